What follows belongs to an exercise in optimizing a design on an open flow for small area, a short achievable clock period and few clock cycles; a production flow would make more cautious choices. In this exercise RTL edits were held to simulation tests only and were not proved equivalent to the original. The runs stand in the order in which they began. Some may have run side by side, so a run need not build on the results above it, and the first need not be the original design. Not every run is shown, and edits may drop behaviour that the tests do not exercise.

## design/flow/design.v

```verilog
`timescale 1ns/100ps
`default_nettype none
module Milestone_1 (
   input  logic            Clock_50,
   input  logic            Resetn, 
   input  logic            Initialize,
	input logic 	[15:0]   SRAM_read_data,
   output logic   [17:0]   SRAM_address,
   output logic   [15:0]   SRAM_write_data,
   output logic            SRAM_we_n,
	output logic 				sim_done
	);
typedef enum logic [6:0] {
	S_WAIT_FOR_PREVIOUS,
	S_LEAD_IN_START_1,
	S_2,
	S_3,
	S_4,
	S_5,
	S_6,
	S_7,
	S_8,
	S_9,
	S_10,
	S_11,
	S_12,
	S_13,
	S_14,
	S_15,
	S_16,
	S_17,
	S_18,
	S_LOOP_0,
	S_LOOP_1,
	S_LOOP_2,
	S_LOOP_3,
	S_LOOP_4,
	S_LOOP_5,
	S_LOOP_6,
	S_LOOP_7,
	S_LOOP_8,
	S_LOOP_9,
	S_LO_0,
	S_LO_1,
	S_LO_2,
	S_LO_3,
	S_LO_4,
	S_LO_5,
	S_LO_6,
	S_LO_7,
	S_LO_8,
	S_LO_9,
	S_LO_10,
	S_LO_11,
	S_LO_12,
	S_LO_13,
	S_LO_14,
	S_LO_15,
	S_LO_16,
	S_LO_17,
	S_LO_18,
	S_LO_19,
	S_LO_20,
	S_LO_21,
	S_LO_22,
	S_LO_23,
	S_LO_24,
	S_LO_25,
	S_LO_26,
	S_LO_27
} M1_state_type;
M1_state_type M1_state;
logic vga_enable;
logic [15:0] PIXEL_ROW_END;
logic [15:0] pixel_col_count;
logic data_req_flag;
logic UV_byte_flag;
logic [15:0] pixel_row_count;
logic [15:0] ee_high;
logic [15:0] ee_low;
logic [15:0] eo_high;
logic [15:0] eo_low;
logic [15:0] oo_high;
logic [15:0] oo_low;
logic [15:0] ee_buff;
logic [15:0] eo_buff;
logic [15:0] oo_buff;
logic [7:0] ee_high_writeout;
logic [7:0] oo_high_writeout;
logic [7:0] eo_high_writeout;
logic [7:0] ee_low_writeout;
logic [7:0] eo_low_writeout;
logic [7:0] oo_low_writeout;
logic [17:0] Y_sram_address;
logic [17:0] U_sram_address;
logic [17:0] V_sram_address;
logic [17:0] write_address;
logic [63:0] U_MAC;
logic [63:0] V_MAC;
logic [7:0] V_prime;
logic [7:0] U_prime;
logic [15:0] Y_data;
logic [15:0] U_data;
logic [15:0] V_data;
logic [15:0] V_data_buff;
logic [15:0] U_data_buff;
logic [7:0] UR[5:0]; 
logic [7:0] VR[5:0];
logic [31:0] a_result;
logic [31:0] b_result;
logic [31:0] c_result;
logic [31:0] a_IN1;
logic [31:0] a_IN2;
logic [31:0] b_IN1;
logic [31:0] b_IN2;
logic [31:0] c_IN1;
logic [31:0] c_IN2;
logic [31:0] a_result_buff;
logic [31:0] b_result_buff;
logic [31:0] c_result_buff;
assign a_result = a_IN1*a_IN2;
assign b_result = b_IN1*b_IN2;
assign c_result = c_IN1*c_IN2;
always @(posedge Clock_50 or negedge Resetn) begin
	if (~Resetn) begin
		pixel_row_count <= 0;
		pixel_col_count <= 0;
		PIXEL_ROW_END <= 320;
		M1_state <= S_WAIT_FOR_PREVIOUS;
		SRAM_address <= 0;
		SRAM_we_n <= 1;
		data_req_flag <= 0;
		UV_byte_flag <= 0;
		a_IN1 <= 0;
		a_IN2 <= 0;
		b_IN1 <= 0;
		b_IN2 <= 0;
		c_IN1 <= 0;
		c_IN2 <= 0;
		Y_sram_address <= 0;
		U_sram_address <= 38400;
		V_sram_address <= 57600;
		write_address <= 146944;
		Y_data <= 0;
		U_data <= 0;
		V_data <= 0;
		a_result_buff <= 0;
		b_result_buff <= 0;
		c_result_buff <= 0;
		VR[0]	<= 0;
		VR[1] <= 0;
		VR[2] <= 0;
		VR[3] <= 0;
		VR[4] <= 0;
		VR[5] <= 0;
		UR[0]	<= 0;
		UR[1] <= 0;
		UR[2] <= 0;
		UR[3] <= 0;
		UR[4] <= 0;
		UR[5] <= 0;
		ee_high <= 0;
		ee_low <= 0;
		eo_high <= 0;
		eo_low <= 0;
		oo_high <= 0;
		oo_low <= 0;
		ee_buff <= 0;
		eo_buff <= 0;
		oo_buff <= 0;
		sim_done <= 0;
		U_data_buff <= 0;
		V_data_buff <= 0;
		U_MAC <= 0;
		V_MAC <= 0;
		U_prime <= 0;
		V_prime <= 0;
		vga_enable <= 0;
	end else begin
		case(M1_state)
			S_WAIT_FOR_PREVIOUS: begin
				vga_enable <= 1;
				if(Initialize == 1) begin
					M1_state <= S_LEAD_IN_START_1;
					vga_enable <= 0;
				end
			end
			S_LEAD_IN_START_1: begin
				SRAM_address <= Y_sram_address;
				Y_sram_address <= Y_sram_address + 1'b1;
				SRAM_we_n <= 1'b1;
				M1_state <= S_2;
				pixel_row_count <= 0;
			end
			S_2: begin	 
				SRAM_address <= V_sram_address;
				V_sram_address <= V_sram_address + 1'b1;
				M1_state <= S_3;
			end
			S_3: begin   
				SRAM_address <= U_sram_address;
				U_sram_address <= U_sram_address + 1'b1;
				M1_state <= S_4;
			end
			S_4: begin  
				SRAM_address <= V_sram_address;
				V_sram_address <= V_sram_address + 1'b1;
				Y_data 		 <= SRAM_read_data;
				M1_state <= S_5;
			end
			S_5: begin  
				SRAM_address <= U_sram_address;
				U_sram_address <= U_sram_address + 1'b1;
				V_data 		 <= SRAM_read_data;
				VR[0]			 <= SRAM_read_data[15:8];
				M1_state <= S_6;
			end
			S_6: begin  
				U_data <= SRAM_read_data;
				UR[0]	 <= SRAM_read_data[15:8];
				VR[0]	<= V_data[15:8];
				VR[1] <= VR[0];
				a_IN1 <= 76284;
				a_IN2 <= Y_data[15:8] - 16;
				b_IN1 <= 104595;
				b_IN2 <= V_data[15:8] -128;
				c_IN1 <= 25624 ;
				c_IN2 <= SRAM_read_data[15:8] - 128;			
				M1_state <= S_7;
			end
			S_7: begin  
				UR[0]	<= U_data[15:8];
				UR[1] <= UR[0];
				VR[0]	<= V_data[15:8];
				VR[1] <= VR[0];
				VR[2] <= VR[1];
				V_data <= SRAM_read_data;
				V_data_buff <= V_data;
				ee_high <= ((a_result + b_result) >> 16);
				a_result_buff <= a_result;
				c_result_buff <= c_result;
				a_IN1 <= 53281;
				a_IN2 <= V_data[15:8] - 128;
				b_IN1 <= 132251;
				b_IN2 <= U_data[15:8] - 128;
				UV_byte_flag <= 1;
				M1_state <= S_8;
			end
			S_8: begin
				U_data <= SRAM_read_data;
				U_data_buff <= U_data;
				ee_low <= (a_result_buff - a_result - c_result_buff) >> 16;
				eo_high <= (a_result_buff + b_result) >> 16;
				b_result_buff <= b_result;
				UR[0]	<= U_data[15:8];
				UR[1] <= UR[0];
				UR[2] <= UR[1];
				VR[0]	<= V_data_buff[7:0];
				VR[1] <= VR[0];
				VR[2] <= VR[1];
				VR[3] <= VR[2];
				M1_state <= S_9;
			end
			S_9: begin
				UR[0]	<= U_data_buff[7:0];
				UR[1] <= UR[0];
				UR[2] <= UR[1];
				UR[3] <= UR[2];
				VR[0]	<= V_data[15:8];
				VR[1] <= VR[0];
				VR[2] <= VR[1];
				VR[3] <= VR[2];
				VR[4] <= VR[3];
				SRAM_we_n <= 1'b0;
				SRAM_address <= write_address;
				SRAM_write_data <= {ee_high_writeout, ee_low_writeout};
				write_address <= write_address + 18'b1;
				pixel_row_count <= pixel_row_count + 1;
				M1_state <= S_10;
			end
			S_10: begin
				SRAM_we_n <= 1'b1;
				UR[0]	<= U_data[15:8];
				UR[1] <= UR[0];
				UR[2] <= UR[1];
				UR[3] <= UR[2];
				UR[4] <= UR[3];
				VR[0]	<= V_data[7:0];
				VR[1] <= VR[0];
				VR[2] <= VR[1];
				VR[3] <= VR[2];
				VR[4] <= VR[3];
				VR[5] <= VR[4];
				M1_state <= S_11;
			end
			S_11: begin
				UR[0]	<= U_data[7:0];
				UR[1] <= UR[0];
				UR[2] <= UR[1];
				UR[3] <= UR[2];
				UR[4] <= UR[3];
				UR[5] <= UR[4];
				a_IN1 <= 21;
				a_IN2 <= VR[5];
				b_IN1 <= 52;
				b_IN2 <= VR[4];
				c_IN1 <= 159 ;
				c_IN2 <= VR[3];		
				M1_state <= S_12;
			end
			S_12: begin
				V_MAC <= a_result - b_result + c_result;
				a_IN1 <= 159;
				a_IN2 <= VR[2];
				b_IN1 <= 52;
				b_IN2 <= VR[1];
				c_IN1 <= 21;
				c_IN2 <= VR[0];
				M1_state <= S_13;
			end
			S_13: begin
				V_prime <= (V_MAC + a_result - b_result + c_result + 128) >> 8;
				a_IN1 <= 21;
				a_IN2 <= UR[5];
				b_IN1 <= 52;
				b_IN2 <= UR[4];
				c_IN1 <= 159 ;
				c_IN2 <= UR[3];		
				M1_state <= S_14;
			end
			S_14: begin
				U_MAC <= a_result - b_result + c_result;
				a_IN1 <= 159;
				a_IN2 <= UR[2];
				b_IN1 <= 52;
				b_IN2 <= UR[1];
				c_IN1 <= 21;
				c_IN2 <= UR[0];
				M1_state <= S_15;
			end
			S_15: begin
				SRAM_address <= Y_sram_address;
				Y_sram_address <= Y_sram_address + 1'b1;
				U_prime <= (U_MAC + a_result - b_result + c_result + 128) >> 8;
				a_IN1 <= 76284;
				a_IN2 <= Y_data[7:0] - 16;
				b_IN1 <= 104595;
				b_IN2 <= V_prime - 128;
				c_IN1 <= 25624 ;
				c_IN2 <= ((U_MAC + a_result - b_result + c_result + 128) >> 8) - 128;			
				M1_state <= S_16;
			end
			S_16: begin
				M1_state <= S_17;
			end
			S_17: begin
				a_IN1 <= 76284;
				a_IN2 <= Y_data[7:0] - 16;
				b_IN1 <= 104595;
				b_IN2 <= V_prime - 128;
				c_IN1 <= 25624 ;
				c_IN2 <= U_prime - 128;		
				SRAM_address <= V_sram_address;
				V_sram_address <= V_sram_address + 1'b1;
				M1_state <= S_18;
			end
			S_18: begin		
				data_req_flag <= 1;
				Y_data <= SRAM_read_data;		
				eo_low <= ((a_result + b_result) >> 16);
				a_result_buff <= a_result;
				c_result_buff <= c_result;
				a_IN1 <= 53281;
				a_IN2 <= V_prime - 128;
				b_IN1 <= 132251;
				b_IN2 <= U_prime - 128;
				M1_state <= S_LOOP_0;
			end
			S_LOOP_0: begin
				oo_high <= (a_result_buff - a_result - c_result_buff) >> 16;
				oo_low <= (a_result_buff + b_result) >> 16;
				if (data_req_flag == 1) begin
					SRAM_address <= U_sram_address;
					U_sram_address <= U_sram_address + 1;
				end
				if( UV_byte_flag == 0) begin
					b_IN2 <= V_data_buff[15:8] - 128;
					c_IN2 <= U_data_buff[15:8] - 128;	
				end else begin
					b_IN2 <= V_data_buff[7:0] - 128;
					c_IN2 <= U_data_buff[7:0] - 128;	
				end
				a_IN1 <= 76284;
				a_IN2 <= Y_data[15:8] - 16;
				b_IN1 <= 104595;
				c_IN1 <= 25624;
				M1_state <= S_LOOP_1;
			end
			S_LOOP_1: begin
				ee_high <= ((a_result + b_result) >> 16);
				SRAM_we_n <= 0;
				SRAM_address <= write_address;
				write_address <= write_address + 1;
				SRAM_write_data <= {eo_high_writeout, eo_low_writeout};
				pixel_row_count <= pixel_row_count + 1;
				if (data_req_flag == 1) begin
					V_data <= SRAM_read_data;
					V_data_buff <= V_data;
					VR[0]	<= SRAM_read_data[15:8];
					VR[1] <= VR[0];
					VR[2] <= VR[1];
					VR[3] <= VR[2];
					VR[4] <= VR[3];
					VR[5] <= VR[4];
				end
				a_result_buff <= a_result;
				c_result_buff <= c_result;
				if(UV_byte_flag == 0) begin
					a_IN2 <= V_data_buff[15:8] - 128;
					b_IN2 <= U_data_buff[15:8] - 128;
					UV_byte_flag <= 1;
				end else begin
					a_IN2 <= V_data_buff[7:0] - 128;
					b_IN2 <= U_data_buff[7:0] - 128;			
					UV_byte_flag <= 0;
				end
				a_IN1 <= 53281;
				b_IN1 <= 132251;
				M1_state <= S_LOOP_2;
			end
			S_LOOP_2: begin
				ee_low <= (a_result_buff - a_result - c_result_buff) >> 16;
				eo_high <= (a_result_buff + b_result) >> 16;
				SRAM_we_n <= 0;
				SRAM_address <= write_address;
				write_address <= write_address + 1;
				SRAM_write_data <= {oo_high_writeout, oo_low_writeout};
				pixel_row_count <= pixel_row_count + 1;
				a_IN1 <= 21;
				a_IN2 <= VR[5];
				b_IN1 <= 52;
				b_IN2 <= VR[4];
				c_IN1 <= 159 ;
				c_IN2 <= VR[3];		
				M1_state <= S_LOOP_3;
			end
			S_LOOP_3: begin
				V_MAC <= a_result - b_result + c_result;
				if (data_req_flag == 1) begin
					U_data_buff <= U_data;
					U_data <= SRAM_read_data;	
					UR[0]	<= SRAM_read_data[15:8];
					UR[1] <= UR[0];
					UR[2] <= UR[1];
					UR[3] <= UR[2];
					UR[4] <= UR[3];
					UR[5] <= UR[4];
				end
				a_IN1 <= 159;
				a_IN2 <= VR[2];
				b_IN1 <= 52;
				b_IN2 <= VR[1];
				c_IN1 <= 21;
				c_IN2 <= VR[0];
				SRAM_we_n <= 0;
				SRAM_address <= write_address;
				write_address <= write_address + 1;
				SRAM_write_data <= {ee_high_writeout, ee_low_writeout};
				pixel_row_count <= pixel_row_count + 1;
				M1_state <= S_LOOP_4;
			end
			S_LOOP_4: begin
				V_prime <= (V_MAC + a_result - b_result + c_result + 128) >> 8;				
				SRAM_we_n <= 1;
				SRAM_address <= Y_sram_address;
				Y_sram_address <= Y_sram_address + 1;
				if (data_req_flag == 1) begin
					VR[0]	<= V_data[7:0];
					VR[1] <= VR[0];
					VR[2] <= VR[1];
					VR[3] <= VR[2];
					VR[4] <= VR[3];
					VR[5] <= VR[4];
				end
				a_IN1 <= 21;
				a_IN2 <= UR[5];
				b_IN1 <= 52;
				b_IN2 <= UR[4];
				c_IN1 <= 159 ;
				c_IN2 <= UR[3];
				M1_state <= S_LOOP_5;
			end			
			S_LOOP_5: begin
				U_MAC <= a_result - b_result + c_result;
				a_IN1 <= 159;
				a_IN2 <= UR[2];
				b_IN1 <= 52;
				b_IN2 <= UR[1];
				c_IN1 <= 21;
				c_IN2 <= UR[0];
				M1_state <= S_LOOP_6;
			end	
			S_LOOP_6: begin
				if( data_req_flag == 0) begin
					SRAM_address <= V_sram_address;
					V_sram_address <= V_sram_address + 1;
				end
				U_prime <= (U_MAC + a_result - b_result + c_result + 128) >> 8;			
				if (data_req_flag == 1) begin
					UR[0]	<= U_data[7:0];
					UR[1] <= UR[0];
					UR[2] <= UR[1];
					UR[3] <= UR[2];
					UR[4] <= UR[3];
					UR[5] <= UR[4];				
				end
				a_IN1 <= 76284;
				a_IN2 <= Y_data[7:0] - 16;
				b_IN1 <= 104595;
				b_IN2 <= V_prime - 128;
				c_IN1 <= 25624 ;
				c_IN2 <= ((U_MAC + a_result - b_result + c_result + 128) >> 8) - 128;	
				M1_state <= S_LOOP_7;
			end	
			S_LOOP_7: begin
				Y_data <= SRAM_read_data;
				eo_low <= ((a_result + b_result) >> 16);
				a_result_buff <= a_result;
				c_result_buff <= c_result;
				a_IN1 <= 53281;
				a_IN2 <= V_prime - 128;
				b_IN1 <= 132251;
				b_IN2 <= U_prime - 128;
				data_req_flag <= ~data_req_flag;
				if(pixel_row_count < 468) begin
					M1_state <= S_LOOP_0;
				end else begin
					M1_state <= S_LO_0;
				end
			end		
			S_LO_0: begin
				oo_high <= (a_result_buff - a_result - c_result_buff) >> 16;
				oo_low <= (a_result_buff + b_result) >> 16;
				a_IN1 <= 76284;
				a_IN2 <= Y_data[15:8] - 16;
				b_IN1 <= 104595;
				b_IN2 <= V_data_buff[7:0] - 128;
				c_IN1 <= 25624;
				c_IN2 <= U_data_buff[7:0] - 128;	
				VR[0]	<= VR[0];
				VR[1] <= VR[0];
				VR[2] <= VR[1];
				VR[3] <= VR[2];
				VR[4] <= VR[3];
				VR[5] <= VR[4];
				M1_state <= S_LO_1;
			end
			S_LO_1: begin
				UR[0]	<= UR[0];
				UR[1] <= UR[0];
				UR[2] <= UR[1];
				UR[3] <= UR[2];
				UR[4] <= UR[3];
				UR[5] <= UR[4];
				ee_high <= ((a_result + b_result) >> 16);
				SRAM_we_n <= 0;
				SRAM_address <= write_address;
				write_address <= write_address + 1;
				SRAM_write_data <= {eo_high_writeout, eo_low_writeout};
				pixel_row_count <= pixel_row_count + 1;
				a_result_buff <= a_result;
				c_result_buff <= c_result;
				a_IN1 <= 53281;
				a_IN2 <= V_data_buff[7:0] - 128;
				b_IN1 <= 132251;
				b_IN2 <= U_data_buff[7:0] - 128;
				M1_state <= S_LO_2;
			end
			S_LO_2: begin
				ee_low <= (a_result_buff - a_result - c_result_buff) >> 16;
				eo_high <= (a_result_buff + b_result) >> 16;
				SRAM_we_n <= 0;
				SRAM_address <= write_address;
				write_address <= write_address + 1;
				SRAM_write_data <= {oo_high_writeout, oo_low_writeout};
				pixel_row_count <= pixel_row_count + 1;
				a_IN1 <= 21;
				a_IN2 <= VR[5];
				b_IN1 <= 52;
				b_IN2 <= VR[4];
				c_IN1 <= 159 ;
				c_IN2 <= VR[3];		
				M1_state <= S_LO_3;
			end
			S_LO_3: begin
				V_MAC <= a_result - b_result + c_result;
				a_IN1 <= 159;
				a_IN2 <= VR[2];
				b_IN1 <= 52;
				b_IN2 <= VR[1];
				c_IN1 <= 21;
				c_IN2 <= VR[0];
				SRAM_we_n <= 0;
				SRAM_address <= write_address;
				write_address <= write_address + 1;
				SRAM_write_data <= {ee_high_writeout, ee_low_writeout};
				pixel_row_count <= pixel_row_count + 1;
				M1_state <= S_LO_4;
			end
			S_LO_4: begin
				SRAM_we_n <= 1;
				V_prime <= (V_MAC + a_result - b_result + c_result + 128) >> 8;				
				a_IN1 <= 21;
				a_IN2 <= UR[5];
				b_IN1 <= 52;
				b_IN2 <= UR[4];
				c_IN1 <= 159 ;
				c_IN2 <= UR[3];
				SRAM_address <= Y_sram_address;
				Y_sram_address <= Y_sram_address + 1;
				M1_state <= S_LO_5;
			end
			S_LO_5: begin
				U_MAC <= a_result - b_result + c_result;
				a_IN1 <= 159;
				a_IN2 <= UR[2];
				b_IN1 <= 52;
				b_IN2 <= UR[1];
				c_IN1 <= 21;
				c_IN2 <= UR[0];
				M1_state <= S_LO_6;
			end
			S_LO_6: begin
				U_prime <= (U_MAC + a_result - b_result + c_result + 128) >> 8;			
				a_IN1 <= 76284;
				a_IN2 <= Y_data[7:0] - 16;
				b_IN1 <= 104595;
				b_IN2 <= V_prime - 128;
				c_IN1 <= 25624 ;
				c_IN2 <= ((U_MAC + a_result - b_result + c_result + 128) >> 8) - 128;	
				M1_state <= S_LO_7;
			end
			S_LO_7: begin
				Y_data <= SRAM_read_data;
				eo_low <= ((a_result + b_result) >> 16);
				a_result_buff <= a_result;
				c_result_buff <= c_result;
				a_IN1 <= 53281;
				a_IN2 <= V_prime - 128;
				b_IN1 <= 132251;
				b_IN2 <= U_prime - 128;
				M1_state <= S_LO_8;
			end
			S_LO_8: begin  
				oo_high <= (a_result_buff - a_result - c_result_buff) >> 16;
				oo_low <= (a_result_buff + b_result) >> 16;
				a_IN1 <= 76284;
				a_IN2 <= Y_data[15:8] - 16;
				b_IN1 <= 104595;
				b_IN2 <= V_data[15:8] - 128;
				c_IN1 <= 25624;
				c_IN2 <= U_data[15:8] - 128;	
				VR[0]	<= VR[0];
				VR[1] <= VR[0];
				VR[2] <= VR[0];
				VR[3] <= VR[2];
				VR[4] <= VR[3];
				VR[5] <= VR[4];
				M1_state <= S_LO_9;
			end
			S_LO_9: begin  
				ee_high <= ((a_result + b_result) >> 16);	
				SRAM_we_n <= 0;
				SRAM_address <= write_address;
				write_address <= write_address + 1;
				SRAM_write_data <= {eo_high_writeout, eo_low_writeout};
				pixel_row_count <= pixel_row_count + 1;
				a_result_buff <= a_result;
				c_result_buff <= c_result;
				a_IN1 <= 53281;
				a_IN2 <= V_data[15:8] - 128;
				b_IN1 <= 132251;
				b_IN2 <= U_data[15:8] - 128;
				UR[0]	<= UR[0];
				UR[1] <= UR[0];
				UR[2] <= UR[0];
				UR[3] <= UR[2];
				UR[4] <= UR[3];
				UR[5] <= UR[4];
				M1_state <= S_LO_10;
			end
			S_LO_10: begin  
				ee_low <= (a_result_buff - a_result - c_result_buff) >> 16;
				eo_high <= (a_result_buff + b_result) >> 16;
				SRAM_we_n <= 0;
				SRAM_address <= write_address;
				write_address <= write_address + 1;
				SRAM_write_data <= {oo_high_writeout, oo_low_writeout};
				pixel_row_count <= pixel_row_count + 1;
				a_IN1 <= 21;
				a_IN2 <= VR[5];
				b_IN1 <= 52;
				b_IN2 <= VR[4];
				c_IN1 <= 159 ;
				c_IN2 <= VR[3];	
				M1_state <= S_LO_11;
			end
			S_LO_11: begin  
				V_MAC <= a_result - b_result + c_result;
				a_IN1 <= 159;
				a_IN2 <= VR[2];
				b_IN1 <= 52;
				b_IN2 <= VR[1];
				c_IN1 <= 21;
				c_IN2 <= VR[0];
				SRAM_we_n <= 0;
				SRAM_address <= write_address;
				write_address <= write_address + 1;
				SRAM_write_data <= {ee_high_writeout, ee_low_writeout};
				pixel_row_count <= pixel_row_count + 1;
				M1_state <= S_LO_12;
			end
			S_LO_12: begin  
				SRAM_we_n <= 1;
				V_prime <= (V_MAC + a_result - b_result + c_result + 128) >> 8;				
				a_IN1 <= 21;
				a_IN2 <= UR[5];
				b_IN1 <= 52;
				b_IN2 <= UR[4];
				c_IN1 <= 159 ;
				c_IN2 <= UR[3];
				SRAM_address <= Y_sram_address;
				Y_sram_address <= Y_sram_address + 1;
				M1_state <= S_LO_13;
			end
			S_LO_13: begin  
				U_MAC <= a_result - b_result + c_result;
				a_IN1 <= 159;
				a_IN2 <= UR[2];
				b_IN1 <= 52;
				b_IN2 <= UR[1];
				c_IN1 <= 21;
				c_IN2 <= UR[0];
				M1_state <= S_LO_14;
			end
			S_LO_14: begin  
				U_prime <= (U_MAC + a_result - b_result + c_result + 128) >> 8;			
				a_IN1 <= 76284;
				a_IN2 <= Y_data[7:0] - 16;
				b_IN1 <= 104595;
				b_IN2 <= V_prime - 128;
				c_IN1 <= 25624 ;
				c_IN2 <= ((U_MAC + a_result - b_result + c_result + 128) >> 8) - 128;	
				M1_state <= S_LO_15;
			end
			S_LO_15: begin  
				Y_data <= SRAM_read_data;
				eo_low <= ((a_result + b_result) >> 16);
				a_result_buff <= a_result;
				c_result_buff <= c_result;
				a_IN1 <= 53281;
				a_IN2 <= V_prime - 128;
				b_IN1 <= 132251;
				b_IN2 <= U_prime - 128;
				M1_state <= S_LO_16;
			end
			S_LO_16: begin  
				oo_high <= (a_result_buff - a_result - c_result_buff) >> 16;
				oo_low <= (a_result_buff + b_result) >> 16;
				a_IN1 <= 76284;
				a_IN2 <= Y_data[15:8] - 16;
				b_IN1 <= 104595;
				b_IN2 <= V_data[7:0] - 128;
				c_IN1 <= 25624;
				c_IN2 <= U_data[7:0] - 128;	
				VR[0]	<= VR[0];
				VR[1] <= VR[0];
				VR[2] <= VR[0];
				VR[3] <= VR[0];
				VR[4] <= VR[3];
				VR[5] <= VR[4];
				M1_state <= S_LO_17;
			end
			S_LO_17: begin  
				ee_high <= ((a_result + b_result) >> 16);	
				SRAM_we_n <= 0;
				SRAM_address <= write_address;
				write_address <= write_address + 1;
				SRAM_write_data <= {eo_high_writeout, eo_low_writeout};
				pixel_row_count <= pixel_row_count + 1;
				a_result_buff <= a_result;
				c_result_buff <= c_result;
				a_IN1 <= 53281;
				a_IN2 <= V_data[7:0] - 128;
				b_IN1 <= 132251;
				b_IN2 <= U_data[7:0] - 128;
				UR[0]	<= UR[0];
				UR[1] <= UR[0];
				UR[2] <= UR[0];
				UR[3] <= UR[0];
				UR[4] <= UR[3];
				UR[5] <= UR[4];
				M1_state <= S_LO_18;
			end
			S_LO_18: begin  
				ee_low <= (a_result_buff - a_result - c_result_buff) >> 16;
				eo_high <= (a_result_buff + b_result) >> 16;
				SRAM_we_n <= 0;
				SRAM_address <= write_address;
				write_address <= write_address + 1;
				SRAM_write_data <= {oo_high_writeout, oo_low_writeout};
				pixel_row_count <= pixel_row_count + 1;
				a_IN1 <= 21;
				a_IN2 <= VR[5];
				b_IN1 <= 52;
				b_IN2 <= VR[4];
				c_IN1 <= 159 ;
				c_IN2 <= VR[3];		
				M1_state <= S_LO_19;
			end
			S_LO_19: begin  
				V_MAC <= a_result - b_result + c_result;
				a_IN1 <= 159;
				a_IN2 <= VR[2];
				b_IN1 <= 52;
				b_IN2 <= VR[1];
				c_IN1 <= 21;
				c_IN2 <= VR[0];
				SRAM_we_n <= 0;
				SRAM_address <= write_address;
				write_address <= write_address + 1;
				SRAM_write_data <= {ee_high_writeout, ee_low_writeout};
				pixel_row_count <= pixel_row_count + 1;
				M1_state <= S_LO_20;
			end
			S_LO_20: begin  
				SRAM_we_n <= 1;
				V_prime <= (V_MAC + a_result - b_result + c_result + 128) >> 8;				
				a_IN1 <= 21;
				a_IN2 <= UR[5];
				b_IN1 <= 52;
				b_IN2 <= UR[4];
				c_IN1 <= 159 ;
				c_IN2 <= UR[3];
				M1_state <= S_LO_21;
			end
			S_LO_21: begin  
				U_MAC <= a_result - b_result + c_result;
				a_IN1 <= 159;
				a_IN2 <= UR[2];
				b_IN1 <= 52;
				b_IN2 <= UR[1];
				c_IN1 <= 21;
				c_IN2 <= UR[0];
				M1_state <= S_LO_22;
			end
			S_LO_22: begin  
				U_prime <= (U_MAC + a_result - b_result + c_result + 128) >> 8;			
				a_IN1 <= 76284;
				a_IN2 <= Y_data[7:0] - 16;
				b_IN1 <= 104595;
				b_IN2 <= V_prime - 128;
				c_IN1 <= 25624 ;
				c_IN2 <= ((U_MAC + a_result - b_result + c_result + 128) >> 8) - 128;	
				M1_state <= S_LO_23;
			end
			S_LO_23: begin  
				eo_low <= ((a_result + b_result) >> 16);
				a_result_buff <= a_result;
				c_result_buff <= c_result;
				a_IN1 <= 53281;
				a_IN2 <= V_prime - 128;
				b_IN1 <= 132251;
				b_IN2 <= U_prime - 128;
				M1_state <= S_LO_24;
			end
			S_LO_24: begin  
				oo_high <= (a_result_buff - a_result - c_result_buff) >> 16;
				oo_low <= (a_result_buff + b_result) >> 16;
				M1_state <= S_LO_25;
			end
			S_LO_25: begin  
				ee_high <= ((a_result + b_result) >> 16);	
				SRAM_we_n <= 0;
				SRAM_address <= write_address;
				write_address <= write_address + 1;
				SRAM_write_data <= {eo_high_writeout, eo_low_writeout};
				pixel_row_count <= pixel_row_count + 1;
				M1_state <= S_LO_26;
			end
			S_LO_26: begin 
				ee_low <= (a_result_buff - a_result - c_result_buff) >> 16;
				eo_high <= (a_result_buff + b_result) >> 16;
				SRAM_we_n <= 0;
				SRAM_address <= write_address;
				write_address <= write_address + 1;
				SRAM_write_data <= {oo_high_writeout, oo_low_writeout};
				pixel_row_count <= pixel_row_count + 1;
				M1_state <= S_LO_27;
			end
			S_LO_27: begin 
				SRAM_we_n <= 1;
			V_sram_address <= V_sram_address - 1;
				if (pixel_col_count == 239) begin
					vga_enable <= 1;
					sim_done <= 1;
					M1_state <= S_WAIT_FOR_PREVIOUS;
				end else begin
					pixel_col_count <= pixel_col_count + 1;
					M1_state <= S_LEAD_IN_START_1;
				end
				VR[0]	<= 0;
				VR[1] <= 0;
				VR[2] <= 0;
				VR[3] <= 0;
				VR[4] <= 0;
				VR[5] <= 0;
				UR[0]	<= 0;
				UR[1] <= 0;
				UR[2] <= 0;
				UR[3] <= 0;
				UR[4] <= 0;
				UR[5] <= 0;
				Y_data <= 0;
				U_data <= 0;
				V_data <= 0;
				U_data_buff <= 0;
				V_data_buff <= 0;
			end
		endcase
	end
end
always_comb begin
	if (ee_high[15] == 1)		ee_high_writeout = 8'd0;
	else if (|ee_high[15:8])	ee_high_writeout = 8'hff;
	else								ee_high_writeout = ee_high[7:0];
	if (ee_low[15] == 1)			ee_low_writeout = 8'd0;
	else if (|ee_low[15:8])		ee_low_writeout = 8'hff;
	else								ee_low_writeout = ee_low[7:0];
	if (eo_high[15] == 1)		eo_high_writeout = 8'd0;
	else if (|eo_high[15:8])	eo_high_writeout = 8'hff;
	else								eo_high_writeout = eo_high[7:0];
	if (eo_low[15] == 1)			eo_low_writeout = 8'd0;
	else if (|eo_low[15:8])		eo_low_writeout = 8'hff;
	else								eo_low_writeout = eo_low[7:0];
	if (oo_high[15] == 1)		oo_high_writeout = 8'd0;
	else if (|oo_high[15:8])	oo_high_writeout = 8'hff;
	else								oo_high_writeout = oo_high[7:0];
	if (oo_low[15] == 1)			oo_low_writeout = 8'd0;
	else if (|oo_low[15:8])		oo_low_writeout = 8'hff;
	else								oo_low_writeout = oo_low[7:0];
end
endmodule
```

## design/flow/run.sh

```bash
#!/bin/bash
# synth_recipe.tcl (not shown) runs the flow's synth.tcl, then flattens the netlist and writes it again
# the make line also repeats each setting of config.mk as NAME=value (left out here)
make -C /OpenROAD-flow-scripts/flow DESIGN_CONFIG=/design/flow/config.mk WORK_HOME=/design/flow/orfs CLKGATE_MAP_FILE= SYNTH_SCRIPT=/design/flow/synth_recipe.tcl finish
```

## design/flow/config.mk

```make
export PLATFORM = sky130hd
export DESIGN_NAME = Milestone_1
export DESIGN_NICKNAME = Milestone_1
export VERILOG_FILES = /design/flow/design.v
export SDC_FILE = /design/flow/constraint.sdc
export NUM_CORES = 4
export LEC_CHECK = 0
export CAP_MARGIN = 20
export CORE_MARGIN = 2
export CORE_UTILIZATION = 40
export SLEW_MARGIN = 20
```

## design/flow/constraint.sdc

```tcl
create_clock -name core_clock -period 14.0 [get_ports {Clock_50}]
set_input_delay 2.8000 -clock core_clock [delete_from_list [all_inputs] [get_ports {Clock_50}]]
set_output_delay 2.8000 -clock core_clock [all_outputs]
set_load 0.01 [all_outputs]
```

==> results of run 1 <==
cell type report:
type,instances,share of cell area
multi-input cells,5315,0.629
flip-flops and latches,623,0.217
inverters,1201,0.0622
well taps,2189,0.0378
clock buffers,105,0.0301
repair buffers,139,0.0165
clock inverters,35,0.00787
diodes,2,0.0000691
routing by layer:
metal	vias to the layer above	share of wire
met5	-	0.000067
met2	1365	0.46
met1	25427	0.45
met4	2	0.036
li1	24464	-
met3	325	0.053
cell families after synthesis:
logic type	Yosys count	synth area share
AOI/OAI and AO/OA	1402	0.135
xor gates and xnor gates	388	0.0518
adders and majority gates	1475	0.347
buffers and inverters	1427	0.0806
DFF	623	0.236
muxes	91	0.0146
other	2	0.000113
and+or+nand+nor	1957	0.135
cell usage in the layout, fill, tap and decap left out, types with 108 or more instances in the layout:
master   Yosys  layout
o21ai_0    469     469
nand2_1    892     892
a21oi_1    301     297
ha_1       853     853
a21o_1     108     108
xor2_1     120     120
and2_1     178     178
dfrtp_1    592     591
inv_1     1200    1199
nand3_1    168     167
xnor2_1    265     265
nor2_1     346     342
fa_1       618     618
through the flow:
stage | area (sq um) | hold WS [ns] | instances | util | setup slack [ns]
after detailed placement | 69700 | 0.447 | 9467 | 0.423 | 1.45
after global placement | 69700 | 0.449 | 9467 | 0.423 | 1.55
final | 72500 | 0.461 | 9609 | 0.439 | 1.27
after global routing | 72500 | 0.497 | 9607 | 0.439 | 0.431
after CTS | 72500 | 0.468 | 9607 | 0.439 | 1.35
after floorplan | 66500 | 0.433 | 7365 | - | 2.85
sequential cells by signal, summed over array words and instances (netlist names), 18 cells and up:
| signal | count |
|---|---|
| V_sram_address | 18 |
| VR | 48 |
| U_MAC | 40 |
| Y_sram_address | 18 |
| U_sram_address | 18 |
| UR | 48 |
| SRAM_address | 18 |
| a_result_buff | 32 |
| c_IN2 | 32 |
| c_result_buff | 32 |
| write_address | 18 |
worst min path at each step:
| stage | slack [ns] | to | from |
|---|---|---|---|
| finish | 0.46 | sim_done | sim_done |
| floorplan | 0.43 | eo_high[5] | eo_high[5] |
| detailed placement | 0.45 | sim_done | sim_done |
| global route | 0.50 | sim_done | sim_done |
| CTS | 0.47 | sim_done | sim_done |
| global placement | 0.45 | sim_done | sim_done |
critical path, delay by kind of cell (launching register included):
family	cells	cell delay, ns
AO/OA/AOI/OAI	15	3.17
XOR/XNOR	3	1.31
adder cells (fa/ha/maj)	12	5.25
buffers and inverters	6	0.70
flip-flops	1	0.66
AND/OR/NAND/NOR	6	1.44
==> run notes, run 1 <==
status timing/DRC/antenna clean; flop-to-flop setup slack 1.27 ns; Max Freq 0.0786 GHz; Post-CTS Setup Inserts 0; Yosys warnings 3; met2 global-route usage 0.368; Reg area 15700 sq um; area grow syn2layout 9.01%; CP Capture Point c_IN2[31]; vias in the first global route 52248; final setup vio count 0; per-cell routed wire length 20.1 microns; GRT busiest layer met2; HPWL Detailed 157000 microns; Period Utilization, post-route 0.909; initial antenna violation count 5; 1st-pass router iterations 11; Worst-Skew Late Latency 0.74 ns; relative slew slack 0.189; Post-CTS Hold Fix Bufs 0; Max clock buf depth 3; largest net degree at the start of global routing 143; clk_skew 0.0891 ns; Fin. Hold Viols 0; met3 Use GR 0.0321; Unique masters post-synth 101; TritonCTS clock tree built; WL final 193000 microns; cell count after synthesis 7365; RSZ-0062 raised after global routing false; # IOs 55; gr ovfl total 0; Worst Setup End Kind flip-flop; met1 GRT Util 0.317; Num CTS Buffers 76; Die ar. 169000 sq um; minimum clock period 12.73 ns; GRT Overall Usage 0.229; TNS Setup 0 ns; htree depth 3; critical path peak fanout 14; Synth area leaders dfrtp_1 22%, fa_1 19%, ha_1 16%; CP peak stage delay 0.66 ns; site row count 149; most frequent cells after synthesis 1200 x inv_1, 892 x nand2_1, 853 x ha_1; Post-synth EDFFs 16; Initial Util 0.403; hold path depth 1; ANT nets after route 0; Port Buffers 54; Chip Height 412 microns; final slew viol count 0; CP max-delay cell dfrtp_1; Die Wd 412 microns; most frequent CP cell fa_1; RR Startpoint b_IN1[7]; Yosys reg bits 623; Syn Area/Cell 9.03 sq um; cts repair resizes 0; worst-margin pin slew 1.21 ns; multi-input combinational cell area 45600 sq um; crit path kind flip-flop to flip-flop; CTS clk-pin slew, worst paths 0.06 ns; leading area contributor after synthesis dfrtp_1; Detailed Route Iter0 Violations 4473; # fillers 16115; ys flop type dfrtp_1; reg2reg end c_IN2[31]; worst min path class flip-flop to flip-flop; synthesized cell area 66500 sq um; first-pass GRT wire length 304000 microns; Nets 8846; core area 165000 sq um; top cell type's share of synthesized area 0.223; Worst Path Required 14.56 ns; CP arrival 13.29 ns; Max-cap violations 0; most frequent cell after synthesis inv_1; FF-to-FF path depth 42; Critical Path Start b_IN1[7]; total number of vias 51583; sequential share of the synthesized area 0.236; # clock sinks 623; Post-route DRC 0; vias per inst 5.37; RePlAce Congestion 0.940; CTS Root Cell clkbuf_16; asr flop ratio synth 0.974; startpoint types flip-flop; layout cells sized above 1 0.0473
Testbench counts, summed over its fixed seeds: cycles 1,242,248.
Power of run 1 is not shown: default switching activity piles up to over one toggle a cycle in this logic, so the estimate is an artifact.
==> run 2: changes to the inputs <==
==> design/flow/design.v (replaced) <==
`timescale 1ns/100ps
`default_nettype none
module Milestone_1 (
   input  logic            Clock_50,
   input  logic            Resetn,
   input  logic            Initialize,
   input  logic   [15:0]   SRAM_read_data,
   output logic   [17:0]   SRAM_address,
   output logic   [15:0]   SRAM_write_data,
   output logic            SRAM_we_n,
   output logic            sim_done
);
localparam [1:0] M_IDLE = 2'd0, M_PRO = 2'd1, M_RUN = 2'd2, M_DONE = 2'd3;
logic [1:0]  mode;
logic [3:0]  cnt;           
logic [7:0]  pcol;          
logic [15:0] y_addr;
logic [15:0] u_addr;
logic [17:0] w_addr;
logic [15:0] yreg;
logic [7:0]  uw [0:5];
logic [7:0]  vw [0:5];
logic [15:0] upend;
logic [7:0]  vhold;
logic [7:0]  vf, ubf;
logic [9:0]  ugf;
wire run = (mode == M_RUN);
wire pro = (mode == M_PRO);
wire b0 = run & (cnt == 4'd0);
wire b1 = run & (cnt == 4'd1);
wire b2 = run & (cnt == 4'd2);
wire b3 = run & (cnt == 4'd3);
wire b4 = run & (cnt == 4'd4);
wire podd = pcol[0];
wire tail = (pcol >= 8'd156);       
wire last_col = (pcol == 8'd159);
wire uv_read = (pcol <= 8'd153);
wire [10:0] xo, go;
wire [9:0]  fo;
wire xs = (cnt == 4'd2);
wire [7:0] xy = (cnt == 4'd0) ? yreg[15:8] : yreg[7:0];
wire [7:0] xx = (cnt == 4'd0) ? vw[2] : (cnt == 4'd1) ? vf : ubf;
m1_unit_rb ux (.s(xs), .y(xy), .x(xx), .o(xo));
wire gs = (cnt == 4'd1);
wire [7:0] gy = (cnt == 4'd2) ? yreg[7:0] : yreg[15:8];
wire [9:0] gu = (cnt == 4'd2) ? ugf : {2'b00, uw[2]};
wire [7:0] gv = (cnt == 4'd2) ? vf : vw[2];
m1_unit_gb ug (.s(gs), .y(gy), .u(gu), .v(gv), .o(go));
wire fsel = (cnt == 4'd0);    
m1_filter uf (.a(fsel ? vw[0] : uw[0]), .b(fsel ? vw[1] : uw[1]),
              .c(fsel ? vw[2] : uw[2]), .d(fsel ? vw[3] : uw[3]),
              .e(fsel ? vw[4] : uw[4]), .f(fsel ? vw[5] : uw[5]), .o(fo));
function automatic [7:0] sat(input [10:0] o);
   sat = ~o[10] ? 8'd0 : (|o[9:8]) ? 8'hff : o[7:0];
endfunction
wire [7:0] xsat = sat(xo);
wire [7:0] gsat = sat(go);
wire shift = b1 | (pro & (cnt >= 4'd3));
logic [1:0] src;
always_comb begin
   if (pro) begin
      case (cnt)
         4'd3, 4'd7: src = 2'd0;
         4'd6, 4'd8: src = 2'd1;
         default:    src = 2'd2;
      endcase
   end else begin
      src = tail ? 2'd2 : podd ? 2'd1 : 2'd0;
   end
end
wire [7:0] unew = (src == 2'd0) ? upend[15:8] : (src == 2'd1) ? upend[7:0] : uw[5];
wire [7:0] vnew = (src == 2'd0) ? SRAM_read_data[15:8] : (src == 2'd1) ? vhold : vw[5];
wire upend_ld = (b1 & podd) | (pro & (cnt == 4'd2 || cnt == 4'd6 || cnt == 4'd8));
wire vhold_ld = shift & (src == 2'd0);
always_ff @(posedge Clock_50) begin
   if (shift) begin
      uw[0] <= uw[1]; uw[1] <= uw[2]; uw[2] <= uw[3]; uw[3] <= uw[4]; uw[4] <= uw[5]; uw[5] <= unew;
      vw[0] <= vw[1]; vw[1] <= vw[2]; vw[2] <= vw[3]; vw[3] <= vw[4]; vw[4] <= vw[5]; vw[5] <= vnew;
   end
   if (upend_ld) upend <= SRAM_read_data;
   if (vhold_ld) vhold <= SRAM_read_data[7:0];
   if (b2 | (pro & (cnt == 4'd4))) yreg <= SRAM_read_data;
   if (b0) vf <= fo[7:0];
   if (b1) begin
      ubf <= fo[7:0];
      ugf <= (pcol == 8'd0) ? {2'b00, fo[7:0]} : fo;
   end
   if (b0) SRAM_write_data <= {xsat, gsat};
   else if (b1 | b2) SRAM_write_data <= {gsat, xsat};
end
wire [16:0] v_addr = {1'b0, u_addr} + 17'd19200;
always_ff @(posedge Clock_50 or negedge Resetn) begin
   if (~Resetn) begin
      mode <= M_IDLE;
      cnt <= 4'd0;
      pcol <= 8'd0;
      y_addr <= 16'd0;
      u_addr <= 16'd38400;
      w_addr <= 18'd146944;
      SRAM_address <= 18'd0;
      SRAM_we_n <= 1'b1;
      sim_done <= 1'b0;
   end else begin
      SRAM_we_n <= 1'b1;
      case (mode)
         M_IDLE: if (Initialize) begin
            mode <= M_PRO;
            cnt <= 4'd0;
            SRAM_address <= {2'b00, u_addr};
         end
         M_PRO: begin
            cnt <= cnt + 4'd1;
            case (cnt)
               4'd0, 4'd4, 4'd7: begin
                  SRAM_address <= {1'b0, v_addr};
                  u_addr <= u_addr + 16'd1;
               end
               4'd1: begin
                  SRAM_address <= {2'b00, y_addr};
                  y_addr <= y_addr + 16'd1;
               end
               4'd3, 4'd5: SRAM_address <= {2'b00, u_addr};
               4'd8: begin
                  SRAM_address <= {2'b00, y_addr};
                  y_addr <= y_addr + 16'd1;
                  mode <= M_RUN;
                  cnt <= 4'd0;
                  pcol <= 8'd0;
               end
               default: ;
            endcase
         end
         M_RUN: begin
            cnt <= (cnt == 4'd4) ? 4'd0 : cnt + 4'd1;
            case (cnt)
               4'd0, 4'd1, 4'd2: begin
                  SRAM_address <= w_addr;
                  SRAM_we_n <= 1'b0;
                  w_addr <= w_addr + 18'd1;
               end
               4'd3: begin
                  if (w_addr == 18'd0) begin
                     mode <= M_DONE;
                     sim_done <= 1'b1;
                  end
                  if (podd) begin
                     SRAM_address <= {1'b0, v_addr};
                     if (uv_read) u_addr <= u_addr + 16'd1;
                  end else begin
                     SRAM_address <= {2'b00, u_addr};
                  end
               end
               default: begin  
                  pcol <= pcol + 8'd1;
                  if (last_col) begin
                     mode <= M_PRO;
                     cnt <= 4'd0;
                     SRAM_address <= {2'b00, u_addr};
                  end else begin
                     SRAM_address <= {2'b00, y_addr};
                     if (pcol != 8'd158) y_addr <= y_addr + 16'd1;
                  end
               end
            endcase
         end
         default: ;
      endcase
   end
end
endmodule
module m1_unit_rb(input s, input [7:0] y, input [7:0] x, output [10:0] o);
  wire t0 = ~y[4] ^ ~x[6];
  wire t1 = ~y[4] & ~x[6];
  wire t2 = ~y[5] ^ ~x[7] ^ (s) & ~x[5];
  wire t3 = (~y[5] & ~x[7]) | (~y[5] & (s) & ~x[5]) | (~x[7] & (s) & ~x[5]);
  wire t4 = (~s) & x[5] ^ (~s) & x[3];
  wire t5 = (~s) & x[5] & (~s) & x[3];
  wire t6 = ~y[6] ^ (s) & ~x[6] ^ (~s) & x[6];
  wire t7 = (~y[6] & (s) & ~x[6]) | (~y[6] & (~s) & x[6]) | ((s) & ~x[6] & (~s) & x[6]);
  wire t8 = (~s) & x[4] ^ (s) & x[3];
  wire t9 = (~s) & x[4] & (s) & x[3];
  wire t10 = ~y[7] ^ y[0] ^ (s) & ~x[7];
  wire t11 = (~y[7] & y[0]) | (~y[7] & (s) & ~x[7]) | (y[0] & (s) & ~x[7]);
  wire t12 = (~s) & x[7] ^ (~s) & x[5];
  wire t13 = (~s) & x[7] & (~s) & x[5];
  wire t14 = y[1] ^ (~s) & x[6];
  wire t15 = y[1] & (~s) & x[6];
  wire t16 = y[2] ^ y[0] ^ (~s) & x[7];
  wire t17 = (y[2] & y[0]) | (y[2] & (~s) & x[7]) | (y[0] & (~s) & x[7]);
  wire t18 = (s) & x[6] ^ x[4];
  wire t19 = (s) & x[6] & x[4];
  wire t20 = y[3] ^ y[1] ^ (s) & x[7];
  wire t21 = (y[3] & y[1]) | (y[3] & (s) & x[7]) | (y[1] & (s) & x[7]);
  wire t22 = x[5] ^ (s) & x[2];
  wire t23 = x[5] & (s) & x[2];
  wire t24 = y[4] ^ y[2] ^ y[0];
  wire t25 = (y[4] & y[2]) | (y[4] & y[0]) | (y[2] & y[0]);
  wire t26 = x[6] ^ (s) & x[3];
  wire t27 = x[6] & (s) & x[3];
  wire t28 = y[5] ^ y[3] ^ y[1];
  wire t29 = (y[5] & y[3]) | (y[5] & y[1]) | (y[3] & y[1]);
  wire t30 = x[7] ^ (s) & x[4];
  wire t31 = x[7] & (s) & x[4];
  wire t32 = y[6] ^ y[4] ^ y[2];
  wire t33 = (y[6] & y[4]) | (y[6] & y[2]) | (y[4] & y[2]);
  wire t34 = (s) & x[5] ^ (~s) & ~x[4] ^ (~s) & x[2];
  wire t35 = ((s) & x[5] & (~s) & ~x[4]) | ((s) & x[5] & (~s) & x[2]) | ((~s) & ~x[4] & (~s) & x[2]);
  wire t36 = y[7] ^ y[5] ^ y[3];
  wire t37 = (y[7] & y[5]) | (y[7] & y[3]) | (y[5] & y[3]);
  wire t38 = y[0] ^ (s) & x[6] ^ (~s) & ~x[5];
  wire t39 = (y[0] & (s) & x[6]) | (y[0] & (~s) & ~x[5]) | ((s) & x[6] & (~s) & ~x[5]);
  wire t40 = (~s) & x[3] ^ (~s) & ~x[1];
  wire t41 = (~s) & x[3] & (~s) & ~x[1];
  wire t42 = y[6] ^ y[4] ^ y[1];
  wire t43 = (y[6] & y[4]) | (y[6] & y[1]) | (y[4] & y[1]);
  wire t44 = (s) & x[7] ^ (~s) & ~x[6] ^ (~s) & x[4];
  wire t45 = ((s) & x[7] & (~s) & ~x[6]) | ((s) & x[7] & (~s) & x[4]) | ((~s) & ~x[6] & (~s) & x[4]);
  wire t46 = (~s) & ~x[2] ^ x[0] ^ (s);
  wire t47 = ((~s) & ~x[2] & x[0]) | ((~s) & ~x[2] & (s)) | (x[0] & (s));
  wire t48 = y[7] ^ y[5] ^ y[2];
  wire t49 = (y[7] & y[5]) | (y[7] & y[2]) | (y[5] & y[2]);
  wire t50 = (~s) & ~x[7] ^ (~s) & x[5] ^ (~s) & ~x[3];
  wire t51 = ((~s) & ~x[7] & (~s) & x[5]) | ((~s) & ~x[7] & (~s) & ~x[3]) | ((~s) & x[5] & (~s) & ~x[3]);
  wire t52 = y[6] ^ y[3] ^ (~s) & x[6];
  wire t53 = (y[6] & y[3]) | (y[6] & (~s) & x[6]) | (y[3] & (~s) & x[6]);
  wire t54 = y[7] ^ y[4];
  wire t55 = y[7] & y[4];
  wire t56 = ~y[0] ^ ~x[2];
  wire t57 = ~y[0] & ~x[2];
  wire t58 = ~y[1] ^ ~x[3] ^ (s) & ~x[1];
  wire t59 = (~y[1] & ~x[3]) | (~y[1] & (s) & ~x[1]) | (~x[3] & (s) & ~x[1]);
  wire t60 = ~y[2] ^ ~x[4] ^ (s) & ~x[2];
  wire t61 = (~y[2] & ~x[4]) | (~y[2] & (s) & ~x[2]) | (~x[4] & (s) & ~x[2]);
  wire t62 = ~y[3] ^ ~x[5] ^ (s) & ~x[3];
  wire t63 = (~y[3] & ~x[5]) | (~y[3] & (s) & ~x[3]) | (~x[5] & (s) & ~x[3]);
  wire t64 = (~s) & x[3] ^ (~s) & x[1];
  wire t65 = (~s) & x[3] & (~s) & x[1];
  wire t66 = t0 ^ (s) & ~x[4] ^ (~s) & x[4];
  wire t67 = (t0 & (s) & ~x[4]) | (t0 & (~s) & x[4]) | ((s) & ~x[4] & (~s) & x[4]);
  wire t68 = (~s) & x[2] ^ (s) & x[1] ^ 1'b1;
  wire t69 = ((~s) & x[2] & (s) & x[1]) | ((~s) & x[2] & 1'b1) | ((s) & x[1] & 1'b1);
  wire t70 = t1 ^ t2 ^ t4;
  wire t71 = (t1 & t2) | (t1 & t4) | (t2 & t4);
  wire t72 = (s) & x[2] ^ x[0] ^ 1'b1;
  wire t73 = ((s) & x[2] & x[0]) | ((s) & x[2] & 1'b1) | (x[0] & 1'b1);
  wire t74 = t3 ^ t5 ^ t6;
  wire t75 = (t3 & t5) | (t3 & t6) | (t5 & t6);
  wire t76 = t8 ^ x[1] ^ 1'b1;
  wire t77 = (t8 & x[1]) | (t8 & 1'b1) | (x[1] & 1'b1);
  wire t78 = t7 ^ t9 ^ t10;
  wire t79 = (t7 & t9) | (t7 & t10) | (t9 & t10);
  wire t80 = t12 ^ (s) & x[4] ^ x[2];
  wire t81 = (t12 & (s) & x[4]) | (t12 & x[2]) | ((s) & x[4] & x[2]);
  wire t82 = t11 ^ t13 ^ t14;
  wire t83 = (t11 & t13) | (t11 & t14) | (t13 & t14);
  wire t84 = (s) & x[5] ^ x[3] ^ (s) & x[0];
  wire t85 = ((s) & x[5] & x[3]) | ((s) & x[5] & (s) & x[0]) | (x[3] & (s) & x[0]);
  wire t86 = t15 ^ t16 ^ t18;
  wire t87 = (t15 & t16) | (t15 & t18) | (t16 & t18);
  wire t88 = (s) & x[1] ^ (~s) & ~x[0] ^ 1'b1;
  wire t89 = ((s) & x[1] & (~s) & ~x[0]) | ((s) & x[1] & 1'b1) | ((~s) & ~x[0] & 1'b1);
  wire t90 = t17 ^ t19 ^ t20;
  wire t91 = (t17 & t19) | (t17 & t20) | (t19 & t20);
  wire t92 = t22 ^ (~s) & ~x[1] ^ (~s);
  wire t93 = (t22 & (~s) & ~x[1]) | (t22 & (~s)) | ((~s) & ~x[1] & (~s));
  wire t94 = t21 ^ t23 ^ t24;
  wire t95 = (t21 & t23) | (t21 & t24) | (t23 & t24);
  wire t96 = t26 ^ (~s) & ~x[2] ^ (~s) & x[0];
  wire t97 = (t26 & (~s) & ~x[2]) | (t26 & (~s) & x[0]) | ((~s) & ~x[2] & (~s) & x[0]);
  wire t98 = t25 ^ t27 ^ t28;
  wire t99 = (t25 & t27) | (t25 & t28) | (t27 & t28);
  wire t100 = t30 ^ (~s) & ~x[3] ^ (~s) & x[1];
  wire t101 = (t30 & (~s) & ~x[3]) | (t30 & (~s) & x[1]) | ((~s) & ~x[3] & (~s) & x[1]);
  wire t102 = t29 ^ t31 ^ t32;
  wire t103 = (t29 & t31) | (t29 & t32) | (t31 & t32);
  wire t104 = t34 ^ (~s) & ~x[0] ^ (~s);
  wire t105 = (t34 & (~s) & ~x[0]) | (t34 & (~s)) | ((~s) & ~x[0] & (~s));
  wire t106 = t33 ^ t35 ^ t36;
  wire t107 = (t33 & t35) | (t33 & t36) | (t35 & t36);
  wire t108 = t38 ^ t40 ^ 1'b1;
  wire t109 = (t38 & t40) | (t38 & 1'b1) | (t40 & 1'b1);
  wire t110 = t37 ^ t39 ^ t41;
  wire t111 = (t37 & t39) | (t37 & t41) | (t39 & t41);
  wire t112 = t42 ^ t44 ^ t46;
  wire t113 = (t42 & t44) | (t42 & t46) | (t44 & t46);
  wire t114 = t43 ^ t45 ^ t47;
  wire t115 = (t43 & t45) | (t43 & t47) | (t45 & t47);
  wire t116 = t48 ^ t50 ^ x[1];
  wire t117 = (t48 & t50) | (t48 & x[1]) | (t50 & x[1]);
  wire t118 = t49 ^ t51 ^ t52;
  wire t119 = (t49 & t51) | (t49 & t52) | (t51 & t52);
  wire t120 = (~s) & ~x[4] ^ x[2] ^ 1'b1;
  wire t121 = ((~s) & ~x[4] & x[2]) | ((~s) & ~x[4] & 1'b1) | (x[2] & 1'b1);
  wire t122 = t53 ^ t54 ^ (~s) & x[7];
  wire t123 = (t53 & t54) | (t53 & (~s) & x[7]) | (t54 & (~s) & x[7]);
  wire t124 = (~s) & ~x[5] ^ x[3] ^ (~s);
  wire t125 = ((~s) & ~x[5] & x[3]) | ((~s) & ~x[5] & (~s)) | (x[3] & (~s));
  wire t126 = t55 ^ y[5] ^ (~s) & ~x[6];
  wire t127 = (t55 & y[5]) | (t55 & (~s) & ~x[6]) | (y[5] & (~s) & ~x[6]);
  wire t128 = x[4] ^ (s);
  wire t129 = x[4] & (s);
  wire t130 = y[6] ^ (~s) & ~x[7] ^ x[5];
  wire t131 = (y[6] & (~s) & ~x[7]) | (y[6] & x[5]) | ((~s) & ~x[7] & x[5]);
  wire t132 = t56 ^ (s) & ~x[0];
  wire t133 = t56 & (s) & ~x[0];
  wire t134 = t57 ^ t58 ^ (~s) & x[1];
  wire t135 = (t57 & t58) | (t57 & (~s) & x[1]) | (t58 & (~s) & x[1]);
  wire t136 = t59 ^ t60 ^ (~s) & x[2];
  wire t137 = (t59 & t60) | (t59 & (~s) & x[2]) | (t60 & (~s) & x[2]);
  wire t138 = t61 ^ t62 ^ t64;
  wire t139 = (t61 & t62) | (t61 & t64) | (t62 & t64);
  wire t140 = t63 ^ t65 ^ t66;
  wire t141 = (t63 & t65) | (t63 & t66) | (t65 & t66);
  wire t142 = t67 ^ t69 ^ t70;
  wire t143 = (t67 & t69) | (t67 & t70) | (t69 & t70);
  wire t144 = t71 ^ t73 ^ t74;
  wire t145 = (t71 & t73) | (t71 & t74) | (t73 & t74);
  wire t146 = t75 ^ t77 ^ t78;
  wire t147 = (t75 & t77) | (t75 & t78) | (t77 & t78);
  wire t148 = t79 ^ t81 ^ t82;
  wire t149 = (t79 & t81) | (t79 & t82) | (t81 & t82);
  wire t150 = t83 ^ t85 ^ t86;
  wire t151 = (t83 & t85) | (t83 & t86) | (t85 & t86);
  wire t152 = t87 ^ t89 ^ t90;
  wire t153 = (t87 & t89) | (t87 & t90) | (t89 & t90);
  wire t154 = t91 ^ t93 ^ t94;
  wire t155 = (t91 & t93) | (t91 & t94) | (t93 & t94);
  wire t156 = t95 ^ t97 ^ t98;
  wire t157 = (t95 & t97) | (t95 & t98) | (t97 & t98);
  wire t158 = t99 ^ t101 ^ t102;
  wire t159 = (t99 & t101) | (t99 & t102) | (t101 & t102);
  wire t160 = t103 ^ t105 ^ t106;
  wire t161 = (t103 & t105) | (t103 & t106) | (t105 & t106);
  wire t162 = t107 ^ t109 ^ t110;
  wire t163 = (t107 & t109) | (t107 & t110) | (t109 & t110);
  wire t164 = t111 ^ t113 ^ t114;
  wire t165 = (t111 & t113) | (t111 & t114) | (t113 & t114);
  wire t166 = t115 ^ t117 ^ t118;
  wire t167 = (t115 & t117) | (t115 & t118) | (t117 & t118);
  wire t168 = t119 ^ t121 ^ t122;
  wire t169 = (t119 & t121) | (t119 & t122) | (t121 & t122);
  wire t170 = t123 ^ t125 ^ t126;
  wire t171 = (t123 & t125) | (t123 & t126) | (t125 & t126);
  wire t172 = t127 ^ t129 ^ t130;
  wire t173 = (t127 & t129) | (t127 & t130) | (t129 & t130);
  wire t174 = t131 ^ y[7] ^ x[6];
  wire t175 = (t131 & y[7]) | (t131 & x[6]) | (y[7] & x[6]);
  wire t176 = t132 ^ (~s) & x[0];
  wire t177 = t132 & (~s) & x[0];
  wire t178 = t133 ^ t134 ^ (s);
  wire t179 = (t133 & t134) | (t133 & (s)) | (t134 & (s));
  wire t180 = t135 ^ t136 ^ (~s) & x[0];
  wire t181 = (t135 & t136) | (t135 & (~s) & x[0]) | (t136 & (~s) & x[0]);
  wire t182 = t137 ^ t138 ^ (s) & x[0];
  wire t183 = (t137 & t138) | (t137 & (s) & x[0]) | (t138 & (s) & x[0]);
  wire t184 = t139 ^ t140 ^ t68;
  wire t185 = (t139 & t140) | (t139 & t68) | (t140 & t68);
  wire t186 = t141 ^ t142 ^ t72;
  wire t187 = (t141 & t142) | (t141 & t72) | (t142 & t72);
  wire t188 = t143 ^ t144 ^ t76;
  wire t189 = (t143 & t144) | (t143 & t76) | (t144 & t76);
  wire t190 = t145 ^ t146 ^ t80;
  wire t191 = (t145 & t146) | (t145 & t80) | (t146 & t80);
  wire t192 = t147 ^ t148 ^ t84;
  wire t193 = (t147 & t148) | (t147 & t84) | (t148 & t84);
  wire t194 = t149 ^ t150 ^ t88;
  wire t195 = (t149 & t150) | (t149 & t88) | (t150 & t88);
  wire t196 = t151 ^ t152 ^ t92;
  wire t197 = (t151 & t152) | (t151 & t92) | (t152 & t92);
  wire t198 = t153 ^ t154 ^ t96;
  wire t199 = (t153 & t154) | (t153 & t96) | (t154 & t96);
  wire t200 = t155 ^ t156 ^ t100;
  wire t201 = (t155 & t156) | (t155 & t100) | (t156 & t100);
  wire t202 = t157 ^ t158 ^ t104;
  wire t203 = (t157 & t158) | (t157 & t104) | (t158 & t104);
  wire t204 = t159 ^ t160 ^ t108;
  wire t205 = (t159 & t160) | (t159 & t108) | (t160 & t108);
  wire t206 = t161 ^ t162 ^ t112;
  wire t207 = (t161 & t162) | (t161 & t112) | (t162 & t112);
  wire t208 = t163 ^ t164 ^ t116;
  wire t209 = (t163 & t164) | (t163 & t116) | (t164 & t116);
  wire t210 = t165 ^ t166 ^ t120;
  wire t211 = (t165 & t166) | (t165 & t120) | (t166 & t120);
  wire t212 = t167 ^ t168 ^ t124;
  wire t213 = (t167 & t168) | (t167 & t124) | (t168 & t124);
  wire t214 = t169 ^ t170 ^ t128;
  wire t215 = (t169 & t170) | (t169 & t128) | (t170 & t128);
  wire t216 = t171 ^ t172 ^ (s);
  wire t217 = (t171 & t172) | (t171 & (s)) | (t172 & (s));
  wire t218 = t173 ^ t174 ^ 1'b1;
  wire t219 = (t173 & t174) | (t173 & 1'b1) | (t174 & 1'b1);
  wire t220 = t175 ^ x[7];
  wire t221 = t175 & x[7];
  wire [26:0] r0 = {1'b0, t221, t219, t217, t215, t213, t211, t209, t207, t205, t203, t201, t199, t197, t195, t193, t191, t189, t187, t185, t183, t181, t179, t177, t176, ~x[1], ~x[0]};
  wire [26:0] r1 = {1'b0, 1'b1, t220, t218, t216, t214, t212, t210, t208, t206, t204, t202, t200, t198, t196, t194, t192, t190, t188, t186, t184, t182, t180, t178, (~s), 1'b0, 1'b1};
  wire [26:0] sm = r0 + r1;
  assign o = sm[26:16];
endmodule
module m1_unit_gb(input s, input [7:0] y, input [9:0] u, input [7:0] v, output [10:0] o);
  wire t0 = ~y[5] ^ (~s) & u[4];
  wire t1 = ~y[5] & (~s) & u[4];
  wire t2 = y[2] ^ y[0];
  wire t3 = y[2] & y[0];
  wire t4 = y[3] ^ y[1] ^ (~s) & ~u[9];
  wire t5 = (y[3] & y[1]) | (y[3] & (~s) & ~u[9]) | (y[1] & (~s) & ~u[9]);
  wire t6 = (~s) & ~u[7] ^ (~s) & ~u[2];
  wire t7 = (~s) & ~u[7] & (~s) & ~u[2];
  wire t8 = y[4] ^ y[2] ^ y[0];
  wire t9 = (y[4] & y[2]) | (y[4] & y[0]) | (y[2] & y[0]);
  wire t10 = y[5] ^ y[3] ^ y[1];
  wire t11 = (y[5] & y[3]) | (y[5] & y[1]) | (y[3] & y[1]);
  wire t12 = y[6] ^ y[4] ^ y[2];
  wire t13 = (y[6] & y[4]) | (y[6] & y[2]) | (y[4] & y[2]);
  wire t14 = y[7] ^ y[5] ^ y[3];
  wire t15 = (y[7] & y[5]) | (y[7] & y[3]) | (y[5] & y[3]);
  wire t16 = y[0] ^ (~s) & ~u[6] ^ (~s) & u[3];
  wire t17 = (y[0] & (~s) & ~u[6]) | (y[0] & (~s) & u[3]) | ((~s) & ~u[6] & (~s) & u[3]);
  wire t18 = y[6] ^ y[4] ^ y[1];
  wire t19 = (y[6] & y[4]) | (y[6] & y[1]) | (y[4] & y[1]);
  wire t20 = (~s) & ~u[7] ^ (~s) & u[4] ^ (~s) & ~u[2];
  wire t21 = ((~s) & ~u[7] & (~s) & u[4]) | ((~s) & ~u[7] & (~s) & ~u[2]) | ((~s) & u[4] & (~s) & ~u[2]);
  wire t22 = (s) & u[7] ^ (s) & u[0];
  wire t23 = (s) & u[7] & (s) & u[0];
  wire t24 = y[7] ^ y[5] ^ y[2];
  wire t25 = (y[7] & y[5]) | (y[7] & y[2]) | (y[5] & y[2]);
  wire t26 = (~s) & ~u[8] ^ (~s) & u[5] ^ (~s) & ~u[3];
  wire t27 = ((~s) & ~u[8] & (~s) & u[5]) | ((~s) & ~u[8] & (~s) & ~u[3]) | ((~s) & u[5] & (~s) & ~u[3]);
  wire t28 = y[6] ^ y[3] ^ (~s) & u[9];
  wire t29 = (y[6] & y[3]) | (y[6] & (~s) & u[9]) | (y[3] & (~s) & u[9]);
  wire t30 = (~s) & u[6] ^ (~s) & ~u[4];
  wire t31 = (~s) & u[6] & (~s) & ~u[4];
  wire t32 = y[7] ^ y[4];
  wire t33 = y[7] & y[4];
  wire t34 = ~y[3] ^ (~s) & u[2] ^ (~s) & ~u[0];
  wire t35 = (~y[3] & (~s) & u[2]) | (~y[3] & (~s) & ~u[0]) | ((~s) & u[2] & (~s) & ~u[0]);
  wire t36 = ~y[4] ^ (~s) & u[3] ^ (~s) & ~u[1];
  wire t37 = (~y[4] & (~s) & u[3]) | (~y[4] & (~s) & ~u[1]) | ((~s) & u[3] & (~s) & ~u[1]);
  wire t38 = (s) & ~u[6] ^ (s) & ~u[4] ^ (s) & u[1];
  wire t39 = ((s) & ~u[6] & (s) & ~u[4]) | ((s) & ~u[6] & (s) & u[1]) | ((s) & ~u[4] & (s) & u[1]);
  wire t40 = t0 ^ (~s) & ~u[2] ^ (s) & ~u[7];
  wire t41 = (t0 & (~s) & ~u[2]) | (t0 & (s) & ~u[7]) | ((~s) & ~u[2] & (s) & ~u[7]);
  wire t42 = (s) & ~u[5] ^ (s) & u[2] ^ (s) & u[0];
  wire t43 = ((s) & ~u[5] & (s) & u[2]) | ((s) & ~u[5] & (s) & u[0]) | ((s) & u[2] & (s) & u[0]);
  wire t44 = (~s) & ~v[7] ^ (~s) & ~v[2];
  wire t45 = (~s) & ~v[7] & (~s) & ~v[2];
  wire t46 = t1 ^ ~y[6] ^ (~s) & u[5];
  wire t47 = (t1 & ~y[6]) | (t1 & (~s) & u[5]) | (~y[6] & (~s) & u[5]);
  wire t48 = (~s) & ~u[3] ^ (s) & ~u[6] ^ (s) & u[3];
  wire t49 = ((~s) & ~u[3] & (s) & ~u[6]) | ((~s) & ~u[3] & (s) & u[3]) | ((s) & ~u[6] & (s) & u[3]);
  wire t50 = (s) & u[1] ^ (~s) & ~v[3] ^ (s);
  wire t51 = ((s) & u[1] & (~s) & ~v[3]) | ((s) & u[1] & (s)) | ((~s) & ~v[3] & (s));
  wire t52 = ~y[7] ^ y[0] ^ (~s) & u[6];
  wire t53 = (~y[7] & y[0]) | (~y[7] & (~s) & u[6]) | (y[0] & (~s) & u[6]);
  wire t54 = (~s) & ~u[4] ^ (s) & ~u[7] ^ (s) & u[4];
  wire t55 = ((~s) & ~u[4] & (s) & ~u[7]) | ((~s) & ~u[4] & (s) & u[4]) | ((s) & ~u[7] & (s) & u[4]);
  wire t56 = (s) & u[2] ^ (~s) & ~v[4];
  wire t57 = (s) & u[2] & (~s) & ~v[4];
  wire t58 = y[1] ^ (~s) & u[7] ^ (~s) & ~u[5];
  wire t59 = (y[1] & (~s) & u[7]) | (y[1] & (~s) & ~u[5]) | ((~s) & u[7] & (~s) & ~u[5]);
  wire t60 = (~s) & ~u[0] ^ (s) & u[5] ^ (s) & u[3];
  wire t61 = ((~s) & ~u[0] & (s) & u[5]) | ((~s) & ~u[0] & (s) & u[3]) | ((s) & u[5] & (s) & u[3]);
  wire t62 = (s) & u[0] ^ (~s) & ~v[5] ^ (~s);
  wire t63 = ((s) & u[0] & (~s) & ~v[5]) | ((s) & u[0] & (~s)) | ((~s) & ~v[5] & (~s));
  wire t64 = t2 ^ (~s) & u[8] ^ (~s) & ~u[6];
  wire t65 = (t2 & (~s) & u[8]) | (t2 & (~s) & ~u[6]) | ((~s) & u[8] & (~s) & ~u[6]);
  wire t66 = (~s) & ~u[1] ^ (s) & u[6] ^ (s) & u[4];
  wire t67 = ((~s) & ~u[1] & (s) & u[6]) | ((~s) & ~u[1] & (s) & u[4]) | ((s) & u[6] & (s) & u[4]);
  wire t68 = (s) & u[1] ^ (~s) & ~v[6] ^ 1'b1;
  wire t69 = ((s) & u[1] & (~s) & ~v[6]) | ((s) & u[1] & 1'b1) | ((~s) & ~v[6] & 1'b1);
  wire t70 = t3 ^ t4 ^ t6;
  wire t71 = (t3 & t4) | (t3 & t6) | (t4 & t6);
  wire t72 = (s) & u[7] ^ (s) & u[5] ^ (s) & u[2];
  wire t73 = ((s) & u[7] & (s) & u[5]) | ((s) & u[7] & (s) & u[2]) | ((s) & u[5] & (s) & u[2]);
  wire t74 = (~s) & ~v[7] ^ (~s) & ~v[0] ^ (~s);
  wire t75 = ((~s) & ~v[7] & (~s) & ~v[0]) | ((~s) & ~v[7] & (~s)) | ((~s) & ~v[0] & (~s));
  wire t76 = t5 ^ t7 ^ t8;
  wire t77 = (t5 & t7) | (t5 & t8) | (t7 & t8);
  wire t78 = (~s) & ~u[8] ^ (~s) & ~u[3] ^ (~s) & u[0];
  wire t79 = ((~s) & ~u[8] & (~s) & ~u[3]) | ((~s) & ~u[8] & (~s) & u[0]) | ((~s) & ~u[3] & (~s) & u[0]);
  wire t80 = (s) & u[6] ^ (s) & u[3] ^ (~s) & ~v[1];
  wire t81 = ((s) & u[6] & (s) & u[3]) | ((s) & u[6] & (~s) & ~v[1]) | ((s) & u[3] & (~s) & ~v[1]);
  wire t82 = t9 ^ t10 ^ (~s) & u[9];
  wire t83 = (t9 & t10) | (t9 & (~s) & u[9]) | (t10 & (~s) & u[9]);
  wire t84 = (~s) & ~u[4] ^ (~s) & u[1] ^ (s) & u[7];
  wire t85 = ((~s) & ~u[4] & (~s) & u[1]) | ((~s) & ~u[4] & (s) & u[7]) | ((~s) & u[1] & (s) & u[7]);
  wire t86 = (s) & u[4] ^ (~s) & ~v[2] ^ (~s) & v[0];
  wire t87 = ((s) & u[4] & (~s) & ~v[2]) | ((s) & u[4] & (~s) & v[0]) | ((~s) & ~v[2] & (~s) & v[0]);
  wire t88 = t11 ^ t12 ^ (~s) & ~u[5];
  wire t89 = (t11 & t12) | (t11 & (~s) & ~u[5]) | (t12 & (~s) & ~u[5]);
  wire t90 = (~s) & u[2] ^ (~s) & ~u[0] ^ (s) & u[5];
  wire t91 = ((~s) & u[2] & (~s) & ~u[0]) | ((~s) & u[2] & (s) & u[5]) | ((~s) & ~u[0] & (s) & u[5]);
  wire t92 = (~s) & ~v[3] ^ (~s) & v[1] ^ (~s);
  wire t93 = ((~s) & ~v[3] & (~s) & v[1]) | ((~s) & ~v[3] & (~s)) | ((~s) & v[1] & (~s));
  wire t94 = t13 ^ t14 ^ t16;
  wire t95 = (t13 & t14) | (t13 & t16) | (t14 & t16);
  wire t96 = (~s) & ~u[1] ^ (s) & u[6] ^ (~s) & ~v[4];
  wire t97 = ((~s) & ~u[1] & (s) & u[6]) | ((~s) & ~u[1] & (~s) & ~v[4]) | ((s) & u[6] & (~s) & ~v[4]);
  wire t98 = (~s) & v[2] ^ (~s) & ~v[0] ^ (s);
  wire t99 = ((~s) & v[2] & (~s) & ~v[0]) | ((~s) & v[2] & (s)) | ((~s) & ~v[0] & (s));
  wire t100 = t15 ^ t17 ^ t18;
  wire t101 = (t15 & t17) | (t15 & t18) | (t17 & t18);
  wire t102 = t20 ^ t22 ^ (~s) & ~v[5];
  wire t103 = (t20 & t22) | (t20 & (~s) & ~v[5]) | (t22 & (~s) & ~v[5]);
  wire t104 = (~s) & v[3] ^ (~s) & ~v[1] ^ (s);
  wire t105 = ((~s) & v[3] & (~s) & ~v[1]) | ((~s) & v[3] & (s)) | ((~s) & ~v[1] & (s));
  wire t106 = t19 ^ t21 ^ t23;
  wire t107 = (t19 & t21) | (t19 & t23) | (t21 & t23);
  wire t108 = t24 ^ t26 ^ (s) & u[1];
  wire t109 = (t24 & t26) | (t24 & (s) & u[1]) | (t26 & (s) & u[1]);
  wire t110 = (~s) & ~v[6] ^ (~s) & v[4] ^ (~s) & ~v[2];
  wire t111 = ((~s) & ~v[6] & (~s) & v[4]) | ((~s) & ~v[6] & (~s) & ~v[2]) | ((~s) & v[4] & (~s) & ~v[2]);
  wire t112 = t25 ^ t27 ^ t28;
  wire t113 = (t25 & t27) | (t25 & t28) | (t27 & t28);
  wire t114 = t30 ^ (s) & u[2] ^ (~s) & ~v[7];
  wire t115 = (t30 & (s) & u[2]) | (t30 & (~s) & ~v[7]) | ((s) & u[2] & (~s) & ~v[7]);
  wire t116 = (~s) & v[5] ^ (~s) & ~v[3] ^ (s);
  wire t117 = ((~s) & v[5] & (~s) & ~v[3]) | ((~s) & v[5] & (s)) | ((~s) & ~v[3] & (s));
  wire t118 = t29 ^ t31 ^ t32;
  wire t119 = (t29 & t31) | (t29 & t32) | (t31 & t32);
  wire t120 = (~s) & u[7] ^ (~s) & ~u[5] ^ (s) & u[3];
  wire t121 = ((~s) & u[7] & (~s) & ~u[5]) | ((~s) & u[7] & (s) & u[3]) | ((~s) & ~u[5] & (s) & u[3]);
  wire t122 = (~s) & v[6] ^ (~s) & ~v[4] ^ (~s);
  wire t123 = ((~s) & v[6] & (~s) & ~v[4]) | ((~s) & v[6] & (~s)) | ((~s) & ~v[4] & (~s));
  wire t124 = t33 ^ y[5] ^ (~s) & u[8];
  wire t125 = (t33 & y[5]) | (t33 & (~s) & u[8]) | (y[5] & (~s) & u[8]);
  wire t126 = (~s) & ~u[6] ^ (s) & u[4] ^ (~s) & v[7];
  wire t127 = ((~s) & ~u[6] & (s) & u[4]) | ((~s) & ~u[6] & (~s) & v[7]) | ((s) & u[4] & (~s) & v[7]);
  wire t128 = (~s) & ~v[5] ^ 1'b1;
  wire t129 = (~s) & ~v[5] & 1'b1;
  wire t130 = y[6] ^ (~s) & ~u[9] ^ (~s) & ~u[7];
  wire t131 = (y[6] & (~s) & ~u[9]) | (y[6] & (~s) & ~u[7]) | ((~s) & ~u[9] & (~s) & ~u[7]);
  wire t132 = (s) & u[5] ^ (~s) & ~v[6];
  wire t133 = (s) & u[5] & (~s) & ~v[6];
  wire t134 = y[7] ^ (~s) & ~u[8];
  wire t135 = y[7] & (~s) & ~u[8];
  wire t136 = ~y[0] ^ (s) & ~u[2];
  wire t137 = ~y[0] & (s) & ~u[2];
  wire t138 = ~y[1] ^ (~s) & u[0] ^ (s) & ~u[3];
  wire t139 = (~y[1] & (~s) & u[0]) | (~y[1] & (s) & ~u[3]) | ((~s) & u[0] & (s) & ~u[3]);
  wire t140 = (s) & ~u[1] ^ (~s) & ~v[3];
  wire t141 = (s) & ~u[1] & (~s) & ~v[3];
  wire t142 = ~y[2] ^ (~s) & u[1] ^ (s) & ~u[4];
  wire t143 = (~y[2] & (~s) & u[1]) | (~y[2] & (s) & ~u[4]) | ((~s) & u[1] & (s) & ~u[4]);
  wire t144 = (s) & ~u[2] ^ (~s) & ~v[4];
  wire t145 = (s) & ~u[2] & (~s) & ~v[4];
  wire t146 = t34 ^ (s) & ~u[5] ^ (s) & ~u[3];
  wire t147 = (t34 & (s) & ~u[5]) | (t34 & (s) & ~u[3]) | ((s) & ~u[5] & (s) & ~u[3]);
  wire t148 = (s) & u[0] ^ (~s) & ~v[5] ^ (~s) & ~v[0];
  wire t149 = ((s) & u[0] & (~s) & ~v[5]) | ((s) & u[0] & (~s) & ~v[0]) | ((~s) & ~v[5] & (~s) & ~v[0]);
  wire t150 = t35 ^ t36 ^ t38;
  wire t151 = (t35 & t36) | (t35 & t38) | (t36 & t38);
  wire t152 = (~s) & ~v[6] ^ (~s) & ~v[1] ^ (s);
  wire t153 = ((~s) & ~v[6] & (~s) & ~v[1]) | ((~s) & ~v[6] & (s)) | ((~s) & ~v[1] & (s));
  wire t154 = t37 ^ t39 ^ t40;
  wire t155 = (t37 & t39) | (t37 & t40) | (t39 & t40);
  wire t156 = t42 ^ t44 ^ (s);
  wire t157 = (t42 & t44) | (t42 & (s)) | (t44 & (s));
  wire t158 = t41 ^ t43 ^ t45;
  wire t159 = (t41 & t43) | (t41 & t45) | (t43 & t45);
  wire t160 = t46 ^ t48 ^ t50;
  wire t161 = (t46 & t48) | (t46 & t50) | (t48 & t50);
  wire t162 = t47 ^ t49 ^ t51;
  wire t163 = (t47 & t49) | (t47 & t51) | (t49 & t51);
  wire t164 = t52 ^ t54 ^ t56;
  wire t165 = (t52 & t54) | (t52 & t56) | (t54 & t56);
  wire t166 = t53 ^ t55 ^ t57;
  wire t167 = (t53 & t55) | (t53 & t57) | (t55 & t57);
  wire t168 = t58 ^ t60 ^ t62;
  wire t169 = (t58 & t60) | (t58 & t62) | (t60 & t62);
  wire t170 = t59 ^ t61 ^ t63;
  wire t171 = (t59 & t61) | (t59 & t63) | (t61 & t63);
  wire t172 = t64 ^ t66 ^ t68;
  wire t173 = (t64 & t66) | (t64 & t68) | (t66 & t68);
  wire t174 = t65 ^ t67 ^ t69;
  wire t175 = (t65 & t67) | (t65 & t69) | (t67 & t69);
  wire t176 = t70 ^ t72 ^ t74;
  wire t177 = (t70 & t72) | (t70 & t74) | (t72 & t74);
  wire t178 = t71 ^ t73 ^ t75;
  wire t179 = (t71 & t73) | (t71 & t75) | (t73 & t75);
  wire t180 = t76 ^ t78 ^ t80;
  wire t181 = (t76 & t78) | (t76 & t80) | (t78 & t80);
  wire t182 = t77 ^ t79 ^ t81;
  wire t183 = (t77 & t79) | (t77 & t81) | (t79 & t81);
  wire t184 = t82 ^ t84 ^ t86;
  wire t185 = (t82 & t84) | (t82 & t86) | (t84 & t86);
  wire t186 = t83 ^ t85 ^ t87;
  wire t187 = (t83 & t85) | (t83 & t87) | (t85 & t87);
  wire t188 = t88 ^ t90 ^ t92;
  wire t189 = (t88 & t90) | (t88 & t92) | (t90 & t92);
  wire t190 = t89 ^ t91 ^ t93;
  wire t191 = (t89 & t91) | (t89 & t93) | (t91 & t93);
  wire t192 = t94 ^ t96 ^ t98;
  wire t193 = (t94 & t96) | (t94 & t98) | (t96 & t98);
  wire t194 = t95 ^ t97 ^ t99;
  wire t195 = (t95 & t97) | (t95 & t99) | (t97 & t99);
  wire t196 = t100 ^ t102 ^ t104;
  wire t197 = (t100 & t102) | (t100 & t104) | (t102 & t104);
  wire t198 = t101 ^ t103 ^ t105;
  wire t199 = (t101 & t103) | (t101 & t105) | (t103 & t105);
  wire t200 = t106 ^ t108 ^ t110;
  wire t201 = (t106 & t108) | (t106 & t110) | (t108 & t110);
  wire t202 = t107 ^ t109 ^ t111;
  wire t203 = (t107 & t109) | (t107 & t111) | (t109 & t111);
  wire t204 = t112 ^ t114 ^ t116;
  wire t205 = (t112 & t114) | (t112 & t116) | (t114 & t116);
  wire t206 = t113 ^ t115 ^ t117;
  wire t207 = (t113 & t115) | (t113 & t117) | (t115 & t117);
  wire t208 = t118 ^ t120 ^ t122;
  wire t209 = (t118 & t120) | (t118 & t122) | (t120 & t122);
  wire t210 = t119 ^ t121 ^ t123;
  wire t211 = (t119 & t121) | (t119 & t123) | (t121 & t123);
  wire t212 = t124 ^ t126 ^ t128;
  wire t213 = (t124 & t126) | (t124 & t128) | (t126 & t128);
  wire t214 = t125 ^ t127 ^ t129;
  wire t215 = (t125 & t127) | (t125 & t129) | (t127 & t129);
  wire t216 = t130 ^ t132 ^ (s);
  wire t217 = (t130 & t132) | (t130 & (s)) | (t132 & (s));
  wire t218 = t131 ^ t133 ^ t134;
  wire t219 = (t131 & t133) | (t131 & t134) | (t133 & t134);
  wire t220 = (s) & u[6] ^ (~s) & ~v[7] ^ (s);
  wire t221 = ((s) & u[6] & (~s) & ~v[7]) | ((s) & u[6] & (s)) | ((~s) & ~v[7] & (s));
  wire t222 = t135 ^ (~s) & u[9];
  wire t223 = t135 & (~s) & u[9];
  wire t224 = t136 ^ (s) & ~u[0];
  wire t225 = t136 & (s) & ~u[0];
  wire t226 = t137 ^ t138 ^ t140;
  wire t227 = (t137 & t138) | (t137 & t140) | (t138 & t140);
  wire t228 = t139 ^ t141 ^ t142;
  wire t229 = (t139 & t141) | (t139 & t142) | (t141 & t142);
  wire t230 = t143 ^ t145 ^ t146;
  wire t231 = (t143 & t145) | (t143 & t146) | (t145 & t146);
  wire t232 = t147 ^ t149 ^ t150;
  wire t233 = (t147 & t149) | (t147 & t150) | (t149 & t150);
  wire t234 = t151 ^ t153 ^ t154;
  wire t235 = (t151 & t153) | (t151 & t154) | (t153 & t154);
  wire t236 = t155 ^ t157 ^ t158;
  wire t237 = (t155 & t157) | (t155 & t158) | (t157 & t158);
  wire t238 = t159 ^ t161 ^ t162;
  wire t239 = (t159 & t161) | (t159 & t162) | (t161 & t162);
  wire t240 = t163 ^ t165 ^ t166;
  wire t241 = (t163 & t165) | (t163 & t166) | (t165 & t166);
  wire t242 = t167 ^ t169 ^ t170;
  wire t243 = (t167 & t169) | (t167 & t170) | (t169 & t170);
  wire t244 = t171 ^ t173 ^ t174;
  wire t245 = (t171 & t173) | (t171 & t174) | (t173 & t174);
  wire t246 = t175 ^ t177 ^ t178;
  wire t247 = (t175 & t177) | (t175 & t178) | (t177 & t178);
  wire t248 = t179 ^ t181 ^ t182;
  wire t249 = (t179 & t181) | (t179 & t182) | (t181 & t182);
  wire t250 = t183 ^ t185 ^ t186;
  wire t251 = (t183 & t185) | (t183 & t186) | (t185 & t186);
  wire t252 = t187 ^ t189 ^ t190;
  wire t253 = (t187 & t189) | (t187 & t190) | (t189 & t190);
  wire t254 = t191 ^ t193 ^ t194;
  wire t255 = (t191 & t193) | (t191 & t194) | (t193 & t194);
  wire t256 = t195 ^ t197 ^ t198;
  wire t257 = (t195 & t197) | (t195 & t198) | (t197 & t198);
  wire t258 = t199 ^ t201 ^ t202;
  wire t259 = (t199 & t201) | (t199 & t202) | (t201 & t202);
  wire t260 = t203 ^ t205 ^ t206;
  wire t261 = (t203 & t205) | (t203 & t206) | (t205 & t206);
  wire t262 = t207 ^ t209 ^ t210;
  wire t263 = (t207 & t209) | (t207 & t210) | (t209 & t210);
  wire t264 = t211 ^ t213 ^ t214;
  wire t265 = (t211 & t213) | (t211 & t214) | (t213 & t214);
  wire t266 = t215 ^ t217 ^ t218;
  wire t267 = (t215 & t217) | (t215 & t218) | (t217 & t218);
  wire t268 = t219 ^ t221 ^ t222;
  wire t269 = (t219 & t221) | (t219 & t222) | (t221 & t222);
  wire t270 = (s) & ~u[0] ^ (~s) & ~v[0];
  wire t271 = (s) & ~u[0] & (~s) & ~v[0];
  wire t272 = (s) & ~u[1] ^ (~s) & ~v[1];
  wire t273 = (s) & ~u[1] & (~s) & ~v[1];
  wire t274 = t224 ^ (~s) & ~v[2] ^ (~s);
  wire t275 = (t224 & (~s) & ~v[2]) | (t224 & (~s)) | ((~s) & ~v[2] & (~s));
  wire t276 = t225 ^ t226 ^ (s);
  wire t277 = (t225 & t226) | (t225 & (s)) | (t226 & (s));
  wire t278 = t227 ^ t228 ^ t144;
  wire t279 = (t227 & t228) | (t227 & t144) | (t228 & t144);
  wire t280 = t229 ^ t230 ^ t148;
  wire t281 = (t229 & t230) | (t229 & t148) | (t230 & t148);
  wire t282 = t231 ^ t232 ^ t152;
  wire t283 = (t231 & t232) | (t231 & t152) | (t232 & t152);
  wire t284 = t233 ^ t234 ^ t156;
  wire t285 = (t233 & t234) | (t233 & t156) | (t234 & t156);
  wire t286 = t235 ^ t236 ^ t160;
  wire t287 = (t235 & t236) | (t235 & t160) | (t236 & t160);
  wire t288 = t237 ^ t238 ^ t164;
  wire t289 = (t237 & t238) | (t237 & t164) | (t238 & t164);
  wire t290 = t239 ^ t240 ^ t168;
  wire t291 = (t239 & t240) | (t239 & t168) | (t240 & t168);
  wire t292 = t241 ^ t242 ^ t172;
  wire t293 = (t241 & t242) | (t241 & t172) | (t242 & t172);
  wire t294 = t243 ^ t244 ^ t176;
  wire t295 = (t243 & t244) | (t243 & t176) | (t244 & t176);
  wire t296 = t245 ^ t246 ^ t180;
  wire t297 = (t245 & t246) | (t245 & t180) | (t246 & t180);
  wire t298 = t247 ^ t248 ^ t184;
  wire t299 = (t247 & t248) | (t247 & t184) | (t248 & t184);
  wire t300 = t249 ^ t250 ^ t188;
  wire t301 = (t249 & t250) | (t249 & t188) | (t250 & t188);
  wire t302 = t251 ^ t252 ^ t192;
  wire t303 = (t251 & t252) | (t251 & t192) | (t252 & t192);
  wire t304 = t253 ^ t254 ^ t196;
  wire t305 = (t253 & t254) | (t253 & t196) | (t254 & t196);
  wire t306 = t255 ^ t256 ^ t200;
  wire t307 = (t255 & t256) | (t255 & t200) | (t256 & t200);
  wire t308 = t257 ^ t258 ^ t204;
  wire t309 = (t257 & t258) | (t257 & t204) | (t258 & t204);
  wire t310 = t259 ^ t260 ^ t208;
  wire t311 = (t259 & t260) | (t259 & t208) | (t260 & t208);
  wire t312 = t261 ^ t262 ^ t212;
  wire t313 = (t261 & t262) | (t261 & t212) | (t262 & t212);
  wire t314 = t263 ^ t264 ^ t216;
  wire t315 = (t263 & t264) | (t263 & t216) | (t264 & t216);
  wire t316 = t265 ^ t266 ^ t220;
  wire t317 = (t265 & t266) | (t265 & t220) | (t266 & t220);
  wire t318 = t267 ^ t268 ^ (s) & u[7];
  wire t319 = (t267 & t268) | (t267 & (s) & u[7]) | (t268 & (s) & u[7]);
  wire t320 = t269 ^ t223 ^ 1'b1;
  wire t321 = (t269 & t223) | (t269 & 1'b1) | (t223 & 1'b1);
  wire [26:0] r0 = {t321, t319, t317, t315, t313, t311, t309, t307, t305, t303, t301, t299, t297, t295, t293, t291, t289, t287, t285, t283, t281, t279, t277, t275, t273, t271, t270};
  wire [26:0] r1 = {1'b0, t320, t318, t316, t314, t312, t310, t308, t306, t304, t302, t300, t298, t296, t294, t292, t290, t288, t286, t284, t282, t280, t278, t276, t274, t272, 1'b1};
  wire [26:0] sm = r0 + r1;
  assign o = sm[26:16];
endmodule
module m1_filter(input [7:0] a, b, c, d, e, f, output [9:0] o);
  wire t0 = a[5] ^ a[3];
  wire t1 = a[5] & a[3];
  wire t2 = a[6] ^ a[4] ^ a[2];
  wire t3 = (a[6] & a[4]) | (a[6] & a[2]) | (a[4] & a[2]);
  wire t4 = ~b[4] ^ b[2] ^ ~b[0];
  wire t5 = (~b[4] & b[2]) | (~b[4] & ~b[0]) | (b[2] & ~b[0]);
  wire t6 = a[7] ^ a[5] ^ a[3];
  wire t7 = (a[7] & a[5]) | (a[7] & a[3]) | (a[5] & a[3]);
  wire t8 = ~b[5] ^ b[3] ^ ~b[1];
  wire t9 = (~b[5] & b[3]) | (~b[5] & ~b[1]) | (b[3] & ~b[1]);
  wire t10 = ~c[7] ^ c[2] ^ c[0];
  wire t11 = (~c[7] & c[2]) | (~c[7] & c[0]) | (c[2] & c[0]);
  wire t12 = ~d[7] ^ d[2];
  wire t13 = ~d[7] & d[2];
  wire t14 = a[6] ^ a[4] ^ ~b[6];
  wire t15 = (a[6] & a[4]) | (a[6] & ~b[6]) | (a[4] & ~b[6]);
  wire t16 = b[4] ^ ~b[2] ^ c[3];
  wire t17 = (b[4] & ~b[2]) | (b[4] & c[3]) | (~b[2] & c[3]);
  wire t18 = c[1] ^ d[3] ^ d[1];
  wire t19 = (c[1] & d[3]) | (c[1] & d[1]) | (d[3] & d[1]);
  wire t20 = a[7] ^ a[5] ^ ~b[7];
  wire t21 = (a[7] & a[5]) | (a[7] & ~b[7]) | (a[5] & ~b[7]);
  wire t22 = b[5] ^ ~b[3] ^ c[4];
  wire t23 = (b[5] & ~b[3]) | (b[5] & c[4]) | (~b[3] & c[4]);
  wire t24 = c[2] ^ d[4];
  wire t25 = c[2] & d[4];
  wire t26 = a[6] ^ b[6];
  wire t27 = a[6] & b[6];
  wire t28 = a[4] ^ a[2] ^ a[0];
  wire t29 = (a[4] & a[2]) | (a[4] & a[0]) | (a[2] & a[0]);
  wire t30 = ~b[2] ^ b[0];
  wire t31 = ~b[2] & b[0];
  wire t32 = t0 ^ a[1] ^ ~b[3];
  wire t33 = (t0 & a[1]) | (t0 & ~b[3]) | (a[1] & ~b[3]);
  wire t34 = b[1] ^ ~c[5] ^ c[0];
  wire t35 = (b[1] & ~c[5]) | (b[1] & c[0]) | (~c[5] & c[0]);
  wire t36 = ~d[5] ^ d[0] ^ ~e[3];
  wire t37 = (~d[5] & d[0]) | (~d[5] & ~e[3]) | (d[0] & ~e[3]);
  wire t38 = t1 ^ t2 ^ t4;
  wire t39 = (t1 & t2) | (t1 & t4) | (t2 & t4);
  wire t40 = ~c[6] ^ c[1] ^ ~d[6];
  wire t41 = (~c[6] & c[1]) | (~c[6] & ~d[6]) | (c[1] & ~d[6]);
  wire t42 = d[1] ^ ~e[4] ^ e[2];
  wire t43 = (d[1] & ~e[4]) | (d[1] & e[2]) | (~e[4] & e[2]);
  wire t44 = ~e[0] ^ f[6];
  wire t45 = ~e[0] & f[6];
  wire t46 = t3 ^ t5 ^ t6;
  wire t47 = (t3 & t5) | (t3 & t6) | (t5 & t6);
  wire t48 = t8 ^ t10 ^ t12;
  wire t49 = (t8 & t10) | (t8 & t12) | (t10 & t12);
  wire t50 = d[0] ^ ~e[5] ^ e[3];
  wire t51 = (d[0] & ~e[5]) | (d[0] & e[3]) | (~e[5] & e[3]);
  wire t52 = ~e[1] ^ f[7] ^ f[5];
  wire t53 = (~e[1] & f[7]) | (~e[1] & f[5]) | (f[7] & f[5]);
  wire t54 = t7 ^ t9 ^ t11;
  wire t55 = (t7 & t9) | (t7 & t11) | (t9 & t11);
  wire t56 = t13 ^ t14 ^ t16;
  wire t57 = (t13 & t14) | (t13 & t16) | (t14 & t16);
  wire t58 = t18 ^ ~e[6] ^ e[4];
  wire t59 = (t18 & ~e[6]) | (t18 & e[4]) | (~e[6] & e[4]);
  wire t60 = ~e[2] ^ f[6] ^ f[4];
  wire t61 = (~e[2] & f[6]) | (~e[2] & f[4]) | (f[6] & f[4]);
  wire t62 = t15 ^ t17 ^ t19;
  wire t63 = (t15 & t17) | (t15 & t19) | (t17 & t19);
  wire t64 = t20 ^ t22 ^ t24;
  wire t65 = (t20 & t22) | (t20 & t24) | (t22 & t24);
  wire t66 = d[2] ^ ~e[7] ^ e[5];
  wire t67 = (d[2] & ~e[7]) | (d[2] & e[5]) | (~e[7] & e[5]);
  wire t68 = ~e[3] ^ f[7] ^ f[5];
  wire t69 = (~e[3] & f[7]) | (~e[3] & f[5]) | (f[7] & f[5]);
  wire t70 = t21 ^ t23 ^ t25;
  wire t71 = (t21 & t23) | (t21 & t25) | (t23 & t25);
  wire t72 = t26 ^ ~b[4] ^ c[5];
  wire t73 = (t26 & ~b[4]) | (t26 & c[5]) | (~b[4] & c[5]);
  wire t74 = c[3] ^ d[5] ^ d[3];
  wire t75 = (c[3] & d[5]) | (c[3] & d[3]) | (d[5] & d[3]);
  wire t76 = e[6] ^ ~e[4] ^ f[6];
  wire t77 = (e[6] & ~e[4]) | (e[6] & f[6]) | (~e[4] & f[6]);
  wire t78 = t27 ^ a[7] ^ b[7];
  wire t79 = (t27 & a[7]) | (t27 & b[7]) | (a[7] & b[7]);
  wire t80 = ~b[5] ^ c[6] ^ c[4];
  wire t81 = (~b[5] & c[6]) | (~b[5] & c[4]) | (c[6] & c[4]);
  wire t82 = d[6] ^ d[4] ^ e[7];
  wire t83 = (d[6] & d[4]) | (d[6] & e[7]) | (d[4] & e[7]);
  wire t84 = ~b[6] ^ c[7];
  wire t85 = ~b[6] & c[7];
  wire t86 = a[2] ^ a[0] ^ ~b[0];
  wire t87 = (a[2] & a[0]) | (a[2] & ~b[0]) | (a[0] & ~b[0]);
  wire t88 = a[3] ^ a[1] ^ ~b[1];
  wire t89 = (a[3] & a[1]) | (a[3] & ~b[1]) | (a[1] & ~b[1]);
  wire t90 = ~c[3] ^ ~d[3] ^ ~e[1];
  wire t91 = (~c[3] & ~d[3]) | (~c[3] & ~e[1]) | (~d[3] & ~e[1]);
  wire t92 = t28 ^ t30 ^ ~c[4];
  wire t93 = (t28 & t30) | (t28 & ~c[4]) | (t30 & ~c[4]);
  wire t94 = ~d[4] ^ ~e[2] ^ e[0];
  wire t95 = (~d[4] & ~e[2]) | (~d[4] & e[0]) | (~e[2] & e[0]);
  wire t96 = f[4] ^ f[2];
  wire t97 = f[4] & f[2];
  wire t98 = t29 ^ t31 ^ t32;
  wire t99 = (t29 & t31) | (t29 & t32) | (t31 & t32);
  wire t100 = t34 ^ t36 ^ e[1];
  wire t101 = (t34 & t36) | (t34 & e[1]) | (t36 & e[1]);
  wire t102 = f[5] ^ f[3] ^ f[1];
  wire t103 = (f[5] & f[3]) | (f[5] & f[1]) | (f[3] & f[1]);
  wire t104 = t33 ^ t35 ^ t37;
  wire t105 = (t33 & t35) | (t33 & t37) | (t35 & t37);
  wire t106 = t38 ^ t40 ^ t42;
  wire t107 = (t38 & t40) | (t38 & t42) | (t40 & t42);
  wire t108 = t44 ^ f[4] ^ f[2];
  wire t109 = (t44 & f[4]) | (t44 & f[2]) | (f[4] & f[2]);
  wire t110 = t39 ^ t41 ^ t43;
  wire t111 = (t39 & t41) | (t39 & t43) | (t41 & t43);
  wire t112 = t45 ^ t46 ^ t48;
  wire t113 = (t45 & t46) | (t45 & t48) | (t46 & t48);
  wire t114 = t50 ^ t52 ^ f[3];
  wire t115 = (t50 & t52) | (t50 & f[3]) | (t52 & f[3]);
  wire t116 = t47 ^ t49 ^ t51;
  wire t117 = (t47 & t49) | (t47 & t51) | (t49 & t51);
  wire t118 = t53 ^ t54 ^ t56;
  wire t119 = (t53 & t54) | (t53 & t56) | (t54 & t56);
  wire t120 = t58 ^ t60 ^ 1'b1;
  wire t121 = (t58 & t60) | (t58 & 1'b1) | (t60 & 1'b1);
  wire t122 = t55 ^ t57 ^ t59;
  wire t123 = (t55 & t57) | (t55 & t59) | (t57 & t59);
  wire t124 = t61 ^ t62 ^ t64;
  wire t125 = (t61 & t62) | (t61 & t64) | (t62 & t64);
  wire t126 = t66 ^ t68 ^ 1'b1;
  wire t127 = (t66 & t68) | (t66 & 1'b1) | (t68 & 1'b1);
  wire t128 = t63 ^ t65 ^ t67;
  wire t129 = (t63 & t65) | (t63 & t67) | (t65 & t67);
  wire t130 = t69 ^ t70 ^ t72;
  wire t131 = (t69 & t70) | (t69 & t72) | (t70 & t72);
  wire t132 = t74 ^ t76 ^ 1'b1;
  wire t133 = (t74 & t76) | (t74 & 1'b1) | (t76 & 1'b1);
  wire t134 = t71 ^ t73 ^ t75;
  wire t135 = (t71 & t73) | (t71 & t75) | (t73 & t75);
  wire t136 = t77 ^ t78 ^ t80;
  wire t137 = (t77 & t78) | (t77 & t80) | (t78 & t80);
  wire t138 = t82 ^ ~e[5] ^ f[7];
  wire t139 = (t82 & ~e[5]) | (t82 & f[7]) | (~e[5] & f[7]);
  wire t140 = t79 ^ t81 ^ t83;
  wire t141 = (t79 & t81) | (t79 & t83) | (t81 & t83);
  wire t142 = t84 ^ c[5] ^ d[7];
  wire t143 = (t84 & c[5]) | (t84 & d[7]) | (c[5] & d[7]);
  wire t144 = d[5] ^ ~e[6] ^ 1'b1;
  wire t145 = (d[5] & ~e[6]) | (d[5] & 1'b1) | (~e[6] & 1'b1);
  wire t146 = t85 ^ ~b[7] ^ c[6];
  wire t147 = (t85 & ~b[7]) | (t85 & c[6]) | (~b[7] & c[6]);
  wire t148 = d[6] ^ ~e[7];
  wire t149 = d[6] & ~e[7];
  wire t150 = a[1] ^ ~c[1];
  wire t151 = a[1] & ~c[1];
  wire t152 = t86 ^ ~c[2] ^ ~d[2];
  wire t153 = (t86 & ~c[2]) | (t86 & ~d[2]) | (~c[2] & ~d[2]);
  wire t154 = ~e[0] ^ f[2];
  wire t155 = ~e[0] & f[2];
  wire t156 = t87 ^ t88 ^ t90;
  wire t157 = (t87 & t88) | (t87 & t90) | (t88 & t90);
  wire t158 = f[3] ^ f[1] ^ 1'b1;
  wire t159 = (f[3] & f[1]) | (f[3] & 1'b1) | (f[1] & 1'b1);
  wire t160 = t89 ^ t91 ^ t92;
  wire t161 = (t89 & t91) | (t89 & t92) | (t91 & t92);
  wire t162 = t94 ^ t96 ^ f[0];
  wire t163 = (t94 & t96) | (t94 & f[0]) | (t96 & f[0]);
  wire t164 = t93 ^ t95 ^ t97;
  wire t165 = (t93 & t95) | (t93 & t97) | (t95 & t97);
  wire t166 = t98 ^ t100 ^ t102;
  wire t167 = (t98 & t100) | (t98 & t102) | (t100 & t102);
  wire t168 = t99 ^ t101 ^ t103;
  wire t169 = (t99 & t101) | (t99 & t103) | (t101 & t103);
  wire t170 = t104 ^ t106 ^ t108;
  wire t171 = (t104 & t106) | (t104 & t108) | (t106 & t108);
  wire t172 = t105 ^ t107 ^ t109;
  wire t173 = (t105 & t107) | (t105 & t109) | (t107 & t109);
  wire t174 = t110 ^ t112 ^ t114;
  wire t175 = (t110 & t112) | (t110 & t114) | (t112 & t114);
  wire t176 = t111 ^ t113 ^ t115;
  wire t177 = (t111 & t113) | (t111 & t115) | (t113 & t115);
  wire t178 = t116 ^ t118 ^ t120;
  wire t179 = (t116 & t118) | (t116 & t120) | (t118 & t120);
  wire t180 = t117 ^ t119 ^ t121;
  wire t181 = (t117 & t119) | (t117 & t121) | (t119 & t121);
  wire t182 = t122 ^ t124 ^ t126;
  wire t183 = (t122 & t124) | (t122 & t126) | (t124 & t126);
  wire t184 = t123 ^ t125 ^ t127;
  wire t185 = (t123 & t125) | (t123 & t127) | (t125 & t127);
  wire t186 = t128 ^ t130 ^ t132;
  wire t187 = (t128 & t130) | (t128 & t132) | (t130 & t132);
  wire t188 = t129 ^ t131 ^ t133;
  wire t189 = (t129 & t131) | (t129 & t133) | (t131 & t133);
  wire t190 = t134 ^ t136 ^ t138;
  wire t191 = (t134 & t136) | (t134 & t138) | (t136 & t138);
  wire t192 = t135 ^ t137 ^ t139;
  wire t193 = (t135 & t137) | (t135 & t139) | (t137 & t139);
  wire t194 = t140 ^ t142 ^ t144;
  wire t195 = (t140 & t142) | (t140 & t144) | (t142 & t144);
  wire t196 = t141 ^ t143 ^ t145;
  wire t197 = (t141 & t143) | (t141 & t145) | (t143 & t145);
  wire t198 = t146 ^ t148 ^ 1'b1;
  wire t199 = (t146 & t148) | (t146 & 1'b1) | (t148 & 1'b1);
  wire t200 = t147 ^ t149 ^ c[7];
  wire t201 = (t147 & t149) | (t147 & c[7]) | (t149 & c[7]);
  wire t202 = d[7] ^ 1'b1;
  wire t203 = d[7] & 1'b1;
  wire t204 = a[0] ^ ~c[0];
  wire t205 = a[0] & ~c[0];
  wire t206 = t150 ^ ~d[1] ^ f[1];
  wire t207 = (t150 & ~d[1]) | (t150 & f[1]) | (~d[1] & f[1]);
  wire t208 = t151 ^ t152 ^ t154;
  wire t209 = (t151 & t152) | (t151 & t154) | (t152 & t154);
  wire t210 = t153 ^ t155 ^ t156;
  wire t211 = (t153 & t155) | (t153 & t156) | (t155 & t156);
  wire t212 = t157 ^ t159 ^ t160;
  wire t213 = (t157 & t159) | (t157 & t160) | (t159 & t160);
  wire t214 = t161 ^ t163 ^ t164;
  wire t215 = (t161 & t163) | (t161 & t164) | (t163 & t164);
  wire t216 = t165 ^ t167 ^ t168;
  wire t217 = (t165 & t167) | (t165 & t168) | (t167 & t168);
  wire t218 = t169 ^ t171 ^ t172;
  wire t219 = (t169 & t171) | (t169 & t172) | (t171 & t172);
  wire t220 = t173 ^ t175 ^ t176;
  wire t221 = (t173 & t175) | (t173 & t176) | (t175 & t176);
  wire t222 = t177 ^ t179 ^ t180;
  wire t223 = (t177 & t179) | (t177 & t180) | (t179 & t180);
  wire t224 = t181 ^ t183 ^ t184;
  wire t225 = (t181 & t183) | (t181 & t184) | (t183 & t184);
  wire t226 = t185 ^ t187 ^ t188;
  wire t227 = (t185 & t187) | (t185 & t188) | (t187 & t188);
  wire t228 = t189 ^ t191 ^ t192;
  wire t229 = (t189 & t191) | (t189 & t192) | (t191 & t192);
  wire t230 = t193 ^ t195 ^ t196;
  wire t231 = (t193 & t195) | (t193 & t196) | (t195 & t196);
  wire t232 = t197 ^ t199 ^ t200;
  wire t233 = (t197 & t199) | (t197 & t200) | (t199 & t200);
  wire t234 = t204 ^ ~d[0];
  wire t235 = t204 & ~d[0];
  wire t236 = t205 ^ t206 ^ 1'b1;
  wire t237 = (t205 & t206) | (t205 & 1'b1) | (t206 & 1'b1);
  wire t238 = t207 ^ t208 ^ f[0];
  wire t239 = (t207 & t208) | (t207 & f[0]) | (t208 & f[0]);
  wire t240 = t209 ^ t210 ^ t158;
  wire t241 = (t209 & t210) | (t209 & t158) | (t210 & t158);
  wire t242 = t211 ^ t212 ^ t162;
  wire t243 = (t211 & t212) | (t211 & t162) | (t212 & t162);
  wire t244 = t213 ^ t214 ^ t166;
  wire t245 = (t213 & t214) | (t213 & t166) | (t214 & t166);
  wire t246 = t215 ^ t216 ^ t170;
  wire t247 = (t215 & t216) | (t215 & t170) | (t216 & t170);
  wire t248 = t217 ^ t218 ^ t174;
  wire t249 = (t217 & t218) | (t217 & t174) | (t218 & t174);
  wire t250 = t219 ^ t220 ^ t178;
  wire t251 = (t219 & t220) | (t219 & t178) | (t220 & t178);
  wire t252 = t221 ^ t222 ^ t182;
  wire t253 = (t221 & t222) | (t221 & t182) | (t222 & t182);
  wire t254 = t223 ^ t224 ^ t186;
  wire t255 = (t223 & t224) | (t223 & t186) | (t224 & t186);
  wire t256 = t225 ^ t226 ^ t190;
  wire t257 = (t225 & t226) | (t225 & t190) | (t226 & t190);
  wire t258 = t227 ^ t228 ^ t194;
  wire t259 = (t227 & t228) | (t227 & t194) | (t228 & t194);
  wire t260 = t229 ^ t230 ^ t198;
  wire t261 = (t229 & t230) | (t229 & t198) | (t230 & t198);
  wire t262 = t231 ^ t232 ^ t202;
  wire t263 = (t231 & t232) | (t231 & t202) | (t232 & t202);
  wire t264 = t233 ^ t201 ^ t203;
  wire t265 = (t233 & t201) | (t233 & t203) | (t201 & t203);
  wire [17:0] r0 = {1'b1, t265, t263, t261, t259, t257, t255, t253, t251, t249, t247, t245, t243, t241, t239, t237, t235, t234};
  wire [17:0] r1 = {1'b0, 1'b1, t264, t262, t260, t258, t256, t254, t252, t250, t248, t246, t244, t242, t240, t238, t236, f[0]};
  wire [17:0] sm = r0 + r1;
  assign o = sm[17:8];
endmodule
==> run notes, run 2 <==
status timing/DRC/antenna clean; synthesized cell area 24000 sq um (-64%); Yosys warnings 3 (unchanged); most frequent cells in the layout 382 x inv_1, 256 x nand2_1, 254 x fa_1, 170 x edfxtp_1, 154 x nor2_1; top cell type's share of synthesized area 0.213 (-0.00988); Period Utilization, post-route 0.612 (-0.297); worst-margin pin slew 1.07 ns (-0.141 ns); most frequent cell after synthesis inv_1; min setup slack post-route 5.43 ns (+4.16 ns); Unique masters post-synth 91 (-9.9%); total number of vias 17599 (-66%); Worst Setup End Kind flip-flop; critical path peak fanout 61 (+47); cell area after layout 26400 sq um (-64%); TritonCTS clock tree built; htree depth 1 (-2); pre-CTS setup slack 5.37 ns (+3.92 ns); minimum clock period 8.57 ns (-4.16 ns); worst min path class flip-flop to flip-flop; site row count 89 (-40%); Die ar. 61900 sq um (-63%); # IOs 55 (unchanged); RR Startpoint cnt[2]; RePlAce Congestion 0.987 (+5.1%); # fillers 5575 (-65%); Initial Util 0.405 (+0.00247); Die Wd 249 microns (-40%); CTS clk-pin slew, worst paths 0.06 ns (about the same); ys flop type edfxtp_1; HPWL Detailed 52900 microns (-66%); vias per inst 5.40 (+0.66%); Post-CTS Hold Fix Bufs 0 (unchanged); Post-synth EDFFs 170 (+154); Syn Area/Cell 9.87 sq um (+9.3%); Post-route DRC 0 (unchanged); Synth area leaders edfxtp_1 21%, fa_1 21%, ha_1 8.0%; most frequent cells after synthesis 382 x inv_1, 258 x nand2_1, 254 x fa_1; Placed Area 25400 sq um (-64%); Antenna diodes 0 (-2); final slew viol count 0 (unchanged); Nets 2890 (-67%); Worst-Skew Late Latency 0.58 ns (-0.16 ns); CP arrival 8.89 ns (-4.40 ns); sequential share of the synthesized area 0.301 (+0.0652); CTS Root Cell clkbuf_16; first-pass GRT wire length 105000 microns (-65%); Final Non-Filler Cells 3257 (-66%); Chip Height 249 microns (-40%); layout cells sized above 1 0.0608 (+0.0135); reg2reg end SRAM_write_data[0]; cell count after synthesis 2429 (-67%); RSZ-0062 raised after global routing false; Critical Path Start cnt[2]; Yosys reg bits 254 (-59%); top flop regs uw: 48 flops, vw: 48 flops; TNS Setup 0 ns (unchanged); cts repair resizes 0 (unchanged); WL final 66300 microns (-66%); Worst Path Required 14.32 ns (-0.24 ns); commonest non-fill, non-tap cell in the layout inv_1; Fin. Hold Viols 0 (unchanged); final setup vio count 0 (unchanged); vias in the first global route 18426 (-65%); Port Buffers 54 (unchanged); gr ovfl total 0 (unchanged); area grow syn2layout 10.0%; startpoint types flip-flop; FF-to-FF path depth 23 (-45%); # clock sinks 254 (-59%); leading area contributor after synthesis edfxtp_1; Detailed Route Iter0 Violations 1310 (-71%); clk_skew 0.0198 ns (-0.0693 ns); per-cell routed wire length 20.3 microns (+1.3%); placed cells 3208 (-66%); Post-CTS Setup Inserts 0 (unchanged); asr flop ratio synth 0.331 (-0.644); flop-to-flop setup slack 5.43 ns (+4.16 ns); core area 59100 sq um (-64%); Max-cap violations 0 (unchanged); Num CTS Buffers 27 (-64%); largest net degree at the start of global routing 85 (-41%); CP Capture Point SRAM_write_data[0]; relative slew slack 0.285 (+0.0965); GRT Overall Usage 0.216 (-0.0136); Max Freq 0.117 GHz (+49%); initial antenna violation count 1 (-4); crit path kind flip-flop to flip-flop; ANT nets after route 0 (unchanged); 1st-pass router iterations 8 (-3); Max clock buf depth 3 (unchanged)
==> run 2: changes by cell type after synthesis, sizes merged, moves of 213 or more <==
cell,previous run,this run
ha,853,153
dfrtp,592,73
nand2,892,258
a21oi,302,89
o21ai,482,136
fa,618,254
inv,1201,384
==> run 2: worst min-delay path by stage <==
stage              from        to  slack, ns  cells after the start
2_1_floorplan  vw[5][0]  vw[4][0]       0.42                      0
3_3_place_gp   vw[1][1]  vw[0][1]       0.43                      0
3_5_place_dp   uw[1][1]  uw[0][1]       0.43                      0
4_1_cts        uw[1][1]  uw[0][1]       0.45                      0
5_1_grt        uw[5][1]  uw[4][1]       0.45                      0
6_report       uw[1][1]  uw[0][1]       0.45                      0
==> run 2: worst max-delay path, cell delays in order (launching register included) <==
cell and delay, ns:
dfrtp_1 0.75, nor2_1 0.24, nand2_2 0.11, buf_4 0.54, inv_2 0.24, mux2i_1 0.17, o21ai_1 0.63, inv_1 0.51
xnor2_1 0.40, nand2_1 0.15, fa_1 0.46, fa_1 0.47, fa_1 0.55, inv_1 0.04, ha_1 0.30, a21oi_1 0.22
nor3_1 0.07, a211oi_1 0.58, o21ai_0 0.33, a22oi_2 0.44, o41a_1 0.18, nand4_1 0.32, a31oi_1 0.44, o22ai_1 0.14
==> run 2: cells by family after synthesis <==
| logic type | synth area share |
|---|---|
| AO/OA/AOI/OAI | 0.115 |
| XOR/XNOR | 0.0639 |
| adder cells (fa/ha/maj) | 0.294 |
| buffers and inverters | 0.0754 |
| flip-flops | 0.301 |
| multiplexers | 0.0354 |
| other | 0.000313 |
| AND/OR/NAND/NOR | 0.114 |
==> run 2: layout make-up <==
type                            instances  area (sq um)  share of cell area
Multi-Input combinational cell       1705         15000               0.568
Sequential cell                       254          7220               0.274
Inverter                              391          1470              0.0558
Tap cell                              773           967              0.0367
Timing Repair Buffer                   85           774              0.0294
Clock buffer                           34           732              0.0278
Clock inverter                         15           231             0.00878
==> run 2: through the flow <==
step                utilization  hold WS, ns
floorplan                     -        0.420
global placement          0.430        0.429
detailed placement        0.430        0.432
CTS                       0.446        0.447
global route              0.446        0.454
finish                    0.446        0.446
==> run 2: metal layers <==
| layer | global-route usage | wire (microns) | vias to the layer above |
|---|---|---|---|
| met3 | 0.0247 | 3510 | 108 |
| li1 | - | - | 8127 |
| met5 | 0 | 13 | - |
| met4 | 0.0592 | 1940 | 2 |
| met2 | 0.373 | 32400 | 543 |
| met1 | 0.286 | 28300 | 8819 |
Testbench counts for the RTL of run 2, summed over its fixed seeds: cycles 776,644.
Power of run 2 is not shown: the default activity estimate is doubtful for this run.
==> run 3: changes to the inputs <==
--- a/design/flow/design.v
+++ b/design/flow/design.v
@@ -15,2 +15,3 @@
 logic [3:0]  cnt;           
+logic [4:0]  ph;            
 logic [7:0]  pcol;          
@@ -24,11 +25,11 @@
 logic [7:0]  vhold;
-logic [7:0]  vf, ubf;
-logic [9:0]  ugf;
+logic [9:0]  f1;           
+logic [7:0]  f2;           
 wire run = (mode == M_RUN);
 wire pro = (mode == M_PRO);
-wire b0 = run & (cnt == 4'd0);
-wire b1 = run & (cnt == 4'd1);
-wire b2 = run & (cnt == 4'd2);
-wire b3 = run & (cnt == 4'd3);
-wire b4 = run & (cnt == 4'd4);
+wire b0 = ph[0];
+wire b1 = ph[1];
+wire b2 = ph[2];
+wire b3 = ph[3];
+wire b4 = ph[4];
 wire podd = pcol[0];
@@ -39,12 +40,12 @@
 wire [9:0]  fo;
-wire xs = (cnt == 4'd2);
-wire [7:0] xy = (cnt == 4'd0) ? yreg[15:8] : yreg[7:0];
-wire [7:0] xx = (cnt == 4'd0) ? vw[2] : (cnt == 4'd1) ? vf : ubf;
+wire xs = b2;
+wire [7:0] xy = b0 ? yreg[15:8] : yreg[7:0];
+wire [7:0] xx = b0 ? vw[2] : f1[7:0];    
 m1_unit_rb ux (.s(xs), .y(xy), .x(xx), .o(xo));
-wire gs = (cnt == 4'd1);
-wire [7:0] gy = (cnt == 4'd2) ? yreg[7:0] : yreg[15:8];
-wire [9:0] gu = (cnt == 4'd2) ? ugf : {2'b00, uw[2]};
-wire [7:0] gv = (cnt == 4'd2) ? vf : vw[2];
+wire gs = b1;
+wire [7:0] gy = b2 ? yreg[7:0] : yreg[15:8];
+wire [9:0] gu = b2 ? {f1[9:8] & {2{pcol != 8'd0}}, f1[7:0]} : {2'b00, uw[2]};
+wire [7:0] gv = b2 ? f2 : vw[2];
 m1_unit_gb ug (.s(gs), .y(gy), .u(gu), .v(gv), .o(go));
-wire fsel = (cnt == 4'd0);    
+wire fsel = b0;    
 m1_filter uf (.a(fsel ? vw[0] : uw[0]), .b(fsel ? vw[1] : uw[1]),
@@ -82,9 +83,5 @@
    if (b2 | (pro & (cnt == 4'd4))) yreg <= SRAM_read_data;
-   if (b0) vf <= fo[7:0];
-   if (b1) begin
-      ubf <= fo[7:0];
-      ugf <= (pcol == 8'd0) ? {2'b00, fo[7:0]} : fo;
-   end
-   if (b0) SRAM_write_data <= {xsat, gsat};
-   else if (b1 | b2) SRAM_write_data <= {gsat, xsat};
+   f1 <= fo;
+   f2 <= f1[7:0];
+   SRAM_write_data <= b0 ? {xsat, gsat} : {gsat, xsat};
 end
@@ -95,2 +92,3 @@
       cnt <= 4'd0;
+      ph <= 5'd0;
       pcol <= 8'd0;
@@ -126,3 +124,3 @@
                   mode <= M_RUN;
-                  cnt <= 4'd0;
+                  ph <= 5'd1;
                   pcol <= 8'd0;
@@ -133,5 +131,5 @@
          M_RUN: begin
-            cnt <= (cnt == 4'd4) ? 4'd0 : cnt + 4'd1;
-            case (cnt)
-               4'd0, 4'd1, 4'd2: begin
+            ph <= {ph[3:0], ph[4]};
+            case (1'b1)
+               b0, b1, b2: begin
                   SRAM_address <= w_addr;
@@ -140,5 +138,6 @@
                end
-               4'd3: begin
+               b3: begin
                   if (w_addr == 18'd0) begin
                      mode <= M_DONE;
+                     ph <= 5'd0;
                      sim_done <= 1'b1;
@@ -156,2 +155,3 @@
                      mode <= M_PRO;
+                     ph <= 5'd0;
                      cnt <= 4'd0;
@@ -171,16 +171,16 @@
 module m1_unit_rb(input s, input [7:0] y, input [7:0] x, output [10:0] o);
-  wire t0 = ~y[4] ^ ~x[6];
-  wire t1 = ~y[4] & ~x[6];
-  wire t2 = ~y[5] ^ ~x[7] ^ (s) & ~x[5];
-  wire t3 = (~y[5] & ~x[7]) | (~y[5] & (s) & ~x[5]) | (~x[7] & (s) & ~x[5]);
-  wire t4 = (~s) & x[5] ^ (~s) & x[3];
-  wire t5 = (~s) & x[5] & (~s) & x[3];
-  wire t6 = ~y[6] ^ (s) & ~x[6] ^ (~s) & x[6];
-  wire t7 = (~y[6] & (s) & ~x[6]) | (~y[6] & (~s) & x[6]) | ((s) & ~x[6] & (~s) & x[6]);
-  wire t8 = (~s) & x[4] ^ (s) & x[3];
-  wire t9 = (~s) & x[4] & (s) & x[3];
-  wire t10 = ~y[7] ^ y[0] ^ (s) & ~x[7];
-  wire t11 = (~y[7] & y[0]) | (~y[7] & (s) & ~x[7]) | (y[0] & (s) & ~x[7]);
-  wire t12 = (~s) & x[7] ^ (~s) & x[5];
-  wire t13 = (~s) & x[7] & (~s) & x[5];
+  wire t0 = y[4] ^ x[6];
+  wire t1 = y[4] | x[6];
+  wire t2 = (s) & ~x[5] ^ (~s) & x[5] ^ (~s) & x[3];
+  wire t3 = ((s) & ~x[5] & (~s) & x[5]) | ((s) & ~x[5] & (~s) & x[3]) | ((~s) & x[5] & (~s) & x[3]);
+  wire t4 = y[5] ^ x[7];
+  wire t5 = y[5] | x[7];
+  wire t6 = (s) & ~x[6] ^ (~s) & x[6] ^ (~s) & x[4];
+  wire t7 = ((s) & ~x[6] & (~s) & x[6]) | ((s) & ~x[6] & (~s) & x[4]) | ((~s) & x[6] & (~s) & x[4]);
+  wire t8 = (s) & x[3] ^ x[1];
+  wire t9 = (s) & x[3] & x[1];
+  wire t10 = y[0] ^ (s) & ~x[7] ^ (~s) & x[7];
+  wire t11 = (y[0] & (s) & ~x[7]) | (y[0] & (~s) & x[7]) | ((s) & ~x[7] & (~s) & x[7]);
+  wire t12 = (~s) & x[5] ^ (s) & x[4];
+  wire t13 = (~s) & x[5] & (s) & x[4];
   wire t14 = y[1] ^ (~s) & x[6];
@@ -227,12 +227,12 @@
   wire t55 = y[7] & y[4];
-  wire t56 = ~y[0] ^ ~x[2];
-  wire t57 = ~y[0] & ~x[2];
-  wire t58 = ~y[1] ^ ~x[3] ^ (s) & ~x[1];
-  wire t59 = (~y[1] & ~x[3]) | (~y[1] & (s) & ~x[1]) | (~x[3] & (s) & ~x[1]);
-  wire t60 = ~y[2] ^ ~x[4] ^ (s) & ~x[2];
-  wire t61 = (~y[2] & ~x[4]) | (~y[2] & (s) & ~x[2]) | (~x[4] & (s) & ~x[2]);
-  wire t62 = ~y[3] ^ ~x[5] ^ (s) & ~x[3];
-  wire t63 = (~y[3] & ~x[5]) | (~y[3] & (s) & ~x[3]) | (~x[5] & (s) & ~x[3]);
-  wire t64 = (~s) & x[3] ^ (~s) & x[1];
-  wire t65 = (~s) & x[3] & (~s) & x[1];
+  wire t56 = y[0] ^ x[2];
+  wire t57 = y[0] | x[2];
+  wire t58 = (s) & ~x[1] ^ (~s) & x[1] ^ (s);
+  wire t59 = ((s) & ~x[1] & (~s) & x[1]) | ((s) & ~x[1] & (s)) | ((~s) & x[1] & (s));
+  wire t60 = (s) & ~x[2] ^ (~s) & x[2] ^ (~s) & x[0];
+  wire t61 = ((s) & ~x[2] & (~s) & x[2]) | ((s) & ~x[2] & (~s) & x[0]) | ((~s) & x[2] & (~s) & x[0]);
+  wire t62 = (s) & ~x[3] ^ (~s) & x[3] ^ (~s) & x[1];
+  wire t63 = ((s) & ~x[3] & (~s) & x[3]) | ((s) & ~x[3] & (~s) & x[1]) | ((~s) & x[3] & (~s) & x[1]);
+  wire t64 = y[3] ^ x[5];
+  wire t65 = y[3] | x[5];
   wire t66 = t0 ^ (s) & ~x[4] ^ (~s) & x[4];
@@ -241,14 +241,14 @@
   wire t69 = ((~s) & x[2] & (s) & x[1]) | ((~s) & x[2] & 1'b1) | ((s) & x[1] & 1'b1);
-  wire t70 = t1 ^ t2 ^ t4;
-  wire t71 = (t1 & t2) | (t1 & t4) | (t2 & t4);
-  wire t72 = (s) & x[2] ^ x[0] ^ 1'b1;
-  wire t73 = ((s) & x[2] & x[0]) | ((s) & x[2] & 1'b1) | (x[0] & 1'b1);
-  wire t74 = t3 ^ t5 ^ t6;
-  wire t75 = (t3 & t5) | (t3 & t6) | (t5 & t6);
-  wire t76 = t8 ^ x[1] ^ 1'b1;
-  wire t77 = (t8 & x[1]) | (t8 & 1'b1) | (x[1] & 1'b1);
+  wire t70 = t2 ^ t4 ^ (s) & x[2];
+  wire t71 = (t2 & t4) | (t2 & (s) & x[2]) | (t4 & (s) & x[2]);
+  wire t72 = ~t1 ^ x[0] ^ 1'b1;
+  wire t73 = (~t1 & x[0]) | (~t1 & 1'b1) | (x[0] & 1'b1);
+  wire t74 = t3 ^ t6 ^ t8;
+  wire t75 = (t3 & t6) | (t3 & t8) | (t6 & t8);
+  wire t76 = t5 ^ y[6] ^ ~1'b1;
+  wire t77 = (t5 & y[6]) | (t5 & ~1'b1) | (y[6] & ~1'b1);
   wire t78 = t7 ^ t9 ^ t10;
   wire t79 = (t7 & t9) | (t7 & t10) | (t9 & t10);
-  wire t80 = t12 ^ (s) & x[4] ^ x[2];
-  wire t81 = (t12 & (s) & x[4]) | (t12 & x[2]) | ((s) & x[4] & x[2]);
+  wire t80 = ~y[7] ^ t12 ^ x[2];
+  wire t81 = (~y[7] & t12) | (~y[7] & x[2]) | (t12 & x[2]);
   wire t82 = t11 ^ t13 ^ t14;
@@ -305,10 +305,10 @@
   wire t133 = t56 & (s) & ~x[0];
-  wire t134 = t57 ^ t58 ^ (~s) & x[1];
-  wire t135 = (t57 & t58) | (t57 & (~s) & x[1]) | (t58 & (~s) & x[1]);
-  wire t136 = t59 ^ t60 ^ (~s) & x[2];
-  wire t137 = (t59 & t60) | (t59 & (~s) & x[2]) | (t60 & (~s) & x[2]);
+  wire t134 = t57 ^ y[1] ^ x[3];
+  wire t135 = (t57 & y[1]) | (t57 & x[3]) | (y[1] & x[3]);
+  wire t136 = y[2] ^ x[4] ^ ~t59;
+  wire t137 = (y[2] & x[4]) | (y[2] & ~t59) | (x[4] & ~t59);
   wire t138 = t61 ^ t62 ^ t64;
   wire t139 = (t61 & t62) | (t61 & t64) | (t62 & t64);
-  wire t140 = t63 ^ t65 ^ t66;
-  wire t141 = (t63 & t65) | (t63 & t66) | (t65 & t66);
+  wire t140 = t63 ^ t66 ^ t68;
+  wire t141 = (t63 & t66) | (t63 & t68) | (t66 & t68);
   wire t142 = t67 ^ t69 ^ t70;
@@ -317,4 +317,4 @@
   wire t145 = (t71 & t73) | (t71 & t74) | (t73 & t74);
-  wire t146 = t75 ^ t77 ^ t78;
-  wire t147 = (t75 & t77) | (t75 & t78) | (t77 & t78);
+  wire t146 = t75 ^ t78 ^ t80;
+  wire t147 = (t75 & t78) | (t75 & t80) | (t78 & t80);
   wire t148 = t79 ^ t81 ^ t82;
@@ -349,16 +349,16 @@
   wire t177 = t132 & (~s) & x[0];
-  wire t178 = t133 ^ t134 ^ (s);
-  wire t179 = (t133 & t134) | (t133 & (s)) | (t134 & (s));
-  wire t180 = t135 ^ t136 ^ (~s) & x[0];
-  wire t181 = (t135 & t136) | (t135 & (~s) & x[0]) | (t136 & (~s) & x[0]);
-  wire t182 = t137 ^ t138 ^ (s) & x[0];
-  wire t183 = (t137 & t138) | (t137 & (s) & x[0]) | (t138 & (s) & x[0]);
-  wire t184 = t139 ^ t140 ^ t68;
-  wire t185 = (t139 & t140) | (t139 & t68) | (t140 & t68);
+  wire t178 = ~t134 ^ t133 ^ t58;
+  wire t179 = (~t134 & t133) | (~t134 & t58) | (t133 & t58);
+  wire t180 = t135 ^ t136 ^ ~t60;
+  wire t181 = (t135 & t136) | (t135 & ~t60) | (t136 & ~t60);
+  wire t182 = ~t137 ^ t138 ^ (s) & x[0];
+  wire t183 = (~t137 & t138) | (~t137 & (s) & x[0]) | (t138 & (s) & x[0]);
+  wire t184 = ~t65 ^ t139 ^ t140;
+  wire t185 = (~t65 & t139) | (~t65 & t140) | (t139 & t140);
   wire t186 = t141 ^ t142 ^ t72;
   wire t187 = (t141 & t142) | (t141 & t72) | (t142 & t72);
-  wire t188 = t143 ^ t144 ^ t76;
-  wire t189 = (t143 & t144) | (t143 & t76) | (t144 & t76);
-  wire t190 = t145 ^ t146 ^ t80;
-  wire t191 = (t145 & t146) | (t145 & t80) | (t146 & t80);
+  wire t188 = ~t76 ^ t143 ^ t144;
+  wire t189 = (~t76 & t143) | (~t76 & t144) | (t143 & t144);
+  wire t190 = ~t77 ^ t145 ^ t146;
+  wire t191 = (~t77 & t145) | (~t77 & t146) | (t145 & t146);
   wire t192 = t147 ^ t148 ^ t84;
@@ -393,4 +393,4 @@
   wire t221 = t175 & x[7];
-  wire [26:0] r0 = {1'b0, t221, t219, t217, t215, t213, t211, t209, t207, t205, t203, t201, t199, t197, t195, t193, t191, t189, t187, t185, t183, t181, t179, t177, t176, ~x[1], ~x[0]};
-  wire [26:0] r1 = {1'b0, 1'b1, t220, t218, t216, t214, t212, t210, t208, t206, t204, t202, t200, t198, t196, t194, t192, t190, t188, t186, t184, t182, t180, t178, (~s), 1'b0, 1'b1};
+  wire [26:0] r0 = {1'b0, t221, t219, t217, t215, t213, t211, t209, t207, t205, t203, t201, t199, t197, t195, t193, t191, t189, t187, t185, t183, ~t181, t179, t177, t176, ~x[1], 1'b1};
+  wire [26:0] r1 = {1'b0, 1'b1, t220, t218, t216, t214, t212, t210, t208, t206, t204, t202, t200, t198, t196, t194, t192, t190, t188, t186, t184, t182, ~t180, t178, (~s), 1'b0, ~x[0]};
   wire [26:0] sm = r0 + r1;
@@ -399,4 +399,4 @@
 module m1_unit_gb(input s, input [7:0] y, input [9:0] u, input [7:0] v, output [10:0] o);
-  wire t0 = ~y[5] ^ (~s) & u[4];
-  wire t1 = ~y[5] & (~s) & u[4];
+  wire t0 = (~s) & u[4] ^ (~s) & ~u[2];
+  wire t1 = (~s) & u[4] & (~s) & ~u[2];
   wire t2 = y[2] ^ y[0];
@@ -433,26 +433,26 @@
   wire t33 = y[7] & y[4];
-  wire t34 = ~y[3] ^ (~s) & u[2] ^ (~s) & ~u[0];
-  wire t35 = (~y[3] & (~s) & u[2]) | (~y[3] & (~s) & ~u[0]) | ((~s) & u[2] & (~s) & ~u[0]);
-  wire t36 = ~y[4] ^ (~s) & u[3] ^ (~s) & ~u[1];
-  wire t37 = (~y[4] & (~s) & u[3]) | (~y[4] & (~s) & ~u[1]) | ((~s) & u[3] & (~s) & ~u[1]);
-  wire t38 = (s) & ~u[6] ^ (s) & ~u[4] ^ (s) & u[1];
-  wire t39 = ((s) & ~u[6] & (s) & ~u[4]) | ((s) & ~u[6] & (s) & u[1]) | ((s) & ~u[4] & (s) & u[1]);
-  wire t40 = t0 ^ (~s) & ~u[2] ^ (s) & ~u[7];
-  wire t41 = (t0 & (~s) & ~u[2]) | (t0 & (s) & ~u[7]) | ((~s) & ~u[2] & (s) & ~u[7]);
-  wire t42 = (s) & ~u[5] ^ (s) & u[2] ^ (s) & u[0];
-  wire t43 = ((s) & ~u[5] & (s) & u[2]) | ((s) & ~u[5] & (s) & u[0]) | ((s) & u[2] & (s) & u[0]);
-  wire t44 = (~s) & ~v[7] ^ (~s) & ~v[2];
-  wire t45 = (~s) & ~v[7] & (~s) & ~v[2];
-  wire t46 = t1 ^ ~y[6] ^ (~s) & u[5];
-  wire t47 = (t1 & ~y[6]) | (t1 & (~s) & u[5]) | (~y[6] & (~s) & u[5]);
-  wire t48 = (~s) & ~u[3] ^ (s) & ~u[6] ^ (s) & u[3];
-  wire t49 = ((~s) & ~u[3] & (s) & ~u[6]) | ((~s) & ~u[3] & (s) & u[3]) | ((s) & ~u[6] & (s) & u[3]);
-  wire t50 = (s) & u[1] ^ (~s) & ~v[3] ^ (s);
-  wire t51 = ((s) & u[1] & (~s) & ~v[3]) | ((s) & u[1] & (s)) | ((~s) & ~v[3] & (s));
-  wire t52 = ~y[7] ^ y[0] ^ (~s) & u[6];
-  wire t53 = (~y[7] & y[0]) | (~y[7] & (~s) & u[6]) | (y[0] & (~s) & u[6]);
-  wire t54 = (~s) & ~u[4] ^ (s) & ~u[7] ^ (s) & u[4];
-  wire t55 = ((~s) & ~u[4] & (s) & ~u[7]) | ((~s) & ~u[4] & (s) & u[4]) | ((s) & ~u[7] & (s) & u[4]);
-  wire t56 = (s) & u[2] ^ (~s) & ~v[4];
-  wire t57 = (s) & u[2] & (~s) & ~v[4];
+  wire t34 = (~s) & u[2] ^ (~s) & ~u[0] ^ (s) & ~u[5];
+  wire t35 = ((~s) & u[2] & (~s) & ~u[0]) | ((~s) & u[2] & (s) & ~u[5]) | ((~s) & ~u[0] & (s) & ~u[5]);
+  wire t36 = (~s) & u[3] ^ (~s) & ~u[1] ^ (s) & ~u[6];
+  wire t37 = ((~s) & u[3] & (~s) & ~u[1]) | ((~s) & u[3] & (s) & ~u[6]) | ((~s) & ~u[1] & (s) & ~u[6]);
+  wire t38 = (s) & ~u[4] ^ (s) & u[1] ^ (~s) & ~v[6];
+  wire t39 = ((s) & ~u[4] & (s) & u[1]) | ((s) & ~u[4] & (~s) & ~v[6]) | ((s) & u[1] & (~s) & ~v[6]);
+  wire t40 = t0 ^ (s) & ~u[7] ^ (s) & ~u[5];
+  wire t41 = (t0 & (s) & ~u[7]) | (t0 & (s) & ~u[5]) | ((s) & ~u[7] & (s) & ~u[5]);
+  wire t42 = (s) & u[2] ^ (s) & u[0] ^ (~s) & ~v[7];
+  wire t43 = ((s) & u[2] & (s) & u[0]) | ((s) & u[2] & (~s) & ~v[7]) | ((s) & u[0] & (~s) & ~v[7]);
+  wire t44 = (~s) & ~v[2] ^ (s);
+  wire t45 = (~s) & ~v[2] & (s);
+  wire t46 = t1 ^ (~s) & u[5] ^ (~s) & ~u[3];
+  wire t47 = (t1 & (~s) & u[5]) | (t1 & (~s) & ~u[3]) | ((~s) & u[5] & (~s) & ~u[3]);
+  wire t48 = (s) & ~u[6] ^ (s) & u[3] ^ (s) & u[1];
+  wire t49 = ((s) & ~u[6] & (s) & u[3]) | ((s) & ~u[6] & (s) & u[1]) | ((s) & u[3] & (s) & u[1]);
+  wire t50 = ~y[6] ^ (~s) & ~v[3] ^ (s);
+  wire t51 = (~y[6] & (~s) & ~v[3]) | (~y[6] & (s)) | ((~s) & ~v[3] & (s));
+  wire t52 = y[0] ^ (~s) & u[6] ^ (~s) & ~u[4];
+  wire t53 = (y[0] & (~s) & u[6]) | (y[0] & (~s) & ~u[4]) | ((~s) & u[6] & (~s) & ~u[4]);
+  wire t54 = (s) & ~u[7] ^ (s) & u[4] ^ (s) & u[2];
+  wire t55 = ((s) & ~u[7] & (s) & u[4]) | ((s) & ~u[7] & (s) & u[2]) | ((s) & u[4] & (s) & u[2]);
+  wire t56 = ~y[7] ^ (~s) & ~v[4];
+  wire t57 = ~y[7] & (~s) & ~v[4];
   wire t58 = y[1] ^ (~s) & u[7] ^ (~s) & ~u[5];
@@ -535,24 +535,24 @@
   wire t135 = y[7] & (~s) & ~u[8];
-  wire t136 = ~y[0] ^ (s) & ~u[2];
-  wire t137 = ~y[0] & (s) & ~u[2];
-  wire t138 = ~y[1] ^ (~s) & u[0] ^ (s) & ~u[3];
-  wire t139 = (~y[1] & (~s) & u[0]) | (~y[1] & (s) & ~u[3]) | ((~s) & u[0] & (s) & ~u[3]);
-  wire t140 = (s) & ~u[1] ^ (~s) & ~v[3];
-  wire t141 = (s) & ~u[1] & (~s) & ~v[3];
-  wire t142 = ~y[2] ^ (~s) & u[1] ^ (s) & ~u[4];
-  wire t143 = (~y[2] & (~s) & u[1]) | (~y[2] & (s) & ~u[4]) | ((~s) & u[1] & (s) & ~u[4]);
-  wire t144 = (s) & ~u[2] ^ (~s) & ~v[4];
-  wire t145 = (s) & ~u[2] & (~s) & ~v[4];
-  wire t146 = t34 ^ (s) & ~u[5] ^ (s) & ~u[3];
-  wire t147 = (t34 & (s) & ~u[5]) | (t34 & (s) & ~u[3]) | ((s) & ~u[5] & (s) & ~u[3]);
-  wire t148 = (s) & u[0] ^ (~s) & ~v[5] ^ (~s) & ~v[0];
-  wire t149 = ((s) & u[0] & (~s) & ~v[5]) | ((s) & u[0] & (~s) & ~v[0]) | ((~s) & ~v[5] & (~s) & ~v[0]);
+  wire t136 = (s) & ~u[2] ^ (s) & ~u[0];
+  wire t137 = (s) & ~u[2] & (s) & ~u[0];
+  wire t138 = (~s) & u[0] ^ (s) & ~u[3] ^ (s) & ~u[1];
+  wire t139 = ((~s) & u[0] & (s) & ~u[3]) | ((~s) & u[0] & (s) & ~u[1]) | ((s) & ~u[3] & (s) & ~u[1]);
+  wire t140 = (~s) & ~v[3] ^ (s);
+  wire t141 = (~s) & ~v[3] & (s);
+  wire t142 = (~s) & u[1] ^ (s) & ~u[4] ^ (s) & ~u[2];
+  wire t143 = ((~s) & u[1] & (s) & ~u[4]) | ((~s) & u[1] & (s) & ~u[2]) | ((s) & ~u[4] & (s) & ~u[2]);
+  wire t144 = ~y[2] ^ (~s) & ~v[4];
+  wire t145 = ~y[2] & (~s) & ~v[4];
+  wire t146 = t34 ^ (s) & ~u[3] ^ (s) & u[0];
+  wire t147 = (t34 & (s) & ~u[3]) | (t34 & (s) & u[0]) | ((s) & ~u[3] & (s) & u[0]);
+  wire t148 = ~y[3] ^ (~s) & ~v[5] ^ (~s) & ~v[0];
+  wire t149 = (~y[3] & (~s) & ~v[5]) | (~y[3] & (~s) & ~v[0]) | ((~s) & ~v[5] & (~s) & ~v[0]);
   wire t150 = t35 ^ t36 ^ t38;
   wire t151 = (t35 & t36) | (t35 & t38) | (t36 & t38);
-  wire t152 = (~s) & ~v[6] ^ (~s) & ~v[1] ^ (s);
-  wire t153 = ((~s) & ~v[6] & (~s) & ~v[1]) | ((~s) & ~v[6] & (s)) | ((~s) & ~v[1] & (s));
+  wire t152 = ~y[4] ^ (~s) & ~v[1] ^ (s);
+  wire t153 = (~y[4] & (~s) & ~v[1]) | (~y[4] & (s)) | ((~s) & ~v[1] & (s));
   wire t154 = t37 ^ t39 ^ t40;
   wire t155 = (t37 & t39) | (t37 & t40) | (t39 & t40);
-  wire t156 = t42 ^ t44 ^ (s);
-  wire t157 = (t42 & t44) | (t42 & (s)) | (t44 & (s));
+  wire t156 = ~y[5] ^ t42 ^ t44;
+  wire t157 = (~y[5] & t42) | (~y[5] & t44) | (t42 & t44);
   wire t158 = t41 ^ t43 ^ t45;
@@ -623,4 +623,4 @@
   wire t223 = t135 & (~s) & u[9];
-  wire t224 = t136 ^ (s) & ~u[0];
-  wire t225 = t136 & (s) & ~u[0];
+  wire t224 = t136 ^ (~s) & ~v[2];
+  wire t225 = t136 & (~s) & ~v[2];
   wire t226 = t137 ^ t138 ^ t140;
@@ -673,6 +673,6 @@
   wire t273 = (s) & ~u[1] & (~s) & ~v[1];
-  wire t274 = t224 ^ (~s) & ~v[2] ^ (~s);
-  wire t275 = (t224 & (~s) & ~v[2]) | (t224 & (~s)) | ((~s) & ~v[2] & (~s));
-  wire t276 = t225 ^ t226 ^ (s);
-  wire t277 = (t225 & t226) | (t225 & (s)) | (t226 & (s));
+  wire t274 = ~y[0] ^ t224 ^ (~s);
+  wire t275 = (~y[0] & t224) | (~y[0] & (~s)) | (t224 & (~s));
+  wire t276 = ~y[1] ^ t225 ^ t226;
+  wire t277 = (~y[1] & t225) | (~y[1] & t226) | (t225 & t226);
   wire t278 = t227 ^ t228 ^ t144;
@@ -727,194 +727,194 @@
 module m1_filter(input [7:0] a, b, c, d, e, f, output [9:0] o);
-  wire t0 = a[5] ^ a[3];
-  wire t1 = a[5] & a[3];
-  wire t2 = a[6] ^ a[4] ^ a[2];
-  wire t3 = (a[6] & a[4]) | (a[6] & a[2]) | (a[4] & a[2]);
-  wire t4 = ~b[4] ^ b[2] ^ ~b[0];
-  wire t5 = (~b[4] & b[2]) | (~b[4] & ~b[0]) | (b[2] & ~b[0]);
-  wire t6 = a[7] ^ a[5] ^ a[3];
-  wire t7 = (a[7] & a[5]) | (a[7] & a[3]) | (a[5] & a[3]);
-  wire t8 = ~b[5] ^ b[3] ^ ~b[1];
-  wire t9 = (~b[5] & b[3]) | (~b[5] & ~b[1]) | (b[3] & ~b[1]);
-  wire t10 = ~c[7] ^ c[2] ^ c[0];
-  wire t11 = (~c[7] & c[2]) | (~c[7] & c[0]) | (c[2] & c[0]);
-  wire t12 = ~d[7] ^ d[2];
-  wire t13 = ~d[7] & d[2];
-  wire t14 = a[6] ^ a[4] ^ ~b[6];
-  wire t15 = (a[6] & a[4]) | (a[6] & ~b[6]) | (a[4] & ~b[6]);
-  wire t16 = b[4] ^ ~b[2] ^ c[3];
-  wire t17 = (b[4] & ~b[2]) | (b[4] & c[3]) | (~b[2] & c[3]);
-  wire t18 = c[1] ^ d[3] ^ d[1];
-  wire t19 = (c[1] & d[3]) | (c[1] & d[1]) | (d[3] & d[1]);
-  wire t20 = a[7] ^ a[5] ^ ~b[7];
-  wire t21 = (a[7] & a[5]) | (a[7] & ~b[7]) | (a[5] & ~b[7]);
-  wire t22 = b[5] ^ ~b[3] ^ c[4];
-  wire t23 = (b[5] & ~b[3]) | (b[5] & c[4]) | (~b[3] & c[4]);
-  wire t24 = c[2] ^ d[4];
-  wire t25 = c[2] & d[4];
-  wire t26 = a[6] ^ b[6];
-  wire t27 = a[6] & b[6];
-  wire t28 = a[4] ^ a[2] ^ a[0];
-  wire t29 = (a[4] & a[2]) | (a[4] & a[0]) | (a[2] & a[0]);
-  wire t30 = ~b[2] ^ b[0];
-  wire t31 = ~b[2] & b[0];
-  wire t32 = t0 ^ a[1] ^ ~b[3];
-  wire t33 = (t0 & a[1]) | (t0 & ~b[3]) | (a[1] & ~b[3]);
-  wire t34 = b[1] ^ ~c[5] ^ c[0];
-  wire t35 = (b[1] & ~c[5]) | (b[1] & c[0]) | (~c[5] & c[0]);
-  wire t36 = ~d[5] ^ d[0] ^ ~e[3];
-  wire t37 = (~d[5] & d[0]) | (~d[5] & ~e[3]) | (d[0] & ~e[3]);
+  wire t0 = b[3] ^ c[5];
+  wire t1 = b[3] | c[5];
+  wire t2 = b[4] ^ b[0] ^ c[6];
+  wire t3 = (b[4] & b[0]) | (b[4] & c[6]) | (b[0] & c[6]);
+  wire t4 = d[6] ^ e[4] ^ e[0];
+  wire t5 = (d[6] & e[4]) | (d[6] & e[0]) | (e[4] & e[0]);
+  wire t6 = b[5] ^ b[1] ^ c[7];
+  wire t7 = (b[5] & b[1]) | (b[5] & c[7]) | (b[1] & c[7]);
+  wire t8 = d[7] ^ e[5] ^ e[1];
+  wire t9 = (d[7] & e[5]) | (d[7] & e[1]) | (e[5] & e[1]);
+  wire t10 = a[7] ^ a[5] ^ a[3];
+  wire t11 = (a[7] & a[5]) | (a[7] & a[3]) | (a[5] & a[3]);
+  wire t12 = b[3] ^ c[2];
+  wire t13 = b[3] & c[2];
+  wire t14 = b[6] ^ b[2] ^ e[6];
+  wire t15 = (b[6] & b[2]) | (b[6] & e[6]) | (b[2] & e[6]);
+  wire t16 = a[6] ^ a[4] ^ b[4];
+  wire t17 = (a[6] & a[4]) | (a[6] & b[4]) | (a[4] & b[4]);
+  wire t18 = c[3] ^ c[1] ^ d[3];
+  wire t19 = (c[3] & c[1]) | (c[3] & d[3]) | (c[1] & d[3]);
+  wire t20 = b[7] ^ b[3] ^ e[7];
+  wire t21 = (b[7] & b[3]) | (b[7] & e[7]) | (b[3] & e[7]);
+  wire t22 = a[7] ^ a[5] ^ b[5];
+  wire t23 = (a[7] & a[5]) | (a[7] & b[5]) | (a[5] & b[5]);
+  wire t24 = c[4] ^ c[2];
+  wire t25 = c[4] & c[2];
+  wire t26 = b[4] ^ e[4];
+  wire t27 = b[4] | e[4];
+  wire t28 = b[2] ^ c[4] ^ d[4];
+  wire t29 = (b[2] & c[4]) | (b[2] & d[4]) | (c[4] & d[4]);
+  wire t30 = a[4] ^ a[2];
+  wire t31 = a[4] & a[2];
+  wire t32 = t0 ^ a[5] ^ a[3];
+  wire t33 = (t0 & a[5]) | (t0 & a[3]) | (a[5] & a[3]);
+  wire t34 = a[1] ^ b[1] ^ c[0];
+  wire t35 = (a[1] & b[1]) | (a[1] & c[0]) | (b[1] & c[0]);
+  wire t36 = d[0] ^ e[1] ^ f[5];
+  wire t37 = (d[0] & e[1]) | (d[0] & f[5]) | (e[1] & f[5]);
   wire t38 = t1 ^ t2 ^ t4;
   wire t39 = (t1 & t2) | (t1 & t4) | (t2 & t4);
-  wire t40 = ~c[6] ^ c[1] ^ ~d[6];
-  wire t41 = (~c[6] & c[1]) | (~c[6] & ~d[6]) | (c[1] & ~d[6]);
-  wire t42 = d[1] ^ ~e[4] ^ e[2];
-  wire t43 = (d[1] & ~e[4]) | (d[1] & e[2]) | (~e[4] & e[2]);
-  wire t44 = ~e[0] ^ f[6];
-  wire t45 = ~e[0] & f[6];
+  wire t40 = a[6] ^ a[4] ^ a[2];
+  wire t41 = (a[6] & a[4]) | (a[6] & a[2]) | (a[4] & a[2]);
+  wire t42 = b[2] ^ c[1] ^ d[1];
+  wire t43 = (b[2] & c[1]) | (b[2] & d[1]) | (c[1] & d[1]);
+  wire t44 = e[2] ^ f[6];
+  wire t45 = e[2] & f[6];
   wire t46 = t3 ^ t5 ^ t6;
   wire t47 = (t3 & t5) | (t3 & t6) | (t5 & t6);
-  wire t48 = t8 ^ t10 ^ t12;
-  wire t49 = (t8 & t10) | (t8 & t12) | (t10 & t12);
-  wire t50 = d[0] ^ ~e[5] ^ e[3];
-  wire t51 = (d[0] & ~e[5]) | (d[0] & e[3]) | (~e[5] & e[3]);
-  wire t52 = ~e[1] ^ f[7] ^ f[5];
-  wire t53 = (~e[1] & f[7]) | (~e[1] & f[5]) | (f[7] & f[5]);
-  wire t54 = t7 ^ t9 ^ t11;
-  wire t55 = (t7 & t9) | (t7 & t11) | (t9 & t11);
-  wire t56 = t13 ^ t14 ^ t16;
-  wire t57 = (t13 & t14) | (t13 & t16) | (t14 & t16);
-  wire t58 = t18 ^ ~e[6] ^ e[4];
-  wire t59 = (t18 & ~e[6]) | (t18 & e[4]) | (~e[6] & e[4]);
-  wire t60 = ~e[2] ^ f[6] ^ f[4];
-  wire t61 = (~e[2] & f[6]) | (~e[2] & f[4]) | (f[6] & f[4]);
-  wire t62 = t15 ^ t17 ^ t19;
-  wire t63 = (t15 & t17) | (t15 & t19) | (t17 & t19);
-  wire t64 = t20 ^ t22 ^ t24;
-  wire t65 = (t20 & t22) | (t20 & t24) | (t22 & t24);
-  wire t66 = d[2] ^ ~e[7] ^ e[5];
-  wire t67 = (d[2] & ~e[7]) | (d[2] & e[5]) | (~e[7] & e[5]);
-  wire t68 = ~e[3] ^ f[7] ^ f[5];
-  wire t69 = (~e[3] & f[7]) | (~e[3] & f[5]) | (f[7] & f[5]);
-  wire t70 = t21 ^ t23 ^ t25;
-  wire t71 = (t21 & t23) | (t21 & t25) | (t23 & t25);
-  wire t72 = t26 ^ ~b[4] ^ c[5];
-  wire t73 = (t26 & ~b[4]) | (t26 & c[5]) | (~b[4] & c[5]);
+  wire t48 = t10 ^ t12 ^ c[0];
+  wire t49 = (t10 & t12) | (t10 & c[0]) | (t12 & c[0]);
+  wire t50 = d[2] ^ d[0] ^ e[3];
+  wire t51 = (d[2] & d[0]) | (d[2] & e[3]) | (d[0] & e[3]);
+  wire t52 = f[7] ^ f[5] ^ f[3];
+  wire t53 = (f[7] & f[5]) | (f[7] & f[3]) | (f[5] & f[3]);
+  wire t54 = t7 ^ t9 ^ t14;
+  wire t55 = (t7 & t9) | (t7 & t14) | (t9 & t14);
+  wire t56 = t11 ^ t13 ^ t16;
+  wire t57 = (t11 & t13) | (t11 & t16) | (t13 & t16);
+  wire t58 = t18 ^ d[1] ^ e[4];
+  wire t59 = (t18 & d[1]) | (t18 & e[4]) | (d[1] & e[4]);
+  wire t60 = f[6] ^ f[4] ^ 1'b1;
+  wire t61 = (f[6] & f[4]) | (f[6] & 1'b1) | (f[4] & 1'b1);
+  wire t62 = t15 ^ t20 ^ e[3];
+  wire t63 = (t15 & t20) | (t15 & e[3]) | (t20 & e[3]);
+  wire t64 = t17 ^ t19 ^ t22;
+  wire t65 = (t17 & t19) | (t17 & t22) | (t19 & t22);
+  wire t66 = t24 ^ d[4] ^ d[2];
+  wire t67 = (t24 & d[4]) | (t24 & d[2]) | (d[4] & d[2]);
+  wire t68 = e[5] ^ f[7] ^ f[5];
+  wire t69 = (e[5] & f[7]) | (e[5] & f[5]) | (f[7] & f[5]);
+  wire t70 = t23 ^ t25 ^ t26;
+  wire t71 = (t23 & t25) | (t23 & t26) | (t25 & t26);
+  wire t72 = a[6] ^ b[6] ^ c[5];
+  wire t73 = (a[6] & b[6]) | (a[6] & c[5]) | (b[6] & c[5]);
   wire t74 = c[3] ^ d[5] ^ d[3];
   wire t75 = (c[3] & d[5]) | (c[3] & d[3]) | (d[5] & d[3]);
-  wire t76 = e[6] ^ ~e[4] ^ f[6];
-  wire t77 = (e[6] & ~e[4]) | (e[6] & f[6]) | (~e[4] & f[6]);
-  wire t78 = t27 ^ a[7] ^ b[7];
-  wire t79 = (t27 & a[7]) | (t27 & b[7]) | (a[7] & b[7]);
-  wire t80 = ~b[5] ^ c[6] ^ c[4];
-  wire t81 = (~b[5] & c[6]) | (~b[5] & c[4]) | (c[6] & c[4]);
-  wire t82 = d[6] ^ d[4] ^ e[7];
-  wire t83 = (d[6] & d[4]) | (d[6] & e[7]) | (d[4] & e[7]);
-  wire t84 = ~b[6] ^ c[7];
-  wire t85 = ~b[6] & c[7];
-  wire t86 = a[2] ^ a[0] ^ ~b[0];
-  wire t87 = (a[2] & a[0]) | (a[2] & ~b[0]) | (a[0] & ~b[0]);
-  wire t88 = a[3] ^ a[1] ^ ~b[1];
-  wire t89 = (a[3] & a[1]) | (a[3] & ~b[1]) | (a[1] & ~b[1]);
-  wire t90 = ~c[3] ^ ~d[3] ^ ~e[1];
-  wire t91 = (~c[3] & ~d[3]) | (~c[3] & ~e[1]) | (~d[3] & ~e[1]);
-  wire t92 = t28 ^ t30 ^ ~c[4];
-  wire t93 = (t28 & t30) | (t28 & ~c[4]) | (t30 & ~c[4]);
-  wire t94 = ~d[4] ^ ~e[2] ^ e[0];
-  wire t95 = (~d[4] & ~e[2]) | (~d[4] & e[0]) | (~e[2] & e[0]);
-  wire t96 = f[4] ^ f[2];
-  wire t97 = f[4] & f[2];
-  wire t98 = t29 ^ t31 ^ t32;
-  wire t99 = (t29 & t31) | (t29 & t32) | (t31 & t32);
-  wire t100 = t34 ^ t36 ^ e[1];
-  wire t101 = (t34 & t36) | (t34 & e[1]) | (t36 & e[1]);
-  wire t102 = f[5] ^ f[3] ^ f[1];
-  wire t103 = (f[5] & f[3]) | (f[5] & f[1]) | (f[3] & f[1]);
+  wire t76 = e[6] ^ f[6] ^ 1'b1;
+  wire t77 = (e[6] & f[6]) | (e[6] & 1'b1) | (f[6] & 1'b1);
+  wire t78 = t27 ^ b[5] ^ e[5];
+  wire t79 = (t27 & b[5]) | (t27 & e[5]) | (b[5] & e[5]);
+  wire t80 = a[7] ^ b[7] ^ c[6];
+  wire t81 = (a[7] & b[7]) | (a[7] & c[6]) | (b[7] & c[6]);
+  wire t82 = c[4] ^ d[6] ^ d[4];
+  wire t83 = (c[4] & d[6]) | (c[4] & d[4]) | (d[6] & d[4]);
+  wire t84 = b[6] ^ e[6];
+  wire t85 = b[6] | e[6];
+  wire t86 = b[0] ^ c[2] ^ d[2];
+  wire t87 = (b[0] & c[2]) | (b[0] & d[2]) | (c[2] & d[2]);
+  wire t88 = b[1] ^ c[3] ^ d[3];
+  wire t89 = (b[1] & c[3]) | (b[1] & d[3]) | (c[3] & d[3]);
+  wire t90 = a[3] ^ a[1] ^ f[3];
+  wire t91 = (a[3] & a[1]) | (a[3] & f[3]) | (a[1] & f[3]);
+  wire t92 = t30 ^ a[0] ^ b[0];
+  wire t93 = (t30 & a[0]) | (t30 & b[0]) | (a[0] & b[0]);
+  wire t94 = e[0] ^ f[4] ^ f[2];
+  wire t95 = (e[0] & f[4]) | (e[0] & f[2]) | (f[4] & f[2]);
+  wire t96 = t28 ^ e[2];
+  wire t97 = t28 | e[2];
+  wire t98 = t29 ^ d[5] ^ e[3];
+  wire t99 = (t29 & d[5]) | (t29 & e[3]) | (d[5] & e[3]);
+  wire t100 = t31 ^ t32 ^ t34;
+  wire t101 = (t31 & t32) | (t31 & t34) | (t32 & t34);
+  wire t102 = t36 ^ f[3] ^ f[1];
+  wire t103 = (t36 & f[3]) | (t36 & f[1]) | (f[3] & f[1]);
   wire t104 = t33 ^ t35 ^ t37;
   wire t105 = (t33 & t35) | (t33 & t37) | (t35 & t37);
-  wire t106 = t38 ^ t40 ^ t42;
-  wire t107 = (t38 & t40) | (t38 & t42) | (t40 & t42);
-  wire t108 = t44 ^ f[4] ^ f[2];
-  wire t109 = (t44 & f[4]) | (t44 & f[2]) | (f[4] & f[2]);
-  wire t110 = t39 ^ t41 ^ t43;
-  wire t111 = (t39 & t41) | (t39 & t43) | (t41 & t43);
-  wire t112 = t45 ^ t46 ^ t48;
-  wire t113 = (t45 & t46) | (t45 & t48) | (t46 & t48);
-  wire t114 = t50 ^ t52 ^ f[3];
-  wire t115 = (t50 & t52) | (t50 & f[3]) | (t52 & f[3]);
-  wire t116 = t47 ^ t49 ^ t51;
-  wire t117 = (t47 & t49) | (t47 & t51) | (t49 & t51);
-  wire t118 = t53 ^ t54 ^ t56;
-  wire t119 = (t53 & t54) | (t53 & t56) | (t54 & t56);
-  wire t120 = t58 ^ t60 ^ 1'b1;
-  wire t121 = (t58 & t60) | (t58 & 1'b1) | (t60 & 1'b1);
-  wire t122 = t55 ^ t57 ^ t59;
-  wire t123 = (t55 & t57) | (t55 & t59) | (t57 & t59);
-  wire t124 = t61 ^ t62 ^ t64;
-  wire t125 = (t61 & t62) | (t61 & t64) | (t62 & t64);
-  wire t126 = t66 ^ t68 ^ 1'b1;
-  wire t127 = (t66 & t68) | (t66 & 1'b1) | (t68 & 1'b1);
-  wire t128 = t63 ^ t65 ^ t67;
-  wire t129 = (t63 & t65) | (t63 & t67) | (t65 & t67);
-  wire t130 = t69 ^ t70 ^ t72;
-  wire t131 = (t69 & t70) | (t69 & t72) | (t70 & t72);
-  wire t132 = t74 ^ t76 ^ 1'b1;
-  wire t133 = (t74 & t76) | (t74 & 1'b1) | (t76 & 1'b1);
+  wire t106 = t40 ^ t42 ^ t44;
+  wire t107 = (t40 & t42) | (t40 & t44) | (t42 & t44);
+  wire t108 = ~t38 ^ f[4] ^ f[2];
+  wire t109 = (~t38 & f[4]) | (~t38 & f[2]) | (f[4] & f[2]);
+  wire t110 = t39 ^ t46 ^ t8;
+  wire t111 = (t39 & t46) | (t39 & t8) | (t46 & t8);
+  wire t112 = t41 ^ t43 ^ t45;
+  wire t113 = (t41 & t43) | (t41 & t45) | (t43 & t45);
+  wire t114 = t48 ^ t50 ^ t52;
+  wire t115 = (t48 & t50) | (t48 & t52) | (t50 & t52);
+  wire t116 = t47 ^ t54 ^ e[2];
+  wire t117 = (t47 & t54) | (t47 & e[2]) | (t54 & e[2]);
+  wire t118 = t49 ^ t51 ^ t53;
+  wire t119 = (t49 & t51) | (t49 & t53) | (t51 & t53);
+  wire t120 = t56 ^ t58 ^ t60;
+  wire t121 = (t56 & t58) | (t56 & t60) | (t58 & t60);
+  wire t122 = t57 ^ t59 ^ t61;
+  wire t123 = (t57 & t59) | (t57 & t61) | (t59 & t61);
+  wire t124 = t64 ^ t66 ^ t68;
+  wire t125 = (t64 & t66) | (t64 & t68) | (t66 & t68);
+  wire t126 = t55 ^ t62 ^ ~1'b1;
+  wire t127 = (t55 & t62) | (t55 & ~1'b1) | (t62 & ~1'b1);
+  wire t128 = t65 ^ t67 ^ t69;
+  wire t129 = (t65 & t67) | (t65 & t69) | (t67 & t69);
+  wire t130 = t70 ^ t72 ^ t74;
+  wire t131 = (t70 & t72) | (t70 & t74) | (t72 & t74);
+  wire t132 = t63 ^ t21 ^ ~t76;
+  wire t133 = (t63 & t21) | (t63 & ~t76) | (t21 & ~t76);
   wire t134 = t71 ^ t73 ^ t75;
   wire t135 = (t71 & t73) | (t71 & t75) | (t73 & t75);
-  wire t136 = t77 ^ t78 ^ t80;
-  wire t137 = (t77 & t78) | (t77 & t80) | (t78 & t80);
-  wire t138 = t82 ^ ~e[5] ^ f[7];
-  wire t139 = (t82 & ~e[5]) | (t82 & f[7]) | (~e[5] & f[7]);
-  wire t140 = t79 ^ t81 ^ t83;
-  wire t141 = (t79 & t81) | (t79 & t83) | (t81 & t83);
-  wire t142 = t84 ^ c[5] ^ d[7];
-  wire t143 = (t84 & c[5]) | (t84 & d[7]) | (c[5] & d[7]);
-  wire t144 = d[5] ^ ~e[6] ^ 1'b1;
-  wire t145 = (d[5] & ~e[6]) | (d[5] & 1'b1) | (~e[6] & 1'b1);
-  wire t146 = t85 ^ ~b[7] ^ c[6];
-  wire t147 = (t85 & ~b[7]) | (t85 & c[6]) | (~b[7] & c[6]);
-  wire t148 = d[6] ^ ~e[7];
-  wire t149 = d[6] & ~e[7];
-  wire t150 = a[1] ^ ~c[1];
-  wire t151 = a[1] & ~c[1];
-  wire t152 = t86 ^ ~c[2] ^ ~d[2];
-  wire t153 = (t86 & ~c[2]) | (t86 & ~d[2]) | (~c[2] & ~d[2]);
-  wire t154 = ~e[0] ^ f[2];
-  wire t155 = ~e[0] & f[2];
-  wire t156 = t87 ^ t88 ^ t90;
-  wire t157 = (t87 & t88) | (t87 & t90) | (t88 & t90);
-  wire t158 = f[3] ^ f[1] ^ 1'b1;
-  wire t159 = (f[3] & f[1]) | (f[3] & 1'b1) | (f[1] & 1'b1);
-  wire t160 = t89 ^ t91 ^ t92;
-  wire t161 = (t89 & t91) | (t89 & t92) | (t91 & t92);
-  wire t162 = t94 ^ t96 ^ f[0];
-  wire t163 = (t94 & t96) | (t94 & f[0]) | (t96 & f[0]);
-  wire t164 = t93 ^ t95 ^ t97;
-  wire t165 = (t93 & t95) | (t93 & t97) | (t95 & t97);
-  wire t166 = t98 ^ t100 ^ t102;
-  wire t167 = (t98 & t100) | (t98 & t102) | (t100 & t102);
-  wire t168 = t99 ^ t101 ^ t103;
-  wire t169 = (t99 & t101) | (t99 & t103) | (t101 & t103);
-  wire t170 = t104 ^ t106 ^ t108;
-  wire t171 = (t104 & t106) | (t104 & t108) | (t106 & t108);
+  wire t136 = t77 ^ t80 ^ t82;
+  wire t137 = (t77 & t80) | (t77 & t82) | (t80 & t82);
+  wire t138 = ~t78 ^ e[7] ^ f[7];
+  wire t139 = (~t78 & e[7]) | (~t78 & f[7]) | (e[7] & f[7]);
+  wire t140 = t81 ^ t83 ^ t84;
+  wire t141 = (t81 & t83) | (t81 & t84) | (t83 & t84);
+  wire t142 = c[7] ^ c[5] ^ d[7];
+  wire t143 = (c[7] & c[5]) | (c[7] & d[7]) | (c[5] & d[7]);
+  wire t144 = ~t79 ^ d[5] ^ 1'b1;
+  wire t145 = (~t79 & d[5]) | (~t79 & 1'b1) | (d[5] & 1'b1);
+  wire t146 = t85 ^ b[7] ^ e[7];
+  wire t147 = (t85 & b[7]) | (t85 & e[7]) | (b[7] & e[7]);
+  wire t148 = c[6] ^ d[6];
+  wire t149 = c[6] & d[6];
+  wire t150 = c[1] ^ d[1];
+  wire t151 = c[1] | d[1];
+  wire t152 = a[2] ^ a[0] ^ f[2];
+  wire t153 = (a[2] & a[0]) | (a[2] & f[2]) | (a[0] & f[2]);
+  wire t154 = t86 ^ e[0];
+  wire t155 = t86 | e[0];
+  wire t156 = t87 ^ t88 ^ e[1];
+  wire t157 = (t87 & t88) | (t87 & e[1]) | (t88 & e[1]);
+  wire t158 = t90 ^ f[1] ^ 1'b1;
+  wire t159 = (t90 & f[1]) | (t90 & 1'b1) | (f[1] & 1'b1);
+  wire t160 = t91 ^ t92 ^ t94;
+  wire t161 = (t91 & t92) | (t91 & t94) | (t92 & t94);
+  wire t162 = ~t89 ^ t96 ^ f[0];
+  wire t163 = (~t89 & t96) | (~t89 & f[0]) | (t96 & f[0]);
+  wire t164 = t93 ^ t95 ^ t100;
+  wire t165 = (t93 & t95) | (t93 & t100) | (t95 & t100);
+  wire t166 = t97 ^ t98 ^ ~t102;
+  wire t167 = (t97 & t98) | (t97 & ~t102) | (t98 & ~t102);
+  wire t168 = t101 ^ t103 ^ t104;
+  wire t169 = (t101 & t103) | (t101 & t104) | (t103 & t104);
+  wire t170 = ~t99 ^ t106 ^ t108;
+  wire t171 = (~t99 & t106) | (~t99 & t108) | (t106 & t108);
   wire t172 = t105 ^ t107 ^ t109;
   wire t173 = (t105 & t107) | (t105 & t109) | (t107 & t109);
-  wire t174 = t110 ^ t112 ^ t114;
-  wire t175 = (t110 & t112) | (t110 & t114) | (t112 & t114);
-  wire t176 = t111 ^ t113 ^ t115;
-  wire t177 = (t111 & t113) | (t111 & t115) | (t113 & t115);
-  wire t178 = t116 ^ t118 ^ t120;
-  wire t179 = (t116 & t118) | (t116 & t120) | (t118 & t120);
-  wire t180 = t117 ^ t119 ^ t121;
-  wire t181 = (t117 & t119) | (t117 & t121) | (t119 & t121);
-  wire t182 = t122 ^ t124 ^ t126;
-  wire t183 = (t122 & t124) | (t122 & t126) | (t124 & t126);
-  wire t184 = t123 ^ t125 ^ t127;
-  wire t185 = (t123 & t125) | (t123 & t127) | (t125 & t127);
-  wire t186 = t128 ^ t130 ^ t132;
-  wire t187 = (t128 & t130) | (t128 & t132) | (t130 & t132);
-  wire t188 = t129 ^ t131 ^ t133;
-  wire t189 = (t129 & t131) | (t129 & t133) | (t131 & t133);
-  wire t190 = t134 ^ t136 ^ t138;
-  wire t191 = (t134 & t136) | (t134 & t138) | (t136 & t138);
+  wire t174 = ~t110 ^ t112 ^ t114;
+  wire t175 = (~t110 & t112) | (~t110 & t114) | (t112 & t114);
+  wire t176 = t113 ^ t115 ^ t118;
+  wire t177 = (t113 & t115) | (t113 & t118) | (t115 & t118);
+  wire t178 = t111 ^ t116 ^ ~t120;
+  wire t179 = (t111 & t116) | (t111 & ~t120) | (t116 & ~t120);
+  wire t180 = t119 ^ t121 ^ t122;
+  wire t181 = (t119 & t121) | (t119 & t122) | (t121 & t122);
+  wire t182 = t117 ^ t126 ^ ~t124;
+  wire t183 = (t117 & t126) | (t117 & ~t124) | (t126 & ~t124);
+  wire t184 = t123 ^ t125 ^ t128;
+  wire t185 = (t123 & t125) | (t123 & t128) | (t125 & t128);
+  wire t186 = t127 ^ t132 ^ ~t130;
+  wire t187 = (t127 & t132) | (t127 & ~t130) | (t132 & ~t130);
+  wire t188 = t129 ^ t131 ^ t134;
+  wire t189 = (t129 & t131) | (t129 & t134) | (t131 & t134);
+  wire t190 = ~t133 ^ t136 ^ t138;
+  wire t191 = (~t133 & t136) | (~t133 & t138) | (t136 & t138);
   wire t192 = t135 ^ t137 ^ t139;
@@ -925,22 +925,22 @@
   wire t197 = (t141 & t143) | (t141 & t145) | (t143 & t145);
-  wire t198 = t146 ^ t148 ^ 1'b1;
-  wire t199 = (t146 & t148) | (t146 & 1'b1) | (t148 & 1'b1);
-  wire t200 = t147 ^ t149 ^ c[7];
-  wire t201 = (t147 & t149) | (t147 & c[7]) | (t149 & c[7]);
-  wire t202 = d[7] ^ 1'b1;
-  wire t203 = d[7] & 1'b1;
-  wire t204 = a[0] ^ ~c[0];
-  wire t205 = a[0] & ~c[0];
-  wire t206 = t150 ^ ~d[1] ^ f[1];
-  wire t207 = (t150 & ~d[1]) | (t150 & f[1]) | (~d[1] & f[1]);
-  wire t208 = t151 ^ t152 ^ t154;
-  wire t209 = (t151 & t152) | (t151 & t154) | (t152 & t154);
-  wire t210 = t153 ^ t155 ^ t156;
-  wire t211 = (t153 & t155) | (t153 & t156) | (t155 & t156);
-  wire t212 = t157 ^ t159 ^ t160;
-  wire t213 = (t157 & t159) | (t157 & t160) | (t159 & t160);
+  wire t198 = ~t146 ^ t148 ^ 1'b1;
+  wire t199 = (~t146 & t148) | (~t146 & 1'b1) | (t148 & 1'b1);
+  wire t200 = t149 ^ c[7] ^ d[7];
+  wire t201 = (t149 & c[7]) | (t149 & d[7]) | (c[7] & d[7]);
+  wire t202 = ~t147 ^ 1'b1;
+  wire t203 = ~t147 & 1'b1;
+  wire t204 = c[0] ^ d[0];
+  wire t205 = c[0] | d[0];
+  wire t206 = t150 ^ a[1] ^ f[1];
+  wire t207 = (t150 & a[1]) | (t150 & f[1]) | (a[1] & f[1]);
+  wire t208 = t152 ^ t154 ^ f[0];
+  wire t209 = (t152 & t154) | (t152 & f[0]) | (t154 & f[0]);
+  wire t210 = t155 ^ t156 ^ ~t153;
+  wire t211 = (t155 & t156) | (t155 & ~t153) | (t156 & ~t153);
+  wire t212 = t159 ^ t160 ^ t162;
+  wire t213 = (t159 & t160) | (t159 & t162) | (t160 & t162);
   wire t214 = t161 ^ t163 ^ t164;
   wire t215 = (t161 & t163) | (t161 & t164) | (t163 & t164);
-  wire t216 = t165 ^ t167 ^ t168;
-  wire t217 = (t165 & t167) | (t165 & t168) | (t167 & t168);
+  wire t216 = t165 ^ t168 ^ t170;
+  wire t217 = (t165 & t168) | (t165 & t170) | (t168 & t170);
   wire t218 = t169 ^ t171 ^ t172;
@@ -949,8 +949,8 @@
   wire t221 = (t173 & t175) | (t173 & t176) | (t175 & t176);
-  wire t222 = t177 ^ t179 ^ t180;
-  wire t223 = (t177 & t179) | (t177 & t180) | (t179 & t180);
-  wire t224 = t181 ^ t183 ^ t184;
-  wire t225 = (t181 & t183) | (t181 & t184) | (t183 & t184);
-  wire t226 = t185 ^ t187 ^ t188;
-  wire t227 = (t185 & t187) | (t185 & t188) | (t187 & t188);
+  wire t222 = t179 ^ t182 ^ ~t177;
+  wire t223 = (t179 & t182) | (t179 & ~t177) | (t182 & ~t177);
+  wire t224 = t183 ^ t186 ^ ~t181;
+  wire t225 = (t183 & t186) | (t183 & ~t181) | (t186 & ~t181);
+  wire t226 = t185 ^ t188 ^ t190;
+  wire t227 = (t185 & t188) | (t185 & t190) | (t188 & t190);
   wire t228 = t189 ^ t191 ^ t192;
@@ -961,26 +961,26 @@
   wire t233 = (t197 & t199) | (t197 & t200) | (t199 & t200);
-  wire t234 = t204 ^ ~d[0];
-  wire t235 = t204 & ~d[0];
-  wire t236 = t205 ^ t206 ^ 1'b1;
-  wire t237 = (t205 & t206) | (t205 & 1'b1) | (t206 & 1'b1);
-  wire t238 = t207 ^ t208 ^ f[0];
-  wire t239 = (t207 & t208) | (t207 & f[0]) | (t208 & f[0]);
-  wire t240 = t209 ^ t210 ^ t158;
-  wire t241 = (t209 & t210) | (t209 & t158) | (t210 & t158);
-  wire t242 = t211 ^ t212 ^ t162;
-  wire t243 = (t211 & t212) | (t211 & t162) | (t212 & t162);
-  wire t244 = t213 ^ t214 ^ t166;
-  wire t245 = (t213 & t214) | (t213 & t166) | (t214 & t166);
-  wire t246 = t215 ^ t216 ^ t170;
-  wire t247 = (t215 & t216) | (t215 & t170) | (t216 & t170);
+  wire t234 = t204 ^ a[0];
+  wire t235 = t204 & a[0];
+  wire t236 = ~t205 ^ t206 ^ 1'b1;
+  wire t237 = (~t205 & t206) | (~t205 & 1'b1) | (t206 & 1'b1);
+  wire t238 = ~t151 ^ t207 ^ t208;
+  wire t239 = (~t151 & t207) | (~t151 & t208) | (t207 & t208);
+  wire t240 = ~t210 ^ t209 ^ t158;
+  wire t241 = (~t210 & t209) | (~t210 & t158) | (t209 & t158);
+  wire t242 = t211 ^ t157 ^ ~t212;
+  wire t243 = (t211 & t157) | (t211 & ~t212) | (t157 & ~t212);
+  wire t244 = ~t166 ^ t213 ^ t214;
+  wire t245 = (~t166 & t213) | (~t166 & t214) | (t213 & t214);
+  wire t246 = ~t167 ^ t215 ^ t216;
+  wire t247 = (~t167 & t215) | (~t167 & t216) | (t215 & t216);
   wire t248 = t217 ^ t218 ^ t174;
   wire t249 = (t217 & t218) | (t217 & t174) | (t218 & t174);
-  wire t250 = t219 ^ t220 ^ t178;
-  wire t251 = (t219 & t220) | (t219 & t178) | (t220 & t178);
-  wire t252 = t221 ^ t222 ^ t182;
-  wire t253 = (t221 & t222) | (t221 & t182) | (t222 & t182);
-  wire t254 = t223 ^ t224 ^ t186;
-  wire t255 = (t223 & t224) | (t223 & t186) | (t224 & t186);
-  wire t256 = t225 ^ t226 ^ t190;
-  wire t257 = (t225 & t226) | (t225 & t190) | (t226 & t190);
+  wire t250 = ~t178 ^ t219 ^ t220;
+  wire t251 = (~t178 & t219) | (~t178 & t220) | (t219 & t220);
+  wire t252 = ~t222 ^ t221 ^ t180;
+  wire t253 = (~t222 & t221) | (~t222 & t180) | (t221 & t180);
+  wire t254 = t223 ^ t224 ^ ~t184;
+  wire t255 = (t223 & t224) | (t223 & ~t184) | (t224 & ~t184);
+  wire t256 = t225 ^ t187 ^ ~t226;
+  wire t257 = (t225 & t187) | (t225 & ~t226) | (t187 & ~t226);
   wire t258 = t227 ^ t228 ^ t194;
@@ -993,4 +993,4 @@
   wire t265 = (t233 & t201) | (t233 & t203) | (t201 & t203);
-  wire [17:0] r0 = {1'b1, t265, t263, t261, t259, t257, t255, t253, t251, t249, t247, t245, t243, t241, t239, t237, t235, t234};
-  wire [17:0] r1 = {1'b0, 1'b1, t264, t262, t260, t258, t256, t254, t252, t250, t248, t246, t244, t242, t240, t238, t236, f[0]};
+  wire [17:0] r0 = {1'b1, t265, t263, t261, t259, ~t257, ~t255, t253, t251, t249, t247, t245, ~t243, t241, t239, t237, t235, t234};
+  wire [17:0] r1 = {1'b0, 1'b1, t264, t262, t260, t258, ~t256, ~t254, t252, t250, t248, t246, t244, ~t242, t240, t238, t236, f[0]};
   wire [17:0] sm = r0 + r1;
==> run notes, run 3 <==
Yosys warnings 3 (unchanged); FF-to-FF path depth 20 (-13%); Max-cap violations 0 (unchanged); relative slew slack 0.238 (-0.0469); Die Wd 245 microns (-1.6%); worst min path class flip-flop to flip-flop; CP peak stage delay 0.77 ns (+0.02 ns); Chip Height 245 microns (-1.6%); Detailed Route Iter0 Violations 1255 (-4.2%); clk_skew 0.0221 ns (+0.00231 ns); hold path depth 0 (unchanged); final slew viol count 0 (unchanged); htree depth 1 (unchanged); TritonCTS clock tree built; CP Capture Point f1[8]; Max Freq 0.136 GHz (+16%); total number of vias 16207 (-7.9%); initial antenna violation count 4 (+3); Num CTS Buffers 29 (+7.4%); largest net degree at the start of global routing 81 (-4.7%); CP top delay family adder cells; status timing/DRC/antenna clean; most frequent cell after synthesis inv_1; Worst Path Required 14.47 ns (+0.15 ns); Antenna diodes 0 (unchanged); TNS Setup 0 ns (unchanged); Reg area 7010 sq um (-2.9%); # fillers 5479 (-1.7%); RSZ-0062 raised after global routing false; Crit. path cell count 20 (-13%); most frequent cells after synthesis 369 x inv_1, 266 x fa_1, 185 x nand2_1; gr ovfl total 0 (unchanged); RePlAce Congestion 0.922 (-6.6%); Critical Path Start ph[0]; WL final 62500 microns (-5.7%); Initial Util 0.403 (-0.00227); flop-to-flop setup slack 6.63 ns (+1.19 ns); Unique masters post-synth 85 (-6.6%); first-pass GRT wire length 98100 microns (-6.8%); commonest non-fill, non-tap cell in the layout inv_1; area grow syn2layout 10.2%; Post-synth EDFFs 136 (-20%); CTS clk-pin slew, worst paths 0.06 ns (about the same); Fin. Hold Viols 0 (unchanged); CP arrival 7.84 ns (-1.05 ns); Worst Setup End Kind flip-flop; worst-margin pin slew 1.11 ns (+0.0386 ns); ANT nets after route 0 (unchanged); per-cell routed wire length 20.3 microns (-0.30%); minimum clock period 7.37 ns (-1.19 ns); crit path kind flip-flop to flip-flop; layout cells sized above 1 0.0665 (+0.00573); cell count after synthesis 2250 (-7.4%); final setup vio count 0 (unchanged); multi-input combinational cell area 14600 sq um (-2.6%); Yosys reg bits 259 (+2.0%); Max clock buf depth 3 (unchanged); Port Buffers 54 (unchanged); CP max-delay cell a2111oi_1; Post-route DRC 0 (unchanged); asr flop ratio synth 0.344 (+0.0129); critical path peak fanout 53 (-13%); startpoint types flip-flop; Worst-Skew Late Latency 0.59 ns (about the same); CP cell instances buf_4 -> mux2i_1 -> inv_1 -> fa_1 -> inv_1 -> fa_1 -> fa_1 -> fa_1 -> fa_1 -> fa_1 -> ha_1 -> a21o_1 -> a21oi_1 -> o21ai_1 -> a2111oi_1 -> o31ai_1 -> o21ai_1 -> nand2b_1 -> a21o_1 -> xnor2_1; HPWL Detailed 50000 microns (-5.5%); most frequent cells in the layout 369 x inv_1, 266 x fa_1, 184 x nand2_1, 168 x ha_1, 136 x edfxtp_1; synthesized cell area 23200 sq um (-3.2%); Nets 2745 (-5.0%); Post-CTS Setup Inserts 0 (unchanged); most frequent CP cell fa_1; Synth area leaders fa_1 23%, edfxtp_1 18%, ha_1 9.1%; vias per inst 5.26 (-2.6%); ys flop type edfxtp_1; RR Startpoint ph[0]; worst path bufs/invs 3 (-1); GRT Overall Usage 0.212 (-0.00327); # IOs 55 (unchanged); Period Utilization, post-route 0.527 (-0.0854); top cell type's share of synthesized area 0.229 (+0.0164); # clock sinks 259 (+2.0%); 1st-pass router iterations 5 (-3); sequential share of the synthesized area 0.302 (+0.000551); core area 57600 sq um (-2.6%); Post-CTS Hold Fix Bufs 0 (unchanged); vias in the first global route 16934 (-8.1%); reg2reg end f1[8]; cts repair resizes 0 (unchanged); CTS Root Cell clkbuf_16; Die ar. 60000 sq um (-3.1%); Syn Area/Cell 10.3 sq um (+4.5%); site row count 88 (-1.1%); top flop regs uw: 48 flops, vw: 48 flops; leading area contributor after synthesis fa_1
[run 3: changes by cell type in the layout (fill, tap and decap cells not counted), moves of 12 or more]
cell and delta:
edfxtp_1 -34, nor2_1 -29, mux2_2 +20, dfxtp_1 +34
xor2_1 +14, fa_1 +12, nand2_1 -72, xnor2_1 -15
inv_1 -13, o21ai_0 -39, ha_1 +15
[run 3: final cells by class]
cell class | count | area share
Sequential cell | 259 | 0.274
Tap cell | 765 | 0.0374
Timing Repair Buffer | 75 | 0.0272
Clock buffer | 35 | 0.0301
Clock inverter | 19 | 0.00704
Multi-Input combinational cell | 1555 | 0.570
Inverter | 372 | 0.0546
[run 3: logic make-up after synthesis]
kind of cell,share of synthesized area
compound gates,0.0999
xor+xnor,0.0656
fa+ha+maj,0.322
buf+inv,0.0715
flops,0.302
mux,0.0455
other cells,0.000323
simple gates,0.0933
[run 3: worst min-delay path by stage]
stage / start / endpoint / slack (ns)
4_1_cts: f1[3] / f2[3] / 0.36
6_report: f1[3] / f2[3] / 0.37
3_5_place_dp: f1[2] / f2[2] / 0.37
3_3_place_gp: f1[3] / f2[3] / 0.37
2_1_floorplan: f1[7] / f2[7] / 0.35
5_1_grt: f1[2] / f2[2] / 0.39
[run 3: metrics by stage]
step	hold slack (ns)	utilization	setup slack [ns]	cell area, sq um	cells
3_5_place_dp	0.367	0.428	6.65	24600	3026
5_1_grt	0.386	0.444	6.26	25600	3080
2_1_floorplan	0.351	-	7.00	23200	2254
3_3_place_gp	0.366	0.428	6.74	24600	3026
6_report	0.368	0.444	6.63	25600	3080
4_1_cts	0.360	0.444	6.61	25600	3080
[run 3: routing by layer]
metal  wire length (microns)  vias to the layer above  share of wire  track usage
met4                    2180                        6          0.035       0.0730
met3                    3310                      113          0.053       0.0262
met2                   30800                      444           0.49        0.368
met5                      32                        -        0.00051            0
met1                   26200                     8139           0.42        0.274
li1                        -                     7505              -            -
Testbench counts for the RTL of run 3, summed over its fixed seeds: cycles 776,644.
Power of run 3 is not shown: default switching activity piles up to over one toggle a cycle in this logic, so the estimate is an artifact.
==> run 4: changes to the inputs <==
--- a/design/flow/config.mk
+++ b/design/flow/config.mk
@@ -7,2 +7,3 @@
 export LEC_CHECK = 0
+export ABC_CLOCK_PERIOD_IN_PS = 4000
 export CAP_MARGIN = 20
@@ -10,2 +11,3 @@
 export CORE_UTILIZATION = 40
+export SETUP_SLACK_MARGIN = 5
 export SLEW_MARGIN = 20
==> run notes, run 4 <==
largest net degree at the start of global routing 81 (unchanged); initial antenna violation count 4 (unchanged); crit path kind flip-flop to flip-flop; Detailed Route Iter0 Violations 1255 (unchanged); Max Freq 0.136 GHz (unchanged); vias in the first global route 16934 (unchanged); TritonCTS clock tree built; Die ar. 60000 sq um (unchanged); most frequent cells in the layout 369 x inv_1, 266 x fa_1, 184 x nand2_1, 168 x ha_1, 136 x edfxtp_1; RR Startpoint ph[0]; Initial Util 0.403 (unchanged); top flop regs uw: 48 flops, vw: 48 flops; Period Utilization, post-route 0.527 (unchanged); most frequent cells after synthesis 369 x inv_1, 266 x fa_1, 185 x nand2_1; relative slew slack 0.238 (unchanged); area grow syn2layout 10.2% (unchanged); Die Wd 245 microns (unchanged); Num CTS Buffers 29 (unchanged); Max-cap violations 0 (unchanged); Post-route DRC 0 (unchanged); CP top delay family adder cells; most frequent CP cell fa_1; worst min path class flip-flop to flip-flop; WL final 62500 microns (unchanged); CP peak stage delay 0.77 ns (about the same); clk_skew 0.0221 ns (unchanged); Antenna diodes 0 (unchanged); cell count after synthesis 2250 (unchanged); Yosys warnings 3 (unchanged); Nets 2745 (unchanged); Post-synth EDFFs 136 (unchanged); final setup vio count 0 (unchanged); asr flop ratio synth 0.344 (unchanged); Chip Height 245 microns (unchanged); reg2reg end f1[8]; CP arrival 7.84 ns (about the same); HPWL Detailed 50000 microns (unchanged); Yosys reg bits 259 (unchanged); 1st-pass router iterations 5 (unchanged); Hold Crit Endpoint f2[3]; Port Buffers 54 (unchanged); # clock sinks 259 (unchanged); gr ovfl total 0 (unchanged); hold path depth 0 (unchanged); synthesized cell area 23200 sq um (unchanged); Post-CTS Hold Fix Bufs 0 (unchanged); worst path bufs/invs 3 (unchanged); Hold Crit Start f1[3]; flop-to-flop setup slack 6.63 ns (about the same); startpoint types flip-flop; CP cell instances buf_4 -> mux2i_1 -> inv_1 -> fa_1 -> inv_1 -> fa_1 -> fa_1 -> fa_1 -> fa_1 -> fa_1 -> ha_1 -> a21o_1 -> a21oi_1 -> o21ai_1 -> a2111oi_1 -> o31ai_1 -> o21ai_1 -> nand2b_1 -> a21o_1 -> xnor2_1; Max clock buf depth 3 (unchanged); commonest non-fill, non-tap cell in the layout inv_1; minimum clock period 7.37 ns (unchanged); # fillers 5479 (unchanged); total number of vias 16207 (unchanged); critical path peak fanout 53 (unchanged); site row count 88 (unchanged); RePlAce Congestion 0.922 (unchanged); first-pass GRT wire length 98100 microns (unchanged); worst-margin pin slew 1.11 ns (unchanged); CTS Root Cell clkbuf_16; TNS Setup 0 ns (unchanged); core area 57600 sq um (unchanged); Worst Path Required 14.47 ns (about the same); ys flop type edfxtp_1; RSZ-0062 raised after global routing false; htree depth 1 (unchanged); Unique masters post-synth 85 (unchanged); most frequent cell after synthesis inv_1; # IOs 55 (unchanged); Post-CTS Setup Inserts 0 (unchanged); Worst Setup End Kind flip-flop; layout cells sized above 1 0.0665 (unchanged); Fin. Hold Viols 0 (unchanged); cts repair resizes 0 (unchanged); status timing/DRC/antenna clean; Worst-Skew Late Latency 0.59 ns (about the same); top cell type's share of synthesized area 0.229 (unchanged); final slew viol count 0 (unchanged); CP max-delay cell a2111oi_1; CTS clk-pin slew, worst paths 0.06 ns (about the same); vias per inst 5.26 (unchanged); ANT nets after route 0 (unchanged); leading area contributor after synthesis fa_1; Synth area leaders fa_1 23%, edfxtp_1 18%, ha_1 9.1%; per-cell routed wire length 20.3 microns (unchanged); sequential share of the synthesized area 0.302 (unchanged); GRT Overall Usage 0.212 (unchanged); FF-to-FF path depth 20 (unchanged); Syn Area/Cell 10.3 sq um (unchanged)
run 4: cell counts after synthesis:
Identical to the previous run, type by type.
run 4: cell type report:
class	count	area, sq um	share of cell area
Timing Repair Buffer	75	696	0.0272
Tap cell	765	957	0.0374
Inverter	372	1400	0.0546
Multi-Input combinational cell	1555	14600	0.570
Clock buffer	35	769	0.0301
Clock inverter	19	180	0.00704
Sequential cell	259	7010	0.274
run 4: through the flow:
step / worst slack [ns] / cell area, sq um / cells / hold WS [ns] / util
after floorplan: 7.00 / 23200 / 2254 / 0.351 / -
after global placement: 6.74 / 24600 / 3026 / 0.366 / 0.428
after detailed placement: 6.65 / 24600 / 3026 / 0.367 / 0.428
after CTS: 6.61 / 25600 / 3080 / 0.360 / 0.444
after global routing: 6.26 / 25600 / 3080 / 0.386 / 0.444
final: 6.63 / 25600 / 3080 / 0.368 / 0.444
run 4: kinds of logic after synthesis:
family / synth area share
and+or+nand+nor: 0.0933
buffers and inverters: 0.0715
adders and majority gates: 0.322
AOI/OAI and AO/OA: 0.0999
DFF: 0.302
xor gates and xnor gates: 0.0656
muxes: 0.0455
other: 0.000323
run 4: layer usage:
metal | track usage | routed length, microns | vias up
met5 | 0 | 32 | -
met4 | 0.0730 | 2180 | 6
met3 | 0.0262 | 3310 | 113
met2 | 0.368 | 30800 | 444
met1 | 0.274 | 26200 | 8139
li1 | - | - | 7505
run 4: worst max-delay path by stage:
stage,from,end,slack (ns),cells after the start
4_1_cts,ph[0],f1[8],6.61,20
2_1_floorplan,ph[0],f1[8],7.00,23
5_1_grt,ph[0],f1[8],6.26,19
6_report,ph[0],f1[8],6.63,20
3_3_place_gp,ph[0],f1[8],6.74,19
3_5_place_dp,ph[0],f1[8],6.65,19
Power of run 4 is left out for the same reason.
==> run 5: changes to the inputs <==
==> design/flow/flow/run.sh (new file) <==
#!/bin/bash
# Standard ORFS layout (standard.sh, standard synthesis script) with a
# larger setup margin for OpenROAD's timing repair, so that repair works the
# design's own paths below the 14 ns constraint. The SDC is unchanged.
set -euo pipefail
MARGIN=$(cat flow/setup_margin.txt)
bash standard.sh SETUP_SLACK_MARGIN=$MARGIN finish > flow_make.log 2>&1
==> design/flow/flow/setup_margin.txt (new file) <==
7
==> design/flow/standard.sh (new file) <==
#!/bin/bash
# synth_recipe.tcl (not shown) runs the flow's synth.tcl, then flattens the netlist and writes it again
# the make line also repeats each setting of config.mk as NAME=value (left out here)
make -C /OpenROAD-flow-scripts/flow DESIGN_CONFIG=/design/flow/config.mk WORK_HOME=/design/flow/orfs CLKGATE_MAP_FILE= SYNTH_SCRIPT=/design/flow/synth_recipe.tcl "${@:-finish}"
--- a/design/flow/config.mk
+++ b/design/flow/config.mk
@@ -7,3 +7,2 @@
 export LEC_CHECK = 0
-export ABC_CLOCK_PERIOD_IN_PS = 4000
 export CAP_MARGIN = 20
@@ -11,3 +10,2 @@
 export CORE_UTILIZATION = 40
-export SETUP_SLACK_MARGIN = 5
 export SLEW_MARGIN = 20
removed: design/flow/run.sh
==> run notes, run 5 <==
synthesized cell area 23200 sq um (unchanged); Nets 2748 (+0.11%); cell count after synthesis 2250 (unchanged); Period Utilization, post-route 0.475 (-0.0512); critical path peak fanout 45 (-15%); Post-route DRC 0 (unchanged); ys flop type edfxtp_1; final setup vio count 0 (unchanged); commonest non-fill, non-tap cell in the layout inv_1; Critical Path Start ph[2]; Yosys reg bits 259 (unchanged); main combinational cell family by area after synthesis adder cells; leading area contributor after synthesis fa_1; vias per inst 5.27 (+0.17%); top cell type's share of synthesized area 0.229 (unchanged); minimum clock period 6.66 ns (-0.717 ns); GRT Overall Usage 0.213 (+0.000885); Max Freq 0.150 GHz (+11%); TNS Setup 0 ns (unchanged); Synth area leaders fa_1 23%, edfxtp_1 18%, ha_1 9.1%; FF-to-FF path depth 21 (+5.0%); initial antenna violation count 4 (unchanged); post-synthesis simple-gate area fraction 0.0933 (unchanged); Antenna diodes 0 (unchanged); Worst Path Required 14.50 ns (+0.03 ns); RSZ-0062 raised after global routing false; largest net degree at the start of global routing 81 (unchanged); most frequent cells in the layout 369 x inv_1, 266 x fa_1, 184 x nand2_1, 168 x ha_1, 136 x edfxtp_1; Fin. Hold Viols 0 (unchanged); top flop regs uw: 48 flops, vw: 48 flops; flop-to-flop setup slack 7.34 ns (+0.72 ns); pre-CTS setup slack 6.65 ns (unchanged); first-pass GRT wire length 98500 microns (+0.41%); CTS clk-pin slew, worst paths 0.06 ns (about the same); CP Capture Point SRAM_write_data[15]; total number of vias 16251 (+0.27%); relative slew slack 0.243 (+0.00414); RePlAce Congestion 0.922 (unchanged); final slew viol count 0 (unchanged); area grow syn2layout 10.7%; core area 57600 sq um (unchanged); layout cells sized above 1 0.0733 (+0.00682); reg2reg end SRAM_write_data[15]; Worst-Skew Late Latency 0.59 ns (about the same); # fillers 5468 (-0.20%); most frequent cell after synthesis inv_1; per-cell routed wire length 20.4 microns (+0.77%); gr ovfl total 0 (unchanged); post-synthesis xor/xnor area fraction 0.0656 (unchanged); Num CTS Buffers 29 (unchanged); post-synthesis mux area share 0.0455 (unchanged); clk_skew 0.0245 ns (+0.00236 ns); Port Buffers 54 (unchanged); worst-margin pin slew 1.10 ns (-0.00604 ns); min setup slack post-route 7.34 ns (+0.717 ns); # clock sinks 259 (unchanged); Chip Height 245 microns (unchanged); status timing/DRC/antenna clean; Detailed Route Iter0 Violations 1205 (-4.0%); compound-gate portion of the synthesized area 0.0999 (unchanged); site row count 88 (unchanged); Max clock buf depth 3 (unchanged); Yosys warnings 3 (unchanged); htree depth 1 (unchanged); RR Startpoint ph[2]; Post-synth EDFFs 136 (unchanged); vias in the first global route 16961 (+0.16%); HPWL Detailed 50000 microns (unchanged); worst min path class flip-flop to flip-flop; sequential share of the synthesized area 0.302 (unchanged); crit path kind flip-flop to flip-flop; CP arrival 7.16 ns (-0.68 ns); 1st-pass router iterations 5 (unchanged); Max-cap violations 0 (unchanged); CTS Root Cell clkbuf_16; Die Wd 245 microns (unchanged); Synth Area in Adders 0.322 (unchanged); Syn Area/Cell 10.3 sq um (unchanged); WL final 63000 microns (+0.87%); ANT nets after route 0 (unchanged); asr flop ratio synth 0.344 (unchanged); Initial Util 0.403 (unchanged); TritonCTS clock tree built; # IOs 55 (unchanged); Unique masters post-synth 85 (unchanged); Die ar. 60000 sq um (unchanged); startpoint types flip-flop; Worst Setup End Kind flip-flop; most frequent cells after synthesis 369 x inv_1, 266 x fa_1, 185 x nand2_1
==> run 5: cell count changes in the layout (fill, tap and decap cells not counted), sizes merged <==
cell / before / now
buf: 22 / 25
clkinv: 11 / 9
clkinvlp: 4 / 6
==> run 5: timing repair <==
action | in CTS | in global routing
gates resized for setup | 5 | 12
setup buffers | 1 | 2
hold buffers | 0 | 0
hold endpoints to repair | 0 | 0
endpoints found under the setup margin | 23 | 20
==> run 5: through the flow <==
step	hold WS (ns)	utilization	instances	cell area (sq um)
final	0.366	0.446	3083	25700
after global routing	0.386	0.446	3083	25700
after CTS	0.360	0.445	3081	25600
after detailed placement	0.367	0.428	3026	24600
after global placement	0.366	0.428	3026	24600
after floorplan	0.351	-	2254	23200
==> run 5: layer usage <==
layer | up-vias | GRT usage | wire [microns]
met4 | 6 | 0.0750 | 2310
met2 | 466 | 0.368 | 30900
met1 | 8128 | 0.275 | 26500
met3 | 123 | 0.0268 | 3290
li1 | 7528 | - | -
met5 | - | 0 | 32
==> run 5: worst max-delay path, stage by stage (launching register included) <==
cell      delay, ns
dfrtp_4        0.64
clkinv_1       0.11
buf_4          0.47
a21boi_0       0.24
buf_4          0.27
xnor2_1        0.30
nand2_1        0.12
xnor2_1        0.21
fa_1           0.47
fa_1           0.48
fa_1           0.52
inv_1          0.06
fa_1           0.55
ha_1           0.38
o21a_1         0.12
o22a_1         0.22
a211oi_4       0.35
o31ai_2        0.16
or4b_4         0.51
nand4_4        0.13
nor2_1         0.09
o22ai_1        0.15
==> run 5: worst min-delay path by stage <==
stage / startpoint / cells past startpoint / end
floorplan: f1[7] / 0 / f2[7]
global placement: f1[3] / 0 / f2[3]
detailed placement: f1[2] / 0 / f2[2]
CTS: f1[3] / 0 / f2[3]
global route: f1[2] / 0 / f2[2]
finish: f1[3] / 0 / f2[3]
==> run 5: area by class of cell <==
| class | count | area, sq um | area share |
|---|---|---|---|
| Inverter | 372 | 1400 | 0.0546 |
| Timing Repair Buffer | 78 | 763 | 0.0297 |
| Clock buffer | 35 | 769 | 0.0299 |
| Tap cell | 765 | 957 | 0.0372 |
| Multi-Input combinational cell | 1555 | 14600 | 0.569 |
| Clock inverter | 19 | 180 | 0.00701 |
| Sequential cell | 259 | 7020 | 0.273 |
==> run 5: kinds of logic after synthesis <==
logic type,after synthesis
buffers and inverters,440
DFF,259
AOI/OAI and AO/OA,366
muxes,99
and+or+nand+nor,471
xor gates and xnor gates,174
other,2
adders and majority gates,439
Power of run 5 is left out for the same reason.
==> run 6: changes to the inputs <==
==> design/flow/design.v (replaced) <==
`timescale 1ns/100ps
`default_nettype none
module Milestone_1 (
   input  logic            Clock_50,
   input  logic            Resetn,
   input  logic            Initialize,
   input  logic   [15:0]   SRAM_read_data,
   output logic   [17:0]   SRAM_address,
   output logic   [15:0]   SRAM_write_data,
   output logic            SRAM_we_n,
   output logic            sim_done
);
localparam [1:0] M_IDLE = 2'd0, M_PRO = 2'd1, M_RUN = 2'd2, M_DONE = 2'd3;
logic [1:0]  mode;
logic [3:0]  cnt;           
logic [4:0]  ph;            
logic [7:0]  pcol;          
logic [15:0] y_addr;
logic [15:0] u_addr;
logic [17:0] w_addr;
logic [15:0] yreg;          
logic [7:0]  uw [0:5];      
logic [7:0]  vw [0:5];      
logic [15:0] upend;         
logic [7:0]  vhold;         
logic [9:0]  f1;            
logic [7:0]  f2;            
wire pro = (mode == M_PRO);
wire b0 = ph[0];
wire b1 = ph[1];
wire b2 = ph[2];
wire b3 = ph[3];
wire b4 = ph[4];
wire podd = pcol[0];
wire tail = (pcol >= 8'd156);       
wire last_col = (pcol == 8'd159);
wire v_read = ~podd & (pcol <= 8'd154);
wire u_read = podd & (pcol <= 8'd153);
wire [7:0] xy = b0 ? yreg[15:8] : yreg[7:0];
wire [7:0] xx = b0 ? vw[2] : f1[7:0];
wire [10:0] xa0_d, xa1_d;
wire xac_d;
m1_unit_rb ux (.s(b2), .y(xy), .x(xx), .o0(xa0_d), .o1(xa1_d), .oc(xac_d));
wire [7:0] gy = b2 ? yreg[7:0] : yreg[15:8];
wire [9:0] gu = b2 ? {f1[9:8] & {2{pcol != 8'd0}}, f1[7:0]} : {2'b00, uw[2]};
wire [7:0] gv = b2 ? f2 : b1 ? 8'd128 : vw[2];
wire [10:0] ga0_d, ga1_d;
wire gac_d;
m1_unit_gb ug (.s(b1), .y(gy), .u(gu), .v(gv), .o0(ga0_d), .o1(ga1_d), .oc(gac_d));
wire fv = b4 | (pro & (cnt == 4'd8));
wire [9:0] fa0_d, fa1_d;
wire fac_d;
m1_filter uf (.a(fv ? vw[0] : uw[0]), .b(fv ? vw[1] : uw[1]),
              .c(fv ? vw[2] : uw[2]), .d(fv ? vw[3] : uw[3]),
              .e(fv ? vw[4] : uw[4]), .f(fv ? vw[5] : uw[5]),
              .o0(fa0_d), .o1(fa1_d), .oc(fac_d));
logic [10:0] xa0, xa1, ga0, ga1;
logic [9:0]  fa0, fa1;
logic        xac, gac, fac;
wire [10:0] xo = xa0 + xa1 + {10'd0, xac};
wire [10:0] go = ga0 + ga1 + {10'd0, gac};
wire [9:0]  fo = fa0 + fa1 + {9'd0, fac};
function automatic [7:0] sat(input [10:0] o);
   sat = ~o[10] ? 8'd0 : (|o[9:8]) ? 8'hff : o[7:0];
endfunction
wire [7:0] xsat = sat(xo);
wire [7:0] gsat = sat(go);
logic [1:0] usrc, vsrc;
logic ush, vsh;
always_comb begin
   if (pro) begin
      ush = (cnt >= 4'd3);
      vsh = (cnt >= 4'd2) & (cnt <= 4'd7);
      case (cnt)
         4'd3, 4'd7: usrc = 2'd0;
         4'd6, 4'd8: usrc = 2'd2;
         default:    usrc = 2'd3;
      endcase
      case (cnt)
         4'd2, 4'd6: vsrc = 2'd0;
         4'd5, 4'd7: vsrc = 2'd1;
         default:    vsrc = 2'd2;
      endcase
   end else begin
      ush = b3;
      vsh = b3;
      usrc = tail ? 2'd3 : podd ? 2'd2 : 2'd1;
      vsrc = tail ? 2'd2 : podd ? 2'd1 : 2'd0;
   end
end
wire [7:0] unew = (usrc == 2'd0) ? SRAM_read_data[15:8] : (usrc == 2'd1) ? upend[15:8] :
                  (usrc == 2'd2) ? upend[7:0] : uw[5];
wire [7:0] vnew = (vsrc == 2'd0) ? SRAM_read_data[15:8] : (vsrc == 2'd1) ? vhold : vw[5];
wire upend_ld = (b3 & podd) | (pro & (cnt == 4'd3 || cnt == 4'd7 || cnt == 4'd8));
wire vhold_ld = vsh & (vsrc == 2'd0);
always_ff @(posedge Clock_50) begin
   if (ush) begin
      uw[0] <= uw[1]; uw[1] <= uw[2]; uw[2] <= uw[3]; uw[3] <= uw[4]; uw[4] <= uw[5]; uw[5] <= unew;
   end
   if (vsh) begin
      vw[0] <= vw[1]; vw[1] <= vw[2]; vw[2] <= vw[3]; vw[3] <= vw[4]; vw[4] <= vw[5]; vw[5] <= vnew;
   end
   if (upend_ld) upend <= SRAM_read_data;
   if (vhold_ld) vhold <= SRAM_read_data[7:0];
   if (b2 | (pro & (cnt == 4'd4))) yreg <= SRAM_read_data;
   xa0 <= xa0_d; xa1 <= xa1_d; xac <= xac_d;
   ga0 <= ga0_d; ga1 <= ga1_d; gac <= gac_d;
   fa0 <= fa0_d; fa1 <= fa1_d; fac <= fac_d;
   f1 <= fo;
   f2 <= f1[7:0];
   SRAM_write_data <= b1 ? {xsat, gsat} : {gsat, xsat};
end
wire [16:0] v_addr = {1'b0, u_addr} + 17'd19200;
always_ff @(posedge Clock_50 or negedge Resetn) begin
   if (~Resetn) begin
      mode <= M_IDLE;
      cnt <= 4'd0;
      ph <= 5'd0;
      pcol <= 8'd0;
      y_addr <= 16'd0;
      u_addr <= 16'd38400;
      w_addr <= 18'd146944;
      SRAM_address <= 18'd0;
      SRAM_we_n <= 1'b1;
      sim_done <= 1'b0;
   end else begin
      SRAM_we_n <= 1'b1;
      case (mode)
         M_IDLE: if (Initialize) begin
            mode <= M_PRO;
            cnt <= 4'd0;
            SRAM_address <= {1'b0, v_addr};
         end
         M_PRO: begin
            cnt <= cnt + 4'd1;
            case (cnt)
               4'd0, 4'd4: begin
                  SRAM_address <= {2'b00, u_addr};
                  u_addr <= u_addr + 16'd1;
               end
               4'd1: begin
                  SRAM_address <= {2'b00, y_addr};
                  y_addr <= y_addr + 16'd1;
               end
               4'd3: SRAM_address <= {1'b0, v_addr};
               4'd5: SRAM_address <= {2'b00, u_addr};
               4'd8: begin
                  SRAM_address <= {2'b00, y_addr};
                  y_addr <= y_addr + 16'd1;
                  mode <= M_RUN;
                  ph <= 5'd1;
                  pcol <= 8'd0;
               end
               default: ;
            endcase
         end
         M_RUN: begin
            ph <= {ph[3:0], ph[4]};
            case (1'b1)
               b0: begin
                  if (podd) begin
                     SRAM_address <= {2'b00, u_addr};
                  end else begin
                     SRAM_address <= {1'b0, v_addr};
                     if (v_read) u_addr <= u_addr + 16'd1;
                  end
               end
               b1, b2, b3: begin
                  SRAM_address <= w_addr;
                  SRAM_we_n <= 1'b0;
                  w_addr <= w_addr + 18'd1;
               end
               default: begin  
                  pcol <= pcol + 8'd1;
                  if (w_addr == 18'd0) begin
                     mode <= M_DONE;
                     ph <= 5'd0;
                     sim_done <= 1'b1;
                  end else if (last_col) begin
                     mode <= M_PRO;
                     ph <= 5'd0;
                     cnt <= 4'd0;
                     SRAM_address <= {1'b0, v_addr};
                  end else begin
                     SRAM_address <= {2'b00, y_addr};
                     if (pcol != 8'd158) y_addr <= y_addr + 16'd1;
                  end
               end
            endcase
         end
         default: ;
      endcase
   end
end
endmodule
module m1_unit_rb(input s, input [7:0] y, input [7:0] x, output [10:0] o0, output [10:0] o1, output oc);
  wire t0 = y[4] ^ x[6];
  wire t1 = y[4] | x[6];
  wire t2 = ((s) & ~x[5]) ^ ((~s) & x[5]) ^ ((~s) & x[3]);
  wire t3 = (((s) & ~x[5]) & ((~s) & x[5])) | (((s) & ~x[5]) & ((~s) & x[3])) | (((~s) & x[5]) & ((~s) & x[3]));
  wire t4 = y[5] ^ x[7];
  wire t5 = y[5] | x[7];
  wire t6 = ((s) & ~x[6]) ^ ((~s) & x[6]) ^ ((~s) & x[4]);
  wire t7 = (((s) & ~x[6]) & ((~s) & x[6])) | (((s) & ~x[6]) & ((~s) & x[4])) | (((~s) & x[6]) & ((~s) & x[4]));
  wire t8 = ((s) & x[3]) ^ (x[1]);
  wire t9 = ((s) & x[3]) & (x[1]);
  wire t10 = (y[0]) ^ ((s) & ~x[7]) ^ ((~s) & x[7]);
  wire t11 = ((y[0]) & ((s) & ~x[7])) | ((y[0]) & ((~s) & x[7])) | (((s) & ~x[7]) & ((~s) & x[7]));
  wire t12 = ((~s) & x[5]) ^ ((s) & x[4]);
  wire t13 = ((~s) & x[5]) & ((s) & x[4]);
  wire t14 = (y[1]) ^ ((~s) & x[6]);
  wire t15 = (y[1]) & ((~s) & x[6]);
  wire t16 = (y[2]) ^ (y[0]) ^ ((~s) & x[7]);
  wire t17 = ((y[2]) & (y[0])) | ((y[2]) & ((~s) & x[7])) | ((y[0]) & ((~s) & x[7]));
  wire t18 = ((s) & x[6]) ^ (x[4]);
  wire t19 = ((s) & x[6]) & (x[4]);
  wire t20 = (y[3]) ^ (y[1]) ^ ((s) & x[7]);
  wire t21 = ((y[3]) & (y[1])) | ((y[3]) & ((s) & x[7])) | ((y[1]) & ((s) & x[7]));
  wire t22 = (x[5]) ^ ((s) & x[2]);
  wire t23 = (x[5]) & ((s) & x[2]);
  wire t24 = (y[4]) ^ (y[2]) ^ (y[0]);
  wire t25 = ((y[4]) & (y[2])) | ((y[4]) & (y[0])) | ((y[2]) & (y[0]));
  wire t26 = (x[6]) ^ ((s) & x[3]);
  wire t27 = (x[6]) & ((s) & x[3]);
  wire t28 = (y[5]) ^ (y[3]) ^ (y[1]);
  wire t29 = ((y[5]) & (y[3])) | ((y[5]) & (y[1])) | ((y[3]) & (y[1]));
  wire t30 = (x[7]) ^ ((s) & x[4]);
  wire t31 = (x[7]) & ((s) & x[4]);
  wire t32 = (y[6]) ^ (y[4]) ^ (y[2]);
  wire t33 = ((y[6]) & (y[4])) | ((y[6]) & (y[2])) | ((y[4]) & (y[2]));
  wire t34 = ((s) & x[5]) ^ ((~s) & ~x[4]) ^ ((~s) & x[2]);
  wire t35 = (((s) & x[5]) & ((~s) & ~x[4])) | (((s) & x[5]) & ((~s) & x[2])) | (((~s) & ~x[4]) & ((~s) & x[2]));
  wire t36 = (y[7]) ^ (y[5]) ^ (y[3]);
  wire t37 = ((y[7]) & (y[5])) | ((y[7]) & (y[3])) | ((y[5]) & (y[3]));
  wire t38 = (y[0]) ^ ((s) & x[6]) ^ ((~s) & ~x[5]);
  wire t39 = ((y[0]) & ((s) & x[6])) | ((y[0]) & ((~s) & ~x[5])) | (((s) & x[6]) & ((~s) & ~x[5]));
  wire t40 = ((~s) & x[3]) ^ ((~s) & ~x[1]);
  wire t41 = ((~s) & x[3]) & ((~s) & ~x[1]);
  wire t42 = (y[6]) ^ (y[4]) ^ (y[1]);
  wire t43 = ((y[6]) & (y[4])) | ((y[6]) & (y[1])) | ((y[4]) & (y[1]));
  wire t44 = ((s) & x[7]) ^ ((~s) & ~x[6]) ^ ((~s) & x[4]);
  wire t45 = (((s) & x[7]) & ((~s) & ~x[6])) | (((s) & x[7]) & ((~s) & x[4])) | (((~s) & ~x[6]) & ((~s) & x[4]));
  wire t46 = ((~s) & ~x[2]) ^ (x[0]) ^ ((s));
  wire t47 = (((~s) & ~x[2]) & (x[0])) | (((~s) & ~x[2]) & ((s))) | ((x[0]) & ((s)));
  wire t48 = (y[7]) ^ (y[5]) ^ (y[2]);
  wire t49 = ((y[7]) & (y[5])) | ((y[7]) & (y[2])) | ((y[5]) & (y[2]));
  wire t50 = ((~s) & ~x[7]) ^ ((~s) & x[5]) ^ ((~s) & ~x[3]);
  wire t51 = (((~s) & ~x[7]) & ((~s) & x[5])) | (((~s) & ~x[7]) & ((~s) & ~x[3])) | (((~s) & x[5]) & ((~s) & ~x[3]));
  wire t52 = (y[6]) ^ (y[3]) ^ ((~s) & x[6]);
  wire t53 = ((y[6]) & (y[3])) | ((y[6]) & ((~s) & x[6])) | ((y[3]) & ((~s) & x[6]));
  wire t54 = (y[7]) ^ (y[4]);
  wire t55 = (y[7]) & (y[4]);
  wire t56 = y[0] ^ x[2];
  wire t57 = y[0] | x[2];
  wire t58 = ((s) & ~x[1]) ^ ((~s) & x[1]) ^ ((s));
  wire t59 = (((s) & ~x[1]) & ((~s) & x[1])) | (((s) & ~x[1]) & ((s))) | (((~s) & x[1]) & ((s)));
  wire t60 = ((s) & ~x[2]) ^ ((~s) & x[2]) ^ ((~s) & x[0]);
  wire t61 = (((s) & ~x[2]) & ((~s) & x[2])) | (((s) & ~x[2]) & ((~s) & x[0])) | (((~s) & x[2]) & ((~s) & x[0]));
  wire t62 = ((s) & ~x[3]) ^ ((~s) & x[3]) ^ ((~s) & x[1]);
  wire t63 = (((s) & ~x[3]) & ((~s) & x[3])) | (((s) & ~x[3]) & ((~s) & x[1])) | (((~s) & x[3]) & ((~s) & x[1]));
  wire t64 = y[3] ^ x[5];
  wire t65 = y[3] | x[5];
  wire t66 = (t0) ^ ((s) & ~x[4]) ^ ((~s) & x[4]);
  wire t67 = ((t0) & ((s) & ~x[4])) | ((t0) & ((~s) & x[4])) | (((s) & ~x[4]) & ((~s) & x[4]));
  wire t68 = ((~s) & x[2]) ^ ((s) & x[1]) ^ (1'b1);
  wire t69 = (((~s) & x[2]) & ((s) & x[1])) | (((~s) & x[2]) & (1'b1)) | (((s) & x[1]) & (1'b1));
  wire t70 = (t2) ^ (t4) ^ ((s) & x[2]);
  wire t71 = ((t2) & (t4)) | ((t2) & ((s) & x[2])) | ((t4) & ((s) & x[2]));
  wire t72 = ~(t1) ^ (x[0]) ^ (1'b1);
  wire t73 = (~(t1) & (x[0])) | (~(t1) & (1'b1)) | ((x[0]) & (1'b1));
  wire t74 = (t3) ^ (t6) ^ (t8);
  wire t75 = ((t3) & (t6)) | ((t3) & (t8)) | ((t6) & (t8));
  wire t76 = (t5) ^ (y[6]) ^ ~(1'b1);
  wire t77 = ((t5) & (y[6])) | ((t5) & ~(1'b1)) | ((y[6]) & ~(1'b1));
  wire t78 = (t7) ^ (t9) ^ (t10);
  wire t79 = ((t7) & (t9)) | ((t7) & (t10)) | ((t9) & (t10));
  wire t80 = ~(y[7]) ^ (t12) ^ (x[2]);
  wire t81 = (~(y[7]) & (t12)) | (~(y[7]) & (x[2])) | ((t12) & (x[2]));
  wire t82 = (t11) ^ (t13) ^ (t14);
  wire t83 = ((t11) & (t13)) | ((t11) & (t14)) | ((t13) & (t14));
  wire t84 = ((s) & x[5]) ^ (x[3]) ^ ((s) & x[0]);
  wire t85 = (((s) & x[5]) & (x[3])) | (((s) & x[5]) & ((s) & x[0])) | ((x[3]) & ((s) & x[0]));
  wire t86 = (t15) ^ (t16) ^ (t18);
  wire t87 = ((t15) & (t16)) | ((t15) & (t18)) | ((t16) & (t18));
  wire t88 = ((s) & x[1]) ^ ((~s) & ~x[0]) ^ (1'b1);
  wire t89 = (((s) & x[1]) & ((~s) & ~x[0])) | (((s) & x[1]) & (1'b1)) | (((~s) & ~x[0]) & (1'b1));
  wire t90 = (t17) ^ (t19) ^ (t20);
  wire t91 = ((t17) & (t19)) | ((t17) & (t20)) | ((t19) & (t20));
  wire t92 = (t22) ^ ((~s) & ~x[1]) ^ ((~s));
  wire t93 = ((t22) & ((~s) & ~x[1])) | ((t22) & ((~s))) | (((~s) & ~x[1]) & ((~s)));
  wire t94 = (t21) ^ (t23) ^ (t24);
  wire t95 = ((t21) & (t23)) | ((t21) & (t24)) | ((t23) & (t24));
  wire t96 = (t26) ^ ((~s) & ~x[2]) ^ ((~s) & x[0]);
  wire t97 = ((t26) & ((~s) & ~x[2])) | ((t26) & ((~s) & x[0])) | (((~s) & ~x[2]) & ((~s) & x[0]));
  wire t98 = (t25) ^ (t27) ^ (t28);
  wire t99 = ((t25) & (t27)) | ((t25) & (t28)) | ((t27) & (t28));
  wire t100 = (t30) ^ ((~s) & ~x[3]) ^ ((~s) & x[1]);
  wire t101 = ((t30) & ((~s) & ~x[3])) | ((t30) & ((~s) & x[1])) | (((~s) & ~x[3]) & ((~s) & x[1]));
  wire t102 = (t29) ^ (t31) ^ (t32);
  wire t103 = ((t29) & (t31)) | ((t29) & (t32)) | ((t31) & (t32));
  wire t104 = (t34) ^ ((~s) & ~x[0]) ^ ((~s));
  wire t105 = ((t34) & ((~s) & ~x[0])) | ((t34) & ((~s))) | (((~s) & ~x[0]) & ((~s)));
  wire t106 = (t33) ^ (t35) ^ (t36);
  wire t107 = ((t33) & (t35)) | ((t33) & (t36)) | ((t35) & (t36));
  wire t108 = (t38) ^ (t40) ^ (1'b1);
  wire t109 = ((t38) & (t40)) | ((t38) & (1'b1)) | ((t40) & (1'b1));
  wire t110 = (t37) ^ (t39) ^ (t41);
  wire t111 = ((t37) & (t39)) | ((t37) & (t41)) | ((t39) & (t41));
  wire t112 = (t42) ^ (t44) ^ (t46);
  wire t113 = ((t42) & (t44)) | ((t42) & (t46)) | ((t44) & (t46));
  wire t114 = (t43) ^ (t45) ^ (t47);
  wire t115 = ((t43) & (t45)) | ((t43) & (t47)) | ((t45) & (t47));
  wire t116 = (t48) ^ (t50) ^ (x[1]);
  wire t117 = ((t48) & (t50)) | ((t48) & (x[1])) | ((t50) & (x[1]));
  wire t118 = (t49) ^ (t51) ^ (t52);
  wire t119 = ((t49) & (t51)) | ((t49) & (t52)) | ((t51) & (t52));
  wire t120 = ((~s) & ~x[4]) ^ (x[2]) ^ (1'b1);
  wire t121 = (((~s) & ~x[4]) & (x[2])) | (((~s) & ~x[4]) & (1'b1)) | ((x[2]) & (1'b1));
  wire t122 = (t53) ^ (t54) ^ ((~s) & x[7]);
  wire t123 = ((t53) & (t54)) | ((t53) & ((~s) & x[7])) | ((t54) & ((~s) & x[7]));
  wire t124 = ((~s) & ~x[5]) ^ (x[3]) ^ ((~s));
  wire t125 = (((~s) & ~x[5]) & (x[3])) | (((~s) & ~x[5]) & ((~s))) | ((x[3]) & ((~s)));
  wire t126 = (t55) ^ (y[5]) ^ ((~s) & ~x[6]);
  wire t127 = ((t55) & (y[5])) | ((t55) & ((~s) & ~x[6])) | ((y[5]) & ((~s) & ~x[6]));
  wire t128 = (x[4]) ^ ((s));
  wire t129 = (x[4]) & ((s));
  wire t130 = (y[6]) ^ ((~s) & ~x[7]) ^ (x[5]);
  wire t131 = ((y[6]) & ((~s) & ~x[7])) | ((y[6]) & (x[5])) | (((~s) & ~x[7]) & (x[5]));
  wire t132 = (t56) ^ ((s) & ~x[0]);
  wire t133 = (t56) & ((s) & ~x[0]);
  wire t134 = (t57) ^ (y[1]) ^ (x[3]);
  wire t135 = ((t57) & (y[1])) | ((t57) & (x[3])) | ((y[1]) & (x[3]));
  wire t136 = (y[2]) ^ (x[4]) ^ ~(t59);
  wire t137 = ((y[2]) & (x[4])) | ((y[2]) & ~(t59)) | ((x[4]) & ~(t59));
  wire t138 = (t61) ^ (t62) ^ (t64);
  wire t139 = ((t61) & (t62)) | ((t61) & (t64)) | ((t62) & (t64));
  wire t140 = (t63) ^ (t66) ^ (t68);
  wire t141 = ((t63) & (t66)) | ((t63) & (t68)) | ((t66) & (t68));
  wire t142 = (t67) ^ (t69) ^ (t70);
  wire t143 = ((t67) & (t69)) | ((t67) & (t70)) | ((t69) & (t70));
  wire t144 = (t71) ^ (t73) ^ (t74);
  wire t145 = ((t71) & (t73)) | ((t71) & (t74)) | ((t73) & (t74));
  wire t146 = (t75) ^ (t78) ^ (t80);
  wire t147 = ((t75) & (t78)) | ((t75) & (t80)) | ((t78) & (t80));
  wire t148 = (t79) ^ (t81) ^ (t82);
  wire t149 = ((t79) & (t81)) | ((t79) & (t82)) | ((t81) & (t82));
  wire t150 = (t83) ^ (t85) ^ (t86);
  wire t151 = ((t83) & (t85)) | ((t83) & (t86)) | ((t85) & (t86));
  wire t152 = (t87) ^ (t89) ^ (t90);
  wire t153 = ((t87) & (t89)) | ((t87) & (t90)) | ((t89) & (t90));
  wire t154 = (t91) ^ (t93) ^ (t94);
  wire t155 = ((t91) & (t93)) | ((t91) & (t94)) | ((t93) & (t94));
  wire t156 = (t95) ^ (t97) ^ (t98);
  wire t157 = ((t95) & (t97)) | ((t95) & (t98)) | ((t97) & (t98));
  wire t158 = (t99) ^ (t101) ^ (t102);
  wire t159 = ((t99) & (t101)) | ((t99) & (t102)) | ((t101) & (t102));
  wire t160 = (t103) ^ (t105) ^ (t106);
  wire t161 = ((t103) & (t105)) | ((t103) & (t106)) | ((t105) & (t106));
  wire t162 = (t107) ^ (t109) ^ (t110);
  wire t163 = ((t107) & (t109)) | ((t107) & (t110)) | ((t109) & (t110));
  wire t164 = (t111) ^ (t113) ^ (t114);
  wire t165 = ((t111) & (t113)) | ((t111) & (t114)) | ((t113) & (t114));
  wire t166 = (t115) ^ (t117) ^ (t118);
  wire t167 = ((t115) & (t117)) | ((t115) & (t118)) | ((t117) & (t118));
  wire t168 = (t119) ^ (t121) ^ (t122);
  wire t169 = ((t119) & (t121)) | ((t119) & (t122)) | ((t121) & (t122));
  wire t170 = (t123) ^ (t125) ^ (t126);
  wire t171 = ((t123) & (t125)) | ((t123) & (t126)) | ((t125) & (t126));
  wire t172 = (t127) ^ (t129) ^ (t130);
  wire t173 = ((t127) & (t129)) | ((t127) & (t130)) | ((t129) & (t130));
  wire t174 = (t131) ^ (y[7]) ^ (x[6]);
  wire t175 = ((t131) & (y[7])) | ((t131) & (x[6])) | ((y[7]) & (x[6]));
  wire t176 = (t132) ^ ((~s) & x[0]);
  wire t177 = (t132) & ((~s) & x[0]);
  wire t178 = ~(t134) ^ (t133) ^ (t58);
  wire t179 = (~(t134) & (t133)) | (~(t134) & (t58)) | ((t133) & (t58));
  wire t180 = (t135) ^ (t136) ^ ~(t60);
  wire t181 = ((t135) & (t136)) | ((t135) & ~(t60)) | ((t136) & ~(t60));
  wire t182 = ~(t137) ^ (t138) ^ ((s) & x[0]);
  wire t183 = (~(t137) & (t138)) | (~(t137) & ((s) & x[0])) | ((t138) & ((s) & x[0]));
  wire t184 = ~(t65) ^ (t139) ^ (t140);
  wire t185 = (~(t65) & (t139)) | (~(t65) & (t140)) | ((t139) & (t140));
  wire t186 = (t141) ^ (t142) ^ (t72);
  wire t187 = ((t141) & (t142)) | ((t141) & (t72)) | ((t142) & (t72));
  wire t188 = ~(t76) ^ (t143) ^ (t144);
  wire t189 = (~(t76) & (t143)) | (~(t76) & (t144)) | ((t143) & (t144));
  wire t190 = ~(t77) ^ (t145) ^ (t146);
  wire t191 = (~(t77) & (t145)) | (~(t77) & (t146)) | ((t145) & (t146));
  wire t192 = (t147) ^ (t148) ^ (t84);
  wire t193 = ((t147) & (t148)) | ((t147) & (t84)) | ((t148) & (t84));
  wire t194 = (t149) ^ (t150) ^ (t88);
  wire t195 = ((t149) & (t150)) | ((t149) & (t88)) | ((t150) & (t88));
  wire t196 = (t151) ^ (t152) ^ (t92);
  wire t197 = ((t151) & (t152)) | ((t151) & (t92)) | ((t152) & (t92));
  wire t198 = (t153) ^ (t154) ^ (t96);
  wire t199 = ((t153) & (t154)) | ((t153) & (t96)) | ((t154) & (t96));
  wire t200 = (t155) ^ (t156) ^ (t100);
  wire t201 = ((t155) & (t156)) | ((t155) & (t100)) | ((t156) & (t100));
  wire t202 = (t157) ^ (t158) ^ (t104);
  wire t203 = ((t157) & (t158)) | ((t157) & (t104)) | ((t158) & (t104));
  wire t204 = (t159) ^ (t160) ^ (t108);
  wire t205 = ((t159) & (t160)) | ((t159) & (t108)) | ((t160) & (t108));
  wire t206 = (t161) ^ (t162) ^ (t112);
  wire t207 = ((t161) & (t162)) | ((t161) & (t112)) | ((t162) & (t112));
  wire t208 = (t163) ^ (t164) ^ (t116);
  wire t209 = ((t163) & (t164)) | ((t163) & (t116)) | ((t164) & (t116));
  wire t210 = (t165) ^ (t166) ^ (t120);
  wire t211 = ((t165) & (t166)) | ((t165) & (t120)) | ((t166) & (t120));
  wire t212 = (t167) ^ (t168) ^ (t124);
  wire t213 = ((t167) & (t168)) | ((t167) & (t124)) | ((t168) & (t124));
  wire t214 = (t169) ^ (t170) ^ (t128);
  wire t215 = ((t169) & (t170)) | ((t169) & (t128)) | ((t170) & (t128));
  wire t216 = (t171) ^ (t172) ^ ((s));
  wire t217 = ((t171) & (t172)) | ((t171) & ((s))) | ((t172) & ((s)));
  wire t218 = (t173) ^ (t174) ^ (1'b1);
  wire t219 = ((t173) & (t174)) | ((t173) & (1'b1)) | ((t174) & (1'b1));
  wire t220 = (t175) ^ (x[7]);
  wire t221 = (t175) & (x[7]);
  wire [26:0] r0 = {1'b0, (t221), (t219), (t217), (t215), (t213), (t211), (t209), (t207), (t205), (t203), (t201), (t199), (t197), (t195), (t193), (t191), (t189), (t187), (t185), (t183), ~(t181), (t179), (t177), (t176), ~(x[1]), (1'b1)};
  wire [26:0] r1 = {1'b0, (1'b1), (t220), (t218), (t216), (t214), (t212), (t210), (t208), (t206), (t204), (t202), (t200), (t198), (t196), (t194), (t192), (t190), (t188), (t186), (t184), (t182), ~(t180), (t178), ((~s)), 1'b0, ~(x[0])};
  wire [16:0] lo = r0[15:0] + r1[15:0];
  assign o0 = r0[26:16];
  assign o1 = r1[26:16];
  assign oc = lo[16];
endmodule
module m1_unit_gb(input s, input [7:0] y, input [9:0] u, input [7:0] v, output [10:0] o0, output [10:0] o1, output oc);
  wire t0 = (y[2]) ^ (y[0]);
  wire t1 = (y[2]) & (y[0]);
  wire t2 = (y[3]) ^ (y[1]) ^ ((~s) & ~u[9]);
  wire t3 = ((y[3]) & (y[1])) | ((y[3]) & ((~s) & ~u[9])) | ((y[1]) & ((~s) & ~u[9]));
  wire t4 = v[7] ^ v[0];
  wire t5 = v[7] | v[0];
  wire t6 = (y[4]) ^ (y[2]) ^ (y[0]);
  wire t7 = ((y[4]) & (y[2])) | ((y[4]) & (y[0])) | ((y[2]) & (y[0]));
  wire t8 = (y[5]) ^ (y[3]) ^ (y[1]);
  wire t9 = ((y[5]) & (y[3])) | ((y[5]) & (y[1])) | ((y[3]) & (y[1]));
  wire t10 = (y[6]) ^ (y[4]) ^ (y[2]);
  wire t11 = ((y[6]) & (y[4])) | ((y[6]) & (y[2])) | ((y[4]) & (y[2]));
  wire t12 = (y[7]) ^ (y[5]) ^ (y[3]);
  wire t13 = ((y[7]) & (y[5])) | ((y[7]) & (y[3])) | ((y[5]) & (y[3]));
  wire t14 = v[4] ^ v[0];
  wire t15 = v[4] | v[0];
  wire t16 = (y[6]) ^ (y[4]) ^ (y[1]);
  wire t17 = ((y[6]) & (y[4])) | ((y[6]) & (y[1])) | ((y[4]) & (y[1]));
  wire t18 = ((~s) & ~u[7]) ^ ((~s) & u[4]) ^ ((~s) & ~u[2]);
  wire t19 = (((~s) & ~u[7]) & ((~s) & u[4])) | (((~s) & ~u[7]) & ((~s) & ~u[2])) | (((~s) & u[4]) & ((~s) & ~u[2]));
  wire t20 = (y[7]) ^ (y[5]) ^ (y[2]);
  wire t21 = ((y[7]) & (y[5])) | ((y[7]) & (y[2])) | ((y[5]) & (y[2]));
  wire t22 = ((~s) & ~u[8]) ^ ((~s) & u[5]) ^ ((~s) & ~u[3]);
  wire t23 = (((~s) & ~u[8]) & ((~s) & u[5])) | (((~s) & ~u[8]) & ((~s) & ~u[3])) | (((~s) & u[5]) & ((~s) & ~u[3]));
  wire t24 = (y[6]) ^ (y[3]) ^ ((~s) & u[9]);
  wire t25 = ((y[6]) & (y[3])) | ((y[6]) & ((~s) & u[9])) | ((y[3]) & ((~s) & u[9]));
  wire t26 = (y[3]) ^ (v[5]) ^ (v[0]);
  wire t27 = ((y[3]) & (v[5])) | ((y[3]) & (v[0])) | ((v[5]) & (v[0]));
  wire t28 = ((~s) & u[2]) ^ ((~s) & ~u[0]);
  wire t29 = ((~s) & u[2]) & ((~s) & ~u[0]);
  wire t30 = (y[4]) ^ (v[6]) ^ (v[1]);
  wire t31 = ((y[4]) & (v[6])) | ((y[4]) & (v[1])) | ((v[6]) & (v[1]));
  wire t32 = ((~s) & u[3]) ^ ((~s) & ~u[1]) ^ ((s) & ~u[6]);
  wire t33 = (((~s) & u[3]) & ((~s) & ~u[1])) | (((~s) & u[3]) & ((s) & ~u[6])) | (((~s) & ~u[1]) & ((s) & ~u[6]));
  wire t34 = ((s) & ~u[4]) ^ ((s) & u[1]);
  wire t35 = ((s) & ~u[4]) & ((s) & u[1]);
  wire t36 = (y[5]) ^ (v[7]) ^ (v[2]);
  wire t37 = ((y[5]) & (v[7])) | ((y[5]) & (v[2])) | ((v[7]) & (v[2]));
  wire t38 = ((~s) & u[4]) ^ ((~s) & ~u[2]) ^ ((s) & ~u[7]);
  wire t39 = (((~s) & u[4]) & ((~s) & ~u[2])) | (((~s) & u[4]) & ((s) & ~u[7])) | (((~s) & ~u[2]) & ((s) & ~u[7]));
  wire t40 = ((s) & ~u[5]) ^ ((s) & u[2]) ^ ((s) & u[0]);
  wire t41 = (((s) & ~u[5]) & ((s) & u[2])) | (((s) & ~u[5]) & ((s) & u[0])) | (((s) & u[2]) & ((s) & u[0]));
  wire t42 = ((~s) & u[5]) ^ ((~s) & ~u[3]) ^ ((s) & ~u[6]);
  wire t43 = (((~s) & u[5]) & ((~s) & ~u[3])) | (((~s) & u[5]) & ((s) & ~u[6])) | (((~s) & ~u[3]) & ((s) & ~u[6]));
  wire t44 = ((s) & u[3]) ^ ((s) & u[1]) ^ ((s));
  wire t45 = (((s) & u[3]) & ((s) & u[1])) | (((s) & u[3]) & ((s))) | (((s) & u[1]) & ((s)));
  wire t46 = y[6] ^ v[3];
  wire t47 = y[6] | v[3];
  wire t48 = (y[0]) ^ ((~s) & u[6]) ^ ((~s) & ~u[4]);
  wire t49 = ((y[0]) & ((~s) & u[6])) | ((y[0]) & ((~s) & ~u[4])) | (((~s) & u[6]) & ((~s) & ~u[4]));
  wire t50 = ((s) & ~u[7]) ^ ((s) & u[4]) ^ ((s) & u[2]);
  wire t51 = (((s) & ~u[7]) & ((s) & u[4])) | (((s) & ~u[7]) & ((s) & u[2])) | (((s) & u[4]) & ((s) & u[2]));
  wire t52 = y[7] ^ v[4];
  wire t53 = y[7] | v[4];
  wire t54 = (y[1]) ^ ((~s) & u[7]) ^ ((~s) & ~u[5]);
  wire t55 = ((y[1]) & ((~s) & u[7])) | ((y[1]) & ((~s) & ~u[5])) | (((~s) & u[7]) & ((~s) & ~u[5]));
  wire t56 = ((~s) & ~u[0]) ^ ((s) & u[5]) ^ ((s) & u[3]);
  wire t57 = (((~s) & ~u[0]) & ((s) & u[5])) | (((~s) & ~u[0]) & ((s) & u[3])) | (((s) & u[5]) & ((s) & u[3]));
  wire t58 = ~(v[5]) ^ ((s) & u[0]) ^ ((~s));
  wire t59 = (~(v[5]) & ((s) & u[0])) | (~(v[5]) & ((~s))) | (((s) & u[0]) & ((~s)));
  wire t60 = (t0) ^ ((~s) & u[8]) ^ ((~s) & ~u[6]);
  wire t61 = ((t0) & ((~s) & u[8])) | ((t0) & ((~s) & ~u[6])) | (((~s) & u[8]) & ((~s) & ~u[6]));
  wire t62 = ((~s) & ~u[1]) ^ ((s) & u[6]) ^ ((s) & u[4]);
  wire t63 = (((~s) & ~u[1]) & ((s) & u[6])) | (((~s) & ~u[1]) & ((s) & u[4])) | (((s) & u[6]) & ((s) & u[4]));
  wire t64 = ~(v[6]) ^ ((s) & u[1]) ^ (1'b1);
  wire t65 = (~(v[6]) & ((s) & u[1])) | (~(v[6]) & (1'b1)) | (((s) & u[1]) & (1'b1));
  wire t66 = (t1) ^ (t2) ^ (t4);
  wire t67 = ((t1) & (t2)) | ((t1) & (t4)) | ((t2) & (t4));
  wire t68 = ((~s) & ~u[7]) ^ ((~s) & ~u[2]) ^ ((s) & u[7]);
  wire t69 = (((~s) & ~u[7]) & ((~s) & ~u[2])) | (((~s) & ~u[7]) & ((s) & u[7])) | (((~s) & ~u[2]) & ((s) & u[7]));
  wire t70 = ((s) & u[5]) ^ ((s) & u[2]) ^ ((~s));
  wire t71 = (((s) & u[5]) & ((s) & u[2])) | (((s) & u[5]) & ((~s))) | (((s) & u[2]) & ((~s)));
  wire t72 = (t3) ^ (t6) ^ ((~s) & ~u[8]);
  wire t73 = ((t3) & (t6)) | ((t3) & ((~s) & ~u[8])) | ((t6) & ((~s) & ~u[8]));
  wire t74 = ((~s) & ~u[3]) ^ ((~s) & u[0]) ^ ((s) & u[6]);
  wire t75 = (((~s) & ~u[3]) & ((~s) & u[0])) | (((~s) & ~u[3]) & ((s) & u[6])) | (((~s) & u[0]) & ((s) & u[6]));
  wire t76 = (t5) ^ (v[1]) ^ ~((s) & u[3]);
  wire t77 = ((t5) & (v[1])) | ((t5) & ~((s) & u[3])) | ((v[1]) & ~((s) & u[3]));
  wire t78 = (t7) ^ (t8) ^ ((~s) & u[9]);
  wire t79 = ((t7) & (t8)) | ((t7) & ((~s) & u[9])) | ((t8) & ((~s) & u[9]));
  wire t80 = ((~s) & ~u[4]) ^ ((~s) & u[1]) ^ ((s) & u[7]);
  wire t81 = (((~s) & ~u[4]) & ((~s) & u[1])) | (((~s) & ~u[4]) & ((s) & u[7])) | (((~s) & u[1]) & ((s) & u[7]));
  wire t82 = ~(v[2]) ^ ((s) & u[4]) ^ (v[0]);
  wire t83 = (~(v[2]) & ((s) & u[4])) | (~(v[2]) & (v[0])) | (((s) & u[4]) & (v[0]));
  wire t84 = (t9) ^ (t10) ^ ((~s) & ~u[5]);
  wire t85 = ((t9) & (t10)) | ((t9) & ((~s) & ~u[5])) | ((t10) & ((~s) & ~u[5]));
  wire t86 = ((~s) & u[2]) ^ ((~s) & ~u[0]) ^ ((s) & u[5]);
  wire t87 = (((~s) & u[2]) & ((~s) & ~u[0])) | (((~s) & u[2]) & ((s) & u[5])) | (((~s) & ~u[0]) & ((s) & u[5]));
  wire t88 = ~(v[3]) ^ (v[1]) ^ ((~s));
  wire t89 = (~(v[3]) & (v[1])) | (~(v[3]) & ((~s))) | ((v[1]) & ((~s)));
  wire t90 = (t11) ^ (t12) ^ (t14);
  wire t91 = ((t11) & (t12)) | ((t11) & (t14)) | ((t12) & (t14));
  wire t92 = (y[0]) ^ ((~s) & ~u[6]) ^ ((~s) & u[3]);
  wire t93 = ((y[0]) & ((~s) & ~u[6])) | ((y[0]) & ((~s) & u[3])) | (((~s) & ~u[6]) & ((~s) & u[3]));
  wire t94 = ((~s) & ~u[1]) ^ ((s) & u[6]) ^ (v[2]);
  wire t95 = (((~s) & ~u[1]) & ((s) & u[6])) | (((~s) & ~u[1]) & (v[2])) | (((s) & u[6]) & (v[2]));
  wire t96 = (t15) ^ (v[5]) ^ (v[1]);
  wire t97 = ((t15) & (v[5])) | ((t15) & (v[1])) | ((v[5]) & (v[1]));
  wire t98 = (t13) ^ (t16) ^ (t18);
  wire t99 = ((t13) & (t16)) | ((t13) & (t18)) | ((t16) & (t18));
  wire t100 = ((s) & u[7]) ^ ((s) & u[0]) ^ (v[3]);
  wire t101 = (((s) & u[7]) & ((s) & u[0])) | (((s) & u[7]) & (v[3])) | (((s) & u[0]) & (v[3]));
  wire t102 = (t17) ^ (t19) ^ (t20);
  wire t103 = ((t17) & (t19)) | ((t17) & (t20)) | ((t19) & (t20));
  wire t104 = (t22) ^ ((s) & u[1]) ^ (v[4]);
  wire t105 = ((t22) & ((s) & u[1])) | ((t22) & (v[4])) | (((s) & u[1]) & (v[4]));
  wire t106 = (v[6]) ^ (v[2]) ^ ~((s));
  wire t107 = ((v[6]) & (v[2])) | ((v[6]) & ~((s))) | ((v[2]) & ~((s)));
  wire t108 = (t21) ^ (t23) ^ (t24);
  wire t109 = ((t21) & (t23)) | ((t21) & (t24)) | ((t23) & (t24));
  wire t110 = ((~s) & u[6]) ^ ((~s) & ~u[4]) ^ ((s) & u[2]);
  wire t111 = (((~s) & u[6]) & ((~s) & ~u[4])) | (((~s) & u[6]) & ((s) & u[2])) | (((~s) & ~u[4]) & ((s) & u[2]));
  wire t112 = (v[7]) ^ (v[3]) ^ ~(v[5]);
  wire t113 = ((v[7]) & (v[3])) | ((v[7]) & ~(v[5])) | ((v[3]) & ~(v[5]));
  wire t114 = (t25) ^ (y[7]) ^ (y[4]);
  wire t115 = ((t25) & (y[7])) | ((t25) & (y[4])) | ((y[7]) & (y[4]));
  wire t116 = ((~s) & u[7]) ^ ((~s) & ~u[5]) ^ ((s) & u[3]);
  wire t117 = (((~s) & u[7]) & ((~s) & ~u[5])) | (((~s) & u[7]) & ((s) & u[3])) | (((~s) & ~u[5]) & ((s) & u[3]));
  wire t118 = ~(v[4]) ^ (v[6]) ^ ((~s));
  wire t119 = (~(v[4]) & (v[6])) | (~(v[4]) & ((~s))) | ((v[6]) & ((~s)));
  wire t120 = (y[5]) ^ ((~s) & u[8]) ^ ((~s) & ~u[6]);
  wire t121 = ((y[5]) & ((~s) & u[8])) | ((y[5]) & ((~s) & ~u[6])) | (((~s) & u[8]) & ((~s) & ~u[6]));
  wire t122 = ((s) & u[4]) ^ (v[7]) ^ ((~s));
  wire t123 = (((s) & u[4]) & (v[7])) | (((s) & u[4]) & ((~s))) | ((v[7]) & ((~s)));
  wire t124 = (y[6]) ^ ((~s) & ~u[9]) ^ ((~s) & ~u[7]);
  wire t125 = ((y[6]) & ((~s) & ~u[9])) | ((y[6]) & ((~s) & ~u[7])) | (((~s) & ~u[9]) & ((~s) & ~u[7]));
  wire t126 = y[0] ^ v[2];
  wire t127 = y[0] | v[2];
  wire t128 = ((~s) & u[0]) ^ ((s) & ~u[3]) ^ ((s) & ~u[1]);
  wire t129 = (((~s) & u[0]) & ((s) & ~u[3])) | (((~s) & u[0]) & ((s) & ~u[1])) | (((s) & ~u[3]) & ((s) & ~u[1]));
  wire t130 = y[1] ^ v[3];
  wire t131 = y[1] | v[3];
  wire t132 = ((~s) & u[1]) ^ ((s) & ~u[4]) ^ ((s) & ~u[2]);
  wire t133 = (((~s) & u[1]) & ((s) & ~u[4])) | (((~s) & u[1]) & ((s) & ~u[2])) | (((s) & ~u[4]) & ((s) & ~u[2]));
  wire t134 = y[2] ^ v[4];
  wire t135 = y[2] | v[4];
  wire t136 = (t28) ^ ((s) & ~u[5]) ^ ((s) & ~u[3]);
  wire t137 = ((t28) & ((s) & ~u[5])) | ((t28) & ((s) & ~u[3])) | (((s) & ~u[5]) & ((s) & ~u[3]));
  wire t138 = ~(t26) ^ ((s) & u[0]) ^ ((s));
  wire t139 = (~(t26) & ((s) & u[0])) | (~(t26) & ((s))) | (((s) & u[0]) & ((s)));
  wire t140 = (t29) ^ (t32) ^ (t34);
  wire t141 = ((t29) & (t32)) | ((t29) & (t34)) | ((t32) & (t34));
  wire t142 = (t27) ^ (t30) ^ ~((s));
  wire t143 = ((t27) & (t30)) | ((t27) & ~((s))) | ((t30) & ~((s)));
  wire t144 = (t33) ^ (t35) ^ (t38);
  wire t145 = ((t33) & (t35)) | ((t33) & (t38)) | ((t35) & (t38));
  wire t146 = (t31) ^ (t36) ^ ~(t40);
  wire t147 = ((t31) & (t36)) | ((t31) & ~(t40)) | ((t36) & ~(t40));
  wire t148 = (t39) ^ (t41) ^ (t42);
  wire t149 = ((t39) & (t41)) | ((t39) & (t42)) | ((t41) & (t42));
  wire t150 = ~(t37) ^ (t44) ^ (t46);
  wire t151 = (~(t37) & (t44)) | (~(t37) & (t46)) | ((t44) & (t46));
  wire t152 = (t43) ^ (t45) ^ (t48);
  wire t153 = ((t43) & (t45)) | ((t43) & (t48)) | ((t45) & (t48));
  wire t154 = ~(t47) ^ (t50) ^ (t52);
  wire t155 = (~(t47) & (t50)) | (~(t47) & (t52)) | ((t50) & (t52));
  wire t156 = (t49) ^ (t51) ^ (t54);
  wire t157 = ((t49) & (t51)) | ((t49) & (t54)) | ((t51) & (t54));
  wire t158 = ~(t53) ^ (t56) ^ (t58);
  wire t159 = (~(t53) & (t56)) | (~(t53) & (t58)) | ((t56) & (t58));
  wire t160 = (t55) ^ (t57) ^ (t59);
  wire t161 = ((t55) & (t57)) | ((t55) & (t59)) | ((t57) & (t59));
  wire t162 = (t60) ^ (t62) ^ (t64);
  wire t163 = ((t60) & (t62)) | ((t60) & (t64)) | ((t62) & (t64));
  wire t164 = (t61) ^ (t63) ^ (t65);
  wire t165 = ((t61) & (t63)) | ((t61) & (t65)) | ((t63) & (t65));
  wire t166 = (t66) ^ (t68) ^ (t70);
  wire t167 = ((t66) & (t68)) | ((t66) & (t70)) | ((t68) & (t70));
  wire t168 = (t67) ^ (t69) ^ (t71);
  wire t169 = ((t67) & (t69)) | ((t67) & (t71)) | ((t69) & (t71));
  wire t170 = ~(t76) ^ (t72) ^ (t74);
  wire t171 = (~(t76) & (t72)) | (~(t76) & (t74)) | ((t72) & (t74));
  wire t172 = (t73) ^ (t75) ^ (t78);
  wire t173 = ((t73) & (t75)) | ((t73) & (t78)) | ((t75) & (t78));
  wire t174 = ~(t77) ^ (t80) ^ (t82);
  wire t175 = (~(t77) & (t80)) | (~(t77) & (t82)) | ((t80) & (t82));
  wire t176 = (t79) ^ (t81) ^ (t83);
  wire t177 = ((t79) & (t81)) | ((t79) & (t83)) | ((t81) & (t83));
  wire t178 = (t84) ^ (t86) ^ (t88);
  wire t179 = ((t84) & (t86)) | ((t84) & (t88)) | ((t86) & (t88));
  wire t180 = (t85) ^ (t87) ^ (t89);
  wire t181 = ((t85) & (t87)) | ((t85) & (t89)) | ((t87) & (t89));
  wire t182 = (t90) ^ (t92) ^ (t94);
  wire t183 = ((t90) & (t92)) | ((t90) & (t94)) | ((t92) & (t94));
  wire t184 = (t91) ^ (t93) ^ (t95);
  wire t185 = ((t91) & (t93)) | ((t91) & (t95)) | ((t93) & (t95));
  wire t186 = ~(t96) ^ (t98) ^ (t100);
  wire t187 = (~(t96) & (t98)) | (~(t96) & (t100)) | ((t98) & (t100));
  wire t188 = (t99) ^ (t101) ^ (t102);
  wire t189 = ((t99) & (t101)) | ((t99) & (t102)) | ((t101) & (t102));
  wire t190 = (t97) ^ (t106) ^ ~(t104);
  wire t191 = ((t97) & (t106)) | ((t97) & ~(t104)) | ((t106) & ~(t104));
  wire t192 = (t103) ^ (t105) ^ (t108);
  wire t193 = ((t103) & (t105)) | ((t103) & (t108)) | ((t105) & (t108));
  wire t194 = (t107) ^ (t112) ^ ~(t110);
  wire t195 = ((t107) & (t112)) | ((t107) & ~(t110)) | ((t112) & ~(t110));
  wire t196 = (t109) ^ (t111) ^ (t114);
  wire t197 = ((t109) & (t111)) | ((t109) & (t114)) | ((t111) & (t114));
  wire t198 = ~(t113) ^ (t116) ^ (t118);
  wire t199 = (~(t113) & (t116)) | (~(t113) & (t118)) | ((t116) & (t118));
  wire t200 = (t115) ^ (t117) ^ (t119);
  wire t201 = ((t115) & (t117)) | ((t115) & (t119)) | ((t117) & (t119));
  wire t202 = ~(v[5]) ^ (t120) ^ (t122);
  wire t203 = (~(v[5]) & (t120)) | (~(v[5]) & (t122)) | ((t120) & (t122));
  wire t204 = (t121) ^ (t123) ^ (t124);
  wire t205 = ((t121) & (t123)) | ((t121) & (t124)) | ((t123) & (t124));
  wire t206 = ~(v[6]) ^ ((s) & u[5]) ^ ((s));
  wire t207 = (~(v[6]) & ((s) & u[5])) | (~(v[6]) & ((s))) | (((s) & u[5]) & ((s)));
  wire t208 = (t125) ^ (y[7]) ^ ((~s) & ~u[8]);
  wire t209 = ((t125) & (y[7])) | ((t125) & ((~s) & ~u[8])) | ((y[7]) & ((~s) & ~u[8]));
  wire t210 = ~(v[7]) ^ ((s) & u[6]);
  wire t211 = ~(v[7]) & ((s) & u[6]);
  wire t212 = (t126) ^ ((s) & ~u[2]);
  wire t213 = (t126) & ((s) & ~u[2]);
  wire t214 = (t128) ^ (t130) ^ ((s));
  wire t215 = ((t128) & (t130)) | ((t128) & ((s))) | ((t130) & ((s)));
  wire t216 = (t129) ^ (t132) ^ (t134);
  wire t217 = ((t129) & (t132)) | ((t129) & (t134)) | ((t132) & (t134));
  wire t218 = (t133) ^ (t136) ^ (t138);
  wire t219 = ((t133) & (t136)) | ((t133) & (t138)) | ((t136) & (t138));
  wire t220 = (t137) ^ (t139) ^ (t140);
  wire t221 = ((t137) & (t139)) | ((t137) & (t140)) | ((t139) & (t140));
  wire t222 = (t143) ^ (t146) ^ ~(t141);
  wire t223 = ((t143) & (t146)) | ((t143) & ~(t141)) | ((t146) & ~(t141));
  wire t224 = (t145) ^ (t148) ^ (t150);
  wire t225 = ((t145) & (t148)) | ((t145) & (t150)) | ((t148) & (t150));
  wire t226 = (t149) ^ (t151) ^ (t152);
  wire t227 = ((t149) & (t151)) | ((t149) & (t152)) | ((t151) & (t152));
  wire t228 = (t153) ^ (t155) ^ (t156);
  wire t229 = ((t153) & (t155)) | ((t153) & (t156)) | ((t155) & (t156));
  wire t230 = (t157) ^ (t159) ^ (t160);
  wire t231 = ((t157) & (t159)) | ((t157) & (t160)) | ((t159) & (t160));
  wire t232 = (t161) ^ (t163) ^ (t164);
  wire t233 = ((t161) & (t163)) | ((t161) & (t164)) | ((t163) & (t164));
  wire t234 = (t165) ^ (t167) ^ (t168);
  wire t235 = ((t165) & (t167)) | ((t165) & (t168)) | ((t167) & (t168));
  wire t236 = (t169) ^ (t171) ^ (t172);
  wire t237 = ((t169) & (t171)) | ((t169) & (t172)) | ((t171) & (t172));
  wire t238 = (t173) ^ (t175) ^ (t176);
  wire t239 = ((t173) & (t175)) | ((t173) & (t176)) | ((t175) & (t176));
  wire t240 = (t177) ^ (t179) ^ (t180);
  wire t241 = ((t177) & (t179)) | ((t177) & (t180)) | ((t179) & (t180));
  wire t242 = (t181) ^ (t183) ^ (t184);
  wire t243 = ((t181) & (t183)) | ((t181) & (t184)) | ((t183) & (t184));
  wire t244 = (t185) ^ (t187) ^ (t188);
  wire t245 = ((t185) & (t187)) | ((t185) & (t188)) | ((t187) & (t188));
  wire t246 = (t191) ^ (t194) ^ ~(t189);
  wire t247 = ((t191) & (t194)) | ((t191) & ~(t189)) | ((t194) & ~(t189));
  wire t248 = (t193) ^ (t196) ^ (t198);
  wire t249 = ((t193) & (t196)) | ((t193) & (t198)) | ((t196) & (t198));
  wire t250 = (t197) ^ (t199) ^ (t200);
  wire t251 = ((t197) & (t199)) | ((t197) & (t200)) | ((t199) & (t200));
  wire t252 = (t201) ^ (t203) ^ (t204);
  wire t253 = ((t201) & (t203)) | ((t201) & (t204)) | ((t203) & (t204));
  wire t254 = (t205) ^ (t207) ^ (t208);
  wire t255 = ((t205) & (t207)) | ((t205) & (t208)) | ((t207) & (t208));
  wire t256 = (t209) ^ (t211) ^ ((~s) & u[9]);
  wire t257 = ((t209) & (t211)) | ((t209) & ((~s) & u[9])) | ((t211) & ((~s) & u[9]));
  wire t258 = ((s) & ~u[0]) ^ ((~s));
  wire t259 = ((s) & ~u[0]) & ((~s));
  wire t260 = ~(v[1]) ^ ((s) & ~u[1]) ^ ((s));
  wire t261 = (~(v[1]) & ((s) & ~u[1])) | (~(v[1]) & ((s))) | (((s) & ~u[1]) & ((s)));
  wire t262 = (t212) ^ ((s) & ~u[0]) ^ ((~s));
  wire t263 = ((t212) & ((s) & ~u[0])) | ((t212) & ((~s))) | (((s) & ~u[0]) & ((~s)));
  wire t264 = ~(t127) ^ (t213) ^ (t214);
  wire t265 = (~(t127) & (t213)) | (~(t127) & (t214)) | ((t213) & (t214));
  wire t266 = ~(t131) ^ (t215) ^ (t216);
  wire t267 = (~(t131) & (t215)) | (~(t131) & (t216)) | ((t215) & (t216));
  wire t268 = ~(t135) ^ (t217) ^ (t218);
  wire t269 = (~(t135) & (t217)) | (~(t135) & (t218)) | ((t217) & (t218));
  wire t270 = ~(t142) ^ (t219) ^ (t220);
  wire t271 = (~(t142) & (t219)) | (~(t142) & (t220)) | ((t219) & (t220));
  wire t272 = ~(t222) ^ (t221) ^ (t144);
  wire t273 = (~(t222) & (t221)) | (~(t222) & (t144)) | ((t221) & (t144));
  wire t274 = (t223) ^ (t147) ^ ~(t224);
  wire t275 = ((t223) & (t147)) | ((t223) & ~(t224)) | ((t147) & ~(t224));
  wire t276 = (t225) ^ (t226) ^ (t154);
  wire t277 = ((t225) & (t226)) | ((t225) & (t154)) | ((t226) & (t154));
  wire t278 = (t227) ^ (t228) ^ (t158);
  wire t279 = ((t227) & (t228)) | ((t227) & (t158)) | ((t228) & (t158));
  wire t280 = (t229) ^ (t230) ^ (t162);
  wire t281 = ((t229) & (t230)) | ((t229) & (t162)) | ((t230) & (t162));
  wire t282 = (t231) ^ (t232) ^ (t166);
  wire t283 = ((t231) & (t232)) | ((t231) & (t166)) | ((t232) & (t166));
  wire t284 = (t233) ^ (t234) ^ (t170);
  wire t285 = ((t233) & (t234)) | ((t233) & (t170)) | ((t234) & (t170));
  wire t286 = (t235) ^ (t236) ^ (t174);
  wire t287 = ((t235) & (t236)) | ((t235) & (t174)) | ((t236) & (t174));
  wire t288 = (t237) ^ (t238) ^ (t178);
  wire t289 = ((t237) & (t238)) | ((t237) & (t178)) | ((t238) & (t178));
  wire t290 = (t239) ^ (t240) ^ (t182);
  wire t291 = ((t239) & (t240)) | ((t239) & (t182)) | ((t240) & (t182));
  wire t292 = (t241) ^ (t242) ^ (t186);
  wire t293 = ((t241) & (t242)) | ((t241) & (t186)) | ((t242) & (t186));
  wire t294 = ~(t190) ^ (t243) ^ (t244);
  wire t295 = (~(t190) & (t243)) | (~(t190) & (t244)) | ((t243) & (t244));
  wire t296 = ~(t246) ^ (t245) ^ (t192);
  wire t297 = (~(t246) & (t245)) | (~(t246) & (t192)) | ((t245) & (t192));
  wire t298 = (t247) ^ (t195) ^ ~(t248);
  wire t299 = ((t247) & (t195)) | ((t247) & ~(t248)) | ((t195) & ~(t248));
  wire t300 = (t249) ^ (t250) ^ (t202);
  wire t301 = ((t249) & (t250)) | ((t249) & (t202)) | ((t250) & (t202));
  wire t302 = (t251) ^ (t252) ^ (t206);
  wire t303 = ((t251) & (t252)) | ((t251) & (t206)) | ((t252) & (t206));
  wire t304 = (t253) ^ (t254) ^ (t210);
  wire t305 = ((t253) & (t254)) | ((t253) & (t210)) | ((t254) & (t210));
  wire t306 = (t255) ^ (t256) ^ ((s) & u[7]);
  wire t307 = ((t255) & (t256)) | ((t255) & ((s) & u[7])) | ((t256) & ((s) & u[7]));
  wire t308 = (t257) ^ (1'b1);
  wire t309 = (t257) & (1'b1);
  wire [26:0] r0 = {(t309), (t307), (t305), (t303), (t301), ~(t299), (t297), (t295), (t293), (t291), (t289), (t287), (t285), (t283), (t281), (t279), (t277), ~(t275), (t273), (t271), (t269), (t267), (t265), (t263), (t261), (t259), (t258)};
  wire [26:0] r1 = {1'b0, (t308), (t306), (t304), (t302), (t300), ~(t298), (t296), (t294), (t292), (t290), (t288), (t286), (t284), (t282), (t280), (t278), (t276), ~(t274), (t272), (t270), (t268), (t266), (t264), (t262), (t260), ~(v[0])};
  wire [16:0] lo = r0[15:0] + r1[15:0];
  assign o0 = r0[26:16];
  assign o1 = r1[26:16];
  assign oc = lo[16];
endmodule
module m1_filter(input [7:0] a, b, c, d, e, f, output [9:0] o0, output [9:0] o1, output oc);
  wire t0 = b[3] ^ c[5];
  wire t1 = b[3] | c[5];
  wire t2 = (b[4]) ^ (b[0]) ^ (c[6]);
  wire t3 = ((b[4]) & (b[0])) | ((b[4]) & (c[6])) | ((b[0]) & (c[6]));
  wire t4 = (d[6]) ^ (e[4]) ^ (e[0]);
  wire t5 = ((d[6]) & (e[4])) | ((d[6]) & (e[0])) | ((e[4]) & (e[0]));
  wire t6 = (b[5]) ^ (b[1]) ^ (c[7]);
  wire t7 = ((b[5]) & (b[1])) | ((b[5]) & (c[7])) | ((b[1]) & (c[7]));
  wire t8 = (d[7]) ^ (e[5]) ^ (e[1]);
  wire t9 = ((d[7]) & (e[5])) | ((d[7]) & (e[1])) | ((e[5]) & (e[1]));
  wire t10 = (a[7]) ^ (a[5]) ^ (a[3]);
  wire t11 = ((a[7]) & (a[5])) | ((a[7]) & (a[3])) | ((a[5]) & (a[3]));
  wire t12 = (b[3]) ^ (c[2]);
  wire t13 = (b[3]) & (c[2]);
  wire t14 = (b[6]) ^ (b[2]) ^ (e[6]);
  wire t15 = ((b[6]) & (b[2])) | ((b[6]) & (e[6])) | ((b[2]) & (e[6]));
  wire t16 = (a[6]) ^ (a[4]) ^ (b[4]);
  wire t17 = ((a[6]) & (a[4])) | ((a[6]) & (b[4])) | ((a[4]) & (b[4]));
  wire t18 = (c[3]) ^ (c[1]) ^ (d[3]);
  wire t19 = ((c[3]) & (c[1])) | ((c[3]) & (d[3])) | ((c[1]) & (d[3]));
  wire t20 = (b[7]) ^ (b[3]) ^ (e[7]);
  wire t21 = ((b[7]) & (b[3])) | ((b[7]) & (e[7])) | ((b[3]) & (e[7]));
  wire t22 = (a[7]) ^ (a[5]) ^ (b[5]);
  wire t23 = ((a[7]) & (a[5])) | ((a[7]) & (b[5])) | ((a[5]) & (b[5]));
  wire t24 = (c[4]) ^ (c[2]);
  wire t25 = (c[4]) & (c[2]);
  wire t26 = b[4] ^ e[4];
  wire t27 = b[4] | e[4];
  wire t28 = (b[2]) ^ (c[4]) ^ (d[4]);
  wire t29 = ((b[2]) & (c[4])) | ((b[2]) & (d[4])) | ((c[4]) & (d[4]));
  wire t30 = (a[4]) ^ (a[2]);
  wire t31 = (a[4]) & (a[2]);
  wire t32 = (t0) ^ (a[5]) ^ (a[3]);
  wire t33 = ((t0) & (a[5])) | ((t0) & (a[3])) | ((a[5]) & (a[3]));
  wire t34 = (a[1]) ^ (b[1]) ^ (c[0]);
  wire t35 = ((a[1]) & (b[1])) | ((a[1]) & (c[0])) | ((b[1]) & (c[0]));
  wire t36 = (d[0]) ^ (e[1]) ^ (f[5]);
  wire t37 = ((d[0]) & (e[1])) | ((d[0]) & (f[5])) | ((e[1]) & (f[5]));
  wire t38 = (t1) ^ (t2) ^ (t4);
  wire t39 = ((t1) & (t2)) | ((t1) & (t4)) | ((t2) & (t4));
  wire t40 = (a[6]) ^ (a[4]) ^ (a[2]);
  wire t41 = ((a[6]) & (a[4])) | ((a[6]) & (a[2])) | ((a[4]) & (a[2]));
  wire t42 = (b[2]) ^ (c[1]) ^ (d[1]);
  wire t43 = ((b[2]) & (c[1])) | ((b[2]) & (d[1])) | ((c[1]) & (d[1]));
  wire t44 = (e[2]) ^ (f[6]);
  wire t45 = (e[2]) & (f[6]);
  wire t46 = (t3) ^ (t5) ^ (t6);
  wire t47 = ((t3) & (t5)) | ((t3) & (t6)) | ((t5) & (t6));
  wire t48 = (t10) ^ (t12) ^ (c[0]);
  wire t49 = ((t10) & (t12)) | ((t10) & (c[0])) | ((t12) & (c[0]));
  wire t50 = (d[2]) ^ (d[0]) ^ (e[3]);
  wire t51 = ((d[2]) & (d[0])) | ((d[2]) & (e[3])) | ((d[0]) & (e[3]));
  wire t52 = (f[7]) ^ (f[5]) ^ (f[3]);
  wire t53 = ((f[7]) & (f[5])) | ((f[7]) & (f[3])) | ((f[5]) & (f[3]));
  wire t54 = (t7) ^ (t9) ^ (t14);
  wire t55 = ((t7) & (t9)) | ((t7) & (t14)) | ((t9) & (t14));
  wire t56 = (t11) ^ (t13) ^ (t16);
  wire t57 = ((t11) & (t13)) | ((t11) & (t16)) | ((t13) & (t16));
  wire t58 = (t18) ^ (d[1]) ^ (e[4]);
  wire t59 = ((t18) & (d[1])) | ((t18) & (e[4])) | ((d[1]) & (e[4]));
  wire t60 = (f[6]) ^ (f[4]) ^ (1'b1);
  wire t61 = ((f[6]) & (f[4])) | ((f[6]) & (1'b1)) | ((f[4]) & (1'b1));
  wire t62 = (t15) ^ (t20) ^ (e[3]);
  wire t63 = ((t15) & (t20)) | ((t15) & (e[3])) | ((t20) & (e[3]));
  wire t64 = (t17) ^ (t19) ^ (t22);
  wire t65 = ((t17) & (t19)) | ((t17) & (t22)) | ((t19) & (t22));
  wire t66 = (t24) ^ (d[4]) ^ (d[2]);
  wire t67 = ((t24) & (d[4])) | ((t24) & (d[2])) | ((d[4]) & (d[2]));
  wire t68 = (e[5]) ^ (f[7]) ^ (f[5]);
  wire t69 = ((e[5]) & (f[7])) | ((e[5]) & (f[5])) | ((f[7]) & (f[5]));
  wire t70 = (t23) ^ (t25) ^ (t26);
  wire t71 = ((t23) & (t25)) | ((t23) & (t26)) | ((t25) & (t26));
  wire t72 = (a[6]) ^ (b[6]) ^ (c[5]);
  wire t73 = ((a[6]) & (b[6])) | ((a[6]) & (c[5])) | ((b[6]) & (c[5]));
  wire t74 = (c[3]) ^ (d[5]) ^ (d[3]);
  wire t75 = ((c[3]) & (d[5])) | ((c[3]) & (d[3])) | ((d[5]) & (d[3]));
  wire t76 = (e[6]) ^ (f[6]) ^ (1'b1);
  wire t77 = ((e[6]) & (f[6])) | ((e[6]) & (1'b1)) | ((f[6]) & (1'b1));
  wire t78 = (t27) ^ (b[5]) ^ (e[5]);
  wire t79 = ((t27) & (b[5])) | ((t27) & (e[5])) | ((b[5]) & (e[5]));
  wire t80 = (a[7]) ^ (b[7]) ^ (c[6]);
  wire t81 = ((a[7]) & (b[7])) | ((a[7]) & (c[6])) | ((b[7]) & (c[6]));
  wire t82 = (c[4]) ^ (d[6]) ^ (d[4]);
  wire t83 = ((c[4]) & (d[6])) | ((c[4]) & (d[4])) | ((d[6]) & (d[4]));
  wire t84 = b[6] ^ e[6];
  wire t85 = b[6] | e[6];
  wire t86 = (b[0]) ^ (c[2]) ^ (d[2]);
  wire t87 = ((b[0]) & (c[2])) | ((b[0]) & (d[2])) | ((c[2]) & (d[2]));
  wire t88 = (b[1]) ^ (c[3]) ^ (d[3]);
  wire t89 = ((b[1]) & (c[3])) | ((b[1]) & (d[3])) | ((c[3]) & (d[3]));
  wire t90 = (a[3]) ^ (a[1]) ^ (f[3]);
  wire t91 = ((a[3]) & (a[1])) | ((a[3]) & (f[3])) | ((a[1]) & (f[3]));
  wire t92 = (t30) ^ (a[0]) ^ (b[0]);
  wire t93 = ((t30) & (a[0])) | ((t30) & (b[0])) | ((a[0]) & (b[0]));
  wire t94 = (e[0]) ^ (f[4]) ^ (f[2]);
  wire t95 = ((e[0]) & (f[4])) | ((e[0]) & (f[2])) | ((f[4]) & (f[2]));
  wire t96 = t28 ^ e[2];
  wire t97 = t28 | e[2];
  wire t98 = (t29) ^ (d[5]) ^ (e[3]);
  wire t99 = ((t29) & (d[5])) | ((t29) & (e[3])) | ((d[5]) & (e[3]));
  wire t100 = (t31) ^ (t32) ^ (t34);
  wire t101 = ((t31) & (t32)) | ((t31) & (t34)) | ((t32) & (t34));
  wire t102 = (t36) ^ (f[3]) ^ (f[1]);
  wire t103 = ((t36) & (f[3])) | ((t36) & (f[1])) | ((f[3]) & (f[1]));
  wire t104 = (t33) ^ (t35) ^ (t37);
  wire t105 = ((t33) & (t35)) | ((t33) & (t37)) | ((t35) & (t37));
  wire t106 = (t40) ^ (t42) ^ (t44);
  wire t107 = ((t40) & (t42)) | ((t40) & (t44)) | ((t42) & (t44));
  wire t108 = ~(t38) ^ (f[4]) ^ (f[2]);
  wire t109 = (~(t38) & (f[4])) | (~(t38) & (f[2])) | ((f[4]) & (f[2]));
  wire t110 = (t39) ^ (t46) ^ (t8);
  wire t111 = ((t39) & (t46)) | ((t39) & (t8)) | ((t46) & (t8));
  wire t112 = (t41) ^ (t43) ^ (t45);
  wire t113 = ((t41) & (t43)) | ((t41) & (t45)) | ((t43) & (t45));
  wire t114 = (t48) ^ (t50) ^ (t52);
  wire t115 = ((t48) & (t50)) | ((t48) & (t52)) | ((t50) & (t52));
  wire t116 = (t47) ^ (t54) ^ (e[2]);
  wire t117 = ((t47) & (t54)) | ((t47) & (e[2])) | ((t54) & (e[2]));
  wire t118 = (t49) ^ (t51) ^ (t53);
  wire t119 = ((t49) & (t51)) | ((t49) & (t53)) | ((t51) & (t53));
  wire t120 = (t56) ^ (t58) ^ (t60);
  wire t121 = ((t56) & (t58)) | ((t56) & (t60)) | ((t58) & (t60));
  wire t122 = (t57) ^ (t59) ^ (t61);
  wire t123 = ((t57) & (t59)) | ((t57) & (t61)) | ((t59) & (t61));
  wire t124 = (t64) ^ (t66) ^ (t68);
  wire t125 = ((t64) & (t66)) | ((t64) & (t68)) | ((t66) & (t68));
  wire t126 = (t55) ^ (t62) ^ ~(1'b1);
  wire t127 = ((t55) & (t62)) | ((t55) & ~(1'b1)) | ((t62) & ~(1'b1));
  wire t128 = (t65) ^ (t67) ^ (t69);
  wire t129 = ((t65) & (t67)) | ((t65) & (t69)) | ((t67) & (t69));
  wire t130 = (t70) ^ (t72) ^ (t74);
  wire t131 = ((t70) & (t72)) | ((t70) & (t74)) | ((t72) & (t74));
  wire t132 = (t63) ^ (t21) ^ ~(t76);
  wire t133 = ((t63) & (t21)) | ((t63) & ~(t76)) | ((t21) & ~(t76));
  wire t134 = (t71) ^ (t73) ^ (t75);
  wire t135 = ((t71) & (t73)) | ((t71) & (t75)) | ((t73) & (t75));
  wire t136 = (t77) ^ (t80) ^ (t82);
  wire t137 = ((t77) & (t80)) | ((t77) & (t82)) | ((t80) & (t82));
  wire t138 = ~(t78) ^ (e[7]) ^ (f[7]);
  wire t139 = (~(t78) & (e[7])) | (~(t78) & (f[7])) | ((e[7]) & (f[7]));
  wire t140 = (t81) ^ (t83) ^ (t84);
  wire t141 = ((t81) & (t83)) | ((t81) & (t84)) | ((t83) & (t84));
  wire t142 = (c[7]) ^ (c[5]) ^ (d[7]);
  wire t143 = ((c[7]) & (c[5])) | ((c[7]) & (d[7])) | ((c[5]) & (d[7]));
  wire t144 = ~(t79) ^ (d[5]) ^ (1'b1);
  wire t145 = (~(t79) & (d[5])) | (~(t79) & (1'b1)) | ((d[5]) & (1'b1));
  wire t146 = (t85) ^ (b[7]) ^ (e[7]);
  wire t147 = ((t85) & (b[7])) | ((t85) & (e[7])) | ((b[7]) & (e[7]));
  wire t148 = (c[6]) ^ (d[6]);
  wire t149 = (c[6]) & (d[6]);
  wire t150 = c[1] ^ d[1];
  wire t151 = c[1] | d[1];
  wire t152 = (a[2]) ^ (a[0]) ^ (f[2]);
  wire t153 = ((a[2]) & (a[0])) | ((a[2]) & (f[2])) | ((a[0]) & (f[2]));
  wire t154 = t86 ^ e[0];
  wire t155 = t86 | e[0];
  wire t156 = (t87) ^ (t88) ^ (e[1]);
  wire t157 = ((t87) & (t88)) | ((t87) & (e[1])) | ((t88) & (e[1]));
  wire t158 = (t90) ^ (f[1]) ^ (1'b1);
  wire t159 = ((t90) & (f[1])) | ((t90) & (1'b1)) | ((f[1]) & (1'b1));
  wire t160 = (t91) ^ (t92) ^ (t94);
  wire t161 = ((t91) & (t92)) | ((t91) & (t94)) | ((t92) & (t94));
  wire t162 = ~(t89) ^ (t96) ^ (f[0]);
  wire t163 = (~(t89) & (t96)) | (~(t89) & (f[0])) | ((t96) & (f[0]));
  wire t164 = (t93) ^ (t95) ^ (t100);
  wire t165 = ((t93) & (t95)) | ((t93) & (t100)) | ((t95) & (t100));
  wire t166 = (t97) ^ (t98) ^ ~(t102);
  wire t167 = ((t97) & (t98)) | ((t97) & ~(t102)) | ((t98) & ~(t102));
  wire t168 = (t101) ^ (t103) ^ (t104);
  wire t169 = ((t101) & (t103)) | ((t101) & (t104)) | ((t103) & (t104));
  wire t170 = ~(t99) ^ (t106) ^ (t108);
  wire t171 = (~(t99) & (t106)) | (~(t99) & (t108)) | ((t106) & (t108));
  wire t172 = (t105) ^ (t107) ^ (t109);
  wire t173 = ((t105) & (t107)) | ((t105) & (t109)) | ((t107) & (t109));
  wire t174 = ~(t110) ^ (t112) ^ (t114);
  wire t175 = (~(t110) & (t112)) | (~(t110) & (t114)) | ((t112) & (t114));
  wire t176 = (t113) ^ (t115) ^ (t118);
  wire t177 = ((t113) & (t115)) | ((t113) & (t118)) | ((t115) & (t118));
  wire t178 = (t111) ^ (t116) ^ ~(t120);
  wire t179 = ((t111) & (t116)) | ((t111) & ~(t120)) | ((t116) & ~(t120));
  wire t180 = (t119) ^ (t121) ^ (t122);
  wire t181 = ((t119) & (t121)) | ((t119) & (t122)) | ((t121) & (t122));
  wire t182 = (t117) ^ (t126) ^ ~(t124);
  wire t183 = ((t117) & (t126)) | ((t117) & ~(t124)) | ((t126) & ~(t124));
  wire t184 = (t123) ^ (t125) ^ (t128);
  wire t185 = ((t123) & (t125)) | ((t123) & (t128)) | ((t125) & (t128));
  wire t186 = (t127) ^ (t132) ^ ~(t130);
  wire t187 = ((t127) & (t132)) | ((t127) & ~(t130)) | ((t132) & ~(t130));
  wire t188 = (t129) ^ (t131) ^ (t134);
  wire t189 = ((t129) & (t131)) | ((t129) & (t134)) | ((t131) & (t134));
  wire t190 = ~(t133) ^ (t136) ^ (t138);
  wire t191 = (~(t133) & (t136)) | (~(t133) & (t138)) | ((t136) & (t138));
  wire t192 = (t135) ^ (t137) ^ (t139);
  wire t193 = ((t135) & (t137)) | ((t135) & (t139)) | ((t137) & (t139));
  wire t194 = (t140) ^ (t142) ^ (t144);
  wire t195 = ((t140) & (t142)) | ((t140) & (t144)) | ((t142) & (t144));
  wire t196 = (t141) ^ (t143) ^ (t145);
  wire t197 = ((t141) & (t143)) | ((t141) & (t145)) | ((t143) & (t145));
  wire t198 = ~(t146) ^ (t148) ^ (1'b1);
  wire t199 = (~(t146) & (t148)) | (~(t146) & (1'b1)) | ((t148) & (1'b1));
  wire t200 = (t149) ^ (c[7]) ^ (d[7]);
  wire t201 = ((t149) & (c[7])) | ((t149) & (d[7])) | ((c[7]) & (d[7]));
  wire t202 = ~(t147) ^ (1'b1);
  wire t203 = ~(t147) & (1'b1);
  wire t204 = c[0] ^ d[0];
  wire t205 = c[0] | d[0];
  wire t206 = (t150) ^ (a[1]) ^ (f[1]);
  wire t207 = ((t150) & (a[1])) | ((t150) & (f[1])) | ((a[1]) & (f[1]));
  wire t208 = (t152) ^ (t154) ^ (f[0]);
  wire t209 = ((t152) & (t154)) | ((t152) & (f[0])) | ((t154) & (f[0]));
  wire t210 = (t155) ^ (t156) ^ ~(t153);
  wire t211 = ((t155) & (t156)) | ((t155) & ~(t153)) | ((t156) & ~(t153));
  wire t212 = (t159) ^ (t160) ^ (t162);
  wire t213 = ((t159) & (t160)) | ((t159) & (t162)) | ((t160) & (t162));
  wire t214 = (t161) ^ (t163) ^ (t164);
  wire t215 = ((t161) & (t163)) | ((t161) & (t164)) | ((t163) & (t164));
  wire t216 = (t165) ^ (t168) ^ (t170);
  wire t217 = ((t165) & (t168)) | ((t165) & (t170)) | ((t168) & (t170));
  wire t218 = (t169) ^ (t171) ^ (t172);
  wire t219 = ((t169) & (t171)) | ((t169) & (t172)) | ((t171) & (t172));
  wire t220 = (t173) ^ (t175) ^ (t176);
  wire t221 = ((t173) & (t175)) | ((t173) & (t176)) | ((t175) & (t176));
  wire t222 = (t179) ^ (t182) ^ ~(t177);
  wire t223 = ((t179) & (t182)) | ((t179) & ~(t177)) | ((t182) & ~(t177));
  wire t224 = (t183) ^ (t186) ^ ~(t181);
  wire t225 = ((t183) & (t186)) | ((t183) & ~(t181)) | ((t186) & ~(t181));
  wire t226 = (t185) ^ (t188) ^ (t190);
  wire t227 = ((t185) & (t188)) | ((t185) & (t190)) | ((t188) & (t190));
  wire t228 = (t189) ^ (t191) ^ (t192);
  wire t229 = ((t189) & (t191)) | ((t189) & (t192)) | ((t191) & (t192));
  wire t230 = (t193) ^ (t195) ^ (t196);
  wire t231 = ((t193) & (t195)) | ((t193) & (t196)) | ((t195) & (t196));
  wire t232 = (t197) ^ (t199) ^ (t200);
  wire t233 = ((t197) & (t199)) | ((t197) & (t200)) | ((t199) & (t200));
  wire t234 = (t204) ^ (a[0]);
  wire t235 = (t204) & (a[0]);
  wire t236 = ~(t205) ^ (t206) ^ (1'b1);
  wire t237 = (~(t205) & (t206)) | (~(t205) & (1'b1)) | ((t206) & (1'b1));
  wire t238 = ~(t151) ^ (t207) ^ (t208);
  wire t239 = (~(t151) & (t207)) | (~(t151) & (t208)) | ((t207) & (t208));
  wire t240 = ~(t210) ^ (t209) ^ (t158);
  wire t241 = (~(t210) & (t209)) | (~(t210) & (t158)) | ((t209) & (t158));
  wire t242 = (t211) ^ (t157) ^ ~(t212);
  wire t243 = ((t211) & (t157)) | ((t211) & ~(t212)) | ((t157) & ~(t212));
  wire t244 = ~(t166) ^ (t213) ^ (t214);
  wire t245 = (~(t166) & (t213)) | (~(t166) & (t214)) | ((t213) & (t214));
  wire t246 = ~(t167) ^ (t215) ^ (t216);
  wire t247 = (~(t167) & (t215)) | (~(t167) & (t216)) | ((t215) & (t216));
  wire t248 = (t217) ^ (t218) ^ (t174);
  wire t249 = ((t217) & (t218)) | ((t217) & (t174)) | ((t218) & (t174));
  wire t250 = ~(t178) ^ (t219) ^ (t220);
  wire t251 = (~(t178) & (t219)) | (~(t178) & (t220)) | ((t219) & (t220));
  wire t252 = ~(t222) ^ (t221) ^ (t180);
  wire t253 = (~(t222) & (t221)) | (~(t222) & (t180)) | ((t221) & (t180));
  wire t254 = (t223) ^ (t224) ^ ~(t184);
  wire t255 = ((t223) & (t224)) | ((t223) & ~(t184)) | ((t224) & ~(t184));
  wire t256 = (t225) ^ (t187) ^ ~(t226);
  wire t257 = ((t225) & (t187)) | ((t225) & ~(t226)) | ((t187) & ~(t226));
  wire t258 = (t227) ^ (t228) ^ (t194);
  wire t259 = ((t227) & (t228)) | ((t227) & (t194)) | ((t228) & (t194));
  wire t260 = (t229) ^ (t230) ^ (t198);
  wire t261 = ((t229) & (t230)) | ((t229) & (t198)) | ((t230) & (t198));
  wire t262 = (t231) ^ (t232) ^ (t202);
  wire t263 = ((t231) & (t232)) | ((t231) & (t202)) | ((t232) & (t202));
  wire t264 = (t233) ^ (t201) ^ (t203);
  wire t265 = ((t233) & (t201)) | ((t233) & (t203)) | ((t201) & (t203));
  wire [17:0] r0 = {(1'b1), (t265), (t263), (t261), (t259), ~(t257), ~(t255), (t253), (t251), (t249), (t247), (t245), ~(t243), (t241), (t239), (t237), (t235), (t234)};
  wire [17:0] r1 = {1'b0, (1'b1), (t264), (t262), (t260), (t258), ~(t256), ~(t254), (t252), (t250), (t248), (t246), (t244), ~(t242), (t240), (t238), (t236), (f[0])};
  wire [8:0] lo = r0[7:0] + r1[7:0];
  assign o0 = r0[17:8];
  assign o1 = r1[17:8];
  assign oc = lo[8];
endmodule
==> design/flow/run.sh (new file) <==
#!/bin/bash
# synth_recipe.tcl (not shown) runs the flow's synth.tcl, then flattens the netlist and writes it again
# the make line also repeats each setting of config.mk as NAME=value (left out here)
make -C /OpenROAD-flow-scripts/flow DESIGN_CONFIG=/design/flow/config.mk WORK_HOME=/design/flow/orfs CLKGATE_MAP_FILE= SYNTH_SCRIPT=/design/flow/synth_recipe.tcl finish
removed: design/flow/flow/run.sh
removed: design/flow/flow/setup_margin.txt
removed: design/flow/standard.sh
==> run notes, run 6 <==
status timing/DRC/antenna clean; final slew viol count 0 (unchanged); worst min path class flip-flop to flip-flop; 1st-pass router iterations 5 (unchanged); cell count after synthesis 2166 (-3.7%); most frequent cells in the layout 505 x inv_1, 329 x fa_1, 160 x ha_1, 136 x edfxtp_1, 100 x nand2_1; Worst-Skew Late Latency 0.58 ns (about the same); core area 60100 sq um (+4.4%); critical path peak fanout 48 (+6.7%); commonest non-fill, non-tap cell in the layout inv_1; gr ovfl total 0 (unchanged); vias in the first global route 16313 (-3.8%); Max clock buf depth 3 (unchanged); clk_skew 0.0279 ns (+0.00341 ns); initial antenna violation count 0 (-4); Hold Crit Start f1[6]; Num CTS Buffers 39 (+34%); synthesized cell area 24200 sq um (+4.4%); GRT Overall Usage 0.190 (-0.0228); RR Startpoint cnt[0]; Nets 2739 (-0.33%); top cell type's share of synthesized area 0.272 (+0.0424); total number of vias 15255 (-6.1%); area grow syn2layout 11.2%; htree depth 2 (+1); cts repair resizes 0 (-5); first-pass GRT wire length 92700 microns (-5.9%); Syn Area/Cell 11.2 sq um (+8.4%); relative slew slack 0.210 (-0.0320); Chip Height 250 microns (+2.1%); # IOs 55 (unchanged); Max-cap violations 0 (unchanged); CTS Root Cell clkbuf_16; # fillers 5665 (+3.6%); Final Non-Filler Cells 3038 (-1.5%); TritonCTS clock tree built; TNS Setup 0 ns (unchanged); # clock sinks 319 (+23%); placed cells 2971 (-1.8%); worst-margin pin slew 1.15 ns (+0.0467 ns); minimum clock period 6.34 ns (-0.313 ns); CP arrival 6.80 ns (-0.36 ns); HPWL Detailed 46700 microns (-6.7%); top flop regs uw: 48 flops, vw: 48 flops; asr flop ratio synth 0.279 (-0.0646); site row count 90 (+2.3%); Max Freq 0.158 GHz (+4.9%); Unique masters post-synth 77 (-9.4%); Synth area leaders fa_1 27%, edfxtp_1 17%, ha_1 8.3%; most frequent cell after synthesis inv_1; ANT nets after route 0 (unchanged); RePlAce Congestion 0.960 (+4.2%); CTS clk-pin slew, worst paths 0.07 ns (about the same); largest net degree at the start of global routing 63 (-22%); Worst Setup End Kind flip-flop; Period Utilization, post-route 0.453 (-0.0224); crit path kind flip-flop to flip-flop; RSZ-0062 raised after global routing false; Fin. Hold Viols 0 (unchanged); layout cells sized above 1 0.0665 (-0.00685); startpoint types flip-flop; Die Wd 250 microns (+2.1%); leading area contributor after synthesis fa_1; hold slack 0.398 ns (+0.0312 ns); final setup vio count 0 (unchanged); vias per inst 5.02 (-4.7%); Port Buffers 54 (unchanged); Worst Path Required 14.46 ns (-0.04 ns); ys flop type edfxtp_1; Post-route DRC 0 (unchanged); Post-synth EDFFs 136 (unchanged); Final Util 0.448 (+0.00190); Critical Path Start cnt[0]; Post-CTS Hold Fix Bufs 0 (unchanged); most frequent cells after synthesis 505 x inv_1, 329 x fa_1, 160 x ha_1; WL final 57800 microns (-8.3%); sequential share of the synthesized area 0.339 (+0.0369); Yosys warnings 3 (unchanged); per-cell routed wire length 19.0 microns (-6.9%); Yosys reg bits 319 (+23%); Antenna diodes 0 (unchanged); Initial Util 0.403 (about the same); Detailed Route Iter0 Violations 1002 (-17%); Die ar. 62600 sq um (+4.3%); Post-CTS Setup Inserts 0 (-1)
==> run 6: cell types whose count changed after synthesis, moves of 9 or more <==
cell and delta:
nand2_1 -85, xnor2_1 -65, o21ai_0 -41, inv_1 +136, nor2_1 -35, dfxtp_1 +60
nand3_1 -20, nand4_1 +10, fa_1 +63, clkbuf_1 -25, a21oi_1 -26, o21a_1 -9
xor2_1 -11
==> run 6: worst paths after layout <==
check                                  to  slack (ns)  cells after the start
max in group asynchronous       w_addr[2]       10.72                      2
worst max register to register        fac        7.66                     20
worst max-delay path                  fac        7.66                     20
worst min-delay path                f2[6]        0.40                      0
min in group asynchronous          cnt[2]        2.15                      1
worst min register to register      f2[6]        0.40                      0
==> run 6: metrics by stage <==
step / setup slack [ns] / instance area [sq um]
after detailed placement: 7.65 / 25700
final: 7.66 / 27000
after global routing: 7.28 / 27000
after global placement: 7.82 / 25700
after CTS: 7.65 / 26900
after floorplan: 8.15 / 24200
==> run 6: layout make-up <==
cell class	count	area, sq um	area share
Multi-Input combinational cell	1292	13900	0.517
Timing Repair Buffer	72	686	0.0254
Clock buffer	46	1010	0.0376
Sequential cell	319	8210	0.304
Tap cell	782	978	0.0363
Clock inverter	20	244	0.00905
Inverter	507	1900	0.0706
==> run 6: cell families after synthesis <==
logic type                 after synthesis  synth area share
buffers and inverters                  555            0.0881
adders and majority gates              494             0.356
and+or+nand+nor                        338            0.0687
DFF                                    319             0.339
AOI/OAI and AO/OA                      268            0.0721
xor gates and xnor gates                98            0.0354
muxes                                   93            0.0405
other                                    1          0.000155
==> run 6: critical path, stage by stage (launching register included) <==
cell     delay [ns]
dfrtp_1        0.39
inv_1          0.10
ha_1           0.31
and3b_1        0.33
a21oi_4        0.17
buf_4          0.64
mux2i_1        0.35
inv_1          0.15
fa_1           0.57
inv_1          0.06
fa_1           0.49
inv_1          0.06
fa_1           0.46
fa_1           0.49
inv_1          0.05
fa_1           0.49
fa_1           0.41
ha_1           0.30
a21o_1         0.16
a21oi_1        0.13
o21ai_1        0.07
==> run 6: metal layers <==
metal	wire, microns	vias up	global-route usage
li1	-	7062	-
met1	27500	7820	0.276
met2	27100	301	0.306
met3	2050	72	0.0213
met4	1130	0	0.0474
met5	0	-	0
Testbench counts for the RTL of run 6, summed over its fixed seeds: cycles 776,648.
Power of run 6 is left out for the same reason.
==> run 7: changes to the inputs <==
==> design/flow/flow/run.sh (new file) <==
#!/bin/bash
# Standard ORFS layout (standard.sh, standard synthesis script) with a
# larger setup margin for OpenROAD's timing repair, so that repair works the
# design's own paths below the 14 ns constraint. The SDC is unchanged.
set -euo pipefail
MARGIN=$(cat flow/setup_margin.txt)
bash standard.sh SETUP_SLACK_MARGIN=$MARGIN finish > flow_make.log 2>&1
==> design/flow/flow/setup_margin.txt (new file) <==
9
==> design/flow/standard.sh (new file) <==
#!/bin/bash
# synth_recipe.tcl (not shown) runs the flow's synth.tcl, then flattens the netlist and writes it again
# the make line also repeats each setting of config.mk as NAME=value (left out here)
make -C /OpenROAD-flow-scripts/flow DESIGN_CONFIG=/design/flow/config.mk WORK_HOME=/design/flow/orfs CLKGATE_MAP_FILE= SYNTH_SCRIPT=/design/flow/synth_recipe.tcl "${@:-finish}"
removed: design/flow/run.sh
==> run notes, run 7 <==
htree depth 2 (unchanged); Post-synth EDFFs 136 (unchanged); CP arrival 5.85 ns (-0.95 ns); Max clock buf depth 3 (unchanged); Syn Area/Cell 11.2 sq um (unchanged); most frequent cells in the layout 487 x inv_1, 308 x fa_1, 156 x ha_1, 136 x edfxtp_1, 100 x nand2_1; RR Startpoint cnt[0]; ANT nets after route 0 (unchanged); top cell type's share of synthesized area 0.272 (unchanged); Max Freq 0.185 GHz (+17%); Post-route DRC 0 (unchanged); sequential share of the synthesized area 0.339 (unchanged); # IOs 55 (unchanged); site row count 90 (unchanged); CTS clk-pin slew, worst paths 0.07 ns (about the same); RSZ-0062 raised after global routing true; Hold Crit Endpoint f2[6]; GRT Overall Usage 0.195 (+0.00490); top flop regs uw: 48 flops, vw: 48 flops; initial antenna violation count 1 (+1); Worst-Skew Late Latency 0.57 ns (about the same); relative slew slack 0.242 (+0.0316); reg2reg end fac; status timing/DRC/antenna clean; minimum clock period 5.42 ns (-0.926 ns); area grow syn2layout 16.9%; Hold Crit Start f1[6]; Period Utilization, post-route 0.387 (-0.0661); final slew viol count 0 (unchanged); worst-margin pin slew 1.11 ns (-0.0461 ns); Detailed Route Iter0 Violations 999 (-0.30%); core area 60100 sq um (unchanged); ys flop type edfxtp_1; FF-to-FF path depth 20 (unchanged); RePlAce Congestion 0.953 (-0.80%); Worst Path Required 14.44 ns (-0.02 ns); first-pass GRT wire length 94700 microns (+2.1%); crit path kind flip-flop to flip-flop; Unique masters post-synth 77 (unchanged); cell count after synthesis 2166 (unchanged); TritonCTS clock tree built; flop-to-flop setup slack 8.58 ns (+0.93 ns); synthesized cell area 24200 sq um (unchanged); layout cells sized above 1 0.136 (+0.0695); Fin. Hold Viols 0 (unchanged); cell area after layout 28300 sq um (+5.1%); asr flop ratio synth 0.279 (unchanged); Chip Height 250 microns (unchanged); per-cell routed wire length 19.2 microns (+1.2%); hold slack 0.381 ns (-0.0168 ns); TNS Setup 0 ns (unchanged); most frequent cells after synthesis 505 x inv_1, 329 x fa_1, 160 x ha_1; Port Buffers 54 (unchanged); # clock sinks 319 (unchanged); Max-cap violations 0 (unchanged); final setup vio count 0 (unchanged); critical path peak fanout 6 (-88%); Die ar. 62600 sq um (unchanged); # fillers 5490 (-3.1%); hold path depth 0 (unchanged); leading area contributor after synthesis fa_1; CTS Root Cell clkbuf_16; vias per inst 5.02 (about the same); Nets 2809 (+2.6%); clk_skew 0.0308 ns (+0.00293 ns); 1st-pass router iterations 5 (unchanged); vias in the first global route 16794 (+2.9%); startpoint types flip-flop; total number of vias 15618 (+2.4%); Die Wd 250 microns (unchanged); Post-CTS Hold Fix Bufs 0 (unchanged); worst min path class flip-flop to flip-flop; Num CTS Buffers 38 (-2.6%); Placed Area 25700 sq um (+0.33%); commonest non-fill, non-tap cell in the layout inv_1; gr ovfl total 0 (unchanged); Yosys reg bits 319 (unchanged); Worst Setup End Kind flip-flop; Initial Util 0.403 (unchanged); Synth area leaders fa_1 27%, edfxtp_1 17%, ha_1 8.3%; largest net degree at the start of global routing 61 (-3.2%); most frequent cell after synthesis inv_1; HPWL Detailed 46000 microns (-1.5%); WL final 59900 microns (+3.7%); Yosys warnings 3 (unchanged); Antenna diodes 0 (unchanged)
-- run 7: cell type report --
type                    instances  area [sq um]  share of cell area
flip-flops and latches        319          8220               0.290
multi-input cells            1292         14400               0.509
inverters                     507          1910              0.0673
repair inverters                1          5.00            0.000177
well taps                     782           978              0.0345
clock inverters                16           168             0.00592
repair buffers                142          1530              0.0542
clock buffers                  54          1090              0.0385
-- run 7: worst max path at each step --
stage / from / endpoint / slack (ns)
6_report: cnt[0] / fac / 8.58
3_5_place_dp: cnt[0] / fac / 7.80
5_1_grt: cnt[1] / fac / 8.42
3_3_place_gp: cnt[1] / fac / 7.97
4_1_cts: cnt[0] / fac / 8.55
2_1_floorplan: cnt[1] / fac / 8.46
-- run 7: what timing repair did --
action                                  CTS  global route
gates resized for setup                  74            58
pin swaps                                17            24
cloned                                    6             2
endpoints found under the setup margin   25            13
buffers inserted                         28            38
-- run 7: worst max-delay path, stage by stage (launching register included) --
cell and delay (ns):
dfrtp_1 0.38, inv_2 0.07, ha_4 0.15, and3b_2 0.23, a21oi_4 0.19, buf_12 0.18, mux2i_4 0.26, inv_2 0.07
fa_1 0.54, inv_1 0.05, fa_1 0.48, inv_1 0.05, fa_1 0.47, fa_1 0.52, inv_1 0.05, fa_1 0.49
fa_1 0.41, ha_1 0.30, a21o_1 0.19, a21oi_2 0.12, o21ai_1 0.06
-- run 7: stage by stage --
stage | worst slack (ns) | instances | utilization
after floorplan | 8.46 | 2166 | -
after global placement | 7.97 | 2969 | 0.428
after detailed placement | 7.80 | 2969 | 0.428
after CTS | 8.55 | 3073 | 0.460
after global routing | 8.42 | 3113 | 0.471
final | 8.58 | 3113 | 0.471
-- run 7: layer usage --
metal / vias to the layer above / routed length [microns] / global-route usage
li1: 7208 / - / -
met1: 7904 / 27000 / 0.270
met2: 413 / 28000 / 0.317
met3: 91 / 3280 / 0.0343
met4: 2 / 1600 / 0.0559
met5: - / 13 / 0
-- run 7: cell families (layout without fill, tap and decap cells) --
logic type,Yosys count,in the layout,synth area share
buf+inv,555,720,0.0881
flops,319,319,0.339
compound gates,268,268,0.0721
fa+ha+maj,494,494,0.356
simple gates,338,338,0.0687
mux,93,93,0.0405
xor+xnor,98,98,0.0354
other cells,1,1,0.000155
Power of run 7 is left out for the same reason.
--- run 8: outline of the changes from run 7 ---
design/flow/design.v: 1017 -> 752 lines; modules unchanged: 0
  Milestone_1: edited, 193 -> 188 lines
  m1_unit_x: new, 316 lines, shown in part
  m1_unit_gb: edited, 318 -> 246 lines
  removed: m1_unit_rb, m1_filter
==> module Milestone_1 as of run 8 <==
module Milestone_1 (
   input  logic            Clock_50,
   input  logic            Resetn,
   input  logic            Initialize,
   input  logic   [15:0]   SRAM_read_data,
   output logic   [17:0]   SRAM_address,
   output logic   [15:0]   SRAM_write_data,
   output logic            SRAM_we_n,
   output logic            sim_done
);
logic        busy;          
logic        pro;           
logic [3:0]  pcnt;          
logic [4:0]  ph;            
logic        wpend;         
logic [7:0]  pcol;          
logic [15:0] y_addr;
logic [15:0] u_addr;
logic [17:0] w_addr;
logic [15:0] yreg;          
logic [7:0]  uw [0:5];      
logic [7:0]  vw [0:5];      
logic [15:0] upend;         
logic [7:0]  vhold;         
logic [10:0] f1;            
logic [9:0]  f2;            
logic [7:0]  f3;
wire c0 = ph[0];
wire c1 = ph[1];
wire c2 = ph[2];
wire c3 = ph[3];
wire c4 = ph[4];
wire podd = pcol[0];
wire tail = (pcol >= 8'd156);       
wire last_col = (pcol == 8'd159);
wire v_read = ~podd & (pcol <= 8'd154);
wire [7:0] xy = c2 ? yreg[15:8] : yreg[7:0];
wire [7:0] xx = c2 ? vw[2] : f2[7:0];
wire [10:0] xa0_d, xa1_d;
wire xac_d;
m1_unit_x ux (.sr(c2 | c3), .sb(c4), .sfv(c0), .sfu(c1), .y(xy), .x(xx),
              .v0(vw[0]), .v1(vw[1]), .v2(vw[2]), .v3(vw[3]), .v4(vw[4]), .v5(vw[5]),
              .u0(uw[0]), .u1(uw[1]), .u2(uw[2]), .u3(uw[3]), .u4(uw[4]), .u5(uw[5]),
              .o0(xa0_d), .o1(xa1_d), .oc(xac_d));
wire [7:0] gy = c4 ? yreg[7:0] : yreg[15:8];
wire [9:0] gu = c4 ? {f2[9:8] & {2{pcol != 8'd0}}, f2[7:0]} : {2'b00, uw[2]};
wire [7:0] gv = c4 ? f3 : c3 ? 8'd128 : vw[2];
wire [10:0] ga0_d, ga1_d;
wire gac_d;
m1_unit_gb ug (.s(c3), .y(gy), .u(gu), .v(gv), .o0(ga0_d), .o1(ga1_d), .oc(gac_d));
logic [10:0] xa0, xa1, ga0, ga1;
logic        xac, gac;
wire [10:0] xo = xa0 + xa1 + {10'd0, xac};
wire [10:0] go = ga0 + ga1 + {10'd0, gac};
function automatic [7:0] sat(input [10:0] o);
   sat = ~o[10] ? 8'd0 : (|o[9:8]) ? 8'hff : o[7:0];
endfunction
wire [7:0] xsat = sat(xo);
wire [7:0] gsat = sat(go);
logic [1:0] usrc, vsrc;
logic ush, vsh, upend_ld;
always_comb begin
   if (pro) begin
      ush = 1'b0; vsh = 1'b0; upend_ld = 1'b0;
      usrc = 2'd3; vsrc = 2'd2;
      case (pcnt)
         4'd2: begin vsh = 1'b1; vsrc = 2'd0; end
         4'd3: begin vsh = 1'b1; ush = 1'b1; usrc = 2'd0; upend_ld = 1'b1; end
         4'd4: begin vsh = 1'b1; ush = 1'b1; end
         4'd5: begin vsh = 1'b1; vsrc = 2'd1; ush = 1'b1; end
         4'd6: begin ush = 1'b1; usrc = 2'd2; end
         4'd7: begin vsh = 1'b1; vsrc = 2'd0; end
         4'd8: begin vsh = 1'b1; vsrc = 2'd1; ush = 1'b1; usrc = 2'd0; upend_ld = 1'b1; end
         4'd9: begin ush = 1'b1; usrc = 2'd2; upend_ld = 1'b1; end
         default: ;
      endcase
   end else begin
      ush = c4;
      vsh = c4;
      upend_ld = c4 & podd;
      usrc = tail ? 2'd3 : podd ? 2'd2 : 2'd1;
      vsrc = tail ? 2'd2 : podd ? 2'd1 : 2'd0;
   end
end
wire [7:0] unew = (usrc == 2'd0) ? SRAM_read_data[15:8] : (usrc == 2'd1) ? upend[15:8] :
                  (usrc == 2'd2) ? upend[7:0] : uw[5];
wire [7:0] vnew = (vsrc == 2'd0) ? SRAM_read_data[15:8] : (vsrc == 2'd1) ? vhold : vw[5];
wire vhold_ld = vsh & (vsrc == 2'd0);
always_ff @(posedge Clock_50) begin
   if (ush) begin
      uw[0] <= uw[1]; uw[1] <= uw[2]; uw[2] <= uw[3]; uw[3] <= uw[4]; uw[4] <= uw[5]; uw[5] <= unew;
   end
   if (vsh) begin
      vw[0] <= vw[1]; vw[1] <= vw[2]; vw[2] <= vw[3]; vw[3] <= vw[4]; vw[4] <= vw[5]; vw[5] <= vnew;
   end
   if (upend_ld) upend <= SRAM_read_data;
   if (vhold_ld) vhold <= SRAM_read_data[7:0];
   if (c0) yreg <= SRAM_read_data;
   xa0 <= xa0_d; xa1 <= xa1_d; xac <= xac_d;
   ga0 <= ga0_d; ga1 <= ga1_d; gac <= gac_d;
   f1 <= xo;
   f2 <= f1[9:0];
   f3 <= f2[7:0];
   SRAM_write_data <= c3 ? {xsat, gsat} : {gsat, xsat};
end
wire [16:0] v_addr = {1'b0, u_addr} + 17'd19200;
always_ff @(posedge Clock_50 or negedge Resetn) begin
   if (~Resetn) begin
      busy <= 1'b0;
      pro <= 1'b0;
      pcnt <= 4'd0;
      ph <= 5'd0;
      wpend <= 1'b0;
      pcol <= 8'd0;
      y_addr <= 16'd0;
      u_addr <= 16'd38400;
      w_addr <= 18'd146944;
      SRAM_address <= 18'd0;
      SRAM_we_n <= 1'b1;
      sim_done <= 1'b0;
   end else begin
      SRAM_we_n <= 1'b1;
      if (~busy) begin
         if (Initialize & ~sim_done) begin
            busy <= 1'b1;
            pro <= 1'b1;
            pcnt <= 4'd0;
            SRAM_address <= {1'b0, v_addr};
         end
      end else begin
         if (ph != 5'd0) ph <= {ph[3:0], ph[4]};
         if (c4) wpend <= 1'b1;
         if (c0) wpend <= 1'b0;
         if (c3 | c4 | (c0 & wpend)) begin
            SRAM_address <= w_addr;
            SRAM_we_n <= 1'b0;
            w_addr <= w_addr + 18'd1;
         end
         if (c1 & ~pro) begin
            if (last_col) begin
               pro <= 1'b1;
               pcnt <= 4'd0;
               SRAM_address <= {1'b0, v_addr};
            end else if (podd) begin
               SRAM_address <= {2'b00, u_addr};
            end else begin
               SRAM_address <= {1'b0, v_addr};
               if (v_read) u_addr <= u_addr + 16'd1;
            end
         end
         if (c2 & ~pro) begin
            SRAM_address <= {2'b00, y_addr};
            if (pcol != 8'd159) y_addr <= y_addr + 16'd1;
         end
         if (c4 & ~last_col) pcol <= pcol + 8'd1;
         if (pro) begin
            pcnt <= pcnt + 4'd1;
            case (pcnt)
               4'd0, 4'd5: begin
                  SRAM_address <= {2'b00, u_addr};
                  u_addr <= u_addr + 16'd1;
               end
               4'd4: begin
                  ph <= 5'd0;
                  SRAM_address <= {1'b0, v_addr};
                  if (w_addr == 18'd0) begin
                     busy <= 1'b0;
                     pro <= 1'b0;
                     sim_done <= 1'b1;
                  end
               end
               4'd6: SRAM_address <= {2'b00, u_addr};
               4'd7: begin
                  SRAM_address <= {2'b00, y_addr};
                  y_addr <= y_addr + 16'd1;
               end
               4'd9: begin
                  pro <= 1'b0;
                  ph <= 5'd1;
                  pcol <= 8'd0;
               end
               default: ;
            endcase
         end
      end
   end
end
endmodule
==> module m1_unit_x as of run 8, first 7 of 316 lines <==
module m1_unit_x(input sr, input sb, input sfv, input sfu, input [7:0] y, input [7:0] x, input [7:0] v0, v1, v2, v3, v4, v5, input [7:0] u0, u1, u2, u3, u4, u5, output [10:0] o0, output [10:0] o1, output oc);
  wire t0 = (((sb | sr) & y[4]) | ((sfv) & v0[5]) | ((sfu) & u0[5])) ^ (((sb | sr) & y[2]) | ((sfv) & v0[3]) | ((sfu) & u0[3]));
  wire t1 = (((sb | sr) & y[4]) | ((sfv) & v0[5]) | ((sfu) & u0[5])) & (((sb | sr) & y[2]) | ((sfv) & v0[3]) | ((sfu) & u0[3]));
  wire t2 = (((sb | sr) & y[5]) | ((sfv) & v0[6]) | ((sfu) & u0[6])) ^ (((sb | sr) & y[3]) | ((sfv) & v0[4]) | ((sfu) & u0[4])) ^ (((sb | sr) & y[1]) | ((sfv) & v0[2]) | ((sfu) & u0[2]));
  wire t3 = ((((sb | sr) & y[5]) | ((sfv) & v0[6]) | ((sfu) & u0[6])) & (((sb | sr) & y[3]) | ((sfv) & v0[4]) | ((sfu) & u0[4]))) | ((((sb | sr) & y[5]) | ((sfv) & v0[6]) | ((sfu) & u0[6])) & (((sb | sr) & y[1]) | ((sfv) & v0[2]) | ((sfu) & u0[2]))) | ((((sb | sr) & y[3]) | ((sfv) & v0[4]) | ((sfu) & u0[4])) & (((sb | sr) & y[1]) | ((sfv) & v0[2]) | ((sfu) & u0[2])));
  wire t4 = (((sb | sr) & x[7]) | ((sfv) & ~v1[4]) | ((sfu) & ~u1[4])) ^ (((sb) & x[4]) | ((sr) & ~x[3]) | ((sfv) & v1[2]) | ((sfu) & u1[2])) ^ (((sr) & x[1]) | ((sfv) & ~v1[0]) | ((sfu) & ~u1[0]));
  wire t5 = ((((sb | sr) & x[7]) | ((sfv) & ~v1[4]) | ((sfu) & ~u1[4])) & (((sb) & x[4]) | ((sr) & ~x[3]) | ((sfv) & v1[2]) | ((sfu) & u1[2]))) | ((((sb | sr) & x[7]) | ((sfv) & ~v1[4]) | ((sfu) & ~u1[4])) & (((sr) & x[1]) | ((sfv) & ~v1[0]) | ((sfu) & ~u1[0]))) | ((((sb) & x[4]) | ((sr) & ~x[3]) | ((sfv) & v1[2]) | ((sfu) & u1[2])) & (((sr) & x[1]) | ((sfv) & ~v1[0]) | ((sfu) & ~u1[0])));
==> module m1_unit_gb as of run 8 <==
module m1_unit_gb(input s, input [7:0] y, input [9:0] u, input [7:0] v, output [10:0] o0, output [10:0] o1, output oc);
  wire t0 = v[4] ^ v[0];
  wire t1 = v[4] | v[0];
  wire t2 = v[5] ^ v[1];
  wire t3 = v[5] | v[1];
  wire t4 = v[6] ^ v[2];
  wire t5 = v[6] | v[2];
  wire t6 = y[3] ^ v[5];
  wire t7 = y[3] | v[5];
  wire t8 = (y[4]) ^ (v[6]) ^ (v[1]);
  wire t9 = ((y[4]) & (v[6])) | ((y[4]) & (v[1])) | ((v[6]) & (v[1]));
  wire t10 = (y[5]) ^ (v[7]) ^ (v[2]);
  wire t11 = ((y[5]) & (v[7])) | ((y[5]) & (v[2])) | ((v[7]) & (v[2]));
  wire t12 = y[6] ^ v[3];
  wire t13 = y[6] | v[3];
  wire t14 = y[7] ^ v[4];
  wire t15 = y[7] | v[4];
  wire t16 = (y[1]) ^ (((~s) & u[7]) | ((s) & u[5]));
  wire t17 = (y[1]) & (((~s) & u[7]) | ((s) & u[5]));
  wire t18 = (y[2]) ^ (y[0]) ^ (1'b1);
  wire t19 = ((y[2]) & (y[0])) | ((y[2]) & (1'b1)) | ((y[0]) & (1'b1));
  wire t20 = (y[3]) ^ (y[1]) ^ (((~s) & ~u[9]) | ((s) & u[7]));
  wire t21 = ((y[3]) & (y[1])) | ((y[3]) & (((~s) & ~u[9]) | ((s) & u[7]))) | ((y[1]) & (((~s) & ~u[9]) | ((s) & u[7])));
  wire t22 = v[7] ^ v[0];
  wire t23 = v[7] | v[0];
  wire t24 = (y[4]) ^ (y[2]) ^ (y[0]);
  wire t25 = ((y[4]) & (y[2])) | ((y[4]) & (y[0])) | ((y[2]) & (y[0]));
  wire t26 = (((~s) & ~u[8]) | ((s) & u[6])) ^ (((~s) & ~u[3]) | ((s) & u[3]));
  wire t27 = (((~s) & ~u[8]) | ((s) & u[6])) & (((~s) & ~u[3]) | ((s) & u[3]));
  wire t28 = (y[5]) ^ (y[3]) ^ (y[1]);
  wire t29 = ((y[5]) & (y[3])) | ((y[5]) & (y[1])) | ((y[3]) & (y[1]));
  wire t30 = (v[0]) ^ (((~s) & u[9]) | ((s) & u[7])) ^ (((~s) & ~u[4]) | ((s) & u[4]));
  wire t31 = ((v[0]) & (((~s) & u[9]) | ((s) & u[7]))) | ((v[0]) & (((~s) & ~u[4]) | ((s) & u[4]))) | ((((~s) & u[9]) | ((s) & u[7])) & (((~s) & ~u[4]) | ((s) & u[4])));
  wire t32 = (y[6]) ^ (y[4]) ^ (y[2]);
  wire t33 = ((y[6]) & (y[4])) | ((y[6]) & (y[2])) | ((y[4]) & (y[2]));
  wire t34 = (v[1]) ^ (((~s) & ~u[5]) | ((s) & u[5])) ^ (((~s) & u[2]));
  wire t35 = ((v[1]) & (((~s) & ~u[5]) | ((s) & u[5]))) | ((v[1]) & (((~s) & u[2]))) | ((((~s) & ~u[5]) | ((s) & u[5])) & (((~s) & u[2])));
  wire t36 = (((~s) & ~u[0])) ^ ((~s));
  wire t37 = (((~s) & ~u[0])) & ((~s));
  wire t38 = (t0) ^ (y[7]) ^ (y[5]);
  wire t39 = ((t0) & (y[7])) | ((t0) & (y[5])) | ((y[7]) & (y[5]));
  wire t40 = (y[3]) ^ (y[0]) ^ (v[2]);
  wire t41 = ((y[3]) & (y[0])) | ((y[3]) & (v[2])) | ((y[0]) & (v[2]));
  wire t42 = (((~s) & ~u[6]) | ((s) & u[6])) ^ (((~s) & u[3])) ^ (((~s) & ~u[1]));
  wire t43 = ((((~s) & ~u[6]) | ((s) & u[6])) & (((~s) & u[3]))) | ((((~s) & ~u[6]) | ((s) & u[6])) & (((~s) & ~u[1]))) | ((((~s) & u[3])) & (((~s) & ~u[1])));
  wire t44 = (t2) ^ (y[6]) ^ (y[4]);
  wire t45 = ((t2) & (y[6])) | ((t2) & (y[4])) | ((y[6]) & (y[4]));
  wire t46 = (y[1]) ^ (v[3]) ^ (((~s) & ~u[7]) | ((s) & u[7]));
  wire t47 = ((y[1]) & (v[3])) | ((y[1]) & (((~s) & ~u[7]) | ((s) & u[7]))) | ((v[3]) & (((~s) & ~u[7]) | ((s) & u[7])));
  wire t48 = ~(t1) ^ (((~s) & u[4]) | ((s) & u[0])) ^ (((~s) & ~u[2]));
  wire t49 = (~(t1) & (((~s) & u[4]) | ((s) & u[0]))) | (~(t1) & (((~s) & ~u[2]))) | ((((~s) & u[4]) | ((s) & u[0])) & (((~s) & ~u[2])));
  wire t50 = (t4) ^ (y[7]) ^ (y[5]);
  wire t51 = ((t4) & (y[7])) | ((t4) & (y[5])) | ((y[7]) & (y[5]));
  wire t52 = (y[2]) ^ (v[4]) ^ (((~s) & ~u[8]) | ((s) & u[1]));
  wire t53 = ((y[2]) & (v[4])) | ((y[2]) & (((~s) & ~u[8]) | ((s) & u[1]))) | ((v[4]) & (((~s) & ~u[8]) | ((s) & u[1])));
  wire t54 = ~(t3) ^ (((~s) & u[5]) | (s)) ^ (((~s) & ~u[3]));
  wire t55 = (~(t3) & (((~s) & u[5]) | (s))) | (~(t3) & (((~s) & ~u[3]))) | ((((~s) & u[5]) | (s)) & (((~s) & ~u[3])));
  wire t56 = (t5) ^ (v[7]) ^ (v[3]);
  wire t57 = ((t5) & (v[7])) | ((t5) & (v[3])) | ((v[7]) & (v[3]));
  wire t58 = (y[6]) ^ (y[3]) ^ (v[5]);
  wire t59 = ((y[6]) & (y[3])) | ((y[6]) & (v[5])) | ((y[3]) & (v[5]));
  wire t60 = (((~s) & u[9]) | ((s) & u[2])) ^ (((~s) & u[6])) ^ (((~s) & ~u[4]));
  wire t61 = ((((~s) & u[9]) | ((s) & u[2])) & (((~s) & u[6]))) | ((((~s) & u[9]) | ((s) & u[2])) & (((~s) & ~u[4]))) | ((((~s) & u[6])) & (((~s) & ~u[4])));
  wire t62 = (y[7]) ^ (y[4]) ^ (v[6]);
  wire t63 = ((y[7]) & (y[4])) | ((y[7]) & (v[6])) | ((y[4]) & (v[6]));
  wire t64 = (((~s) & u[7]) | ((s) & u[3])) ^ (((~s) & ~u[5])) ^ ((~s));
  wire t65 = ((((~s) & u[7]) | ((s) & u[3])) & (((~s) & ~u[5]))) | ((((~s) & u[7]) | ((s) & u[3])) & ((~s))) | ((((~s) & ~u[5])) & ((~s)));
  wire t66 = (y[5]) ^ (v[7]) ^ (((~s) & u[8]) | ((s) & u[4]));
  wire t67 = ((y[5]) & (v[7])) | ((y[5]) & (((~s) & u[8]) | ((s) & u[4]))) | ((v[7]) & (((~s) & u[8]) | ((s) & u[4])));
  wire t68 = y[1] ^ v[3];
  wire t69 = y[1] | v[3];
  wire t70 = y[2] ^ v[4];
  wire t71 = y[2] | v[4];
  wire t72 = (t6) ^ (((~s) & u[2]) | ((s) & ~u[5])) ^ (((~s) & ~u[0]) | ((s) & ~u[3]));
  wire t73 = ((t6) & (((~s) & u[2]) | ((s) & ~u[5]))) | ((t6) & (((~s) & ~u[0]) | ((s) & ~u[3]))) | ((((~s) & u[2]) | ((s) & ~u[5])) & (((~s) & ~u[0]) | ((s) & ~u[3])));
  wire t74 = (((s) & u[0])) ^ ((s));
  wire t75 = (((s) & u[0])) & ((s));
  wire t76 = (((~s) & u[3]) | ((s) & ~u[6])) ^ (((~s) & ~u[1]) | ((s) & ~u[4])) ^ (((s) & u[1]));
  wire t77 = ((((~s) & u[3]) | ((s) & ~u[6])) & (((~s) & ~u[1]) | ((s) & ~u[4]))) | ((((~s) & u[3]) | ((s) & ~u[6])) & (((s) & u[1]))) | ((((~s) & ~u[1]) | ((s) & ~u[4])) & (((s) & u[1])));
  wire t78 = (t7) ^ (t8) ^ ~((s));
  wire t79 = ((t7) & (t8)) | ((t7) & ~((s))) | ((t8) & ~((s)));
  wire t80 = (((~s) & u[4]) | ((s) & ~u[7])) ^ (((~s) & ~u[2]) | ((s) & ~u[5])) ^ (((s) & u[2]));
  wire t81 = ((((~s) & u[4]) | ((s) & ~u[7])) & (((~s) & ~u[2]) | ((s) & ~u[5]))) | ((((~s) & u[4]) | ((s) & ~u[7])) & (((s) & u[2]))) | ((((~s) & ~u[2]) | ((s) & ~u[5])) & (((s) & u[2])));
  wire t82 = (t9) ^ (t10) ^ ~(((s) & u[0]));
  wire t83 = ((t9) & (t10)) | ((t9) & ~(((s) & u[0]))) | ((t10) & ~(((s) & u[0])));
  wire t84 = (t12) ^ (((~s) & u[5]) | ((s) & ~u[6])) ^ (((~s) & ~u[3]) | ((s) & u[3]));
  wire t85 = ((t12) & (((~s) & u[5]) | ((s) & ~u[6]))) | ((t12) & (((~s) & ~u[3]) | ((s) & u[3]))) | ((((~s) & u[5]) | ((s) & ~u[6])) & (((~s) & ~u[3]) | ((s) & u[3])));
  wire t86 = ~(t11) ^ (((s) & u[1])) ^ ((s));
  wire t87 = (~(t11) & (((s) & u[1]))) | (~(t11) & ((s))) | ((((s) & u[1])) & ((s)));
  wire t88 = (t14) ^ (y[0]) ^ (((~s) & u[6]) | ((s) & ~u[7]));
  wire t89 = ((t14) & (y[0])) | ((t14) & (((~s) & u[6]) | ((s) & ~u[7]))) | ((y[0]) & (((~s) & u[6]) | ((s) & ~u[7])));
  wire t90 = ~(t13) ^ (((~s) & ~u[4]) | ((s) & u[4])) ^ (((s) & u[2]));
  wire t91 = (~(t13) & (((~s) & ~u[4]) | ((s) & u[4]))) | (~(t13) & (((s) & u[2]))) | ((((~s) & ~u[4]) | ((s) & u[4])) & (((s) & u[2])));
  wire t92 = (t16) ^ (((~s) & ~u[5]) | ((s) & u[3])) ^ (((~s) & ~u[0]) | ((s) & u[0]));
  wire t93 = ((t16) & (((~s) & ~u[5]) | ((s) & u[3]))) | ((t16) & (((~s) & ~u[0]) | ((s) & u[0]))) | ((((~s) & ~u[5]) | ((s) & u[3])) & (((~s) & ~u[0]) | ((s) & u[0])));
  wire t94 = (t15) ^ (v[5]) ^ ~((~s));
  wire t95 = ((t15) & (v[5])) | ((t15) & ~((~s))) | ((v[5]) & ~((~s)));
  wire t96 = (t17) ^ (t18) ^ (((~s) & u[8]) | ((s) & u[6]));
  wire t97 = ((t17) & (t18)) | ((t17) & (((~s) & u[8]) | ((s) & u[6]))) | ((t18) & (((~s) & u[8]) | ((s) & u[6])));
  wire t98 = ~(v[6]) ^ (((~s) & ~u[6]) | ((s) & u[4])) ^ (((~s) & ~u[1]) | ((s) & u[1]));
  wire t99 = (~(v[6]) & (((~s) & ~u[6]) | ((s) & u[4]))) | (~(v[6]) & (((~s) & ~u[1]) | ((s) & u[1]))) | ((((~s) & ~u[6]) | ((s) & u[4])) & (((~s) & ~u[1]) | ((s) & u[1])));
  wire t100 = (t19) ^ (t20) ^ (t22);
  wire t101 = ((t19) & (t20)) | ((t19) & (t22)) | ((t20) & (t22));
  wire t102 = (((~s) & ~u[7]) | ((s) & u[5])) ^ (((~s) & ~u[2]) | ((s) & u[2])) ^ ((~s));
  wire t103 = ((((~s) & ~u[7]) | ((s) & u[5])) & (((~s) & ~u[2]) | ((s) & u[2]))) | ((((~s) & ~u[7]) | ((s) & u[5])) & ((~s))) | ((((~s) & ~u[2]) | ((s) & u[2])) & ((~s)));
  wire t104 = (t21) ^ (t24) ^ (t26);
  wire t105 = ((t21) & (t24)) | ((t21) & (t26)) | ((t24) & (t26));
  wire t106 = (t23) ^ (v[1]) ^ ~(((~s) & u[0]));
  wire t107 = ((t23) & (v[1])) | ((t23) & ~(((~s) & u[0]))) | ((v[1]) & ~(((~s) & u[0])));
  wire t108 = (t25) ^ (t27) ^ (t28);
  wire t109 = ((t25) & (t27)) | ((t25) & (t28)) | ((t27) & (t28));
  wire t110 = ~(v[2]) ^ (t30) ^ (((~s) & u[1]));
  wire t111 = (~(v[2]) & (t30)) | (~(v[2]) & (((~s) & u[1]))) | ((t30) & (((~s) & u[1])));
  wire t112 = (t29) ^ (t31) ^ (t32);
  wire t113 = ((t29) & (t31)) | ((t29) & (t32)) | ((t31) & (t32));
  wire t114 = ~(v[3]) ^ (t34) ^ (t36);
  wire t115 = (~(v[3]) & (t34)) | (~(v[3]) & (t36)) | ((t34) & (t36));
  wire t116 = (t33) ^ (t35) ^ (t37);
  wire t117 = ((t33) & (t35)) | ((t33) & (t37)) | ((t35) & (t37));
  wire t118 = (t38) ^ (t40) ^ (t42);
  wire t119 = ((t38) & (t40)) | ((t38) & (t42)) | ((t40) & (t42));
  wire t120 = (t39) ^ (t41) ^ (t43);
  wire t121 = ((t39) & (t41)) | ((t39) & (t43)) | ((t41) & (t43));
  wire t122 = (t44) ^ (t46) ^ (t48);
  wire t123 = ((t44) & (t46)) | ((t44) & (t48)) | ((t46) & (t48));
  wire t124 = (t45) ^ (t47) ^ (t49);
  wire t125 = ((t45) & (t47)) | ((t45) & (t49)) | ((t47) & (t49));
  wire t126 = (t50) ^ (t52) ^ (t54);
  wire t127 = ((t50) & (t52)) | ((t50) & (t54)) | ((t52) & (t54));
  wire t128 = (t51) ^ (t53) ^ (t55);
  wire t129 = ((t51) & (t53)) | ((t51) & (t55)) | ((t53) & (t55));
  wire t130 = ~(t56) ^ (t58) ^ (t60);
  wire t131 = (~(t56) & (t58)) | (~(t56) & (t60)) | ((t58) & (t60));
  wire t132 = (t59) ^ (t61) ^ (t62);
  wire t133 = ((t59) & (t61)) | ((t59) & (t62)) | ((t61) & (t62));
  wire t134 = (t57) ^ (v[4]) ^ ~(t64);
  wire t135 = ((t57) & (v[4])) | ((t57) & ~(t64)) | ((v[4]) & ~(t64));
  wire t136 = (t63) ^ (t65) ^ (t66);
  wire t137 = ((t63) & (t65)) | ((t63) & (t66)) | ((t65) & (t66));
  wire t138 = ~(v[5]) ^ (((~s) & ~u[6])) ^ ((~s));
  wire t139 = (~(v[5]) & (((~s) & ~u[6]))) | (~(v[5]) & ((~s))) | ((((~s) & ~u[6])) & ((~s)));
  wire t140 = (t67) ^ (y[6]) ^ (((~s) & ~u[9]) | ((s) & u[5]));
  wire t141 = ((t67) & (y[6])) | ((t67) & (((~s) & ~u[9]) | ((s) & u[5]))) | ((y[6]) & (((~s) & ~u[9]) | ((s) & u[5])));
  wire t142 = ~(v[6]) ^ (((~s) & ~u[7]) | (s));
  wire t143 = ~(v[6]) & (((~s) & ~u[7]) | (s));
  wire t144 = (y[7]) ^ (((~s) & ~u[8]) | ((s) & u[6]));
  wire t145 = (y[7]) & (((~s) & ~u[8]) | ((s) & u[6]));
  wire t146 = y[0] ^ v[2];
  wire t147 = y[0] | v[2];
  wire t148 = (t68) ^ (((~s) & u[0]) | ((s) & ~u[3])) ^ (((s) & ~u[1]));
  wire t149 = ((t68) & (((~s) & u[0]) | ((s) & ~u[3]))) | ((t68) & (((s) & ~u[1]))) | ((((~s) & u[0]) | ((s) & ~u[3])) & (((s) & ~u[1])));
  wire t150 = (t70) ^ (((~s) & u[1]) | ((s) & ~u[4])) ^ (((s) & ~u[2]));
  wire t151 = ((t70) & (((~s) & u[1]) | ((s) & ~u[4]))) | ((t70) & (((s) & ~u[2]))) | ((((~s) & u[1]) | ((s) & ~u[4])) & (((s) & ~u[2])));
  wire t152 = (t71) ^ (v[0]) ^ ~(t72);
  wire t153 = ((t71) & (v[0])) | ((t71) & ~(t72)) | ((v[0]) & ~(t72));
  wire t154 = (t73) ^ (t75) ^ (t76);
  wire t155 = ((t73) & (t75)) | ((t73) & (t76)) | ((t75) & (t76));
  wire t156 = (t79) ^ (t82) ^ ~(t77);
  wire t157 = ((t79) & (t82)) | ((t79) & ~(t77)) | ((t82) & ~(t77));
  wire t158 = (t81) ^ (t84) ^ (t86);
  wire t159 = ((t81) & (t84)) | ((t81) & (t86)) | ((t84) & (t86));
  wire t160 = (t85) ^ (t87) ^ (t88);
  wire t161 = ((t85) & (t87)) | ((t85) & (t88)) | ((t87) & (t88));
  wire t162 = (t89) ^ (t91) ^ (t92);
  wire t163 = ((t89) & (t91)) | ((t89) & (t92)) | ((t91) & (t92));
  wire t164 = (t93) ^ (t96) ^ (t98);
  wire t165 = ((t93) & (t96)) | ((t93) & (t98)) | ((t96) & (t98));
  wire t166 = (t97) ^ (t99) ^ (t100);
  wire t167 = ((t97) & (t99)) | ((t97) & (t100)) | ((t99) & (t100));
  wire t168 = (t101) ^ (t103) ^ (t104);
  wire t169 = ((t101) & (t103)) | ((t101) & (t104)) | ((t103) & (t104));
  wire t170 = (t105) ^ (t108) ^ (t110);
  wire t171 = ((t105) & (t108)) | ((t105) & (t110)) | ((t108) & (t110));
  wire t172 = (t109) ^ (t111) ^ (t112);
  wire t173 = ((t109) & (t111)) | ((t109) & (t112)) | ((t111) & (t112));
  wire t174 = (t113) ^ (t115) ^ (t116);
  wire t175 = ((t113) & (t115)) | ((t113) & (t116)) | ((t115) & (t116));
  wire t176 = (t117) ^ (t119) ^ (t120);
  wire t177 = ((t117) & (t119)) | ((t117) & (t120)) | ((t119) & (t120));
  wire t178 = (t121) ^ (t123) ^ (t124);
  wire t179 = ((t121) & (t123)) | ((t121) & (t124)) | ((t123) & (t124));
  wire t180 = (t125) ^ (t127) ^ (t128);
  wire t181 = ((t125) & (t127)) | ((t125) & (t128)) | ((t127) & (t128));
  wire t182 = (t129) ^ (t131) ^ (t132);
  wire t183 = ((t129) & (t131)) | ((t129) & (t132)) | ((t131) & (t132));
  wire t184 = (t133) ^ (t136) ^ (t138);
  wire t185 = ((t133) & (t136)) | ((t133) & (t138)) | ((t136) & (t138));
  wire t186 = (t137) ^ (t139) ^ (t140);
  wire t187 = ((t137) & (t139)) | ((t137) & (t140)) | ((t139) & (t140));
  wire t188 = (t141) ^ (t143) ^ (t144);
  wire t189 = ((t141) & (t143)) | ((t141) & (t144)) | ((t143) & (t144));
  wire t190 = (((s) & ~u[1])) ^ ((s));
  wire t191 = (((s) & ~u[1])) & ((s));
  wire t192 = (t146) ^ (((s) & ~u[2]) | (~s)) ^ (((s) & ~u[0]));
  wire t193 = ((t146) & (((s) & ~u[2]) | (~s))) | ((t146) & (((s) & ~u[0]))) | ((((s) & ~u[2]) | (~s)) & (((s) & ~u[0])));
  wire t194 = ~(t147) ^ (t148) ^ ((s));
  wire t195 = (~(t147) & (t148)) | (~(t147) & ((s))) | ((t148) & ((s)));
  wire t196 = ~(t69) ^ (t149) ^ (t150);
  wire t197 = (~(t69) & (t149)) | (~(t69) & (t150)) | ((t149) & (t150));
  wire t198 = ~(t152) ^ (t151) ^ (t74);
  wire t199 = (~(t152) & (t151)) | (~(t152) & (t74)) | ((t151) & (t74));
  wire t200 = (t153) ^ (t78) ^ ~(t154);
  wire t201 = ((t153) & (t78)) | ((t153) & ~(t154)) | ((t78) & ~(t154));
  wire t202 = ~(t156) ^ (t155) ^ (t80);
  wire t203 = (~(t156) & (t155)) | (~(t156) & (t80)) | ((t155) & (t80));
  wire t204 = (t157) ^ (t83) ^ ~(t158);
  wire t205 = ((t157) & (t83)) | ((t157) & ~(t158)) | ((t83) & ~(t158));
  wire t206 = (t159) ^ (t160) ^ (t90);
  wire t207 = ((t159) & (t160)) | ((t159) & (t90)) | ((t160) & (t90));
  wire t208 = ~(t94) ^ (t161) ^ (t162);
  wire t209 = (~(t94) & (t161)) | (~(t94) & (t162)) | ((t161) & (t162));
  wire t210 = ~(t95) ^ (t163) ^ (t164);
  wire t211 = (~(t95) & (t163)) | (~(t95) & (t164)) | ((t163) & (t164));
  wire t212 = (t165) ^ (t166) ^ (t102);
  wire t213 = ((t165) & (t166)) | ((t165) & (t102)) | ((t166) & (t102));
  wire t214 = ~(t106) ^ (t167) ^ (t168);
  wire t215 = (~(t106) & (t167)) | (~(t106) & (t168)) | ((t167) & (t168));
  wire t216 = ~(t107) ^ (t169) ^ (t170);
  wire t217 = (~(t107) & (t169)) | (~(t107) & (t170)) | ((t169) & (t170));
  wire t218 = (t171) ^ (t172) ^ (t114);
  wire t219 = ((t171) & (t172)) | ((t171) & (t114)) | ((t172) & (t114));
  wire t220 = (t173) ^ (t174) ^ (t118);
  wire t221 = ((t173) & (t174)) | ((t173) & (t118)) | ((t174) & (t118));
  wire t222 = (t175) ^ (t176) ^ (t122);
  wire t223 = ((t175) & (t176)) | ((t175) & (t122)) | ((t176) & (t122));
  wire t224 = (t177) ^ (t178) ^ (t126);
  wire t225 = ((t177) & (t178)) | ((t177) & (t126)) | ((t178) & (t126));
  wire t226 = (t179) ^ (t180) ^ (t130);
  wire t227 = ((t179) & (t180)) | ((t179) & (t130)) | ((t180) & (t130));
  wire t228 = ~(t134) ^ (t181) ^ (t182);
  wire t229 = (~(t134) & (t181)) | (~(t134) & (t182)) | ((t181) & (t182));
  wire t230 = ~(t135) ^ (t183) ^ (t184);
  wire t231 = (~(t135) & (t183)) | (~(t135) & (t184)) | ((t183) & (t184));
  wire t232 = (t185) ^ (t186) ^ (t142);
  wire t233 = ((t185) & (t186)) | ((t185) & (t142)) | ((t186) & (t142));
  wire t234 = ~(v[7]) ^ (t187) ^ (t188);
  wire t235 = (~(v[7]) & (t187)) | (~(v[7]) & (t188)) | ((t187) & (t188));
  wire t236 = (t189) ^ (t145) ^ (((~s) & u[9]) | ((s) & u[7]));
  wire t237 = ((t189) & (t145)) | ((t189) & (((~s) & u[9]) | ((s) & u[7]))) | ((t145) & (((~s) & u[9]) | ((s) & u[7])));
  wire [26:0] r0 = {1'b0, (t237), (t235), (t233), (t231), (t229), (t227), (t225), (t223), (t221), (t219), (t217), (t215), (t213), (t211), (t209), (t207), ~(t205), (t203), ~(t201), (t199), (t197), (t195), (t193), (t191), (t190), (((s) & ~u[0]) | (~s))};
  wire [26:0] r1 = {1'b0, (1'b1), (t236), (t234), (t232), (t230), (t228), (t226), (t224), (t222), (t220), (t218), (t216), (t214), (t212), (t210), (t208), (t206), ~(t204), (t202), ~(t200), (t198), (t196), (t194), (t192), ~(v[1]), ~(v[0])};
  wire [16:0] lo = r0[15:0] + r1[15:0];
  assign o0 = r0[26:16];
  assign o1 = r1[26:16];
  assign oc = lo[16];
endmodule
removed: design/flow/flow/run.sh
removed: design/flow/flow/setup_margin.txt
removed: design/flow/standard.sh
==> design/flow/run.sh (new file) <==
#!/bin/bash
# synth_recipe.tcl (not shown) runs the flow's synth.tcl, then flattens the netlist and writes it again
# the make line also repeats each setting of config.mk as NAME=value (left out here)
make -C /OpenROAD-flow-scripts/flow DESIGN_CONFIG=/design/flow/config.mk WORK_HOME=/design/flow/orfs CLKGATE_MAP_FILE= SYNTH_SCRIPT=/design/flow/synth_recipe.tcl finish
==> run notes, run 8 <==
Port Buffers 54 (unchanged); asr flop ratio synth 0.289 (+0.0104); CTS Root Cell clkbuf_16; Syn Area/Cell 10.6 sq um (-4.9%); per-cell routed wire length 21.4 microns (+11%); Post-route DRC 0 (unchanged); TNS Setup 0 ns (unchanged); leading area contributor after synthesis fa_1; largest net degree at the start of global routing 63 (+3.3%); top cell type's share of synthesized area 0.206 (-0.0656); minimum clock period 6.07 ns (+0.657 ns); # IOs 55 (unchanged); area grow syn2layout 11.5%; worst-margin pin slew 1.06 ns (-0.0449 ns); core area 54800 sq um (-8.9%); worst min path class flip-flop to flip-flop; most frequent cells after synthesis 348 x inv_1, 227 x fa_1, 136 x edfxtp_1, 136 x nand2_1, 129 x ha_1; CP max-delay cell dfrtp_2; Initial Util 0.402 (-0.000678); Detailed Route Iter0 Violations 1350 (+35%); # fillers 5135 (-6.5%); final setup vio count 0 (unchanged); Max-cap violations 0 (unchanged); startpoint types flip-flop; cts repair resizes 0 (-100%); CP top delay family adder cells; Die ar. 57000 sq um (-8.9%); hold path depth 0 (unchanged); ANT nets after route 0 (unchanged); first-pass GRT wire length 94600 microns (-0.12%); sequential share of the synthesized area 0.365 (+0.0267); Antenna diodes 0 (unchanged); Worst Setup End Kind flip-flop; RePlAce Congestion 0.982 (+3.1%); # clock sinks 311 (-2.5%); commonest non-fill, non-tap cell in the layout inv_1; Unique masters post-synth 83 (+7.8%); Period Utilization, post-route 0.434 (+0.0470); TritonCTS clock tree built; Die Wd 239 microns (-4.6%); CP arrival 6.53 ns (+0.68 ns); Yosys reg bits 311 (-2.5%); FF-to-FF path depth 16 (-20%); CP cell instances clkinv_1 -> buf_4 -> o22ai_1 -> a21oi_1 -> fa_1 -> inv_1 -> fa_1 -> fa_1 -> inv_1 -> fa_1 -> fa_1 -> fa_1 -> inv_1 -> ha_1 -> a21oi_1 -> o21ai_0; initial antenna violation count 0 (-1); Reg area 8060 sq um (-2.0%); gr ovfl total 0 (unchanged); Post-CTS Hold Fix Bufs 0 (unchanged); multi-input combinational cell area 12400 sq um (-14%); worst path bufs/invs 5 (-1); most frequent cell after synthesis inv_1; critical path peak fanout 38 (+32); htree depth 2 (unchanged); WL final 60900 microns (+1.6%); CTS clk-pin slew, worst paths 0.07 ns (about the same); GRT Overall Usage 0.218 (+0.0227); final slew viol count 0 (unchanged); Worst Path Required 14.46 ns (+0.02 ns); most frequent CP cell fa_1; layout cells sized above 1 0.0715 (-0.0645); Yosys warnings 5 (+2); Nets 2485 (-12%); Crit. path cell count 16 (-20%); vias per inst 5.47 (+9.1%); flop-to-flop setup slack 7.93 ns (-0.66 ns); RSZ-0062 raised after global routing false; synthesized cell area 22000 sq um (-9.1%); Chip Height 239 microns (-4.6%); Worst-Skew Late Latency 0.58 ns (about the same); most frequent cells in the layout 348 x inv_1, 227 x fa_1, 136 x nand2_1, 136 x edfxtp_1, 129 x ha_1; HPWL Detailed 46800 microns (+1.8%); cell count after synthesis 2071 (-4.4%); Num CTS Buffers 37 (-2.6%); Max clock buf depth 3 (unchanged); status timing/DRC/antenna clean; site row count 86 (-4.4%); Max Freq 0.165 GHz (-11%); vias in the first global route 15788 (-6.0%); CP peak stage delay 0.86 ns (+0.32 ns); 1st-pass router iterations 9 (+4); ys flop type edfxtp_1; Fin. Hold Viols 0 (unchanged); top flop regs uw: 48 flops, vw: 48 flops; Synth area leaders fa_1 21%, edfxtp_1 19%, dfrtp_1 9.0%; relative slew slack 0.291 (+0.0488); Post-CTS Setup Inserts 0 (-100%); total number of vias 15560 (-0.37%); Post-synth EDFFs 136 (unchanged); clk_skew 0.0289 ns (-0.00193 ns); crit path kind flip-flop to flip-flop
[run 8: final timing paths]
path	startpoint	endpoint
max in group asynchronous	Resetn	y_addr[11]
setup / recovery	ph[0]	xac
setup reg to reg	ph[0]	xac
hold reg to reg	f1[8]	f2[8]
min in group asynchronous	Resetn	pcnt[0]
hold / removal	f1[8]	f2[8]
[run 8: worst register-to-register path, stage by stage (launching register included)]
cell and delay (ns):
dfrtp_2 0.86, clkinv_1 0.66, buf_4 0.42, o22ai_1 0.21
a21oi_1 0.10, fa_1 0.57, inv_1 0.05, fa_1 0.48
fa_1 0.55, inv_1 0.05, fa_1 0.41, fa_1 0.49
fa_1 0.51, inv_1 0.04, ha_1 0.30, a21oi_1 0.14
o21ai_0 0.10
[run 8: through the flow]
stage / std cells / utilization / worst slack [ns] / cell area, sq um / hold slack (ns)
6_report: 2843 / 0.449 / 7.93 / 24600 / 0.327
3_3_place_gp: 2775 / 0.426 / 8.05 / 23300 / 0.312
4_1_cts: 2843 / 0.449 / 7.90 / 24600 / 0.327
5_1_grt: 2843 / 0.449 / 7.66 / 24600 / 0.334
3_5_place_dp: 2775 / 0.426 / 7.94 / 23300 / 0.312
2_1_floorplan: 2071 / - / 8.64 / 22000 / 0.310
[run 8: layout make-up]
| cell class | instances | share of cell area |
|---|---|---|
| inverters | 352 | 0.0538 |
| multi-input cells | 1331 | 0.504 |
| well taps | 704 | 0.0358 |
| flip-flops and latches | 311 | 0.328 |
| clock buffers | 52 | 0.0424 |
| repair buffers | 77 | 0.0289 |
| clock inverters | 16 | 0.00759 |
[run 8: layer usage]
metal / vias to the layer above / GRT usage / share of wire
li1: 7010 / - / -
met1: 7771 / 0.306 / 0.44
met2: 650 / 0.345 / 0.46
met3: 129 / 0.0321 / 0.069
met4: 0 / 0.0748 / 0.033
met5: - / 0 / 0
[run 8: kinds of logic (layout without fill, tap and decap cells)]
logic type               count (synthesis)  in the layout  share of synthesized area
buffers and inverters                  429            497                     0.0740
AND/OR/NAND/NOR                        403            403                     0.0857
AO/OA/AOI/OAI                          402            402                      0.122
adder cells (fa/ha/maj)                359            359                      0.281
flip-flops                             311            311                      0.365
XOR/XNOR                                98             98                     0.0390
multiplexers                            69             69                     0.0330
Testbench counts for the RTL of run 8, summed over its fixed seeds: cycles 774,748.
Power of run 8 is left out for the same reason.
==> run 9: changes to the inputs <==
==> design/flow/flow/run.sh (new file) <==
#!/bin/bash
# Standard ORFS layout (standard.sh, standard synthesis script) with a
# larger setup margin for OpenROAD's timing repair, so that repair works the
# design's own paths below the 14 ns constraint. The SDC is unchanged.
set -euo pipefail
MARGIN=$(cat flow/setup_margin.txt)
bash standard.sh SETUP_SLACK_MARGIN=$MARGIN finish > flow_make.log 2>&1
==> design/flow/flow/setup_margin.txt (new file) <==
9
==> design/flow/standard.sh (new file) <==
#!/bin/bash
# synth_recipe.tcl (not shown) runs the flow's synth.tcl, then flattens the netlist and writes it again
# the make line also repeats each setting of config.mk as NAME=value (left out here)
make -C /OpenROAD-flow-scripts/flow DESIGN_CONFIG=/design/flow/config.mk WORK_HOME=/design/flow/orfs CLKGATE_MAP_FILE= SYNTH_SCRIPT=/design/flow/synth_recipe.tcl "${@:-finish}"
removed: design/flow/run.sh
==> run notes, run 9 <==
WL final 65000 microns (+6.8%); Die ar. 57000 sq um (unchanged); Initial Util 0.402 (unchanged); Worst-Skew Late Latency 0.56 ns (-0.02 ns); htree depth 2 (unchanged); CP Capture Point xac; top cell type's share of synthesized area 0.206 (unchanged); RSZ-0062 raised after global routing true; worst min path class flip-flop to flip-flop; sequential share of the synthesized area 0.365 (unchanged); cell area after layout 25200 sq um (+2.5%); post-synthesis xor/xnor area fraction 0.0390 (unchanged); 1st-pass router iterations 10 (+1); clk_skew 0.0295 ns (+0.000641 ns); core area 54800 sq um (unchanged); relative slew slack 0.283 (-0.00759); Unique masters post-synth 83 (unchanged); Max Freq 0.203 GHz (+23%); post-synthesis simple-gate area fraction 0.0857 (unchanged); total number of vias 15850 (+1.9%); Final Util 0.460 (+0.0111); Critical Path Start ph[4]; Fin. Hold Viols 0 (unchanged); final slew viol count 0 (unchanged); Syn Area/Cell 10.6 sq um (unchanged); initial antenna violation count 0 (unchanged); gr ovfl total 0 (unchanged); vias in the first global route 16565 (+4.9%); final setup vio count 0 (unchanged); GRT Overall Usage 0.231 (+0.0131); area grow syn2layout 14.3%; Worst Path Required 14.43 ns (-0.03 ns); Nets 2526 (+1.6%); startpoint types flip-flop; synthesized cell area 22000 sq um (unchanged); Port Buffers 54 (unchanged); hold slack 0.325 ns (-0.00175 ns); largest net degree at the start of global routing 53 (-16%); FF-to-FF path depth 17 (+1); Yosys warnings 5 (unchanged); main combinational cell family by area after synthesis adder cells; crit path kind flip-flop to flip-flop; CTS clk-pin slew, worst paths 0.06 ns (about the same); Num CTS Buffers 37 (unchanged); leading area contributor after synthesis fa_1; site row count 86 (unchanged); TNS Setup 0 ns (unchanged); post-synthesis mux area share 0.0330 (unchanged); Max clock buf depth 3 (unchanged); cell count after synthesis 2071 (unchanged); most frequent cell after synthesis inv_1; Worst Setup End Kind flip-flop; ys flop type edfxtp_1; Post-route DRC 0 (unchanged); status timing/DRC/antenna clean; top flop regs uw: 48 flops, vw: 48 flops; reg2reg end xac; compound-gate portion of the synthesized area 0.122 (unchanged); most frequent cells after synthesis 348 x inv_1, 227 x fa_1, 136 x edfxtp_1, 136 x nand2_1, 129 x ha_1; first-pass GRT wire length 99000 microns (+4.7%); Chip Height 239 microns (unchanged); most frequent cells in the layout 344 x inv_1, 224 x fa_1, 136 x edfxtp_1, 134 x nand2_1, 126 x ha_1; vias per inst 5.50 (+0.45%); Yosys reg bits 311 (unchanged); Antenna diodes 0 (unchanged); critical path peak fanout 11 (-71%); CTS Root Cell clkbuf_16; flop-to-flop setup slack 9.07 ns (+1.14 ns); Synth area leaders fa_1 21%, edfxtp_1 19%, dfrtp_1 9.0%; # clock sinks 311 (unchanged); commonest non-fill, non-tap cell in the layout inv_1; asr flop ratio synth 0.289 (unchanged); Post-CTS Hold Fix Bufs 0 (unchanged); ANT nets after route 0 (unchanged); Die Wd 239 microns (unchanged); TritonCTS clock tree built; Detailed Route Iter0 Violations 1641 (+22%); CP arrival 5.37 ns (-1.16 ns); per-cell routed wire length 22.5 microns (+5.3%); Max-cap violations 0 (unchanged); Placed Area 23400 sq um (about the same); worst-margin pin slew 1.07 ns (+0.0114 ns); HPWL Detailed 49200 microns (+5.1%); RePlAce Congestion 0.959 (-2.3%); layout cells sized above 1 0.105 (+0.0331); minimum clock period 4.93 ns (-1.14 ns); Period Utilization, post-route 0.352 (-0.0816); Hold Crit Start f1[6]; Post-synth EDFFs 136 (unchanged); RR Startpoint ph[4]; Synth Area in Adders 0.281 (unchanged); # IOs 55 (unchanged)
-- run 9: cell counts after synthesis --
Identical to the previous run, type by type.
-- run 9: kinds of logic (layout without fill, tap and decap cells) --
| family | after synthesis | in the layout |
|---|---|---|
| buffers and inverters | 429 | 537 |
| XOR/XNOR | 98 | 98 |
| adder cells (fa/ha/maj) | 359 | 359 |
| AND/OR/NAND/NOR | 403 | 403 |
| flip-flops | 311 | 311 |
| multiplexers | 69 | 69 |
| AO/OA/AOI/OAI | 402 | 402 |
-- run 9: how the worst min path moves through the flow --
| stage | endpoint | slack, ns | depth (start not counted) |
|---|---|---|---|
| after global placement | f2[9] | 0.31 | 0 |
| after detailed placement | f2[2] | 0.31 | 0 |
| final | f2[6] | 0.32 | 0 |
| after CTS | f2[6] | 0.32 | 0 |
| after global routing | f2[0] | 0.33 | 0 |
| after floorplan | f2[0] | 0.31 | 0 |
-- run 9: area by class of cell --
class                      count  area [sq um]
multi-input combinational   1331         12600
sequential                   311          8060
timing repair buffer         118          1160
clock inverter                15           151
fill                        5078         29600
inverter                     352          1340
clock buffer                  52          1020
tap                          704           881
-- run 9: worst max-delay path, stage by stage (launching register included) --
cell,delay [ns]
dfrtp_2,0.46
buf_12,0.18
nor3_4,0.24
buf_12,0.16
nor2_1,0.07
a221o_1,0.37
ha_4,0.26
xor2_2,0.18
fa_1,0.51
fa_1,0.55
inv_1,0.06
fa_2,0.36
fa_1,0.47
fa_1,0.50
inv_1,0.07
ha_4,0.22
a21oi_1,0.11
o21ai_1,0.08
-- run 9: what timing repair did --
action	CTS	global route
hold endpoints to repair	0	0
setup buffers	20	18
pin swaps	7	10
resized for setup	41	26
setup endpoints to repair	14	6
gates cloned	3	1
-- run 9: stage by stage --
stage | instances | worst slack (ns)
6_report | 2883 | 9.07
5_1_grt | 2883 | 8.91
4_1_cts | 2864 | 8.99
3_5_place_dp | 2774 | 8.33
3_3_place_gp | 2774 | 8.36
2_1_floorplan | 2071 | 8.99
-- run 9: per-layer routing --
| metal | part of all wire | GRT usage | vias up |
|---|---|---|---|
| met5 | 0 | 0 | - |
| met4 | 0.041 | 0.0919 | 0 |
| met3 | 0.084 | 0.0585 | 158 |
| met2 | 0.47 | 0.372 | 664 |
| met1 | 0.41 | 0.299 | 7916 |
| li1 | - | - | 7112 |
Power of run 9 is left out for the same reason.
==> run 10: changes to the inputs <==
==> design/flow/flow/run.sh (replaced) <==
#!/bin/bash
# Standard ORFS layout (standard.sh, standard synthesis script) with
# two changes to how the layout is made: synthesis leaves the adders to ABC
# (no full-adder cell extraction), and OpenROAD's timing repair aims for a
# larger setup margin, so that repair works the design's own paths below the
# 14 ns constraint. The SDC is unchanged. make's output goes to flow_make.log.
set -euo pipefail
MARGIN=$(cat flow/setup_margin.txt)
bash standard.sh ADDER_MAP_FILE= SETUP_SLACK_MARGIN=$MARGIN finish > flow_make.log 2>&1
==> run notes, run 10 <==
core area 60000 sq um (+9.6%); RePlAce Congestion 0.967 (+0.84%); first-pass GRT wire length 117000 microns (+18%); ys flop type edfxtp_1; ANT nets after route 0 (unchanged); Max Freq 0.204 GHz (+0.72%); GRT busiest layer met2; flop-to-flop setup slack 9.10 ns (+0.04 ns); relative slew slack 0.222 (-0.0616); Period Utilization, post-route 0.350 (-0.00253); met3 Use GR 0.0420 (-0.0165); Hold Crit Endpoint f2[7]; FF-to-FF path depth 15 (-2); Fin. Hold Viols 0 (unchanged); final setup vio count 0 (unchanged); vias in the first global route 19289 (+16%); initial antenna violation count 0 (unchanged); Port Buffers 54 (unchanged); hold path depth 0 (unchanged); Hold Crit Start f1[7]; commonest non-fill, non-tap cell in the layout xnor2_1; cell count after synthesis 2670 (+29%); Initial Util 0.402 (about the same); top flop regs uw: 48 flops, vw: 48 flops; Unique masters post-synth 99 (+19%); most frequent CP cell o211a_1; worst min path class flip-flop to flip-flop; htree depth 2 (unchanged); area grow syn2layout 10.5%; met1 GRT Util 0.326 (+0.0270); CTS clk-pin slew, worst paths 0.06 ns (about the same); Die ar. 62300 sq um (+9.4%); minimum clock period 4.90 ns (-0.0354 ns); Yosys reg bits 311 (unchanged); Num CTS Buffers 38 (+2.7%); status timing/DRC/antenna clean; 1st-pass router iterations 8 (-2); Worst Path Required 14.46 ns (+0.03 ns); # clock sinks 311 (unchanged); CP max-delay cell dfrtp_4; HPWL Detailed 57300 microns (+17%); CTS Root Cell clkbuf_16; Max clock buf depth 3 (unchanged); Synth area leaders edfxtp_1 17%, xnor2_1 14%, dfrtp_1 8.2%; most frequent cell after synthesis xnor2_1; RSZ-0062 raised after global routing false; clk_skew 0.0209 ns (-0.00864 ns); WL final 77500 microns (+19%); Detailed Route Iter0 Violations 2200 (+34%); asr flop ratio synth 0.289 (unchanged); sequential share of the synthesized area 0.334 (-0.0318); per-cell routed wire length 22.2 microns (-1.4%); RR Startpoint ph[4]; Chip Height 250 microns (+4.6%); cell area after layout 26700 sq um (+5.9%); Syn Area/Cell 9.04 sq um (-15%); GRT Overall Usage 0.242 (+0.0105); most frequent cells in the layout 387 x xnor2_1, 300 x nand2_1, 206 x nor2_1, 140 x maj3_1, 137 x o21ai_0; TritonCTS clock tree built; # IOs 55 (unchanged); largest net degree at the start of global routing 80 (+51%); most frequent cells after synthesis 387 x xnor2_1, 301 x nand2_1, 207 x nor2_1; Final Non-Filler Cells 3484 (+21%); critical path peak fanout 67 (+56); TNS Setup 0 ns (unchanged); vias per inst 5.83 (+6.1%); CP peak stage delay 0.48 ns (-0.07 ns); Post-synth EDFFs 136 (unchanged); CP arrival 5.36 ns (about the same); Yosys warnings 5 (unchanged); Max-cap violations 0 (unchanged); CP cell instances buf_8 -> buf_12 -> o21ba_2 -> a22oi_2 -> o221ai_2 -> maj3_1 -> xnor3_2 -> xnor2_1 -> mux2_2 -> o32a_1 -> nand3_1 -> a21oi_1 -> o211a_1 -> maj3_2 -> o211a_1; met2 global-route usage 0.389 (+0.0168); gr ovfl total 0 (unchanged); Post-route DRC 0 (unchanged); crit path kind flip-flop to flip-flop; Post-CTS Hold Fix Bufs 0 (unchanged); Placed Area 25300 sq um (+8.1%); layout cells sized above 1 0.0866 (-0.0180); synthesized cell area 24100 sq um (+9.5%); site row count 90 (+4.7%); final slew viol count 0 (unchanged); leading area contributor after synthesis edfxtp_1; worst-margin pin slew 1.16 ns (+0.0860 ns); reg2reg end xac; startpoint types flip-flop; Worst-Skew Late Latency 0.57 ns (about the same); Worst Setup End Kind flip-flop; total number of vias 20328 (+28%); Antenna diodes 0 (unchanged); placed cells 3409 (+23%); Die Wd 250 microns (+4.6%); Nets 2691 (+6.5%); top cell type's share of synthesized area 0.169 (-0.0370)
==> run 10: how the worst max path moves through the flow <==
stage / depth (start not counted) / slack [ns] / startpoint / endpoint
6_report: 15 / 9.10 / ph[4] / xac
5_1_grt: 16 / 8.98 / ph[4] / xac
3_5_place_dp: 15 / 8.57 / ph[4] / xac
2_1_floorplan: 8 / 9.77 / pcnt[0] / uw[5][0]
4_1_cts: 15 / 8.92 / ph[4] / xac
3_3_place_gp: 15 / 8.72 / ph[4] / xac
==> run 10: what timing repair did <==
item / in CTS / in global routing
gates resized for setup: 4 / 31
pin swaps: 0 / 4
setup buffers: 0 / 5
endpoints found under the setup margin: 16 / 13
gates cloned: 0 / 0
==> run 10: metal layers <==
| metal | routed length [microns] | vias to the layer above |
|---|---|---|
| met5 | 0 | - |
| met2 | 35200 | 811 |
| met3 | 5990 | 156 |
| li1 | - | 9545 |
| met4 | 2730 | 0 |
| met1 | 33500 | 9816 |
==> run 10: final cells by class <==
cell class	count	area (sq um)
Clock buffer	53	1070
Clock inverter	17	161
Fill cell	5825	33300
Inverter	87	330
Multi-Input combinational cell	2147	15200
Sequential cell	311	8070
Tap cell	782	978
Timing Repair Buffer	87	840
==> run 10: critical path, delay by kind of cell (launching register included) <==
kind / cells / cell delay [ns]
AOI/OAI and AO/OA: 7 / 1.74
adders and majority gates: 2 / 0.75
xor gates and xnor gates: 2 / 0.67
buffers and inverters: 2 / 0.54
DFF: 1 / 0.48
muxes: 1 / 0.39
and+or+nand+nor: 1 / 0.15
==> run 10: cell families (layout without fill, tap and decap cells) <==
| family | Yosys count | after routing | synth area share |
|---|---|---|---|
| compound gates | 655 | 655 | 0.183 |
| xor+xnor | 540 | 540 | 0.210 |
| fa+ha+maj | 166 | 166 | 0.0702 |
| buf+inv | 212 | 244 | 0.0390 |
| flops | 311 | 311 | 0.334 |
| mux | 76 | 76 | 0.0352 |
| simple gates | 710 | 710 | 0.129 |
==> run 10: per-stage QoR <==
stage          hold WS, ns   util  setup WS [ns]
6_report             0.326  0.444           9.10
5_1_grt              0.332  0.444           8.98
4_1_cts              0.326  0.442           8.92
3_5_place_dp         0.312  0.421           8.57
3_3_place_gp         0.314  0.421           8.72
2_1_floorplan        0.310      -           9.77
Power of run 10 is left out for the same reason.
==> run 11: changes to the inputs <==
--- a/design/flow/design.v
+++ b/design/flow/design.v
@@ -19,3 +19,2 @@
 logic [15:0] y_addr;
-logic [15:0] u_addr;
 logic [17:0] w_addr;
@@ -37,3 +36,2 @@
 wire last_col = (pcol == 8'd159);
-wire v_read = ~podd & (pcol <= 8'd154);
 wire [7:0] xy = c2 ? yreg[15:8] : yreg[7:0];
@@ -107,3 +105,20 @@
 end
-wire [16:0] v_addr = {1'b0, u_addr} + 17'd19200;
+logic       uv_v;
+logic [1:0] uv_k;
+always_comb begin
+   uv_v = 1'b1; uv_k = 2'd2;
+   if (pro) begin
+      case (pcnt)
+         4'd0:    begin uv_v = 1'b0; uv_k = 2'd0; end
+         4'd4:    begin uv_v = 1'b1; uv_k = 2'd1; end
+         4'd5:    begin uv_v = 1'b0; uv_k = 2'd1; end
+         default: begin uv_v = 1'b0; uv_k = 2'd2; end
+      endcase
+   end else if (~busy | last_col) begin
+      uv_k = 2'd0;                             
+   end else begin
+      uv_v = ~podd;
+   end
+end
+wire [16:0] uv_addr = {2'b00, y_addr[15:1]} + (uv_v ? 17'd57600 : 17'd38400) + {15'd0, uv_k};
 always_ff @(posedge Clock_50 or negedge Resetn) begin
@@ -117,3 +132,2 @@
       y_addr <= 16'd0;
-      u_addr <= 16'd38400;
       w_addr <= 18'd146944;
@@ -129,3 +143,3 @@
             pcnt <= 4'd0;
-            SRAM_address <= {1'b0, v_addr};
+            SRAM_address <= {1'b0, uv_addr};
          end
@@ -141,2 +155,3 @@
          if (c1 & ~pro) begin
+            SRAM_address <= {1'b0, uv_addr};
             if (last_col) begin
@@ -144,8 +159,2 @@
                pcnt <= 4'd0;
-               SRAM_address <= {1'b0, v_addr};
-            end else if (podd) begin
-               SRAM_address <= {2'b00, u_addr};
-            end else begin
-               SRAM_address <= {1'b0, v_addr};
-               if (v_read) u_addr <= u_addr + 16'd1;
             end
@@ -160,9 +169,6 @@
             case (pcnt)
-               4'd0, 4'd5: begin
-                  SRAM_address <= {2'b00, u_addr};
-                  u_addr <= u_addr + 16'd1;
-               end
+               4'd0, 4'd5, 4'd6: SRAM_address <= {1'b0, uv_addr};
                4'd4: begin
                   ph <= 5'd0;
-                  SRAM_address <= {1'b0, v_addr};
+                  SRAM_address <= {1'b0, uv_addr};
                   if (w_addr == 18'd0) begin
@@ -173,3 +179,2 @@
                end
-               4'd6: SRAM_address <= {2'b00, u_addr};
                4'd7: begin
==> design/flow/flow/run.sh (replaced) <==
#!/bin/bash
# Standard ORFS layout (standard.sh, standard synthesis script) with a
# larger setup margin for OpenROAD's timing repair, so that repair works the
# design's own paths below the 14 ns constraint. The SDC is unchanged.
set -euo pipefail
MARGIN=$(cat flow/setup_margin.txt)
bash standard.sh SETUP_SLACK_MARGIN=$MARGIN finish > flow_make.log 2>&1
==> run notes, run 11 <==
status timing/DRC/antenna clean; Port Buffers 54 (unchanged); cell count after synthesis 2024 (-24%); worst min path class flip-flop to flip-flop; initial antenna violation count 0 (unchanged); Synth area leaders fa_1 21%, edfxtp_1 19%, dfxtp_1 7.9%; top cell type's share of synthesized area 0.211 (+0.0419); met2 wire length 28500 microns (-19%); Post-route DRC 0 (unchanged); Max-cap violations 0 (unchanged); Max clock buf depth 3 (unchanged); Num CTS Buffers 35 (-7.9%); Nets 2480 (-7.8%); vias in the first global route 15786 (-18%); leading area contributor after synthesis fa_1; Die ar. 55900 sq um (-10%); # IOs 55 (unchanged); GRT Overall Usage 0.226 (-0.0153); Die Wd 236 microns (-5.3%); most frequent cells in the layout 339 x inv_1, 221 x fa_1, 149 x nand2_1, 136 x edfxtp_1, 135 x ha_1; multi-input combinational cell area 12600 sq um (-17%); site row count 85 (-5.6%); TritonCTS clock tree built; Yosys reg bits 295 (-5.1%); Post-CTS Hold Fix Bufs 0 (unchanged); # fillers 5022 (-14%); WL final 62300 microns (-20%); Chip Height 236 microns (-5.3%); # clock sinks 295 (-5.1%); Syn Area/Cell 10.7 sq um (+18%); CP arrival 5.59 ns (+0.23 ns); critical path peak fanout 5 (-93%); metal3 WL 4640 microns (-23%); M1 WL 27100 microns (-19%); worst-margin pin slew 0.970 ns (-0.187 ns); crit path kind flip-flop to flip-flop; layout cells sized above 1 0.102 (+0.0156); ys flop type edfxtp_1; per-cell routed wire length 22.1 microns (-0.51%); gr ovfl total 0 (unchanged); core area 53600 sq um (-11%); relative slew slack 0.353 (+0.131); final setup vio count 0 (unchanged); Antenna diodes 0 (unchanged); Max Used Layer met4; 1st-pass router iterations 8 (unchanged); Worst Path Required 14.42 ns (-0.04 ns); CTS Root Cell clkbuf_16; commonest non-fill, non-tap cell in the layout inv_1; ANT nets after route 0 (unchanged); top flop regs uw: 48 flops, vw: 48 flops; Detailed Route Iter0 Violations 1554 (-29%); htree depth 2 (unchanged); total number of vias 15485 (-24%); Final Util 0.461 (+0.0162); CTS clk-pin slew, worst paths 0.06 ns (about the same); Fin. Hold Viols 0 (unchanged); first-pass GRT wire length 96400 microns (-17%); synthesized cell area 21600 sq um (-10%); vias per inst 5.49 (-5.9%); Unique masters post-synth 87 (-12%); HPWL Detailed 47400 microns (-17%); startpoint types flip-flop; RSZ-0062 raised after global routing true; most frequent cells after synthesis 344 x inv_1, 228 x fa_1, 150 x nand2_1; Max Freq 0.193 GHz (-5.3%); Yosys warnings 5 (unchanged); TNS Setup 0 ns (unchanged); minimum clock period 5.17 ns (+0.274 ns); Reg area 7660 sq um (-5.1%); RePlAce Congestion 0.950 (-1.8%); Worst Setup End Kind flip-flop; most frequent cell after synthesis inv_1; Initial Util 0.403 (+0.00119); sequential share of the synthesized area 0.354 (+0.0201); clk_skew 0.0244 ns (+0.00355 ns); largest net degree at the start of global routing 75 (-6.3%); asr flop ratio synth 0.251 (-0.0385); final slew viol count 0 (unchanged); Period Utilization, post-route 0.369 (+0.0196); Post-synth EDFFs 136 (unchanged); Worst-Skew Late Latency 0.57 ns (about the same); area grow syn2layout 14.2%
-- run 11: cell count changes after synthesis, sizes merged, moves of 81 or more --
cell and delta:
xor2 -100, fa +228, a21oi -81, xnor2 -339, ha +136, inv +262, nand2 -153, nor2 -111
maj3 -163
-- run 11: layout make-up --
cell class,count,area share
flip-flops and latches,295,0.310
repair buffers,110,0.0471
multi-input cells,1310,0.510
well taps,696,0.0353
inverters,345,0.0526
clock inverters,16,0.00618
clock buffers,47,0.0385
-- run 11: layer usage --
metal	vias to the layer above	track usage
li1	7000	-
met2	630	0.359
met3	125	0.0424
met1	7730	0.313
met5	-	0
met4	0	0.0752
-- run 11: kinds of logic (layout without fill, tap and decap cells) --
family          Yosys count  in the layout  synth area share
fa+ha+maj               367            367             0.291
mux                      64             64            0.0315
xor+xnor                 80             80            0.0324
compound gates          400            400             0.130
simple gates            399            399            0.0873
flops                   295            295             0.354
buf+inv                 419            518            0.0741
-- run 11: what timing repair did --
item,in CTS,in global routing
setup buffers,24,5
endpoints found under the hold margin,0,0
pin swaps,18,11
setup endpoints to repair,13,10
gates cloned,6,0
gates resized for setup,54,19
-- run 11: through the flow --
stage	hold slack, ns	cell area, sq um	cells	setup WS [ns]
floorplan	0.310	21700	2024	9.01
global placement	0.319	22900	2721	8.42
detailed placement	0.318	22900	2721	8.37
CTS	0.331	24600	2814	8.89
global route	0.336	24700	2819	8.66
finish	0.329	24700	2819	8.83
-- run 11: path summary, 6_finish.rpt --
path | from | endpoint | slack [ns] | cells past startpoint
max | ph[2] | xac | 8.83 | 20
min reg2reg | f1[4] | f2[4] | 0.33 | 0
max reg2reg | ph[2] | xac | 8.83 | 20
min | f1[4] | f2[4] | 0.33 | 0
min in group asynchronous | Resetn | y_addr[15] | 2.39 | 1
max in group asynchronous | Resetn | ph[1] | 10.86 | 1
-- run 11: critical path, stage by stage (launching register included) --
cell,delay [ns]
dfrtp_2,0.48
buf_16,0.17
nor3_4,0.23
buf_12,0.15
buf_4,0.15
nor2_1,0.10
a221o_1,0.29
ha_1,0.31
xnor2_2,0.17
fa_2,0.36
fa_1,0.54
inv_1,0.05
fa_1,0.47
inv_1,0.05
fa_1,0.49
inv_1,0.04
ha_1,0.31
a21o_1,0.16
a21o_1,0.18
a211oi_2,0.20
o31ai_1,0.10
Testbench counts for the RTL of run 11, summed over its fixed seeds: cycles 774,748.
Power of run 11 is left out for the same reason.
==> run 12: changes to the inputs <==
==> design/flow/flow/run.sh (replaced) <==
#!/bin/bash
# Standard ORFS layout through standard.sh, with two changes to how
# the layout is made:
#  - synthesis is the standard script with Yosys's quick ABC pass in
#    `synth` skipped (-noabc), so the full adders extract_fa finds keep the
#    polarity they are written with; registers are unchanged;
#  - OpenROAD's timing repair aims for a larger setup margin, so that repair
#    works the design's paths below the 14 ns constraint.
# The SDC is unchanged. make's output goes to flow_make.log.
set -euo pipefail
MARGIN=$(cat flow/setup_margin.txt)
sed 's/yosys synth -nofsm -noshare /yosys synth -nofsm -noshare -noabc /' synth_recipe.tcl > flow_synth.tcl
grep -q -- '-noabc' flow_synth.tcl
bash standard.sh SYNTH_SCRIPT="$PWD/flow_synth.tcl" SETUP_SLACK_MARGIN=$MARGIN finish > flow_make.log 2>&1
==> run notes, run 12 <==
CP max-delay cell fa_1; 1st-pass router iterations 7 (-1); clk_skew 0.0339 ns (+0.00946 ns); CP arrival 5.79 ns (+0.20 ns); Port Buffers 54 (unchanged); synthesized cell area 20700 sq um (-4.3%); Fin. Hold Viols 0 (unchanged); leading area contributor after synthesis fa_1; ys flop type edfxtp_1; Max clock buf depth 3 (unchanged); Initial Util 0.404 (+0.000923); startpoint types flip-flop; TritonCTS clock tree built; Post-synth EDFFs 136 (unchanged); first-pass GRT wire length 91100 microns (-5.5%); Chip Height 231 microns (-2.1%); initial antenna violation count 0 (unchanged); Synth area leaders fa_1 23%, edfxtp_1 20%, dfxtp_1 8.2%; CP peak stage delay 0.57 ns (+0.03 ns); TNS Setup 0 ns (unchanged); crit path kind flip-flop to flip-flop; area grow syn2layout 14.4%; most frequent CP cell fa_1; # clock sinks 295 (unchanged); GRT Overall Usage 0.225 (-0.00133); vias per inst 5.56 (+1.3%); most frequent cells in the layout 238 x fa_1, 159 x inv_1, 138 x nand2_1, 136 x edfxtp_1, 131 x ha_1; critical path peak fanout 11 (+6); Die ar. 53600 sq um (-4.2%); final slew viol count 0 (unchanged); ANT nets after route 0 (unchanged); asr flop ratio synth 0.251 (unchanged); largest net degree at the start of global routing 69 (-8.0%); Period Utilization, post-route 0.382 (+0.0130); Die Wd 231 microns (-2.1%); top flop regs uw: 48 flops, vw: 48 flops; Detailed Route Iter0 Violations 1282 (-18%); Worst-Skew Late Latency 0.56 ns (about the same); Yosys warnings 5 (unchanged); CP cell instances buf_4 -> nor2_4 -> inv_4 -> nor2_4 -> inv_8 -> a222oi_1 -> inv_1 -> fa_1 -> fa_1 -> fa_2 -> fa_2 -> fa_1 -> fa_1 -> ha_1 -> nand4_1 -> nor2_1 -> a21oi_1 -> o211ai_1 -> a41o_1; commonest non-fill, non-tap cell in the layout fa_1; htree depth 2 (unchanged); CTS clk-pin slew, worst paths 0.06 ns (about the same); core area 51200 sq um (-4.5%); Worst Path Required 14.44 ns (+0.02 ns); Max Freq 0.187 GHz (-3.4%); HPWL Detailed 45100 microns (-4.8%); minimum clock period 5.35 ns (+0.182 ns); hold slack 0.326 ns (-0.00218 ns); Max-cap violations 0 (unchanged); layout cells sized above 1 0.113 (+0.0113); worst min path class flip-flop to flip-flop; Syn Area/Cell 11.6 sq um (+8.7%); total number of vias 14272 (-7.8%); RePlAce Congestion 0.970 (+2.2%); most frequent cells after synthesis 241 x fa_1, 164 x inv_1, 138 x nand2_1; Num CTS Buffers 35 (unchanged); vias in the first global route 14746 (-6.6%); # fillers 4631 (-7.8%); most frequent cell after synthesis fa_1; status timing/DRC/antenna clean; per-cell routed wire length 23.0 microns (+4.2%); top cell type's share of synthesized area 0.233 (+0.0220); Worst Setup End Kind flip-flop; # IOs 55 (unchanged); Post-CTS Hold Fix Bufs 0 (unchanged); WL final 59100 microns (-5.2%); cell count after synthesis 1782 (-12%); gr ovfl total 0 (unchanged); sequential share of the synthesized area 0.369 (+0.0158); final setup vio count 0 (unchanged); RSZ-0062 raised after global routing true; site row count 83 (-2.4%); Antenna diodes 0 (unchanged); Post-route DRC 0 (unchanged); Unique masters post-synth 77 (-11%); relative slew slack 0.333 (-0.0204); CTS Root Cell clkbuf_16; Yosys reg bits 295 (unchanged); worst-margin pin slew 0.997 ns (+0.0269 ns); Nets 2254 (-9.1%)
## run 12: changes by cell type after synthesis, moves of 12 or more
cell      delta
o21bai_1    +15
nand2_1     -12
xor2_1      -16
a22oi_1     -12
fa_1        +13
o32ai_1     -13
o21ai_0     -20
nand2b_1    -15
a211oi_1    -20
inv_1      -180
## run 12: final cells by class
type                       count  area [sq um]  share of cell area
clock inverter                23           238              0.0100
inverter                     169           656              0.0277
multi-input combinational   1258         12400               0.523
tap                          680           851              0.0359
timing repair buffer         100           977              0.0413
timing repair inverter         1          6.26            0.000264
clock buffer                  40           905              0.0382
sequential                   295          7660               0.323
## run 12: timing repair
item / CTS / global route
cloned: 2 / 1
pin swaps: 11 / 6
setup endpoints to repair: 17 / 5
resized for setup: 29 / 27
setup buffers: 16 / 10
## run 12: path summary, 6_finish.rpt
path                              from               to  slack (ns)  cells after the start
worst max-delay path             ph[2]              xac        8.65                     19
worst min-delay path             f1[9]            f2[9]        0.33                      0
worst max register to register   ph[2]              xac        8.65                     19
worst min register to register   f1[9]            f2[9]        0.33                      0
max in group asynchronous       Resetn            ph[4]       10.83                      2
min in group asynchronous       Resetn  SRAM_address[3]        2.15                      1
## run 12: kinds of logic (layout without fill, tap and decap cells)
group,count (synthesis),count (layout),synth area share
simple gates,382,383,0.0871
mux,66,66,0.0335
fa+ha+maj,375,375,0.314
flops,295,295,0.369
buf+inv,230,333,0.0431
xor+xnor,67,67,0.0284
compound gates,367,367,0.124
## run 12: routing by layer
metal  up-vias  track usage  part of all wire
met5         -            0                 0
met4         0       0.0653             0.028
met3        92       0.0290             0.053
met2       488        0.363              0.47
met1      7283        0.317              0.45
li1       6409            -                 -
## run 12: critical path, delay by kind of cell (launching register included)
family,cells,cell delay [ns]
AND/OR/NAND/NOR,4,0.46
AO/OA/AOI/OAI,4,0.73
flip-flops,1,0.43
adder cells (fa/ha/maj),7,3.20
buffers and inverters,4,0.42
## run 12: stage by stage
stage / utilization / area, sq um / worst slack [ns] / instances
2_1_floorplan: - / 20700 / 8.78 / 1782
3_3_place_gp: 0.430 / 22000 / 7.52 / 2474
3_5_place_dp: 0.430 / 22000 / 7.46 / 2474
4_1_cts: 0.457 / 23400 / 8.71 / 2555
5_1_grt: 0.462 / 23700 / 8.51 / 2566
6_report: 0.462 / 23700 / 8.65 / 2566
Power of run 12 is left out for the same reason.
==> run 13: changes to the inputs <==
==> design/flow/flow/run.sh (replaced) <==
#!/bin/bash
# Standard ORFS layout (standard.sh, standard synthesis script) with a
# larger setup margin for OpenROAD's timing repair, so that repair works the
# design's own paths below the 14 ns constraint. The SDC is unchanged.
set -euo pipefail
MARGIN=$(cat flow/setup_margin.txt)
bash standard.sh SETUP_SLACK_MARGIN=$MARGIN finish > flow_make.log 2>&1
==> design/flow/flow/setup_margin.txt (replaced) <==
9.5
==> run notes, run 13 <==
asr flop ratio synth 0.251 (unchanged); Syn Area/Cell 10.7 sq um (-8.0%); post-synthesis simple-gate area fraction 0.0873 (+0.000220); ys flop type edfxtp_1; Port Buffers 54 (unchanged); main combinational cell family by area after synthesis adder cells; Worst-Skew Late Latency 0.57 ns (about the same); synthesized cell area 21600 sq um (+4.5%); most frequent cells after synthesis 344 x inv_1, 228 x fa_1, 150 x nand2_1; Synth Area in Adders 0.291 (-0.0229); Post-route DRC 0 (unchanged); vias per inst 5.47 (-1.6%); Worst Path Required 14.42 ns (-0.02 ns); ANT nets after route 0 (unchanged); final setup vio count 0 (unchanged); sequential share of the synthesized area 0.354 (-0.0158); site row count 85 (+2.4%); Unique masters post-synth 87 (+13%); Synth area leaders fa_1 21%, edfxtp_1 19%, dfxtp_1 7.9%; top flop regs uw: 48 flops, vw: 48 flops; Yosys reg bits 295 (unchanged); leading area contributor after synthesis fa_1; per-cell routed wire length 21.9 microns (-4.8%); total number of vias 15661 (+9.7%); Max-cap violations 0 (unchanged); Yosys warnings 5 (unchanged); TritonCTS clock tree built; largest net degree at the start of global routing 75 (+8.7%); post-synthesis mux area share 0.0315 (-0.00201); Period Utilization, post-route 0.362 (-0.0207); status timing/DRC/antenna clean; Worst Setup End Kind flip-flop; multi-input combinational cell area 12900 sq um (+4.2%); commonest non-fill, non-tap cell in the layout inv_1; Initial Util 0.403 (-0.000923); CP cell instances buf_12 -> buf_4 -> nor2_4 -> buf_6 -> clkinvlp_4 -> buf_4 -> a221o_1 -> fa_1 -> inv_1 -> fa_1 -> inv_1 -> fa_1 -> inv_1 -> fa_1 -> inv_1 -> ha_1 -> a21oi_1 -> nor2_1 -> a211oi_2 -> o31ai_1; startpoint types flip-flop; CP peak stage delay 0.54 ns (-0.03 ns); CTS Root Cell clkbuf_16; post-synthesis xor/xnor area fraction 0.0324 (+0.00406); cell count after synthesis 2024 (+14%); worst min path class flip-flop to flip-flop; CTS clk-pin slew, worst paths 0.06 ns (about the same); CP max-delay cell fa_1; # clock sinks 295 (unchanged); # fillers 4952 (+6.9%); critical path peak fanout 8 (-3); first-pass GRT wire length 96900 microns (+6.4%); Die ar. 55900 sq um (+4.4%); clk_skew 0.0280 ns (-0.00592 ns); area grow syn2layout 18.1%; Num CTS Buffers 36 (+2.9%); Max Freq 0.198 GHz (+5.7%); vias in the first global route 16081 (+9.1%); relative slew slack 0.353 (+0.0201); Nets 2521 (+12%); Die Wd 236 microns (+2.2%); crit path kind flip-flop to flip-flop; 1st-pass router iterations 6 (-1); gr ovfl total 0 (unchanged); # IOs 55 (unchanged); core area 53600 sq um (+4.7%); layout cells sized above 1 0.152 (+0.0385); RePlAce Congestion 0.972 (+0.15%); CP arrival 5.48 ns (-0.31 ns); top cell type's share of synthesized area 0.211 (-0.0220); worst-margin pin slew 0.971 ns (-0.0264 ns); Reg area 7660 sq um (about the same); initial antenna violation count 0 (unchanged); Chip Height 236 microns (+2.2%); RSZ-0062 raised after global routing true; WL final 62800 microns (+6.2%); final slew viol count 0 (unchanged); HPWL Detailed 47000 microns (+4.3%); most frequent cells in the layout 321 x inv_1, 206 x fa_1, 146 x nand2_1, 136 x edfxtp_1, 130 x ha_1; most frequent cell after synthesis inv_1; Fin. Hold Viols 0 (unchanged); minimum clock period 5.06 ns (-0.289 ns); Detailed Route Iter0 Violations 1516 (+18%); Post-synth EDFFs 136 (unchanged); GRT Overall Usage 0.228 (+0.00269); Max clock buf depth 3 (unchanged); htree depth 2 (unchanged); TNS Setup 0 ns (unchanged); compound-gate portion of the synthesized area 0.130 (+0.00540)
run 13: cell types whose count changed after synthesis, moves of 15 or more:
cell and change:
a211oi_1 +20, xor2_1 +16, nand2b_1 +15, o21ai_0 +20, o21bai_1 -15, inv_1 +180
run 13: cell families after synthesis:
| family | count (synthesis) |
|---|---|
| xor gates and xnor gates | 80 |
| DFF | 295 |
| muxes | 64 |
| adders and majority gates | 367 |
| and+or+nand+nor | 399 |
| AOI/OAI and AO/OA | 400 |
| buffers and inverters | 419 |
run 13: final timing paths:
path                       slack [ns]  startpoint    endpoint  cells after the start
max                              8.94       ph[2]         xac                     20
min                              0.33       f1[0]       f2[0]                      0
max reg2reg                      8.94       ph[2]         xac                     20
min reg2reg                      0.33       f1[0]       f2[0]                      0
max in group asynchronous       10.85      Resetn       ph[0]                      1
min in group asynchronous        2.38      Resetn  y_addr[12]                      1
run 13: area by class of cell:
cell class,instances,share of cell area
clock buffers,50,0.0401
inverters,345,0.0522
multi-input cells,1310,0.506
flip-flops and latches,295,0.300
clock inverters,15,0.00721
well taps,696,0.0341
diodes,1,0.0000980
repair buffers,150,0.0606
run 13: per-stage QoR:
| step | std cells | setup slack, ns | cell area (sq um) | utilization | hold WS [ns] |
|---|---|---|---|---|---|
| after floorplan | 2024 | 9.16 | 21700 | - | 0.310 |
| after global placement | 2720 | 8.31 | 22900 | 0.428 | 0.316 |
| after detailed placement | 2720 | 8.22 | 22900 | 0.428 | 0.312 |
| after CTS | 2822 | 8.82 | 24900 | 0.464 | 0.325 |
| after global routing | 2861 | 8.76 | 25500 | 0.476 | 0.340 |
| final | 2862 | 8.94 | 25500 | 0.476 | 0.330 |
run 13: worst max-delay path, delay by kind of cell, from the launching register on:
kind                     cells  cell delay [ns]
adder cells (fa/ha/maj)      5             2.32
buffers and inverters        9             1.06
AO/OA/AOI/OAI                4             0.87
flip-flops                   1             0.46
AND/OR/NAND/NOR              2             0.18
run 13: layer usage:
| metal | routed length [microns] | global-route usage | up-vias |
|---|---|---|---|
| li1 | - | - | 7093 |
| met1 | 27200 | 0.313 | 7877 |
| met2 | 29100 | 0.364 | 577 |
| met3 | 4600 | 0.0441 | 114 |
| met4 | 1890 | 0.0723 | 0 |
| met5 | 0 | 0 | - |
run 13: repair_timing:
item	in CTS	in global routing
setup buffers	31	38
resized for setup	79	89
hold buffers	0	0
pin swaps	16	28
cloned	6	1
setup endpoints to repair	19	15
Power of run 13 is left out for the same reason.
==> run 14: changes to the inputs <==
==> design/flow/flow/run.sh (replaced) <==
#!/bin/bash
# Standard ORFS layout through standard.sh, with two changes to how
# the layout is made:
#  - synthesis is the standard script with Yosys's quick ABC pass in
#    `synth` skipped (-noabc), so the full adders extract_fa finds keep the
#    polarity they are written with; registers are unchanged;
#  - OpenROAD's timing repair aims for a larger setup margin, so that repair
#    works the design's paths below the 14 ns constraint.
# The SDC is unchanged. make's output goes to flow_make.log.
set -euo pipefail
MARGIN=$(cat flow/setup_margin.txt)
sed 's/yosys synth -nofsm -noshare /yosys synth -nofsm -noshare -noabc /' synth_recipe.tcl > flow_synth.tcl
grep -q -- '-noabc' flow_synth.tcl
bash standard.sh SYNTH_SCRIPT="$PWD/flow_synth.tcl" SETUP_SLACK_MARGIN=$MARGIN finish > flow_make.log 2>&1
==> run notes, run 14 <==
vias in the first global route 14599 (-9.2%); Fin. Hold Viols 0 (unchanged); Hold Crit Start f1[0]; final setup vio count 0 (unchanged); TNS Setup 0 ns (unchanged); Post-CTS Hold Fix Bufs 0 (unchanged); ANT nets after route 0 (unchanged); Unique masters post-synth 77 (-11%); critical path peak fanout 7 (-1); Yosys warnings 5 (unchanged); status timing/DRC/antenna clean; ys flop type edfxtp_1; Worst-Skew Late Latency 0.57 ns (about the same); hold slack 0.323 ns (-0.00678 ns); worst min path class flip-flop to flip-flop; # IOs 55 (unchanged); Post-route DRC 0 (unchanged); min setup slack post-route 8.61 ns (-0.328 ns); hold path depth 0 (unchanged); RSZ-0062 raised after global routing true; Detailed Route Iter0 Violations 1201 (-21%); vias per inst 5.49 (+0.39%); Max-cap violations 0 (unchanged); HPWL Detailed 44200 microns (-6.0%); RR Startpoint ph[2]; worst-margin pin slew 1.02 ns (+0.0491 ns); crit path kind flip-flop to flip-flop; initial antenna violation count 0 (unchanged); 1st-pass router iterations 6 (unchanged); sequential share of the synthesized area 0.369 (+0.0158); most frequent cells after synthesis 241 x fa_1, 164 x inv_1, 138 x nand2_1; site row count 83 (-2.4%); Period Utilization, post-route 0.385 (+0.0234); CTS clk-pin slew, worst paths 0.06 ns (about the same); Synth area leaders fa_1 23%, edfxtp_1 20%, dfxtp_1 8.2%; most frequent cells in the layout 202 x fa_1, 154 x inv_1, 136 x edfxtp_1, 135 x nand2_1, 129 x ha_1; Critical Path Start ph[2]; CTS Root Cell clkbuf_16; GRT Overall Usage 0.226 (-0.00176); cell count after synthesis 1782 (-12%); FF-to-FF path depth 16 (-20%); gr ovfl total 0 (unchanged); htree depth 2 (unchanged); clk_skew 0.0378 ns (+0.00982 ns); Yosys reg bits 295 (unchanged); WL final 59800 microns (-4.7%); most frequent cell after synthesis fa_1; Num CTS Buffers 36 (unchanged); minimum clock period 5.39 ns (+0.328 ns); startpoint types flip-flop; pre-CTS setup slack 7.29 ns (-0.934 ns); TritonCTS clock tree built; core area 51200 sq um (-4.5%); commonest non-fill, non-tap cell in the layout fa_1; Die Wd 231 microns (-2.1%); per-cell routed wire length 23.0 microns (+4.8%); Worst Path Required 14.44 ns (+0.02 ns); largest net degree at the start of global routing 75 (unchanged); CP arrival 5.83 ns (+0.35 ns); top cell type's share of synthesized area 0.233 (+0.0220); Worst Setup End Kind flip-flop; Die ar. 53600 sq um (-4.2%); top flop regs uw: 48 flops, vw: 48 flops; Post-synth EDFFs 136 (unchanged); leading area contributor after synthesis fa_1; layout cells sized above 1 0.161 (+0.00941); Max clock buf depth 3 (unchanged); area grow syn2layout 17.3%; Port Buffers 54 (unchanged); Initial Util 0.404 (+0.000923); Antenna diodes 0 (-1); Syn Area/Cell 11.6 sq um (+8.7%); Final Util 0.474 (-0.00191); Max Freq 0.186 GHz (-6.1%); synthesized cell area 20700 sq um (-4.3%); first-pass GRT wire length 90800 microns (-6.3%); asr flop ratio synth 0.251 (unchanged); RePlAce Congestion 0.944 (-2.8%); # clock sinks 295 (unchanged); final slew viol count 0 (unchanged); relative slew slack 0.320 (-0.0327); Nets 2287 (-9.3%); total number of vias 14289 (-8.8%); Chip Height 231 microns (-2.1%)
run 14: stage by stage:
stage                     instance area [sq um]  std cells
final                                     24300       2601
after global routing                      24300       2601
after CTS                                 23700       2570
after detailed placement                  22000       2471
after global placement                    22000       2471
after floorplan                           20700       1782
run 14: worst paths after layout:
path,to,slack [ns]
worst min-delay path,f2[0],0.32
worst max-delay path,xac,8.61
max in group asynchronous,ph[3],10.89
min in group asynchronous,y_addr[3],2.38
worst max register to register,xac,8.61
worst min register to register,f2[0],0.32
run 14: cell type report:
| class | instances | area [sq um] |
|---|---|---|
| Clock inverter | 17 | 131 |
| Fill cell | 4583 | 26900 |
| Multi-Input combinational cell | 1258 | 12600 |
| Sequential cell | 295 | 7660 |
| Timing Repair inverter | 2 | 15.0 |
| Inverter | 169 | 667 |
| Tap cell | 680 | 851 |
| Clock buffer | 49 | 1010 |
| Timing Repair Buffer | 131 | 1310 |
run 14: kinds of logic (layout without fill, tap and decap cells):
logic type      after synthesis  after routing  synth area share
fa+ha+maj                   375            375             0.314
compound gates              367            367             0.124
flops                       295            295             0.369
mux                          66             66            0.0335
xor+xnor                     67             67            0.0284
buf+inv                     230            368            0.0431
simple gates                382            383            0.0871
run 14: per-layer routing:
metal / routed length [microns] / global-route usage / up-vias
met5: 0 / 0 / -
met4: 2170 / 0.0810 / 0
met3: 4240 / 0.0550 / 113
met2: 28000 / 0.361 / 483
met1: 25500 / 0.299 / 7205
li1: - / - / 6488
run 14: timing repair:
action,in CTS,in global routing
setup endpoints to repair,25,17
pin swaps,15,39
gates cloned,4,1
buffers inserted,29,30
gates resized for setup,62,83
run 14: worst max-delay path, stage by stage (launching register included):
cell and delay (ns):
dfrtp_4 0.55, buf_12 0.17, buf_6 0.11, mux2_4 0.35, a222oi_1 0.40, inv_1 0.19
fa_2 0.59, fa_1 0.45, fa_2 0.56, fa_2 0.48, fa_1 0.51, ha_1 0.30
nand4_1 0.09, nor2_1 0.07, a21oi_1 0.12, o211ai_1 0.09, a41o_1 0.21
Power of run 14 is left out for the same reason.
==> run 15: changes to the inputs <==
==> design/flow/flow/setup_margin.txt (replaced) <==
9
--- a/design/flow/config.mk
+++ b/design/flow/config.mk
@@ -9,3 +9,3 @@
 export CORE_MARGIN = 2
-export CORE_UTILIZATION = 40
+export CORE_UTILIZATION = 55
 export SLEW_MARGIN = 20
==> run notes, run 15 <==
Synth Area in Adders 0.314 (unchanged); post-synthesis simple-gate area fraction 0.0871 (unchanged); Num CTS Buffers 34 (-5.6%); Max-cap violations 0 (unchanged); relative slew slack 0.352 (+0.0320); Fin. Hold Viols 0 (unchanged); area grow syn2layout 14.6%; initial antenna violation count 0 (unchanged); asr flop ratio synth 0.251 (unchanged); Post-CTS Hold Fix Bufs 0 (unchanged); total number of vias 14428 (+0.97%); most frequent cells in the layout 237 x fa_1, 155 x inv_1, 138 x nand2_1, 136 x edfxtp_1, 132 x ha_1; TNS Setup 0 ns (unchanged); # fillers 2952 (-36%); Worst-Skew Late Latency 0.55 ns (-0.02 ns); CTS Root Cell clkbuf_16; flop-to-flop setup slack 8.59 ns (-0.02 ns); Worst Path Required 14.44 ns (about the same); RR Startpoint ph[2]; Max clock buf depth 3 (unchanged); TritonCTS clock tree built; hold path depth 0 (unchanged); startpoint types flip-flop; post-synthesis xor/xnor area fraction 0.0284 (unchanged); Post-route DRC 0 (unchanged); Initial Util 0.553 (+0.149); Die Wd 198 microns (-14%); # clock sinks 295 (unchanged); Unique masters post-synth 77 (unchanged); Worst Setup End Kind flip-flop; Final Util 0.634 (+0.160); top flop regs uw: 48 flops, vw: 48 flops; sequential share of the synthesized area 0.369 (unchanged); main combinational cell family by area after synthesis adder cells; per-cell routed wire length 24.2 microns (+5.4%); status timing/DRC/antenna clean; cell count after synthesis 1782 (unchanged); layout cells sized above 1 0.127 (-0.0341); Synth area leaders fa_1 23%, edfxtp_1 20%, dfxtp_1 8.2%; CTS clk-pin slew, worst paths 0.07 ns (about the same); final setup vio count 0 (unchanged); Antenna diodes 0 (unchanged); RePlAce Congestion 0.954 (+1.0%); Chip Height 198 microns (-14%); cell area after layout 23700 sq um (-2.4%); Yosys warnings 5 (unchanged); GRT Overall Usage 0.311 (+0.0847); ys flop type edfxtp_1; Nets 2270 (-0.74%); crit path kind flip-flop to flip-flop; Post-synth EDFFs 136 (unchanged); HPWL Detailed 44300 microns (+0.32%); post-synthesis mux area share 0.0335 (unchanged); minimum clock period 5.41 ns (+0.0159 ns); RSZ-0062 raised after global routing true; leading area contributor after synthesis fa_1; Hold Crit Start f1[6]; core area 37400 sq um (-27%); compound-gate portion of the synthesized area 0.124 (unchanged); clk_skew 0.0126 ns (-0.0252 ns); Detailed Route Iter0 Violations 1322 (+10%); Reg area 7650 sq um (about the same); WL final 58500 microns (-2.2%); final slew viol count 0 (unchanged); gr ovfl total 0 (unchanged); Port Buffers 54 (unchanged); FF-to-FF path depth 21 (+5); site row count 71 (-14%); CP arrival 5.85 ns (+0.02 ns); reg2reg end xac; Hold Crit Endpoint f2[6]; ANT nets after route 0 (unchanged); Syn Area/Cell 11.6 sq um (unchanged); 1st-pass router iterations 6 (unchanged); largest net degree at the start of global routing 75 (unchanged); most frequent cells after synthesis 241 x fa_1, 164 x inv_1, 138 x nand2_1; vias in the first global route 14699 (+0.68%); most frequent cell after synthesis fa_1; worst-margin pin slew 0.972 ns (-0.0481 ns); Placed Area 21800 sq um (-0.96%); worst min path class flip-flop to flip-flop; # IOs 55 (unchanged); htree depth 2 (unchanged); first-pass GRT wire length 89400 microns (-1.5%); synthesized cell area 20700 sq um (unchanged); vias per inst 5.98 (+8.9%); commonest non-fill, non-tap cell in the layout fa_1; Period Utilization, post-route 0.386 (+0.00113); Die ar. 39200 sq um (-27%); hold slack 0.329 ns (+0.00622 ns); Yosys reg bits 295 (unchanged); top cell type's share of synthesized area 0.233 (unchanged); Max Freq 0.185 GHz (-0.29%); critical path peak fanout 3 (-4); multi-input combinational cell area 12400 sq um (-1.7%)
[run 15: cell counts after synthesis]
No cell type changed its count.
[run 15: stage by stage]
stage,setup slack [ns],std cells
2_1_floorplan,8.78,1782
3_3_place_gp,7.41,2303
3_5_place_dp,7.39,2303
4_1_cts,8.62,2382
5_1_grt,8.43,2412
6_report,8.59,2412
[run 15: how the worst max path moves through the flow]
| stage | depth (start not counted) | to | slack (ns) | from |
|---|---|---|---|---|
| 5_1_grt | 21 | xac | 8.43 | ph[2] |
| 4_1_cts | 19 | xac | 8.62 | ph[2] |
| 3_5_place_dp | 18 | xac | 7.39 | ph[3] |
| 6_report | 21 | xac | 8.59 | ph[2] |
| 3_3_place_gp | 18 | xac | 7.41 | ph[3] |
| 2_1_floorplan | 18 | xac | 8.78 | ph[3] |
[run 15: metal layers]
| layer | track usage | share of wire | vias to the layer above |
|---|---|---|---|
| met5 | 0 | 0 | - |
| met4 | 0.119 | 0.038 | 0 |
| met3 | 0.0501 | 0.063 | 141 |
| met2 | 0.484 | 0.46 | 530 |
| met1 | 0.440 | 0.44 | 7312 |
| li1 | - | - | 6445 |
[run 15: repair_timing]
item / 4_1_cts / 5_1_grt
gates cloned: 4 / 1
setup buffers: 14 / 29
setup endpoints to repair: 17 / 3
gates resized for setup: 28 / 38
pin swaps: 8 / 19
[run 15: cell families (layout without fill, tap and decap cells)]
kind of cell | Yosys count | count (layout)
AO/OA/AOI/OAI | 367 | 367
XOR/XNOR | 67 | 67
adder cells (fa/ha/maj) | 375 | 375
buffers and inverters | 230 | 348
flip-flops | 295 | 295
multiplexers | 66 | 66
AND/OR/NAND/NOR | 382 | 383
[run 15: layout make-up]
| type | instances | share of cell area |
|---|---|---|
| repair inverters | 1 | 0.000264 |
| well taps | 511 | 0.0270 |
| clock inverters | 14 | 0.00844 |
| clock buffers | 47 | 0.0401 |
| inverters | 169 | 0.0279 |
| flip-flops and latches | 295 | 0.323 |
| repair buffers | 117 | 0.0496 |
| multi-input cells | 1258 | 0.524 |
[run 15: worst max-delay path, cell delays in order, from the launching register on]
cell and delay (ns):
dfrtp_2 0.42, buf_4 0.15, nor2_4 0.15, inv_4 0.06
nor2_4 0.14, buf_4 0.13, buf_6 0.11, nor2_1 0.07
a221oi_2 0.26, inv_1 0.10, ha_1 0.33, fa_1 0.50
fa_1 0.44, fa_1 0.52, fa_1 0.44, fa_1 0.49
ha_1 0.33, nand4_1 0.12, nor2_1 0.07, a21oi_1 0.13
o211ai_1 0.11, a41o_1 0.22
Power of run 15 is left out for the same reason.
==> run 16: changes to the inputs <==
--- a/design/flow/design.v
+++ b/design/flow/design.v
@@ -38,4 +38,4 @@
 wire [7:0] xx = c2 ? vw[2] : f2[7:0];
-wire [10:0] xa0_d, xa1_d;
-wire xac_d;
+wire [18:0] xa0_d, xa1_d;    
+wire xac_d;                  
 m1_unit_x ux (.sr(c2 | c3), .sb(c4), .sfv(c0), .sfu(c1), .y(xy), .x(xx),
@@ -50,5 +50,7 @@
 m1_unit_gb ug (.s(c3), .y(gy), .u(gu), .v(gv), .o0(ga0_d), .o1(ga1_d), .oc(gac_d));
-logic [10:0] xa0, xa1, ga0, ga1;
+logic [18:0] xa0, xa1;
+logic [10:0] ga0, ga1;
 logic        xac, gac;
-wire [10:0] xo = xa0 + xa1 + {10'd0, xac};
+wire [18:0] xs = xa0 + xa1 + {18'd0, xac};
+wire [10:0] xo = xs[18:8];
 wire [10:0] go = ga0 + ga1 + {10'd0, gac};
@@ -195,3 +197,3 @@
 endmodule
-module m1_unit_x(input sr, input sb, input sfv, input sfu, input [7:0] y, input [7:0] x, input [7:0] v0, v1, v2, v3, v4, v5, input [7:0] u0, u1, u2, u3, u4, u5, output [10:0] o0, output [10:0] o1, output oc);
+module m1_unit_x(input sr, input sb, input sfv, input sfu, input [7:0] y, input [7:0] x, input [7:0] v0, v1, v2, v3, v4, v5, input [7:0] u0, u1, u2, u3, u4, u5, output [18:0] o0, output [18:0] o1, output oc);
   wire t0 = (((sb | sr) & y[4]) | ((sfv) & v0[5]) | ((sfu) & u0[5])) ^ (((sb | sr) & y[2]) | ((sfv) & v0[3]) | ((sfu) & u0[3]));
@@ -506,6 +508,6 @@
   wire [26:0] r1 = {1'b0, (1'b1), (t306), (t304), (t302), (t300), (t298), (t296), (t294), (t292), (t290), (t288), (t286), (t284), (t282), (t280), (t278), (t276), (t274), (t272), (t270), (t268), (t266), (t264), ((sr)), 1'b0, ((sb | sr))};
-  wire [16:0] lo = r0[15:0] + r1[15:0];
-  assign o0 = r0[26:16];
-  assign o1 = r1[26:16];
-  assign oc = lo[16];
+  wire [8:0] lo = r0[7:0] + r1[7:0];
+  assign o0 = r0[26:8];
+  assign o1 = r1[26:8];
+  assign oc = lo[8];
 endmodule
--- a/design/flow/config.mk
+++ b/design/flow/config.mk
@@ -9,3 +9,3 @@
 export CORE_MARGIN = 2
-export CORE_UTILIZATION = 55
+export CORE_UTILIZATION = 40
 export SLEW_MARGIN = 20
==> run notes, run 16 <==
status timing/DRC/antenna clean; compound-gate portion of the synthesized area 0.119 (-0.00487); total number of vias 14833 (+2.8%); Post-route DRC 0 (unchanged); TNS Setup 0 ns (unchanged); clk_skew 0.0342 ns (+0.0216 ns); minimum clock period 4.86 ns (-0.544 ns); asr flop ratio synth 0.238 (-0.0129); ys flop type edfxtp_1; synthesized cell area 21200 sq um (+2.6%); crit path kind flip-flop to flip-flop; pre-CTS setup slack 8.30 ns (+0.913 ns); CP cell instances mux2i_1 -> nor2_1 -> a221o_1 -> fa_1 -> fa_1 -> fa_1 -> fa_1 -> fa_1 -> fa_1; Fin. Hold Viols 0 (unchanged); initial antenna violation count 0 (unchanged); first-pass GRT wire length 93200 microns (+4.2%); cell count after synthesis 1864 (+4.6%); Chip Height 234 microns (+18%); reg2reg end xa1[10]; core area 52600 sq um (+41%); Worst-Skew Late Latency 0.57 ns (+0.02 ns); 1st-pass router iterations 6 (unchanged); vias in the first global route 15266 (+3.9%); TritonCTS clock tree built; Crit. path cell count 9 (-57%); Die ar. 54900 sq um (+40%); layout cells sized above 1 0.0949 (-0.0324); most frequent CP cell fa_1; gr ovfl total 0 (unchanged); post-synthesis xor/xnor area fraction 0.0264 (-0.00196); HPWL Detailed 47000 microns (+6.1%); Worst Path Required 14.43 ns (about the same); Detailed Route Iter0 Violations 1443 (+9.2%); CTS Root Cell clkbuf_16; Period Utilization, post-route 0.347 (-0.0389); Post-synth EDFFs 136 (unchanged); GRT busiest layer met2; Max-cap violations 0 (unchanged); worst min path class flip-flop to flip-flop; Antenna diodes 0 (unchanged); htree depth 2 (unchanged); # IOs 55 (unchanged); RSZ-0062 raised after global routing true; RePlAce Congestion 0.947 (-0.80%); Port Buffers 54 (unchanged); top flop regs uw: 48 flops, vw: 48 flops, xa0: 19 flops; most frequent cells in the layout 239 x fa_1, 169 x inv_1, 162 x nand2_1, 136 x edfxtp_1, 135 x ha_1; largest net degree at the start of global routing 75 (unchanged); flop-to-flop setup slack 9.14 ns (+0.54 ns); CP Capture Point xa1[10]; # clock sinks 311 (+5.4%); min setup slack post-route 9.14 ns (+0.544 ns); RR Startpoint ph[2]; site row count 84 (+18%); Num CTS Buffers 38 (+12%); Nets 2315 (+2.0%); Yosys warnings 5 (unchanged); CP arrival 5.29 ns (-0.56 ns); hold slack 0.326 ns (-0.00340 ns); CP max-delay cell mux2i_1; leading area contributor after synthesis fa_1; Synth area leaders fa_1 23%, edfxtp_1 19%, dfxtp_1 9.5%; met1 GRT Util 0.319 (-0.121); CTS clk-pin slew, worst paths 0.06 ns (about the same); GRT Overall Usage 0.226 (-0.0845); ANT nets after route 0 (unchanged); post-synthesis simple-gate area fraction 0.0933 (+0.00621); Initial Util 0.404 (-0.149); Post-CTS Hold Fix Bufs 0 (unchanged); Critical Path Start ph[2]; final setup vio count 0 (unchanged); Die Wd 234 microns (+18%); Unique masters post-synth 76 (-1.3%); met3 Use GR 0.0338 (-0.0163); main combinational cell family by area after synthesis adder cells; most frequent cell after synthesis fa_1; Syn Area/Cell 11.4 sq um (-1.9%); WL final 61600 microns (+5.3%); FF-to-FF path depth 9 (-57%); Max Freq 0.206 GHz (+11%); most frequent cells after synthesis 239 x fa_1, 170 x inv_1, 162 x nand2_1; Synth Area in Adders 0.305 (-0.00927); worst-margin pin slew 1.00 ns (+0.0321 ns); CP peak stage delay 0.63 ns (+0.11 ns); post-synthesis mux area share 0.0359 (+0.00239); critical path peak fanout 12 (+9); startpoint types flip-flop; Yosys reg bits 311 (+5.4%); relative slew slack 0.328 (-0.0239); sequential share of the synthesized area 0.375 (+0.00570); met2 global-route usage 0.358 (-0.127); area grow syn2layout 13.4%; vias per inst 5.62 (-6.0%); worst path bufs/invs 0 (-5); per-cell routed wire length 23.4 microns (-3.7%); top cell type's share of synthesized area 0.225 (-0.00781); commonest non-fill, non-tap cell in the layout fa_1; Max clock buf depth 3 (unchanged); Worst Setup End Kind flip-flop; final slew viol count 0 (unchanged); CP top delay family adder cells
[run 16: through the flow]
step,std cells,util,area (sq um)
2_1_floorplan,1864,-,21200
3_3_place_gp,2552,0.428,22500
3_5_place_dp,2552,0.428,22500
4_1_cts,2622,0.454,23800
5_1_grt,2638,0.458,24100
6_report,2638,0.458,24100
[run 16: cell families after synthesis]
logic type      Yosys count
compound gates          370
xor+xnor                 64
fa+ha+maj               374
buf+inv                 246
flops                   311
mux                      72
simple gates            427
[run 16: area by class of cell]
class	instances	area, sq um
multi-input cells	1307	12400
inverters	174	664
fillers	4867	28500
repair buffers	90	922
clock buffers	53	1100
clock inverters	15	144
well taps	688	861
flip-flops and latches	311	7980
[run 16: per-layer routing]
metal / part of all wire / vias to the layer above
met4: 0.036 / 0
met5: 0 / -
li1: - / 6594
met3: 0.062 / 123
met1: 0.45 / 7572
met2: 0.46 / 544
[run 16: repair_timing]
item / CTS / global route
endpoints found under the hold margin: 0 / 0
gates resized for setup: 16 / 17
setup endpoints to repair: 23 / 12
setup buffers: 2 / 12
pin swaps: 0 / 1
gates cloned: 0 / 4
[run 16: worst min path at each step]
stage,start,to,slack (ns),cells past startpoint
after floorplan,f1[0],f2[0],0.31,0
after global placement,f1[2],f2[2],0.32,0
after detailed placement,f1[8],f2[8],0.31,0
after CTS,f1[7],f2[7],0.33,0
after global routing,f1[7],f2[7],0.34,0
final,f1[7],f2[7],0.33,0
Testbench counts for the RTL of run 16, summed over its fixed seeds: cycles 774,748.
Power of run 16 is not shown: the default activity estimate is doubtful for this run.
==> run 17: changes to the inputs <==
==> design/flow/flow/run.sh (replaced) <==
#!/bin/bash
# Standard ORFS layout (standard.sh, standard synthesis script) with a
# larger setup margin for OpenROAD's timing repair, so that repair works the
# design's own paths below the 14 ns constraint. The SDC is unchanged.
set -euo pipefail
MARGIN=$(cat flow/setup_margin.txt)
bash standard.sh SETUP_SLACK_MARGIN=$MARGIN finish > flow_make.log 2>&1
==> run notes, run 17 <==
site row count 84 (unchanged); Final Non-Filler Cells 2743 (+4.0%); CP peak stage delay 0.51 ns (-0.12 ns); core area 52700 sq um (+0.20%); critical path peak fanout 19 (+7); most frequent cells in the layout 333 x inv_1, 228 x fa_1, 136 x ha_1, 136 x edfxtp_1, 121 x nand2_1; GRT Overall Usage 0.218 (-0.00813); clk_skew 0.0354 ns (+0.00125 ns); asr flop ratio synth 0.238 (unchanged); total number of vias 14769 (-0.43%); Max clock buf depth 3 (unchanged); Hold Crit Start f1[0]; WL final 60100 microns (-2.5%); layout cells sized above 1 0.0827 (-0.0121); 1st-pass router iterations 7 (+1); worst min path class flip-flop to flip-flop; startpoint types flip-flop; Max Freq 0.206 GHz (about the same); htree depth 2 (unchanged); Synth area leaders fa_1 21%, edfxtp_1 19%, dfxtp_1 9.5%; Nets 2411 (+4.1%); CTS clk-pin slew, worst paths 0.06 ns (about the same); pre-CTS setup slack 8.37 ns (+0.0678 ns); TritonCTS clock tree built; CP max-delay cell fa_1; gr ovfl total 0 (unchanged); worst path bufs/invs 4 (+4); Die ar. 55300 sq um (+0.65%); Detailed Route Iter0 Violations 1249 (-13%); Period Utilization, post-route 0.347 (about the same); Worst-Skew Late Latency 0.58 ns (about the same); vias per inst 5.38 (-4.2%); relative slew slack 0.253 (-0.0747); ys flop type edfxtp_1; largest net degree at the start of global routing 75 (unchanged); Max-cap violations 0 (unchanged); area grow syn2layout 13.4% (about the same); CP arrival 5.28 ns (about the same); crit path kind flip-flop to flip-flop; Post-CTS Hold Fix Bufs 0 (unchanged); CTS Root Cell clkbuf_16; synthesized cell area 21400 sq um (+0.67%); first-pass GRT wire length 92400 microns (-0.87%); Num CTS Buffers 37 (-2.6%); commonest non-fill, non-tap cell in the layout inv_1; status timing/DRC/antenna clean; CP cell instances nor2_4 -> inv_6 -> nor2_4 -> buf_8 -> clkinvlp_4 -> and2_1 -> a221o_1 -> ha_1 -> xnor2_2 -> fa_1 -> fa_1 -> fa_1 -> fa_1 -> inv_1 -> fa_1; final setup vio count 0 (unchanged); Worst Path Required 14.42 ns (about the same); min setup slack post-route 9.14 ns (+0.00286 ns); Yosys warnings 5 (unchanged); Worst Setup End Kind flip-flop; Initial Util 0.406 (+0.00188); top flop regs uw: 48 flops, vw: 48 flops, xa0: 19 flops; vias in the first global route 15107 (-1.0%); RePlAce Congestion 0.947 (about the same); Port Buffers 54 (unchanged); sequential share of the synthesized area 0.373 (-0.00248); cell count after synthesis 1959 (+5.1%); Fin. Hold Viols 0 (unchanged); leading area contributor after synthesis fa_1; Critical Path Start ph[2]; # clock sinks 311 (unchanged); RSZ-0062 raised after global routing true; ANT nets after route 0 (unchanged); most frequent cells after synthesis 334 x inv_1, 228 x fa_1, 137 x ha_1; most frequent CP cell fa_1; per-cell routed wire length 21.9 microns (-6.2%); Unique masters post-synth 75 (-1.3%); CP top delay family adder cells; Yosys reg bits 311 (unchanged); final slew viol count 0 (unchanged); Syn Area/Cell 10.9 sq um (-4.2%); most frequent cell after synthesis inv_1; Chip Height 235 microns (+0.33%); # IOs 55 (unchanged); placed cells 2663 (+4.3%); Die Wd 235 microns (+0.33%); Antenna diodes 0 (unchanged); Post-route DRC 0 (unchanged); initial antenna violation count 1 (+1); RR Startpoint ph[2]; worst-margin pin slew 1.09 ns (+0.0846 ns); minimum clock period 4.86 ns (-0.00286 ns); top cell type's share of synthesized area 0.214 (-0.0118); TNS Setup 0 ns (unchanged); Post-synth EDFFs 136 (unchanged); HPWL Detailed 47100 microns (+0.15%)
==> run 17: cell types whose count changed after synthesis, sizes merged, moves of 18 or more <==
cell | before | now
clkbuf | 55 | 37
a21oi | 55 | 74
o211ai | 27 | 2
inv | 170 | 336
nand2 | 162 | 125
nor3 | 24 | 5
==> run 17: cells by family (layout without fill, tap and decap cells) <==
kind of cell,count (synthesis),count (layout),synth area share
flip-flops,311,311,0.373
XOR/XNOR,75,75,0.0307
buffers and inverters,403,499,0.0720
adder cells (fa/ha/maj),366,366,0.294
AO/OA/AOI/OAI,381,381,0.119
AND/OR/NAND/NOR,350,350,0.0757
multiplexers,73,73,0.0356
==> run 17: repair_timing <==
| item | in CTS | in global routing |
|---|---|---|
| resized for setup | 15 | 32 |
| pin swaps | 1 | 2 |
| setup buffers | 7 | 3 |
| cloned | 1 | 2 |
| setup endpoints to repair | 21 | 14 |
==> run 17: area by class of cell <==
class,count,area [sq um]
clock inverters,22,240
repair inverters,1,5.00
well taps,688,861
multi-input cells,1245,12000
fillers,4854,28400
clock buffers,45,977
repair buffers,92,897
inverters,339,1290
flip-flops and latches,311,7980
==> run 17: through the flow <==
step	hold WS [ns]	util	area, sq um
final	0.325	0.460	24200
after global routing	0.326	0.460	24200
after CTS	0.326	0.457	24100
after detailed placement	0.312	0.432	22700
after global placement	0.311	0.432	22700
after floorplan	0.310	-	21400
==> run 17: final timing paths <==
check	end	slack, ns	cells past startpoint
worst min register to register	f2[0]	0.32	0
worst min-delay path	f2[0]	0.32	0
min in group asynchronous	pcnt[0]	2.34	1
max in group asynchronous	ph[1]	10.90	1
worst max-delay path	xa1[7]	9.14	15
worst max register to register	xa1[7]	9.14	15
==> run 17: worst register-to-register path, delay by kind of cell, from the launching register on <==
family / cells / cell delay [ns]
xor+xnor: 1 / 0.16
compound gates: 1 / 0.33
flops: 1 / 0.45
fa+ha+maj: 6 / 2.74
buf+inv: 4 / 0.47
simple gates: 3 / 0.55
==> run 17: per-layer routing <==
layer / part of all wire / track usage / up-vias
met5: 0.00020 / 0 / -
met4: 0.025 / 0.0585 / 2
met3: 0.062 / 0.0360 / 86
met2: 0.45 / 0.339 / 528
met1: 0.46 / 0.316 / 7439
li1: - / - / 6714
Power of run 17 is left out: the tool's default activity adds up to more than one toggle a clock period on the data nets, which glitch-free logic cannot reach.
==> run 18: changes to the inputs <==
--- a/design/flow/design.v
+++ b/design/flow/design.v
@@ -16,2 +16,5 @@
 logic [4:0]  ph;            
+logic [4:0]  ph_n;
+logic        sr;            
+logic        srb;           
 logic        wpend;         
@@ -40,3 +43,3 @@
 wire xac_d;                  
-m1_unit_x ux (.sr(c2 | c3), .sb(c4), .sfv(c0), .sfu(c1), .y(xy), .x(xx),
+m1_unit_x ux (.sr(sr), .sb(c4), .srb(srb), .sfv(c0), .sfu(c1), .y(xy), .x(xx),
               .v0(vw[0]), .v1(vw[1]), .v2(vw[2]), .v3(vw[3]), .v4(vw[4]), .v5(vw[5]),
@@ -107,2 +110,8 @@
 end
+always_comb begin
+   ph_n = {ph[3:0], ph[4]};
+   if (pro & (pcnt == 4'd4)) ph_n = 5'd0;
+   if (pro & (pcnt == 4'd9)) ph_n = 5'd1;
+   if (~busy) ph_n = 5'd0;
+end
 logic       uv_v;
@@ -131,2 +140,4 @@
       ph <= 5'd0;
+      sr <= 1'b0;
+      srb <= 1'b0;
       wpend <= 1'b0;
@@ -148,3 +159,5 @@
       end else begin
-         if (ph != 5'd0) ph <= {ph[3:0], ph[4]};
+         ph <= ph_n;
+         sr <= ph_n[2] | ph_n[3];
+         srb <= ph_n[2] | ph_n[3] | ph_n[4];
          if (c4) wpend <= 1'b1;
@@ -173,3 +186,2 @@
                4'd4: begin
-                  ph <= 5'd0;
                   SRAM_address <= {1'b0, uv_addr};
@@ -187,3 +199,2 @@
                   pro <= 1'b0;
-                  ph <= 5'd1;
                   pcol <= 8'd0;
@@ -197,11 +208,11 @@
 endmodule
-module m1_unit_x(input sr, input sb, input sfv, input sfu, input [7:0] y, input [7:0] x, input [7:0] v0, v1, v2, v3, v4, v5, input [7:0] u0, u1, u2, u3, u4, u5, output [18:0] o0, output [18:0] o1, output oc);
-  wire t0 = (((sb | sr) & y[4]) | ((sfv) & v0[5]) | ((sfu) & u0[5])) ^ (((sb | sr) & y[2]) | ((sfv) & v0[3]) | ((sfu) & u0[3]));
-  wire t1 = (((sb | sr) & y[4]) | ((sfv) & v0[5]) | ((sfu) & u0[5])) & (((sb | sr) & y[2]) | ((sfv) & v0[3]) | ((sfu) & u0[3]));
-  wire t2 = (((sb | sr) & y[5]) | ((sfv) & v0[6]) | ((sfu) & u0[6])) ^ (((sb | sr) & y[3]) | ((sfv) & v0[4]) | ((sfu) & u0[4])) ^ (((sb | sr) & y[1]) | ((sfv) & v0[2]) | ((sfu) & u0[2]));
-  wire t3 = ((((sb | sr) & y[5]) | ((sfv) & v0[6]) | ((sfu) & u0[6])) & (((sb | sr) & y[3]) | ((sfv) & v0[4]) | ((sfu) & u0[4]))) | ((((sb | sr) & y[5]) | ((sfv) & v0[6]) | ((sfu) & u0[6])) & (((sb | sr) & y[1]) | ((sfv) & v0[2]) | ((sfu) & u0[2]))) | ((((sb | sr) & y[3]) | ((sfv) & v0[4]) | ((sfu) & u0[4])) & (((sb | sr) & y[1]) | ((sfv) & v0[2]) | ((sfu) & u0[2])));
-  wire t4 = (((sb | sr) & x[7]) | ((sfv) & ~v1[4]) | ((sfu) & ~u1[4])) ^ (((sb) & x[4]) | ((sr) & ~x[3]) | ((sfv) & v1[2]) | ((sfu) & u1[2])) ^ (((sr) & x[1]) | ((sfv) & ~v1[0]) | ((sfu) & ~u1[0]));
-  wire t5 = ((((sb | sr) & x[7]) | ((sfv) & ~v1[4]) | ((sfu) & ~u1[4])) & (((sb) & x[4]) | ((sr) & ~x[3]) | ((sfv) & v1[2]) | ((sfu) & u1[2]))) | ((((sb | sr) & x[7]) | ((sfv) & ~v1[4]) | ((sfu) & ~u1[4])) & (((sr) & x[1]) | ((sfv) & ~v1[0]) | ((sfu) & ~u1[0]))) | ((((sb) & x[4]) | ((sr) & ~x[3]) | ((sfv) & v1[2]) | ((sfu) & u1[2])) & (((sr) & x[1]) | ((sfv) & ~v1[0]) | ((sfu) & ~u1[0])));
-  wire t6 = (((sb | sr) & y[6]) | ((sfv) & v0[7]) | ((sfu) & u0[7])) ^ (((sb | sr) & y[4]) | ((sfv) & v0[5]) | ((sfu) & u0[5])) ^ (((sb | sr) & y[2]) | ((sfv) & v0[3]) | ((sfu) & u0[3]));
-  wire t7 = ((((sb | sr) & y[6]) | ((sfv) & v0[7]) | ((sfu) & u0[7])) & (((sb | sr) & y[4]) | ((sfv) & v0[5]) | ((sfu) & u0[5]))) | ((((sb | sr) & y[6]) | ((sfv) & v0[7]) | ((sfu) & u0[7])) & (((sb | sr) & y[2]) | ((sfv) & v0[3]) | ((sfu) & u0[3]))) | ((((sb | sr) & y[4]) | ((sfv) & v0[5]) | ((sfu) & u0[5])) & (((sb | sr) & y[2]) | ((sfv) & v0[3]) | ((sfu) & u0[3])));
+module m1_unit_x(input sr, input sb, input srb, input sfv, input sfu, input [7:0] y, input [7:0] x, input [7:0] v0, v1, v2, v3, v4, v5, input [7:0] u0, u1, u2, u3, u4, u5, output [18:0] o0, output [18:0] o1, output oc);
+  wire t0 = (((srb) & y[4]) | ((sfv) & v0[5]) | ((sfu) & u0[5])) ^ (((srb) & y[2]) | ((sfv) & v0[3]) | ((sfu) & u0[3]));
+  wire t1 = (((srb) & y[4]) | ((sfv) & v0[5]) | ((sfu) & u0[5])) & (((srb) & y[2]) | ((sfv) & v0[3]) | ((sfu) & u0[3]));
+  wire t2 = (((srb) & y[5]) | ((sfv) & v0[6]) | ((sfu) & u0[6])) ^ (((srb) & y[3]) | ((sfv) & v0[4]) | ((sfu) & u0[4])) ^ (((srb) & y[1]) | ((sfv) & v0[2]) | ((sfu) & u0[2]));
+  wire t3 = ((((srb) & y[5]) | ((sfv) & v0[6]) | ((sfu) & u0[6])) & (((srb) & y[3]) | ((sfv) & v0[4]) | ((sfu) & u0[4]))) | ((((srb) & y[5]) | ((sfv) & v0[6]) | ((sfu) & u0[6])) & (((srb) & y[1]) | ((sfv) & v0[2]) | ((sfu) & u0[2]))) | ((((srb) & y[3]) | ((sfv) & v0[4]) | ((sfu) & u0[4])) & (((srb) & y[1]) | ((sfv) & v0[2]) | ((sfu) & u0[2])));
+  wire t4 = (((srb) & x[7]) | ((sfv) & ~v1[4]) | ((sfu) & ~u1[4])) ^ (((sb) & x[4]) | ((sr) & ~x[3]) | ((sfv) & v1[2]) | ((sfu) & u1[2])) ^ (((sr) & x[1]) | ((sfv) & ~v1[0]) | ((sfu) & ~u1[0]));
+  wire t5 = ((((srb) & x[7]) | ((sfv) & ~v1[4]) | ((sfu) & ~u1[4])) & (((sb) & x[4]) | ((sr) & ~x[3]) | ((sfv) & v1[2]) | ((sfu) & u1[2]))) | ((((srb) & x[7]) | ((sfv) & ~v1[4]) | ((sfu) & ~u1[4])) & (((sr) & x[1]) | ((sfv) & ~v1[0]) | ((sfu) & ~u1[0]))) | ((((sb) & x[4]) | ((sr) & ~x[3]) | ((sfv) & v1[2]) | ((sfu) & u1[2])) & (((sr) & x[1]) | ((sfv) & ~v1[0]) | ((sfu) & ~u1[0])));
+  wire t6 = (((srb) & y[6]) | ((sfv) & v0[7]) | ((sfu) & u0[7])) ^ (((srb) & y[4]) | ((sfv) & v0[5]) | ((sfu) & u0[5])) ^ (((srb) & y[2]) | ((sfv) & v0[3]) | ((sfu) & u0[3]));
+  wire t7 = ((((srb) & y[6]) | ((sfv) & v0[7]) | ((sfu) & u0[7])) & (((srb) & y[4]) | ((sfv) & v0[5]) | ((sfu) & u0[5]))) | ((((srb) & y[6]) | ((sfv) & v0[7]) | ((sfu) & u0[7])) & (((srb) & y[2]) | ((sfv) & v0[3]) | ((sfu) & u0[3]))) | ((((srb) & y[4]) | ((sfv) & v0[5]) | ((sfu) & u0[5])) & (((srb) & y[2]) | ((sfv) & v0[3]) | ((sfu) & u0[3])));
   wire t8 = (((sb) & x[5]) | ((sr) & ~x[4]) | ((sfv) & ~v1[5]) | ((sfu) & ~u1[5])) ^ (((sr) & x[2]) | ((sfv) & v1[3]) | ((sfu) & u1[3])) ^ (((sr) & ~x[0]) | ((sfv) & ~v1[1]) | ((sfu) & ~u1[1]));
@@ -212,22 +223,22 @@
   wire t13 = (((sfv) & ~v3[7]) | ((sfu) & ~u3[7])) & (((sfv) & v3[2]) | ((sfu) & u3[2]));
-  wire t14 = (1'b1) ^ (((sb | sr) & y[7]) | ((sfv) & v0[6]) | ((sfu) & u0[6])) ^ (((sb | sr) & y[5]) | ((sfv) & v0[4]) | ((sfu) & u0[4]));
-  wire t15 = ((1'b1) & (((sb | sr) & y[7]) | ((sfv) & v0[6]) | ((sfu) & u0[6]))) | ((1'b1) & (((sb | sr) & y[5]) | ((sfv) & v0[4]) | ((sfu) & u0[4]))) | ((((sb | sr) & y[7]) | ((sfv) & v0[6]) | ((sfu) & u0[6])) & (((sb | sr) & y[5]) | ((sfv) & v0[4]) | ((sfu) & u0[4])));
-  wire t16 = (((sb | sr) & y[3]) | ((sfv) & ~v1[6]) | ((sfu) & ~u1[6])) ^ (((sb | sr) & y[0]) | ((sfv) & v1[4]) | ((sfu) & u1[4])) ^ (((sb) & x[6]) | ((sr) & ~x[5]) | ((sfv) & ~v1[2]) | ((sfu) & ~u1[2]));
-  wire t17 = ((((sb | sr) & y[3]) | ((sfv) & ~v1[6]) | ((sfu) & ~u1[6])) & (((sb | sr) & y[0]) | ((sfv) & v1[4]) | ((sfu) & u1[4]))) | ((((sb | sr) & y[3]) | ((sfv) & ~v1[6]) | ((sfu) & ~u1[6])) & (((sb) & x[6]) | ((sr) & ~x[5]) | ((sfv) & ~v1[2]) | ((sfu) & ~u1[2]))) | ((((sb | sr) & y[0]) | ((sfv) & v1[4]) | ((sfu) & u1[4])) & (((sb) & x[6]) | ((sr) & ~x[5]) | ((sfv) & ~v1[2]) | ((sfu) & ~u1[2])));
+  wire t14 = (1'b1) ^ (((srb) & y[7]) | ((sfv) & v0[6]) | ((sfu) & u0[6])) ^ (((srb) & y[5]) | ((sfv) & v0[4]) | ((sfu) & u0[4]));
+  wire t15 = ((1'b1) & (((srb) & y[7]) | ((sfv) & v0[6]) | ((sfu) & u0[6]))) | ((1'b1) & (((srb) & y[5]) | ((sfv) & v0[4]) | ((sfu) & u0[4]))) | ((((srb) & y[7]) | ((sfv) & v0[6]) | ((sfu) & u0[6])) & (((srb) & y[5]) | ((sfv) & v0[4]) | ((sfu) & u0[4])));
+  wire t16 = (((srb) & y[3]) | ((sfv) & ~v1[6]) | ((sfu) & ~u1[6])) ^ (((srb) & y[0]) | ((sfv) & v1[4]) | ((sfu) & u1[4])) ^ (((sb) & x[6]) | ((sr) & ~x[5]) | ((sfv) & ~v1[2]) | ((sfu) & ~u1[2]));
+  wire t17 = ((((srb) & y[3]) | ((sfv) & ~v1[6]) | ((sfu) & ~u1[6])) & (((srb) & y[0]) | ((sfv) & v1[4]) | ((sfu) & u1[4]))) | ((((srb) & y[3]) | ((sfv) & ~v1[6]) | ((sfu) & ~u1[6])) & (((sb) & x[6]) | ((sr) & ~x[5]) | ((sfv) & ~v1[2]) | ((sfu) & ~u1[2]))) | ((((srb) & y[0]) | ((sfv) & v1[4]) | ((sfu) & u1[4])) & (((sb) & x[6]) | ((sr) & ~x[5]) | ((sfv) & ~v1[2]) | ((sfu) & ~u1[2])));
   wire t18 = (((sr) & x[3]) | ((sfv) & v2[3]) | ((sfu) & u2[3])) ^ (((sr) & ~x[1]) | ((sfv) & v2[1]) | ((sfu) & u2[1])) ^ (((sfv) & v3[3]) | ((sfu) & u3[3]));
   wire t19 = ((((sr) & x[3]) | ((sfv) & v2[3]) | ((sfu) & u2[3])) & (((sr) & ~x[1]) | ((sfv) & v2[1]) | ((sfu) & u2[1]))) | ((((sr) & x[3]) | ((sfv) & v2[3]) | ((sfu) & u2[3])) & (((sfv) & v3[3]) | ((sfu) & u3[3]))) | ((((sr) & ~x[1]) | ((sfv) & v2[1]) | ((sfu) & u2[1])) & (((sfv) & v3[3]) | ((sfu) & u3[3])));
-  wire t20 = ((sb | sfu | sfv) | ((sr) & ~x[6])) ^ (((sb | sr) & y[6]) | ((sfv) & v0[7]) | ((sfu) & u0[7])) ^ (((sb | sr) & y[4]) | ((sfv) & v0[5]) | ((sfu) & u0[5]));
-  wire t21 = (((sb | sfu | sfv) | ((sr) & ~x[6])) & (((sb | sr) & y[6]) | ((sfv) & v0[7]) | ((sfu) & u0[7]))) | (((sb | sfu | sfv) | ((sr) & ~x[6])) & (((sb | sr) & y[4]) | ((sfv) & v0[5]) | ((sfu) & u0[5]))) | ((((sb | sr) & y[6]) | ((sfv) & v0[7]) | ((sfu) & u0[7])) & (((sb | sr) & y[4]) | ((sfv) & v0[5]) | ((sfu) & u0[5])));
-  wire t22 = (((sb | sr) & y[1]) | ((sfv) & ~v1[7]) | ((sfu) & ~u1[7])) ^ (((sb | sr) & x[0]) | ((sfv) & v1[5]) | ((sfu) & u1[5])) ^ (((sb) & x[7]) | ((sr) & x[4]) | ((sfv) & ~v1[3]) | ((sfu) & ~u1[3]));
-  wire t23 = ((((sb | sr) & y[1]) | ((sfv) & ~v1[7]) | ((sfu) & ~u1[7])) & (((sb | sr) & x[0]) | ((sfv) & v1[5]) | ((sfu) & u1[5]))) | ((((sb | sr) & y[1]) | ((sfv) & ~v1[7]) | ((sfu) & ~u1[7])) & (((sb) & x[7]) | ((sr) & x[4]) | ((sfv) & ~v1[3]) | ((sfu) & ~u1[3]))) | ((((sb | sr) & x[0]) | ((sfv) & v1[5]) | ((sfu) & u1[5])) & (((sb) & x[7]) | ((sr) & x[4]) | ((sfv) & ~v1[3]) | ((sfu) & ~u1[3])));
+  wire t20 = ((sb | sfu | sfv) | ((sr) & ~x[6])) ^ (((srb) & y[6]) | ((sfv) & v0[7]) | ((sfu) & u0[7])) ^ (((srb) & y[4]) | ((sfv) & v0[5]) | ((sfu) & u0[5]));
+  wire t21 = (((sb | sfu | sfv) | ((sr) & ~x[6])) & (((srb) & y[6]) | ((sfv) & v0[7]) | ((sfu) & u0[7]))) | (((sb | sfu | sfv) | ((sr) & ~x[6])) & (((srb) & y[4]) | ((sfv) & v0[5]) | ((sfu) & u0[5]))) | ((((srb) & y[6]) | ((sfv) & v0[7]) | ((sfu) & u0[7])) & (((srb) & y[4]) | ((sfv) & v0[5]) | ((sfu) & u0[5])));
+  wire t22 = (((srb) & y[1]) | ((sfv) & ~v1[7]) | ((sfu) & ~u1[7])) ^ (((srb) & x[0]) | ((sfv) & v1[5]) | ((sfu) & u1[5])) ^ (((sb) & x[7]) | ((sr) & x[4]) | ((sfv) & ~v1[3]) | ((sfu) & ~u1[3]));
+  wire t23 = ((((srb) & y[1]) | ((sfv) & ~v1[7]) | ((sfu) & ~u1[7])) & (((srb) & x[0]) | ((sfv) & v1[5]) | ((sfu) & u1[5]))) | ((((srb) & y[1]) | ((sfv) & ~v1[7]) | ((sfu) & ~u1[7])) & (((sb) & x[7]) | ((sr) & x[4]) | ((sfv) & ~v1[3]) | ((sfu) & ~u1[3]))) | ((((srb) & x[0]) | ((sfv) & v1[5]) | ((sfu) & u1[5])) & (((sb) & x[7]) | ((sr) & x[4]) | ((sfv) & ~v1[3]) | ((sfu) & ~u1[3])));
   wire t24 = (((sr) & ~x[2]) | ((sfv) & v2[4]) | ((sfu) & u2[4])) ^ (((sfv) & v2[2]) | ((sfu) & u2[2]));
   wire t25 = (((sr) & ~x[2]) | ((sfv) & v2[4]) | ((sfu) & u2[4])) & (((sfv) & v2[2]) | ((sfu) & u2[2]));
-  wire t26 = (((sb | sr) & y[7]) | (sfu | sfv)) ^ (((sb | sr) & y[5]) | ((sfv) & v0[6]) | ((sfu) & u0[6]));
-  wire t27 = (((sb | sr) & y[7]) | (sfu | sfv)) & (((sb | sr) & y[5]) | ((sfv) & v0[6]) | ((sfu) & u0[6]));
-  wire t28 = (((sb | sr) & y[3]) | ((sfv) & v0[4]) | ((sfu) & u0[4])) ^ (((sb | sr) & y[1]) | ((sfv) & v0[2]) | ((sfu) & u0[2])) ^ (((sb | sr) & x[5]) | ((sfv) & v0[0]) | ((sfu) & u0[0]));
-  wire t29 = ((((sb | sr) & y[3]) | ((sfv) & v0[4]) | ((sfu) & u0[4])) & (((sb | sr) & y[1]) | ((sfv) & v0[2]) | ((sfu) & u0[2]))) | ((((sb | sr) & y[3]) | ((sfv) & v0[4]) | ((sfu) & u0[4])) & (((sb | sr) & x[5]) | ((sfv) & v0[0]) | ((sfu) & u0[0]))) | ((((sb | sr) & y[1]) | ((sfv) & v0[2]) | ((sfu) & u0[2])) & (((sb | sr) & x[5]) | ((sfv) & v0[0]) | ((sfu) & u0[0])));
+  wire t26 = (((srb) & y[7]) | (sfu | sfv)) ^ (((srb) & y[5]) | ((sfv) & v0[6]) | ((sfu) & u0[6]));
+  wire t27 = (((srb) & y[7]) | (sfu | sfv)) & (((srb) & y[5]) | ((sfv) & v0[6]) | ((sfu) & u0[6]));
+  wire t28 = (((srb) & y[3]) | ((sfv) & v0[4]) | ((sfu) & u0[4])) ^ (((srb) & y[1]) | ((sfv) & v0[2]) | ((sfu) & u0[2])) ^ (((srb) & x[5]) | ((sfv) & v0[0]) | ((sfu) & u0[0]));
+  wire t29 = ((((srb) & y[3]) | ((sfv) & v0[4]) | ((sfu) & u0[4])) & (((srb) & y[1]) | ((sfv) & v0[2]) | ((sfu) & u0[2]))) | ((((srb) & y[3]) | ((sfv) & v0[4]) | ((sfu) & u0[4])) & (((srb) & x[5]) | ((sfv) & v0[0]) | ((sfu) & u0[0]))) | ((((srb) & y[1]) | ((sfv) & v0[2]) | ((sfu) & u0[2])) & (((srb) & x[5]) | ((sfv) & v0[0]) | ((sfu) & u0[0])));
   wire t30 = (((sb) & x[7]) | ((sr) & ~x[1]) | ((sfv) & ~v1[2]) | ((sfu) & ~u1[2])) ^ (((sb) & x[2]) | ((sfv) & v1[0]) | ((sfu) & u1[0]) | (sr));
   wire t31 = (((sb) & x[7]) | ((sr) & ~x[1]) | ((sfv) & ~v1[2]) | ((sfu) & ~u1[2])) & (((sb) & x[2]) | ((sfv) & v1[0]) | ((sfu) & u1[0]) | (sr));
-  wire t32 = (t0) ^ (((sb | sr) & y[0]) | ((sfv) & v0[1]) | ((sfu) & u0[1])) ^ (((sb | sr) & x[6]) | ((sfv) & ~v1[3]) | ((sfu) & ~u1[3]));
-  wire t33 = ((t0) & (((sb | sr) & y[0]) | ((sfv) & v0[1]) | ((sfu) & u0[1]))) | ((t0) & (((sb | sr) & x[6]) | ((sfv) & ~v1[3]) | ((sfu) & ~u1[3]))) | ((((sb | sr) & y[0]) | ((sfv) & v0[1]) | ((sfu) & u0[1])) & (((sb | sr) & x[6]) | ((sfv) & ~v1[3]) | ((sfu) & ~u1[3])));
+  wire t32 = (t0) ^ (((srb) & y[0]) | ((sfv) & v0[1]) | ((sfu) & u0[1])) ^ (((srb) & x[6]) | ((sfv) & ~v1[3]) | ((sfu) & ~u1[3]));
+  wire t33 = ((t0) & (((srb) & y[0]) | ((sfv) & v0[1]) | ((sfu) & u0[1]))) | ((t0) & (((srb) & x[6]) | ((sfv) & ~v1[3]) | ((sfu) & ~u1[3]))) | ((((srb) & y[0]) | ((sfv) & v0[1]) | ((sfu) & u0[1])) & (((srb) & x[6]) | ((sfv) & ~v1[3]) | ((sfu) & ~u1[3])));
   wire t34 = (((sb) & x[3]) | ((sr) & ~x[2]) | ((sfv) & v1[1]) | ((sfu) & u1[1])) ^ (((sr) & x[0]) | ((sfv) & ~v2[5]) | ((sfu) & ~u2[5])) ^ (((sfv) & v2[0]) | ((sfu) & u2[0]));
@@ -270,4 +281,4 @@
   wire t71 = ((t21) & (t23)) | ((t21) & (t25)) | ((t23) & (t25));
-  wire t72 = (t26) ^ (((sb | sr) & y[2]) | ((sfv) & v1[6]) | ((sfu) & u1[6])) ^ (((sb | sr) & x[1]) | ((sfv) & ~v1[4]) | ((sfu) & ~u1[4]));
-  wire t73 = ((t26) & (((sb | sr) & y[2]) | ((sfv) & v1[6]) | ((sfu) & u1[6]))) | ((t26) & (((sb | sr) & x[1]) | ((sfv) & ~v1[4]) | ((sfu) & ~u1[4]))) | ((((sb | sr) & y[2]) | ((sfv) & v1[6]) | ((sfu) & u1[6])) & (((sb | sr) & x[1]) | ((sfv) & ~v1[4]) | ((sfu) & ~u1[4])));
+  wire t72 = (t26) ^ (((srb) & y[2]) | ((sfv) & v1[6]) | ((sfu) & u1[6])) ^ (((srb) & x[1]) | ((sfv) & ~v1[4]) | ((sfu) & ~u1[4]));
+  wire t73 = ((t26) & (((srb) & y[2]) | ((sfv) & v1[6]) | ((sfu) & u1[6]))) | ((t26) & (((srb) & x[1]) | ((sfv) & ~v1[4]) | ((sfu) & ~u1[4]))) | ((((srb) & y[2]) | ((sfv) & v1[6]) | ((sfu) & u1[6])) & (((srb) & x[1]) | ((sfv) & ~v1[4]) | ((sfu) & ~u1[4])));
   wire t74 = (((sr) & ~x[7]) | ((sfv) & v2[5]) | ((sfu) & u2[5])) ^ (((sr) & x[5]) | ((sfv) & v2[3]) | ((sfu) & u2[3])) ^ (((sr) & ~x[3]) | ((sfv) & v3[5]) | ((sfu) & u3[5]));
@@ -276,16 +287,16 @@
   wire t77 = ((((sfv) & v3[3]) | ((sfu) & u3[3])) & (((sfv) & v4[6]) | ((sfu) & u4[6]))) | ((((sfv) & v3[3]) | ((sfu) & u3[3])) & (((sfv) & ~v4[4]) | ((sfu) & ~u4[4]))) | ((((sfv) & v4[6]) | ((sfu) & u4[6])) & (((sfv) & ~v4[4]) | ((sfu) & ~u4[4])));
-  wire t78 = (t27) ^ (((sb | sr) & y[6]) | ((sfv) & v0[7]) | ((sfu) & u0[7])) ^ (((sb | sr) & y[3]) | ((sfv) & v1[7]) | ((sfu) & u1[7]));
-  wire t79 = ((t27) & (((sb | sr) & y[6]) | ((sfv) & v0[7]) | ((sfu) & u0[7]))) | ((t27) & (((sb | sr) & y[3]) | ((sfv) & v1[7]) | ((sfu) & u1[7]))) | ((((sb | sr) & y[6]) | ((sfv) & v0[7]) | ((sfu) & u0[7])) & (((sb | sr) & y[3]) | ((sfv) & v1[7]) | ((sfu) & u1[7])));
-  wire t80 = (((sb | sr) & x[2]) | ((sfv) & ~v1[5]) | ((sfu) & ~u1[5])) ^ ((sb | sr) | ((sfv) & v2[6]) | ((sfu) & u2[6])) ^ (((sr) & x[6]) | ((sfv) & v2[4]) | ((sfu) & u2[4]));
-  wire t81 = ((((sb | sr) & x[2]) | ((sfv) & ~v1[5]) | ((sfu) & ~u1[5])) & ((sb | sr) | ((sfv) & v2[6]) | ((sfu) & u2[6]))) | ((((sb | sr) & x[2]) | ((sfv) & ~v1[5]) | ((sfu) & ~u1[5])) & (((sr) & x[6]) | ((sfv) & v2[4]) | ((sfu) & u2[4]))) | (((sb | sr) | ((sfv) & v2[6]) | ((sfu) & u2[6])) & (((sr) & x[6]) | ((sfv) & v2[4]) | ((sfu) & u2[4])));
+  wire t78 = (t27) ^ (((srb) & y[6]) | ((sfv) & v0[7]) | ((sfu) & u0[7])) ^ (((srb) & y[3]) | ((sfv) & v1[7]) | ((sfu) & u1[7]));
+  wire t79 = ((t27) & (((srb) & y[6]) | ((sfv) & v0[7]) | ((sfu) & u0[7]))) | ((t27) & (((srb) & y[3]) | ((sfv) & v1[7]) | ((sfu) & u1[7]))) | ((((srb) & y[6]) | ((sfv) & v0[7]) | ((sfu) & u0[7])) & (((srb) & y[3]) | ((sfv) & v1[7]) | ((sfu) & u1[7])));
+  wire t80 = (((srb) & x[2]) | ((sfv) & ~v1[5]) | ((sfu) & ~u1[5])) ^ ((srb) | ((sfv) & v2[6]) | ((sfu) & u2[6])) ^ (((sr) & x[6]) | ((sfv) & v2[4]) | ((sfu) & u2[4]));
+  wire t81 = ((((srb) & x[2]) | ((sfv) & ~v1[5]) | ((sfu) & ~u1[5])) & ((srb) | ((sfv) & v2[6]) | ((sfu) & u2[6]))) | ((((srb) & x[2]) | ((sfv) & ~v1[5]) | ((sfu) & ~u1[5])) & (((sr) & x[6]) | ((sfv) & v2[4]) | ((sfu) & u2[4]))) | (((srb) | ((sfv) & v2[6]) | ((sfu) & u2[6])) & (((sr) & x[6]) | ((sfv) & v2[4]) | ((sfu) & u2[4])));
   wire t82 = (((sr) & ~x[4]) | ((sfv) & v3[6]) | ((sfu) & u3[6])) ^ (((sfv) & v3[4]) | ((sfu) & u3[4])) ^ (((sfv) & v4[7]) | ((sfu) & u4[7]));
   wire t83 = ((((sr) & ~x[4]) | ((sfv) & v3[6]) | ((sfu) & u3[6])) & (((sfv) & v3[4]) | ((sfu) & u3[4]))) | ((((sr) & ~x[4]) | ((sfv) & v3[6]) | ((sfu) & u3[6])) & (((sfv) & v4[7]) | ((sfu) & u4[7]))) | ((((sfv) & v3[4]) | ((sfu) & u3[4])) & (((sfv) & v4[7]) | ((sfu) & u4[7])));
-  wire t84 = ((sfu | sfv | sr)) ^ (((sb | sr) & y[7]) | ((sfv) & ~v1[6]) | ((sfu) & ~u1[6]));
-  wire t85 = ((sfu | sfv | sr)) & (((sb | sr) & y[7]) | ((sfv) & ~v1[6]) | ((sfu) & ~u1[6]));
-  wire t86 = (((sb | sr) & y[1]) | ((sfv) & v0[2]) | ((sfu) & u0[2])) ^ (((sb | sr) & x[3]) | ((sfv) & v0[0]) | ((sfu) & u0[0])) ^ (((sr) & x[6]) | ((sb) & x[5]) | ((sfv) & ~v1[0]) | ((sfu) & ~u1[0]));
-  wire t87 = ((((sb | sr) & y[1]) | ((sfv) & v0[2]) | ((sfu) & u0[2])) & (((sb | sr) & x[3]) | ((sfv) & v0[0]) | ((sfu) & u0[0]))) | ((((sb | sr) & y[1]) | ((sfv) & v0[2]) | ((sfu) & u0[2])) & (((sr) & x[6]) | ((sb) & x[5]) | ((sfv) & ~v1[0]) | ((sfu) & ~u1[0]))) | ((((sb | sr) & x[3]) | ((sfv) & v0[0]) | ((sfu) & u0[0])) & (((sr) & x[6]) | ((sb) & x[5]) | ((sfv) & ~v1[0]) | ((sfu) & ~u1[0])));
-  wire t88 = (1'b1) ^ (((sb | sr) & y[2]) | ((sfv) & v0[3]) | ((sfu) & u0[3])) ^ (((sb | sr) & y[0]) | ((sfv) & v0[1]) | ((sfu) & u0[1]));
-  wire t89 = ((1'b1) & (((sb | sr) & y[2]) | ((sfv) & v0[3]) | ((sfu) & u0[3]))) | ((1'b1) & (((sb | sr) & y[0]) | ((sfv) & v0[1]) | ((sfu) & u0[1]))) | ((((sb | sr) & y[2]) | ((sfv) & v0[3]) | ((sfu) & u0[3])) & (((sb | sr) & y[0]) | ((sfv) & v0[1]) | ((sfu) & u0[1])));
-  wire t90 = (((sb | sr) & x[4]) | ((sfv) & ~v1[1]) | ((sfu) & ~u1[1])) ^ (((sr) & x[7]) | ((sb) & x[6]) | ((sfv) & ~v2[3]) | ((sfu) & ~u2[3])) ^ (((sb) & x[1]) | ((sr) & ~x[0]) | ((sfv) & ~v3[3]) | ((sfu) & ~u3[3]));
-  wire t91 = ((((sb | sr) & x[4]) | ((sfv) & ~v1[1]) | ((sfu) & ~u1[1])) & (((sr) & x[7]) | ((sb) & x[6]) | ((sfv) & ~v2[3]) | ((sfu) & ~u2[3]))) | ((((sb | sr) & x[4]) | ((sfv) & ~v1[1]) | ((sfu) & ~u1[1])) & (((sb) & x[1]) | ((sr) & ~x[0]) | ((sfv) & ~v3[3]) | ((sfu) & ~u3[3]))) | ((((sr) & x[7]) | ((sb) & x[6]) | ((sfv) & ~v2[3]) | ((sfu) & ~u2[3])) & (((sb) & x[1]) | ((sr) & ~x[0]) | ((sfv) & ~v3[3]) | ((sfu) & ~u3[3])));
+  wire t84 = ((sfu | sfv | sr)) ^ (((srb) & y[7]) | ((sfv) & ~v1[6]) | ((sfu) & ~u1[6]));
+  wire t85 = ((sfu | sfv | sr)) & (((srb) & y[7]) | ((sfv) & ~v1[6]) | ((sfu) & ~u1[6]));
+  wire t86 = (((srb) & y[1]) | ((sfv) & v0[2]) | ((sfu) & u0[2])) ^ (((srb) & x[3]) | ((sfv) & v0[0]) | ((sfu) & u0[0])) ^ (((sr) & x[6]) | ((sb) & x[5]) | ((sfv) & ~v1[0]) | ((sfu) & ~u1[0]));
+  wire t87 = ((((srb) & y[1]) | ((sfv) & v0[2]) | ((sfu) & u0[2])) & (((srb) & x[3]) | ((sfv) & v0[0]) | ((sfu) & u0[0]))) | ((((srb) & y[1]) | ((sfv) & v0[2]) | ((sfu) & u0[2])) & (((sr) & x[6]) | ((sb) & x[5]) | ((sfv) & ~v1[0]) | ((sfu) & ~u1[0]))) | ((((srb) & x[3]) | ((sfv) & v0[0]) | ((sfu) & u0[0])) & (((sr) & x[6]) | ((sb) & x[5]) | ((sfv) & ~v1[0]) | ((sfu) & ~u1[0])));
+  wire t88 = (1'b1) ^ (((srb) & y[2]) | ((sfv) & v0[3]) | ((sfu) & u0[3])) ^ (((srb) & y[0]) | ((sfv) & v0[1]) | ((sfu) & u0[1]));
+  wire t89 = ((1'b1) & (((srb) & y[2]) | ((sfv) & v0[3]) | ((sfu) & u0[3]))) | ((1'b1) & (((srb) & y[0]) | ((sfv) & v0[1]) | ((sfu) & u0[1]))) | ((((srb) & y[2]) | ((sfv) & v0[3]) | ((sfu) & u0[3])) & (((srb) & y[0]) | ((sfv) & v0[1]) | ((sfu) & u0[1])));
+  wire t90 = (((srb) & x[4]) | ((sfv) & ~v1[1]) | ((sfu) & ~u1[1])) ^ (((sr) & x[7]) | ((sb) & x[6]) | ((sfv) & ~v2[3]) | ((sfu) & ~u2[3])) ^ (((sb) & x[1]) | ((sr) & ~x[0]) | ((sfv) & ~v3[3]) | ((sfu) & ~u3[3]));
+  wire t91 = ((((srb) & x[4]) | ((sfv) & ~v1[1]) | ((sfu) & ~u1[1])) & (((sr) & x[7]) | ((sb) & x[6]) | ((sfv) & ~v2[3]) | ((sfu) & ~u2[3]))) | ((((srb) & x[4]) | ((sfv) & ~v1[1]) | ((sfu) & ~u1[1])) & (((sb) & x[1]) | ((sr) & ~x[0]) | ((sfv) & ~v3[3]) | ((sfu) & ~u3[3]))) | ((((sr) & x[7]) | ((sb) & x[6]) | ((sfv) & ~v2[3]) | ((sfu) & ~u2[3])) & (((sb) & x[1]) | ((sr) & ~x[0]) | ((sfv) & ~v3[3]) | ((sfu) & ~u3[3])));
   wire t92 = (t28) ^ (t30) ^ (((sfv) & ~v2[4]) | ((sfu) & ~u2[4]));
@@ -340,22 +351,22 @@
   wire t141 = ((t79) & (t81)) | ((t79) & (t83)) | ((t81) & (t83));
-  wire t142 = (t84) ^ (((sb | sr) & y[4]) | ((sfv) & v2[7]) | ((sfu) & u2[7])) ^ (((sb | sr) & x[3]) | ((sfv) & v2[5]) | ((sfu) & u2[5]));
-  wire t143 = ((t84) & (((sb | sr) & y[4]) | ((sfv) & v2[7]) | ((sfu) & u2[7]))) | ((t84) & (((sb | sr) & x[3]) | ((sfv) & v2[5]) | ((sfu) & u2[5]))) | ((((sb | sr) & y[4]) | ((sfv) & v2[7]) | ((sfu) & u2[7])) & (((sb | sr) & x[3]) | ((sfv) & v2[5]) | ((sfu) & u2[5])));
+  wire t142 = (t84) ^ (((srb) & y[4]) | ((sfv) & v2[7]) | ((sfu) & u2[7])) ^ (((srb) & x[3]) | ((sfv) & v2[5]) | ((sfu) & u2[5]));
+  wire t143 = ((t84) & (((srb) & y[4]) | ((sfv) & v2[7]) | ((sfu) & u2[7]))) | ((t84) & (((srb) & x[3]) | ((sfv) & v2[5]) | ((sfu) & u2[5]))) | ((((srb) & y[4]) | ((sfv) & v2[7]) | ((sfu) & u2[7])) & (((srb) & x[3]) | ((sfv) & v2[5]) | ((sfu) & u2[5])));
   wire t144 = (((sr) & x[7]) | ((sfv) & v3[7]) | ((sfu) & u3[7])) ^ (((sr) & ~x[5]) | ((sfv) & v3[5]) | ((sfu) & u3[5])) ^ (((sfv) & ~v4[6]) | ((sfu) & ~u4[6]));
   wire t145 = ((((sr) & x[7]) | ((sfv) & v3[7]) | ((sfu) & u3[7])) & (((sr) & ~x[5]) | ((sfv) & v3[5]) | ((sfu) & u3[5]))) | ((((sr) & x[7]) | ((sfv) & v3[7]) | ((sfu) & u3[7])) & (((sfv) & ~v4[6]) | ((sfu) & ~u4[6]))) | ((((sr) & ~x[5]) | ((sfv) & v3[5]) | ((sfu) & u3[5])) & (((sfv) & ~v4[6]) | ((sfu) & ~u4[6])));
-  wire t146 = (t85) ^ ((sb | sfu | sfv) | ((sr) & ~x[6])) ^ (((sb | sr) & y[5]) | ((sfv) & ~v1[7]) | ((sfu) & ~u1[7]));
-  wire t147 = ((t85) & ((sb | sfu | sfv) | ((sr) & ~x[6]))) | ((t85) & (((sb | sr) & y[5]) | ((sfv) & ~v1[7]) | ((sfu) & ~u1[7]))) | (((sb | sfu | sfv) | ((sr) & ~x[6])) & (((sb | sr) & y[5]) | ((sfv) & ~v1[7]) | ((sfu) & ~u1[7])));
-  wire t148 = (((sb | sr) & x[4]) | ((sfv) & v2[6]) | ((sfu) & u2[6])) ^ (((sfv) & v3[6]) | ((sfu) & u3[6]));
-  wire t149 = (((sb | sr) & x[4]) | ((sfv) & v2[6]) | ((sfu) & u2[6])) & (((sfv) & v3[6]) | ((sfu) & u3[6]));
-  wire t150 = (((sb | sr) & ~y[4])) ^ (((sb | sr) & ~x[6]));
-  wire t151 = (((sb | sr) & ~y[4])) & (((sb | sr) & ~x[6]));
-  wire t152 = (((sb | sr) & ~y[5])) ^ (((sb | sr) & ~x[7])) ^ (((sb | sr) & x[0]));
-  wire t153 = ((((sb | sr) & ~y[5])) & (((sb | sr) & ~x[7]))) | ((((sb | sr) & ~y[5])) & (((sb | sr) & x[0]))) | ((((sb | sr) & ~x[7])) & (((sb | sr) & x[0])));
-  wire t154 = ((sb | sr)) ^ (((sb) & ~x[5]) | ((sr) & x[5]));
-  wire t155 = ((sb | sr)) & (((sb) & ~x[5]) | ((sr) & x[5]));
-  wire t156 = (((sb | sr) & ~y[6]) | ((sfv) & v0[0]) | ((sfu) & u0[0])) ^ (((sb | sr) & x[1]) | ((sfv) & ~v2[0]) | ((sfu) & ~u2[0])) ^ ((sb | sr) | ((sfv) & ~v3[0]) | ((sfu) & ~u3[0]));
-  wire t157 = ((((sb | sr) & ~y[6]) | ((sfv) & v0[0]) | ((sfu) & u0[0])) & (((sb | sr) & x[1]) | ((sfv) & ~v2[0]) | ((sfu) & ~u2[0]))) | ((((sb | sr) & ~y[6]) | ((sfv) & v0[0]) | ((sfu) & u0[0])) & ((sb | sr) | ((sfv) & ~v3[0]) | ((sfu) & ~u3[0]))) | ((((sb | sr) & x[1]) | ((sfv) & ~v2[0]) | ((sfu) & ~u2[0])) & ((sb | sr) | ((sfv) & ~v3[0]) | ((sfu) & ~u3[0])));
+  wire t146 = (t85) ^ ((sb | sfu | sfv) | ((sr) & ~x[6])) ^ (((srb) & y[5]) | ((sfv) & ~v1[7]) | ((sfu) & ~u1[7]));
+  wire t147 = ((t85) & ((sb | sfu | sfv) | ((sr) & ~x[6]))) | ((t85) & (((srb) & y[5]) | ((sfv) & ~v1[7]) | ((sfu) & ~u1[7]))) | (((sb | sfu | sfv) | ((sr) & ~x[6])) & (((srb) & y[5]) | ((sfv) & ~v1[7]) | ((sfu) & ~u1[7])));
+  wire t148 = (((srb) & x[4]) | ((sfv) & v2[6]) | ((sfu) & u2[6])) ^ (((sfv) & v3[6]) | ((sfu) & u3[6]));
+  wire t149 = (((srb) & x[4]) | ((sfv) & v2[6]) | ((sfu) & u2[6])) & (((sfv) & v3[6]) | ((sfu) & u3[6]));
+  wire t150 = (((srb) & ~y[4])) ^ (((srb) & ~x[6]));
+  wire t151 = (((srb) & ~y[4])) & (((srb) & ~x[6]));
+  wire t152 = (((srb) & ~y[5])) ^ (((srb) & ~x[7])) ^ (((srb) & x[0]));
+  wire t153 = ((((srb) & ~y[5])) & (((srb) & ~x[7]))) | ((((srb) & ~y[5])) & (((srb) & x[0]))) | ((((srb) & ~x[7])) & (((srb) & x[0])));
+  wire t154 = ((srb)) ^ (((sb) & ~x[5]) | ((sr) & x[5]));
+  wire t155 = ((srb)) & (((sb) & ~x[5]) | ((sr) & x[5]));
+  wire t156 = (((srb) & ~y[6]) | ((sfv) & v0[0]) | ((sfu) & u0[0])) ^ (((srb) & x[1]) | ((sfv) & ~v2[0]) | ((sfu) & ~u2[0])) ^ ((srb) | ((sfv) & ~v3[0]) | ((sfu) & ~u3[0]));
+  wire t157 = ((((srb) & ~y[6]) | ((sfv) & v0[0]) | ((sfu) & u0[0])) & (((srb) & x[1]) | ((sfv) & ~v2[0]) | ((sfu) & ~u2[0]))) | ((((srb) & ~y[6]) | ((sfv) & v0[0]) | ((sfu) & u0[0])) & ((srb) | ((sfv) & ~v3[0]) | ((sfu) & ~u3[0]))) | ((((srb) & x[1]) | ((sfv) & ~v2[0]) | ((sfu) & ~u2[0])) & ((srb) | ((sfv) & ~v3[0]) | ((sfu) & ~u3[0])));
   wire t158 = (((sb) & ~x[6]) | ((sr) & x[6]) | ((sfv) & v5[0]) | ((sfu) & u5[0])) ^ (((sr) & x[4]) | ((sb) & x[3]));
   wire t159 = (((sb) & ~x[6]) | ((sr) & x[6]) | ((sfv) & v5[0]) | ((sfu) & u5[0])) & (((sr) & x[4]) | ((sb) & x[3]));
-  wire t160 = (((sb | sr) & ~y[7]) | (sfu | sfv)) ^ (((sb | sr) & y[0]) | ((sfv) & v0[1]) | ((sfu) & u0[1])) ^ (((sb | sr) & x[2]) | ((sfv) & ~v2[1]) | ((sfu) & ~u2[1]));
-  wire t161 = ((((sb | sr) & ~y[7]) | (sfu | sfv)) & (((sb | sr) & y[0]) | ((sfv) & v0[1]) | ((sfu) & u0[1]))) | ((((sb | sr) & ~y[7]) | (sfu | sfv)) & (((sb | sr) & x[2]) | ((sfv) & ~v2[1]) | ((sfu) & ~u2[1]))) | ((((sb | sr) & y[0]) | ((sfv) & v0[1]) | ((sfu) & u0[1])) & (((sb | sr) & x[2]) | ((sfv) & ~v2[1]) | ((sfu) & ~u2[1])));
+  wire t160 = (((srb) & ~y[7]) | (sfu | sfv)) ^ (((srb) & y[0]) | ((sfv) & v0[1]) | ((sfu) & u0[1])) ^ (((srb) & x[2]) | ((sfv) & ~v2[1]) | ((sfu) & ~u2[1]));
+  wire t161 = ((((srb) & ~y[7]) | (sfu | sfv)) & (((srb) & y[0]) | ((sfv) & v0[1]) | ((sfu) & u0[1]))) | ((((srb) & ~y[7]) | (sfu | sfv)) & (((srb) & x[2]) | ((sfv) & ~v2[1]) | ((sfu) & ~u2[1]))) | ((((srb) & y[0]) | ((sfv) & v0[1]) | ((sfu) & u0[1])) & (((srb) & x[2]) | ((sfv) & ~v2[1]) | ((sfu) & ~u2[1])));
   wire t162 = (((sb) & ~x[7]) | ((sr) & x[7]) | ((sfv) & ~v3[1]) | ((sfu) & ~u3[1])) ^ (((sr) & x[5]) | ((sb) & x[4]) | ((sfv) & v5[1]) | ((sfu) & u5[1]));
@@ -412,16 +423,16 @@
   wire t213 = ((t147) & (t149)) | ((t147) & ((sb | sfu | sfv) | ((sr) & ~x[7]))) | ((t149) & ((sb | sfu | sfv) | ((sr) & ~x[7])));
-  wire t214 = (((sb | sr) & y[6]) | ((sfv) & v2[7]) | ((sfu) & u2[7])) ^ (((sb | sr) & x[5]) | ((sfv) & v3[7]) | ((sfu) & u3[7]));
-  wire t215 = (((sb | sr) & y[6]) | ((sfv) & v2[7]) | ((sfu) & u2[7])) & (((sb | sr) & x[5]) | ((sfv) & v3[7]) | ((sfu) & u3[7]));
-  wire t216 = (((sb | sr) & y[7])) ^ (((sb | sr) & x[6]));
-  wire t217 = (((sb | sr) & y[7])) & (((sb | sr) & x[6]));
-  wire t218 = (((sb | sr) & ~y[0])) ^ (((sb | sr) & ~x[2]));
-  wire t219 = (((sb | sr) & ~y[0])) & (((sb | sr) & ~x[2]));
-  wire t220 = (((sb | sr) & ~y[1])) ^ (((sb | sr) & ~x[3])) ^ (((sb) & ~x[1]) | ((sr) & x[1]));
-  wire t221 = ((((sb | sr) & ~y[1])) & (((sb | sr) & ~x[3]))) | ((((sb | sr) & ~y[1])) & (((sb) & ~x[1]) | ((sr) & x[1]))) | ((((sb | sr) & ~x[3])) & (((sb) & ~x[1]) | ((sr) & x[1])));
-  wire t222 = (((sb | sr) & ~y[2])) ^ (((sb | sr) & ~x[4])) ^ (((sb) & ~x[2]) | ((sr) & x[2]));
-  wire t223 = ((((sb | sr) & ~y[2])) & (((sb | sr) & ~x[4]))) | ((((sb | sr) & ~y[2])) & (((sb) & ~x[2]) | ((sr) & x[2]))) | ((((sb | sr) & ~x[4])) & (((sb) & ~x[2]) | ((sr) & x[2])));
-  wire t224 = (((sb | sr) & ~y[3])) ^ (((sb | sr) & ~x[5])) ^ (((sb) & ~x[3]) | ((sr) & x[3]));
-  wire t225 = ((((sb | sr) & ~y[3])) & (((sb | sr) & ~x[5]))) | ((((sb | sr) & ~y[3])) & (((sb) & ~x[3]) | ((sr) & x[3]))) | ((((sb | sr) & ~x[5])) & (((sb) & ~x[3]) | ((sr) & x[3])));
-  wire t226 = (t150) ^ ((sb | sr)) ^ (((sb) & ~x[4]) | ((sr) & x[4]));
-  wire t227 = ((t150) & ((sb | sr))) | ((t150) & (((sb) & ~x[4]) | ((sr) & x[4]))) | (((sb | sr)) & (((sb) & ~x[4]) | ((sr) & x[4])));
+  wire t214 = (((srb) & y[6]) | ((sfv) & v2[7]) | ((sfu) & u2[7])) ^ (((srb) & x[5]) | ((sfv) & v3[7]) | ((sfu) & u3[7]));
+  wire t215 = (((srb) & y[6]) | ((sfv) & v2[7]) | ((sfu) & u2[7])) & (((srb) & x[5]) | ((sfv) & v3[7]) | ((sfu) & u3[7]));
+  wire t216 = (((srb) & y[7])) ^ (((srb) & x[6]));
+  wire t217 = (((srb) & y[7])) & (((srb) & x[6]));
+  wire t218 = (((srb) & ~y[0])) ^ (((srb) & ~x[2]));
+  wire t219 = (((srb) & ~y[0])) & (((srb) & ~x[2]));
+  wire t220 = (((srb) & ~y[1])) ^ (((srb) & ~x[3])) ^ (((sb) & ~x[1]) | ((sr) & x[1]));
+  wire t221 = ((((srb) & ~y[1])) & (((srb) & ~x[3]))) | ((((srb) & ~y[1])) & (((sb) & ~x[1]) | ((sr) & x[1]))) | ((((srb) & ~x[3])) & (((sb) & ~x[1]) | ((sr) & x[1])));
+  wire t222 = (((srb) & ~y[2])) ^ (((srb) & ~x[4])) ^ (((sb) & ~x[2]) | ((sr) & x[2]));
+  wire t223 = ((((srb) & ~y[2])) & (((srb) & ~x[4]))) | ((((srb) & ~y[2])) & (((sb) & ~x[2]) | ((sr) & x[2]))) | ((((srb) & ~x[4])) & (((sb) & ~x[2]) | ((sr) & x[2])));
+  wire t224 = (((srb) & ~y[3])) ^ (((srb) & ~x[5])) ^ (((sb) & ~x[3]) | ((sr) & x[3]));
+  wire t225 = ((((srb) & ~y[3])) & (((srb) & ~x[5]))) | ((((srb) & ~y[3])) & (((sb) & ~x[3]) | ((sr) & x[3]))) | ((((srb) & ~x[5])) & (((sb) & ~x[3]) | ((sr) & x[3])));
+  wire t226 = (t150) ^ ((srb)) ^ (((sb) & ~x[4]) | ((sr) & x[4]));
+  wire t227 = ((t150) & ((srb))) | ((t150) & (((sb) & ~x[4]) | ((sr) & x[4]))) | (((srb)) & (((sb) & ~x[4]) | ((sr) & x[4])));
   wire t228 = (t151) ^ (t152) ^ (t154);
@@ -502,8 +513,8 @@
   wire t303 = ((t257) & (t258)) | ((t257) & (t214)) | ((t258) & (t214));
-  wire t304 = (t259) ^ (t260) ^ ((sb | sr));
-  wire t305 = ((t259) & (t260)) | ((t259) & ((sb | sr))) | ((t260) & ((sb | sr)));
-  wire t306 = (t261) ^ (t217) ^ (((sb | sr) & x[7]) | (sfu | sfv));
-  wire t307 = ((t261) & (t217)) | ((t261) & (((sb | sr) & x[7]) | (sfu | sfv))) | ((t217) & (((sb | sr) & x[7]) | (sfu | sfv)));
-  wire [26:0] r0 = {((sfu | sfv)), (t307), (t305), (t303), (t301), (t299), (t297), (t295), (t293), (t291), (t289), (t287), (t285), (t283), (t281), (t279), (t277), (t275), (t273), (t271), (t269), (t267), (t265), (t263), (t262), (((sb | sr) & ~x[1])), (((sb | sr) & ~x[0]))};
-  wire [26:0] r1 = {1'b0, (1'b1), (t306), (t304), (t302), (t300), (t298), (t296), (t294), (t292), (t290), (t288), (t286), (t284), (t282), (t280), (t278), (t276), (t274), (t272), (t270), (t268), (t266), (t264), ((sr)), 1'b0, ((sb | sr))};
+  wire t304 = (t259) ^ (t260) ^ ((srb));
+  wire t305 = ((t259) & (t260)) | ((t259) & ((srb))) | ((t260) & ((srb)));
+  wire t306 = (t261) ^ (t217) ^ (((srb) & x[7]) | (sfu | sfv));
+  wire t307 = ((t261) & (t217)) | ((t261) & (((srb) & x[7]) | (sfu | sfv))) | ((t217) & (((srb) & x[7]) | (sfu | sfv)));
+  wire [26:0] r0 = {((sfu | sfv)), (t307), (t305), (t303), (t301), (t299), (t297), (t295), (t293), (t291), (t289), (t287), (t285), (t283), (t281), (t279), (t277), (t275), (t273), (t271), (t269), (t267), (t265), (t263), (t262), (((srb) & ~x[1])), (((srb) & ~x[0]))};
+  wire [26:0] r1 = {1'b0, (1'b1), (t306), (t304), (t302), (t300), (t298), (t296), (t294), (t292), (t290), (t288), (t286), (t284), (t282), (t280), (t278), (t276), (t274), (t272), (t270), (t268), (t266), (t264), ((sr)), 1'b0, ((srb))};
   wire [8:0] lo = r0[7:0] + r1[7:0];
==> run notes, run 18 <==
status timing/DRC/antenna clean; Post-CTS Hold Fix Bufs 0 (unchanged); Yosys warnings 5 (unchanged); total number of vias 15277 (+3.4%); hold slack 0.326 ns (+0.000833 ns); Antenna diodes 0 (unchanged); vias per inst 5.43 (+0.76%); Die ar. 56500 sq um (+2.1%); leading area contributor after synthesis fa_1; CP cell instances inv_1 -> nor2_1 -> nor2b_1 -> fa_1 -> fa_1 -> inv_1 -> fa_1 -> inv_1 -> fa_1 -> fa_1 -> inv_1 -> fa_1; most frequent cell after synthesis inv_1; Worst Path Required 14.43 ns (about the same); Port Buffers 54 (unchanged); Syn Area/Cell 10.7 sq um (-1.8%); commonest non-fill, non-tap cell in the layout inv_1; WL final 61300 microns (+2.0%); Max clock buf depth 3 (unchanged); asr flop ratio synth 0.243 (+0.00487); top cell type's share of synthesized area 0.213 (-0.000872); RePlAce Congestion 1.01 (+6.3%); Chip Height 238 microns (+1.1%); Post-route DRC 0 (unchanged); gr ovfl total 0 (unchanged); relative slew slack 0.333 (+0.0800); Die Wd 238 microns (+1.1%); final slew viol count 0 (unchanged); HPWL Detailed 48000 microns (+1.8%); per-cell routed wire length 21.8 microns (-0.63%); Worst Setup End Kind flip-flop; Yosys reg bits 313 (+0.64%); ys flop type edfxtp_1; Post-synth EDFFs 136 (unchanged); largest net degree at the start of global routing 77 (+2.7%); CP arrival 5.34 ns (+0.06 ns); Max-cap violations 0 (unchanged); minimum clock period 4.91 ns (+0.0484 ns); crit path kind flip-flop to flip-flop; Num CTS Buffers 38 (+2.7%); Worst-Skew Late Latency 0.58 ns (about the same); 1st-pass router iterations 6 (-1); ANT nets after route 0 (unchanged); TritonCTS clock tree built; synthesized cell area 21800 sq um (+2.2%); Nets 2474 (+2.6%); Fin. Hold Viols 0 (unchanged); htree depth 2 (unchanged); sequential share of the synthesized area 0.367 (-0.00563); CTS clk-pin slew, worst paths 0.06 ns (about the same); clk_skew 0.0250 ns (-0.0104 ns); site row count 85 (+1.2%); # fillers 4935 (+1.7%); CP top delay family adder cells; core area 53900 sq um (+2.4%); layout cells sized above 1 0.0750 (-0.00773); RSZ-0062 raised after global routing true; # IOs 55 (unchanged); CP peak stage delay 0.86 ns (+0.35 ns); startpoint types flip-flop; placed cells 2743 (+3.0%); Detailed Route Iter0 Violations 1369 (+9.6%); most frequent cells after synthesis 351 x inv_1, 232 x fa_1, 164 x nand2_1; vias in the first global route 15656 (+3.6%); critical path peak fanout 18 (-1); Synth area leaders fa_1 21%, edfxtp_1 19%, dfxtp_1 9.3%; most frequent CP cell fa_1; worst-margin pin slew 1.00 ns (-0.0889 ns); Final Util 0.456 (-0.00439); Final Non-Filler Cells 2816 (+2.7%); initial antenna violation count 0 (-1); Max Freq 0.204 GHz (-0.99%); Initial Util 0.405 (-0.000915); CTS Root Cell clkbuf_16; Period Utilization, post-route 0.351 (+0.00345); multi-input combinational cell area 12300 sq um (+2.2%); cell count after synthesis 2038 (+4.0%); worst path bufs/invs 4 (unchanged); top flop regs uw: 48 flops, vw: 48 flops, xa0: 19 flops; most frequent cells in the layout 348 x inv_1, 232 x fa_1, 164 x nand2_1, 136 x edfxtp_1, 131 x ha_1; final setup vio count 0 (unchanged); Reg area 8030 sq um (+0.61%); worst min path class flip-flop to flip-flop; TNS Setup 0 ns (unchanged); GRT Overall Usage 0.219 (+0.00149); area grow syn2layout 12.6%; # clock sinks 313 (+0.64%); first-pass GRT wire length 94500 microns (+2.3%); Unique masters post-synth 85 (+13%); CP max-delay cell dfrtp_1
## run 18: changes by cell type in the layout (fill, tap and decap cells not counted), moves of 8 or more
cell,change
nor2_1,-15
xnor2_1,-8
a211oi_1,-8
nand2_1,+43
nand3_1,+12
o211ai_1,+8
inv_1,+15
nor2b_1,-9
a21oi_1,-8
## run 18: cells by family after synthesis
| family | after synthesis | synth area share |
|---|---|---|
| compound gates | 391 | 0.123 |
| mux | 69 | 0.0327 |
| flops | 313 | 0.367 |
| xor+xnor | 72 | 0.0289 |
| buf+inv | 427 | 0.0752 |
| fa+ha+maj | 364 | 0.288 |
| simple gates | 402 | 0.0846 |
## run 18: per-stage QoR
stage                     instance area (sq um)  worst slack, ns
after global placement                    23200             8.71
after global routing                      24600             8.95
final                                     24600             9.09
after CTS                                 24500             9.01
after floorplan                           21800             9.02
after detailed placement                  23200             8.56
## run 18: what timing repair did
action                                  in CTS  in global routing
endpoints found under the setup margin      16                 12
gates cloned                                 0                  0
endpoints found under the hold margin        0                  0
resized for setup                           15                 13
setup buffers                                1                  4
pin swaps                                    0                  0
## run 18: final timing paths
path                            startpoint      end  slack, ns  cells after the start
min in group asynchronous           Resetn  pcnt[1]       2.36                      1
worst max-delay path                    sr   xa1[9]       9.09                     12
worst min-delay path                 f1[0]    f2[0]       0.33                      0
worst max register to register          sr   xa1[9]       9.09                     12
max in group asynchronous           Resetn    ph[4]      10.85                      1
worst min register to register       f1[0]    f2[0]       0.33                      0
## run 18: layout make-up
type | instances | area share
clock buffers | 50 | 0.0425
clock inverters | 18 | 0.00789
inverters | 352 | 0.0542
multi-input cells | 1298 | 0.499
flip-flops and latches | 313 | 0.326
well taps | 696 | 0.0354
repair buffers | 89 | 0.0347
## run 18: metal layers
metal,vias to the layer above,GRT usage,wire length [microns]
met5,-,0,0
met4,0,0.0783,1880
met3,100,0.0338,3830
met2,530,0.339,27600
met1,7674,0.314,28000
li1,6973,-,-
Testbench counts for the RTL of run 18, summed over its fixed seeds: cycles 774,748.
Power of run 18 is left out for the same reason.
==> run 19: changes to the inputs <==
==> design/flow/design.v: back to that of run 16 <==
==> design/flow/flow/setup_margin.txt (replaced) <==
9.5
==> run notes, run 19 <==
status timing/DRC/antenna clean; critical path peak fanout 7 (-11); cell area after layout 25300 sq um (+2.9%); cell count after synthesis 1959 (-3.9%); CTS Root Cell clkbuf_16; minimum clock period 4.62 ns (-0.292 ns); initial antenna violation count 0 (unchanged); Chip Height 235 microns (-1.0%); largest net degree at the start of global routing 75 (-2.6%); Post-route DRC 0 (unchanged); most frequent cells after synthesis 334 x inv_1, 228 x fa_1, 137 x ha_1; synthesized cell area 21400 sq um (-2.1%); leading area contributor after synthesis fa_1; TritonCTS clock tree built; Yosys reg bits 311 (-0.64%); Unique masters post-synth 75 (-12%); most frequent cells in the layout 307 x inv_1, 199 x fa_1, 136 x edfxtp_1, 131 x ha_1, 121 x nand2_1; Post-synth EDFFs 136 (unchanged); startpoint types flip-flop; site row count 84 (-1.2%); Synth area leaders fa_1 21%, edfxtp_1 19%, dfxtp_1 9.5%; layout cells sized above 1 0.154 (+0.0790); Placed Area 22700 sq um (-2.0%); Syn Area/Cell 10.9 sq um (+1.8%); Max-cap violations 0 (unchanged); relative slew slack 0.347 (+0.0138); # fillers 4835 (-2.0%); # clock sinks 311 (-0.64%); CTS clk-pin slew, worst paths 0.06 ns (about the same); WL final 61500 microns (+0.32%); area grow syn2layout 18.3%; 1st-pass router iterations 5 (-1); final slew viol count 0 (unchanged); RePlAce Congestion 0.922 (-8.4%); clk_skew 0.0301 ns (+0.00508 ns); Nets 2465 (-0.36%); Detailed Route Iter0 Violations 1218 (-11%); top flop regs uw: 48 flops, vw: 48 flops, xa0: 19 flops; top cell type's share of synthesized area 0.214 (+0.000872); core area 52700 sq um (-2.3%); RSZ-0062 raised after global routing true; htree depth 2 (unchanged); vias per inst 5.36 (-1.2%); Die ar. 55300 sq um (-2.1%); worst-margin pin slew 0.979 ns (-0.0207 ns); Yosys warnings 5 (unchanged); Initial Util 0.406 (+0.000915); # IOs 55 (unchanged); GRT Overall Usage 0.223 (+0.00339); worst min path class flip-flop to flip-flop; Die Wd 235 microns (-1.0%); asr flop ratio synth 0.238 (-0.00487); CP arrival 5.14 ns (-0.20 ns); Max Freq 0.217 GHz (+6.3%); Worst Path Required 14.52 ns (+0.09 ns); Antenna diodes 0 (unchanged); placed cells 2662 (-3.0%); per-cell routed wire length 22.0 microns (+0.93%); gr ovfl total 0 (unchanged); Final Non-Filler Cells 2799 (-0.60%); Worst Setup End Kind flip-flop; total number of vias 15000 (-1.8%); Port Buffers 54 (unchanged); most frequent cell after synthesis inv_1; first-pass GRT wire length 94300 microns (-0.19%); ys flop type edfxtp_1; vias in the first global route 15480 (-1.1%); Num CTS Buffers 39 (+2.6%); commonest non-fill, non-tap cell in the layout inv_1; ANT nets after route 0 (unchanged); Max clock buf depth 3 (unchanged); Worst-Skew Late Latency 0.58 ns (about the same); HPWL Detailed 46700 microns (-2.6%); crit path kind flip-flop to flip-flop; Period Utilization, post-route 0.330 (-0.0208); Fin. Hold Viols 0 (unchanged); TNS Setup 0 ns (unchanged); sequential share of the synthesized area 0.373 (+0.00563); final setup vio count 0 (unchanged)
## run 19: cell types whose count changed after synthesis, moves of 8 or more
cell	before	now
nand3_1	33	21
xnor2_1	39	48
nor2b_1	4	13
nand2_1	164	122
inv_1	351	334
o211ai_1	10	2
buf_2	3	12
nor2_1	93	109
clkbuf_1	56	37
## run 19: per-layer routing
layer  share of wire  vias to the layer above  global-route usage
li1                -                     6821                   -
met1            0.45                     7577               0.314
met2            0.46                      495               0.352
met3           0.063                      107              0.0393
met4           0.028                        0              0.0654
met5               0                        -                   0
## run 19: metrics by stage
stage / utilization / setup slack [ns] / hold slack (ns)
2_1_floorplan: - / 9.46 / 0.310
3_3_place_gp: 0.432 / 7.68 / 0.313
3_5_place_dp: 0.432 / 7.54 / 0.312
4_1_cts: 0.472 / 9.36 / 0.326
5_1_grt: 0.480 / 9.23 / 0.330
6_report: 0.480 / 9.38 / 0.325
## run 19: logic make-up after synthesis
kind of cell | after synthesis | share of synthesized area
buf+inv | 403 | 0.0720
compound gates | 381 | 0.119
fa+ha+maj | 366 | 0.294
simple gates | 350 | 0.0757
flops | 311 | 0.373
xor+xnor | 75 | 0.0307
mux | 73 | 0.0356
## run 19: final cells by class
class,instances,area (sq um),share of cell area
Timing Repair Buffer,142,1450,0.0572
Inverter,339,1310,0.0516
Tap cell,688,861,0.0340
Multi-Input combinational cell,1246,12400,0.491
Timing Repair inverter,2,11.3,0.000445
Clock buffer,59,1130,0.0447
Sequential cell,311,7980,0.315
Clock inverter,12,154,0.00608
## run 19: worst paths after layout
| check | start | endpoint | slack, ns | cells past startpoint |
|---|---|---|---|---|
| worst max register to register | ph[2] | xa1[9] | 9.38 | 17 |
| min in group asynchronous | Resetn | pcnt[0] | 2.34 | 1 |
| worst max-delay path | ph[2] | xa1[9] | 9.38 | 17 |
| worst min-delay path | f1[3] | f2[3] | 0.33 | 0 |
| max in group asynchronous | Resetn | ph[0] | 10.85 | 1 |
| worst min register to register | f1[3] | f2[3] | 0.33 | 0 |
## run 19: critical path, cell delays in order (launching register included)
cell	delay, ns
dfrtp_1	0.38
buf_12	0.15
nor2_4	0.06
inv_8	0.05
nor2_4	0.05
buf_4	0.13
buf_6	0.12
nor2_1	0.35
nor2_1	0.13
fa_1	0.59
inv_2	0.05
fa_1	0.49
fa_2	0.55
inv_2	0.04
fa_2	0.37
fa_1	0.49
inv_2	0.04
fa_2	0.52
## run 19: timing repair
action | CTS | global route
setup endpoints to repair | 46 | 18
buffers inserted | 28 | 29
cloned | 7 | 2
resized for setup | 101 | 70
pin swaps | 44 | 44
hold buffers | 0 | 0
Testbench counts for the RTL of run 19, summed over its fixed seeds: cycles 774,748.
Power of run 19 is left out for the same reason.
==> run 20: changes to the inputs <==
==> design/flow/flow/run.sh (replaced) <==
#!/bin/bash
# Standard ORFS layout through standard.sh, with two changes to how
# the layout is made:
#  - synthesis is the standard script with Yosys's quick ABC pass in
#    `synth` skipped (-noabc), so the full adders extract_fa finds keep the
#    polarity they are written with; registers are unchanged;
#  - OpenROAD's timing repair aims for a larger setup margin, so that repair
#    works the design's paths below the 14 ns constraint.
# The SDC is unchanged. make's output goes to flow_make.log.
set -euo pipefail
MARGIN=$(cat flow/setup_margin.txt)
sed 's/yosys synth -nofsm -noshare /yosys synth -nofsm -noshare -noabc /' synth_recipe.tcl > flow_synth.tcl
grep -q -- '-noabc' flow_synth.tcl
bash standard.sh SYNTH_SCRIPT="$PWD/flow_synth.tcl" SETUP_SLACK_MARGIN=$MARGIN finish > flow_make.log 2>&1
==> run notes, run 20 <==
top flop regs uw: 48 flops, vw: 48 flops, xa0: 19 flops; Port Buffers 54 (unchanged); startpoint types flip-flop; compound-gate portion of the synthesized area 0.119 (+0.000322); first-pass GRT wire length 94400 microns (+0.10%); CP cell instances buf_12 -> buf_12 -> mux2_4 -> a222oi_1 -> inv_1 -> fa_2 -> fa_1 -> fa_2 -> fa_2 -> fa_1 -> fa_1; Max clock buf depth 3 (unchanged); Worst Setup End Kind flip-flop; largest net degree at the start of global routing 75 (unchanged); RSZ-0062 raised after global routing true; # fillers 4677 (-3.3%); CTS Root Cell clkbuf_16; critical path peak fanout 5 (-2); most frequent cell after synthesis fa_1; asr flop ratio synth 0.238 (unchanged); CTS clk-pin slew, worst paths 0.06 ns (about the same); core area 52600 sq um (-0.20%); Die Wd 234 microns (-0.33%); vias per inst 5.59 (+4.3%); Period Utilization, post-route 0.325 (-0.00485); clk_skew 0.0263 ns (-0.00385 ns); TritonCTS clock tree built; most frequent cells in the layout 215 x fa_1, 162 x nand2_1, 155 x inv_1, 136 x edfxtp_1, 126 x ha_1; Detailed Route Iter0 Violations 1439 (+18%); Chip Height 234 microns (-0.33%); ys flop type edfxtp_1; Num CTS Buffers 37 (-5.1%); Yosys reg bits 311 (unchanged); top cell type's share of synthesized area 0.225 (+0.0118); total number of vias 15021 (+0.14%); Die ar. 54900 sq um (-0.65%); synthesized cell area 21200 sq um (-0.66%); TNS Setup 0 ns (unchanged); ANT nets after route 0 (unchanged); Yosys warnings 5 (unchanged); minimum clock period 4.55 ns (-0.0680 ns); Post-route DRC 0 (unchanged); worst-margin pin slew 0.996 ns (+0.0169 ns); Synth Area in Adders 0.305 (+0.0107); initial antenna violation count 0 (unchanged); commonest non-fill, non-tap cell in the layout fa_1; Nets 2365 (-4.1%); sequential share of the synthesized area 0.375 (+0.00248); final slew viol count 0 (unchanged); Unique masters post-synth 76 (+1.3%); WL final 62800 microns (+2.2%); cell count after synthesis 1864 (-4.8%); Max Freq 0.220 GHz (+1.5%); CP peak stage delay 0.61 ns (+0.02 ns); GRT Overall Usage 0.231 (+0.00826); RePlAce Congestion 0.965 (+4.7%); CP arrival 4.97 ns (-0.17 ns); CP max-delay cell fa_2; Antenna diodes 0 (unchanged); Post-synth EDFFs 136 (unchanged); # clock sinks 311 (unchanged); crit path kind flip-flop to flip-flop; Worst Path Required 14.42 ns (-0.10 ns); most frequent cells after synthesis 239 x fa_1, 170 x inv_1, 162 x nand2_1; htree depth 2 (unchanged); worst min path class flip-flop to flip-flop; HPWL Detailed 46900 microns (+0.47%); # IOs 55 (unchanged); Fin. Hold Viols 0 (unchanged); final setup vio count 0 (unchanged); Initial Util 0.404 (-0.00188); vias in the first global route 15245 (-1.5%); post-synthesis mux area share 0.0359 (+0.000296); layout cells sized above 1 0.150 (-0.00388); Synth area leaders fa_1 23%, edfxtp_1 19%, dfxtp_1 9.5%; leading area contributor after synthesis fa_1; Syn Area/Cell 11.4 sq um (+4.4%); relative slew slack 0.328 (-0.0197); main combinational cell family by area after synthesis adder cells; 1st-pass router iterations 8 (+3); post-synthesis xor/xnor area fraction 0.0264 (-0.00433); Max-cap violations 0 (unchanged); post-synthesis simple-gate area fraction 0.0933 (+0.0176); status timing/DRC/antenna clean; Post-CTS Hold Fix Bufs 0 (unchanged); Worst-Skew Late Latency 0.56 ns (-0.02 ns); site row count 84 (unchanged); area grow syn2layout 17.8%; gr ovfl total 0 (unchanged); per-cell routed wire length 23.4 microns (+6.4%)
run 20: cells by family after synthesis:
group	after synthesis
simple gates	427
fa+ha+maj	374
compound gates	370
flops	311
buf+inv	246
mux	72
xor+xnor	64
run 20: per-stage QoR:
step	hold slack, ns	setup WS [ns]	util	cell area (sq um)	cells
final	0.328	9.45	0.476	25000	2687
after global placement	0.317	8.50	0.429	22600	2552
after CTS	0.330	9.41	0.467	24500	2657
after global routing	0.344	9.35	0.476	25000	2687
after detailed placement	0.314	8.35	0.429	22600	2552
after floorplan	0.310	9.49	-	21300	1864
run 20: cell type report:
type	count	area [sq um]	area share
Timing Repair Buffer	140	1450	0.0578
Sequential cell	311	7980	0.319
Tap cell	688	861	0.0344
Clock buffer	50	1110	0.0444
Multi-Input combinational cell	1307	12800	0.511
Clock inverter	16	156	0.00625
Timing Repair inverter	1	5.00	0.000200
Inverter	174	688	0.0275
run 20: worst paths after layout:
path / slack, ns / startpoint / depth (start not counted) / endpoint
min reg2reg: 0.33 / f1[3] / 0 / f2[3]
max in group asynchronous: 10.86 / Resetn / 1 / ph[3]
max reg2reg: 9.45 / ph[2] / 11 / xa1[8]
max: 9.45 / ph[2] / 11 / xa1[8]
min: 0.33 / f1[3] / 0 / f2[3]
min in group asynchronous: 2.37 / Resetn / 1 / SRAM_address[6]
run 20: critical path: cells and delay by family, from the launching register on:
kind	cells	cell delay, ns
muxes	1	0.34
adders and majority gates	6	2.83
DFF	1	0.49
AOI/OAI and AO/OA	1	0.28
buffers and inverters	3	0.46
run 20: metal layers:
layer / wire, microns / vias to the layer above / global-route usage
li1: - / 6707 / -
met5: 0 / - / 0
met1: 27800 / 7576 / 0.323
met3: 4040 / 135 / 0.0392
met4: 1950 / 0 / 0.0688
met2: 29000 / 603 / 0.370
run 20: repair_timing:
action / CTS / global route
setup endpoints to repair: 30 / 17
pin swaps: 31 / 38
resized for setup: 60 / 64
gates cloned: 8 / 0
buffers inserted: 31 / 30
Power of run 20 is not shown: the default activity estimate is doubtful for this run.

## re-timing with driven ports
Ports are ideal in the flow. The routed layouts listed here were re-timed in OpenROAD. Step 1: set_driving_cell puts a clkbuf_16 on Clock_50 and a buf_2 on each other input, an assumption about the parent block. Step 2 moves the port delays by t, midway between the first and last clock arrival at a register: inputs arrive t later, outputs are due t later. That takes back most of the time a late clock gives input paths. Three values: no drivers, after step 1, after step 2; two values: the first two.
run | shift t [ns] | setup WS [ns] | worst slew at a driven data input, ns
run 1 | 0.776 | 1.272 / 1.272 / 1.272 | 0.05
run 2 | 0.625 | 5.432 / 5.432 / 5.432 | 0.04
run 3 | 0.635 | 6.627 / 6.627 / 6.627 | 0.11
run 4 | 0.635 | 6.627 / 6.627 / 6.627 | 0.11
run 5 | 0.637 | 7.344 / 7.344 / 7.344 | 0.10
run 6 | 0.625 | 7.657 / 7.657 / 7.657 | 0.03
run 7 | 0.615 | 8.583 / 8.583 / 8.583 | 0.03
run 8 | 0.629 | 7.926 / 7.926 / 7.926 | 0.06
run 9 | 0.605 | 9.069 / 9.069 / 9.069 | 0.05
run 10 | 0.623 | 9.104 / 9.104 / 9.104 | 0.03
run 11 | 0.613 | 8.830 / 8.830 / 8.830 | 0.03
run 12 | 0.597 | 8.648 / 8.648 / 8.648 | 0.04
run 13 | 0.611 | 8.937 / 8.937 / 8.937 | 0.05
run 14 | 0.606 | 8.610 / 8.610 / 8.610 | 0.04
run 15 | 0.599 | 8.594 / 8.594 / 8.594 | 0.03
run 16 | 0.607 | 9.138 / 9.138 / 9.138 | 0.03
run 17 | 0.620 | 9.141 / 9.141 / 9.140 | 0.03
run 18 | 0.621 | 9.093 / 9.093 / 9.093 | 0.03
run 19 | 0.626 | 9.384 / 9.384 / 9.274 | 0.03
run 20 | 0.611 | 9.452 / 9.452 / 9.319 | 0.04
After both steps setup and hold are still met in every run listed. The setup slack of run 20, which loses most, moves by 0.000 ns with the drivers and by -0.133 ns with both steps.
